This is an optimization exercise on Yosys and OpenROAD, whose aim is small area, a short achievable clock period and few clock cycles per item, not a production implementation.
Where RTL was checked, it was by simulation tests only, not by an equivalence proof against the original.
Order is by start time. A run may have started before the one above it ended, and the first run may already hold edits.
Not every run is shown, and edits may drop behaviour that the tests do not exercise.
No functional check of the RTL was part of runs 3 to 17, 25, 28 to 30 and 32.

==> flow/design.v <==
`timescale 1ns / 1ps
module absolute_value #(
        parameter DATA_WIDTH = 16
    ) (
        input signed [DATA_WIDTH-1:0] x_in,
        input signed [DATA_WIDTH-1:0] y_in,
        output reg [DATA_WIDTH-1:0] x_out,
        output reg [DATA_WIDTH-1:0] y_out
    );
    always @* begin
        x_out = x_in[DATA_WIDTH-1] ? {1'b0,~x_in[DATA_WIDTH-2:0]+1'b1} : x_in;
        y_out = y_in[DATA_WIDTH-1] ? {1'b0,~y_in[DATA_WIDTH-2:0]+1'b1} : y_in;
    end
endmodule
`timescale 1ns / 1ps
module ip_upscale #(
        parameter DATA_WIDTH = 32,
        parameter CORDIC_WIDTH = 22
    ) (
	      input [DATA_WIDTH-1:0] x_in,
        input [DATA_WIDTH-1:0] y_in,
        input enable,
        output [CORDIC_WIDTH-1:0] x_out,
        output [CORDIC_WIDTH-1:0] y_out
    );
    assign x_out = {x_in,{CORDIC_WIDTH-DATA_WIDTH{1'b0}}};
    assign y_out = {y_in,{CORDIC_WIDTH-DATA_WIDTH{1'b0}}};
endmodule
`timescale 1ns / 1ps
module vec_quad_check(
        input clk,
        input nreset,
        input enable,
        input x_in_MSB,
        input y_in_MSB,
        output [1:0] quad_out
    );
    reg [1:0] quad;    
    always @(posedge clk or negedge nreset) begin
        if (~nreset)
            quad <= 2'b00;
        else if (enable)
            quad <= {y_in_MSB,x_in_MSB};
    end
    assign quad_out = enable ? {y_in_MSB,x_in_MSB} : quad;
endmodule
`timescale 1ns / 1ps
module vec_block_first_stage #(
        parameter CORDIC_WIDTH = 22
    ) (
        input clk,
        input nreset,
        input enable,
        input signed [CORDIC_WIDTH-1:0] x_in,
        input signed [CORDIC_WIDTH-1:0] y_in,
		output signed [CORDIC_WIDTH-1:0] x_out,
		output signed [CORDIC_WIDTH-1:0] y_out,
        output reg micro_rot_o,
        output reg enable_next_stage,
        output reg vec_microRot_out_start         
    );
    reg signed [CORDIC_WIDTH-1:0] x_temp_out;
    reg signed [CORDIC_WIDTH-1:0] y_temp_out;
    assign x_out = x_temp_out;
    assign y_out = y_temp_out;
    always @(posedge clk or negedge nreset) begin
        if (~nreset) begin
            x_temp_out <= {CORDIC_WIDTH{1'b0}};
            y_temp_out <= {CORDIC_WIDTH{1'b0}};
            micro_rot_o <= 1'b0;
            enable_next_stage <= 1'b0;
            vec_microRot_out_start <= 1'b0;
        end
        else begin
            if (enable) begin
                x_temp_out <= x_in + y_in;   
                y_temp_out <= y_in - x_in;   
                micro_rot_o <= 1'b0;
                enable_next_stage <= 1'b1;
                vec_microRot_out_start <= 1'b1;
            end
            else begin
                enable_next_stage <= 1'b0;
                vec_microRot_out_start <= 1'b0;
            end
        end
    end    
endmodule
`timescale 1ns / 1ps
module vec_block #(
        parameter CORDIC_WIDTH = 22,
        parameter MICRO_ROT_STAGE = 1
    ) (
        input clk,
        input nreset,
        input enable,
        input signed [CORDIC_WIDTH-1:0] x_in,
        input signed [CORDIC_WIDTH-1:0] y_in,
        output signed [CORDIC_WIDTH-1:0] x_out,
        output signed [CORDIC_WIDTH-1:0] y_out,
        output reg micro_rot_o,
        output reg enable_next_stage
    );
	reg signed [CORDIC_WIDTH-1:0]	x_temp_out;
	reg signed [CORDIC_WIDTH-1:0]	y_temp_out;
	assign x_out = x_temp_out;
	assign y_out = y_temp_out;
	always @(posedge clk or negedge nreset) begin
	    if (~nreset) begin
		    x_temp_out <= {CORDIC_WIDTH{1'b0}};
			y_temp_out <= {CORDIC_WIDTH{1'b0}};
			micro_rot_o <= 1'b0;
			enable_next_stage <= 1'b0;
		end
		else begin
			if (enable) begin
			    enable_next_stage <= 1'b1;
			    if (!(y_in[CORDIC_WIDTH-1])) begin
				    x_temp_out <= x_in + {{MICRO_ROT_STAGE{y_in[CORDIC_WIDTH-1]}}, y_in[CORDIC_WIDTH-1:MICRO_ROT_STAGE]};  
					y_temp_out <= y_in - {{MICRO_ROT_STAGE{x_in[CORDIC_WIDTH-1]}}, x_in[CORDIC_WIDTH-1:MICRO_ROT_STAGE]};  
					micro_rot_o <= 1'b0;
				end
				else begin
					x_temp_out <= x_in - {{MICRO_ROT_STAGE{y_in[CORDIC_WIDTH-1]}}, y_in[CORDIC_WIDTH-1:MICRO_ROT_STAGE]}; 
					y_temp_out <= y_in + {{MICRO_ROT_STAGE{x_in[CORDIC_WIDTH-1]}}, x_in[CORDIC_WIDTH-1:MICRO_ROT_STAGE]};  
					micro_rot_o <= 1'b1;
				end
			end
			else 
				enable_next_stage <= 1'b0;
		end
	end	
endmodule
`timescale 1ns / 1ps
module vec_block_last_stage #(
        parameter CORDIC_WIDTH = 22,
        parameter MICRO_ROT_STAGE = 15
    ) (
        input clk,
        input nreset,
        input enable,
        input signed [CORDIC_WIDTH-1:0] x_in,
        input signed [CORDIC_WIDTH-1:0] y_in,
        output signed [CORDIC_WIDTH-1:0] x_out,
        output reg micro_rot_o,
        output reg op_valid
    );
	reg signed [CORDIC_WIDTH-1:0]	x_temp_out;
    assign x_out = x_temp_out;
    always @(posedge clk or negedge nreset) begin
        if (~nreset) begin
            x_temp_out <= {CORDIC_WIDTH{1'b0}};
            micro_rot_o <= 1'b0;
            op_valid <= 1'b0;
        end
        else begin
            if (enable) begin
                op_valid <= 1'b1;
                if (!(y_in [CORDIC_WIDTH-1])) begin
                    x_temp_out <= x_in + {{MICRO_ROT_STAGE{y_in[CORDIC_WIDTH-1]}}, y_in [CORDIC_WIDTH-1:MICRO_ROT_STAGE]};   
                    micro_rot_o <= 1'b0;
                end
                else begin
                    x_temp_out <= x_in - {{MICRO_ROT_STAGE{y_in[CORDIC_WIDTH-1]}}, y_in [CORDIC_WIDTH-1:MICRO_ROT_STAGE]};   
                    micro_rot_o <= 1'b1;
                end
            end
            else 
                op_valid <= 1'b0;
        end
    end    
endmodule
`timescale 1ns / 1ps
module vec_scaling #(
        parameter CORDIC_WIDTH = 22
    ) (
		input signed [CORDIC_WIDTH-1:0] x_in,
		input en,
		output reg signed [CORDIC_WIDTH-1:0] scale_out
    );
    always @* begin
	    if (en)
            scale_out = {x_in[CORDIC_WIDTH-1],x_in[CORDIC_WIDTH-1:1]} + {{4{x_in[CORDIC_WIDTH-1]}},x_in[CORDIC_WIDTH-1:4]} +
                        {{5{x_in[CORDIC_WIDTH-1]}},x_in[CORDIC_WIDTH-1:5]} + {{7{x_in[CORDIC_WIDTH-1]}},x_in[CORDIC_WIDTH-1:7]} +
                        {{8{x_in[CORDIC_WIDTH-1]}},x_in[CORDIC_WIDTH-1:8]} + {{10{x_in[CORDIC_WIDTH-1]}},x_in[CORDIC_WIDTH-1:10]} +
                        {{11{x_in[CORDIC_WIDTH-1]}},x_in[CORDIC_WIDTH-1:11]} + {{12{x_in[CORDIC_WIDTH-1]}},x_in[CORDIC_WIDTH-1:12]} +
                        {{14{x_in[CORDIC_WIDTH-1]}},x_in[CORDIC_WIDTH-1:14]};                                 
        else
            scale_out = {CORDIC_WIDTH{1'b0}};
    end
endmodule
`timescale 1ns / 1ps
module vec_op_downscale #(
        parameter CORDIC_WIDTH = 22,
        parameter DATA_WIDTH = 16
   ) (  
        input clk,
        input nreset,
        input enable,
	    input signed [CORDIC_WIDTH-1:0] x_in,
        output signed [DATA_WIDTH-1:0] x_out,
        output op_vld
    );
	reg signed [DATA_WIDTH-1:0] x_downscaled;
	reg enable_r;
	always @(posedge clk or negedge nreset) begin
	    if (~nreset) begin
	        x_downscaled <= {DATA_WIDTH{1'b0}};
	        enable_r <= 1'b0;
	    end
	    else begin
	        if (enable) begin   
			    x_downscaled <= x_in [CORDIC_WIDTH-1:CORDIC_WIDTH-DATA_WIDTH];
                enable_r <= 1'b1;
            end
            else
                enable_r <= 1'b0;
        end
    end
    assign x_out = x_downscaled;
    assign op_vld = enable_r;
endmodule
`timescale 1ns / 1ps
module vec_angle_calc #(
        parameter ANGLE_WIDTH = 16,
        parameter CORDIC_STAGES = 16
    ) (
        input clk,
        input nreset,
        input [CORDIC_STAGES-1:0] enable_in,
        input [CORDIC_STAGES-1:0] micro_rot_dir_in,
        input [1:0] quad_in,
        input quad_vld_in,
        output reg signed [ANGLE_WIDTH-1:0] angle_out
    );
    reg [ANGLE_WIDTH-1:0] atan [CORDIC_STAGES-1:0];
    always @(posedge clk) begin
        atan[0] <= 16'h2000;
        atan[1] <= 16'h12E4;
        atan[2] <= 16'h09FB;
        atan[3] <= 16'h0511;
        atan[4] <= 16'h028B;
        atan[5] <= 16'h0145;
        atan[6] <= 16'h00A2;
        atan[7] <= 16'h0051;
        atan[8] <= 16'h0028;
        atan[9] <= 16'h0014;
        atan[10] <= 16'h000A;
        atan[11] <= 16'h0005;
        atan[12] <= 16'h0002;
        atan[13] <= 16'h0001;
        atan[14] <= 16'h0000;
        atan[15] <= 16'h0000;
    end
    genvar i;
    reg signed [ANGLE_WIDTH-1:0] angle_temp [CORDIC_STAGES-2:0];  
    always @(posedge clk or negedge nreset) begin
        if (~nreset)
            angle_temp[0] <= {ANGLE_WIDTH{1'b0}};
        else if (enable_in[0])
            angle_temp[0] <= micro_rot_dir_in[0] ? -atan[0] : atan[0];
    end
    generate 
        for (i=1;i<CORDIC_STAGES-1;i=i+1) begin: CVM_angle_acc
            always @(posedge clk or negedge nreset) begin
                if (~nreset)
                    angle_temp[i] <= {ANGLE_WIDTH{1'b0}};
                else if (enable_in[i])
                    angle_temp[i] <= micro_rot_dir_in[i] ? angle_temp[i-1]-atan[i] :
                                                                                angle_temp[i-1]+atan[i];
            end
        end
    endgenerate
    wire signed [ANGLE_WIDTH-1:0] angle_final; 
    assign angle_final = enable_in[CORDIC_STAGES-1] && micro_rot_dir_in[CORDIC_STAGES-1] ?
                                                  angle_temp[CORDIC_STAGES-2] - atan[CORDIC_STAGES-1] :
                                                  angle_temp[CORDIC_STAGES-2] + atan[CORDIC_STAGES-1];
    wire signed [ANGLE_WIDTH-1:0] angle_final_neg;  
    assign angle_final_neg = ~angle_final[ANGLE_WIDTH-1:0] + 1'b1;
    reg [1:0] quad_r [CORDIC_STAGES-1:0];
    integer k;
    always @(posedge clk or negedge nreset) begin
        if (~nreset) 
            for (k=0;k<CORDIC_STAGES;k=k+1)
                quad_r[k] <= 2'b00;
        else begin
            if (quad_vld_in) 
                quad_r[0] <= quad_in;
            for (k=1;k<CORDIC_STAGES;k=k+1)
                quad_r[k] <= enable_in[k-1] ? quad_r[k-1] : quad_r[k];
        end
    end
    always @(posedge clk or negedge nreset) begin
        if (~nreset)
            angle_out <= {ANGLE_WIDTH{1'b0}};
        else if (enable_in[CORDIC_STAGES-1]) begin
            case (quad_r[CORDIC_STAGES-1])
                2'b00: angle_out <= angle_final;
                2'b01: angle_out <= {1'b0,angle_final_neg[ANGLE_WIDTH-2:0]}; 
                2'b11: angle_out <= {1'b1,angle_final[ANGLE_WIDTH-2:0]};
                2'b10: angle_out <= {1'b1,angle_final_neg[ANGLE_WIDTH-2:0]};            
            endcase
        end
    end
endmodule
`timescale 1ns / 1ps
module CORDIC_Vectoring_top1 #(
        parameter DATA_WIDTH = 16,
        parameter CORDIC_WIDTH = 22,
        parameter CORDIC_STAGES = 16,
        parameter ANGLE_WIDTH = 16
    ) (        
        input clk,
        input nreset,
        input vec_en,
        input signed [DATA_WIDTH-1:0] x_vec_in,
        input signed [DATA_WIDTH-1:0] y_vec_in,
        input angle_calc_enable_in,    
        output signed [DATA_WIDTH-1:0] x_vec_out,
        output output_valid_o,
        output [CORDIC_STAGES-1:0] micro_angle_o,
        output [1:0] quad_out,
        output vec_microRot_out_start,
        output signed [ANGLE_WIDTH-1:0] angle_out
    );
    wire [DATA_WIDTH-1:0] x_abs;	
    wire [DATA_WIDTH-1:0] y_abs;    
	wire [CORDIC_WIDTH-1:0] x_upscaled;
    wire [CORDIC_WIDTH-1:0] y_upscaled;
	wire upscaled_opvld;
	wire [CORDIC_STAGES*CORDIC_WIDTH-1:0] vect_stage_xin;   
    wire [CORDIC_STAGES*CORDIC_WIDTH-1:0] vect_stage_yin;   
    wire [CORDIC_STAGES-1:0] vect_stage_enable;             
	wire signed [CORDIC_WIDTH-1:0] x_last_stage_out;      
	wire vec_op_vld;    
	wire signed [CORDIC_WIDTH-1:0] x_scaled_o;            
    wire signed [DATA_WIDTH-1:0] x_downscale; 
    wire downscale_vld;   
    wire [CORDIC_STAGES-1:0] angle_calc_enable;
    wire angle_calc_quad_vld;    
    vec_quad_check Vec_Quad_chk(
        .clk (clk),
        .nreset (nreset),
        .enable (vec_en),
        .x_in_MSB (x_vec_in[DATA_WIDTH-1]),            
        .y_in_MSB (y_vec_in[DATA_WIDTH-1]),            
	    .quad_out (quad_out)
	);
	absolute_value #(
	   .DATA_WIDTH (DATA_WIDTH)
    ) abs (
        .x_in (x_vec_in),
        .y_in (y_vec_in),
	    .x_out (x_abs),
	    .y_out (y_abs)
	);
	ip_upscale #(
        .DATA_WIDTH (DATA_WIDTH),
        .CORDIC_WIDTH (CORDIC_WIDTH)
    ) ip_up(
        .enable(vec_en),
        .x_in (x_abs),
        .y_in (y_abs),
        .x_out (x_upscaled),
        .y_out (y_upscaled)
    );
    assign vect_stage_enable[0] = vec_en;
    assign vect_stage_xin[CORDIC_WIDTH-1:0] = x_upscaled;
    assign vect_stage_yin[CORDIC_WIDTH-1:0] = y_upscaled;
	vec_block_first_stage #(
	    .CORDIC_WIDTH (CORDIC_WIDTH)
    ) Vec_Stage_0(
		.clk (clk),
        .nreset (nreset),
        .enable (vect_stage_enable[0]),
        .x_in (vect_stage_xin[CORDIC_WIDTH-1:0]),
        .y_in (vect_stage_yin[CORDIC_WIDTH-1:0]),
        .x_out (vect_stage_xin[2*CORDIC_WIDTH-1:CORDIC_WIDTH]),
        .y_out (vect_stage_yin[2*CORDIC_WIDTH-1:CORDIC_WIDTH]),
        .micro_rot_o (micro_angle_o[0]),
        .enable_next_stage (vect_stage_enable[1]),
        .vec_microRot_out_start (vec_microRot_out_start)
    );    	   
	genvar i;
	generate
        for (i=1;i<CORDIC_STAGES-1;i=i+1) begin: Vec_Stage
	        vec_block #(
	            .CORDIC_WIDTH (CORDIC_WIDTH),
	            .MICRO_ROT_STAGE (i)
	        ) Vect_Block (
		        .clk (clk),
                .nreset (nreset),
                .enable (vect_stage_enable[i]),
                .x_in (vect_stage_xin[CORDIC_WIDTH*(i+1)-1:CORDIC_WIDTH*i]),
                .y_in (vect_stage_yin[CORDIC_WIDTH*(i+1)-1:CORDIC_WIDTH*i]),
                .x_out (vect_stage_xin[CORDIC_WIDTH*(i+2)-1:CORDIC_WIDTH*(i+1)]),
                .y_out (vect_stage_yin[CORDIC_WIDTH*(i+2)-1:CORDIC_WIDTH*(i+1)]),
                .micro_rot_o (micro_angle_o[i]),
                .enable_next_stage (vect_stage_enable[i+1])
            );
	    end
    endgenerate    
	vec_block_last_stage #(
        .CORDIC_WIDTH (CORDIC_WIDTH),
        .MICRO_ROT_STAGE (CORDIC_STAGES-1)
    ) Vec_Stage_Last(
        .clk (clk),
        .nreset (nreset),
        .enable (vect_stage_enable[CORDIC_STAGES-1]),
        .x_in (vect_stage_xin[CORDIC_WIDTH*(CORDIC_STAGES)-1:CORDIC_WIDTH*(CORDIC_STAGES-1)]),
        .y_in (vect_stage_yin[CORDIC_WIDTH*(CORDIC_STAGES)-1:CORDIC_WIDTH*(CORDIC_STAGES-1)]),
        .x_out (x_last_stage_out),
        .micro_rot_o (micro_angle_o[CORDIC_STAGES-1]),
        .op_valid (vec_op_vld)
    );           
	vec_scaling #(
        .CORDIC_WIDTH (CORDIC_WIDTH)
    ) scaling (
		.en (vec_op_vld),
		.x_in (x_last_stage_out),
		.scale_out (x_scaled_o)
	);
	vec_op_downscale #(
        .DATA_WIDTH (DATA_WIDTH),
        .CORDIC_WIDTH (CORDIC_WIDTH)
    ) op_down(
        .clk (clk),
        .nreset (nreset),
        .enable (vec_op_vld),
        .x_in (x_scaled_o),
        .x_out (x_downscale),
        .op_vld (downscale_vld)
    );
	assign angle_calc_enable = angle_calc_enable_in ? 
	           {vec_op_vld,vect_stage_enable[CORDIC_STAGES-1:1]} : {CORDIC_STAGES{1'b0}};
	assign angle_calc_quad_vld = angle_calc_enable_in ? vect_stage_enable[0] : 2'b00;
	vec_angle_calc #(
	   .ANGLE_WIDTH (ANGLE_WIDTH),
	   .CORDIC_STAGES (CORDIC_STAGES)
	) angle_calculation (
	   .clk (clk),
	   .nreset (nreset),
       .enable_in (angle_calc_enable),
       .micro_rot_dir_in (micro_angle_o),
       .quad_in (quad_out),
       .quad_vld_in (angle_calc_quad_vld),
       .angle_out (angle_out)
	);
	assign x_vec_out = x_downscale;
	assign output_valid_o = downscale_vld;		
endmodule
`timescale 1ns / 1ps
module quad_chk #(
        parameter DATA_WIDTH = 16,
        parameter ANGLE_WIDTH = 16,
        parameter CORDIC_STAGES = 16
    ) (
    	input clk,
    	input nreset,
    	input signed [DATA_WIDTH-1:0] x_in,
        input signed [DATA_WIDTH-1:0] y_in,
        input signed [ANGLE_WIDTH-1:0] angle_in,
        input [CORDIC_STAGES-1:0] micro_rot_in,
        input enable,
        input angle_microRot_n,
        input [1:0] quad_in,
        output reg signed [DATA_WIDTH-1:0] x_out,
        output reg signed [DATA_WIDTH-1:0] y_out,  
        output reg signed [ANGLE_WIDTH-1:0] angle_out,
        output [CORDIC_STAGES-1:0] micro_rot_out    
    );
	wire [1:0] quad;
	assign quad = angle_microRot_n ? angle_in[ANGLE_WIDTH-1:ANGLE_WIDTH-2] : {quad_in[1],quad_in[1]^quad_in[0]};	
    reg [CORDIC_STAGES-2:0] quad_r;
    always @(posedge clk or negedge nreset) begin
        if (~nreset)
            quad_r <= {CORDIC_STAGES-1{1'b0}};
        else
            quad_r <= {quad_r[CORDIC_STAGES-3:0],enable && quad[0]};
    end
    assign micro_rot_out = {quad_r,quad[0]} ^ micro_rot_in;
	always @* begin
	    case ({enable,quad})
	        3'b100:									 
			    begin
			        x_out = x_in;
					y_out = y_in;
					angle_out = angle_in;
				end
			3'b101: 
			    begin						 
				    x_out = ~x_in + 1'b1;	 
					y_out = ~y_in + 1'b1;
				    angle_out = {1'b1,angle_in[ANGLE_WIDTH-2:0]};
				end
			3'b110:
			    begin						 
				    x_out = ~x_in + 1'b1;	 
					y_out = ~y_in + 1'b1;
				    angle_out = {1'b0,angle_in[ANGLE_WIDTH-2:0]};
				end
			3'b111: 
			    begin						 
				    x_out = x_in;
					y_out = y_in;
					angle_out = angle_in;
				end
			default: 
			    begin
				    x_out = x_in;
					y_out = y_in;
					angle_out = angle_in;
				end
		endcase
	end	
endmodule
`timescale 1ns / 1ps
module micro_rot_gen #(
        parameter ANGLE_WIDTH = 16,
        parameter CORDIC_STAGES = 16
    ) (
        input clk,
        input nreset,
        input enable_in,
        input angle_microRot_n,
        input signed [ANGLE_WIDTH-1:0] angle_in,     
        input [CORDIC_STAGES-1:0] micro_rot_in,   
        output [CORDIC_STAGES-1:0] micro_rot_out
    );
    reg [ANGLE_WIDTH-1:0] atan [CORDIC_STAGES-1:0];
    always @(posedge clk) begin
        atan[0] <= 16'h2000;
        atan[1] <= 16'h12E4;
        atan[2] <= 16'h09FB;
        atan[3] <= 16'h0511;
        atan[4] <= 16'h028B;
        atan[5] <= 16'h0145;
        atan[6] <= 16'h00A2;
        atan[7] <= 16'h0051;
        atan[8] <= 16'h0028;
        atan[9] <= 16'h0014;
        atan[10] <= 16'h000A;
        atan[11] <= 16'h0005;
        atan[12] <= 16'h0002;
        atan[13] <= 16'h0001;
        atan[14] <= 16'h0000;
        atan[15] <= 16'h0000;
    end
    reg [CORDIC_STAGES-2:0] angle_microRot_n_r;
    always @(posedge clk or negedge nreset) begin
        if (~nreset)
            angle_microRot_n_r <= {CORDIC_STAGES-1{1'b0}};
        else
            angle_microRot_n_r <= {angle_microRot_n_r[CORDIC_STAGES-3:0],enable_in && angle_microRot_n};
    end
    reg signed [ANGLE_WIDTH-1:0] angle_diff [CORDIC_STAGES-2:0];
    always @(posedge clk or negedge nreset) begin
        if (~nreset)
            angle_diff[0] <= {ANGLE_WIDTH{1'b0}};
        else begin
            if (enable_in && angle_microRot_n) begin
                if (angle_in[ANGLE_WIDTH-1])
                    angle_diff[0] <= angle_in + atan[0]; 
                else
                    angle_diff[0] <= angle_in - atan[0];
            end
            else if (~enable_in && angle_microRot_n_r[0])
                angle_diff[0] <= {ANGLE_WIDTH{1'b0}};
        end 
    end
    genvar i;        
    generate
        for (i=1;i<CORDIC_STAGES-1;i=i+1) begin:genblk_CRM_angle_diff
            always @(posedge clk or negedge nreset) begin
                if (~nreset)
                    angle_diff[i] <= {ANGLE_WIDTH{1'b0}};
                else if (angle_microRot_n_r[i-1]) begin
                    if (angle_diff[i-1][ANGLE_WIDTH-1])
                        angle_diff[i] <= angle_diff[i-1] + atan[i];
                    else
                        angle_diff[i] <= angle_diff[i-1] - atan[i];
                end
            end
        end
    endgenerate 
    wire [CORDIC_STAGES-1:0] micro_rot;
    assign micro_rot[0] = angle_in[ANGLE_WIDTH-1];
    generate  
        for (i=1;i<CORDIC_STAGES;i=i+1) begin:genblk_microRot_angle_direct
            assign micro_rot[i] = angle_diff[i-1][ANGLE_WIDTH-1];
        end
    endgenerate
    assign micro_rot_out[0] = angle_microRot_n ? micro_rot[0] : micro_rot_in[0];
    generate  
        for (i=1;i<CORDIC_STAGES;i=i+1) begin:genblk_microRot_out  
            assign micro_rot_out[i] = angle_microRot_n_r[i-1] ? micro_rot[i] : micro_rot_in[i];
        end
    endgenerate
endmodule
`timescale 1ns / 1ps
module rot_block_first_stage #(
        parameter CORDIC_WIDTH = 22
    ) (
        input clk,
        input nreset,
        input enable,    
        input signed [CORDIC_WIDTH-1:0] x_in,
        input signed [CORDIC_WIDTH-1:0] y_in,
        input microRot_dir_in,
        output reg signed [CORDIC_WIDTH-1:0] x_out,
        output reg signed [CORDIC_WIDTH-1:0] y_out,    
        output reg enable_next,
        output reg rot_active
    );
    always @(posedge clk or negedge nreset) begin
        if (~nreset) begin
            x_out <= {CORDIC_WIDTH{1'b0}};
            y_out <= {CORDIC_WIDTH{1'b0}};
            enable_next <= 1'b0;
            rot_active <= 1'b0;
        end
        else begin
            if (!enable) begin
                x_out <= {CORDIC_WIDTH{1'b0}};
                y_out <= {CORDIC_WIDTH{1'b0}};
                enable_next <= 1'b0;
                rot_active <= 1'b0;
            end
            else begin
                enable_next <= 1'b1;
                rot_active <= 1'b1;
                if (~microRot_dir_in) begin
                    x_out <= x_in + y_in;       
                    y_out <= y_in - x_in;
                end
                else begin
                    x_out <= x_in - y_in;
                    y_out <= y_in + x_in;
                end
            end
        end
    end 
endmodule
`timescale 1ns / 1ps
module rot_block #(
        parameter CORDIC_WIDTH = 22,
        parameter MICRO_ROT_STAGE = 1
    ) (
        input clk,
        input nreset,
        input enable,    
        input signed [CORDIC_WIDTH-1:0] x_in,
        input signed [CORDIC_WIDTH-1:0] y_in,
        input microRot_dir_in,
        output reg signed [CORDIC_WIDTH-1:0] x_out,
        output reg signed [CORDIC_WIDTH-1:0] y_out,    
        output reg enable_next
    );
    always @(posedge clk or negedge nreset) begin
        if (~nreset) begin
            x_out <= {CORDIC_WIDTH{1'b0}};
            y_out <= {CORDIC_WIDTH{1'b0}};
            enable_next <= 1'b0;
        end
        else begin
            if (!enable) begin
                x_out <= {CORDIC_WIDTH{1'b0}};
                y_out <= {CORDIC_WIDTH{1'b0}};
                enable_next <= 1'b0;
            end
            else begin
                enable_next <= 1'b1;
                if (~microRot_dir_in) begin     
                    x_out <= x_in + {{MICRO_ROT_STAGE{y_in[CORDIC_WIDTH-1]}},y_in[CORDIC_WIDTH-1:MICRO_ROT_STAGE]};       
                    y_out <= y_in - {{MICRO_ROT_STAGE{x_in[CORDIC_WIDTH-1]}},x_in[CORDIC_WIDTH-1:MICRO_ROT_STAGE]};
                end
                else begin                           
                    x_out <= x_in - {{MICRO_ROT_STAGE{y_in[CORDIC_WIDTH-1]}},y_in[CORDIC_WIDTH-1:MICRO_ROT_STAGE]};
                    y_out <= y_in + {{MICRO_ROT_STAGE{x_in[CORDIC_WIDTH-1]}},x_in[CORDIC_WIDTH-1:MICRO_ROT_STAGE]};
                end
            end
        end
    end 
endmodule
`timescale 1ns / 1ps
module rot_block_last_stage #(
        parameter CORDIC_WIDTH = 22,
        parameter MICRO_ROT_STAGE = 15
    ) (
        input clk,
        input nreset,
        input enable,    
        input signed [CORDIC_WIDTH-1:0] x_in,
        input signed [CORDIC_WIDTH-1:0] y_in,
        input microRot_dir_in,
        output reg signed [CORDIC_WIDTH-1:0] x_out,
        output reg signed [CORDIC_WIDTH-1:0] y_out,
        output reg op_valid
    );
    always @(posedge clk or negedge nreset) begin
        if (~nreset) begin
            x_out <= {CORDIC_WIDTH{1'b0}};
            y_out <= {CORDIC_WIDTH{1'b0}};
            op_valid <= 1'b0;
        end
        else begin
            if (!enable) begin
                x_out <= {CORDIC_WIDTH{1'b0}};
                y_out <= {CORDIC_WIDTH{1'b0}};
                op_valid <= 1'b0;
            end
            else begin
                op_valid <= 1'b1;
                if (~microRot_dir_in) begin
                    x_out <= x_in + {{MICRO_ROT_STAGE{y_in[CORDIC_WIDTH-1]}},y_in[CORDIC_WIDTH-1:MICRO_ROT_STAGE]};       
                    y_out <= y_in - {{MICRO_ROT_STAGE{x_in[CORDIC_WIDTH-1]}},x_in[CORDIC_WIDTH-1:MICRO_ROT_STAGE]};
                end
                else begin
                    x_out <= x_in - {{MICRO_ROT_STAGE{y_in[CORDIC_WIDTH-1]}},y_in[CORDIC_WIDTH-1:MICRO_ROT_STAGE]};
                    y_out <= y_in + {{MICRO_ROT_STAGE{x_in[CORDIC_WIDTH-1]}},x_in[CORDIC_WIDTH-1:MICRO_ROT_STAGE]};
                end
            end
        end
    end 
endmodule
`timescale 1ns / 1ps
module output_scale #(
        parameter CORDIC_WIDTH = 22
    ) (
	    input signed [CORDIC_WIDTH-1:0] x_in,
        input signed [CORDIC_WIDTH-1:0] y_in,
        input en,
        output reg signed [CORDIC_WIDTH-1:0] x_out,
        output reg signed [CORDIC_WIDTH-1:0] y_out    
    );
	always @* begin 
	   if (en) begin
	       x_out = {x_in[CORDIC_WIDTH-1],x_in[CORDIC_WIDTH-1:1]} + {{4{x_in[CORDIC_WIDTH-1]}},x_in[CORDIC_WIDTH-1:4]} +
						{{5{x_in[CORDIC_WIDTH-1]}},x_in[CORDIC_WIDTH-1:5]} + {{7{x_in[CORDIC_WIDTH-1]}},x_in[CORDIC_WIDTH-1:7]} +
						{{8{x_in[CORDIC_WIDTH-1]}},x_in[CORDIC_WIDTH-1:8]} + {{10{x_in[CORDIC_WIDTH-1]}},x_in[CORDIC_WIDTH-1:10]} +
						{{11{x_in[CORDIC_WIDTH-1]}},x_in[CORDIC_WIDTH-1:11]} + {{12{x_in[CORDIC_WIDTH-1]}},x_in[CORDIC_WIDTH-1:12]} +
						{{14{x_in[CORDIC_WIDTH-1]}},x_in[CORDIC_WIDTH-1:14]};
	       y_out = {y_in[CORDIC_WIDTH-1],y_in[CORDIC_WIDTH-1:1]} + {{4{y_in[CORDIC_WIDTH-1]}},y_in[CORDIC_WIDTH-1:4]} +
                        {{5{y_in[CORDIC_WIDTH-1]}},y_in[CORDIC_WIDTH-1:5]} + {{7{y_in[CORDIC_WIDTH-1]}},y_in[CORDIC_WIDTH-1:7]} +
                        {{8{y_in[CORDIC_WIDTH-1]}},y_in[CORDIC_WIDTH-1:8]} + {{10{y_in[CORDIC_WIDTH-1]}},y_in[CORDIC_WIDTH-1:10]} +
                        {{11{y_in[CORDIC_WIDTH-1]}},y_in[CORDIC_WIDTH-1:11]} + {{12{y_in[CORDIC_WIDTH-1]}},y_in[CORDIC_WIDTH-1:12]} +
                        {{14{y_in[CORDIC_WIDTH-1]}},y_in[CORDIC_WIDTH-1:14]};
       end
	   else begin
	       x_out = {CORDIC_WIDTH{1'b0}};
	       y_out = {CORDIC_WIDTH{1'b0}};
       end
   end
endmodule
`timescale 1ns / 1ps
module op_downscale #(
        parameter CORDIC_WIDTH = 22,
        parameter DATA_WIDTH = 16
   ) (
	    input clk,
	    input nreset,
	    input [CORDIC_WIDTH-1:0] x_in,
        input [CORDIC_WIDTH-1:0] y_in,
        input enable,
        output [DATA_WIDTH-1:0] x_out,
        output [DATA_WIDTH-1:0] y_out,
        output op_vld
    );
	reg signed [DATA_WIDTH-1:0] x_downscaled;
    reg signed [DATA_WIDTH-1:0] y_downscaled;
    reg enable_r;
    always @(posedge clk or negedge nreset) begin
        if (~nreset) begin
            x_downscaled <= {DATA_WIDTH{1'b0}};
            y_downscaled <= {DATA_WIDTH{1'b0}};
            enable_r <= 1'b0;
        end
        else begin
            if (enable) begin   
                x_downscaled <= x_in [CORDIC_WIDTH-1:CORDIC_WIDTH-DATA_WIDTH];
                y_downscaled <= y_in [CORDIC_WIDTH-1:CORDIC_WIDTH-DATA_WIDTH];
                enable_r <= 1'b1;
            end
            else
                enable_r <= 1'b0;
        end
    end
    assign x_out = x_downscaled;
    assign y_out = y_downscaled;
    assign op_vld = enable_r;
endmodule
`timescale 1ns / 1ps
module CORDIC_Rotation_top #(
        parameter DATA_WIDTH = 16,
        parameter CORDIC_WIDTH = 22,
        parameter ANGLE_WIDTH = 16,
        parameter CORDIC_STAGES = 16
    ) (
        input clk,
        input nreset,
        input enable_in,
        input angle_microRot_n,                      
        input signed [DATA_WIDTH-1:0] x_in,
        input signed [DATA_WIDTH-1:0] y_in,
        input signed [ANGLE_WIDTH-1:0] angle_in,     
        input [CORDIC_STAGES-1:0] microRot_dir_in,   
        input [1:0] quad_in,                         
        output signed [DATA_WIDTH-1:0] x_out,
        output signed [DATA_WIDTH-1:0] y_out,
        output output_valid_o
    );
	wire signed [DATA_WIDTH-1:0] x_quadChk_out;	
    wire signed [DATA_WIDTH-1:0] y_quadChk_out;
	wire [CORDIC_STAGES-1:0] micro_rot_quadChk_out;
	wire signed [ANGLE_WIDTH-1:0] angle;
	wire signed [CORDIC_WIDTH-1:0] x_upscaled;
	wire signed [CORDIC_WIDTH-1:0] y_upscaled;	
	wire upscaled_opvld;
    wire [CORDIC_STAGES-1:0] microRot_dir;
    wire [CORDIC_STAGES-1:0] enable;
    wire [CORDIC_STAGES*CORDIC_WIDTH-1:0] rot_stage_xin;
    wire [CORDIC_STAGES*CORDIC_WIDTH-1:0] rot_stage_yin;            
    wire signed [CORDIC_WIDTH-1:0] rot_lastStage_xout;
    wire signed [CORDIC_WIDTH-1:0] rot_lastStage_yout;
	wire rot_LastStage_opvld;
	wire signed [CORDIC_WIDTH-1:0] x_scaled_out;
	wire signed [CORDIC_WIDTH-1:0] y_scaled_out;	
	wire signed [DATA_WIDTH-1:0] x_downscale;
    wire signed [DATA_WIDTH-1:0] y_downscale;
    wire downscale_vld;
	wire rot_active_o;
	quad_chk #(
	    .DATA_WIDTH (DATA_WIDTH),
	    .ANGLE_WIDTH (ANGLE_WIDTH),
	    .CORDIC_STAGES (CORDIC_STAGES)
	) Quad(  
        .clk (clk),
        .nreset (nreset),	
		.x_in (x_in),
		.y_in (y_in),
		.angle_in (angle_in),
		.micro_rot_in (microRot_dir_in),
		.enable (enable_in),
		.angle_microRot_n (angle_microRot_n),
		.quad_in (quad_in),
		.x_out (x_quadChk_out),
		.y_out (y_quadChk_out),
		.angle_out (angle),
		.micro_rot_out (micro_rot_quadChk_out)
	);
	ip_upscale #(
        .DATA_WIDTH (DATA_WIDTH),
        .CORDIC_WIDTH (CORDIC_WIDTH)
    ) ip_up(
        .enable (enable_in),
        .x_in (x_quadChk_out),
        .y_in (y_quadChk_out),
        .x_out (x_upscaled),
        .y_out (y_upscaled)
    );
    micro_rot_gen #(
        .ANGLE_WIDTH (ANGLE_WIDTH),
        .CORDIC_STAGES (CORDIC_STAGES)
    ) microRot_Gen(
        .clk (clk),
        .nreset (nreset),
        .enable_in (enable_in),
        .angle_microRot_n (angle_microRot_n),
        .micro_rot_in (micro_rot_quadChk_out),
        .angle_in (angle),
        .micro_rot_out (microRot_dir)
    );
    assign rot_stage_xin[CORDIC_WIDTH-1:0] = x_upscaled;
    assign rot_stage_yin[CORDIC_WIDTH-1:0] = y_upscaled;
    assign enable[0] = enable_in;
	rot_block_first_stage #(
	    .CORDIC_WIDTH (CORDIC_WIDTH)
	) Rot_Stage_0 (
	    .clk (clk),
	    .nreset (nreset),
	    .enable (enable[0]),
	    .x_in (rot_stage_xin[CORDIC_WIDTH-1:0]),
	    .y_in (rot_stage_yin[CORDIC_WIDTH-1:0]),
        .microRot_dir_in (microRot_dir[0]),
        .x_out (rot_stage_xin[CORDIC_WIDTH*2-1:CORDIC_WIDTH]),
        .y_out (rot_stage_yin[CORDIC_WIDTH*2-1:CORDIC_WIDTH]),    
        .enable_next (enable[1]),
        .rot_active (rot_active_o)
	);    	
	genvar i;
	generate
        for (i=1;i<CORDIC_STAGES-1;i=i+1) begin: Rot_Stage
	        rot_block #(
	            .CORDIC_WIDTH (CORDIC_WIDTH),
	            .MICRO_ROT_STAGE (i)
	        ) MicroRot_Stage (
        	    .clk (clk),
                .nreset (nreset),
                .enable (enable[i]),
                .x_in (rot_stage_xin[CORDIC_WIDTH*(i+1)-1:CORDIC_WIDTH*i]),
                .y_in (rot_stage_yin[CORDIC_WIDTH*(i+1)-1:CORDIC_WIDTH*i]),
                .microRot_dir_in (microRot_dir[i]),
                .x_out (rot_stage_xin[CORDIC_WIDTH*(i+2)-1:CORDIC_WIDTH*(i+1)]),
                .y_out (rot_stage_yin[CORDIC_WIDTH*(i+2)-1:CORDIC_WIDTH*(i+1)]),    
                .enable_next (enable[i+1])
            );	            
	    end
	endgenerate
	rot_block_last_stage #(
	    .CORDIC_WIDTH (CORDIC_WIDTH)
	) Rot_Stage_Last (
	    .clk (clk),
	    .nreset (nreset),
	    .enable (enable[CORDIC_STAGES-1]),
	    .x_in (rot_stage_xin[CORDIC_WIDTH*(CORDIC_STAGES)-1:CORDIC_WIDTH*(CORDIC_STAGES-1)]),
	    .y_in (rot_stage_yin[CORDIC_WIDTH*(CORDIC_STAGES)-1:CORDIC_WIDTH*(CORDIC_STAGES-1)]),
        .microRot_dir_in (microRot_dir[CORDIC_STAGES-1]),
        .x_out (rot_lastStage_xout),
        .y_out (rot_lastStage_yout),    
        .op_valid (rot_LastStage_opvld)
	);    		
	output_scale #(
	    .CORDIC_WIDTH (CORDIC_WIDTH)
	) scaling (
		.x_in (rot_lastStage_xout),
		.y_in (rot_lastStage_yout),
		.en (rot_LastStage_opvld),
		.x_out (x_scaled_out),
		.y_out (y_scaled_out)
    );
	op_downscale #(
	    .DATA_WIDTH (DATA_WIDTH),
        .CORDIC_WIDTH (CORDIC_WIDTH)
    ) op_down(
        .clk (clk),
        .nreset (nreset),
        .enable (rot_LastStage_opvld),
		.x_in (x_scaled_out),
		.y_in (y_scaled_out),
		.x_out (x_downscale),
		.y_out (y_downscale),
		.op_vld (downscale_vld)
    );
	assign x_out = x_downscale;
	assign y_out = y_downscale;
    assign output_valid_o = downscale_vld;
endmodule
`timescale 1ns / 1ps
module CORDIC_doubly_pipe_top #(
        parameter DATA_WIDTH = 16,
        parameter CORDIC_WIDTH = 22,
        parameter ANGLE_WIDTH = 16,
        parameter CORDIC_STAGES = 16
    ) (
        input clk,
        input nreset,
        input cordic_vec_en,
        input signed [DATA_WIDTH-1:0] cordic_vec_xin,
        input signed [DATA_WIDTH-1:0] cordic_vec_yin,
        input cordic_vec_angle_calc_en,                                         
        input cordic_rot_en,
        input signed [DATA_WIDTH-1:0] cordic_rot_xin,
        input signed [DATA_WIDTH-1:0] cordic_rot_yin,
        input cordic_rot_angle_microRot_n,                               
        input signed [ANGLE_WIDTH-1:0] cordic_rot_angle_in,     
        input [CORDIC_STAGES-1:0] cordic_rot_microRot_ext_in,
        input cordic_rot_microRot_ext_vld,                                  
        input [1:0] cordic_rot_quad_in,        
        output cordic_vec_opvld,
        output signed [DATA_WIDTH-1:0] cordic_vec_xout,
        output [1:0] vec_quad,
        output signed [ANGLE_WIDTH-1:0] vec_angle_out,
        output [CORDIC_STAGES-1:0] vec_microRot_dir, 
        output vec_microRot_out_start,
        output cordic_rot_opvld,
        output signed [DATA_WIDTH-1:0] cordic_rot_xout,
        output signed [DATA_WIDTH-1:0] cordic_rot_yout
    );
    reg [CORDIC_STAGES-1:0] cordic_rot_microRot_ext_r;
    reg [CORDIC_STAGES-1:0] cordic_rot_microRot_ext_vld_r;
    wire [CORDIC_STAGES-1:0] rot_microRot_dir;
    wire [CORDIC_STAGES-1:0] cordic_rot_microRot;    
    wire [1:0] rot_quad;
    always @(posedge clk or negedge nreset) begin
        if (~nreset)
            cordic_rot_microRot_ext_r <= {CORDIC_STAGES{1'b0}};        
        else
            cordic_rot_microRot_ext_r <= cordic_rot_microRot_ext_in;
    end
    always @(posedge clk or negedge nreset) begin
        if (~nreset)
            cordic_rot_microRot_ext_vld_r <= {CORDIC_STAGES{1'b0}};
        else
            cordic_rot_microRot_ext_vld_r <= {cordic_rot_microRot_ext_vld_r[CORDIC_STAGES-2:0],
                                                                  cordic_rot_en && cordic_rot_microRot_ext_vld};
    end
    genvar i;
    generate
        for (i=0;i<CORDIC_STAGES;i=i+1) begin:genblk_CRM_microRot            
            if (i == 0) begin : g_first
                assign cordic_rot_microRot[i] = cordic_rot_microRot_ext_vld ? 
                                                              cordic_rot_microRot_ext_in[i] : vec_microRot_dir[i];
            end else begin : g_rest
                assign cordic_rot_microRot[i] = {cordic_rot_microRot_ext_vld_r[i-1],cordic_rot_microRot_ext_vld} ? 
                                                              cordic_rot_microRot_ext_in[i] : vec_microRot_dir[i];
            end
        end    
    endgenerate
    assign rot_quad = cordic_rot_microRot_ext_vld ? cordic_rot_quad_in : vec_quad;
    CORDIC_Rotation_top #(
        .DATA_WIDTH (DATA_WIDTH),
        .CORDIC_WIDTH (CORDIC_WIDTH),
        .ANGLE_WIDTH (ANGLE_WIDTH),
        .CORDIC_STAGES (CORDIC_STAGES)
    ) CORDIC_Rotation_Mode(
        .clk (clk),
        .nreset (nreset),
        .enable_in (cordic_rot_en),
        .angle_microRot_n (cordic_rot_angle_microRot_n),                      
        .x_in (cordic_rot_xin),
        .y_in (cordic_rot_yin),
        .angle_in (cordic_rot_angle_in),
        .microRot_dir_in (cordic_rot_microRot),
        .quad_in (rot_quad),
        .x_out (cordic_rot_xout),
        .y_out (cordic_rot_yout),
        .output_valid_o (cordic_rot_opvld)
    );
    CORDIC_Vectoring_top1 #(
        .DATA_WIDTH (DATA_WIDTH),
        .CORDIC_WIDTH (CORDIC_WIDTH),
        .CORDIC_STAGES (CORDIC_STAGES),
        .ANGLE_WIDTH (ANGLE_WIDTH)
    ) CORDIC_Vectoring_Mode(        
        .clk (clk),
        .nreset (nreset),
        .vec_en (cordic_vec_en),
        .x_vec_in (cordic_vec_xin),
        .y_vec_in (cordic_vec_yin),
        .angle_calc_enable_in (cordic_vec_angle_calc_en),
        .x_vec_out (cordic_vec_xout),
        .output_valid_o (cordic_vec_opvld),
        .micro_angle_o (vec_microRot_dir),
        .quad_out (vec_quad),
        .vec_microRot_out_start (vec_microRot_out_start),
        .angle_out (vec_angle_out)        
    );
endmodule
`timescale 1ns / 1ps
module norm_5d #(
    parameter DIMENSIONS = 5,
    parameter DATA_WIDTH = 32,
    parameter CORDIC_WIDTH = 38,
    parameter CORDIC_STAGES = 32,
    parameter ANGLE_WIDTH = 32,
    parameter FRAC_WIDTH = 20
)(
    input clk,
    input nreset,
    input [DIMENSIONS*DATA_WIDTH-1:0] w_in,
    input start,
    output reg [DIMENSIONS*DATA_WIDTH-1:0] W_out,
    output done,
    output reg ica_cordic_vec_en,
    output reg signed [DATA_WIDTH-1:0] ica_cordic_vec_xin,
    output reg signed [DATA_WIDTH-1:0] ica_cordic_vec_yin,
    output reg ica_cordic_vec_angle_calc_en,                       
    output reg ica_cordic_rot1_en,
    output reg signed [DATA_WIDTH-1:0] ica_cordic_rot1_xin,
    output reg signed [DATA_WIDTH-1:0] ica_cordic_rot1_yin,        
    output reg [CORDIC_STAGES-1:0] ica_cordic_rot1_microRot_in,    
    output reg ica_cordic_rot1_microRot_ext_vld,                   
    output reg [1:0] ica_cordic_rot1_quad_in,                  
    output reg ica_cordic_rot1_angle_microRot_n,
    output reg cordic_nrst,
    input cordic_vec_opvld,
    input signed [DATA_WIDTH-1:0] cordic_vec_xout,
    input [CORDIC_STAGES-1:0] cordic_vec_microRot_out,
    input [1:0] cordic_vec_quad_out,
    input cordic_vec_microRot_out_start,
    input signed [ANGLE_WIDTH-1:0] cordic_vec_angle_out,
    input cordic_rot1_opvld,                                         
    input signed [DATA_WIDTH-1:0] cordic_rot1_xout,                 
    input signed [DATA_WIDTH-1:0] cordic_rot1_yout                  
);
    reg signed [DATA_WIDTH-1:0] temp_ica_cordic_vec_xin;
    reg signed [DATA_WIDTH-1:0] temp_ica_cordic_vec_yin;
    reg                     temp_ica_cordic_vec_angle_calc_en;
    reg signed [DATA_WIDTH-1:0] temp_ica_cordic_rot1_xin;
    reg signed [DATA_WIDTH-1:0] temp_ica_cordic_rot1_yin;
    reg signed [ANGLE_WIDTH-1:0] temp_ica_cordic_rot1_angle_in;
    reg                     temp_ica_cordic_rot1_angle_microRot_n;
    reg [CORDIC_STAGES-1:0] temp_ica_cordic_rot1_microRot_in;
    reg [1:0]               temp_ica_cordic_rot1_quad_in;
    reg                     temp_ica_cordic_vec_en; 
    reg                     temp_ica_cordic_rot1_en;
    reg temp_ica_cordic_rot1_microRot_ext_vld;
    wire signed [DATA_WIDTH-1:0] w1, w2, w3, w4, w5;
    assign w1 = w_in[DATA_WIDTH-1:0];
    assign w2 = w_in[2*DATA_WIDTH-1:DATA_WIDTH];
    assign w3 = w_in[3*DATA_WIDTH-1:2*DATA_WIDTH];
    assign w4 = w_in[4*DATA_WIDTH-1:3*DATA_WIDTH];
    assign w5 = w_in[5*DATA_WIDTH-1:4*DATA_WIDTH];
    reg [CORDIC_STAGES-1:0] theta_1, theta_2, theta_3, theta_4;
    reg [1:0] quad_1, quad_2, quad_3, quad_4;
    reg [DATA_WIDTH-1:0] vec_x1_to_y2_ff;
    reg [DATA_WIDTH-1:0] vec_x2_to_y3_ff;
    reg [DATA_WIDTH-1:0] vec_x3_to_y4_ff;
    reg [DATA_WIDTH-1:0] rot_x1_to_y2_fb;
    reg [DATA_WIDTH-1:0] rot_x2_to_y3_fb;
    reg [DATA_WIDTH-1:0] rot_x3_to_y4_fb;
    wire [DATA_WIDTH-1:0] x_zero = {DATA_WIDTH{1'b0}};          
    wire [DATA_WIDTH-1:0] y_one = 32'h00100000;                  
    reg [3:0] current_state, next_state;
    localparam IDLE = 4'd0, 
               VEC_1 = 4'd1,
               VEC_2 = 4'd2,
               VEC_3 = 4'd3,
               VEC_4 = 4'd4,
               ROT_1 = 4'd5,
               ROT_2 = 4'd6,
               ROT_3 = 4'd7,
               ROT_4 = 4'd8,
               DONE = 4'd9;
    always @(posedge clk or negedge nreset) begin
        if (~nreset) begin
            theta_1 <= {CORDIC_STAGES{1'b0}};
            theta_2 <= {CORDIC_STAGES{1'b0}};
            theta_3 <= {CORDIC_STAGES{1'b0}};
            theta_4 <= {CORDIC_STAGES{1'b0}};
            quad_1 <= 2'b00;
            quad_2 <= 2'b00;
            quad_3 <= 2'b00;
            quad_4 <= 2'b00;
            vec_x1_to_y2_ff <= {DATA_WIDTH{1'b0}};
            vec_x2_to_y3_ff <= {DATA_WIDTH{1'b0}};
            vec_x3_to_y4_ff <= {DATA_WIDTH{1'b0}};
            rot_x1_to_y2_fb <= {DATA_WIDTH{1'b0}};
            rot_x2_to_y3_fb <= {DATA_WIDTH{1'b0}};
            rot_x3_to_y4_fb <= {DATA_WIDTH{1'b0}};
        end else if (cordic_vec_opvld) begin
            case(current_state)
                VEC_1: begin
                    theta_1 <= cordic_vec_microRot_out;
                    quad_1 <= cordic_vec_quad_out;
                    vec_x1_to_y2_ff <= cordic_vec_xout;
                end
                VEC_2: begin
                    theta_2 <= cordic_vec_microRot_out;
                    quad_2 <= cordic_vec_quad_out;
                    vec_x2_to_y3_ff <= cordic_vec_xout;
                end
                VEC_3: begin
                    theta_3 <= cordic_vec_microRot_out;
                    quad_3 <= cordic_vec_quad_out;
                    vec_x3_to_y4_ff <= cordic_vec_xout;
                end
                VEC_4: begin
                    theta_4 <= cordic_vec_microRot_out;
                    quad_4 <= cordic_vec_quad_out;
                end
            endcase
        end else if (cordic_rot1_opvld) begin
            case(current_state)
                ROT_1: begin
                    rot_x1_to_y2_fb <= cordic_rot1_xout;
                end
                ROT_2: begin
                    rot_x2_to_y3_fb <= cordic_rot1_xout;
                end
                ROT_3: begin
                    rot_x3_to_y4_fb <= cordic_rot1_xout;                     
                end
            endcase
        end
    end
    always @(posedge clk or negedge nreset) begin
        if (~nreset) begin
            W_out <= {(DIMENSIONS*DATA_WIDTH){1'b0}};
        end else if (current_state == IDLE && start && ~|w_in) begin
            W_out <= { (DIMENSIONS*DATA_WIDTH){1'b0} };
        end else if (cordic_rot1_opvld) begin
            case(current_state)
                ROT_1: begin
                    W_out[5*DATA_WIDTH-1:4*DATA_WIDTH] <= cordic_rot1_yout;
                end
                ROT_2: begin
                    W_out[4*DATA_WIDTH-1:3*DATA_WIDTH] <= cordic_rot1_yout;
                end
                ROT_3: begin
                    W_out[3*DATA_WIDTH-1:2*DATA_WIDTH] <= cordic_rot1_yout;
                end
                ROT_4: begin
                    W_out[DATA_WIDTH-1:0] <= cordic_rot1_yout;                     
                    W_out[2*DATA_WIDTH-1:DATA_WIDTH] <= cordic_rot1_xout;          
                end
            endcase
        end
    end
    always @(*) begin
        case (current_state)
            IDLE: begin
                if (start) begin
                    if (|w_in)  
                        next_state = VEC_1;
                    else
                        next_state = DONE;  
                end else begin
                    next_state = IDLE;
                end
            end
            VEC_1: next_state = (cordic_vec_opvld) ? VEC_2 : VEC_1;
            VEC_2: next_state = (cordic_vec_opvld) ? VEC_3 : VEC_2;
            VEC_3: next_state = (cordic_vec_opvld) ? VEC_4 : VEC_3;
            VEC_4: next_state = (cordic_vec_opvld) ? ROT_1 : VEC_4;  
            ROT_1: next_state = (cordic_rot1_opvld) ? ROT_2 : ROT_1;
            ROT_2: next_state = (cordic_rot1_opvld) ? ROT_3 : ROT_2;
            ROT_3: next_state = (cordic_rot1_opvld) ? ROT_4 : ROT_3;
            ROT_4: next_state = (cordic_rot1_opvld) ? DONE : ROT_4;  
            DONE: next_state = IDLE;
            default: next_state = IDLE;
        endcase
    end
    always @(posedge clk or negedge nreset) begin
        if (~nreset) begin
            current_state <= IDLE;
            temp_ica_cordic_rot1_angle_microRot_n <= 1'b0;
            temp_ica_cordic_rot1_microRot_ext_vld <= 1'b1;              
            temp_ica_cordic_vec_en <= 1'b0;
            temp_ica_cordic_rot1_en <= 1'b0;                                   
            temp_ica_cordic_vec_xin <= {DATA_WIDTH{1'b0}};
            temp_ica_cordic_vec_yin <= {DATA_WIDTH{1'b0}};
            temp_ica_cordic_vec_angle_calc_en <= 1'b0;                  
            temp_ica_cordic_rot1_xin <= {DATA_WIDTH{1'b0}};                     
            temp_ica_cordic_rot1_yin <= {DATA_WIDTH{1'b0}};                     
            temp_ica_cordic_rot1_microRot_in <= {CORDIC_STAGES{1'b0}};          
            temp_ica_cordic_rot1_quad_in <= 2'b00;
            cordic_nrst <= 0;                         
        end else begin
            current_state <= next_state;
            case (next_state)
                IDLE: begin
                    temp_ica_cordic_vec_en <= 1'b0;
                    temp_ica_cordic_rot1_en <= 1'b0;
                    cordic_nrst <= 0;                        
                end
                VEC_1: begin
                    temp_ica_cordic_vec_en <= 1'b1;
                    temp_ica_cordic_rot1_en <= 1'b0;                           
                    temp_ica_cordic_vec_xin <= w1;
                    temp_ica_cordic_vec_yin <= w2;
                    temp_ica_cordic_vec_angle_calc_en <= 1'b0;                  
                    cordic_nrst <= 1;
                end
                VEC_2: begin
                    temp_ica_cordic_vec_en <= 1'b1;
                    temp_ica_cordic_rot1_en <= 1'b0;                           
                    temp_ica_cordic_vec_xin <= w3;
                    temp_ica_cordic_vec_yin <= vec_x1_to_y2_ff;                  
                    temp_ica_cordic_vec_angle_calc_en <= 1'b0;                   
                    cordic_nrst <= 1;
                end
                VEC_3: begin
                    temp_ica_cordic_vec_en <= 1'b1;
                    temp_ica_cordic_rot1_en <= 1'b0;                           
                    temp_ica_cordic_vec_xin <= w4;
                    temp_ica_cordic_vec_yin <= vec_x2_to_y3_ff;                  
                    temp_ica_cordic_vec_angle_calc_en <= 1'b0;                   
                    cordic_nrst <= 1;
                end
                VEC_4: begin
                    temp_ica_cordic_vec_en <= 1'b1;
                    temp_ica_cordic_rot1_en <= 1'b0;
                    temp_ica_cordic_vec_xin <= w5;
                    temp_ica_cordic_vec_yin <= vec_x3_to_y4_ff;
                    temp_ica_cordic_vec_angle_calc_en <= 1'b0;
                    cordic_nrst <= 1;
                end
                ROT_1: begin
                    cordic_nrst <= 1;
                    temp_ica_cordic_rot1_angle_microRot_n <= 1'b0;      
                    temp_ica_cordic_rot1_microRot_ext_vld <= 1'b1;      
                    temp_ica_cordic_vec_en <= 1'b0;
                    temp_ica_cordic_rot1_en <= 1'b1;                           
                    temp_ica_cordic_rot1_xin <= x_zero;                         
                    temp_ica_cordic_rot1_yin <= y_one;                          
                    temp_ica_cordic_rot1_microRot_in <= theta_4;                
                    temp_ica_cordic_rot1_quad_in  <= quad_4;                   
                end
                ROT_2: begin
                    cordic_nrst <= 1;
                    temp_ica_cordic_rot1_angle_microRot_n <= 1'b0;      
                    temp_ica_cordic_rot1_microRot_ext_vld <= 1'b1;      
                    temp_ica_cordic_vec_en <= 1'b0;
                    temp_ica_cordic_rot1_en <= 1'b1;                           
                    temp_ica_cordic_rot1_xin <= x_zero;                         
                    temp_ica_cordic_rot1_yin <= rot_x1_to_y2_fb;   
                    temp_ica_cordic_rot1_microRot_in <= theta_3;                
                    temp_ica_cordic_rot1_quad_in  <= quad_3;                   
                end
                ROT_3: begin
                    cordic_nrst <= 1;
                    temp_ica_cordic_rot1_angle_microRot_n <= 1'b0;      
                    temp_ica_cordic_rot1_microRot_ext_vld <= 1'b1;      
                    temp_ica_cordic_vec_en <= 1'b0;
                    temp_ica_cordic_rot1_en <= 1'b1;                           
                    temp_ica_cordic_rot1_xin <= x_zero;                         
                    temp_ica_cordic_rot1_yin <= rot_x2_to_y3_fb;   
                    temp_ica_cordic_rot1_microRot_in <= theta_2;                
                    temp_ica_cordic_rot1_quad_in  <= quad_2;                   
                end
                ROT_4: begin
                    cordic_nrst <= 1;
                    temp_ica_cordic_rot1_angle_microRot_n <= 1'b0;
                    temp_ica_cordic_rot1_microRot_ext_vld <= 1'b1;      
                    temp_ica_cordic_vec_en <= 1'b0;
                    temp_ica_cordic_rot1_en <= 1'b1;                           
                    temp_ica_cordic_rot1_xin <= x_zero;                         
                    temp_ica_cordic_rot1_yin <= rot_x3_to_y4_fb;   
                    temp_ica_cordic_rot1_microRot_in <= theta_1;                
                    temp_ica_cordic_rot1_quad_in  <= quad_1;                   
                end
                DONE: begin
                    temp_ica_cordic_vec_en <= 1'b0;
                    temp_ica_cordic_rot1_en <= 1'b0;                      
                end
            endcase
            if ((cordic_vec_opvld && (current_state == VEC_1 || current_state == VEC_2 ||
                                      current_state == VEC_3 || current_state == VEC_4)) ||
                (!cordic_vec_opvld && cordic_rot1_opvld &&
                 (current_state == ROT_1 || current_state == ROT_2 || current_state == ROT_3))) begin
                cordic_nrst <= 0;
                temp_ica_cordic_vec_en <= 1'b0;
                temp_ica_cordic_rot1_en <= 1'b0;
            end
        end
    end
    always @(posedge clk) begin
        ica_cordic_vec_xin <= temp_ica_cordic_vec_xin;
        ica_cordic_vec_yin <= temp_ica_cordic_vec_yin;
        ica_cordic_vec_angle_calc_en <= temp_ica_cordic_vec_angle_calc_en;
        ica_cordic_rot1_xin <= temp_ica_cordic_rot1_xin;
        ica_cordic_rot1_yin <= temp_ica_cordic_rot1_yin;
        ica_cordic_rot1_angle_microRot_n <= temp_ica_cordic_rot1_angle_microRot_n;
        ica_cordic_rot1_microRot_in <= temp_ica_cordic_rot1_microRot_in;
        ica_cordic_rot1_quad_in <= temp_ica_cordic_rot1_quad_in;
        ica_cordic_vec_en <= temp_ica_cordic_vec_en;
        ica_cordic_rot1_en <= temp_ica_cordic_rot1_en;
        ica_cordic_rot1_microRot_ext_vld <= temp_ica_cordic_rot1_microRot_ext_vld;
    end
    assign done = (current_state == DONE);
endmodule
`timescale 1ns / 1ps
module norm5_unit #(
    parameter DIMENSIONS    = 5,
    parameter DATA_WIDTH    = 32,
    parameter CORDIC_WIDTH  = 38,
    parameter CORDIC_STAGES = 16,
    parameter ANGLE_WIDTH   = 16
)(
    input                              clk,
    input                              nreset,
    input                              start,
    input  [DIMENSIONS*DATA_WIDTH-1:0] w_in,
    output [DIMENSIONS*DATA_WIDTH-1:0] w_out,
    output                             done
);
    wire ica_cordic_vec_en;
    wire signed [DATA_WIDTH-1:0] ica_cordic_vec_xin;
    wire signed [DATA_WIDTH-1:0] ica_cordic_vec_yin;
    wire ica_cordic_vec_angle_calc_en;
    wire ica_cordic_rot1_en;
    wire signed [DATA_WIDTH-1:0] ica_cordic_rot1_xin;
    wire signed [DATA_WIDTH-1:0] ica_cordic_rot1_yin;
    wire [CORDIC_STAGES-1:0] ica_cordic_rot1_microRot_in;
    wire [1:0] ica_cordic_rot1_quad_in;
    wire ica_cordic_rot1_angle_microRot_n;
    wire ica_cordic_rot1_microRot_ext_vld;
    wire cordic_nrst;
    wire cordic_vec_opvld;
    wire signed [DATA_WIDTH-1:0] cordic_vec_xout;
    wire [CORDIC_STAGES-1:0] cordic_vec_microRot_out;
    wire [1:0] cordic_vec_quad_out;
    wire cordic_vec_microRot_out_start;
    wire signed [ANGLE_WIDTH-1:0] cordic_vec_angle_out;
    wire cordic_rot1_opvld;
    wire signed [DATA_WIDTH-1:0] cordic_rot1_xout;
    wire signed [DATA_WIDTH-1:0] cordic_rot1_yout;
    norm_5d #(
        .DIMENSIONS(DIMENSIONS),
        .DATA_WIDTH(DATA_WIDTH),
        .CORDIC_WIDTH(CORDIC_WIDTH),
        .CORDIC_STAGES(CORDIC_STAGES),
        .ANGLE_WIDTH(ANGLE_WIDTH)
    ) u_norm (
        .clk(clk),
        .nreset(nreset),
        .w_in(w_in),
        .start(start),
        .W_out(w_out),
        .done(done),
        .cordic_nrst(cordic_nrst),
        .ica_cordic_vec_en(ica_cordic_vec_en),
        .ica_cordic_vec_xin(ica_cordic_vec_xin),
        .ica_cordic_vec_yin(ica_cordic_vec_yin),
        .ica_cordic_vec_angle_calc_en(ica_cordic_vec_angle_calc_en),
        .ica_cordic_rot1_en(ica_cordic_rot1_en),
        .ica_cordic_rot1_xin(ica_cordic_rot1_xin),
        .ica_cordic_rot1_yin(ica_cordic_rot1_yin),
        .ica_cordic_rot1_microRot_in(ica_cordic_rot1_microRot_in),
        .ica_cordic_rot1_quad_in(ica_cordic_rot1_quad_in),
        .cordic_vec_opvld(cordic_vec_opvld),
        .cordic_vec_xout(cordic_vec_xout),
        .cordic_vec_microRot_out(cordic_vec_microRot_out),
        .cordic_vec_quad_out(cordic_vec_quad_out),
        .cordic_vec_microRot_out_start(cordic_vec_microRot_out_start),
        .cordic_vec_angle_out(cordic_vec_angle_out),
        .cordic_rot1_opvld(cordic_rot1_opvld),
        .cordic_rot1_xout(cordic_rot1_xout),
        .cordic_rot1_yout(cordic_rot1_yout),
        .ica_cordic_rot1_angle_microRot_n(ica_cordic_rot1_angle_microRot_n),
        .ica_cordic_rot1_microRot_ext_vld(ica_cordic_rot1_microRot_ext_vld)
    );
    CORDIC_doubly_pipe_top #(
        .DATA_WIDTH(DATA_WIDTH),
        .CORDIC_WIDTH(CORDIC_WIDTH),
        .ANGLE_WIDTH(ANGLE_WIDTH),
        .CORDIC_STAGES(CORDIC_STAGES)
    ) u_cordic (
        .clk(clk),
        .nreset(cordic_nrst),
        .cordic_vec_en(ica_cordic_vec_en),
        .cordic_vec_xin(ica_cordic_vec_xin),
        .cordic_vec_yin(ica_cordic_vec_yin),
        .cordic_vec_angle_calc_en(ica_cordic_vec_angle_calc_en),
        .cordic_rot_en(ica_cordic_rot1_en),
        .cordic_rot_xin(ica_cordic_rot1_xin),
        .cordic_rot_yin(ica_cordic_rot1_yin),
        .cordic_rot_angle_microRot_n(ica_cordic_rot1_angle_microRot_n),
        .cordic_rot_angle_in({ANGLE_WIDTH{1'b0}}),
        .cordic_rot_microRot_ext_in(ica_cordic_rot1_microRot_in),
        .cordic_rot_microRot_ext_vld(ica_cordic_rot1_microRot_ext_vld),
        .cordic_rot_quad_in(ica_cordic_rot1_quad_in),
        .cordic_vec_opvld(cordic_vec_opvld),
        .cordic_vec_xout(cordic_vec_xout),
        .vec_quad(cordic_vec_quad_out),
        .vec_angle_out(cordic_vec_angle_out),
        .vec_microRot_dir(cordic_vec_microRot_out),
        .vec_microRot_out_start(cordic_vec_microRot_out_start),
        .cordic_rot_opvld(cordic_rot1_opvld),
        .cordic_rot_xout(cordic_rot1_xout),
        .cordic_rot_yout(cordic_rot1_yout)
    );
endmodule
==> flow/run.sh <==
#!/bin/bash
# synth_recipe.tcl (not shown) runs the flow's synth.tcl, then flattens the netlist and writes it again
# the make line also repeats each setting of config.mk as NAME=value (left out here)
make -C /OpenROAD-flow-scripts/flow DESIGN_CONFIG=/design/flow/config.mk WORK_HOME=/design/flow/orfs CLKGATE_MAP_FILE= SYNTH_SCRIPT=/design/flow/synth_recipe.tcl finish
==> flow/config.mk <==
export PLATFORM = sky130hd
export DESIGN_NAME = norm5_unit
export DESIGN_NICKNAME = norm5_unit
export VERILOG_FILES = /design/flow/design.v
export SDC_FILE = /design/flow/constraint.sdc
export NUM_CORES = 8
export LEC_CHECK = 0
export CAP_MARGIN = 20
export CORE_MARGIN = 2
export CORE_UTILIZATION = 40
export SLEW_MARGIN = 20
==> flow/constraint.sdc <==
create_clock -name core_clock -period 10.0 [get_ports {clk}]
set_input_delay 2.0000 -clock core_clock [delete_from_list [all_inputs] [get_ports {clk}]]
set_output_delay 2.0000 -clock core_clock [all_outputs]
set_load 0.01 [all_outputs]
==> results of run 1 <==
-- stage by stage --
step                        util  area, µm²  cells  hold WS (ns)  worst slack [ns]
after detailed placement  0.4209     280600  38830        0.3348             2.690
after floorplan                -     267400  30265        0.3242            -13.54
final                     0.4407     293800  39543        0.3523             3.488
after CTS                 0.4406     293700  39530        0.3511             3.522
after global placement    0.4209     280600  38830        0.3304             2.769
after global routing      0.4407     293800  39536        0.3644             3.120
-- layer usage --
metal	vias to the layer above	track usage	part of all wire	wire [µm]
li1	107141	-	-	-
met1	107508	0.3276	0.47	376500
met2	5216	0.3712	0.45	362700
met3	993	0.02419	0.048	38400
met4	12	0.06171	0.030	23820
met5	-	0	0.00010	83
-- worst max-delay path, stage by stage --
cell             delay (ns)
clkdlybuf4s50_1        0.49
nor4_1                 0.87
nand4_1                0.42
or4_1                  0.59
nor3_4                 0.44
buf_4                  0.38
a211o_1                0.20
nor2b_4                0.14
buf_4                  0.56
nand2b_2               0.53
nor2b_4                0.28
a221o_1                0.40
-- cells in the final DEF, fill, tap and decap left out, types with 289 or more instances in the layout --
cell	Yosys	routed
xnor2_1	2203	2188
nand3_1	453	449
clkbuf_16	0	378
fa_1	567	567
nor2_1	2941	2939
nand2_1	1866	1863
inv_1	1734	1729
a21oi_1	2670	2670
nor2b_1	381	377
a21o_1	1147	1147
ha_1	2426	2426
clkdlybuf4s50_1	0	322
xor2_1	1390	1375
dfrtp_1	3014	2981
o21ai_0	1515	1515
o21a_1	289	289
nand2b_1	416	415
nor3_1	796	795
and2_1	421	421
o21bai_1	318	318
mux2_2	1136	1136
-- cells by family (layout without fill, tap and decap cells) --
kind of cell             Yosys count  count (layout)  synth area share
AND/OR/NAND/NOR                 8736            8736            0.1569
flip-flops                      3129            3129            0.2907
multiplexers                    1408            1408           0.05803
AO/OA/AOI/OAI                   7819            7819            0.1841
other                              0              11                 0
buffers and inverters           2586            2944           0.03647
XOR/XNOR                        3594            3594            0.1178
adder cells (fa/ha/maj)         2993            2993            0.1560
-- final cells by class --
class / instances / area [µm²]
diodes: 11 / 27.53
clock buffers: 512 / 10640
clock inverters: 188 / 2521
fillers: 65071 / 372800
inverters: 1747 / 6563
multi-input cells: 24550 / 180400
flip-flops and latches: 3129 / 77800
well taps: 8909 / 11150
repair buffers: 497 / 4732
-- how the worst min path moves through the flow --
stage,slack [ns],startpoint,to,cells after the start
final,0.35,u_norm.temp_ica_cordic_rot1_en,u_norm.ica_cordic_rot1_en,0
after global routing,0.36,u_norm.temp_ica_cordic_rot1_en,u_norm.ica_cordic_rot1_en,0
after CTS,0.35,u_norm.temp_ica_cordic_rot1_en,u_norm.ica_cordic_rot1_en,0
after detailed placement,0.33,u_norm.temp_ica_cordic_rot1_en,u_norm.ica_cordic_rot1_en,0
after global placement,0.33,u_norm.temp_ica_cordic_rot1_en,u_norm.ica_cordic_rot1_en,0
after floorplan,0.32,u_norm.temp_ica_cordic_rot1_en,u_norm.ica_cordic_rot1_en,0
==> run summary, run 1 <==
- Status: complete, no violations
- Top-area cell type share of the netlist area: 0.2821
- Nets: 33456
- Max Freq: ~0.15 GHz
- Req. time, crit path: about 11 ns
- Worst Skew: 0.07772 ns
- Crit path launch type: primary input
- Net Count, Synth: 33421
- Final hold vios: 0
- Final period util: 0.6512
- First-pass GRT wire length: ~1300000 µm
- Drt initial violations: roughly 16000
- CTS H-tree lvls: 5
- Reg2Reg Depth: 21
- Crit. End Element: flip-flop
- FF+latch count, synth: ~3100
- Pin slew with the least headroom to its limit: approximately 1.1 ns
- GR Overflow Total: 0
- DRT Wirelength: between 800000 and 900000 µm
- Post-Syn Area: between 200000 and 300000 µm²
- # IOs: about 320
- Post-synth top flop: dfrtp_1
- Commonest cells post-synth: dfrtp_1, nor2_1, a21oi_1
- Critical path startpoint: w_in[156]
- Min-Delay Path Class: reg2reg
- Ranking of synthesized cells by area: dfrtp_1, ha_1, xnor2_1
- GRT Overall Usage: 0.2299
- Critical path type: in2reg
- Critical path arrival: between 7 and 8 ns
- Initial Util: 0.4010
- Relative slew slack: 0.2403
- Share of cells above drive strength 1: 0.07429
- Core footprint: 666600 µm²
- Vias per Instance: 5.586
- Max Slew Vio Count: 0
- DRT Pass-1 Iters: 6
- Post-DP HPWL: roughly 640000 µm
- Largest net degree at the start of global routing: about 170
- Sequential share of the synthesized area: 0.2907
- Die span in x: ~820 µm
- Clock transition at path regs: approximately 0.070 ns
- Post-CTS sizing: 0
- Clk sinks: around 3100
- Most common cell in the netlist: dfrtp_1
- TritonCTS buffer count: about 380
- Setup TNS: 0 ns
- CTS tree: yes
- Layout area overhead: 9.899%
- RSZ-0062 raised after global routing: false
- Vias in the first global route: ~210k
- Routed Antenna Nets: 0
- EDFF count, synth: 0
- WL/cell: 20.27 µm
- Syn avg cell area: 8.834 µm²
- Distinct cells, synth: approximately 120
- Worst skew pair latency: approximately 1.0 ns
- Register-to-Register Setup Slack: ~3.5 ns
- Yosys top cell by area: dfrtp_1
- GPL Wtd Cong: between 0.9 and 1
- Clk buf depth: 4
- DRC: 0
- Input/output buffers: 323
- Cts hold-fix bufs: 0
- Root buffer cell: clkbuf_16
- DIE AREA: about 670000 µm²
- Crit path capture: u_norm.temp_ica_cordic_rot1_yin[26]
- Ys Warns: between 40 and 50
- Synth Instances: 30265
- Async SR Flop Fraction: 0.9632
- Chip Height: approximately 800 µm
- Final min period: approximately 6.5 ns
- Crit Path Max Fanout: 50
- Rows: 300
- Post-CTS setup buffer count: 0
- Max-Cap Viols: 0
- Final setup violation count: 0
- Antenna violations before repair: 32
- Via count: 220870
Testbench counts, summed over its fixed seeds: cycles 30,912, items 192.
Power of run 1 is not shown: default switching activity piles up to over one toggle a cycle in this logic, so the estimate is an artifact.
==> run 2, diff against run 1 <==
==> flow/design.v (replaced) <==
`timescale 1ns / 1ps
module norm5_unit #(
    parameter DIMENSIONS    = 5,
    parameter DATA_WIDTH    = 32,
    parameter CORDIC_WIDTH  = 38,
    parameter CORDIC_STAGES = 16,
    parameter ANGLE_WIDTH   = 16
)(
    input                              clk,
    input                              nreset,
    input                              start,
    input  [DIMENSIONS*DATA_WIDTH-1:0] w_in,
    output [DIMENSIONS*DATA_WIDTH-1:0] w_out,
    output                             done
);
    localparam W  = 36;      
    localparam OW = 22;      
    localparam P_IDLE = 3'd0,    
               P_A1   = 3'd1,    
               P_V    = 3'd2,    
               P_VS   = 3'd3,    
               P_R1L  = 3'd4,    
               P_R    = 3'd5,    
               P_RSY  = 3'd6,    
               P_RSX  = 3'd7;    
    reg  [2:0] ph;
    reg  [1:0] p;
    reg  [3:0] i;
    reg        done_r;
    reg signed [W-1:0] X, Y;
    reg        f;                
    reg        qf;               
    reg        zf;               
    reg [15:0] T1, T2, T3, T4;   
    reg        n1;               
    reg [OW-1:0] O3, O4, O5;
    wire [31:0] w1 = w_in[31:0];
    wire [31:0] w2 = w_in[63:32];
    wire [31:0] w3 = w_in[95:64];
    wire [31:0] w4 = w_in[127:96];
    wire [31:0] w5 = w_in[159:128];
    reg [31:0] wsel;
    always @(*) begin
        case (ph)
            P_IDLE:  wsel = w2;
            P_A1:    wsel = w1;
            default: wsel = (p == 2'd0) ? w3 : (p == 2'd1) ? w4 : w5;
        endcase
    end
    wire [W-1:0] ld = {wsel[29:0], 6'b0} ^ {W{wsel[31]}};
    reg [15:0] Tcur;
    always @(*) begin
        case (p)
            2'd0:    Tcur = T4;
            2'd1:    Tcur = T3;
            2'd2:    Tcur = T2;
            default: Tcur = T1;
        endcase
    end
    wire isV = (ph == P_V);
    wire s0  = (i == 4'd0);
    wire d   = isV ? (~s0 & Y[W-1]) : (s0 ? Tcur[0] : Tcur[1]);
    wire ix  = d;
    wire cx  = s0 ? (d ^ f) : d;
    wire iy  = (s0 & ~isV) ? 1'b0 : ~d;
    wire cy  = s0 ? (isV ? ~f : f) : ~d;
    wire signed [W-1:0] ysh = Y >>> i;
    wire signed [W-1:0] xsh = X >>> i;
    wire [W-1:0] xa = X + (ysh ^ {W{ix}}) + cx;
    wire [W-1:0] ya = Y + (xsh ^ {W{iy}}) + cy;
    wire signed [W-1:0] sci = (ph == P_RSY) ? Y : X;
    wire [W-1:0] sc = (sci >>> 1) + (sci >>> 4) + (sci >>> 5) + (sci >>> 7) + (sci >>> 8) +
                      (sci >>> 10) + (sci >>> 11) + (sci >>> 12) + (sci >>> 14);
    wire [W-1:0] sct = {sc[W-1:6], 6'b0};
    wire nn = (p == 2'd0) ? T3[0] : (p == 2'd1) ? T2[0] : n1;
    localparam [W-1:0] ONE = 36'h004000000;    
    localparam [W-1:0] MONE = -ONE;
    always @(posedge clk) begin
        case (ph)
            P_IDLE: begin X <= ld; Y <= {W{1'b0}}; f <= wsel[31]; zf <= ~|w_in; end
            P_A1:   begin X <= ld; Y <= ya; f <= wsel[31]; qf <= w1[31] ^ w2[31]; n1 <= w1[31]; end
            P_V:    begin X <= xa; Y <= ya; end
            P_VS:   begin X <= ld; Y <= sct; f <= wsel[31]; qf <= wsel[31]; end
            P_R1L:  begin
                        X <= zf ? {W{1'b0}} : ONE;
                        Y <= zf ? {W{1'b0}} : (f ? MONE : ONE);
                    end
            P_R:    begin X <= xa; Y <= ya; end
            P_RSY:  begin Y <= sc; end
            P_RSX:  begin
                        if (p != 2'd3) begin
                            X <= {W{1'b0}};
                            Y <= sct ^ {W{nn}};
                            f <= nn;
                        end else begin
                            X <= sc;
                        end
                    end
        endcase
    end
    wire r = (isV & s0) ? qf : (Y[W-1] ^ qf);
    wire rsh = (ph == P_R) & ~s0;
    always @(posedge clk) begin
        if ((isV && p == 2'd0) || (rsh && p == 2'd3)) T1 <= {r, T1[15:1]};
        if ((isV && p == 2'd1) || (rsh && p == 2'd2)) T2 <= {r, T2[15:1]};
        if ((isV && p == 2'd2) || (rsh && p == 2'd1)) T3 <= {r, T3[15:1]};
        if ((isV && p == 2'd3) || ph == P_R1L || (rsh && p == 2'd0)) T4 <= {r, T4[15:1]};
    end
    always @(posedge clk) begin
        if (ph == P_RSY) begin
            if (p == 2'd0) O5 <= sc[OW+5:6];
            if (p == 2'd1) O4 <= sc[OW+5:6];
            if (p == 2'd2) O3 <= sc[OW+5:6];
        end
    end
    always @(posedge clk or negedge nreset) begin
        if (~nreset) begin
            ph <= P_IDLE;
            p <= 2'd0;
            i <= 4'd0;
            done_r <= 1'b0;
        end else begin
            done_r <= (ph == P_RSX) && (p == 2'd3);
            case (ph)
                P_IDLE: if (start) ph <= P_A1;
                P_A1:   begin ph <= P_V; p <= 2'd0; i <= 4'd0; end
                P_V: begin
                    i <= i + 4'd1;
                    if (p == 2'd3 && i == 4'd14) ph <= P_R1L;
                    else if (i == 4'd15) ph <= P_VS;
                end
                P_VS:   begin ph <= P_V; p <= p + 2'd1; i <= 4'd0; end
                P_R1L:  begin ph <= P_R; p <= 2'd0; i <= 4'd1; end
                P_R: begin
                    i <= i + 4'd1;
                    if (i == 4'd15) ph <= P_RSY;
                end
                P_RSY:  ph <= P_RSX;
                P_RSX: begin
                    i <= 4'd0;
                    if (p == 2'd3) ph <= P_IDLE;
                    else begin ph <= P_R; p <= p + 2'd1; end
                end
            endcase
        end
    end
    assign done = done_r;
    wire [OW-1:0] r1 = Y[OW+5:6];
    wire [OW-1:0] r2 = X[OW+5:6];
    assign w_out = {{(32-OW){O5[OW-1]}}, O5,
                    {(32-OW){O4[OW-1]}}, O4,
                    {(32-OW){O3[OW-1]}}, O3,
                    {(32-OW){r2[OW-1]}}, r2,
                    {(32-OW){r1[OW-1]}}, r1};
endmodule
==> run 2 against run 1 <==
- sequential cell count down 2913
- non-clock buffer count fell by 140
- first-iteration DRC count is 90% lower
- via count fell by 91%
- register-to-register slack got worse by 2.3 ns
- count of clock-buffer cells in the layout shrank 482
- critical path type is now reg2reg
- largest cell class unchanged
==> run summary, run 2 <==
- Status: complete, no violations (unchanged)
- Via count: 20635 (was 220870)
- Most frequent cells in the layout: clkdlybuf4s50_1, nand2_1, inv_1 (was dfrtp_1, nor2_1, a21oi_1)
- Critical path depth: 24 (was 12)
- Initial Util: 0.4067 (was 0.4010)
- Ranking of synthesized cells by area: edfxtp_1, fa_1, ha_1 (was dfrtp_1, ha_1, xnor2_1)
- CTS tree: yes (unchanged)
- CTS H-tree lvls: 1 (was 5)
- Top Registers: X: 36 flops, Y: 36 flops
- Setup TNS: 0 ns (unchanged)
- Bufs and invs on worst path: 5 (was 3)
- Most common cell in the netlist: nand2_1 (was dfrtp_1)
- Chip Height: 252.2 µm (was 821.6 µm)
- Fin area: 28900 µm² (was 293800 µm²)
- Slowest stage delay, CP: 0.80 ns (was 0.87 ns)
- # IOs: 324 (unchanged)
- Fill cells: 5764 (was 65071)
- Top layer in use: met4 (was met5)
- Routed Antenna Nets: 0 (unchanged)
- Rows: 90 (was 300)
- Net Count, Synth: 3044 (was 33421)
- Worst Skew: 0.03694 ns (was 0.07772 ns)
- Routed length on met1: 34180 µm (was 376500 µm)
- Post-DP HPWL: 68690 µm (was 638600 µm)
- Layout area overhead: 17.31% (was 9.899%)
- Crit Path Max Fanout: 45 (was 50)
- Distinct cells, synth: 80 (was 119)
- Routed wl met2: 41600 µm (was 362700 µm)
- Ys Warns: 1 (was 48)
- Vias per Instance: 5.813 (was 5.586)
- Reg2Reg Depth: 24 (was 21)
- WL met3: 5231 µm (was 38400 µm)
- Max Freq: 0.1141 GHz (was 0.1536 GHz)
- Input/output buffers: 323 (unchanged)
- Synth Instances: 2586 (was 30265)
- Nets: 3205 (was 33456)
- Relative slew slack: 0.2544 (was 0.2403)
- Critical path startpoint: ph[2] (was w_in[156])
- Pin slew with the least headroom to its limit: 1.118 ns (was 1.129 ns)
- Commonest cells post-synth: nand2_1, inv_1, edfxtp_1 (was dfrtp_1, nor2_1, a21oi_1)
- Slowest CP cell: dfrtp_1 (was nor4_1)
- Critical R2R Launch: ph[2]
- Final period util: 0.8763 (was 0.6512)
- Min-Delay Path Class: reg2reg (unchanged)
- Final min period: 8.763 ns (was 6.512 ns)
- Post-CTS sizing: 0 (unchanged)
- DRC: 0 (unchanged)
- TritonCTS buffer count: 27 (was 375)
- Largest net degree at the start of global routing: 67 (was 172)
- FF+latch count, synth: 216 (was 3129)
- Max Slew Vio Count: 0 (unchanged)
- Worst r2r dst: Y[26]
- Drt initial violations: 1686 (was 16418)
- Max-Cap Viols: 0 (unchanged)
- Cts hold-fix bufs: 0 (unchanged)
- Post-CTS setup buffer count: 0 (unchanged)
- Async SR Flop Fraction: 0.04630 (was 0.9632)
- Crit. End Element: flip-flop (unchanged)
- Clk sinks: 216 (was 3129)
- Crit path capture: Y[26] (was u_norm.temp_ica_cordic_rot1_yin[26])
- RSZ-0062 raised after global routing: false (unchanged)
- Req. time, crit path: 10.30 ns (was 10.88 ns)
- Placed inst area: 27970 µm² (was 280600 µm²)
- DRT Wirelength: 84740 µm (was 801500 µm)
- Hold path depth: 0 (unchanged)
- Vias in the first global route: 20381 (was 214411)
- Crit path launch type: flip-flop (was primary input)
- Final setup violation count: 0 (unchanged)
- Clock transition at path regs: 0.07 ns (about the same)
- First-pass GRT wire length: 125800 µm (was 1259000 µm)
- DIE AREA: 63600 µm² (was 674900 µm²)
- Post-synth top flop: edfxtp_1 (was dfrtp_1)
- Clk buf depth: 3 (was 4)
- GRT Overall Usage: 0.2613 (was 0.2299)
- Post-Syn Area: 24640 µm² (was 267400 µm²)
- Syn avg cell area: 9.528 µm² (was 8.834 µm²)
- Root buffer cell: clkbuf_16 (unchanged)
- DRT Pass-1 Iters: 7 (was 6)
- Die span in x: 252.2 µm (was 821.6 µm)
- Top-area cell type share of the netlist area: 0.2511 (was 0.2821)
- Critical path type: reg2reg (was in2reg)
- Most common cell on crit path: fa_1
- Core footprint: 60580 µm² (was 666600 µm²)
- WL/cell: 23.87 µm (was 20.27 µm)
- Final hold vios: 0 (unchanged)
- Yosys top cell by area: edfxtp_1 (was dfrtp_1)
- Critical path arrival: 9.07 ns (was 7.40 ns)
- GR Overflow Total: 0 (unchanged)
- Sequential share of the synthesized area: 0.2612 (was 0.2907)
- EDFF count, synth: 206 (was 0)
- GPL Wtd Cong: 0.9349 (was 0.9760)
- Share of cells above drive strength 1: 0.06433 (was 0.07429)
- Antenna violations before repair: 1 (was 32)
- Register-to-Register Setup Slack: 1.24 ns (was 3.54 ns)
- Commonest non-fill, non-tap cell in the layout: clkdlybuf4s50_1 (was dfrtp_1)
- Worst skew pair latency: 0.59 ns (was 1.04 ns)
- Crit-path leading delay family: adder cells (was simple AND/OR/NAND/NOR gates)
- Crit-path cells: inv_1 -> nor3_2 -> buf_4 -> inv_2 -> nand2_1 -> nand2_1 -> fa_1 -> fa_1 -> fa_1 -> inv_1 -> fa_1 -> inv_1 -> ha_1 -> fa_1 -> a21oi_1 -> o211ai_1 -> a21oi_1 -> or3_1 -> nand2_1 -> a21oi_1 -> o21ai_0 -> xor2_1 -> mux2i_1 -> nand2_1 (was clkdlybuf4s50_1 -> nor4_1 -> nand4_1 -> or4_1 -> nor3_4 -> buf_4 -> a211o_1 -> nor2b_4 -> buf_4 -> nand2b_2 -> nor2b_4 -> a221o_1)
run 2: changes by cell type in the layout (fill, tap and decap cells not counted), sizes merged, moves of 1085 or more:
cell	delta
dfrtp	-3004
nor2	-2829
a21oi	-2479
ha	-2289
xnor2	-2091
nand2	-1617
inv	-1522
o21ai	-1407
xor2	-1297
mux2	-1125
a21o	-1085
run 2: layout make-up:
cell class | instances | area, µm² | area share
diodes | 1 | 2.502 | 0.00008658
clock buffers | 30 | 686.9 | 0.02377
clock inverters | 19 | 239.0 | 0.008268
inverters | 236 | 885.9 | 0.03065
multi-input cells | 1909 | 16180 | 0.5597
flip-flops and latches | 216 | 6446 | 0.2230
well taps | 782 | 978.4 | 0.03385
repair buffers | 357 | 3488 | 0.1207
run 2: logic make-up after synthesis:
logic type	Yosys count	synth area share
XOR/XNOR	206	0.07323
AO/OA/AOI/OAI	618	0.1614
multiplexers	209	0.1109
adder cells (fa/ha/maj)	295	0.1979
AND/OR/NAND/NOR	581	0.1099
buffers and inverters	461	0.08547
flip-flops	216	0.2612
run 2: worst register-to-register path: stages, from the launching register on:
cell,delay (ns)
dfrtp_1,0.80
inv_1,0.41
nor3_2,0.27
buf_4,0.55
inv_2,0.55
nand2_1,0.22
nand2_1,0.23
fa_1,0.63
fa_1,0.47
fa_1,0.55
inv_1,0.05
fa_1,0.47
inv_1,0.04
ha_1,0.21
fa_1,0.48
a21oi_1,0.29
o211ai_1,0.16
a21oi_1,0.35
or3_1,0.17
nand2_1,0.15
a21oi_1,0.47
o21ai_0,0.20
xor2_1,0.45
mux2i_1,0.25
nand2_1,0.07
run 2: metal layers:
layer  vias to the layer above  GRT usage
li1                       9503          -
met1                     10110     0.3335
met3                       135    0.02915
met2                       887     0.4520
met5                         -          0
met4                         0     0.1055
run 2: per-stage QoR:
stage / utilization / hold WS (ns) / setup slack (ns) / std cells
after floorplan: - / 0.4003 / 2.402 / 2586
after global placement: 0.4617 / 0.4049 / 1.614 / 3500
after detailed placement: 0.4617 / 0.4045 / 1.380 / 3500
after CTS: 0.4770 / 0.4209 / 1.322 / 3549
after global routing: 0.4770 / 0.4258 / 0.6285 / 3549
final: 0.4771 / 0.4148 / 1.237 / 3550
run 2: how the worst min path moves through the flow:
stage / slack, ns / start / to
2_1_floorplan: 0.40 / T1[11] / T1[10]
3_3_place_gp: 0.40 / T2[2] / T2[1]
3_5_place_dp: 0.40 / T1[6] / T1[5]
4_1_cts: 0.42 / T3[10] / T3[9]
5_1_grt: 0.43 / T2[2] / T2[1]
6_report: 0.41 / T3[12] / T3[11]
Testbench counts for the RTL of run 2, summed over its fixed seeds: cycles 27,072, items 192.
Power of run 2 is left out for the same reason.
==> run 3, diff against run 2 <==
--- a/flow/design.v
+++ b/flow/design.v
@@ -1,4 +1,304 @@
 `timescale 1ns / 1ps
+module gain_comp (input [35:0] v, output [35:0] s);
+    wire n1 = ~v[14] ^ v[1];
+    wire n2 = ~v[14] & v[1];
+    wire n3 = ~v[14] ^ ~v[15] ^ v[2];
+    wire n4 = (~v[14] & ~v[15]) | (~v[14] & v[2]) | (~v[15] & v[2]);
+    wire n5 = v[5] ^ v[6];
+    wire n6 = v[5] & v[6];
+    wire n7 = ~v[15] ^ ~v[16] ^ v[3];
+    wire n8 = (~v[15] & ~v[16]) | (~v[15] & v[3]) | (~v[16] & v[3]);
+    wire n9 = n1 ^ v[4] ^ v[5];
+    wire n10 = (n1 & v[4]) | (n1 & v[5]) | (v[4] & v[5]);
+    wire n11 = v[7] ^ v[8];
+    wire n12 = v[7] & v[8];
+    wire n13 = n2 ^ n3 ^ n5;
+    wire n14 = (n2 & n3) | (n2 & n5) | (n3 & n5);
+    wire n15 = v[8] ^ v[9] ^ v[11];
+    wire n16 = (v[8] & v[9]) | (v[8] & v[11]) | (v[9] & v[11]);
+    wire n17 = v[12] ^ v[13];
+    wire n18 = v[12] & v[13];
+    wire n19 = n4 ^ n6 ^ n7;
+    wire n20 = (n4 & n6) | (n4 & n7) | (n6 & n7);
+    wire n21 = v[6] ^ v[7] ^ v[9];
+    wire n22 = (v[6] & v[7]) | (v[6] & v[9]) | (v[7] & v[9]);
+    wire n23 = v[10] ^ v[12] ^ v[13];
+    wire n24 = (v[10] & v[12]) | (v[10] & v[13]) | (v[12] & v[13]);
+    wire n25 = n8 ^ ~v[16] ^ ~v[17];
+    wire n26 = (n8 & ~v[16]) | (n8 & ~v[17]) | (~v[16] & ~v[17]);
+    wire n27 = v[4] ^ v[7] ^ v[8];
+    wire n28 = (v[4] & v[7]) | (v[4] & v[8]) | (v[7] & v[8]);
+    wire n29 = v[10] ^ v[11] ^ v[13];
+    wire n30 = (v[10] & v[11]) | (v[10] & v[13]) | (v[11] & v[13]);
+    wire n31 = ~v[17] ^ ~v[18] ^ v[5];
+    wire n32 = (~v[17] & ~v[18]) | (~v[17] & v[5]) | (~v[18] & v[5]);
+    wire n33 = v[8] ^ v[9] ^ v[11];
+    wire n34 = (v[8] & v[9]) | (v[8] & v[11]) | (v[9] & v[11]);
+    wire n35 = ~v[14] ^ ~v[18] ^ ~v[19];
+    wire n36 = (~v[14] & ~v[18]) | (~v[14] & ~v[19]) | (~v[18] & ~v[19]);
+    wire n37 = v[6] ^ v[9] ^ v[10];
+    wire n38 = (v[6] & v[9]) | (v[6] & v[10]) | (v[9] & v[10]);
+    wire n39 = v[12] ^ v[13];
+    wire n40 = v[12] & v[13];
+    wire n41 = ~v[15] ^ ~v[19] ^ ~v[20];
+    wire n42 = (~v[15] & ~v[19]) | (~v[15] & ~v[20]) | (~v[19] & ~v[20]);
+    wire n43 = v[7] ^ v[10] ^ v[11];
+    wire n44 = (v[7] & v[10]) | (v[7] & v[11]) | (v[10] & v[11]);
+    wire n45 = ~v[16] ^ ~v[20] ^ ~v[21];
+    wire n46 = (~v[16] & ~v[20]) | (~v[16] & ~v[21]) | (~v[20] & ~v[21]);
+    wire n47 = ~v[14] ^ ~v[17] ^ ~v[21];
+    wire n48 = (~v[14] & ~v[17]) | (~v[14] & ~v[21]) | (~v[17] & ~v[21]);
+    wire n49 = ~v[22] ^ v[9];
+    wire n50 = ~v[22] & v[9];
+    wire n51 = ~v[15] ^ ~v[18] ^ ~v[22];
+    wire n52 = (~v[15] & ~v[18]) | (~v[15] & ~v[22]) | (~v[18] & ~v[22]);
+    wire n53 = v[22] ^ v[24];
+    wire n54 = v[22] & v[24];
+    wire n55 = n9 ^ n11 ^ v[10];
+    wire n56 = (n9 & n11) | (n9 & v[10]) | (n11 & v[10]);
+    wire n57 = n10 ^ n12 ^ n13;
+    wire n58 = (n10 & n12) | (n10 & n13) | (n12 & n13);
+    wire n59 = n15 ^ n17;
+    wire n60 = n15 & n17;
+    wire n61 = n14 ^ n16 ^ n18;
+    wire n62 = (n14 & n16) | (n14 & n18) | (n16 & n18);
+    wire n63 = n19 ^ n21 ^ n23;
+    wire n64 = (n19 & n21) | (n19 & n23) | (n21 & n23);
+    wire n65 = n20 ^ n22 ^ n24;
+    wire n66 = (n20 & n22) | (n20 & n24) | (n22 & n24);
+    wire n67 = n25 ^ n27 ^ n29;
+    wire n68 = (n25 & n27) | (n25 & n29) | (n27 & n29);
+    wire n69 = n26 ^ n28 ^ n30;
+    wire n70 = (n26 & n28) | (n26 & n30) | (n28 & n30);
+    wire n71 = n31 ^ n33 ^ v[12];
+    wire n72 = (n31 & n33) | (n31 & v[12]) | (n33 & v[12]);
+    wire n73 = n32 ^ n34 ^ n35;
+    wire n74 = (n32 & n34) | (n32 & n35) | (n34 & n35);
+    wire n75 = n37 ^ n39 ^ 1'b1;
+    wire n76 = (n37 & n39) | (n37 & 1'b1) | (n39 & 1'b1);
+    wire n77 = n36 ^ n38 ^ n40;
+    wire n78 = (n36 & n38) | (n36 & n40) | (n38 & n40);
+    wire n79 = n41 ^ n43 ^ v[13];
+    wire n80 = (n41 & n43) | (n41 & v[13]) | (n43 & v[13]);
+    wire n81 = n42 ^ n44 ^ n45;
+    wire n82 = (n42 & n44) | (n42 & n45) | (n44 & n45);
+    wire n83 = v[8] ^ v[11] ^ v[12];
+    wire n84 = (v[8] & v[11]) | (v[8] & v[12]) | (v[11] & v[12]);
+    wire n85 = n46 ^ n47 ^ n49;
+    wire n86 = (n46 & n47) | (n46 & n49) | (n47 & n49);
+    wire n87 = v[12] ^ v[13] ^ 1'b1;
+    wire n88 = (v[12] & v[13]) | (v[12] & 1'b1) | (v[13] & 1'b1);
+    wire n89 = n48 ^ n50 ^ n51;
+    wire n90 = (n48 & n50) | (n48 & n51) | (n50 & n51);
+    wire n91 = ~v[23] ^ v[10] ^ v[13];
+    wire n92 = (~v[23] & v[10]) | (~v[23] & v[13]) | (v[10] & v[13]);
+    wire n93 = n52 ^ ~v[16] ^ ~v[19];
+    wire n94 = (n52 & ~v[16]) | (n52 & ~v[19]) | (~v[16] & ~v[19]);
+    wire n95 = ~v[23] ^ ~v[24] ^ v[11];
+    wire n96 = (~v[23] & ~v[24]) | (~v[23] & v[11]) | (~v[24] & v[11]);
+    wire n97 = v[14] ^ ~v[17] ^ ~v[20];
+    wire n98 = (v[14] & ~v[17]) | (v[14] & ~v[20]) | (~v[17] & ~v[20]);
+    wire n99 = ~v[24] ^ ~v[25] ^ v[12];
+    wire n100 = (~v[24] & ~v[25]) | (~v[24] & v[12]) | (~v[25] & v[12]);
+    wire n101 = v[15] ^ ~v[18] ^ ~v[21];
+    wire n102 = (v[15] & ~v[18]) | (v[15] & ~v[21]) | (~v[18] & ~v[21]);
+    wire n103 = ~v[25] ^ ~v[26] ^ v[13];
+    wire n104 = (~v[25] & ~v[26]) | (~v[25] & v[13]) | (~v[26] & v[13]);
+    wire n105 = v[14] ^ v[16] ^ ~v[19];
+    wire n106 = (v[14] & v[16]) | (v[14] & ~v[19]) | (v[16] & ~v[19]);
+    wire n107 = ~v[22] ^ ~v[26] ^ ~v[27];
+    wire n108 = (~v[22] & ~v[26]) | (~v[22] & ~v[27]) | (~v[26] & ~v[27]);
+    wire n109 = v[15] ^ v[17] ^ ~v[20];
+    wire n110 = (v[15] & v[17]) | (v[15] & ~v[20]) | (v[17] & ~v[20]);
+    wire n111 = ~v[23] ^ ~v[27] ^ ~v[28];
+    wire n112 = (~v[23] & ~v[27]) | (~v[23] & ~v[28]) | (~v[27] & ~v[28]);
+    wire n113 = v[16] ^ v[18] ^ ~v[21];
+    wire n114 = (v[16] & v[18]) | (v[16] & ~v[21]) | (v[18] & ~v[21]);
+    wire n115 = ~v[24] ^ ~v[28] ^ ~v[29];
+    wire n116 = (~v[24] & ~v[28]) | (~v[24] & ~v[29]) | (~v[28] & ~v[29]);
+    wire n117 = v[17] ^ v[19] ^ ~v[22];
+    wire n118 = (v[17] & v[19]) | (v[17] & ~v[22]) | (v[19] & ~v[22]);
+    wire n119 = ~v[25] ^ ~v[29] ^ ~v[30];
+    wire n120 = (~v[25] & ~v[29]) | (~v[25] & ~v[30]) | (~v[29] & ~v[30]);
+    wire n121 = v[18] ^ v[20] ^ ~v[23];
+    wire n122 = (v[18] & v[20]) | (v[18] & ~v[23]) | (v[20] & ~v[23]);
+    wire n123 = ~v[26] ^ ~v[30] ^ ~v[31];
+    wire n124 = (~v[26] & ~v[30]) | (~v[26] & ~v[31]) | (~v[30] & ~v[31]);
+    wire n125 = v[19] ^ v[21] ^ ~v[24];
+    wire n126 = (v[19] & v[21]) | (v[19] & ~v[24]) | (v[21] & ~v[24]);
+    wire n127 = ~v[27] ^ ~v[31] ^ ~v[32];
+    wire n128 = (~v[27] & ~v[31]) | (~v[27] & ~v[32]) | (~v[31] & ~v[32]);
+    wire n129 = v[20] ^ v[22] ^ ~v[25];
+    wire n130 = (v[20] & v[22]) | (v[20] & ~v[25]) | (v[22] & ~v[25]);
+    wire n131 = ~v[28] ^ ~v[32] ^ ~v[33];
+    wire n132 = (~v[28] & ~v[32]) | (~v[28] & ~v[33]) | (~v[32] & ~v[33]);
+    wire n133 = v[21] ^ v[23] ^ ~v[26];
+    wire n134 = (v[21] & v[23]) | (v[21] & ~v[26]) | (v[23] & ~v[26]);
+    wire n135 = ~v[29] ^ ~v[33] ^ ~v[34];
+    wire n136 = (~v[29] & ~v[33]) | (~v[29] & ~v[34]) | (~v[33] & ~v[34]);
+    wire n137 = n53 ^ ~v[27] ^ ~v[30];
+    wire n138 = (n53 & ~v[27]) | (n53 & ~v[30]) | (~v[27] & ~v[30]);
+    wire n139 = ~v[34] ^ v[35] ^ 1'b1;
+    wire n140 = (~v[34] & v[35]) | (~v[34] & 1'b1) | (v[35] & 1'b1);
+    wire n141 = n54 ^ v[23] ^ v[25];
+    wire n142 = (n54 & v[23]) | (n54 & v[25]) | (v[23] & v[25]);
+    wire n143 = ~v[28] ^ ~v[31] ^ v[35];
+    wire n144 = (~v[28] & ~v[31]) | (~v[28] & v[35]) | (~v[31] & v[35]);
+    wire n145 = v[24] ^ v[26] ^ ~v[29];
+    wire n146 = (v[24] & v[26]) | (v[24] & ~v[29]) | (v[26] & ~v[29]);
+    wire n147 = ~v[32] ^ 1'b1;
+    wire n148 = ~v[32] & 1'b1;
+    wire n149 = v[25] ^ v[27] ^ ~v[30];
+    wire n150 = (v[25] & v[27]) | (v[25] & ~v[30]) | (v[27] & ~v[30]);
+    wire n151 = ~v[33] ^ 1'b1;
+    wire n152 = ~v[33] & 1'b1;
+    wire n153 = v[26] ^ v[28] ^ ~v[31];
+    wire n154 = (v[26] & v[28]) | (v[26] & ~v[31]) | (v[28] & ~v[31]);
+    wire n155 = ~v[34] ^ 1'b1;
+    wire n156 = ~v[34] & 1'b1;
+    wire n157 = v[27] ^ v[29] ^ ~v[32];
+    wire n158 = (v[27] & v[29]) | (v[27] & ~v[32]) | (v[29] & ~v[32]);
+    wire n159 = v[28] ^ v[30];
+    wire n160 = v[28] & v[30];
+    wire n161 = v[29] ^ v[31];
+    wire n162 = v[29] & v[31];
+    wire n163 = n55 ^ v[11];
+    wire n164 = n55 & v[11];
+    wire n165 = n56 ^ n57 ^ n59;
+    wire n166 = (n56 & n57) | (n56 & n59) | (n57 & n59);
+    wire n167 = n58 ^ n60 ^ n61;
+    wire n168 = (n58 & n60) | (n58 & n61) | (n60 & n61);
+    wire n169 = n62 ^ n64 ^ n65;
+    wire n170 = (n62 & n64) | (n62 & n65) | (n64 & n65);
+    wire n171 = n66 ^ n68 ^ n69;
+    wire n172 = (n66 & n68) | (n66 & n69) | (n68 & n69);
+    wire n173 = n70 ^ n72 ^ n73;
+    wire n174 = (n70 & n72) | (n70 & n73) | (n72 & n73);
+    wire n175 = n74 ^ n76 ^ n77;
+    wire n176 = (n74 & n76) | (n74 & n77) | (n76 & n77);
+    wire n177 = n78 ^ n80 ^ n81;
+    wire n178 = (n78 & n80) | (n78 & n81) | (n80 & n81);
+    wire n179 = n82 ^ n84 ^ n85;
+    wire n180 = (n82 & n84) | (n82 & n85) | (n84 & n85);
+    wire n181 = n86 ^ n88 ^ n89;
+    wire n182 = (n86 & n88) | (n86 & n89) | (n88 & n89);
+    wire n183 = n90 ^ n92 ^ n93;
+    wire n184 = (n90 & n92) | (n90 & n93) | (n92 & n93);
+    wire n185 = n94 ^ n96 ^ n97;
+    wire n186 = (n94 & n96) | (n94 & n97) | (n96 & n97);
+    wire n187 = n98 ^ n100 ^ n101;
+    wire n188 = (n98 & n100) | (n98 & n101) | (n100 & n101);
+    wire n189 = n102 ^ n104 ^ n105;
+    wire n190 = (n102 & n104) | (n102 & n105) | (n104 & n105);
+    wire n191 = n106 ^ n108 ^ n109;
+    wire n192 = (n106 & n108) | (n106 & n109) | (n108 & n109);
+    wire n193 = n110 ^ n112 ^ n113;
+    wire n194 = (n110 & n112) | (n110 & n113) | (n112 & n113);
+    wire n195 = n114 ^ n116 ^ n117;
+    wire n196 = (n114 & n116) | (n114 & n117) | (n116 & n117);
+    wire n197 = n118 ^ n120 ^ n121;
+    wire n198 = (n118 & n120) | (n118 & n121) | (n120 & n121);
+    wire n199 = n122 ^ n124 ^ n125;
+    wire n200 = (n122 & n124) | (n122 & n125) | (n124 & n125);
+    wire n201 = n126 ^ n128 ^ n129;
+    wire n202 = (n126 & n128) | (n126 & n129) | (n128 & n129);
+    wire n203 = n130 ^ n132 ^ n133;
+    wire n204 = (n130 & n132) | (n130 & n133) | (n132 & n133);
+    wire n205 = n134 ^ n136 ^ n137;
+    wire n206 = (n134 & n136) | (n134 & n137) | (n136 & n137);
+    wire n207 = n138 ^ n140 ^ n141;
+    wire n208 = (n138 & n140) | (n138 & n141) | (n140 & n141);
+    wire n209 = n142 ^ n144 ^ n145;
+    wire n210 = (n142 & n144) | (n142 & n145) | (n144 & n145);
+    wire n211 = n146 ^ n148 ^ n149;
+    wire n212 = (n146 & n148) | (n146 & n149) | (n148 & n149);
+    wire n213 = n150 ^ n152 ^ n153;
+    wire n214 = (n150 & n152) | (n150 & n153) | (n152 & n153);
+    wire n215 = n154 ^ n156 ^ n157;
+    wire n216 = (n154 & n156) | (n154 & n157) | (n156 & n157);
+    wire n217 = n158 ^ n159 ^ ~v[33];
+    wire n218 = (n158 & n159) | (n158 & ~v[33]) | (n159 & ~v[33]);
+    wire n219 = n160 ^ n161 ^ ~v[34];
+    wire n220 = (n160 & n161) | (n160 & ~v[34]) | (n161 & ~v[34]);
+    wire n221 = n162 ^ v[30] ^ v[32];
+    wire n222 = (n162 & v[30]) | (n162 & v[32]) | (v[30] & v[32]);
+    wire n223 = v[31] ^ v[33];
+    wire n224 = v[31] & v[33];
+    wire n225 = v[32] ^ v[34];
+    wire n226 = v[32] & v[34];
+    wire n227 = n163 ^ v[12];
+    wire n228 = n163 & v[12];
+    wire n229 = n164 ^ n165 ^ 1'b1;
+    wire n230 = (n164 & n165) | (n164 & 1'b1) | (n165 & 1'b1);
+    wire n231 = n166 ^ n167 ^ n63;
+    wire n232 = (n166 & n167) | (n166 & n63) | (n167 & n63);
+    wire n233 = n168 ^ n169 ^ n67;
+    wire n234 = (n168 & n169) | (n168 & n67) | (n169 & n67);
+    wire n235 = n170 ^ n171 ^ n71;
+    wire n236 = (n170 & n171) | (n170 & n71) | (n171 & n71);
+    wire n237 = n172 ^ n173 ^ n75;
+    wire n238 = (n172 & n173) | (n172 & n75) | (n173 & n75);
+    wire n239 = n174 ^ n175 ^ n79;
+    wire n240 = (n174 & n175) | (n174 & n79) | (n175 & n79);
+    wire n241 = n176 ^ n177 ^ n83;
+    wire n242 = (n176 & n177) | (n176 & n83) | (n177 & n83);
+    wire n243 = n178 ^ n179 ^ n87;
+    wire n244 = (n178 & n179) | (n178 & n87) | (n179 & n87);
+    wire n245 = n180 ^ n181 ^ n91;
+    wire n246 = (n180 & n181) | (n180 & n91) | (n181 & n91);
+    wire n247 = n182 ^ n183 ^ n95;
+    wire n248 = (n182 & n183) | (n182 & n95) | (n183 & n95);
+    wire n249 = n184 ^ n185 ^ n99;
+    wire n250 = (n184 & n185) | (n184 & n99) | (n185 & n99);
+    wire n251 = n186 ^ n187 ^ n103;
+    wire n252 = (n186 & n187) | (n186 & n103) | (n187 & n103);
+    wire n253 = n188 ^ n189 ^ n107;
+    wire n254 = (n188 & n189) | (n188 & n107) | (n189 & n107);
+    wire n255 = n190 ^ n191 ^ n111;
+    wire n256 = (n190 & n191) | (n190 & n111) | (n191 & n111);
+    wire n257 = n192 ^ n193 ^ n115;
+    wire n258 = (n192 & n193) | (n192 & n115) | (n193 & n115);
+    wire n259 = n194 ^ n195 ^ n119;
+    wire n260 = (n194 & n195) | (n194 & n119) | (n195 & n119);
+    wire n261 = n196 ^ n197 ^ n123;
+    wire n262 = (n196 & n197) | (n196 & n123) | (n197 & n123);
+    wire n263 = n198 ^ n199 ^ n127;
+    wire n264 = (n198 & n199) | (n198 & n127) | (n199 & n127);
+    wire n265 = n200 ^ n201 ^ n131;
+    wire n266 = (n200 & n201) | (n200 & n131) | (n201 & n131);
+    wire n267 = n202 ^ n203 ^ n135;
+    wire n268 = (n202 & n203) | (n202 & n135) | (n203 & n135);
+    wire n269 = n204 ^ n205 ^ n139;
+    wire n270 = (n204 & n205) | (n204 & n139) | (n205 & n139);
+    wire n271 = n206 ^ n207 ^ n143;
+    wire n272 = (n206 & n207) | (n206 & n143) | (n207 & n143);
+    wire n273 = n208 ^ n209 ^ n147;
+    wire n274 = (n208 & n209) | (n208 & n147) | (n209 & n147);
+    wire n275 = n210 ^ n211 ^ n151;
+    wire n276 = (n210 & n211) | (n210 & n151) | (n211 & n151);
+    wire n277 = n212 ^ n213 ^ n155;
+    wire n278 = (n212 & n213) | (n212 & n155) | (n213 & n155);
+    wire n279 = n214 ^ n215 ^ v[35];
+    wire n280 = (n214 & n215) | (n214 & v[35]) | (n215 & v[35]);
+    wire n281 = n216 ^ n217 ^ 1'b1;
+    wire n282 = (n216 & n217) | (n216 & 1'b1) | (n217 & 1'b1);
+    wire n283 = n218 ^ n219 ^ 1'b1;
+    wire n284 = (n218 & n219) | (n218 & 1'b1) | (n219 & 1'b1);
+    wire n285 = n220 ^ n221 ^ v[35];
+    wire n286 = (n220 & n221) | (n220 & v[35]) | (n221 & v[35]);
+    wire n287 = n222 ^ n223 ^ 1'b1;
+    wire n288 = (n222 & n223) | (n222 & 1'b1) | (n223 & 1'b1);
+    wire n289 = n224 ^ n225 ^ 1'b1;
+    wire n290 = (n224 & n225) | (n224 & 1'b1) | (n225 & 1'b1);
+    wire n291 = n226 ^ v[33] ^ ~v[35];
+    wire n292 = (n226 & v[33]) | (n226 & ~v[35]) | (v[33] & ~v[35]);
+    wire n293 = v[34] ^ 1'b1;
+    wire n294 = v[34] & 1'b1;
+    wire [35:0] ra = {1'b1, n294, n292, n290, n288, n286, n284, n282, n280, n278, n276, n274, n272, n270, n268, n266, n264, n262, n260, n258, n256, n254, n252, n250, n248, n246, n244, n242, n240, n238, n236, n234, n232, n230, n228, n227};
+    wire [35:0] rb = {1'b0, ~v[35], n293, n291, n289, n287, n285, n283, n281, n279, n277, n275, n273, n271, n269, n267, n265, n263, n261, n259, n257, n255, n253, n251, n249, n247, n245, n243, n241, n239, n237, n235, n233, n231, n229, 1'b1};
+    assign s = ra + rb;
+endmodule
+`timescale 1ns / 1ps
 module norm5_unit #(
     parameter DIMENSIONS    = 5,
     parameter DATA_WIDTH    = 32,
@@ -31,9 +331,12 @@
     reg        f;                
     reg        qf;               
     reg        zf;               
-    reg [15:0] T1, T2, T3, T4;   
+    reg [15:0] T1;               
     reg        n1;               
-    reg [OW-1:0] O3, O4, O5;
+    reg [OW-1:0] O3, O4, O5;     
+    wire [15:0] T2 = O3[15:0];
+    wire [15:0] T3 = O4[15:0];
+    wire [15:0] T4 = O5[15:0];
     wire [31:0] w1 = w_in[31:0];
     wire [31:0] w2 = w_in[63:32];
     wire [31:0] w3 = w_in[95:64];
@@ -69,8 +372,8 @@
     wire [W-1:0] xa = X + (ysh ^ {W{ix}}) + cx;
     wire [W-1:0] ya = Y + (xsh ^ {W{iy}}) + cy;
     wire signed [W-1:0] sci = (ph == P_RSY) ? Y : X;
-    wire [W-1:0] sc = (sci >>> 1) + (sci >>> 4) + (sci >>> 5) + (sci >>> 7) + (sci >>> 8) +
-                      (sci >>> 10) + (sci >>> 11) + (sci >>> 12) + (sci >>> 14);
+    wire [W-1:0] sc;
+    gain_comp u_gc (.v(sci), .s(sc));
     wire [W-1:0] sct = {sc[W-1:6], 6'b0};
     wire nn = (p == 2'd0) ? T3[0] : (p == 2'd1) ? T2[0] : n1;
     localparam [W-1:0] ONE = 36'h004000000;    
@@ -100,18 +403,15 @@
     end
     wire r = (isV & s0) ? qf : (Y[W-1] ^ qf);
     wire rsh = (ph == P_R) & ~s0;
+    wire rsy = (ph == P_RSY);
     always @(posedge clk) begin
         if ((isV && p == 2'd0) || (rsh && p == 2'd3)) T1 <= {r, T1[15:1]};
-        if ((isV && p == 2'd1) || (rsh && p == 2'd2)) T2 <= {r, T2[15:1]};
-        if ((isV && p == 2'd2) || (rsh && p == 2'd1)) T3 <= {r, T3[15:1]};
-        if ((isV && p == 2'd3) || ph == P_R1L || (rsh && p == 2'd0)) T4 <= {r, T4[15:1]};
-    end
-    always @(posedge clk) begin
-        if (ph == P_RSY) begin
-            if (p == 2'd0) O5 <= sc[OW+5:6];
-            if (p == 2'd1) O4 <= sc[OW+5:6];
-            if (p == 2'd2) O3 <= sc[OW+5:6];
-        end
+        if (rsy && p == 2'd2) O3 <= sc[OW+5:6];
+        else if ((isV && p == 2'd1) || (rsh && p == 2'd2)) O3[15:0] <= {r, O3[15:1]};
+        if (rsy && p == 2'd1) O4 <= sc[OW+5:6];
+        else if ((isV && p == 2'd2) || (rsh && p == 2'd1)) O4[15:0] <= {r, O4[15:1]};
+        if (rsy && p == 2'd0) O5 <= sc[OW+5:6];
+        else if ((isV && p == 2'd3) || ph == P_R1L || (rsh && p == 2'd0)) O5[15:0] <= {r, O5[15:1]};
     end
     always @(posedge clk or negedge nreset) begin
         if (~nreset) begin
--- a/flow/config.mk
+++ b/flow/config.mk
@@ -5,7 +5,9 @@
 export SDC_FILE = /design/flow/constraint.sdc
 export NUM_CORES = 8
 export LEC_CHECK = 0
+export ABC_CLOCK_PERIOD_IN_PS = 4000
 export CAP_MARGIN = 20
 export CORE_MARGIN = 2
 export CORE_UTILIZATION = 40
+export SETUP_SLACK_MARGIN = 5
 export SLEW_MARGIN = 20
==> run 3 against run 2 <==
- via count rose by 6.2%
- critical path type unchanged
- cell area is 1.6% higher
- routed wire length increased by 8.3%
- still clean on timing, DRC and antenna
==> run summary, run 3 <==
- WL/cell: 24.78 µm (was 23.87 µm)
- Setup TNS: 0 ns (unchanged)
- Routed Antenna Nets: 0 (unchanged)
- Status: complete, no violations (unchanged)
- Relative slew slack: 0.2236 (was 0.2544)
- Ys Warns: 1 (unchanged)
- Share of cells above drive strength 1: 0.1506 (was 0.06433)
- Final period util: 0.6455 (was 0.8763)
- Post-Syn Area: 22970 µm² (was 24640 µm²)
- Min-Delay Path Class: reg2reg (unchanged)
- EDFF count, synth: 158 (was 206)
- Vias in the first global route: 21860 (was 20381)
- DIE AREA: 59360 µm² (was 63600 µm²)
- Final min period: 6.455 ns (was 8.763 ns)
- Die span in x: 243.6 µm (was 252.2 µm)
- Top-area cell type share of the netlist area: 0.2066 (was 0.2511)
- DRT Pass-1 Iters: 6 (was 7)
- TritonCTS buffer count: 17 (was 27)
- First-pass GRT wire length: 135400 µm (was 125800 µm)
- Crit-path leading delay family: adder cells (unchanged)
- Top Registers: X: 36 flops, Y: 36 flops (unchanged)
- Root buffer cell: clkbuf_16 (unchanged)
- Bufs and invs on worst path: 8 (was 5)
- GR Util met1: 0.3782 (was 0.3335)
- Final hold vios: 0 (unchanged)
- Fill cells: 5238 (was 5764)
- Cts hold-fix bufs: 0 (unchanged)
- Nets: 3348 (was 3205)
- Most common cell in the netlist: nand2_1 (unchanged)
- Crit. End Element: flip-flop (unchanged)
- Crit Path Max Fanout: 5 (was 45)
- Req. time, crit path: 10.19 ns (was 10.30 ns)
- Final Util: 0.5187 (was 0.4771)
- Layout area overhead: 27.81% (was 17.31%)
- Net Count, Synth: 3087 (was 3044)
- Commonest cells post-synth: nand2_1, inv_1, o21ai_0 (was nand2_1, inv_1, edfxtp_1)
- Post-synth top flop: edfxtp_1 (unchanged)
- Max Slew Vio Count: 0 (unchanged)
- Clk buf depth: 2 (was 3)
- Post-DP HPWL: 69280 µm (was 68690 µm)
- DRC: 0 (unchanged)
- Final setup violation count: 0 (unchanged)
- Met3 usage: 0.07898 (was 0.02915)
- Commonest non-fill, non-tap cell in the layout: nand2_1 (was clkdlybuf4s50_1)
- Input/output buffers: 323 (unchanged)
- Most Used Layer, Global Route: met2 (unchanged)
- Worst Skew: 0.02541 ns (was 0.03694 ns)
- # IOs: 324 (unchanged)
- Worst skew pair latency: 0.51 ns (was 0.59 ns)
- Syn avg cell area: 8.590 µm² (was 9.528 µm²)
- Chip Height: 243.6 µm (was 252.2 µm)
- Ranking of synthesized cells by area: edfxtp_1, fa_1, ha_1 (unchanged)
- Clk sinks: 168 (was 216)
- Most frequent cells in the layout: nand2_1, clkdlybuf4s50_1, inv_1 (was clkdlybuf4s50_1, nand2_1, inv_1)
- Drt initial violations: 2183 (was 1686)
- Sequential share of the synthesized area: 0.2175 (was 0.2612)
- CTS H-tree lvls: 4 (was 1)
- Rows: 87 (was 90)
- Initial Util: 0.4058 (was 0.4067)
- GR Overflow Total: 0 (unchanged)
- Met2 usage: 0.4868 (was 0.4520)
- Max-Cap Viols: 0 (unchanged)
- Core footprint: 56600 µm² (was 60580 µm²)
- Distinct cells, synth: 75 (was 80)
- Largest net degree at the start of global routing: 66 (was 67)
- Synth Instances: 2674 (was 2586)
- FF+latch count, synth: 168 (was 216)
- RSZ-0062 raised after global routing: true (was false)
- Yosys top cell by area: edfxtp_1 (unchanged)
- Critical path type: reg2reg (unchanged)
- Diode count: 0 (was 1)
- Slowest stage delay, CP: 0.53 ns (was 0.80 ns)
- Antenna violations before repair: 1 (unchanged)
- Max Freq: 0.1549 GHz (was 0.1141 GHz)
- GRT Overall Usage: 0.3034 (was 0.2613)
- Async SR Flop Fraction: 0.05952 (was 0.04630)
- Vias per Instance: 5.915 (was 5.813)
- CTS tree: yes (unchanged)
- Crit path launch type: flip-flop (unchanged)
- Clock transition at path regs: 0.08 ns (was 0.07 ns)
- GPL Wtd Cong: 1.060 (was 0.9349)
- Critical path arrival: 6.64 ns (was 9.07 ns)
- Pin slew with the least headroom to its limit: 1.152 ns (was 1.118 ns)
- DRT Wirelength: 91790 µm (was 84740 µm)
- Via count: 21911 (was 20635)
- Slowest CP cell: fa_2 (was dfrtp_1)
==> run 3: stage by stage <==
step	cell area (µm²)	hold slack (ns)	cells	setup slack, ns
finish	29360	0.4231	3704	3.545
global route	29360	0.4309	3704	3.406
CTS	28800	0.4236	3671	3.575
detailed placement	26590	0.4045	3557	2.596
global placement	26590	0.4076	3557	2.678
floorplan	23380	0.4003	2674	3.974
==> run 3: path summary, 6_finish.rpt <==
check / from / to / slack [ns] / cells after the start
min in group asynchronous: nreset / p[1] / 1.87 / 1
worst max-delay path: ph[0] / Y[24] / 3.54 / 27
worst min register to register: T1[13] / T1[12] / 0.42 / 0
worst max register to register: ph[0] / Y[24] / 3.54 / 27
max in group asynchronous: nreset / i[0] / 7.69 / 1
worst min-delay path: T1[13] / T1[12] / 0.42 / 0
==> run 3: kinds of logic after synthesis <==
family | after synthesis | synth area share
buffers and inverters | 480 | 0.09435
DFF | 168 | 0.2175
AOI/OAI and AO/OA | 669 | 0.1841
and+or+nand+nor | 685 | 0.1357
muxes | 213 | 0.1148
xor gates and xnor gates | 207 | 0.07893
adders and majority gates | 252 | 0.1746
==> run 3: final cells by class <==
class	instances	area, µm²	area share
sequential	168	5002	0.1704
timing repair inverter	2	17.52	0.0005967
multi-input combinational	2027	17120	0.5831
clock buffer	17	425.4	0.01449
inverter	253	975.9	0.03324
clock inverter	15	178.9	0.006094
tap	756	945.9	0.03222
timing repair buffer	466	4693	0.1599
==> run 3: timing repair <==
| action | 4_1_cts | 5_1_grt |
|---|---|---|
| resized for setup | 155 | 78 |
| setup buffers | 78 | 33 |
| pin swaps | 65 | 46 |
| gates cloned | 4 | 0 |
| setup endpoints to repair | 136 | 136 |
==> run 3: worst register-to-register path, stage by stage, from the launching register on <==
cell       delay [ns]
dfrtp_2          0.43
nor2b_4          0.12
and2_4           0.25
buf_12           0.17
buf_12           0.12
mux2i_4          0.25
and2_4           0.19
nor2_4           0.04
xnor2_2          0.13
fa_2             0.53
inv_2            0.04
fa_2             0.35
fa_1             0.51
inv_2            0.05
fa_2             0.53
inv_2            0.04
ha_4             0.16
a2111oi_4        0.39
o21a_1           0.27
o221ai_4         0.18
and3_4           0.25
buf_4            0.14
buf_6            0.11
o31ai_4          0.21
buf_6            0.16
nand2_4          0.06
xor2_4           0.30
o221ai_1         0.18
==> run 3: per-layer routing <==
metal  wire (µm)  vias to the layer above  share of wire
met3        8780                      246          0.096
met4        5195                        2          0.057
met1       36040                    10623           0.39
met5          11                        -        0.00012
met2       41760                     1123           0.45
li1            -                     9917              -
Power of run 3 is left out for the same reason.
==> run 4, diff against run 3 <==
--- a/flow/config.mk
+++ b/flow/config.mk
@@ -5,9 +5,7 @@
 export SDC_FILE = /design/flow/constraint.sdc
 export NUM_CORES = 8
 export LEC_CHECK = 0
-export ABC_CLOCK_PERIOD_IN_PS = 4000
 export CAP_MARGIN = 20
 export CORE_MARGIN = 2
 export CORE_UTILIZATION = 40
-export SETUP_SLACK_MARGIN = 5
 export SLEW_MARGIN = 20
==> run 4 against run 3 <==
- global-route usage is 1.2 points lower
- cell area is 8.0% lower
- non-clock buffer count is 95 lower
- area after synthesis stayed put
- sequential share of layout area is 1.5 points higher
- maximum frequency is 23% lower
==> run summary, run 4 <==
- Crit path launch type: flip-flop (unchanged)
- Die span in x: 243.6 µm (unchanged)
- Clock transition at path regs: 0.08 ns (about the same)
- Final setup violation count: 0 (unchanged)
- CTS H-tree lvls: 4 (unchanged)
- Most frequent cells in the layout: nand2_1, clkdlybuf4s50_1, inv_1 (unchanged)
- Top-area cell type share of the netlist area: 0.2066 (unchanged)
- Most common cell in the netlist: nand2_1 (unchanged)
- Yosys top cell by area: edfxtp_1 (unchanged)
- Critical path type: reg2reg (unchanged)
- Distinct cells, synth: 75 (unchanged)
- Core footprint: 56600 µm² (unchanged)
- Net Count, Synth: 3087 (unchanged)
- Final period util: 0.8404 (was 0.6455)
- Top Registers: X: 36 flops, Y: 36 flops (unchanged)
- GPL Wtd Cong: 0.9599 (was 1.060)
- DIE AREA: 59360 µm² (unchanged)
- Final min period: 8.404 ns (was 6.455 ns)
- Sequential share of the synthesized area: 0.2175 (unchanged)
- Clk sinks: 168 (unchanged)
- Crit Path Max Fanout: 36 (was 5)
- Syn avg cell area: 8.590 µm² (unchanged)
- DRT Wirelength: 88050 µm (was 91790 µm)
- FF+latch count, synth: 168 (unchanged)
- Crit-path leading delay family: adder cells (unchanged)
- Placed inst area: 26370 µm² (was 26590 µm²)
- Initial Util: 0.4058 (unchanged)
- Vias in the first global route: 20495 (was 21860)
- Post-Syn Area: 22970 µm² (unchanged)
- Max Freq: 0.1190 GHz (was 0.1549 GHz)
- GRT Overall Usage: 0.2911 (was 0.3034)
- Nets: 3250 (was 3348)
- Ranking of synthesized cells by area: edfxtp_1, fa_1, ha_1 (unchanged)
- Post-CTS setup buffer count: 0 (was 78)
- Critical path arrival: 8.61 ns (was 6.64 ns)
- # IOs: 324 (unchanged)
- Post-synth top flop: edfxtp_1 (unchanged)
- DRC: 0 (unchanged)
- First-pass GRT wire length: 130000 µm (was 135400 µm)
- GR Overflow Total: 0 (unchanged)
- Input/output buffers: 323 (unchanged)
- DRT Pass-1 Iters: 6 (unchanged)
- Vias per Instance: 5.805 (was 5.915)
- Root buffer cell: clkbuf_16 (unchanged)
- Post-DP HPWL: 69500 µm (was 69280 µm)
- Commonest non-fill, non-tap cell in the layout: nand2_1 (unchanged)
- Status: complete, no violations (unchanged)
- Min-Delay Path Class: reg2reg (unchanged)
- Largest net degree at the start of global routing: 69 (was 66)
- Worst skew pair latency: 0.47 ns (was 0.51 ns)
- Fin area: 27010 µm² (was 29360 µm²)
- Crit. End Element: flip-flop (unchanged)
- EDFF count, synth: 158 (unchanged)
- Pin slew with the least headroom to its limit: 1.015 ns (was 1.152 ns)
- Share of cells above drive strength 1: 0.06246 (was 0.1506)
- Worst Skew: 0.01755 ns (was 0.02541 ns)
- RSZ-0062 raised after global routing: false (was true)
- Bufs and invs on worst path: 5 (was 8)
- Setup TNS: 0 ns (unchanged)
- Post-CTS sizing: 0 (was 155)
- Ys Warns: 1 (unchanged)
- Async SR Flop Fraction: 0.05952 (unchanged)
- CTS tree: yes (unchanged)
- Slowest CP cell: dfrtp_1 (was fa_2)
- Diode count: 0 (unchanged)
- Routed Antenna Nets: 0 (unchanged)
- Final hold vios: 0 (unchanged)
- Synth Instances: 2674 (unchanged)
- Chip Height: 243.6 µm (unchanged)
- Most common cell on crit path: fa_1
- Via count: 20933 (was 21911)
- TritonCTS buffer count: 17 (unchanged)
- Drt initial violations: 2145 (was 2183)
- Max Slew Vio Count: 0 (unchanged)
- Layout area overhead: 17.59% (was 27.81%)
- Req. time, crit path: 10.21 ns (was 10.19 ns)
- Commonest cells post-synth: nand2_1, inv_1, o21ai_0 (unchanged)
- Max-Cap Viols: 0 (unchanged)
- Cts hold-fix bufs: 0 (unchanged)
- Slowest stage delay, CP: 0.95 ns (was 0.53 ns)
- Relative slew slack: 0.3231 (was 0.2236)
- Antenna violations before repair: 0 (was 1)
- Rows: 87 (unchanged)
- WL/cell: 24.42 µm (was 24.78 µm)
- Clk buf depth: 2 (unchanged)
==> run 4: cell count changes in the layout (fill, tap and decap cells not counted), sizes merged <==
| cell | before | now |
|---|---|---|
| buf | 142 | 48 |
| clkinv | 11 | 9 |
| and2 | 16 | 15 |
| bufbuf | 1 | 0 |
==> run 4: cell families after synthesis <==
family	Yosys count	synth area share
xor+xnor	207	0.07893
simple gates	685	0.1357
buf+inv	480	0.09435
mux	213	0.1148
compound gates	669	0.1841
flops	168	0.2175
fa+ha+maj	252	0.1746
==> run 4: final timing paths <==
kind	start	end	cells after the start	slack [ns]
min in group asynchronous	nreset	p[1]	1	1.90
max in group asynchronous	nreset	i[0]	1	7.67
max	ph[2]	Y[19]	25	1.60
min	T1[2]	T1[1]	0	0.43
min reg2reg	T1[2]	T1[1]	0	0.43
max reg2reg	ph[2]	Y[19]	25	1.60
==> run 4: metrics by stage <==
stage	worst slack (ns)	util	hold slack [ns]	std cells
6_report	1.596	0.4772	0.4278	3606
3_5_place_dp	1.681	0.4659	0.4090	3574
5_1_grt	1.147	0.4772	0.4470	3606
2_1_floorplan	2.472	-	0.4003	2674
4_1_cts	1.641	0.4771	0.4299	3606
3_3_place_gp	1.834	0.4659	0.4077	3574
==> run 4: final cells by class <==
type,count,area [µm²]
timing repair buffer,371,3593
clock buffer,17,425.4
tap,756,945.9
inverter,253,949.7
multi-input combinational,2026,15880
clock inverter,15,211.5
sequential,168,5002
fill,5519,29590
==> run 4: layer usage <==
metal	global-route usage	vias up	wire (µm)	share of wire
li1	-	9710	-	-
met1	0.3933	10204	37380	0.42
met2	0.4800	911	41380	0.47
met3	0.04693	108	6851	0.078
met4	0.08501	0	2437	0.028
met5	0	-	0	0
Power of run 4 is left out for the same reason.
==> run 5, diff against run 4 <==
--- a/flow/design.v
+++ b/flow/design.v
@@ -1,5 +1,5 @@
 `timescale 1ns / 1ps
-module gain_comp (input [35:0] v, output [35:0] s);
+module gain_comp_rows (input [35:0] v, output [35:0] ra, output [35:0] rb);
     wire n1 = ~v[14] ^ v[1];
     wire n2 = ~v[14] & v[1];
     wire n3 = ~v[14] ^ ~v[15] ^ v[2];
@@ -294,9 +294,8 @@
     wire n292 = (n226 & v[33]) | (n226 & ~v[35]) | (v[33] & ~v[35]);
     wire n293 = v[34] ^ 1'b1;
     wire n294 = v[34] & 1'b1;
-    wire [35:0] ra = {1'b1, n294, n292, n290, n288, n286, n284, n282, n280, n278, n276, n274, n272, n270, n268, n266, n264, n262, n260, n258, n256, n254, n252, n250, n248, n246, n244, n242, n240, n238, n236, n234, n232, n230, n228, n227};
-    wire [35:0] rb = {1'b0, ~v[35], n293, n291, n289, n287, n285, n283, n281, n279, n277, n275, n273, n271, n269, n267, n265, n263, n261, n259, n257, n255, n253, n251, n249, n247, n245, n243, n241, n239, n237, n235, n233, n231, n229, 1'b1};
-    assign s = ra + rb;
+    assign ra = {1'b1, n294, n292, n290, n288, n286, n284, n282, n280, n278, n276, n274, n272, n270, n268, n266, n264, n262, n260, n258, n256, n254, n252, n250, n248, n246, n244, n242, n240, n238, n236, n234, n232, n230, n228, n227};
+    assign rb = {1'b0, ~v[35], n293, n291, n289, n287, n285, n283, n281, n279, n277, n275, n273, n271, n269, n267, n265, n263, n261, n259, n257, n255, n253, n251, n249, n247, n245, n243, n241, n239, n237, n235, n233, n231, n229, 1'b1};
 endmodule
 `timescale 1ns / 1ps
 module norm5_unit #(
@@ -315,18 +314,22 @@
 );
     localparam W  = 36;      
     localparam OW = 22;      
-    localparam P_IDLE = 3'd0,    
-               P_A1   = 3'd1,    
-               P_V    = 3'd2,    
-               P_VS   = 3'd3,    
-               P_R1L  = 3'd4,    
-               P_R    = 3'd5,    
-               P_RSY  = 3'd6,    
-               P_RSX  = 3'd7;    
-    reg  [2:0] ph;
-    reg  [1:0] p;
-    reg  [3:0] i;
-    reg        done_r;
+    localparam CW = W - 6;   
+    reg st_idle;    
+    reg st_a1;      
+    reg st_v;       
+    reg st_va;      
+    reg st_vb;      
+    reg st_r1l;     
+    reg st_r;       
+    reg st_ra;      
+    reg st_rb;      
+    reg st_rc;      
+    reg [1:0] p;
+    reg [3:0] i;     
+    reg [3:0] ix;    
+    reg wo3, wo4, wo5;
+    reg done_r;
     reg signed [W-1:0] X, Y;
     reg        f;                
     reg        qf;               
@@ -337,19 +340,16 @@
     wire [15:0] T2 = O3[15:0];
     wire [15:0] T3 = O4[15:0];
     wire [15:0] T4 = O5[15:0];
+    reg [CW-1:0] RA, RB;         
+    reg          RC6;            
     wire [31:0] w1 = w_in[31:0];
     wire [31:0] w2 = w_in[63:32];
     wire [31:0] w3 = w_in[95:64];
     wire [31:0] w4 = w_in[127:96];
     wire [31:0] w5 = w_in[159:128];
-    reg [31:0] wsel;
-    always @(*) begin
-        case (ph)
-            P_IDLE:  wsel = w2;
-            P_A1:    wsel = w1;
-            default: wsel = (p == 2'd0) ? w3 : (p == 2'd1) ? w4 : w5;
-        endcase
-    end
+    wire [31:0] wsel = st_idle ? w2 :
+                       st_a1   ? w1 :
+                       (p == 2'd0) ? w3 : (p == 2'd1) ? w4 : w5;
     wire [W-1:0] ld = {wsel[29:0], 6'b0} ^ {W{wsel[31]}};
     reg [15:0] Tcur;
     always @(*) begin
@@ -360,88 +360,96 @@
             default: Tcur = T1;
         endcase
     end
-    wire isV = (ph == P_V);
     wire s0  = (i == 4'd0);
-    wire d   = isV ? (~s0 & Y[W-1]) : (s0 ? Tcur[0] : Tcur[1]);
-    wire ix  = d;
-    wire cx  = s0 ? (d ^ f) : d;
-    wire iy  = (s0 & ~isV) ? 1'b0 : ~d;
-    wire cy  = s0 ? (isV ? ~f : f) : ~d;
+    wire d   = st_v ? (~s0 & Y[W-1]) : (s0 ? Tcur[0] : Tcur[1]);
+    wire inx = d;
+    wire cnx = s0 ? (d ^ f) : d;
+    wire iny = (s0 & ~st_v) ? 1'b0 : ~d;
+    wire cny = s0 ? (st_v ? ~f : f) : ~d;
     wire signed [W-1:0] ysh = Y >>> i;
-    wire signed [W-1:0] xsh = X >>> i;
-    wire [W-1:0] xa = X + (ysh ^ {W{ix}}) + cx;
-    wire [W-1:0] ya = Y + (xsh ^ {W{iy}}) + cy;
-    wire signed [W-1:0] sci = (ph == P_RSY) ? Y : X;
-    wire [W-1:0] sc;
-    gain_comp u_gc (.v(sci), .s(sc));
-    wire [W-1:0] sct = {sc[W-1:6], 6'b0};
+    wire signed [W-1:0] xsh = X >>> ix;
+    wire [W:0] xs = {X, 1'b1} + {ysh ^ {W{inx}}, cnx};
+    wire [W:0] ys = {Y, 1'b1} + {xsh ^ {W{iny}}, cny};
+    wire [W-1:0] xa = xs[W:1];
+    wire [W-1:0] ya = ys[W:1];
+    wire [W-1:0] tin = st_rb ? Y : X;
+    wire [W-1:0] ra, rb;
+    gain_comp_rows u_gc (.v(tin), .ra(ra), .rb(rb));
+    wire [6:0] lo = ra[5:0] + rb[5:0];
+    always @(posedge clk) begin
+        RA  <= ra[W-1:6];
+        RB  <= rb[W-1:6];
+        RC6 <= lo[6];
+    end
+    wire [CW:0]   cs  = {RA, 1'b1} + {RB, RC6};
+    wire [CW-1:0] cpa = cs[CW:1];                  
     wire nn = (p == 2'd0) ? T3[0] : (p == 2'd1) ? T2[0] : n1;
     localparam [W-1:0] ONE = 36'h004000000;    
     localparam [W-1:0] MONE = -ONE;
     always @(posedge clk) begin
-        case (ph)
-            P_IDLE: begin X <= ld; Y <= {W{1'b0}}; f <= wsel[31]; zf <= ~|w_in; end
-            P_A1:   begin X <= ld; Y <= ya; f <= wsel[31]; qf <= w1[31] ^ w2[31]; n1 <= w1[31]; end
-            P_V:    begin X <= xa; Y <= ya; end
-            P_VS:   begin X <= ld; Y <= sct; f <= wsel[31]; qf <= wsel[31]; end
-            P_R1L:  begin
-                        X <= zf ? {W{1'b0}} : ONE;
-                        Y <= zf ? {W{1'b0}} : (f ? MONE : ONE);
-                    end
-            P_R:    begin X <= xa; Y <= ya; end
-            P_RSY:  begin Y <= sc; end
-            P_RSX:  begin
-                        if (p != 2'd3) begin
-                            X <= {W{1'b0}};
-                            Y <= sct ^ {W{nn}};
-                            f <= nn;
-                        end else begin
-                            X <= sc;
-                        end
-                    end
-        endcase
+        if (st_idle | st_a1 | st_va | st_vb)
+            X <= ld;
+        else if (st_v | st_r | st_ra)
+            X <= xa;
+        else if (st_r1l)
+            X <= zf ? {W{1'b0}} : ONE;
+        else if (st_rb)
+            X <= (p == 2'd3) ? {cpa, 6'b0} : {W{1'b0}};
+        if (st_idle)
+            Y <= {W{1'b0}};
+        else if (st_a1 | st_v | st_r | st_va)
+            Y <= ya;
+        else if (st_r1l)
+            Y <= zf ? {W{1'b0}} : (f ? MONE : ONE);
+        else if (st_vb | st_rb | st_rc)
+            Y <= {cpa ^ {CW{st_rb & nn & (p != 2'd3)}}, {6{st_rb & nn & (p != 2'd3)}}};
+        if (st_idle | st_a1 | st_va) f <= wsel[31];
+        else if (st_rb) f <= nn;
+        if (st_a1) begin qf <= w1[31] ^ w2[31]; n1 <= w1[31]; end
+        else if (st_va) qf <= wsel[31];
+        if (st_idle) zf <= ~|w_in;
     end
-    wire r = (isV & s0) ? qf : (Y[W-1] ^ qf);
-    wire rsh = (ph == P_R) & ~s0;
-    wire rsy = (ph == P_RSY);
+    wire r = (st_v & s0) ? qf : (Y[W-1] ^ qf);
+    wire rsh = st_r & ~s0;
     always @(posedge clk) begin
-        if ((isV && p == 2'd0) || (rsh && p == 2'd3)) T1 <= {r, T1[15:1]};
-        if (rsy && p == 2'd2) O3 <= sc[OW+5:6];
-        else if ((isV && p == 2'd1) || (rsh && p == 2'd2)) O3[15:0] <= {r, O3[15:1]};
-        if (rsy && p == 2'd1) O4 <= sc[OW+5:6];
-        else if ((isV && p == 2'd2) || (rsh && p == 2'd1)) O4[15:0] <= {r, O4[15:1]};
-        if (rsy && p == 2'd0) O5 <= sc[OW+5:6];
-        else if ((isV && p == 2'd3) || ph == P_R1L || (rsh && p == 2'd0)) O5[15:0] <= {r, O5[15:1]};
+        if ((st_v && p == 2'd0) || (rsh && p == 2'd3)) T1 <= {r, T1[15:1]};
+        if (wo3) O3 <= cpa[OW-1:0];
+        else if ((st_v && p == 2'd1) || (rsh && p == 2'd2)) O3[15:0] <= {r, O3[15:1]};
+        if (wo4) O4 <= cpa[OW-1:0];
+        else if ((st_v && p == 2'd2) || (rsh && p == 2'd1)) O4[15:0] <= {r, O4[15:1]};
+        if (wo5) O5 <= cpa[OW-1:0];
+        else if ((st_v && p == 2'd3) || st_r1l || (rsh && p == 2'd0)) O5[15:0] <= {r, O5[15:1]};
     end
     always @(posedge clk or negedge nreset) begin
         if (~nreset) begin
-            ph <= P_IDLE;
+            st_idle <= 1'b1;
+            st_a1 <= 1'b0; st_v <= 1'b0; st_va <= 1'b0; st_vb <= 1'b0; st_r1l <= 1'b0;
+            st_r <= 1'b0; st_ra <= 1'b0; st_rb <= 1'b0; st_rc <= 1'b0;
             p <= 2'd0;
             i <= 4'd0;
+            ix <= 4'd0;
+            wo3 <= 1'b0; wo4 <= 1'b0; wo5 <= 1'b0;
             done_r <= 1'b0;
         end else begin
-            done_r <= (ph == P_RSX) && (p == 2'd3);
-            case (ph)
-                P_IDLE: if (start) ph <= P_A1;
-                P_A1:   begin ph <= P_V; p <= 2'd0; i <= 4'd0; end
-                P_V: begin
-                    i <= i + 4'd1;
-                    if (p == 2'd3 && i == 4'd14) ph <= P_R1L;
-                    else if (i == 4'd15) ph <= P_VS;
-                end
-                P_VS:   begin ph <= P_V; p <= p + 2'd1; i <= 4'd0; end
-                P_R1L:  begin ph <= P_R; p <= 2'd0; i <= 4'd1; end
-                P_R: begin
-                    i <= i + 4'd1;
-                    if (i == 4'd15) ph <= P_RSY;
-                end
-                P_RSY:  ph <= P_RSX;
-                P_RSX: begin
-                    i <= 4'd0;
-                    if (p == 2'd3) ph <= P_IDLE;
-                    else begin ph <= P_R; p <= p + 2'd1; end
-                end
-            endcase
+            st_idle <= (st_idle & ~start) | st_rc;
+            st_a1   <= st_idle & start;
+            st_v    <= st_a1 | st_vb | (st_v & ~(i == 4'd15) & ~(p == 2'd3 && i == 4'd14));
+            st_va   <= st_v & (i == 4'd15) & (p != 2'd3);
+            st_vb   <= st_va;
+            st_r1l  <= st_v & (p == 2'd3) & (i == 4'd14);
+            st_r    <= st_r1l | (st_rb & (p != 2'd3)) | (st_r & (i != 4'd15));
+            st_ra   <= st_r & (i == 4'd15);
+            st_rb   <= st_ra;
+            st_rc   <= st_rb & (p == 2'd3);
+            wo5 <= st_rb & (p == 2'd0);
+            wo4 <= st_rb & (p == 2'd1);
+            wo3 <= st_rb & (p == 2'd2);
+            done_r <= st_rc;
+            if (st_a1 | st_r1l) p <= 2'd0;
+            else if (st_vb | st_rb) p <= p + 2'd1;
+            if (st_a1 | st_vb | st_rb) begin i <= 4'd0; ix <= 4'd0; end
+            else if (st_r1l) begin i <= 4'd1; ix <= 4'd1; end
+            else if (st_v | st_r) begin i <= i + 4'd1; ix <= ix + 4'd1; end
         end
     end
     assign done = done_r;
--- a/flow/config.mk
+++ b/flow/config.mk
@@ -7,5 +7,7 @@
 export LEC_CHECK = 0
 export CAP_MARGIN = 20
 export CORE_MARGIN = 2
-export CORE_UTILIZATION = 40
+export CORE_UTILIZATION = 60
+export PLACE_DENSITY = 0.75
+export SETUP_SLACK_MARGIN = 5
 export SLEW_MARGIN = 20
==> run 5 against run 4 <==
- still clean
- critical path depth is 5 lower
- non-clock buffer count is 24 higher
- worst hold slack worse by 0.050 ns
- final cell count is 3.2% lower
- count of clock-buffer cells in the layout is 18 higher
- routed wire length is 2.0% higher
- register-to-register slack better by 3.5 ns
- area after synthesis is 6.8% higher
- critical path type unchanged
==> run summary, run 5 <==
- Crit Path Max Fanout: 17 (was 36)
- DIE AREA: 42530 µm² (was 59360 µm²)
- Crit. End Element: flip-flop (unchanged)
- Clock transition at path regs: 0.06 ns (was 0.08 ns)
- Chip Height: 206.2 µm (was 243.6 µm)
- CTS tree: yes (unchanged)
- Async SR Flop Fraction: 0.09959 (was 0.05952)
- Largest family of logic cells by synthesized area: adder cells (was compound AO/OA/AOI/OAI gates)
- Post-synthesis compound-gate area fraction: 0.1616 (was 0.1841)
- Max-Cap Viols: 0 (unchanged)
- Commonest cells post-synth: nand2_1, a21oi_1, inv_1 (was nand2_1, inv_1, o21ai_0)
- DRT Wirelength: 89810 µm (was 88050 µm)
- Fill cells: 3079 (was 5519)
- Rows: 74 (was 87)
- Final hold vios: 0 (unchanged)
- Max Freq: 0.2045 GHz (was 0.1190 GHz)
- WL/cell: 25.73 µm (was 24.42 µm)
- Worst skew pair latency: 0.61 ns (was 0.47 ns)
- Relative slew slack: 0.1346 (was 0.3231)
- Post-synth top flop: edfxtp_1 (unchanged)
- Ranking of synthesized cells by area: edfxtp_1, fa_1, dfxtp_1 (was edfxtp_1, fa_1, ha_1)
- Top Registers: X: 36 flops, Y: 36 flops (unchanged)
- Bufs and invs on worst path: 3 (was 5)
- Syn avg cell area: 8.894 µm² (was 8.590 µm²)
- Via count: 22677 (was 20933)
- Final min period: 4.890 ns (was 8.404 ns)
- Core footprint: 40550 µm² (was 56600 µm²)
- Routed wl met2: 39240 µm (was 41380 µm)
- Post-Syn Area: 24540 µm² (was 22970 µm²)
- Distinct cells, synth: 84 (was 75)
- Largest net degree at the start of global routing: 70 (was 69)
- Multiplexer area fraction after synthesis: 0.1191 (was 0.1148)
- Initial Util: 0.6051 (was 0.4058)
- # IOs: 324 (unchanged)
- Final setup violation count: 0 (unchanged)
- Top layer in use: met5 (was met4)
- Vias per Instance: 6.498 (was 5.805)
- Setup TNS: 0 ns (unchanged)
- Clk sinks: 241 (was 168)
- Slowest CP cell: dfrtp_4 (was dfrtp_1)
- Post-synthesis xor/xnor area fraction: 0.08036 (was 0.07893)
- Net Count, Synth: 3180 (was 3087)
- Most common cell in the netlist: nand2_1 (unchanged)
- WL met3: 10190 µm (was 6851 µm)
- Share of cells above drive strength 1: 0.1095 (was 0.06246)
- Input/output buffers: 323 (unchanged)
- Critical path type: reg2reg (unchanged)
- Worst Skew: 0.05185 ns (was 0.01755 ns)
- Req. time, crit path: 10.48 ns (was 10.21 ns)
- Top-area cell type share of the netlist area: 0.1493 (was 0.2066)
- Commonest non-fill, non-tap cell in the layout: clkdlybuf4s50_1 (was nand2_1)
- RSZ-0062 raised after global routing: true (was false)
- Root buffer cell: clkbuf_16 (unchanged)
- Synth Instances: 2759 (was 2674)
- TritonCTS buffer count: 28 (was 17)
- First-pass GRT wire length: 131400 µm (was 130000 µm)
- Critical path arrival: 5.37 ns (was 8.61 ns)
- GRT Overall Usage: 0.4133 (was 0.2911)
- Routed Antenna Nets: 0 (unchanged)
- Die span in x: 206.2 µm (was 243.6 µm)
- FF+latch count, synth: 241 (was 168)
- Crit path launch type: flip-flop (unchanged)
- Crit-path cells: clkinv_8 -> ha_1 -> or3b_4 -> mux2i_2 -> nand4_1 -> buf_4 -> and2_4 -> xnor2_1 -> ha_1 -> a21o_1 -> and4_1 -> o211ai_1 -> buf_4 -> o41ai_4 -> o21ai_0 -> a21boi_0 -> o21ai_0 -> and3_1 -> o41ai_1 -> a21o_1
- GR Overflow Total: 0 (unchanged)
- Diode count: 0 (unchanged)
- Nets: 3358 (was 3250)
- Final period util: 0.4890 (was 0.8404)
- Simple-gate share of the synthesized area: 0.1333 (was 0.1357)
- Routed length on met1: 33630 µm (was 37380 µm)
- Pin slew with the least headroom to its limit: 1.289 ns (was 1.015 ns)
- Vias in the first global route: 21782 (was 20495)
- Status: complete, no violations (unchanged)
- Antenna violations before repair: 3 (was 0)
- Slowest stage delay, CP: 0.52 ns (was 0.95 ns)
- Cts hold-fix bufs: 0 (unchanged)
- DRT Pass-1 Iters: 5 (was 6)
- CTS H-tree lvls: 1 (was 4)
- EDFF count, synth: 122 (was 158)
- Most frequent cells in the layout: clkdlybuf4s50_1, nand2_1, a21oi_1 (was nand2_1, clkdlybuf4s50_1, inv_1)
- Ys Warns: 1 (unchanged)
- Drt initial violations: 2644 (was 2145)
- Sequential share of the synthesized area: 0.2513 (was 0.2175)
- Layout area overhead: 19.13% (was 17.59%)
- Max Slew Vio Count: 0 (unchanged)
- Post-DP HPWL: 67560 µm (was 69500 µm)
- Hold slack: 0.3777 ns (was 0.4278 ns)
- DRC: 0 (unchanged)
- Clk buf depth: 3 (was 2)
- Adder-cell share of the synthesized area: 0.1692 (was 0.1746)
- GPL Wtd Cong: 0.9752 (was 0.9599)
- Min-Delay Path Class: reg2reg (unchanged)
- Crit-path leading delay family: compound AO/OA/AOI/OAI gates (was adder cells)
- Yosys top cell by area: edfxtp_1 (unchanged)
[run 5: cell count changes after synthesis, moves of 38 or more]
cell     change
nand2_1    -105
dfxtp_1     +95
nor2_1      +87
xnor2_1     +56
mux2_2      +51
xor2_1      -43
a21oi_1     +42
inv_1       -40
mux2i_1     -38
[run 5: stage by stage]
| step | util | area, µm² | cells | setup slack (ns) |
|---|---|---|---|---|
| 6_report | 0.7208 | 29230 | 3490 | 5.110 |
| 5_1_grt | 0.7208 | 29230 | 3490 | 4.926 |
| 4_1_cts | 0.7100 | 28790 | 3464 | 5.005 |
| 3_5_place_dp | 0.6783 | 27510 | 3399 | 3.458 |
| 3_3_place_gp | 0.6782 | 27500 | 3399 | 3.602 |
| 2_1_floorplan | - | 24610 | 2759 | 5.019 |
[run 5: logic make-up (layout without fill, tap and decap cells)]
group / after synthesis / after routing
multiplexers: 230 / 230
adder cells (fa/ha/maj): 258 / 258
buffers and inverters: 458 / 657
AO/OA/AOI/OAI: 640 / 640
AND/OR/NAND/NOR: 710 / 710
flip-flops: 241 / 241
XOR/XNOR: 222 / 222
[run 5: timing repair]
action	4_1_cts	5_1_grt
setup endpoints to repair	61	27
buffers inserted	13	24
gates cloned	1	1
pin swaps	4	14
gates resized for setup	42	45
[run 5: layout make-up]
| cell class | count | area [µm²] | share of cell area |
|---|---|---|---|
| clock inverters | 16 | 222.7 | 0.007619 |
| inverters | 211 | 810.8 | 0.02774 |
| clock buffers | 35 | 747.0 | 0.02555 |
| flip-flops and latches | 241 | 6188 | 0.2117 |
| multi-input cells | 2060 | 16670 | 0.5703 |
| repair buffers | 395 | 3925 | 0.1343 |
| well taps | 532 | 665.6 | 0.02277 |
[run 5: final timing paths]
check                      startpoint  cells past startpoint    end  slack (ns)
hold reg to reg                 st_va                      0  st_vb        0.38
setup / recovery                 i[0]                     20  X[27]        5.11
hold / removal                  st_va                      0  st_vb        0.38
min in group asynchronous      nreset                      2    wo5        1.79
max in group asynchronous      nreset                      2   i[1]        7.87
setup reg to reg                 i[0]                     20  X[27]        5.11
[run 5: worst register-to-register path: stages (launching register included)]
cell and delay, ns:
dfrtp_4 0.52, clkinv_8 0.11, ha_1 0.19, or3b_4 0.45, mux2i_2 0.22, nand4_1 0.15, buf_4 0.18, and2_4 0.21
xnor2_1 0.15, ha_1 0.33, a21o_1 0.15, and4_1 0.23, o211ai_1 0.09, buf_4 0.16, o41ai_4 0.50, o21ai_0 0.18
a21boi_0 0.22, o21ai_0 0.13, and3_1 0.20, o41ai_1 0.31, a21o_1 0.13
[run 5: per-layer routing]
layer | global-route usage | vias to the layer above
met5 | 0 | -
met4 | 0.2691 | 2
met3 | 0.1091 | 279
met2 | 0.6188 | 1446
met1 | 0.5286 | 10907
li1 | - | 10043
Power of run 5 is not shown: the default activity estimate is doubtful for this run.
==> run 6, diff against run 5 <==
--- a/flow/config.mk
+++ b/flow/config.mk
@@ -7,7 +7,6 @@
 export LEC_CHECK = 0
 export CAP_MARGIN = 20
 export CORE_MARGIN = 2
-export CORE_UTILIZATION = 60
-export PLACE_DENSITY = 0.75
+export CORE_UTILIZATION = 40
 export SETUP_SLACK_MARGIN = 5
 export SLEW_MARGIN = 20
==> run 6 against run 5 <==
- utilization decreased by 23 points
- register-to-register slack better by 0.06 ns
- synthesized cell count is the same
- non-clock buffer count is 2 lower
- via count decreased by 3.0%
- worst setup slack gained 0.061 ns
- highest routed layer is now met4
==> run summary, run 6 <==
- Crit path launch type: flip-flop (unchanged)
- Startpoint of the worst hold path: st_va (unchanged)
- Drt initial violations: 1686 (was 2644)
- Share of cells above drive strength 1: 0.1131 (was 0.1095)
- Worst skew pair latency: 0.61 ns (about the same)
- Yosys top cell by area: edfxtp_1 (unchanged)
- Hold Crit Endpoint: st_vb (unchanged)
- Setup TNS: 0 ns (unchanged)
- Most common cell in the netlist: nand2_1 (unchanged)
- Pin slew with the least headroom to its limit: 1.159 ns (was 1.289 ns)
- Min-Delay Path Class: reg2reg (unchanged)
- Chip Height: 251.7 µm (was 206.2 µm)
- Routed Antenna Nets: 0 (unchanged)
- WL/cell: 25.37 µm (was 25.73 µm)
- DRT Wirelength: 94980 µm (was 89810 µm)
- Layout area overhead: 20.94% (was 19.13%)
- Critical path type: reg2reg (unchanged)
- Clk sinks: 241 (unchanged)
- Worst Setup Slack, final: 5.171 ns (was 5.110 ns)
- Input/output buffers: 323 (unchanged)
- Nets: 3359 (was 3358)
- Most frequent cells in the layout: clkdlybuf4s50_1, nand2_1, a21oi_1 (unchanged)
- # IOs: 324 (unchanged)
- Post-DP HPWL: 73190 µm (was 67560 µm)
- Final setup violation count: 0 (unchanged)
- Root buffer cell: clkbuf_16 (unchanged)
- Clock transition at path regs: 0.06 ns (about the same)
- EDFF count, synth: 122 (unchanged)
- Final period util: 0.4829 (was 0.4890)
- Critical R2R Launch: i[0] (unchanged)
- Distinct cells, synth: 84 (unchanged)
- Critical path arrival: 5.33 ns (was 5.37 ns)
- Top-area cell type share of the netlist area: 0.1493 (unchanged)
- DRC: 0 (unchanged)
- Sequential share of the synthesized area: 0.2513 (unchanged)
- Area of the multi-input gates: 16750 µm² (was 16670 µm²)
- Worst r2r dst: Y[34] (was X[27])
- Met2 usage: 0.4507 (was 0.6188)
- Final min period: 4.829 ns (was 4.890 ns)
- CTS tree: yes (unchanged)
- Top Registers: X: 36 flops, Y: 36 flops (unchanged)
- Vias per Instance: 5.878 (was 6.498)
- Initial Util: 0.4058 (was 0.6051)
- Post-synth top flop: edfxtp_1 (unchanged)
- Rows: 90 (was 74)
- FF+latch count, synth: 241 (unchanged)
- CTS H-tree lvls: 1 (unchanged)
- Register-to-Register Setup Slack: 5.17 ns (was 5.11 ns)
- TritonCTS buffer count: 30 (was 28)
- Synth Instances: 2759 (unchanged)
- Vias in the first global route: 21353 (was 21782)
- Sequential cell area: 6185 µm² (was 6188 µm²)
- GPL Wtd Cong: 0.9697 (was 0.9752)
- Reg2Reg Depth: 18 (was 20)
- Crit Path Max Fanout: 18 (was 17)
- DIE AREA: 63340 µm² (was 42530 µm²)
- Met3 usage: 0.06046 (was 0.1091)
- Core footprint: 60470 µm² (was 40550 µm²)
- Ranking of synthesized cells by area: edfxtp_1, fa_1, dfxtp_1 (unchanged)
- Max-Cap Viols: 0 (unchanged)
- Syn avg cell area: 8.894 µm² (unchanged)
- Relative slew slack: 0.2239 (was 0.1346)
- Ys Warns: 1 (unchanged)
- Final hold vios: 0 (unchanged)
- GR Overflow Total: 0 (unchanged)
- Max Slew Vio Count: 0 (unchanged)
- Async SR Flop Fraction: 0.09959 (unchanged)
- Cts hold-fix bufs: 0 (unchanged)
- Via count: 22006 (was 22677)
- RSZ-0062 raised after global routing: true (unchanged)
- Commonest cells post-synth: nand2_1, a21oi_1, inv_1 (unchanged)
- Diode count: 0 (unchanged)
- Status: complete, no violations (unchanged)
- Most Used Layer, Global Route: met2 (unchanged)
- Req. time, crit path: 10.50 ns (was 10.48 ns)
- Post-Syn Area: 24540 µm² (unchanged)
- Die span in x: 251.7 µm (was 206.2 µm)
- GR Util met1: 0.3971 (was 0.5286)
- First-pass GRT wire length: 139200 µm (was 131400 µm)
- Commonest non-fill, non-tap cell in the layout: clkdlybuf4s50_1 (unchanged)
- Worst Skew: 0.02626 ns (was 0.05185 ns)
- Max Freq: 0.2071 GHz (was 0.2045 GHz)
- Antenna violations before repair: 0 (was 3)
- GRT Overall Usage: 0.2908 (was 0.4133)
- Worst slack, placed: 3.383 ns (was 3.458 ns)
- DRT Pass-1 Iters: 6 (was 5)
- Clk buf depth: 3 (unchanged)
- Net Count, Synth: 3180 (unchanged)
- Hold path depth: 0 (unchanged)
- Fill cells: 5669 (was 3079)
- Largest net degree at the start of global routing: 70 (unchanged)
- Crit. End Element: flip-flop (unchanged)
==> run 6: cell counts after synthesis <==
No cell type changed its count.
==> run 6: cells by family (layout without fill, tap and decap cells) <==
group,count (synthesis),count (layout),share of synthesized area
AOI/OAI and AO/OA,640,640,0.1616
xor gates and xnor gates,222,222,0.08036
adders and majority gates,258,258,0.1692
buffers and inverters,458,660,0.08515
DFF,241,241,0.2513
muxes,230,230,0.1191
and+or+nand+nor,710,711,0.1333
==> run 6: stage by stage <==
step | area, µm² | util | cells | hold slack (ns)
final | 29680 | 0.4908 | 3744 | 0.3815
after global routing | 29680 | 0.4908 | 3744 | 0.3923
after CTS | 29150 | 0.4821 | 3717 | 0.3759
after detailed placement | 27860 | 0.4607 | 3650 | 0.3625
after global placement | 27860 | 0.4607 | 3650 | 0.3527
after floorplan | 24610 | - | 2759 | 0.3461
==> run 6: metal layers <==
layer	vias to the layer above	part of all wire	wire (µm)
met1	10825	0.43	40430
li1	10048	-	-
met3	160	0.083	7837
met4	0	0.049	4660
met5	-	0	0
met2	973	0.44	42050
==> run 6: worst max-delay path by stage <==
stage               cells after the start  start  slack, ns  endpoint
floorplan                              25   i[1]       5.02     X[21]
global placement                       18   i[0]       3.41     Y[31]
detailed placement                     18   i[0]       3.38     Y[31]
CTS                                    19   i[0]       5.01     X[21]
global route                           19   i[0]       4.91     X[35]
finish                                 18   i[0]       5.17     Y[34]
==> run 6: layout make-up <==
class                      count  share of cell area
multi-input combinational   2061              0.5645
sequential                   241              0.2084
timing repair buffer         393              0.1316
tap                          782             0.03297
inverter                     211             0.02732
clock buffer                  36             0.02639
clock inverter                20            0.008812
==> run 6: timing repair <==
| item | CTS | global route |
|---|---|---|
| endpoints found under the hold margin | 0 | 0 |
| resized for setup | 37 | 61 |
| setup buffers | 11 | 24 |
| gates cloned | 0 | 3 |
| setup endpoints to repair | 59 | 40 |
| pin swaps | 4 | 13 |
==> run 6: worst max-delay path: stages, from the launching register on <==
cell and delay (ns):
dfrtp_4 0.54, clkinv_8 0.11, ha_1 0.18, or3b_4 0.44, nand3_2 0.19, and2_4 0.24
buf_12 0.19, xnor2_1 0.11, ha_1 0.37, nand2_1 0.17, a21oi_1 0.19, a31o_4 0.27
a2111oi_1 0.12, or3_4 0.45, o31a_1 0.31, o21ai_2 0.20, a211oi_1 0.13, or4_1 0.41
o311ai_1 0.09
Power of run 6 is not shown: the default activity estimate is doubtful for this run.
==> run 7, diff against run 6 <==
--- a/flow/design.v
+++ b/flow/design.v
@@ -329,6 +329,10 @@
     reg [3:0] i;     
     reg [3:0] ix;    
     reg wo3, wo4, wo5;
+    reg s0;          
+    reg tsel;        
+    reg ysg;         
+    reg rinx, rcnx, riny, rcny;
     reg done_r;
     reg signed [W-1:0] X, Y;
     reg        f;                
@@ -340,8 +344,7 @@
     wire [15:0] T2 = O3[15:0];
     wire [15:0] T3 = O4[15:0];
     wire [15:0] T4 = O5[15:0];
-    reg [CW-1:0] RA, RB;         
-    reg          RC6;            
+    reg [W-1:0]  RA, RB;         
     wire [31:0] w1 = w_in[31:0];
     wire [31:0] w2 = w_in[63:32];
     wire [31:0] w3 = w_in[95:64];
@@ -360,29 +363,26 @@
             default: Tcur = T1;
         endcase
     end
-    wire s0  = (i == 4'd0);
-    wire d   = st_v ? (~s0 & Y[W-1]) : (s0 ? Tcur[0] : Tcur[1]);
-    wire inx = d;
-    wire cnx = s0 ? (d ^ f) : d;
-    wire iny = (s0 & ~st_v) ? 1'b0 : ~d;
-    wire cny = s0 ? (st_v ? ~f : f) : ~d;
+    wire vd  = ~s0 & ysg;
+    wire inx = st_v ? vd : rinx;
+    wire cnx = st_v ? (s0 ? f : ysg) : rcnx;
+    wire iny = st_v ? ~vd : riny;
+    wire cny = st_v ? (s0 ? ~f : ~ysg) : rcny;
     wire signed [W-1:0] ysh = Y >>> i;
     wire signed [W-1:0] xsh = X >>> ix;
     wire [W:0] xs = {X, 1'b1} + {ysh ^ {W{inx}}, cnx};
     wire [W:0] ys = {Y, 1'b1} + {xsh ^ {W{iny}}, cny};
     wire [W-1:0] xa = xs[W:1];
     wire [W-1:0] ya = ys[W:1];
-    wire [W-1:0] tin = st_rb ? Y : X;
+    wire [W-1:0] tin = tsel ? Y : X;
     wire [W-1:0] ra, rb;
     gain_comp_rows u_gc (.v(tin), .ra(ra), .rb(rb));
-    wire [6:0] lo = ra[5:0] + rb[5:0];
     always @(posedge clk) begin
-        RA  <= ra[W-1:6];
-        RB  <= rb[W-1:6];
-        RC6 <= lo[6];
+        RA <= ra;
+        RB <= rb;
     end
-    wire [CW:0]   cs  = {RA, 1'b1} + {RB, RC6};
-    wire [CW-1:0] cpa = cs[CW:1];                  
+    wire [W-1:0]  cs  = RA + RB;
+    wire [CW-1:0] cpa = cs[W-1:6];                 
     wire nn = (p == 2'd0) ? T3[0] : (p == 2'd1) ? T2[0] : n1;
     localparam [W-1:0] ONE = 36'h004000000;    
     localparam [W-1:0] MONE = -ONE;
@@ -409,7 +409,28 @@
         else if (st_va) qf <= wsel[31];
         if (st_idle) zf <= ~|w_in;
     end
-    wire r = (st_v & s0) ? qf : (Y[W-1] ^ qf);
+    always @(posedge clk) ysg <= ya[W-1];
+    wire [15:0] Tnext = (p == 2'd0) ? T3 : (p == 2'd1) ? T2 : T1;    
+    reg  nd;
+    always @(*) begin
+        if (st_rb)        nd = Tnext[0];           
+        else if (st_r1l)  nd = T4[2];              
+        else if (s0)      nd = Tcur[1];            
+        else              nd = Tcur[2];            
+    end
+    wire n0 = st_rb;                               
+    wire nf = st_rb ? nn : f;
+    always @(posedge clk) begin
+        if (st_idle) begin
+            rinx <= 1'b0; rcnx <= 1'b0; riny <= 1'b0; rcny <= wsel[31];
+        end else begin
+            rinx <= nd;
+            rcnx <= n0 ? (nd ^ nf) : nd;
+            riny <= n0 ? 1'b0 : ~nd;
+            rcny <= n0 ? nf : ~nd;
+        end
+    end
+    wire r = (st_v & s0) ? qf : (ysg ^ qf);
     wire rsh = st_r & ~s0;
     always @(posedge clk) begin
         if ((st_v && p == 2'd0) || (rsh && p == 2'd3)) T1 <= {r, T1[15:1]};
@@ -429,6 +450,8 @@
             i <= 4'd0;
             ix <= 4'd0;
             wo3 <= 1'b0; wo4 <= 1'b0; wo5 <= 1'b0;
+            s0 <= 1'b1;
+            tsel <= 1'b0;
             done_r <= 1'b0;
         end else begin
             st_idle <= (st_idle & ~start) | st_rc;
@@ -445,6 +468,8 @@
             wo4 <= st_rb & (p == 2'd1);
             wo3 <= st_rb & (p == 2'd2);
             done_r <= st_rc;
+            tsel <= st_ra;
+            s0 <= st_a1 | st_vb | st_rb | (s0 & ~(st_v | st_r | st_r1l));
             if (st_a1 | st_r1l) p <= 2'd0;
             else if (st_vb | st_rb) p <= p + 2'd1;
             if (st_a1 | st_vb | st_rb) begin i <= 4'd0; ix <= 4'd0; end
==> run 7 against run 6 <==
- worst hold slack improved by 0.019 ns
- utilization fell by 0.53 points
- count of clock-buffer cells in the layout did not move
- clock skew rose by 0.0065 ns
- non-clock buffer count fell by 16
- cell area fell by 1.3%
- critical path type unchanged
- critical endpoint is now X[32]
- highest routed layer unchanged
==> run summary, run 7 <==
- Hold path depth: 0 (unchanged)
- DRC: 0 (unchanged)
- FF+latch count, synth: 257 (was 241)
- Most frequent cells in the layout: clkdlybuf4s50_1, a21oi_1, inv_1 (was clkdlybuf4s50_1, nand2_1, a21oi_1)
- Post-Syn Area: 24390 µm² (was 24540 µm²)
- Final hold vios: 0 (unchanged)
- Rows: 90 (unchanged)
- Root buffer cell: clkbuf_16 (unchanged)
- Clk sinks: 257 (was 241)
- Chip Height: 251.0 µm (was 251.7 µm)
- GRT Overall Usage: 0.2738 (was 0.2908)
- Ranking of synthesized cells by area: edfxtp_1, fa_1, dfxtp_1 (unchanged)
- # IOs: 324 (unchanged)
- Routed length on met1: 38680 µm (was 40430 µm)
- Crit Path Max Fanout: 6 (was 18)
- Input/output buffers: 323 (unchanged)
- Commonest non-fill, non-tap cell in the layout: clkdlybuf4s50_1 (unchanged)
- CTS tree: yes (unchanged)
- Reg2Reg Depth: 16 (was 18)
- Vias in the first global route: 20591 (was 21353)
- Crit-path cells: buf_6 -> mux4_2 -> mux4_2 -> xnor2_1 -> ha_1 -> nand3_2 -> o22ai_1 -> a221oi_2 -> o22ai_2 -> or2_1 -> a221o_1 -> a221oi_2 -> nor2_1 -> mux2_1 -> o21ai_1 -> a22oi_1 (was clkinv_8 -> ha_1 -> or3b_4 -> nand3_2 -> and2_4 -> buf_12 -> xnor2_1 -> ha_1 -> nand2_1 -> a21oi_1 -> a31o_4 -> a2111oi_1 -> or3_4 -> o31a_1 -> o21ai_2 -> a211oi_1 -> or4_1 -> o311ai_1)
- Critical path arrival: 5.13 ns (was 5.33 ns)
- Status: complete, no violations (unchanged)
- Critical path startpoint: i[0] (unchanged)
- Diode count: 0 (unchanged)
- DIE AREA: 62980 µm² (was 63340 µm²)
- Fill cells: 5740 (was 5669)
- Crit path launch type: flip-flop (unchanged)
- Largest net degree at the start of global routing: 74 (was 70)
- Hold Crit Endpoint: tsel (was st_vb)
- Register-to-Register Setup Slack: 5.20 ns (was 5.17 ns)
- Top layer in use: met4 (unchanged)
- Antenna violations before repair: 3 (was 0)
- Bufs and invs on worst path: 1 (was 2)
- CTS H-tree lvls: 1 (unchanged)
- Share of cells above drive strength 1: 0.1136 (was 0.1131)
- Async SR Flop Fraction: 0.09728 (was 0.09959)
- Min-Delay Path Class: reg2reg (unchanged)
- Crit. End Element: flip-flop (unchanged)
- GR Overflow Total: 0 (unchanged)
- Routed Antenna Nets: 0 (unchanged)
- Commonest cells post-synth: a21oi_1, inv_1, nor2_1 (was nand2_1, a21oi_1, inv_1)
- Max-Cap Viols: 0 (unchanged)
- Critical path type: reg2reg (unchanged)
- Worst r2r dst: X[32] (was Y[34])
- Max Freq: 0.2085 GHz (was 0.2071 GHz)
- WL/cell: 24.20 µm (was 25.37 µm)
- Crit-path leading delay family: compound AO/OA/AOI/OAI gates (was simple AND/OR/NAND/NOR gates)
- TritonCTS buffer count: 31 (was 30)
- Startpoint of the worst hold path: st_ra (was st_va)
- Via count: 20997 (was 22006)
- Worst skew pair latency: 0.63 ns (was 0.61 ns)
- Pin slew with the least headroom to its limit: 1.163 ns (was 1.159 ns)
- Most common cell in the netlist: a21oi_1 (was nand2_1)
- Die span in x: 251.0 µm (was 251.7 µm)
- First-pass GRT wire length: 131400 µm (was 139200 µm)
- Initial Util: 0.4042 (was 0.4058)
- WL met3: 6987 µm (was 7837 µm)
- Worst Skew: 0.03273 ns (was 0.02626 ns)
- Slowest stage delay, CP: 0.54 ns (about the same)
- Relative slew slack: 0.2208 (was 0.2239)
- Ys Warns: 1 (unchanged)
- EDFF count, synth: 121 (was 122)
- Setup TNS: 0 ns (unchanged)
- DRT Pass-1 Iters: 10 (was 6)
- Vias per Instance: 5.762 (was 5.878)
- Syn avg cell area: 9.167 µm² (was 8.894 µm²)
- Nets: 3256 (was 3359)
- RSZ-0062 raised after global routing: true (unchanged)
- Final Util: 0.4855 (was 0.4908)
- Net Count, Synth: 3080 (was 3180)
- Core footprint: 60360 µm² (was 60470 µm²)
- Final setup violation count: 0 (unchanged)
- Post-synth top flop: edfxtp_1 (unchanged)
- Req. time, crit path: 10.33 ns (was 10.50 ns)
- GPL Wtd Cong: 0.9678 (was 0.9697)
- Clk buf depth: 3 (unchanged)
- Drt initial violations: 1888 (was 1686)
- Synth Instances: 2661 (was 2759)
- DRT Wirelength: 88180 µm (was 94980 µm)
- Routed wl met2: 38440 µm (was 42050 µm)
- Hold slack: 0.4009 ns (was 0.3815 ns)
- Critical R2R Launch: i[0] (unchanged)
- Post-DP HPWL: 68500 µm (was 73190 µm)
- Top Registers: X: 36 flops, Y: 36 flops, RA: 35 flops (was X: 36 flops, Y: 36 flops)
- Max Slew Vio Count: 0 (unchanged)
- Sequential share of the synthesized area: 0.2658 (was 0.2513)
- Distinct cells, synth: 76 (was 84)
- Top-area cell type share of the netlist area: 0.1489 (was 0.1493)
- Slowest CP cell: mux4_2 (was dfrtp_4)
- Final min period: 4.797 ns (was 4.829 ns)
- Layout area overhead: 20.13% (was 20.94%)
- Yosys top cell by area: edfxtp_1 (unchanged)
- Cts hold-fix bufs: 0 (unchanged)
- Final period util: 0.4797 (was 0.4829)
- Clock transition at path regs: 0.07 ns (was 0.06 ns)
-- run 7: changes by cell type after synthesis, sizes merged, moves of 13 or more --
cell / previous run / this run
nand2: 245 / 177
xor2: 56 / 114
xnor2: 164 / 109
a221oi: 15 / 38
nand3: 49 / 31
mux2i: 113 / 96
clkbuf: 121 / 105
dfxtp: 95 / 111
mux2: 75 / 88
-- run 7: cells by family (layout without fill, tap and decap cells) --
group / after synthesis / in the layout / share of synthesized area
mux: 231 / 231 / 0.1234
flops: 257 / 257 / 0.2658
buf+inv: 444 / 645 / 0.08304
compound gates: 647 / 647 / 0.1647
fa+ha+maj: 256 / 256 / 0.1688
simple gates: 603 / 603 / 0.1142
xor+xnor: 223 / 223 / 0.08006
-- run 7: how the worst max path moves through the flow --
stage,to,slack (ns),depth (start not counted)
final,X[32],5.20,16
after global routing,X[32],4.95,16
after CTS,X[32],5.00,17
after detailed placement,X[34],4.34,18
after global placement,X[34],4.39,18
after floorplan,X[32],5.03,18
-- run 7: stage by stage --
stage	setup WS (ns)	instance area, µm²	cells
detailed placement	4.335	27750	3558
global route	4.948	29300	3644
finish	5.203	29300	3644
CTS	4.995	28970	3622
floorplan	5.032	24390	2661
global placement	4.389	27740	3558
-- run 7: cell type report --
class                      instances  area, µm²  area share
clock inverter                    22      255.2    0.008710
tap                              782      978.4     0.03339
timing repair inverter             3      17.52   0.0005978
clock buffer                      36      867.1     0.02959
sequential                       257       6501      0.2219
multi-input combinational       1960      16150      0.5512
inverter                         207      797.0     0.02720
timing repair buffer             377       3736      0.1275
-- run 7: what timing repair did --
item,4_1_cts,5_1_grt
setup buffers,4,19
pin swaps,0,6
resized for setup,16,35
cloned,2,2
endpoints found under the setup margin,27,23
-- run 7: layer usage --
| metal | global-route usage | vias to the layer above |
|---|---|---|
| met4 | 0.1102 | 0 |
| met2 | 0.4150 | 862 |
| met5 | 0 | - |
| li1 | - | 9704 |
| met3 | 0.05902 | 141 |
| met1 | 0.3800 | 10290 |
Power of run 7 is not shown: the default activity estimate is doubtful for this run.
==> run 8, diff against run 7 <==
==> flow/flow/run.sh (new file) <==
#!/bin/bash
set -euo pipefail
sed 's/SETUP_SLACK_MARGIN=[0-9.]*/SETUP_SLACK_MARGIN=6.5/' standard.sh > standard_margin.sh
bash standard_margin.sh > standard.log 2>&1
==> flow/standard.sh (new file) <==
#!/bin/bash
# synth_recipe.tcl (not shown) runs the flow's synth.tcl, then flattens the netlist and writes it again
# the make line also repeats each setting of config.mk as NAME=value (left out here)
make -C /OpenROAD-flow-scripts/flow DESIGN_CONFIG=/design/flow/config.mk WORK_HOME=/design/flow/orfs CLKGATE_MAP_FILE= SYNTH_SCRIPT=/design/flow/synth_recipe.tcl "${@:-finish}"
removed: flow/run.sh
==> run 8 against run 7 <==
- still clean on timing, DRC and antenna
- global-route usage rose by 2.7 points
- die area did not move
- utilization rose by 6.7 points
- final cell count rose by 7.5%
- worst hold slack improved by 0.0024 ns
- first-iteration DRC count rose by 9.2%
- clock skew fell by 0.0087 ns
- critical endpoint is now X[33]
- largest cell class unchanged
==> run summary, run 8 <==
- Adder-cell share of the synthesized area: 0.1688 (unchanged)
- Final min period: 4.743 ns (was 4.797 ns)
- Fin area: 33350 µm² (was 29300 µm²)
- Antenna violations before repair: 2 (was 3)
- Rows: 90 (unchanged)
- Top-area cell type share of the netlist area: 0.1489 (unchanged)
- Post-synthesis compound-gate area fraction: 0.1647 (unchanged)
- Final hold vios: 0 (unchanged)
- Ys Warns: 1 (unchanged)
- Synth Instances: 2661 (unchanged)
- Status: complete, no violations (unchanged)
- Max Freq: 0.2108 GHz (was 0.2085 GHz)
- Vias per Instance: 5.882 (was 5.762)
- Largest net degree at the start of global routing: 74 (unchanged)
- Critical path type: reg2reg (unchanged)
- Relative slew slack: 0.1348 (was 0.2208)
- Hold path depth: 0 (unchanged)
- DIE AREA: 62980 µm² (unchanged)
- Via count: 23034 (was 20997)
- Ranking of synthesized cells by area: edfxtp_1, fa_1, dfxtp_1 (unchanged)
- Setup TNS: 0 ns (unchanged)
- Req. time, crit path: 10.34 ns (was 10.33 ns)
- Drt initial violations: 2062 (was 1888)
- Core footprint: 60360 µm² (unchanged)
- Final Util: 0.5526 (was 0.4855)
- Vias in the first global route: 22088 (was 20591)
- RSZ-0062 raised after global routing: true (unchanged)
- Layout area overhead: 36.72% (was 20.13%)
- Crit. End Element: flip-flop (unchanged)
- Final period util: 0.4743 (was 0.4797)
- Most common cell in the netlist: a21oi_1 (unchanged)
- Placed inst area: 27940 µm² (was 27750 µm²)
- Crit path launch type: flip-flop (unchanged)
- Most frequent cells in the layout: buf_4, nor2_1, a21oi_1 (was clkdlybuf4s50_1, a21oi_1, inv_1)
- Worst Skew: 0.02403 ns (was 0.03273 ns)
- EDFF count, synth: 121 (unchanged)
- Max-Cap Viols: 0 (unchanged)
- Post-synth top flop: edfxtp_1 (unchanged)
- Commonest non-fill, non-tap cell in the layout: buf_4 (was clkdlybuf4s50_1)
- Largest family of logic cells by synthesized area: adder cells (unchanged)
- Cts hold-fix bufs: 0 (unchanged)
- Critical path arrival: 5.08 ns (was 5.13 ns)
- Post-DP HPWL: 70360 µm (was 68500 µm)
- Nets: 3522 (was 3256)
- Async SR Flop Fraction: 0.09728 (unchanged)
- DRT Pass-1 Iters: 5 (was 10)
- Net Count, Synth: 3080 (unchanged)
- CTS H-tree lvls: 1 (unchanged)
- Clk buf depth: 3 (unchanged)
- Worst skew pair latency: 0.63 ns (about the same)
- Final setup violation count: 0 (unchanged)
- WL/cell: 25.43 µm (was 24.20 µm)
- Commonest cells post-synth: a21oi_1, inv_1, nor2_1 (unchanged)
- Root buffer cell: clkbuf_16 (unchanged)
- Yosys top cell by area: edfxtp_1 (unchanged)
- Simple-gate share of the synthesized area: 0.1142 (unchanged)
- Input/output buffers: 323 (unchanged)
- First-pass GRT wire length: 142800 µm (was 131400 µm)
- GRT Overall Usage: 0.3007 (was 0.2738)
- Chip Height: 251.0 µm (unchanged)
- Post-synthesis xor/xnor area fraction: 0.08006 (unchanged)
- Min-Delay Path Class: reg2reg (unchanged)
- TritonCTS buffer count: 31 (unchanged)
- GPL Wtd Cong: 1.003 (was 0.9678)
- Share of cells above drive strength 1: 0.2868 (was 0.1136)
- Die span in x: 251.0 µm (unchanged)
- Multiplexer area fraction after synthesis: 0.1234 (unchanged)
- Placed Instances: 3557 (was 3558)
- # IOs: 324 (unchanged)
- CTS tree: yes (unchanged)
- Post-Syn Area: 24390 µm² (unchanged)
- Finished Layout Cells: 3916 (was 3644)
- Sequential share of the synthesized area: 0.2658 (unchanged)
- DRC: 0 (unchanged)
- Clock transition at path regs: 0.07 ns (about the same)
- Distinct cells, synth: 76 (unchanged)
- Reg2Reg Depth: 21 (was 16)
- Crit Path Max Fanout: 5 (was 6)
- DRT Wirelength: 99570 µm (was 88180 µm)
- GR Overflow Total: 0 (unchanged)
- Clk sinks: 257 (unchanged)
- FF+latch count, synth: 257 (unchanged)
- Pin slew with the least headroom to its limit: 1.293 ns (was 1.163 ns)
- Routed Antenna Nets: 0 (unchanged)
- Max Slew Vio Count: 0 (unchanged)
- Top Registers: X: 36 flops, Y: 36 flops, RA: 35 flops (unchanged)
- Syn avg cell area: 9.167 µm² (unchanged)
- Initial Util: 0.4042 (unchanged)
-- run 8: cell types whose count changed in the layout (fill, tap and decap cells not counted), sizes merged --
cell / change
buf: +295
bufbuf: +1
bufinv: -3
clkbuf: +8
clkdlybuf4s15: +3
clkdlybuf4s50: -159
clkinvlp: +9
diode: +6
dlygate4sd2: +114
dlymetal6s2s: +9
inv: -11
-- run 8: what timing repair did --
item	CTS	global route
buffers inserted	204	76
endpoints found under the hold margin	0	0
gates resized for setup	570	213
pin swaps	130	108
gates cloned	13	2
setup endpoints to repair	275	154
-- run 8: final timing paths --
path | from | end | slack [ns]
min in group asynchronous | nreset | ix[3] | 1.77
max in group asynchronous | nreset | s0 | 7.86
worst max-delay path | i[0] | X[33] | 5.26
worst min register to register | st_ra | tsel | 0.40
worst min-delay path | st_ra | tsel | 0.40
worst max register to register | i[0] | X[33] | 5.26
-- run 8: area by class of cell --
class	count	area, µm²
fillers	5363	27000
repair inverters	4	25.02
clock inverters	16	152.6
clock buffers	42	940.9
repair buffers	642	6212
well taps	782	978.4
flip-flops and latches	257	6584
diodes	6	15.01
multi-input cells	1960	17620
inverters	207	825.8
-- run 8: worst max-delay path, stage by stage (launching register included) --
cell      delay (ns)
dfrtp_4         0.50
buf_12          0.14
mux4_2          0.49
and2_1          0.17
a31oi_1         0.14
nor2_1          0.07
a21oi_1         0.20
xor2_1          0.10
buf_4           0.17
fa_2            0.38
a21o_1          0.19
a21o_1          0.20
a211oi_2        0.25
o41a_1          0.28
o31ai_4         0.13
buf_4           0.17
a21oi_2         0.16
o21ai_2         0.09
a21o_1          0.18
a21oi_2         0.15
xor2_1          0.23
o21ai_1         0.08
-- run 8: metrics by stage --
stage          worst slack (ns)  hold slack (ns)
6_report                  5.257           0.4033
2_1_floorplan             5.587           0.3669
3_5_place_dp              4.167           0.3855
5_1_grt                   5.043           0.4073
4_1_cts                   5.305           0.4027
3_3_place_gp              4.180           0.3740
-- run 8: logic make-up after synthesis --
kind of cell / Yosys count
flops: 257
compound gates: 647
xor+xnor: 223
buf+inv: 444
simple gates: 603
mux: 231
fa+ha+maj: 256
-- run 8: per-layer routing --
| metal | vias to the layer above | track usage | part of all wire |
|---|---|---|---|
| met5 | - | 0 | 0 |
| met4 | 0 | 0.1621 | 0.064 |
| met3 | 266 | 0.07227 | 0.10 |
| met2 | 1276 | 0.4440 | 0.42 |
| met1 | 11238 | 0.4068 | 0.41 |
| li1 | 10254 | - | - |
Power of run 8 is not shown: the default activity estimate is doubtful for this run.
==> run 9, diff against run 8 <==
==> flow/run.sh (new file) <==
#!/bin/bash
# synth_recipe.tcl (not shown) runs the flow's synth.tcl, then flattens the netlist and writes it again
# the make line also repeats each setting of config.mk as NAME=value (left out here)
make -C /OpenROAD-flow-scripts/flow DESIGN_CONFIG=/design/flow/config.mk WORK_HOME=/design/flow/orfs CLKGATE_MAP_FILE= SYNTH_SCRIPT=/design/flow/synth_recipe.tcl finish
--- a/flow/config.mk
+++ b/flow/config.mk
@@ -8,5 +8,5 @@
 export CAP_MARGIN = 20
 export CORE_MARGIN = 2
 export CORE_UTILIZATION = 40
-export SETUP_SLACK_MARGIN = 5
+export SETUP_SLACK_MARGIN = 4.5
 export SLEW_MARGIN = 20
removed: flow/flow/run.sh
removed: flow/standard.sh
==> run 9 against run 8 <==
- die area unchanged
- critical path type unchanged
- worst hold slack worse by 0.0023 ns
- worst setup slack worse by 0.42 ns
- maximum frequency decreased by 8.2%
- global-route usage shrank 2.8 points
- still clean
- synthesized cell count is the same
- non-clock buffer count decreased by 282
- largest cell class unchanged
- first-iteration DRC count shrank 8.9%
- critical endpoint is now X[32]
==> run summary, run 9 <==
- Hold slack: 0.4010 ns (was 0.4033 ns)
- Distinct cells, synth: 76 (unchanged)
- Relative slew slack: 0.2177 (was 0.1348)
- Critical path arrival: 5.49 ns (was 5.08 ns)
- Crit. End Element: flip-flop (unchanged)
- Sequential share of the synthesized area: 0.2658 (unchanged)
- Final setup violation count: 0 (unchanged)
- Die span in x: 251.0 µm (unchanged)
- Ys Warns: 1 (unchanged)
- Max-Cap Viols: 0 (unchanged)
- Most frequent cells in the layout: clkdlybuf4s50_1, a21oi_1, inv_1 (was buf_4, nor2_1, a21oi_1)
- TritonCTS buffer count: 31 (unchanged)
- Diode count: 0 (was 6)
- Min-Delay Path Class: reg2reg (unchanged)
- Met2 usage: 0.4148 (was 0.4440)
- Routed Antenna Nets: 0 (unchanged)
- Clk sinks: 257 (unchanged)
- First-pass GRT wire length: 131000 µm (was 142800 µm)
- GRT Overall Usage: 0.2727 (was 0.3007)
- Async SR Flop Fraction: 0.09728 (unchanged)
- Req. time, crit path: 10.33 ns (was 10.34 ns)
- CTS H-tree lvls: 1 (unchanged)
- Post-DP HPWL: 68500 µm (was 70360 µm)
- Max Freq: 0.1936 GHz (was 0.2108 GHz)
- Yosys top cell by area: edfxtp_1 (unchanged)
- WL/cell: 24.20 µm (was 25.43 µm)
- RSZ-0062 raised after global routing: false (was true)
- Crit path launch type: flip-flop (unchanged)
- Drt initial violations: 1878 (was 2062)
- GR Util met1: 0.3772 (was 0.4068)
- DRC: 0 (unchanged)
- Placed inst area: 27750 µm² (was 27940 µm²)
- Commonest non-fill, non-tap cell in the layout: clkdlybuf4s50_1 (was buf_4)
- Final min period: 5.166 ns (was 4.743 ns)
- GR Overflow Total: 0 (unchanged)
- Nets: 3237 (was 3522)
- Cts hold-fix bufs: 0 (unchanged)
- Chip Height: 251.0 µm (unchanged)
- Input/output buffers: 323 (unchanged)
- Met3 usage: 0.05974 (was 0.07227)
- Net Count, Synth: 3080 (unchanged)
- Syn avg cell area: 9.167 µm² (unchanged)
- Fill cells: 5758 (was 5363)
- Top-area cell type share of the netlist area: 0.1489 (unchanged)
- Critical path type: reg2reg (unchanged)
- Worst skew pair latency: 0.63 ns (about the same)
- Post-synth top flop: edfxtp_1 (unchanged)
- Clock transition at path regs: 0.06 ns (was 0.07 ns)
- Final period util: 0.5166 (was 0.4743)
- Share of cells above drive strength 1: 0.1013 (was 0.2868)
- Most common cell in the netlist: a21oi_1 (unchanged)
- Layout area overhead: 18.95% (was 36.72%)
- Clk buf depth: 3 (unchanged)
- FF+latch count, synth: 257 (unchanged)
- Initial Util: 0.4042 (unchanged)
- Core footprint: 60360 µm² (unchanged)
- Final Util: 0.4808 (was 0.5526)
- Pin slew with the least headroom to its limit: 1.169 ns (was 1.293 ns)
- Ranking of synthesized cells by area: edfxtp_1, fa_1, dfxtp_1 (unchanged)
- Max Slew Vio Count: 0 (unchanged)
- DRT Wirelength: 87740 µm (was 99570 µm)
- Status: complete, no violations (unchanged)
- Vias in the first global route: 20539 (was 22088)
- Worst Skew: 0.03281 ns (was 0.02403 ns)
- Final hold vios: 0 (unchanged)
- EDFF count, synth: 121 (unchanged)
- DRT Pass-1 Iters: 6 (was 5)
- Vias per Instance: 5.794 (was 5.882)
- Synth Instances: 2661 (unchanged)
- Crit Path Max Fanout: 33 (was 5)
- Fin area: 29020 µm² (was 33350 µm²)
- Antenna violations before repair: 3 (was 2)
- GPL Wtd Cong: 0.9678 (was 1.003)
- Post-Syn Area: 24390 µm² (unchanged)
- Via count: 21004 (was 23034)
- Largest net degree at the start of global routing: 74 (unchanged)
- Setup TNS: 0 ns (unchanged)
- CTS tree: yes (unchanged)
- Root buffer cell: clkbuf_16 (unchanged)
- Rows: 90 (unchanged)
- Top Registers: X: 36 flops, Y: 36 flops, RA: 35 flops (unchanged)
- Commonest cells post-synth: a21oi_1, inv_1, nor2_1 (unchanged)
- Most Used Layer, Global Route: met2 (unchanged)
- DIE AREA: 62980 µm² (unchanged)
- # IOs: 324 (unchanged)
-- run 9: cell count changes in the layout (fill, tap and decap cells not counted), moves of 23 or more --
cell and change:
dlygate4sd2_1 -114, inv_2 -27, a21oi_1 +37, inv_1 +37, a21oi_2 -33, buf_4 -187, o21ai_0 +60, buf_6 -91
o21ai_1 -39, mux2i_1 +23, clkdlybuf4s50_1 +159
-- run 9: kinds of logic (layout without fill, tap and decap cells) --
kind of cell,Yosys count,after routing,share of synthesized area
simple gates,603,603,0.1142
mux,231,231,0.1234
flops,257,257,0.2658
compound gates,647,647,0.1647
fa+ha+maj,256,256,0.1688
buf+inv,444,626,0.08304
xor+xnor,223,223,0.08006
-- run 9: per-layer routing --
metal	wire length, µm	up-vias
li1	-	9670
met1	38470	10343
met2	38220	843
met3	6958	148
met4	4090	0
met5	0	-
-- run 9: area by class of cell --
type / count / area, µm² / area share
inverter: 207 / 787.0 / 0.02712
clock inverter: 22 / 255.2 / 0.008796
timing repair inverter: 1 / 7.507 / 0.0002587
timing repair buffer: 360 / 3548 / 0.1223
sequential: 257 / 6499 / 0.2240
clock buffer: 36 / 867.1 / 0.02988
tap: 782 / 978.4 / 0.03372
multi-input combinational: 1960 / 16080 / 0.5540
-- run 9: final timing paths --
path,from,endpoint,slack (ns),cells after the start
max in group asynchronous,nreset,st_idle,7.92,2
max reg2reg,i[1],X[32],4.83,19
min in group asynchronous,nreset,st_vb,1.75,2
min reg2reg,st_ra,tsel,0.40,0
min,st_ra,tsel,0.40,0
max,i[1],X[32],4.83,19
-- run 9: timing repair --
item	in CTS	in global routing
gates cloned	0	1
buffers inserted	0	7
gates resized for setup	2	17
endpoints found under the setup margin	5	20
endpoints found under the hold margin	0	0
-- run 9: worst max-delay path, stage by stage (launching register included) --
cell	delay, ns
dfrtp_2	0.52
buf_8	0.29
mux2_2	0.38
o21ai_0	0.29
mux2i_1	0.18
nor2_1	0.14
a31oi_1	0.07
xnor2_1	0.17
ha_1	0.36
nand3_1	0.18
o22ai_1	0.13
a221oi_2	0.35
o22ai_1	0.15
or2_1	0.29
a221o_1	0.42
a221oi_2	0.31
nor2_1	0.08
mux2_1	0.31
o21ai_1	0.12
a22oi_1	0.10
-- run 9: through the flow --
stage / worst slack, ns / instances
after floorplan: 5.032 / 2661
after global placement: 4.389 / 3558
after detailed placement: 4.335 / 3558
after CTS: 4.448 / 3616
after global routing: 4.524 / 3625
final: 4.834 / 3625
Power of run 9 is not shown: the default activity estimate is doubtful for this run.
==> run 10, diff against run 9 <==
--- a/flow/config.mk
+++ b/flow/config.mk
@@ -7,6 +7,6 @@
 export LEC_CHECK = 0
 export CAP_MARGIN = 20
 export CORE_MARGIN = 2
-export CORE_UTILIZATION = 40
-export SETUP_SLACK_MARGIN = 4.5
+export CORE_UTILIZATION = 55
+export SETUP_SLACK_MARGIN = 5
 export SLEW_MARGIN = 20
==> run 10 against run 9 <==
- still clean on timing, DRC and antenna
- global-route usage grew 10 points
- routed wire length shrank 0.26%
- maximum frequency grew 6.8%
- register-to-register slack gained 0.33 ns
- final cell count shrank 4.3%
- critical endpoint is now Y[32]
==> run summary, run 10 <==
- Rows: 77 (was 90)
- Synth Instances: 2661 (unchanged)
- Fill cells: 3614 (was 5758)
- Sequential share of the synthesized area: 0.2658 (unchanged)
- Final setup violation count: 0 (unchanged)
- Pin slew with the least headroom to its limit: 1.173 ns (was 1.169 ns)
- Final Util: 0.6670 (was 0.4808)
- DRT Wirelength: 87510 µm (was 87740 µm)
- Multiplexer area fraction after synthesis: 0.1234 (unchanged)
- EDFF count, synth: 121 (unchanged)
- Ys Warns: 1 (unchanged)
- Critical path arrival: 5.30 ns (was 5.49 ns)
- Vias in the first global route: 21361 (was 20539)
- Commonest cells post-synth: a21oi_1, inv_1, nor2_1 (unchanged)
- Worst r2r dst: Y[32] (was X[32])
- Nets: 3269 (was 3237)
- Root buffer cell: clkbuf_16 (unchanged)
- Worst skew pair latency: 0.62 ns (was 0.63 ns)
- Most frequent cells in the layout: clkdlybuf4s50_1, a21oi_1, inv_1 (unchanged)
- Most common cell on crit path: a21oi_1
- Most common cell in the netlist: a21oi_1 (unchanged)
- Hold path depth: 0 (unchanged)
- GR Overflow Total: 0 (unchanged)
- Critical path type: reg2reg (unchanged)
- Register-to-Register Setup Slack: 5.17 ns (was 4.83 ns)
- CTS tree: yes (unchanged)
- Area of the multi-input gates: 16310 µm² (was 16080 µm²)
- Slowest stage delay, CP: 0.51 ns (was 0.52 ns)
- Commonest non-fill, non-tap cell in the layout: clkdlybuf4s50_1 (unchanged)
- Worst Skew: 0.03281 ns (about the same)
- Hold Crit Endpoint: tsel (unchanged)
- Setup TNS: 0 ns (unchanged)
- Chip Height: 214.6 µm (was 251.0 µm)
- Adder-cell share of the synthesized area: 0.1688 (unchanged)
- Sequential cell area: 6499 µm² (unchanged)
- Share of cells above drive strength 1: 0.1214 (was 0.1013)
- Async SR Flop Fraction: 0.09728 (unchanged)
- GRT Overall Usage: 0.3726 (was 0.2727)
- Max Freq: 0.2068 GHz (was 0.1936 GHz)
- RSZ-0062 raised after global routing: false (unchanged)
- Clk buf depth: 3 (unchanged)
- Crit path launch type: flip-flop (unchanged)
- Syn avg cell area: 9.167 µm² (unchanged)
- DIE AREA: 46060 µm² (was 62980 µm²)
- Crit. End Element: flip-flop (unchanged)
- Reg2Reg Depth: 18 (was 19)
- Input/output buffers: 323 (unchanged)
- Vias per Instance: 6.252 (was 5.794)
- WL/cell: 25.23 µm (was 24.20 µm)
- Status: complete, no violations (unchanged)
- DRC: 0 (unchanged)
- Slowest CP cell: dfrtp_4 (was dfrtp_2)
- Antenna violations before repair: 8 (was 3)
- Post-synthesis xor/xnor area fraction: 0.08006 (unchanged)
- Crit Path Max Fanout: 7 (was 33)
- FF+latch count, synth: 257 (unchanged)
- Layout area overhead: 20.38% (was 18.95%)
- Clock transition at path regs: 0.07 ns (was 0.06 ns)
- Top-area cell type share of the netlist area: 0.1489 (unchanged)
- Crit-path cells: clkbuf_4 -> buf_4 -> mux2_2 -> nor2_1 -> a21oi_1 -> mux4_2 -> xnor2_1 -> ha_1 -> a21oi_1 -> o21ai_0 -> a221o_1 -> a211oi_2 -> o311ai_0 -> a31o_2 -> a21o_1 -> xor2_1 -> a221oi_1 -> nor3_1 (was buf_8 -> mux2_2 -> o21ai_0 -> mux2i_1 -> nor2_1 -> a31oi_1 -> xnor2_1 -> ha_1 -> nand3_1 -> o22ai_1 -> a221oi_2 -> o22ai_1 -> or2_1 -> a221o_1 -> a221oi_2 -> nor2_1 -> mux2_1 -> o21ai_1 -> a22oi_1)
- Min-Delay Path Class: reg2reg (unchanged)
- First-pass GRT wire length: 131300 µm (was 131000 µm)
- Routed Antenna Nets: 0 (unchanged)
- Final hold vios: 0 (unchanged)
- # IOs: 324 (unchanged)
- Simple-gate share of the synthesized area: 0.1142 (unchanged)
- Critical R2R Launch: ix[0] (was i[1])
- Final period util: 0.4835 (was 0.5166)
- Largest net degree at the start of global routing: 73 (was 74)
- Net Count, Synth: 3080 (unchanged)
- Post-synthesis compound-gate area fraction: 0.1647 (unchanged)
- Req. time, crit path: 10.46 ns (was 10.33 ns)
- Die span in x: 214.6 µm (was 251.0 µm)
- Core footprint: 44030 µm² (was 60360 µm²)
- Drt initial violations: 2126 (was 1878)
- DRT Pass-1 Iters: 6 (unchanged)
- Post-synth top flop: edfxtp_1 (unchanged)
- Initial Util: 0.5541 (was 0.4042)
- Clk sinks: 257 (unchanged)
- CTS H-tree lvls: 1 (unchanged)
- Post-DP HPWL: 66010 µm (was 68500 µm)
- Ranking of synthesized cells by area: edfxtp_1, fa_1, dfxtp_1 (unchanged)
- Yosys top cell by area: edfxtp_1 (unchanged)
- Cts hold-fix bufs: 0 (unchanged)
- Max Slew Vio Count: 0 (unchanged)
- Max-Cap Viols: 0 (unchanged)
- TritonCTS buffer count: 31 (unchanged)
- Top Registers: X: 36 flops, Y: 36 flops, RA: 35 flops (unchanged)
- GPL Wtd Cong: 0.9918 (was 0.9678)
- Relative slew slack: 0.2144 (was 0.2177)
- Distinct cells, synth: 76 (unchanged)
- Via count: 21683 (was 21004)
- Final min period: 4.835 ns (was 5.166 ns)
- Largest family of logic cells by synthesized area: adder cells (unchanged)
- Post-Syn Area: 24390 µm² (unchanged)
- Startpoint of the worst hold path: st_ra (unchanged)
[run 10: changes by cell type in the layout (fill, tap and decap cells not counted), sizes merged]
cell	previous run	this run
buf	37	64
clkbuf	36	43
inv	211	205
clkinvlp	7	9
diode	0	2
bufbuf	0	1
bufinv	4	5
clkinv	8	7
[run 10: area by class of cell]
cell class,instances,share of cell area
clock inverter,15,0.007797
inverter,207,0.02718
multi-input combinational,1960,0.5555
clock buffer,42,0.03098
timing repair inverter,4,0.0008522
sequential,257,0.2213
tap,592,0.02522
antenna,2,0.0001704
timing repair buffer,389,0.1310
[run 10: how the worst max path moves through the flow]
stage               start  slack, ns  endpoint
floorplan            i[0]       5.03     X[32]
global placement     i[0]       4.29     X[34]
detailed placement   i[0]       4.23     X[34]
CTS                  i[1]       5.01     X[32]
global route         i[0]       4.99     X[32]
finish              ix[0]       5.17     Y[32]
[run 10: what timing repair did]
action | in CTS | in global routing
gates cloned | 4 | 1
hold endpoints to repair | 0 | 0
setup buffers | 11 | 25
pin swaps | 1 | 10
endpoints found under the setup margin | 29 | 27
resized for setup | 19 | 60
[run 10: layer usage]
metal	routed length (µm)	part of all wire	global-route usage
met5	13	0.00015	0
met4	5515	0.063	0.1991
met3	8985	0.10	0.1011
met2	39310	0.45	0.5850
met1	33680	0.38	0.4702
[run 10: metrics by stage]
| step | instances | setup WS, ns | hold slack (ns) | area, µm² |
|---|---|---|---|---|
| after floorplan | 2661 | 5.032 | 0.3669 | 24390 |
| after global placement | 3368 | 4.291 | 0.3828 | 27520 |
| after detailed placement | 3368 | 4.234 | 0.3886 | 27520 |
| after CTS | 3440 | 5.009 | 0.4188 | 28880 |
| after global routing | 3467 | 4.985 | 0.4084 | 29360 |
| final | 3468 | 5.165 | 0.4206 | 29370 |
[run 10: worst max-delay path, delay by kind of cell, from the launching register on]
family	cells	cell delay (ns)
flops	1	0.51
xor+xnor	2	0.31
compound gates	9	2.22
fa+ha+maj	1	0.27
mux	2	0.84
simple gates	2	0.17
buf+inv	2	0.35
[run 10: logic make-up (layout without fill, tap and decap cells)]
logic type,Yosys count,count (layout)
compound gates,647,647
mux,231,231
flops,257,257
xor+xnor,223,223
simple gates,603,603
fa+ha+maj,256,256
buf+inv,444,657
other cells,0,2
Power of run 10 is not shown: the default activity estimate is doubtful for this run.
==> run 11, diff against run 10 <==
==> flow/flow/run.sh (new file) <==
#!/bin/bash
# The standard layout (standard.sh), with the port buffers made of the smallest
# buffer cell (sky130_fd_sc_hd__buf_1) instead of the one buffer_ports picks by default.
set -euo pipefail
sed 's|"\${@:-finish}"|BUFFER_PORTS_ARGS="-buffer_cell sky130_fd_sc_hd__buf_1" "${@:-finish}"|' standard.sh > standard_buf.sh
grep -q BUFFER_PORTS_ARGS standard_buf.sh
bash standard_buf.sh > standard.log 2>&1
==> flow/standard.sh (new file) <==
#!/bin/bash
# synth_recipe.tcl (not shown) runs the flow's synth.tcl, then flattens the netlist and writes it again
# the make line also repeats each setting of config.mk as NAME=value (left out here)
make -C /OpenROAD-flow-scripts/flow DESIGN_CONFIG=/design/flow/config.mk WORK_HOME=/design/flow/orfs CLKGATE_MAP_FILE= SYNTH_SCRIPT=/design/flow/synth_recipe.tcl "${@:-finish}"
--- a/flow/config.mk
+++ b/flow/config.mk
@@ -7,6 +7,6 @@
 export LEC_CHECK = 0
 export CAP_MARGIN = 20
 export CORE_MARGIN = 2
-export CORE_UTILIZATION = 55
+export CORE_UTILIZATION = 40
 export SETUP_SLACK_MARGIN = 5
 export SLEW_MARGIN = 20
removed: flow/run.sh
==> run 11 against run 10 <==
- via count down 2.4%
- utilization decreased by 22 points
- register-to-register slack got worse by 0.08 ns
- worst hold slack worse by 0.0043 ns
- critical path type unchanged
- critical endpoint is now X[32]
- largest cell class unchanged
==> run summary, run 11 <==
- Routed length on met1: 37840 µm (was 33680 µm)
- Drt initial violations: 1877 (was 2126)
- DRT Pass-1 Iters: 6 (unchanged)
- Worst Skew: 0.04299 ns (was 0.03281 ns)
- GPL Wtd Cong: 0.9694 (was 0.9918)
- Input/output buffers: 323 (unchanged)
- Commonest cells post-synth: a21oi_1, inv_1, nor2_1 (unchanged)
- DRT Wirelength: 86750 µm (was 87510 µm)
- Slowest CP cell: mux4_2 (was dfrtp_4)
- RSZ-0062 raised after global routing: true (was false)
- Share of cells above drive strength 1: 0.1134 (was 0.1214)
- Relative slew slack: 0.1536 (was 0.2144)
- Largest net degree at the start of global routing: 74 (was 73)
- Yosys top cell by area: edfxtp_1 (unchanged)
- Vias in the first global route: 20229 (was 21361)
- Req. time, crit path: 10.35 ns (was 10.46 ns)
- Min-Delay Path Class: reg2reg (unchanged)
- CTS tree: yes (unchanged)
- Setup TNS: 0 ns (unchanged)
- Clock transition at path regs: 0.06 ns (was 0.07 ns)
- First-pass GRT wire length: 127500 µm (was 131300 µm)
- DRC: 0 (unchanged)
- Crit. End Element: flip-flop (unchanged)
- Clk sinks: 257 (unchanged)
- Async SR Flop Fraction: 0.09728 (unchanged)
- DIE AREA: 62980 µm² (was 46060 µm²)
- Max Freq: 0.2036 GHz (was 0.2068 GHz)
- Most common cell in the netlist: a21oi_1 (unchanged)
- WL met3: 7630 µm (was 8985 µm)
- Clk buf depth: 3 (unchanged)
- Nets: 3255 (was 3269)
- Placed Instances: 3555 (was 3368)
- Final min period: 4.911 ns (was 4.835 ns)
- Critical path type: reg2reg (unchanged)
- GRT Overall Usage: 0.2652 (was 0.3726)
- Post-DP HPWL: 67400 µm (was 66010 µm)
- Hold slack: 0.4163 ns (was 0.4206 ns)
- Top layer in use: met5 (unchanged)
- Final setup violation count: 0 (unchanged)
- Area of the multi-input gates: 16220 µm² (was 16310 µm²)
- Sequential cell area: 6507 µm² (was 6499 µm²)
- Routed wl met2: 37700 µm (was 39310 µm)
- Critical path arrival: 5.26 ns (was 5.30 ns)
- Die span in x: 251.0 µm (was 214.6 µm)
- Max-Cap Viols: 0 (unchanged)
- Final hold vios: 0 (unchanged)
- Synth Instances: 2661 (unchanged)
- Crit Path Max Fanout: 6 (was 7)
- Max Slew Vio Count: 0 (unchanged)
- Vias per Instance: 5.809 (was 6.252)
- Final period util: 0.4911 (was 0.4835)
- GR Overflow Total: 0 (unchanged)
- CTS H-tree lvls: 1 (unchanged)
- Ys Warns: 1 (unchanged)
- Finished Layout Cells: 3643 (was 3468)
- Crit path launch type: flip-flop (unchanged)
- Worst skew pair latency: 0.62 ns (about the same)
- Initial Util: 0.4042 (was 0.5541)
- Root buffer cell: clkbuf_16 (unchanged)
- Layout area overhead: 11.67% (was 20.38%)
- Distinct cells, synth: 76 (unchanged)
- Routed Antenna Nets: 0 (unchanged)
- Top Registers: X: 36 flops, Y: 36 flops, RA: 35 flops (unchanged)
- Rows: 90 (was 77)
- FF+latch count, synth: 257 (unchanged)
- Syn avg cell area: 9.167 µm² (unchanged)
- Net Count, Synth: 3080 (unchanged)
- Commonest non-fill, non-tap cell in the layout: buf_1 (was clkdlybuf4s50_1)
- Antenna violations before repair: 5 (was 8)
- TritonCTS buffer count: 30 (was 31)
- Slowest stage delay, CP: 0.55 ns (was 0.51 ns)
- Core footprint: 60360 µm² (was 44030 µm²)
- Fill cells: 5912 (was 3614)
- Crit-path cells: buf_8 -> mux4_2 -> mux4_2 -> xnor2_1 -> ha_1 -> nand3_2 -> o22ai_1 -> a221oi_2 -> o22ai_2 -> or2_4 -> a221o_1 -> a221oi_2 -> nor2_1 -> mux2_1 -> o21ai_1 -> a22oi_1 (was clkbuf_4 -> buf_4 -> mux2_2 -> nor2_1 -> a21oi_1 -> mux4_2 -> xnor2_1 -> ha_1 -> a21oi_1 -> o21ai_0 -> a221o_1 -> a211oi_2 -> o311ai_0 -> a31o_2 -> a21o_1 -> xor2_1 -> a221oi_1 -> nor3_1)
- Via count: 21163 (was 21683)
- Post-Syn Area: 24390 µm² (unchanged)
- EDFF count, synth: 121 (unchanged)
- WL/cell: 23.81 µm (was 25.23 µm)
- Post-synth top flop: edfxtp_1 (unchanged)
- Sequential share of the synthesized area: 0.2658 (unchanged)
- Chip Height: 251.0 µm (was 214.6 µm)
- # IOs: 324 (unchanged)
- Status: complete, no violations (unchanged)
- Ranking of synthesized cells by area: edfxtp_1, fa_1, dfxtp_1 (unchanged)
- Most frequent cells in the layout: buf_1, a21oi_1, inv_1 (was clkdlybuf4s50_1, a21oi_1, inv_1)
- Pin slew with the least headroom to its limit: 1.265 ns (was 1.173 ns)
- Top-area cell type share of the netlist area: 0.1489 (unchanged)
## run 11: cell type report
type | instances | share of cell area
inverter | 207 | 0.02930
timing repair buffer | 376 | 0.06233
sequential | 257 | 0.2389
clock buffer | 40 | 0.03234
timing repair inverter | 4 | 0.0009186
tap | 782 | 0.03592
clock inverter | 14 | 0.004547
antenna | 3 | 0.0002756
multi-input combinational | 1960 | 0.5955
## run 11: cells by family after synthesis
kind of cell             share of synthesized area
AO/OA/AOI/OAI                               0.1647
AND/OR/NAND/NOR                             0.1142
buffers and inverters                      0.08304
flip-flops                                  0.2658
adder cells (fa/ha/maj)                     0.1688
multiplexers                                0.1234
XOR/XNOR                                   0.08006
## run 11: stage by stage
| stage | util | cell area, µm² | worst slack, ns |
|---|---|---|---|
| global route | 0.4512 | 27230 | 4.951 |
| floorplan | - | 24390 | 5.032 |
| CTS | 0.4449 | 26850 | 5.023 |
| global placement | 0.4259 | 25700 | 4.161 |
| detailed placement | 0.4260 | 25710 | 4.089 |
| finish | 0.4513 | 27240 | 5.089 |
## run 11: final timing paths
path	depth (start not counted)	slack, ns	from	to
worst max-delay path	16	5.09	i[0]	X[32]
min in group asynchronous	2	1.40	nreset	wo4
worst max register to register	16	5.09	i[0]	X[32]
worst min-delay path	0	0.42	st_ra	tsel
max in group asynchronous	2	8.26	nreset	i[3]
worst min register to register	0	0.42	st_ra	tsel
## run 11: repair_timing
action / 4_1_cts / 5_1_grt
setup buffers: 8 / 17
gates resized for setup: 17 / 47
cloned: 3 / 2
pin swaps: 0 / 10
hold buffers: 0 / 0
setup endpoints to repair: 30 / 20
## run 11: critical path, delay by kind of cell (launching register included)
| kind | cells | cell delay (ns) |
|---|---|---|
| AO/OA/AOI/OAI | 7 | 1.63 |
| XOR/XNOR | 1 | 0.14 |
| adder cells (fa/ha/maj) | 1 | 0.37 |
| buffers and inverters | 1 | 0.15 |
| flip-flops | 1 | 0.49 |
| multiplexers | 3 | 1.37 |
| AND/OR/NAND/NOR | 3 | 0.50 |
## run 11: per-layer routing
metal | vias up | GRT usage
met2 | 919 | 0.4004
met1 | 10377 | 0.3709
met3 | 156 | 0.06026
met4 | 4 | 0.09881
met5 | - | 0
li1 | 9707 | -
Power of run 11 is not shown: the default activity estimate is doubtful for this run.
==> run 12, diff against run 11 <==
--- a/flow/design.v
+++ b/flow/design.v
@@ -327,7 +327,7 @@
     reg st_rc;      
     reg [1:0] p;
     reg [3:0] i;     
-    reg [3:0] ix;    
+    reg [3:0] yl, yh, xl, xh;    
     reg wo3, wo4, wo5;
     reg s0;          
     reg tsel;        
@@ -368,8 +368,24 @@
     wire cnx = st_v ? (s0 ? f : ysg) : rcnx;
     wire iny = st_v ? ~vd : riny;
     wire cny = st_v ? (s0 ? ~f : ~ysg) : rcny;
-    wire signed [W-1:0] ysh = Y >>> i;
-    wire signed [W-1:0] xsh = X >>> ix;
+    reg [W-1:0] yt, xt, ysh, xsh;
+    integer b, k;
+    always @(*) begin
+        for (b = 0; b < W; b = b + 1) begin
+            yt[b] = 1'b0; xt[b] = 1'b0;
+            for (k = 0; k < 4; k = k + 1) begin
+                yt[b] = yt[b] | (yl[k] & Y[(b + k > W - 1) ? W - 1 : b + k]);
+                xt[b] = xt[b] | (xl[k] & X[(b + k > W - 1) ? W - 1 : b + k]);
+            end
+        end
+        for (b = 0; b < W; b = b + 1) begin
+            ysh[b] = 1'b0; xsh[b] = 1'b0;
+            for (k = 0; k < 4; k = k + 1) begin
+                ysh[b] = ysh[b] | (yh[k] & yt[(b + 4 * k > W - 1) ? W - 1 : b + 4 * k]);
+                xsh[b] = xsh[b] | (xh[k] & xt[(b + 4 * k > W - 1) ? W - 1 : b + 4 * k]);
+            end
+        end
+    end
     wire [W:0] xs = {X, 1'b1} + {ysh ^ {W{inx}}, cnx};
     wire [W:0] ys = {Y, 1'b1} + {xsh ^ {W{iny}}, cny};
     wire [W-1:0] xa = xs[W:1];
@@ -448,7 +464,7 @@
             st_r <= 1'b0; st_ra <= 1'b0; st_rb <= 1'b0; st_rc <= 1'b0;
             p <= 2'd0;
             i <= 4'd0;
-            ix <= 4'd0;
+            yl <= 4'd1; yh <= 4'd1; xl <= 4'd1; xh <= 4'd1;
             wo3 <= 1'b0; wo4 <= 1'b0; wo5 <= 1'b0;
             s0 <= 1'b1;
             tsel <= 1'b0;
@@ -472,9 +488,21 @@
             s0 <= st_a1 | st_vb | st_rb | (s0 & ~(st_v | st_r | st_r1l));
             if (st_a1 | st_r1l) p <= 2'd0;
             else if (st_vb | st_rb) p <= p + 2'd1;
-            if (st_a1 | st_vb | st_rb) begin i <= 4'd0; ix <= 4'd0; end
-            else if (st_r1l) begin i <= 4'd1; ix <= 4'd1; end
-            else if (st_v | st_r) begin i <= i + 4'd1; ix <= ix + 4'd1; end
+            if (st_a1 | st_vb | st_rb) begin
+                i <= 4'd0;
+                yl <= 4'd1; yh <= 4'd1; xl <= 4'd1; xh <= 4'd1;
+            end else if (st_r1l) begin
+                i <= 4'd1;
+                yl <= 4'd2; yh <= 4'd1; xl <= 4'd2; xh <= 4'd1;
+            end else if (st_v | st_r) begin
+                i <= i + 4'd1;
+                yl <= {yl[2:0], yl[3]};
+                xl <= {xl[2:0], xl[3]};
+                if (i[1:0] == 2'd3) begin
+                    yh <= {yh[2:0], yh[3]};
+                    xh <= {xh[2:0], xh[3]};
+                end
+            end
         end
     end
     assign done = done_r;
==> run 12 against run 11 <==
- register-to-register slack improved by 0.12 ns
- synthesized cell count grew 5.8%
- critical endpoint is now X[33]
- critical path type unchanged
- worst hold slack worse by 0.041 ns
==> run summary, run 12 <==
- DIE AREA: 64260 µm² (was 62980 µm²)
- RSZ-0062 raised after global routing: false (was true)
- Vias per Instance: 5.974 (was 5.809)
- Post-synth top flop: edfxtp_1 (unchanged)
- Most common cell on crit path: a21oi_1
- GR Overflow Total: 0 (unchanged)
- Distinct cells, synth: 82 (was 76)
- Async SR Flop Fraction: 0.1375 (was 0.09728)
- Drt initial violations: 2494 (was 1877)
- Layout area overhead: 10.71% (was 11.67%)
- Ranking of synthesized cells by area: edfxtp_1, fa_1, dfxtp_1 (unchanged)
- Largest net degree at the start of global routing: 71 (was 74)
- Clock transition at path regs: 0.06 ns (about the same)
- Crit path launch type: flip-flop (unchanged)
- Share of cells above drive strength 1: 0.07759 (was 0.1134)
- DRC: 0 (unchanged)
- Max Freq: 0.2088 GHz (was 0.2036 GHz)
- Core footprint: 61600 µm² (was 60360 µm²)
- Commonest cells post-synth: nand2_1, inv_1, a21oi_1 (was a21oi_1, inv_1, nor2_1)
- Nets: 3369 (was 3255)
- Top Registers: X: 36 flops, Y: 36 flops, RA: 35 flops (unchanged)
- # IOs: 324 (unchanged)
- Post-CTS setup buffer count: 0 (was 8)
- Critical path type: reg2reg (unchanged)
- CTS H-tree lvls: 2 (was 1)
- Crit. End Element: flip-flop (unchanged)
- Final period util: 0.4789 (was 0.4911)
- First-pass GRT wire length: 138000 µm (was 127500 µm)
- Die span in x: 253.5 µm (was 251.0 µm)
- Status: complete, no violations (unchanged)
- Clk buf depth: 3 (unchanged)
- Slowest stage delay, CP: 0.98 ns (was 0.55 ns)
- Crit-path cells: a22oi_1 -> nand2_1 -> a22o_1 -> a221oi_1 -> xor2_1 -> ha_1 -> o21a_1 -> o21ai_0 -> a211o_1 -> o2111a_1 -> a311oi_2 -> a21oi_1 -> or3_1 -> a21oi_1 -> xnor2_1 -> o221ai_1 (was buf_8 -> mux4_2 -> mux4_2 -> xnor2_1 -> ha_1 -> nand3_2 -> o22ai_1 -> a221oi_2 -> o22ai_2 -> or2_4 -> a221o_1 -> a221oi_2 -> nor2_1 -> mux2_1 -> o21ai_1 -> a22oi_1)
- Pin slew with the least headroom to its limit: 1.238 ns (was 1.265 ns)
- EDFF count, synth: 121 (unchanged)
- GRT Overall Usage: 0.2859 (was 0.2652)
- DRT Wirelength: 93780 µm (was 86750 µm)
- Post-Syn Area: 24900 µm² (was 24390 µm²)
- DRT Pass-1 Iters: 7 (was 6)
- Req. time, crit path: 10.29 ns (was 10.35 ns)
- Via count: 22798 (was 21163)
- Syn avg cell area: 8.845 µm² (was 9.167 µm²)
- TritonCTS buffer count: 34 (was 30)
- Final min period: 4.789 ns (was 4.911 ns)
- WL/cell: 24.58 µm (was 23.81 µm)
- Setup TNS: 0 ns (unchanged)
- Vias in the first global route: 21445 (was 20229)
- Net Count, Synth: 3233 (was 3080)
- Commonest non-fill, non-tap cell in the layout: buf_1 (unchanged)
- Crit Path Max Fanout: 38 (was 6)
- Fill cells: 6033 (was 5912)
- Antenna violations before repair: 7 (was 5)
- Clk sinks: 269 (was 257)
- FF+latch count, synth: 269 (was 257)
- Slowest CP cell: dfstp_2 (was mux4_2)
- Ys Warns: 1 (unchanged)
- Worst skew pair latency: 0.58 ns (was 0.62 ns)
- Relative slew slack: 0.1717 (was 0.1536)
- Yosys top cell by area: edfxtp_1 (unchanged)
- Critical path arrival: 5.08 ns (was 5.26 ns)
- Post-DP HPWL: 71740 µm (was 67400 µm)
- Chip Height: 253.5 µm (was 251.0 µm)
- Most common cell in the netlist: nand2_1 (was a21oi_1)
- Final setup violation count: 0 (unchanged)
- Input/output buffers: 323 (unchanged)
- Top-area cell type share of the netlist area: 0.1459 (was 0.1489)
- GPL Wtd Cong: 0.9409 (was 0.9694)
- Final hold vios: 0 (unchanged)
- CTS tree: yes (unchanged)
- Most frequent cells in the layout: buf_1, nand2_1, inv_1 (was buf_1, a21oi_1, inv_1)
- Root buffer cell: clkbuf_16 (unchanged)
- Initial Util: 0.4042 (about the same)
- Max-Cap Viols: 0 (unchanged)
- Routed Antenna Nets: 0 (unchanged)
- Min-Delay Path Class: reg2reg (unchanged)
- Max Slew Vio Count: 0 (unchanged)
- Synth Instances: 2815 (was 2661)
- Worst Setup Slack, final: 5.211 ns (was 5.089 ns)
- Rows: 91 (was 90)
- Worst Skew: 0.04141 ns (was 0.04299 ns)
- Worst slack, placed: 4.878 ns (was 4.089 ns)
- Sequential share of the synthesized area: 0.2727 (was 0.2658)
[run 12: changes by cell type in the layout (fill, tap and decap cells not counted), sizes merged, moves of 16 or more]
cell and delta:
inv +16, mux2i -51, mux2 -19, mux4 -46, a22o +40, a22oi +165, o21ai -38, nand2 +59
[run 12: final timing paths]
path                       slack (ns)  cells after the start  startpoint  endpoint
max                              5.21                     16       yl[0]     X[33]
min                              0.37                      0       st_va     st_vb
max reg2reg                      5.21                     16       yl[0]     X[33]
min reg2reg                      0.37                      0       st_va     st_vb
max in group asynchronous        7.74                      1      nreset     yl[1]
min in group asynchronous        1.58                      1      nreset     xh[3]
[run 12: metal layers]
metal | global-route usage | part of all wire | vias to the layer above
li1 | - | - | 10312
met1 | 0.3965 | 0.43 | 11128
met2 | 0.4294 | 0.44 | 1179
met3 | 0.06258 | 0.092 | 177
met4 | 0.1185 | 0.042 | 2
met5 | 0 | 0.00013 | -
[run 12: critical path: cells and delay by family (launching register included)]
kind | cells | cell delay (ns)
compound gates | 11 | 2.24
flops | 1 | 0.98
simple gates | 2 | 0.52
fa+ha+maj | 1 | 0.44
xor+xnor | 2 | 0.34
[run 12: layout make-up]
cell class | instances | area (µm²) | share of cell area
Antenna cell | 2 | 5.005 | 0.0001816
Clock buffer | 47 | 1002 | 0.03636
Clock inverter | 15 | 202.7 | 0.007353
Inverter | 216 | 810.8 | 0.02941
Multi-Input combinational cell | 2070 | 16190 | 0.5873
Sequential cell | 269 | 6810 | 0.2471
Tap cell | 837 | 1047 | 0.03799
Timing Repair Buffer | 360 | 1499 | 0.05438
[run 12: timing repair]
action,in CTS,in global routing
resized for setup,5,10
hold buffers,0,0
setup endpoints to repair,5,11
[run 12: through the flow]
stage          hold WS (ns)  utilization  instances  area (µm²)
2_1_floorplan        0.3461            -       2815       24900
3_3_place_gp         0.3537       0.4263       3751       26260
3_5_place_dp         0.3596       0.4269       3752       26300
4_1_cts              0.3749       0.4467       3814       27520
5_1_grt              0.3888       0.4475       3815       27560
6_report             0.3750       0.4475       3816       27570
[run 12: kinds of logic (layout without fill, tap and decap cells)]
kind of cell / count (synthesis) / in the layout / synth area share
compound gates: 832 / 832 / 0.2279
simple gates: 637 / 637 / 0.1151
fa+ha+maj: 255 / 255 / 0.1649
flops: 269 / 269 / 0.2727
buf+inv: 476 / 638 / 0.08623
mux: 115 / 115 / 0.05020
xor+xnor: 231 / 231 / 0.08296
other cells: 0 / 2 / 0
Power of run 12 is not shown: the default activity estimate is doubtful for this run.
==> run 13, diff against run 12 <==
==> flow/run.sh (new file) <==
#!/bin/bash
# synth_recipe.tcl (not shown) runs the flow's synth.tcl, then flattens the netlist and writes it again
# the make line also repeats each setting of config.mk as NAME=value (left out here)
make -C /OpenROAD-flow-scripts/flow DESIGN_CONFIG=/design/flow/config.mk WORK_HOME=/design/flow/orfs CLKGATE_MAP_FILE= SYNTH_SCRIPT=/design/flow/synth_recipe.tcl finish
removed: flow/flow/run.sh
removed: flow/standard.sh
==> run 13 against run 12 <==
- utilization is 3.4 points higher
- still clean
- area after synthesis stayed put
- via count is 0.25% higher
- non-clock buffer count is 5 higher
- final cell count is 0.10% higher
- global-route usage is 0.72 points higher
- sequential cell count stayed put
==> run summary, run 13 <==
- Status: complete, no violations (unchanged)
- Worst Skew: 0.02191 ns (was 0.04141 ns)
- Top Registers: X: 36 flops, Y: 36 flops, RA: 35 flops (unchanged)
- Ranking of synthesized cells by area: edfxtp_1, fa_1, dfxtp_1 (unchanged)
- Max-Cap Viols: 0 (unchanged)
- FF+latch count, synth: 269 (unchanged)
- CTS tree: yes (unchanged)
- Core footprint: 61600 µm² (unchanged)
- Critical path type: reg2reg (unchanged)
- Crit Path Max Fanout: 7 (was 38)
- Syn avg cell area: 8.845 µm² (unchanged)
- Max Freq: 0.2095 GHz (was 0.2088 GHz)
- Commonest non-fill, non-tap cell in the layout: clkdlybuf4s50_1 (was buf_1)
- Final period util: 0.4773 (was 0.4789)
- Rows: 91 (unchanged)
- Async SR Flop Fraction: 0.1375 (unchanged)
- Yosys top cell by area: edfxtp_1 (unchanged)
- Setup TNS: 0 ns (unchanged)
- Post-Syn Area: 24900 µm² (unchanged)
- CTS H-tree lvls: 2 (unchanged)
- DRC: 0 (unchanged)
- Register-to-Register Setup Slack: 5.23 ns (was 5.21 ns)
- Clk sinks: 269 (unchanged)
- Req. time, crit path: 10.44 ns (was 10.29 ns)
- DRT Wirelength: 95900 µm (was 93780 µm)
- Antenna violations before repair: 12 (was 7)
- Net Count, Synth: 3233 (unchanged)
- Crit path launch type: flip-flop (unchanged)
- Via count: 22855 (was 22798)
- Distinct cells, synth: 82 (unchanged)
- GPL Wtd Cong: 0.9646 (was 0.9409)
- Die span in x: 253.5 µm (unchanged)
- Fin area: 29650 µm² (was 27570 µm²)
- Most frequent cells in the layout: clkdlybuf4s50_1, nand2_1, inv_1 (was buf_1, nand2_1, inv_1)
- Final hold vios: 0 (unchanged)
- First-pass GRT wire length: 141200 µm (was 138000 µm)
- DRT Pass-1 Iters: 6 (was 7)
- # IOs: 324 (unchanged)
- Post-synth top flop: edfxtp_1 (unchanged)
- Vias per Instance: 5.983 (was 5.974)
- Most common cell in the netlist: nand2_1 (unchanged)
- Most Used Layer, Global Route: met2 (unchanged)
- Placed inst area: 28270 µm² (was 26300 µm²)
- EDFF count, synth: 121 (unchanged)
- Critical path arrival: 5.22 ns (was 5.08 ns)
- Post-DP HPWL: 73670 µm (was 71740 µm)
- Cts hold-fix bufs: 0 (unchanged)
- Drt initial violations: 2478 (was 2494)
- Clock transition at path regs: 0.06 ns (about the same)
- Input/output buffers: 323 (unchanged)
- WL/cell: 25.11 µm (was 24.58 µm)
- Commonest cells post-synth: nand2_1, inv_1, a21oi_1 (unchanged)
- Max Slew Vio Count: 0 (unchanged)
- Worst skew pair latency: 0.57 ns (was 0.58 ns)
- Vias in the first global route: 21780 (was 21445)
- Chip Height: 253.5 µm (unchanged)
- DIE AREA: 64260 µm² (unchanged)
- RSZ-0062 raised after global routing: false (unchanged)
- Final min period: 4.773 ns (was 4.789 ns)
- Pin slew with the least headroom to its limit: 1.163 ns (was 1.238 ns)
- Met3 usage: 0.06504 (was 0.06258)
- Top-area cell type share of the netlist area: 0.1459 (unchanged)
- Nets: 3374 (was 3369)
- Relative slew slack: 0.2206 (was 0.1717)
- Root buffer cell: clkbuf_16 (unchanged)
- GRT Overall Usage: 0.2931 (was 0.2859)
- GR Util met1: 0.4035 (was 0.3965)
- Met2 usage: 0.4336 (was 0.4294)
- Ys Warns: 1 (unchanged)
- Largest net degree at the start of global routing: 109 (was 71)
- Sequential share of the synthesized area: 0.2727 (unchanged)
- Clk buf depth: 3 (unchanged)
- Share of cells above drive strength 1: 0.07881 (was 0.07759)
- Min-Delay Path Class: reg2reg (unchanged)
- Final setup violation count: 0 (unchanged)
- Crit. End Element: flip-flop (unchanged)
- TritonCTS buffer count: 34 (unchanged)
- Initial Util: 0.4042 (unchanged)
- Routed Antenna Nets: 0 (unchanged)
- Synth Instances: 2815 (unchanged)
- Layout area overhead: 19.10% (was 10.71%)
- GR Overflow Total: 0 (unchanged)
[run 13: per-stage QoR]
stage	instances	util	hold slack (ns)	setup WS, ns
after detailed placement	3748	0.4590	0.3524	4.924
after global placement	3747	0.4587	0.3581	5.052
after CTS	3810	0.4796	0.3798	5.032
final	3820	0.4814	0.3849	5.227
after global routing	3819	0.4814	0.4041	5.003
after floorplan	2815	-	0.3461	5.492
[run 13: layer usage]
layer  wire (µm)  up-vias
met2       41000     1256
met4        5195        0
met1       40690    11064
met5           0        -
met3        9014      198
li1            -    10337
[run 13: final timing paths]
check | endpoint | startpoint | depth (start not counted)
worst max-delay path | Y[35] | X[19] | 16
worst min-delay path | st_vb | st_va | 0
worst max register to register | Y[35] | X[19] | 16
worst min register to register | st_vb | st_va | 0
max in group asynchronous | xl[3] | nreset | 1
min in group asynchronous | xh[3] | nreset | 1
[run 13: layout make-up]
type                       count  area (µm²)
antenna                        1       2.502
inverter                     216       810.8
fill                        5823       31940
clock buffer                  39       900.9
timing repair buffer         365        3558
multi-input combinational   2070       16150
tap                          837        1047
sequential                   269        6819
clock inverter                23       365.4
[run 13: cell families after synthesis]
kind of cell,synth area share
AOI/OAI and AO/OA,0.2279
xor gates and xnor gates,0.08296
adders and majority gates,0.1649
buffers and inverters,0.08623
DFF,0.2727
muxes,0.05020
and+or+nand+nor,0.1151
[run 13: worst max-delay path: stages (launching register included)]
cell and delay, ns:
edfxtp_1 0.71, a22oi_1 0.32, nand2_1 0.17, a22o_1 0.25
a221oi_1 0.35, xor2_1 0.22, ha_1 0.33, and4_1 0.28
and3_1 0.19, a22oi_1 0.21, o31ai_2 0.17, a31oi_1 0.50
o21ai_0 0.19, and3_1 0.20, o21a_1 0.19, xnor2_1 0.14
a22o_1 0.21
[run 13: timing repair]
item	in CTS	in global routing
resized for setup	2	9
gates cloned	0	0
setup buffers	0	8
endpoints found under the setup margin	4	13
pin swaps	0	0
Power of run 13 is not shown: the default activity estimate is doubtful for this run.
==> run 14, diff against run 13 <==
==> flow/flow/run.sh (new file) <==
#!/bin/bash
# The standard layout (standard.sh), with the port buffers made of the smallest
# buffer cell (sky130_fd_sc_hd__buf_1) and the timing repair aimed 6.0 ns below the period.
set -euo pipefail
sed -e 's|"\${@:-finish}"|BUFFER_PORTS_ARGS="-buffer_cell sky130_fd_sc_hd__buf_1" "${@:-finish}"|' \
    -e 's|SETUP_SLACK_MARGIN=[0-9.]*|SETUP_SLACK_MARGIN=6.0|' standard.sh > standard_mod.sh
grep -q BUFFER_PORTS_ARGS standard_mod.sh
bash standard_mod.sh > standard.log 2>&1
==> flow/standard.sh (new file) <==
#!/bin/bash
# synth_recipe.tcl (not shown) runs the flow's synth.tcl, then flattens the netlist and writes it again
# the make line also repeats each setting of config.mk as NAME=value (left out here)
make -C /OpenROAD-flow-scripts/flow DESIGN_CONFIG=/design/flow/config.mk WORK_HOME=/design/flow/orfs CLKGATE_MAP_FILE= SYNTH_SCRIPT=/design/flow/synth_recipe.tcl "${@:-finish}"
removed: flow/run.sh
==> run 14 against run 13 <==
- routed wire length grew 3.3%
- sequential share of layout area shrank 0.27 points
- sequential cell count is the same
==> run summary, run 14 <==
- Status: complete, no violations (unchanged)
- GR Overflow Total: 0 (unchanged)
- RSZ-0062 raised after global routing: true (was false)
- Input/output buffers: 323 (unchanged)
- Cts hold-fix bufs: 0 (unchanged)
- Placed Instances: 3754 (was 3748)
- First-pass GRT wire length: 143000 µm (was 141200 µm)
- Crit Path Max Fanout: 8 (was 7)
- GPL Wtd Cong: 0.9865 (was 0.9646)
- Routed Antenna Nets: 0 (unchanged)
- Final setup violation count: 0 (unchanged)
- Synth Instances: 2815 (unchanged)
- Clock transition at path regs: 0.06 ns (about the same)
- Sequential share of the synthesized area: 0.2727 (unchanged)
- Crit path capture: X[33] (was Y[35])
- Largest net degree at the start of global routing: 109 (unchanged)
- Post-Syn Area: 24900 µm² (unchanged)
- Die span in x: 253.5 µm (unchanged)
- Clk buf depth: 3 (unchanged)
- Top Registers: X: 36 flops, Y: 36 flops, RA: 35 flops (unchanged)
- Final period util: 0.4277 (was 0.4773)
- DRT Pass-1 Iters: 7 (was 6)
- Worst Skew: 0.02415 ns (was 0.02191 ns)
- Placed inst area: 26340 µm² (was 28270 µm²)
- DRC: 0 (unchanged)
- Fin area: 30000 µm² (was 29650 µm²)
- Relative slew slack: 0.2337 (was 0.2206)
- Vias in the first global route: 22621 (was 21780)
- Antenna violations before repair: 20 (was 12)
- DRT Wirelength: 99060 µm (was 95900 µm)
- TritonCTS buffer count: 35 (was 34)
- Min-Delay Path Class: reg2reg (unchanged)
- Yosys top cell by area: edfxtp_1 (unchanged)
- DIE AREA: 64260 µm² (unchanged)
- Max Slew Vio Count: 0 (unchanged)
- Max-Cap Viols: 0 (unchanged)
- CTS tree: yes (unchanged)
- Critical path arrival: 4.56 ns (was 5.22 ns)
- Critical path type: reg2reg (unchanged)
- Final hold vios: 0 (unchanged)
- Reg2Reg Depth: 17 (was 16)
- Vias per Instance: 6.009 (was 5.983)
- Commonest cells post-synth: nand2_1, inv_1, a21oi_1 (unchanged)
- Nets: 3531 (was 3374)
- Initial Util: 0.4042 (unchanged)
- # IOs: 324 (unchanged)
- EDFF count, synth: 121 (unchanged)
- Syn avg cell area: 8.845 µm² (unchanged)
- Req. time, crit path: 10.28 ns (was 10.44 ns)
- Max Freq: 0.2338 GHz (was 0.2095 GHz)
- FF+latch count, synth: 269 (unchanged)
- Clk sinks: 269 (unchanged)
- Drt initial violations: 2893 (was 2478)
- Final min period: 4.277 ns (was 4.773 ns)
- Worst slack, placed: 4.962 ns (was 4.924 ns)
- Ys Warns: 1 (unchanged)
- Worst skew pair latency: 0.56 ns (was 0.57 ns)
- Pin slew with the least headroom to its limit: 1.148 ns (was 1.163 ns)
- Top-area cell type share of the netlist area: 0.1459 (unchanged)
- Rows: 91 (unchanged)
- Most frequent cells in the layout: buf_1, inv_1, nand2_1 (was clkdlybuf4s50_1, nand2_1, inv_1)
- Distinct cells, synth: 82 (unchanged)
- Most common cell in the netlist: nand2_1 (unchanged)
- Core footprint: 61600 µm² (unchanged)
- Fill cells: 5890 (was 5823)
- Critical R2R Launch: yl[2] (was X[19])
- WL/cell: 24.89 µm (was 25.11 µm)
- GRT Overall Usage: 0.2958 (was 0.2931)
- Post-DP HPWL: 72470 µm (was 73670 µm)
- Crit. End Element: flip-flop (unchanged)
- Register-to-Register Setup Slack: 5.72 ns (was 5.23 ns)
- Ranking of synthesized cells by area: edfxtp_1, fa_1, dfxtp_1 (unchanged)
- Layout area overhead: 20.47% (was 19.10%)
- Net Count, Synth: 3233 (unchanged)
- Worst Setup Slack, final: 5.723 ns (was 5.227 ns)
- Chip Height: 253.5 µm (unchanged)
- Async SR Flop Fraction: 0.1375 (unchanged)
- Root buffer cell: clkbuf_16 (unchanged)
- Finished Layout Cells: 3980 (was 3820)
- Commonest non-fill, non-tap cell in the layout: buf_1 (was clkdlybuf4s50_1)
- CTS H-tree lvls: 2 (unchanged)
- Critical path startpoint: yl[2] (was X[19])
- Worst r2r dst: X[33] (was Y[35])
- Setup TNS: 0 ns (unchanged)
- Via count: 23915 (was 22855)
- Post-synth top flop: edfxtp_1 (unchanged)
- Hold path depth: 0 (unchanged)
- Crit path launch type: flip-flop (unchanged)
- Share of cells above drive strength 1: 0.1811 (was 0.07881)
## run 14: worst min-delay path by stage
stage	startpoint	end	slack, ns
2_1_floorplan	st_va	st_vb	0.35
3_3_place_gp	st_ra	tsel	0.39
3_5_place_dp	st_va	st_vb	0.40
4_1_cts	st_va	st_vb	0.41
5_1_grt	T1[8]	T1[7]	0.42
6_report	T1[11]	T1[10]	0.42
## run 14: cells by family (layout without fill, tap and decap cells)
kind of cell	count (synthesis)	count (layout)	synth area share
AOI/OAI and AO/OA	832	832	0.2279
xor gates and xnor gates	231	231	0.08296
adders and majority gates	255	255	0.1649
buffers and inverters	476	798	0.08623
DFF	269	269	0.2727
muxes	115	115	0.05020
other	0	6	0
and+or+nand+nor	637	637	0.1151
## run 14: metrics by stage
stage / hold slack, ns / utilization
after global placement: 0.3873 / 0.4272
after global routing: 0.4247 / 0.4869
final: 0.4153 / 0.4869
after floorplan: 0.3461 / -
after detailed placement: 0.3960 / 0.4276
after CTS: 0.4140 / 0.4693
## run 14: repair_timing
item,4_1_cts,5_1_grt
pin swaps,88,97
cloned,2,1
gates resized for setup,132,143
endpoints found under the setup margin,68,52
buffers inserted,103,53
## run 14: area by class of cell
type | count | area [µm²] | share of cell area
clock inverters | 20 | 221.5 | 0.007383
flip-flops and latches | 269 | 6818 | 0.2273
multi-input cells | 2070 | 17220 | 0.5740
repair buffers | 521 | 2948 | 0.09828
inverters | 216 | 810.8 | 0.02703
clock buffers | 41 | 918.4 | 0.03062
diodes | 6 | 15.01 | 0.0005006
well taps | 837 | 1047 | 0.03491
## run 14: per-layer routing
layer  wire, µm  track usage  vias to the layer above  share of wire
met5        100            0                        -         0.0010
met3      10640      0.08491                      273           0.11
met2      42780       0.4368                     1379           0.43
met1      40240       0.3950                    11606           0.41
li1           -            -                    10643              -
met4       5294       0.1454                       14          0.053
## run 14: worst max-delay path, stage by stage (launching register included)
cell and delay, ns:
dfrtp_4 0.56, buf_8 0.17, a22oi_1 0.18, nand2_1 0.11, a22o_1 0.26, a221oi_2 0.21, xor2_1 0.13, ha_1 0.36
nand4_1 0.20, nor3_4 0.26, nor4b_4 0.08, o2111a_1 0.29, a311oi_4 0.30, a21oi_2 0.15, or3_4 0.35, a21oi_2 0.16
xnor2_1 0.13, o221ai_1 0.11
Power of run 14 is not shown: the default activity estimate is doubtful for this run.
==> run 15, diff against run 14 <==
==> flow/flow/run.sh (replaced) <==
#!/bin/bash
# The standard layout (standard.sh), with the port buffers made of the smallest
# buffer cell (sky130_fd_sc_hd__buf_1) and the timing repair aimed 5.5 ns below the period.
set -euo pipefail
sed -e 's|"\${@:-finish}"|BUFFER_PORTS_ARGS="-buffer_cell sky130_fd_sc_hd__buf_1" "${@:-finish}"|' \
    -e 's|SETUP_SLACK_MARGIN=[0-9.]*|SETUP_SLACK_MARGIN=5.5|' standard.sh > standard_mod.sh
grep -q BUFFER_PORTS_ARGS standard_mod.sh
bash standard_mod.sh > standard.log 2>&1
==> run 15 against run 14 <==
- final cell count fell by 2.7%
- utilization is 2.7 points lower
- clock skew decreased by 0.0044 ns
- largest cell class unchanged
==> run summary, run 15 <==
- Status: complete, no violations (unchanged)
- Max Freq: 0.2236 GHz (was 0.2338 GHz)
- # IOs: 324 (unchanged)
- Core footprint: 61600 µm² (unchanged)
- CTS H-tree lvls: 2 (unchanged)
- Via count: 23176 (was 23915)
- Critical path type: reg2reg (unchanged)
- Relative slew slack: 0.2135 (was 0.2337)
- Worst slack, placed: 4.863 ns (was 4.962 ns)
- Async SR Flop Fraction: 0.1375 (unchanged)
- Placed Instances: 3751 (was 3754)
- CTS tree: yes (unchanged)
- Setup TNS: 0 ns (unchanged)
- Distinct cells, synth: 82 (unchanged)
- Slowest CP cell: edfxtp_1 (was dfrtp_4)
- Rows: 91 (unchanged)
- Finished Layout Cells: 3873 (was 3980)
- Synth Instances: 2815 (unchanged)
- WL/cell: 24.88 µm (was 24.89 µm)
- WL met3: 8108 µm (was 10640 µm)
- Sequential share of the synthesized area: 0.2727 (unchanged)
- RSZ-0062 raised after global routing: true (unchanged)
- Final Util: 0.4595 (was 0.4869)
- Share of cells above drive strength 1: 0.1088 (was 0.1811)
- Root buffer cell: clkbuf_16 (unchanged)
- Routed wl met2: 42610 µm (was 42780 µm)
- Antenna violations before repair: 12 (was 20)
- Top Registers: X: 36 flops, Y: 36 flops, RA: 35 flops (unchanged)
- Max-Cap Viols: 0 (unchanged)
- Nets: 3424 (was 3531)
- Initial Util: 0.4042 (unchanged)
- Crit. End Element: flip-flop (unchanged)
- Drt initial violations: 2463 (was 2893)
- First-pass GRT wire length: 139800 µm (was 143000 µm)
- DIE AREA: 64260 µm² (unchanged)
- GR Overflow Total: 0 (unchanged)
- Clk sinks: 269 (unchanged)
- DRT Pass-1 Iters: 9 (was 7)
- Chip Height: 253.5 µm (unchanged)
- Worst skew pair latency: 0.56 ns (about the same)
- Crit Path Max Fanout: 7 (was 8)
- Die span in x: 253.5 µm (unchanged)
- Post-DP HPWL: 72630 µm (was 72470 µm)
- TritonCTS buffer count: 35 (unchanged)
- Input/output buffers: 323 (unchanged)
- Yosys top cell by area: edfxtp_1 (unchanged)
- Routed Antenna Nets: 0 (unchanged)
- Slowest stage delay, CP: 0.61 ns (was 0.56 ns)
- Most frequent cells in the layout: buf_1, nand2_1, inv_1 (was buf_1, inv_1, nand2_1)
- Worst Setup Slack, final: 5.528 ns (was 5.723 ns)
- Largest net degree at the start of global routing: 109 (unchanged)
- Crit path launch type: flip-flop (unchanged)
- Cts hold-fix bufs: 0 (unchanged)
- Worst Skew: 0.01978 ns (was 0.02415 ns)
- GPL Wtd Cong: 0.9525 (was 0.9865)
- GRT Overall Usage: 0.2895 (was 0.2958)
- Top layer in use: met5 (unchanged)
- Routed length on met1: 41180 µm (was 40240 µm)
- Crit-path cells: a22oi_1 -> nand2_1 -> a22o_1 -> a221oi_1 -> xor2_1 -> ha_1 -> and4_1 -> and3_1 -> a22oi_2 -> o31ai_4 -> buf_4 -> a31oi_4 -> o21ai_0 -> and3_1 -> o21a_1 -> xnor2_1 -> a22o_1 (was buf_8 -> a22oi_1 -> nand2_1 -> a22o_1 -> a221oi_2 -> xor2_1 -> ha_1 -> nand4_1 -> nor3_4 -> nor4b_4 -> o2111a_1 -> a311oi_4 -> a21oi_2 -> or3_4 -> a21oi_2 -> xnor2_1 -> o221ai_1)
- Clk buf depth: 3 (unchanged)
- Vias in the first global route: 21879 (was 22621)
- Syn avg cell area: 8.845 µm² (unchanged)
- Final min period: 4.472 ns (was 4.277 ns)
- Post-synth top flop: edfxtp_1 (unchanged)
- Ranking of synthesized cells by area: edfxtp_1, fa_1, dfxtp_1 (unchanged)
- DRC: 0 (unchanged)
- Max Slew Vio Count: 0 (unchanged)
- FF+latch count, synth: 269 (unchanged)
- Commonest non-fill, non-tap cell in the layout: buf_1 (unchanged)
- Net Count, Synth: 3233 (unchanged)
- DRT Wirelength: 96370 µm (was 99060 µm)
- Req. time, crit path: 10.50 ns (was 10.28 ns)
- Pin slew with the least headroom to its limit: 1.176 ns (was 1.148 ns)
- Critical path arrival: 4.97 ns (was 4.56 ns)
- Post-Syn Area: 24900 µm² (unchanged)
- Vias per Instance: 5.984 (was 6.009)
- Commonest cells post-synth: nand2_1, inv_1, a21oi_1 (unchanged)
- Final setup violation count: 0 (unchanged)
- Final hold vios: 0 (unchanged)
- Ys Warns: 1 (unchanged)
- Clock transition at path regs: 0.06 ns (about the same)
- Most common cell in the netlist: nand2_1 (unchanged)
- EDFF count, synth: 121 (unchanged)
- Top-area cell type share of the netlist area: 0.1459 (unchanged)
- Min-Delay Path Class: reg2reg (unchanged)
- Final period util: 0.4472 (was 0.4277)
- Layout area overhead: 13.67% (was 20.47%)
==> run 15: cell types whose count changed in the layout (fill, tap and decap cells not counted), sizes merged <==
cell      change
clkinv        -1
clkbuf        +2
inv           +1
bufbuf        -1
bufinv        +2
clkinvlp      -2
diode         -3
buf         -105
==> run 15: critical path: cells and delay by family, from the launching register on <==
family                     cells  cell delay [ns]
adders and majority gates      1             0.33
and+or+nand+nor                4             0.83
buffers and inverters          1             0.17
DFF                            1             0.61
AOI/OAI and AO/OA              9             1.98
xor gates and xnor gates       2             0.49
==> run 15: repair_timing <==
item / CTS / global route
setup buffers: 10 / 45
resized for setup: 26 / 59
setup endpoints to repair: 32 / 28
pin swaps: 0 / 26
==> run 15: logic make-up (layout without fill, tap and decap cells) <==
| logic type | after synthesis | in the layout | synth area share |
|---|---|---|---|
| buffers and inverters | 476 | 694 | 0.08623 |
| adders and majority gates | 255 | 255 | 0.1649 |
| DFF | 269 | 269 | 0.2727 |
| and+or+nand+nor | 637 | 637 | 0.1151 |
| AOI/OAI and AO/OA | 832 | 832 | 0.2279 |
| other | 0 | 3 | 0 |
| muxes | 115 | 115 | 0.05020 |
| xor gates and xnor gates | 231 | 231 | 0.08296 |
==> run 15: final cells by class <==
type,count,area (µm²)
Multi-Input combinational cell,2070,16480
Inverter,216,810.8
Antenna cell,3,7.507
Clock inverter,20,264.0
Clock buffer,44,909.6
Tap cell,837,1047
Fill cell,6081,33300
Sequential cell,269,6823
Timing Repair Buffer,414,1959
==> run 15: per-layer routing <==
metal / GRT usage / up-vias
met4: 0.1202 / 2
met5: 0 / -
li1: - / 10428
met3: 0.05869 / 187
met1: 0.3987 / 11406
met2: 0.4419 / 1153
==> run 15: per-stage QoR <==
step	instance area [µm²]	hold WS, ns
5_1_grt	28300	0.3937
3_3_place_gp	26250	0.3568
3_5_place_dp	26260	0.3525
4_1_cts	27620	0.3690
2_1_floorplan	24900	0.3461
6_report	28300	0.3698
==> run 15: path summary, 6_finish.rpt <==
| kind | start | endpoint | slack [ns] | cells after the start |
|---|---|---|---|---|
| max reg2reg | X[17] | Y[35] | 5.53 | 17 |
| max in group asynchronous | nreset | xl[1] | 7.67 | 1 |
| min in group asynchronous | nreset | yl[2] | 1.59 | 1 |
| min | st_va | st_vb | 0.37 | 0 |
| min reg2reg | st_va | st_vb | 0.37 | 0 |
| max | X[17] | Y[35] | 5.53 | 17 |
Power of run 15 is not shown: the default activity estimate is doubtful for this run.
==> run 16, diff against run 15 <==
--- a/flow/design.v
+++ b/flow/design.v
@@ -330,7 +330,6 @@
     reg [3:0] yl, yh, xl, xh;    
     reg wo3, wo4, wo5;
     reg s0;          
-    reg tsel;        
     reg ysg;         
     reg rinx, rcnx, riny, rcny;
     reg done_r;
@@ -390,7 +389,7 @@
     wire [W:0] ys = {Y, 1'b1} + {xsh ^ {W{iny}}, cny};
     wire [W-1:0] xa = xs[W:1];
     wire [W-1:0] ya = ys[W:1];
-    wire [W-1:0] tin = tsel ? Y : X;
+    wire [W-1:0] tin = X;
     wire [W-1:0] ra, rb;
     gain_comp_rows u_gc (.v(tin), .ra(ra), .rb(rb));
     always @(posedge clk) begin
@@ -405,19 +404,21 @@
     always @(posedge clk) begin
         if (st_idle | st_a1 | st_va | st_vb)
             X <= ld;
-        else if (st_v | st_r | st_ra)
+        else if (st_v | st_r)
             X <= xa;
+        else if (st_ra)
+            X <= Y;                          
         else if (st_r1l)
             X <= zf ? {W{1'b0}} : ONE;
         else if (st_rb)
             X <= (p == 2'd3) ? {cpa, 6'b0} : {W{1'b0}};
         if (st_idle)
             Y <= {W{1'b0}};
-        else if (st_a1 | st_v | st_r | st_va)
+        else if (st_a1 | st_v | st_r | st_va | st_ra)
             Y <= ya;
         else if (st_r1l)
             Y <= zf ? {W{1'b0}} : (f ? MONE : ONE);
-        else if (st_vb | st_rb | st_rc)
+        else     
             Y <= {cpa ^ {CW{st_rb & nn & (p != 2'd3)}}, {6{st_rb & nn & (p != 2'd3)}}};
         if (st_idle | st_a1 | st_va) f <= wsel[31];
         else if (st_rb) f <= nn;
@@ -462,12 +463,6 @@
             st_idle <= 1'b1;
             st_a1 <= 1'b0; st_v <= 1'b0; st_va <= 1'b0; st_vb <= 1'b0; st_r1l <= 1'b0;
             st_r <= 1'b0; st_ra <= 1'b0; st_rb <= 1'b0; st_rc <= 1'b0;
-            p <= 2'd0;
-            i <= 4'd0;
-            yl <= 4'd1; yh <= 4'd1; xl <= 4'd1; xh <= 4'd1;
-            wo3 <= 1'b0; wo4 <= 1'b0; wo5 <= 1'b0;
-            s0 <= 1'b1;
-            tsel <= 1'b0;
             done_r <= 1'b0;
         end else begin
             st_idle <= (st_idle & ~start) | st_rc;
@@ -480,28 +475,29 @@
             st_ra   <= st_r & (i == 4'd15);
             st_rb   <= st_ra;
             st_rc   <= st_rb & (p == 2'd3);
-            wo5 <= st_rb & (p == 2'd0);
-            wo4 <= st_rb & (p == 2'd1);
-            wo3 <= st_rb & (p == 2'd2);
-            done_r <= st_rc;
-            tsel <= st_ra;
-            s0 <= st_a1 | st_vb | st_rb | (s0 & ~(st_v | st_r | st_r1l));
-            if (st_a1 | st_r1l) p <= 2'd0;
-            else if (st_vb | st_rb) p <= p + 2'd1;
-            if (st_a1 | st_vb | st_rb) begin
-                i <= 4'd0;
-                yl <= 4'd1; yh <= 4'd1; xl <= 4'd1; xh <= 4'd1;
-            end else if (st_r1l) begin
-                i <= 4'd1;
-                yl <= 4'd2; yh <= 4'd1; xl <= 4'd2; xh <= 4'd1;
-            end else if (st_v | st_r) begin
-                i <= i + 4'd1;
-                yl <= {yl[2:0], yl[3]};
-                xl <= {xl[2:0], xl[3]};
-                if (i[1:0] == 2'd3) begin
-                    yh <= {yh[2:0], yh[3]};
-                    xh <= {xh[2:0], xh[3]};
-                end
+            done_r  <= st_rc;
+        end
+    end
+    always @(posedge clk) begin
+        wo5 <= st_rb & (p == 2'd0);
+        wo4 <= st_rb & (p == 2'd1);
+        wo3 <= st_rb & (p == 2'd2);
+        s0 <= st_a1 | st_vb | st_rb | (s0 & ~(st_v | st_r | st_r1l));
+        if (st_a1 | st_r1l) p <= 2'd0;
+        else if (st_vb | st_rb) p <= p + 2'd1;
+        if (st_idle | st_a1 | st_vb | st_rb) begin      
+            i <= 4'd0;
+            yl <= 4'd1; yh <= 4'd1; xl <= 4'd1; xh <= 4'd1;
+        end else if (st_r1l) begin
+            i <= 4'd1;
+            yl <= 4'd2; yh <= 4'd1; xl <= 4'd2; xh <= 4'd1;
+        end else if (st_v | st_r) begin
+            i <= i + 4'd1;
+            yl <= {yl[2:0], yl[3]};
+            xl <= {xl[2:0], xl[3]};
+            if (i[1:0] == 2'd3) begin
+                yh <= {yh[2:0], yh[3]};
+                xh <= {xh[2:0], xh[3]};
             end
         end
     end
==> run 16 against run 15 <==
- utilization grew 0.72 points
- highest routed layer is now met4
- final cell count shrank 1.1%
- die area shrank 1.9%
- still clean
- register-to-register slack gained 0.08 ns
- first-iteration DRC count shrank 4.8%
- critical endpoint is now X[34]
==> run summary, run 16 <==
- Status: complete, no violations (unchanged)
- Crit Path Max Fanout: 11 (was 7)
- Top Registers: X: 36 flops, Y: 36 flops, RA: 35 flops (unchanged)
- DRT Pass-1 Iters: 8 (was 9)
- Routed Antenna Nets: 0 (unchanged)
- Slowest CP cell: ha_1 (was edfxtp_1)
- GR Overflow Total: 0 (unchanged)
- Rows: 90 (was 91)
- Syn avg cell area: 8.769 µm² (was 8.845 µm²)
- Root buffer cell: clkbuf_16 (unchanged)
- Pin slew with the least headroom to its limit: 1.138 ns (was 1.176 ns)
- Most common cell in the netlist: nand2_1 (unchanged)
- Commonest non-fill, non-tap cell in the layout: buf_1 (unchanged)
- Fill cells: 5934 (was 6081)
- Critical path arrival: 4.68 ns (was 4.97 ns)
- Final setup violation count: 0 (unchanged)
- Final hold vios: 0 (unchanged)
- Most common cell on crit path: a21o_1
- First-pass GRT wire length: 143400 µm (was 139800 µm)
- Largest net degree at the start of global routing: 73 (was 109)
- Worst Skew: 0.01352 ns (was 0.01978 ns)
- Max Freq: 0.2275 GHz (was 0.2236 GHz)
- Drt initial violations: 2346 (was 2463)
- Setup TNS: 0 ns (unchanged)
- Initial Util: 0.4045 (was 0.4042)
- Vias per Instance: 6.091 (was 5.984)
- Fin area: 28170 µm² (was 28300 µm²)
- Crit-path leading delay family: compound AO/OA/AOI/OAI gates (unchanged)
- Async SR Flop Fraction: 0.04089 (was 0.1375)
- Relative slew slack: 0.2391 (was 0.2135)
- WL/cell: 25.78 µm (was 24.88 µm)
- Bufs and invs on worst path: 2 (was 1)
- Die span in x: 251.0 µm (was 253.5 µm)
- Critical path type: reg2reg (unchanged)
- Chip Height: 251.0 µm (was 253.5 µm)
- Most frequent cells in the layout: buf_1, nand2_1, a21oi_1 (was buf_1, nand2_1, inv_1)
- Max Slew Vio Count: 0 (unchanged)
- Min-Delay Path Class: reg2reg (unchanged)
- Crit. End Element: flip-flop (unchanged)
- Layout area overhead: 15.39% (was 13.67%)
- Ys Warns: 1 (unchanged)
- GRT Overall Usage: 0.3026 (was 0.2895)
- Max-Cap Viols: 0 (unchanged)
- Synth Instances: 2784 (was 2815)
- Ranking of synthesized cells by area: edfxtp_1, dfxtp_1, fa_1 (was edfxtp_1, fa_1, dfxtp_1)
- Antenna violations before repair: 8 (was 12)
- Crit path launch type: flip-flop (unchanged)
- Final min period: 4.396 ns (was 4.472 ns)
- Slowest stage delay, CP: 0.41 ns (was 0.61 ns)
- Final Util: 0.4667 (was 0.4595)
- Top-area cell type share of the netlist area: 0.1488 (was 0.1459)
- Post-synth top flop: dfxtp_1 (was edfxtp_1)
- EDFF count, synth: 121 (unchanged)
- Cts hold-fix bufs: 0 (unchanged)
- Yosys top cell by area: edfxtp_1 (unchanged)
- Placed inst area: 25780 µm² (was 26260 µm²)
- DRC: 0 (unchanged)
- Via count: 23324 (was 23176)
- Final period util: 0.4396 (was 0.4472)
- Clk sinks: 269 (unchanged)
- Post-Syn Area: 24410 µm² (was 24900 µm²)
- Net Count, Synth: 3200 (was 3233)
- Worst skew pair latency: 0.57 ns (was 0.56 ns)
- Share of cells above drive strength 1: 0.1152 (was 0.1088)
- CTS tree: yes (unchanged)
- Core footprint: 60360 µm² (was 61600 µm²)
- DIE AREA: 63020 µm² (was 64260 µm²)
- Crit-path cells: buf_4 -> clkbuf_16 -> or3_1 -> o21ai_1 -> nor2_1 -> a221oi_1 -> xor2_1 -> ha_1 -> a21o_1 -> a21o_1 -> a21oi_1 -> nor2b_1 -> nor2_1 -> o21ai_0 -> a21o_1 -> or3_1 -> nand3_1 -> a22oi_1 (was a22oi_1 -> nand2_1 -> a22o_1 -> a221oi_1 -> xor2_1 -> ha_1 -> and4_1 -> and3_1 -> a22oi_2 -> o31ai_4 -> buf_4 -> a31oi_4 -> o21ai_0 -> and3_1 -> o21a_1 -> xnor2_1 -> a22o_1)
- Vias in the first global route: 22242 (was 21879)
- Commonest cells post-synth: nand2_1, a21oi_1, inv_1 (was nand2_1, inv_1, a21oi_1)
- FF+latch count, synth: 269 (unchanged)
- Hold slack: 0.3884 ns (was 0.3698 ns)
- Clock transition at path regs: 0.06 ns (about the same)
- Sequential share of the synthesized area: 0.2725 (was 0.2727)
- TritonCTS buffer count: 35 (unchanged)
- Clk buf depth: 3 (unchanged)
- GPL Wtd Cong: 0.9959 (was 0.9525)
- Req. time, crit path: 10.28 ns (was 10.50 ns)
- RSZ-0062 raised after global routing: true (unchanged)
- Input/output buffers: 323 (unchanged)
- Post-DP HPWL: 75030 µm (was 72630 µm)
- Nets: 3435 (was 3424)
- DRT Wirelength: 98710 µm (was 96370 µm)
- CTS H-tree lvls: 2 (unchanged)
- # IOs: 324 (unchanged)
- Distinct cells, synth: 89 (was 82)
## run 16: kinds of logic (layout without fill, tap and decap cells)
family	after synthesis	after routing	share of synthesized area
xor gates and xnor gates	230	230	0.08252
other	0	1	0
buffers and inverters	465	727	0.08646
adders and majority gates	253	253	0.1672
and+or+nand+nor	648	648	0.1200
AOI/OAI and AO/OA	837	837	0.2348
muxes	82	82	0.03654
DFF	269	269	0.2725
## run 16: what timing repair did
item                                    in CTS  in global routing
gates cloned                                 0                  3
setup buffers                               55                 32
endpoints found under the setup margin      41                 23
gates resized for setup                     31                 82
pin swaps                                    4                 28
endpoints found under the hold margin        0                  0
## run 16: worst paths after layout
kind / from / endpoint / slack, ns / cells after the start
max: yl[3] / X[34] / 5.60 / 18
min: st_va / st_vb / 0.39 / 0
max reg2reg: yl[3] / X[34] / 5.60 / 18
min reg2reg: st_va / st_vb / 0.39 / 0
max in group asynchronous: nreset / st_v / 8.10 / 1
min in group asynchronous: nreset / done_r / 1.43 / 1
## run 16: metal layers
| layer | GRT usage | routed length, µm |
|---|---|---|
| met1 | 0.3848 | 39450 |
| met3 | 0.05974 | 8077 |
| met4 | 0.1617 | 6154 |
| met5 | 0 | 0 |
| met2 | 0.4856 | 45030 |
## run 16: area by class of cell
type,count,area (µm²),share of cell area
antenna,1,2.502,0.00008883
clock buffer,45,954.7,0.03389
clock inverter,19,229.0,0.008128
inverter,205,773.2,0.02745
multi-input combinational,2050,16160,0.5736
sequential,269,6675,0.2370
tap,782,978.4,0.03473
timing repair buffer,458,2399,0.08515
## run 16: through the flow
step	worst slack, ns	cells
after floorplan	5.586	2784
after global placement	4.838	3672
after detailed placement	4.671	3674
after CTS	5.484	3793
after global routing	5.451	3829
final	5.604	3829
Power of run 16 is not shown: the default activity estimate is doubtful for this run.
==> run 17, diff against run 16 <==
==> flow/flow/run.sh (replaced) <==
#!/bin/bash
# The standard layout (standard.sh), with the port buffers made of the smallest
# buffer cell (sky130_fd_sc_hd__buf_1) and the timing repair aimed 6.0 ns below the period.
set -euo pipefail
sed -e 's|"\${@:-finish}"|BUFFER_PORTS_ARGS="-buffer_cell sky130_fd_sc_hd__buf_1" "${@:-finish}"|' \
    -e 's|SETUP_SLACK_MARGIN=[0-9.]*|SETUP_SLACK_MARGIN=6.0|' standard.sh > standard_mod.sh
grep -q BUFFER_PORTS_ARGS standard_mod.sh
bash standard_mod.sh > standard.log 2>&1
==> run 17 against run 16 <==
- worst setup slack improved by 0.085 ns
- synthesized cell count is the same
- sequential share of layout area down 1.1 points
- global-route usage is 0.32 points higher
- utilization rose by 2.4 points
- critical path type unchanged
- area after synthesis is the same
- maximum frequency up 2.0%
- first-iteration DRC count grew 6.7%
- register-to-register slack gained 0.09 ns
==> run summary, run 17 <==
- CTS tree: yes (unchanged)
- Chip Height: 251.0 µm (unchanged)
- Req. time, crit path: 10.29 ns (was 10.28 ns)
- Distinct cells, synth: 89 (unchanged)
- Async SR Flop Fraction: 0.04089 (unchanged)
- Diode count: 0 (was 1)
- Slowest stage delay, CP: 0.39 ns (was 0.41 ns)
- Most common cell in the netlist: nand2_1 (unchanged)
- Worst Skew: 0.01449 ns (was 0.01352 ns)
- Commonest cells post-synth: nand2_1, a21oi_1, inv_1 (unchanged)
- CTS H-tree lvls: 2 (unchanged)
- Relative slew slack: 0.2743 (was 0.2391)
- WL/cell: 25.82 µm (was 25.78 µm)
- Hold slack: 0.3714 ns (was 0.3884 ns)
- Worst skew pair latency: 0.57 ns (about the same)
- Critical path type: reg2reg (unchanged)
- Slowest CP cell: dfxtp_4 (was ha_1)
- TritonCTS buffer count: 36 (was 35)
- Final min period: 4.311 ns (was 4.396 ns)
- DIE AREA: 63020 µm² (unchanged)
- Critical path arrival: 4.61 ns (was 4.68 ns)
- Clock transition at path regs: 0.06 ns (about the same)
- Vias per Instance: 6.074 (was 6.091)
- Sequential share of the synthesized area: 0.2725 (unchanged)
- Nets: 3494 (was 3435)
- Clk buf depth: 3 (unchanged)
- Via count: 23611 (was 23324)
- Max-Cap Viols: 0 (unchanged)
- Top-area cell type share of the netlist area: 0.1488 (unchanged)
- GPL Wtd Cong: 1.026 (was 0.9959)
- Max Slew Vio Count: 0 (unchanged)
- Antenna violations before repair: 3 (was 8)
- Critical path startpoint: yl[1] (was yl[3])
- Crit. End Element: flip-flop (unchanged)
- DRT Wirelength: 100400 µm (was 98710 µm)
- Fin area: 29640 µm² (was 28170 µm²)
- Cts hold-fix bufs: 0 (unchanged)
- Layout area overhead: 21.42% (was 15.39%)
- FF+latch count, synth: 269 (unchanged)
- Commonest non-fill, non-tap cell in the layout: buf_1 (unchanged)
- Post-DP HPWL: 73860 µm (was 75030 µm)
- Initial Util: 0.4045 (unchanged)
- Root buffer cell: clkbuf_16 (unchanged)
- Ys Warns: 1 (unchanged)
- GRT Overall Usage: 0.3058 (was 0.3026)
- Setup TNS: 0 ns (unchanged)
- Max Freq: 0.2320 GHz (was 0.2275 GHz)
- Final setup violation count: 0 (unchanged)
- DRC: 0 (unchanged)
- Post-Syn Area: 24410 µm² (unchanged)
- Die span in x: 251.0 µm (unchanged)
- Top Registers: X: 36 flops, Y: 36 flops, RA: 35 flops (unchanged)
- First-pass GRT wire length: 144800 µm (was 143400 µm)
- Crit Path Max Fanout: 5 (was 11)
- Drt initial violations: 2504 (was 2346)
- Largest net degree at the start of global routing: 73 (unchanged)
- Vias in the first global route: 22828 (was 22242)
- Crit-path cells: buf_12 -> a22oi_2 -> nand2_2 -> a22o_1 -> a221oi_4 -> xor2_2 -> ha_4 -> and3_4 -> a31o_4 -> a211oi_4 -> buf_4 -> o211ai_1 -> a221oi_2 -> buf_4 -> nor2_4 -> a31oi_4 -> xnor2_1 -> a222oi_1 -> a21oi_1 (was buf_4 -> clkbuf_16 -> or3_1 -> o21ai_1 -> nor2_1 -> a221oi_1 -> xor2_1 -> ha_1 -> a21o_1 -> a21o_1 -> a21oi_1 -> nor2b_1 -> nor2_1 -> o21ai_0 -> a21o_1 -> or3_1 -> nand3_1 -> a22oi_1)
- Routed Antenna Nets: 0 (unchanged)
- Crit path launch type: flip-flop (unchanged)
- Core footprint: 60360 µm² (unchanged)
- Min-Delay Path Class: reg2reg (unchanged)
- Critical R2R Launch: yl[1] (was yl[3])
- Ranking of synthesized cells by area: edfxtp_1, dfxtp_1, fa_1 (unchanged)
- Placed inst area: 25760 µm² (was 25780 µm²)
- Post-synth top flop: dfxtp_1 (unchanged)
- Share of cells above drive strength 1: 0.1791 (was 0.1152)
- EDFF count, synth: 121 (unchanged)
- Input/output buffers: 323 (unchanged)
- # IOs: 324 (unchanged)
- Final period util: 0.4311 (was 0.4396)
- GR Overflow Total: 0 (unchanged)
- Most common cell on crit path: buf_4 (was a21o_1)
- Synth Instances: 2784 (unchanged)
- Syn avg cell area: 8.769 µm² (unchanged)
- Startpoint of the worst hold path: st_va (unchanged)
- Yosys top cell by area: edfxtp_1 (unchanged)
- Pin slew with the least headroom to its limit: 1.079 ns (was 1.138 ns)
- Status: complete, no violations (unchanged)
- Most frequent cells in the layout: buf_1, nand2_1, a21oi_1 (unchanged)
- Final hold vios: 0 (unchanged)
- RSZ-0062 raised after global routing: true (unchanged)
- Net Count, Synth: 3200 (unchanged)
- DRT Pass-1 Iters: 7 (was 8)
- Clk sinks: 269 (unchanged)
- Rows: 90 (unchanged)
[run 17: cell types whose count changed in the layout (fill, tap and decap cells not counted), moves of 14 or more]
cell	change
o21ai_0	-16
a22oi_2	+14
a21oi_2	+17
nand2_1	-18
dfxtp_1	-15
a221oi_1	-18
a21oi_1	-18
buf_4	+38
buf_6	+19
dfxtp_2	+15
a22oi_1	-14
nand2_2	+18
[run 17: critical path, delay by kind of cell, from the launching register on]
kind,cells,cell delay [ns]
DFF,1,0.39
buffers and inverters,3,0.52
adders and majority gates,1,0.25
AOI/OAI and AO/OA,10,2.17
and+or+nand+nor,3,0.35
xor gates and xnor gates,2,0.35
[run 17: final cells by class]
type	count	area, µm²
Fill cell	5758	30720
Multi-Input combinational cell	2050	17020
Sequential cell	269	6694
Timing Repair Buffer	516	2968
Clock buffer	51	1072
Tap cell	782	978.4
Inverter	205	772.0
Clock inverter	14	135.1
[run 17: timing repair]
item                       in CTS  in global routing
setup endpoints to repair      54                 42
resized for setup             155                174
pin swaps                      83                103
gates cloned                    4                  2
buffers inserted              110                 30
[run 17: path summary, 6_finish.rpt]
| path | to | cells after the start | slack [ns] |
|---|---|---|---|
| max | X[29] | 19 | 5.69 |
| max in group asynchronous | st_v | 1 | 8.11 |
| max reg2reg | X[29] | 19 | 5.69 |
| min reg2reg | st_vb | 0 | 0.37 |
| min | st_vb | 0 | 0.37 |
| min in group asynchronous | done_r | 1 | 1.43 |
[run 17: kinds of logic after synthesis]
family	after synthesis	share of synthesized area
XOR/XNOR	230	0.08252
adder cells (fa/ha/maj)	253	0.1672
buffers and inverters	465	0.08646
flip-flops	269	0.2725
AND/OR/NAND/NOR	648	0.1200
AO/OA/AOI/OAI	837	0.2348
multiplexers	82	0.03654
[run 17: per-stage QoR]
step                      setup WS, ns  utilization  instances
after floorplan                  5.951            -       2784
after CTS                        5.742       0.4733       3855
after global routing             5.532       0.4911       3887
after detailed placement         4.795       0.4268       3676
after global placement           4.802       0.4268       3676
final                            5.689       0.4911       3887
[run 17: per-layer routing]
layer	track usage	routed length (µm)	vias to the layer above	part of all wire
met1	0.3801	38970	11519	0.39
li1	-	-	10572	-
met2	0.4904	45790	1245	0.46
met4	0.1760	6749	0	0.067
met3	0.06709	8842	275	0.088
met5	0	0	-	0
Power of run 17 is not shown: the default activity estimate is doubtful for this run.
==> run 18, diff against run 17 <==
--- a/flow/design.v
+++ b/flow/design.v
@@ -337,7 +337,7 @@
     reg        f;                
     reg        qf;               
     reg        zf;               
-    reg [15:0] T1;               
+    reg [OW-1:0] T1;             
     reg        n1;               
     reg [OW-1:0] O3, O4, O5;     
     wire [15:0] T2 = O3[15:0];
@@ -359,7 +359,7 @@
             2'd0:    Tcur = T4;
             2'd1:    Tcur = T3;
             2'd2:    Tcur = T2;
-            default: Tcur = T1;
+            default: Tcur = T1[15:0];
         endcase
     end
     wire vd  = ~s0 & ysg;
@@ -410,8 +410,8 @@
             X <= Y;                          
         else if (st_r1l)
             X <= zf ? {W{1'b0}} : ONE;
-        else if (st_rb)
-            X <= (p == 2'd3) ? {cpa, 6'b0} : {W{1'b0}};
+        else     
+            X <= {W{1'b0}};
         if (st_idle)
             Y <= {W{1'b0}};
         else if (st_a1 | st_v | st_r | st_va | st_ra)
@@ -427,7 +427,7 @@
         if (st_idle) zf <= ~|w_in;
     end
     always @(posedge clk) ysg <= ya[W-1];
-    wire [15:0] Tnext = (p == 2'd0) ? T3 : (p == 2'd1) ? T2 : T1;    
+    wire [15:0] Tnext = (p == 2'd0) ? T3 : (p == 2'd1) ? T2 : T1[15:0];    
     reg  nd;
     always @(*) begin
         if (st_rb)        nd = Tnext[0];           
@@ -450,7 +450,8 @@
     wire r = (st_v & s0) ? qf : (ysg ^ qf);
     wire rsh = st_r & ~s0;
     always @(posedge clk) begin
-        if ((st_v && p == 2'd0) || (rsh && p == 2'd3)) T1 <= {r, T1[15:1]};
+        if (st_rb && p == 2'd3) T1 <= cpa[OW-1:0];
+        else if ((st_v && p == 2'd0) || (rsh && p == 2'd3)) T1[15:0] <= {r, T1[15:1]};
         if (wo3) O3 <= cpa[OW-1:0];
         else if ((st_v && p == 2'd1) || (rsh && p == 2'd2)) O3[15:0] <= {r, O3[15:1]};
         if (wo4) O4 <= cpa[OW-1:0];
@@ -503,7 +504,7 @@
     end
     assign done = done_r;
     wire [OW-1:0] r1 = Y[OW+5:6];
-    wire [OW-1:0] r2 = X[OW+5:6];
+    wire [OW-1:0] r2 = T1;
     assign w_out = {{(32-OW){O5[OW-1]}}, O5,
                     {(32-OW){O4[OW-1]}}, O4,
                     {(32-OW){O3[OW-1]}}, O3,
==> flow/flow/run.sh (replaced) <==
#!/bin/bash
# The standard layout (standard.sh), with the port buffers made of the smallest
# buffer cell (sky130_fd_sc_hd__buf_1) and the timing repair aimed 5.5 ns below the period.
set -euo pipefail
sed -e 's|"\${@:-finish}"|BUFFER_PORTS_ARGS="-buffer_cell sky130_fd_sc_hd__buf_1" "${@:-finish}"|' \
    -e 's|SETUP_SLACK_MARGIN=[0-9.]*|SETUP_SLACK_MARGIN=5.5|' standard.sh > standard_mod.sh
grep -q BUFFER_PORTS_ARGS standard_mod.sh
bash standard_mod.sh > standard.log 2>&1
==> run 18 against run 17 <==
- largest cell class unchanged
- global-route usage is 2.9 points lower
- final cell count is 4.9% lower
- worst setup slack worse by 0.037 ns
- critical endpoint is now Y[35]
- area after synthesis is 2.1% lower
- worst hold slack worse by 0.00050 ns
- critical path type unchanged
- first-iteration DRC count is 14% lower
- cell area is 11% lower
- still clean on timing, DRC and antenna
- utilization is 4.2 points lower
- sequential cell count is 6 higher
- sequential share of layout area is 2.0 points higher
- register-to-register slack worse by 0.04 ns
- maximum frequency is 0.86% lower
==> run summary, run 18 <==
- Core footprint: 59020 µm² (was 60360 µm²)
- Post-synthesis compound-gate area fraction: 0.2316 (was 0.2348)
- Relative slew slack: 0.1991 (was 0.2743)
- Worst r2r dst: Y[35] (was X[29])
- Hold path depth: 0 (unchanged)
- Rows: 89 (was 90)
- Distinct cells, synth: 86 (was 89)
- Chip Height: 248.4 µm (was 251.0 µm)
- Largest family of logic cells by synthesized area: compound AO/OA/AOI/OAI gates (unchanged)
- Status: complete, no violations (unchanged)
- Top layer in use: met4 (unchanged)
- Max Slew Vio Count: 0 (unchanged)
- Crit. End Element: flip-flop (unchanged)
- Sequential cell area: 6524 µm² (was 6694 µm²)
- Commonest non-fill, non-tap cell in the layout: buf_1 (unchanged)
- Crit-path cells: a22oi_1 -> nand2_1 -> a22o_1 -> a221oi_1 -> xor2_1 -> ha_1 -> a21oi_1 -> o21ai_0 -> a221oi_1 -> o41a_1 -> o21ai_1 -> a211o_1 -> a21oi_1 -> xor2_1 -> a21oi_1 -> o2bb2ai_1 (was buf_12 -> a22oi_2 -> nand2_2 -> a22o_1 -> a221oi_4 -> xor2_2 -> ha_4 -> and3_4 -> a31o_4 -> a211oi_4 -> buf_4 -> o211ai_1 -> a221oi_2 -> buf_4 -> nor2_4 -> a31oi_4 -> xnor2_1 -> a222oi_1 -> a21oi_1)
- Via count: 22171 (was 23611)
- Clk buf depth: 3 (unchanged)
- Most frequent cells in the layout: buf_1, nand2_1, a21oi_1 (unchanged)
- Post-synth top flop: dfxtp_1 (unchanged)
- Setup TNS: 0 ns (unchanged)
- Largest net degree at the start of global routing: 102 (was 73)
- Drt initial violations: 2153 (was 2504)
- CTS H-tree lvls: 1 (was 2)
- Yosys top cell by area: dfxtp_1 (was edfxtp_1)
- Vias in the first global route: 22026 (was 22828)
- GPL Wtd Cong: 1.006 (was 1.026)
- Die span in x: 248.4 µm (was 251.0 µm)
- Critical R2R Launch: X[24] (was yl[1])
- Top Registers: X: 36 flops, Y: 36 flops, RA: 35 flops (unchanged)
- Cts hold-fix bufs: 0 (unchanged)
- Max-Cap Viols: 0 (unchanged)
- Adder-cell share of the synthesized area: 0.1708 (was 0.1672)
- Reg2Reg Depth: 16 (was 19)
- Register-to-Register Setup Slack: 5.65 ns (was 5.69 ns)
- Final setup violation count: 0 (unchanged)
- Initial Util: 0.4049 (was 0.4045)
- Antenna violations before repair: 3 (unchanged)
- Sequential share of the synthesized area: 0.2709 (was 0.2725)
- Vias per Instance: 5.997 (was 6.074)
- Slowest CP cell: dfxtp_1 (was dfxtp_4)
- Worst skew pair latency: 0.61 ns (was 0.57 ns)
- Final min period: 4.348 ns (was 4.311 ns)
- Critical path arrival: 4.87 ns (was 4.61 ns)
- GR Overflow Total: 0 (unchanged)
- Layout area overhead: 10.98% (was 21.42%)
- Share of cells above drive strength 1: 0.07666 (was 0.1791)
- Synth Instances: 2739 (was 2784)
- Post-synthesis xor/xnor area fraction: 0.08320 (was 0.08252)
- Max Freq: 0.2300 GHz (was 0.2320 GHz)
- # IOs: 324 (unchanged)
- Clk sinks: 275 (was 269)
- Root buffer cell: clkbuf_16 (unchanged)
- Post-DP HPWL: 68180 µm (was 73860 µm)
- Nets: 3313 (was 3494)
- Async SR Flop Fraction: 0.04000 (was 0.04089)
- EDFF count, synth: 91 (was 121)
- Net Count, Synth: 3155 (was 3200)
- Critical path type: reg2reg (unchanged)
- DRT Pass-1 Iters: 8 (was 7)
- Input/output buffers: 323 (unchanged)
- WL met3: 7084 µm (was 8842 µm)
- GRT Overall Usage: 0.2772 (was 0.3058)
- Routed length on met1: 35360 µm (was 38970 µm)
- Most common cell on crit path: a21oi_1 (was buf_4)
- DRT Wirelength: 89340 µm (was 100400 µm)
- Clock transition at path regs: 0.07 ns (was 0.06 ns)
- CTS tree: yes (unchanged)
- Final period util: 0.4348 (was 0.4311)
- Hold slack: 0.3709 ns (was 0.3714 ns)
- Crit Path Max Fanout: 8 (was 5)
- Simple-gate share of the synthesized area: 0.1209 (was 0.1200)
- Hold Crit Endpoint: st_vb (unchanged)
- Req. time, crit path: 10.53 ns (was 10.29 ns)
- Ranking of synthesized cells by area: dfxtp_1, edfxtp_1, fa_1 (was edfxtp_1, dfxtp_1, fa_1)
- Commonest cells post-synth: nand2_1, a21oi_1, inv_1 (unchanged)
- RSZ-0062 raised after global routing: true (unchanged)
- Syn avg cell area: 8.725 µm² (was 8.769 µm²)
- FF+latch count, synth: 275 (was 269)
- Routed wl met2: 41940 µm (was 45790 µm)
- Routed Antenna Nets: 0 (unchanged)
- DRC: 0 (unchanged)
- Area of the multi-input gates: 15620 µm² (was 17020 µm²)
- Startpoint of the worst hold path: st_va (unchanged)
- Fill cells: 5746 (was 5758)
- Multiplexer area fraction after synthesis: 0.04131 (was 0.03654)
- Ys Warns: 1 (unchanged)
- Min-Delay Path Class: reg2reg (unchanged)
- Most common cell in the netlist: nand2_1 (unchanged)
- First-pass GRT wire length: 133400 µm (was 144800 µm)
- Final hold vios: 0 (unchanged)
- Pin slew with the least headroom to its limit: 1.190 ns (was 1.079 ns)
- Top-area cell type share of the netlist area: 0.1449 (was 0.1488)
- DIE AREA: 61710 µm² (was 63020 µm²)
- Crit path launch type: flip-flop (unchanged)
- Post-Syn Area: 23900 µm² (was 24410 µm²)
- Slowest stage delay, CP: 0.51 ns (was 0.39 ns)
- TritonCTS buffer count: 31 (was 36)
- Worst Skew: 0.02600 ns (was 0.01449 ns)
- WL/cell: 24.17 µm (was 25.82 µm)
## run 18: cells by family (layout without fill, tap and decap cells)
kind of cell	after synthesis	count (layout)
XOR/XNOR	227	227
AND/OR/NAND/NOR	635	635
buffers and inverters	441	624
flip-flops	275	275
multiplexers	91	91
other	0	2
AO/OA/AOI/OAI	817	817
adder cells (fa/ha/maj)	253	253
## run 18: area by class of cell
cell class	instances	share of cell area
antenna	2	0.0001887
multi-input combinational	2023	0.5889
sequential	275	0.2460
timing repair buffer	365	0.05817
inverter	201	0.02845
clock buffer	36	0.03071
clock inverter	22	0.01113
tap	773	0.03647
## run 18: per-stage QoR
stage          area (µm²)  std cells  setup WS [ns]    util
6_report            26520       3697          5.652  0.4494
5_1_grt             26520       3696          5.442  0.4493
4_1_cts             26360       3693          5.564  0.4466
2_1_floorplan       23900       2739          5.957       -
3_3_place_gp        25240       3635          5.379  0.4277
3_5_place_dp        25240       3635          5.321  0.4277
## run 18: timing repair
action | 4_1_cts | 5_1_grt
buffers inserted | 0 | 2
resized for setup | 4 | 46
setup endpoints to repair | 12 | 20
pin swaps | 0 | 3
## run 18: layer usage
layer / global-route usage / up-vias
met5: 0 / -
met2: 0.4601 / 1059
li1: - / 10111
met3: 0.05422 / 230
met1: 0.3397 / 10771
met4: 0.1473 / 0
## run 18: critical path, delay by kind of cell (launching register included)
family	cells	cell delay, ns
AOI/OAI and AO/OA	12	2.88
xor gates and xnor gates	2	0.45
adders and majority gates	1	0.31
DFF	1	0.51
and+or+nand+nor	1	0.15
## run 18: how the worst max path moves through the flow
stage | from | endpoint | slack [ns] | depth (start not counted)
floorplan | s0 | X[31] | 5.96 | 17
global placement | xl[1] | Y[33] | 5.38 | 16
detailed placement | yl[3] | X[31] | 5.32 | 16
CTS | ysg | Y[35] | 5.56 | 16
global route | xl[0] | Y[35] | 5.44 | 17
finish | X[24] | Y[35] | 5.65 | 16
Testbench counts for the RTL of run 18, summed over its fixed seeds: cycles 27,840, items 192.
Power of run 18 is not shown: the default activity estimate is doubtful for this run.
==> run 19, diff against run 18 <==
==> flow/flow/run.sh (replaced) <==
#!/bin/bash
# The standard layout (standard.sh), with the port buffers made of the smallest
# buffer cell (sky130_fd_sc_hd__buf_1) and the timing repair aimed 5.75 ns below the period.
set -euo pipefail
sed -e 's|"\${@:-finish}"|BUFFER_PORTS_ARGS="-buffer_cell sky130_fd_sc_hd__buf_1" "${@:-finish}"|' \
    -e 's|SETUP_SLACK_MARGIN=[0-9.]*|SETUP_SLACK_MARGIN=5.75|' standard.sh > standard_mod.sh
grep -q BUFFER_PORTS_ARGS standard_mod.sh
bash standard_mod.sh > standard.log 2>&1
==> run 19 against run 18 <==
- worst setup slack gained 0.15 ns
- die area is the same
- maximum frequency grew 3.7%
- clock skew grew 0.0020 ns
- non-clock buffer count grew 22
- worst hold slack lost 0.00075 ns
- highest routed layer unchanged
==> run summary, run 19 <==
- Most common cell in the netlist: nand2_1 (unchanged)
- Clock transition at path regs: 0.06 ns (was 0.07 ns)
- Post-synth top flop: dfxtp_1 (unchanged)
- Most Used Layer, Global Route: met2 (unchanged)
- RSZ-0062 raised after global routing: true (unchanged)
- Final period util: 0.4193 (was 0.4348)
- Final min period: 4.193 ns (was 4.348 ns)
- WL/cell: 24.37 µm (was 24.17 µm)
- Fill cells: 5710 (was 5746)
- Net Count, Synth: 3155 (unchanged)
- Pin slew with the least headroom to its limit: 1.163 ns (was 1.190 ns)
- Crit Path Max Fanout: 20 (was 8)
- Slowest stage delay, CP: 0.43 ns (was 0.51 ns)
- TritonCTS buffer count: 31 (unchanged)
- Min-Delay Path Class: reg2reg (unchanged)
- Bufs and invs on worst path: 1 (was 0)
- Syn avg cell area: 8.725 µm² (unchanged)
- Max Slew Vio Count: 0 (unchanged)
- # IOs: 324 (unchanged)
- Req. time, crit path: 10.44 ns (was 10.53 ns)
- Critical path arrival: 4.64 ns (was 4.87 ns)
- Final hold vios: 0 (unchanged)
- FF+latch count, synth: 275 (unchanged)
- Vias per Instance: 5.992 (was 5.997)
- Crit. End Element: flip-flop (unchanged)
- Crit path launch type: flip-flop (unchanged)
- GRT Overall Usage: 0.2776 (was 0.2772)
- Max-Cap Viols: 0 (unchanged)
- Most frequent cells in the layout: buf_1, nand2_1, a21oi_1 (unchanged)
- Layout area overhead: 14.18% (was 10.98%)
- Via count: 22277 (was 22171)
- Worst Skew: 0.02795 ns (was 0.02600 ns)
- Chip Height: 248.4 µm (unchanged)
- CTS H-tree lvls: 1 (unchanged)
- Distinct cells, synth: 86 (unchanged)
- Commonest cells post-synth: nand2_1, a21oi_1, inv_1 (unchanged)
- Sequential share of the synthesized area: 0.2709 (unchanged)
- Slowest CP cell: dfxtp_4 (was dfxtp_1)
- Setup TNS: 0 ns (unchanged)
- Final setup violation count: 0 (unchanged)
- Drt initial violations: 2141 (was 2153)
- Antenna violations before repair: 3 (unchanged)
- Status: complete, no violations (unchanged)
- Area of the multi-input gates: 16110 µm² (was 15620 µm²)
- GR Overflow Total: 0 (unchanged)
- DRC: 0 (unchanged)
- Initial Util: 0.4049 (unchanged)
- GPL Wtd Cong: 1.006 (unchanged)
- Crit-path leading delay family: compound AO/OA/AOI/OAI gates (unchanged)
- DRT Wirelength: 90610 µm (was 89340 µm)
- Nets: 3335 (was 3313)
- Post-DP HPWL: 68180 µm (unchanged)
- Crit-path cells: buf_6 -> a22oi_1 -> nand2_2 -> a22o_1 -> a221oi_2 -> xor2_1 -> ha_2 -> nand2_1 -> nor2_2 -> a21oi_2 -> a211oi_2 -> o31a_1 -> o31a_1 -> or2_4 -> xor2_1 -> a221oi_2 -> a21oi_1 (was a22oi_1 -> nand2_1 -> a22o_1 -> a221oi_1 -> xor2_1 -> ha_1 -> a21oi_1 -> o21ai_0 -> a221oi_1 -> o41a_1 -> o21ai_1 -> a211o_1 -> a21oi_1 -> xor2_1 -> a21oi_1 -> o2bb2ai_1)
- Ys Warns: 1 (unchanged)
- Async SR Flop Fraction: 0.04000 (unchanged)
- Routed Antenna Nets: 0 (unchanged)
- GR Util met1: 0.3389 (was 0.3397)
- Clk sinks: 275 (unchanged)
- Vias in the first global route: 22064 (was 22026)
- Sequential cell area: 6563 µm² (was 6524 µm²)
- Ranking of synthesized cells by area: dfxtp_1, edfxtp_1, fa_1 (unchanged)
- DRT Pass-1 Iters: 9 (was 8)
- Die span in x: 248.4 µm (unchanged)
- CTS tree: yes (unchanged)
- Critical path type: reg2reg (unchanged)
- Top Registers: X: 36 flops, Y: 36 flops, RA: 35 flops (unchanged)
- Max Freq: 0.2385 GHz (was 0.2300 GHz)
- Root buffer cell: clkbuf_16 (unchanged)
- Top-area cell type share of the netlist area: 0.1449 (unchanged)
- Worst skew pair latency: 0.61 ns (about the same)
- EDFF count, synth: 91 (unchanged)
- Largest net degree at the start of global routing: 102 (unchanged)
- First-pass GRT wire length: 133600 µm (was 133400 µm)
- Synth Instances: 2739 (unchanged)
- Met2 usage: 0.4615 (was 0.4601)
- Clk buf depth: 3 (unchanged)
- Share of cells above drive strength 1: 0.1199 (was 0.07666)
- Post-Syn Area: 23900 µm² (unchanged)
- Rows: 89 (unchanged)
- Input/output buffers: 323 (unchanged)
- Met3 usage: 0.05600 (was 0.05422)
- Yosys top cell by area: dfxtp_1 (unchanged)
- Core footprint: 59020 µm² (unchanged)
- Commonest non-fill, non-tap cell in the layout: buf_1 (unchanged)
- DIE AREA: 61710 µm² (unchanged)
- Relative slew slack: 0.2189 (was 0.1991)
-- run 19: cell counts after synthesis --
Identical to the previous run, type by type.
-- run 19: per-stage QoR --
stage / hold slack [ns] / util / cell area [µm²] / setup WS, ns / std cells
after floorplan: 0.3461 / - / 23900 / 5.957 / 2739
after global placement: 0.3547 / 0.4277 / 25240 / 5.379 / 3635
after detailed placement: 0.3590 / 0.4277 / 25240 / 5.321 / 3635
after CTS: 0.3727 / 0.4482 / 26450 / 5.741 / 3693
after global routing: 0.3958 / 0.4623 / 27290 / 5.692 / 3718
final: 0.3702 / 0.4623 / 27290 / 5.807 / 3718
-- run 19: path summary, 6_finish.rpt --
kind	startpoint	end	slack [ns]	depth (start not counted)
worst max-delay path	yl[2]	X[27]	5.81	17
worst min-delay path	st_va	st_vb	0.37	0
worst max register to register	yl[2]	X[27]	5.81	17
worst min register to register	st_va	st_vb	0.37	0
max in group asynchronous	nreset	st_v	8.16	1
min in group asynchronous	nreset	st_rc	1.39	1
-- run 19: routing by layer --
layer,vias to the layer above,share of wire
li1,10157,-
met1,10814,0.39
met2,1070,0.47
met3,236,0.078
met4,0,0.056
met5,-,0
-- run 19: area by class of cell --
| class | instances | share of cell area |
|---|---|---|
| diodes | 1 | 0.00009171 |
| well taps | 773 | 0.03545 |
| clock inverters | 22 | 0.01082 |
| flip-flops and latches | 275 | 0.2405 |
| clock buffers | 36 | 0.02985 |
| repair buffers | 387 | 0.06534 |
| inverters | 201 | 0.02765 |
| multi-input cells | 2023 | 0.5903 |
-- run 19: worst reg2reg max path, delay by kind of cell, from the launching register on --
family / cells / cell delay [ns]
AO/OA/AOI/OAI: 9 / 2.09
XOR/XNOR: 2 / 0.37
flip-flops: 1 / 0.43
AND/OR/NAND/NOR: 4 / 0.61
buffers and inverters: 1 / 0.20
adder cells (fa/ha/maj): 1 / 0.33
-- run 19: logic make-up (layout without fill, tap and decap cells) --
family                     after synthesis  in the layout  share of synthesized area
muxes                                   91             91                    0.04131
buffers and inverters                  441            646                    0.08131
other                                    0              1                          0
xor gates and xnor gates               227            227                    0.08320
and+or+nand+nor                        635            635                     0.1209
adders and majority gates              253            253                     0.1708
AOI/OAI and AO/OA                      817            817                     0.2316
DFF                                    275            275                     0.2709
-- run 19: what timing repair did --
| item | in CTS | in global routing |
|---|---|---|
| endpoints found under the setup margin | 35 | 29 |
| pin swaps | 0 | 39 |
| gates resized for setup | 37 | 152 |
| gates cloned | 0 | 1 |
| setup buffers | 0 | 23 |
| hold buffers | 0 | 0 |
Power of run 19 is not shown: the default activity estimate is doubtful for this run.
==> run 20, diff against run 19 <==
==> flow/flow/run.sh (replaced) <==
#!/bin/bash
# The standard layout (standard.sh), with the port buffers made of the smallest
# buffer cell (sky130_fd_sc_hd__buf_1) and the timing repair aimed 6.0 ns below the period.
set -euo pipefail
sed -e 's|"\${@:-finish}"|BUFFER_PORTS_ARGS="-buffer_cell sky130_fd_sc_hd__buf_1" "${@:-finish}"|' \
    -e 's|SETUP_SLACK_MARGIN=[0-9.]*|SETUP_SLACK_MARGIN=6.0|' standard.sh > standard_mod.sh
grep -q BUFFER_PORTS_ARGS standard_mod.sh
bash standard_mod.sh > standard.log 2>&1
==> run 20 against run 19 <==
- critical path depth rose by 1
- cell area increased by 4.4%
- register-to-register slack improved by 0.18 ns
- highest routed layer is now met5
- via count grew 2.4%
- utilization rose by 2.0 points
- count of clock-buffer cells in the layout is 15 higher
==> run summary, run 20 <==
- Post-synthesis compound-gate area fraction: 0.2316 (unchanged)
- Max Slew Vio Count: 0 (unchanged)
- TritonCTS buffer count: 34 (was 31)
- Die span in x: 248.4 µm (unchanged)
- Status: complete, no violations (unchanged)
- DRT Wirelength: 93680 µm (was 90610 µm)
- Final setup violation count: 0 (unchanged)
- Max-Cap Viols: 0 (unchanged)
- Final min period: 4.017 ns (was 4.193 ns)
- Req. time, crit path: 10.46 ns (was 10.44 ns)
- CTS tree: yes (unchanged)
- Most common cell in the netlist: nand2_1 (unchanged)
- Hold path depth: 0 (unchanged)
- Input/output buffers: 323 (unchanged)
- Worst r2r dst: X[31] (was X[27])
- Yosys top cell by area: dfxtp_1 (unchanged)
- Hold slack: 0.3714 ns (was 0.3702 ns)
- Critical R2R Launch: yl[1] (was yl[2])
- Via count: 22801 (was 22277)
- GRT Overall Usage: 0.2847 (was 0.2776)
- Ys Warns: 1 (unchanged)
- Simple-gate share of the synthesized area: 0.1209 (unchanged)
- Commonest non-fill, non-tap cell in the layout: buf_1 (unchanged)
- Post-synthesis xor/xnor area fraction: 0.08320 (unchanged)
- Root buffer cell: clkbuf_16 (unchanged)
- Share of cells above drive strength 1: 0.1666 (was 0.1199)
- Sequential share of the synthesized area: 0.2709 (unchanged)
- Startpoint of the worst hold path: st_va (unchanged)
- # IOs: 324 (unchanged)
- Async SR Flop Fraction: 0.04000 (unchanged)
- Rows: 89 (unchanged)
- Post-DP HPWL: 69200 µm (was 68180 µm)
- FF+latch count, synth: 275 (unchanged)
- Distinct cells, synth: 86 (unchanged)
- Vias per Instance: 6.008 (was 5.992)
- Critical path arrival: 4.48 ns (was 4.64 ns)
- DIE AREA: 61710 µm² (unchanged)
- Antenna violations before repair: 4 (was 3)
- Clk sinks: 275 (unchanged)
- Placed inst area: 25290 µm² (was 25240 µm²)
- Vias in the first global route: 22051 (was 22064)
- Core footprint: 59020 µm² (unchanged)
- CTS H-tree lvls: 2 (was 1)
- Adder-cell share of the synthesized area: 0.1708 (unchanged)
- Worst skew pair latency: 0.56 ns (was 0.61 ns)
- RSZ-0062 raised after global routing: true (unchanged)
- Initial Util: 0.4049 (unchanged)
- Ranking of synthesized cells by area: dfxtp_1, edfxtp_1, fa_1 (unchanged)
- Clock transition at path regs: 0.06 ns (about the same)
- Critical path type: reg2reg (unchanged)
- Clk buf depth: 3 (unchanged)
- Register-to-Register Setup Slack: 5.98 ns (was 5.81 ns)
- Finished Layout Cells: 3795 (was 3718)
- Max Freq: 0.2489 GHz (was 0.2385 GHz)
- Most frequent cells in the layout: buf_1, nand2_1, a21oi_1 (unchanged)
- DRC: 0 (unchanged)
- First-pass GRT wire length: 135800 µm (was 133600 µm)
- Largest family of logic cells by synthesized area: compound AO/OA/AOI/OAI gates (unchanged)
- Placed Instances: 3638 (was 3635)
- Reg2Reg Depth: 18 (was 17)
- GPL Wtd Cong: 0.9576 (was 1.006)
- Nets: 3412 (was 3335)
- Commonest cells post-synth: nand2_1, a21oi_1, inv_1 (unchanged)
- Syn avg cell area: 8.725 µm² (unchanged)
- Hold Crit Endpoint: st_vb (unchanged)
- Multiplexer area fraction after synthesis: 0.04131 (unchanged)
- Net Count, Synth: 3155 (unchanged)
- Relative slew slack: 0.2409 (was 0.2189)
- Post-synth top flop: dfxtp_1 (unchanged)
- Largest net degree at the start of global routing: 72 (was 102)
- Final hold vios: 0 (unchanged)
- DRT Pass-1 Iters: 7 (was 9)
- Chip Height: 248.4 µm (unchanged)
- Layout area overhead: 19.24% (was 14.18%)
- Min-Delay Path Class: reg2reg (unchanged)
- Crit path launch type: flip-flop (unchanged)
- GR Overflow Total: 0 (unchanged)
- Routed Antenna Nets: 0 (unchanged)
- Top-area cell type share of the netlist area: 0.1449 (unchanged)
- Post-Syn Area: 23900 µm² (unchanged)
- Crit Path Max Fanout: 10 (was 20)
- EDFF count, synth: 91 (unchanged)
- Drt initial violations: 2431 (was 2141)
- Crit. End Element: flip-flop (unchanged)
- Final period util: 0.4017 (was 0.4193)
- Pin slew with the least headroom to its limit: 1.130 ns (was 1.163 ns)
- Fin area: 28490 µm² (was 27290 µm²)
- Worst Skew: 0.02653 ns (was 0.02795 ns)
- Top Registers: X: 36 flops, Y: 36 flops, RA: 35 flops (unchanged)
- Setup TNS: 0 ns (unchanged)
- Synth Instances: 2739 (unchanged)
- WL/cell: 24.68 µm (was 24.37 µm)
[run 20: cells by family after synthesis]
group,Yosys count
compound gates,817
mux,91
xor+xnor,227
flops,275
fa+ha+maj,253
simple gates,635
buf+inv,441
[run 20: what timing repair did]
| item | CTS | global route |
|---|---|---|
| hold buffers | 0 | 0 |
| cloned | 1 | 4 |
| endpoints found under the setup margin | 47 | 33 |
| pin swaps | 32 | 88 |
| buffers inserted | 32 | 58 |
| resized for setup | 108 | 211 |
| hold endpoints to repair | 0 | 0 |
[run 20: layout make-up]
type                    count  area [µm²]
clock inverters             9       80.08
fillers                  5602       30520
well taps                 773       967.2
repair buffers            461        2532
diodes                      2       5.005
clock buffers              51       991.0
multi-input cells        2023       16580
inverters                 201       754.5
flip-flops and latches    275        6581
[run 20: critical path: stages, from the launching register on]
cell	delay (ns)
dfxtp_4	0.39
buf_6	0.17
a22oi_1	0.18
nand2_1	0.11
buf_4	0.17
a22oi_2	0.17
nand2_1	0.15
xnor2_1	0.16
ha_1	0.35
a21oi_2	0.19
o211ai_1	0.14
nand4_1	0.19
a211oi_2	0.11
o31a_1	0.33
o31a_1	0.33
or2_4	0.29
a21oi_2	0.15
xor2_1	0.10
a221oi_1	0.25
[run 20: through the flow]
step,util,setup slack [ns]
final,0.4828,5.983
after global routing,0.4828,5.849
after CTS,0.4581,5.939
after detailed placement,0.4285,5.328
after global placement,0.4279,5.382
after floorplan,-,6.000
[run 20: worst max-delay path by stage]
stage | startpoint | end | slack [ns] | cells after the start
after floorplan | yl[1] | X[31] | 6.00 | 19
after global placement | yl[1] | X[31] | 5.38 | 16
after detailed placement | yl[1] | X[31] | 5.33 | 16
after CTS | xl[1] | Y[35] | 5.94 | 17
after global routing | yl[0] | X[35] | 5.85 | 17
final | yl[1] | X[31] | 5.98 | 18
[run 20: metal layers]
layer	wire [µm]	vias to the layer above	part of all wire	track usage
met1	36730	11014	0.39	0.3523
met5	13	-	0.00014	0
met2	43530	1196	0.46	0.4677
li1	-	10309	-	-
met4	6260	2	0.067	0.1625
met3	7153	280	0.076	0.04972
Power of run 20 is not shown: the default activity estimate is doubtful for this run.
==> run 21, diff against run 20 <==
==> flow/flow/run.sh (replaced) <==
#!/bin/bash
# The standard layout (standard.sh), with the port buffers made of the smallest
# buffer cell (sky130_fd_sc_hd__buf_1) and the timing repair aimed 5.75 ns below the period.
set -euo pipefail
sed -e 's|"\${@:-finish}"|BUFFER_PORTS_ARGS="-buffer_cell sky130_fd_sc_hd__buf_1" "${@:-finish}"|' \
    -e 's|SETUP_SLACK_MARGIN=[0-9.]*|SETUP_SLACK_MARGIN=5.75|' standard.sh > standard_mod.sh
grep -q BUFFER_PORTS_ARGS standard_mod.sh
bash standard_mod.sh > standard.log 2>&1
--- a/flow/config.mk
+++ b/flow/config.mk
@@ -8,5 +8,6 @@
 export CAP_MARGIN = 20
 export CORE_MARGIN = 2
 export CORE_UTILIZATION = 40
+export CTS_BUF_LIST = sky130_fd_sc_hd__clkbuf_4
 export SETUP_SLACK_MARGIN = 5
 export SLEW_MARGIN = 20
==> run 21 against run 20 <==
- register-to-register slack worse by 0.17 ns
- sequential share of layout area up 0.80 points
- sequential cell count unchanged
- still clean on timing, DRC and antenna
- clock skew is 0.056 ns higher
- utilization shrank 1.7 points
- worst setup slack got worse by 0.17 ns
- critical endpoint is now X[35]
- non-clock buffer count shrank 58
- maximum frequency down 4.1%
- die area is the same
- final cell count grew 0.69%
- global-route usage shrank 0.31 points
==> run summary, run 21 <==
- Status: complete, no violations (unchanged)
- DIE AREA: 61710 µm² (unchanged)
- Distinct cells, synth: 86 (unchanged)
- DRC: 0 (unchanged)
- CTS H-tree lvls: 3 (was 2)
- Relative slew slack: 0.1764 (was 0.2409)
- Clock transition at path regs: 0.08 ns (was 0.06 ns)
- Post-Syn Area: 23900 µm² (unchanged)
- Critical path arrival: 4.93 ns (was 4.48 ns)
- Top-area cell type share of the netlist area: 0.1449 (unchanged)
- GPL Wtd Cong: 1.006 (was 0.9576)
- Hold Crit Endpoint: st_vb (unchanged)
- Crit Path Max Fanout: 18 (was 10)
- Max-Cap Viols: 0 (unchanged)
- DRT Pass-1 Iters: 9 (was 7)
- Nets: 3397 (was 3412)
- Yosys top cell by area: dfxtp_1 (unchanged)
- Sequential share of the synthesized area: 0.2709 (unchanged)
- Share of cells above drive strength 1: 0.1518 (was 0.1666)
- Syn avg cell area: 8.725 µm² (unchanged)
- Via count: 22811 (was 22801)
- Synth Instances: 2739 (unchanged)
- Initial Util: 0.4049 (unchanged)
- Most frequent cells in the layout: buf_1, nand2_1, a21oi_1 (unchanged)
- Commonest non-fill, non-tap cell in the layout: buf_1 (unchanged)
- Largest net degree at the start of global routing: 102 (was 72)
- GRT Overall Usage: 0.2816 (was 0.2847)
- Final setup violation count: 0 (unchanged)
- Antenna violations before repair: 5 (was 4)
- Max Slew Vio Count: 0 (unchanged)
- Net Count, Synth: 3155 (unchanged)
- TritonCTS buffer count: 77 (was 34)
- GR Overflow Total: 0 (unchanged)
- Min-Delay Path Class: reg2reg (unchanged)
- Reg2Reg Depth: 17 (was 18)
- Max Freq: 0.2388 GHz (was 0.2489 GHz)
- Vias per Instance: 5.970 (was 6.008)
- Clk buf depth: 3 (unchanged)
- FF+latch count, synth: 275 (unchanged)
- Layout area overhead: 14.96% (was 19.24%)
- Ranking of synthesized cells by area: dfxtp_1, edfxtp_1, fa_1 (unchanged)
- # IOs: 324 (unchanged)
- Post-DP HPWL: 68180 µm (was 69200 µm)
- Critical R2R Launch: yl[2] (was yl[1])
- Final period util: 0.4187 (was 0.4017)
- Final min period: 4.187 ns (was 4.017 ns)
- Drt initial violations: 1931 (was 2431)
- Setup TNS: 0 ns (unchanged)
- Worst skew pair latency: 0.87 ns (was 0.56 ns)
- CTS tree: yes (unchanged)
- Cts hold-fix bufs: 0 (unchanged)
- Worst Skew: 0.08248 ns (was 0.02653 ns)
- Commonest cells post-synth: nand2_1, a21oi_1, inv_1 (unchanged)
- Hold path depth: 0 (unchanged)
- Post-synth top flop: dfxtp_1 (unchanged)
- Top Registers: X: 36 flops, Y: 36 flops, RA: 35 flops (unchanged)
- Ys Warns: 1 (unchanged)
- Startpoint of the worst hold path: st_va (unchanged)
- Final hold vios: 0 (unchanged)
- Rows: 89 (unchanged)
- Req. time, crit path: 10.74 ns (was 10.46 ns)
- Fin area: 27470 µm² (was 28490 µm²)
- WL/cell: 23.94 µm (was 24.68 µm)
- RSZ-0062 raised after global routing: false (was true)
- EDFF count, synth: 91 (unchanged)
- DRT Wirelength: 91490 µm (was 93680 µm)
- Input/output buffers: 323 (unchanged)
- Chip Height: 248.4 µm (unchanged)
- Pin slew with the least headroom to its limit: 1.226 ns (was 1.130 ns)
- Worst r2r dst: X[35] (was X[31])
- First-pass GRT wire length: 134600 µm (was 135800 µm)
- Core footprint: 59020 µm² (unchanged)
- Most common cell in the netlist: nand2_1 (unchanged)
- Clk sinks: 275 (unchanged)
- Crit. End Element: flip-flop (unchanged)
- Die span in x: 248.4 µm (unchanged)
- Root buffer cell: clkbuf_4 (was clkbuf_16)
- Register-to-Register Setup Slack: 5.81 ns (was 5.98 ns)
- Routed Antenna Nets: 0 (unchanged)
- Critical path type: reg2reg (unchanged)
- Vias in the first global route: 22418 (was 22051)
- Async SR Flop Fraction: 0.04000 (unchanged)
- Placed inst area: 25240 µm² (was 25290 µm²)
- Crit path launch type: flip-flop (unchanged)
-- run 21: worst max path at each step --
stage,from,end,slack (ns)
5_1_grt,yl[2],X[35],5.70
2_1_floorplan,s0,X[31],5.96
6_report,yl[2],X[35],5.81
4_1_cts,yl[1],X[31],5.74
3_3_place_gp,xl[1],Y[33],5.38
3_5_place_dp,yl[3],X[31],5.32
-- run 21: cells by family (layout without fill, tap and decap cells) --
group | count (synthesis) | count (layout) | share of synthesized area
and+or+nand+nor | 635 | 635 | 0.1209
adders and majority gates | 253 | 253 | 0.1708
other | 0 | 5 | 0
AOI/OAI and AO/OA | 817 | 817 | 0.2316
xor gates and xnor gates | 227 | 227 | 0.08320
buffers and inverters | 441 | 745 | 0.08131
DFF | 275 | 275 | 0.2709
muxes | 91 | 91 | 0.04131
-- run 21: critical path, stage by stage (launching register included) --
cell and delay, ns:
dfxtp_4 0.41, buf_6 0.19, a22oi_1 0.16, nand2_1 0.16, a22o_1 0.28, a221oi_2 0.32
xor2_1 0.12, ha_1 0.41, nand2_1 0.11, nor2_2 0.17, nand4_1 0.22, a211oi_2 0.31
o31a_1 0.20, o31a_1 0.26, a21oi_1 0.11, a21oi_1 0.20, xnor2_1 0.10, o221ai_1 0.33
-- run 21: timing repair --
item	in CTS	in global routing
gates resized for setup	40	179
pin swaps	0	46
endpoints found under the setup margin	36	30
gates cloned	0	2
buffers inserted	0	38
-- run 21: area by class of cell --
| type | instances | area (µm²) |
|---|---|---|
| Clock inverter | 31 | 186.4 |
| Tap cell | 773 | 967.2 |
| Fill cell | 5752 | 31550 |
| Antenna cell | 5 | 12.51 |
| Timing Repair Buffer | 403 | 1944 |
| Clock buffer | 110 | 825.8 |
| Inverter | 201 | 754.5 |
| Sequential cell | 275 | 6565 |
| Multi-Input combinational cell | 2023 | 16220 |
-- run 21: metrics by stage --
stage,hold slack (ns),instances,setup slack [ns],util
2_1_floorplan,0.3461,2739,5.957,-
5_1_grt,0.3968,3819,5.701,0.4654
3_5_place_dp,0.3590,3635,5.321,0.4277
6_report,0.3693,3821,5.813,0.4655
4_1_cts,0.3726,3776,5.742,0.4467
3_3_place_gp,0.3547,3635,5.379,0.4277
-- run 21: metal layers --
metal / global-route usage / vias up / wire length (µm)
met3: 0.06595 / 288 / 7520
li1: - / 10338 / -
met4: 0.1660 / 0 / 5345
met2: 0.4578 / 1160 / 42690
met1: 0.3398 / 11025 / 35930
met5: 0 / - / 0
Power of run 21 is not shown: the default activity estimate is doubtful for this run.
==> run 22, diff against run 21 <==
--- a/flow/config.mk
+++ b/flow/config.mk
@@ -8,6 +8,6 @@
 export CAP_MARGIN = 20
 export CORE_MARGIN = 2
 export CORE_UTILIZATION = 40
-export CTS_BUF_LIST = sky130_fd_sc_hd__clkbuf_4
+export CTS_BUF_LIST = sky130_fd_sc_hd__clkbuf_8
 export SETUP_SLACK_MARGIN = 5
 export SLEW_MARGIN = 20
==> run 22 against run 21 <==
- utilization down 0.093 points
- critical path depth stayed put
- first-iteration DRC count increased by 4.7%
- register-to-register slack barely moved
- critical endpoint is now X[27]
- worst hold slack worse by 0.00050 ns
- maximum frequency is 0.25% higher
- sequential share of layout area is 0.085 points higher
- still clean on timing, DRC and antenna
- critical path type unchanged
- die area unchanged
- via count fell by 0.83%
==> run summary, run 22 <==
- Most common cell in the netlist: nand2_1 (unchanged)
- Crit-path leading delay family: compound AO/OA/AOI/OAI gates (unchanged)
- Max-Cap Viols: 0 (unchanged)
- EDFF count, synth: 91 (unchanged)
- Worst Skew: 0.04860 ns (was 0.08248 ns)
- Root buffer cell: clkbuf_8 (was clkbuf_4)
- Die span in x: 248.4 µm (unchanged)
- Post-Syn Area: 23900 µm² (unchanged)
- Clk buf depth: 3 (unchanged)
- Post-synth top flop: dfxtp_1 (unchanged)
- Yosys top cell by area: dfxtp_1 (unchanged)
- Bufs and invs on worst path: 1 (unchanged)
- Antenna violations before repair: 3 (was 5)
- Worst r2r dst: X[27] (was X[35])
- Most frequent cells in the layout: buf_1, nand2_1, inv_1, a21oi_1, nor2_1 (was buf_1, nand2_1, a21oi_1)
- # IOs: 324 (unchanged)
- Hold Crit Endpoint: st_vb (unchanged)
- WL/cell: 24.30 µm (was 23.94 µm)
- DIE AREA: 61710 µm² (unchanged)
- Syn avg cell area: 8.725 µm² (unchanged)
- Register-to-Register Setup Slack: 5.82 ns (was 5.81 ns)
- Reg2Reg Depth: 17 (unchanged)
- Ranking of synthesized cells by area: dfxtp_1, edfxtp_1, fa_1 (unchanged)
- DRT Wirelength: 91410 µm (was 91490 µm)
- Distinct cells, synth: 86 (unchanged)
- Routed Antenna Nets: 0 (unchanged)
- Critical path arrival: 4.66 ns (was 4.93 ns)
- Crit path launch type: flip-flop (unchanged)
- Post-DP HPWL: 68180 µm (unchanged)
- Req. time, crit path: 10.48 ns (was 10.74 ns)
- Worst skew pair latency: 0.67 ns (was 0.87 ns)
- GRT Overall Usage: 0.2796 (was 0.2816)
- Top-area cell type share of the netlist area: 0.1449 (unchanged)
- Slowest stage delay, CP: 0.37 ns (was 0.41 ns)
- Crit-path cells: buf_6 -> a22oi_1 -> nand2_1 -> a22o_1 -> a221oi_2 -> xor2_1 -> ha_4 -> a21o_1 -> a31oi_4 -> o21ai_2 -> a32o_2 -> o31a_1 -> o31a_1 -> or2_4 -> xor2_2 -> a221oi_2 -> a21oi_1 (was buf_6 -> a22oi_1 -> nand2_1 -> a22o_1 -> a221oi_2 -> xor2_1 -> ha_1 -> nand2_1 -> nor2_2 -> nand4_1 -> a211oi_2 -> o31a_1 -> o31a_1 -> a21oi_1 -> a21oi_1 -> xnor2_1 -> o221ai_1)
- Startpoint of the worst hold path: st_va (unchanged)
- Input/output buffers: 323 (unchanged)
- CTS H-tree lvls: 2 (was 3)
- Final setup violation count: 0 (unchanged)
- DRC: 0 (unchanged)
- Min-Delay Path Class: reg2reg (unchanged)
- Ys Warns: 1 (unchanged)
- Via count: 22621 (was 22811)
- Net Count, Synth: 3155 (unchanged)
- Chip Height: 248.4 µm (unchanged)
- TritonCTS buffer count: 49 (was 77)
- Status: complete, no violations (unchanged)
- Core footprint: 59020 µm² (unchanged)
- GR Overflow Total: 0 (unchanged)
- DRT Pass-1 Iters: 6 (was 9)
- Final period util: 0.4177 (was 0.4187)
- Clk sinks: 275 (unchanged)
- Largest net degree at the start of global routing: 102 (unchanged)
- Critical R2R Launch: yl[3] (was yl[2])
- Final min period: 4.177 ns (was 4.187 ns)
- Initial Util: 0.4049 (unchanged)
- Layout area overhead: 14.73% (was 14.96%)
- Final hold vios: 0 (unchanged)
- Top Registers: X: 36 flops, Y: 36 flops, RA: 35 flops (unchanged)
- Relative slew slack: 0.1280 (was 0.1764)
- Crit Path Max Fanout: 5 (was 18)
- Critical path type: reg2reg (unchanged)
- Setup TNS: 0 ns (unchanged)
- Sequential share of the synthesized area: 0.2709 (unchanged)
- FF+latch count, synth: 275 (unchanged)
- CTS tree: yes (unchanged)
- Rows: 89 (unchanged)
- Max Freq: 0.2394 GHz (was 0.2388 GHz)
- Slowest CP cell: dfxtp_4 (unchanged)
- Placed inst area: 25240 µm² (unchanged)
- Clock transition at path regs: 0.06 ns (was 0.08 ns)
- Max Slew Vio Count: 0 (unchanged)
- Vias in the first global route: 22184 (was 22418)
- Nets: 3363 (was 3397)
- Async SR Flop Fraction: 0.04000 (unchanged)
- Fin area: 27420 µm² (was 27470 µm²)
- Pin slew with the least headroom to its limit: 1.298 ns (was 1.226 ns)
- Commonest cells post-synth: nand2_1, a21oi_1, inv_1 (unchanged)
- RSZ-0062 raised after global routing: true (was false)
- Drt initial violations: 2022 (was 1931)
- First-pass GRT wire length: 134100 µm (was 134600 µm)
- Synth Instances: 2739 (unchanged)
- Crit. End Element: flip-flop (unchanged)
- Commonest non-fill, non-tap cell in the layout: buf_1 (unchanged)
- Vias per Instance: 6.013 (was 5.970)
- GPL Wtd Cong: 1.006 (unchanged)
- Share of cells above drive strength 1: 0.1286 (was 0.1518)
- Fill cells: 5720 (was 5752)
- Hold path depth: 0 (unchanged)
## run 22: per-layer routing
metal	vias to the layer above	wire [µm]	GRT usage
met1	10952	36290	0.3391
li1	10231	-	-
met4	0	5629	0.1622
met2	1138	42460	0.4556
met5	-	0	0
met3	300	7031	0.06291
## run 22: final cells by class
class | instances | area [µm²] | share of cell area
Antenna cell | 3 | 7.507 | 0.0002738
Timing Repair Buffer | 397 | 1929 | 0.07037
Tap cell | 773 | 967.2 | 0.03528
Multi-Input combinational cell | 2023 | 16120 | 0.5878
Clock buffer | 60 | 825.8 | 0.03012
Inverter | 201 | 754.5 | 0.02752
Clock inverter | 30 | 242.7 | 0.008853
Sequential cell | 275 | 6575 | 0.2398
## run 22: worst max path at each step
stage / start / endpoint / slack, ns / cells after the start
finish: yl[3] / X[27] / 5.82 / 17
global route: yl[2] / X[27] / 5.67 / 15
CTS: xl[2] / Y[33] / 5.75 / 16
detailed placement: yl[3] / X[31] / 5.32 / 16
global placement: xl[1] / Y[33] / 5.38 / 16
floorplan: s0 / X[31] / 5.96 / 17
## run 22: cell families after synthesis
kind of cell,synth area share
AO/OA/AOI/OAI,0.2316
flip-flops,0.2709
XOR/XNOR,0.08320
adder cells (fa/ha/maj),0.1708
AND/OR/NAND/NOR,0.1209
buffers and inverters,0.08131
multiplexers,0.04131
## run 22: worst reg2reg max path, delay by kind of cell, from the launching register on
kind,cells,cell delay [ns]
compound gates,11,2.37
simple gates,2,0.44
flops,1,0.37
buf+inv,1,0.14
xor+xnor,2,0.43
fa+ha+maj,1,0.26
## run 22: through the flow
step	cells	setup slack, ns	hold slack (ns)	util
after floorplan	2739	5.957	0.3461	-
after CTS	3725	5.755	0.3718	0.4477
after global routing	3761	5.671	0.3950	0.4645
final	3762	5.823	0.3688	0.4646
after global placement	3635	5.379	0.3547	0.4277
after detailed placement	3635	5.321	0.3590	0.4277
## run 22: what timing repair did
action	in CTS	in global routing
resized for setup	38	158
buffers inserted	0	29
cloned	0	5
endpoints found under the setup margin	35	20
hold buffers	0	0
pin swaps	0	42
Power of run 22 is not shown: the default activity estimate is doubtful for this run.
==> run 23, diff against run 22 <==
--- a/flow/config.mk
+++ b/flow/config.mk
@@ -8,6 +8,6 @@
 export CAP_MARGIN = 20
 export CORE_MARGIN = 2
 export CORE_UTILIZATION = 40
-export CTS_BUF_LIST = sky130_fd_sc_hd__clkbuf_8
+export PLACE_DENSITY = 0.75
 export SETUP_SLACK_MARGIN = 5
 export SLEW_MARGIN = 20
==> run 23 against run 22 <==
- critical endpoint unchanged
- area after synthesis did not move
- first-iteration DRC count rose by 40%
- die area did not move
- synthesized cell count did not move
- register-to-register slack got worse by 0.06 ns
- global-route usage fell by 2.9 points
- cell area fell by 1.3%
- via count fell by 1.2%
- worst hold slack improved by 0.0055 ns
- critical path depth did not move
- clock skew fell by 0.018 ns
- final cell count fell by 1.2%
==> run summary, run 23 <==
- Vias per Instance: 6.013 (about the same)
- # IOs: 324 (unchanged)
- Routed Antenna Nets: 0 (unchanged)
- Largest net degree at the start of global routing: 72 (was 102)
- Req. time, crit path: 10.46 ns (was 10.48 ns)
- FF+latch count, synth: 275 (unchanged)
- Final min period: 4.238 ns (was 4.177 ns)
- Top Registers: X: 36 flops, Y: 36 flops, RA: 35 flops (unchanged)
- CTS tree: yes (unchanged)
- Via count: 22345 (was 22621)
- Worst skew pair latency: 0.61 ns (was 0.67 ns)
- Net Count, Synth: 3155 (unchanged)
- Synth Instances: 2739 (unchanged)
- Chip Height: 248.4 µm (unchanged)
- Post-DP HPWL: 60750 µm (was 68180 µm)
- Crit path capture: X[27] (unchanged)
- DRC: 0 (unchanged)
- Max-Cap Viols: 0 (unchanged)
- Min-Delay Path Class: reg2reg (unchanged)
- Most frequent cells in the layout: buf_1, nand2_1, a21oi_1 (was buf_1, nand2_1, inv_1, a21oi_1, nor2_1)
- Register-to-Register Setup Slack: 5.76 ns (was 5.82 ns)
- Post-synth top flop: dfxtp_1 (unchanged)
- Crit Path Max Fanout: 19 (was 5)
- Critical path startpoint: yl[0] (was yl[3])
- Area of the multi-input gates: 16060 µm² (was 16120 µm²)
- Share of cells above drive strength 1: 0.1150 (was 0.1286)
- Drt initial violations: 2826 (was 2022)
- Layout area overhead: 13.29% (was 14.73%)
- Input/output buffers: 323 (unchanged)
- Yosys top cell by area: dfxtp_1 (unchanged)
- Ys Warns: 1 (unchanged)
- Critical path type: reg2reg (unchanged)
- Rows: 89 (unchanged)
- WL/cell: 22.19 µm (was 24.30 µm)
- Worst r2r dst: X[27] (unchanged)
- Antenna violations before repair: 3 (unchanged)
- Max Slew Vio Count: 0 (unchanged)
- Sequential cell area: 6559 µm² (was 6575 µm²)
- Critical R2R Launch: yl[0] (was yl[3])
- Clk buf depth: 3 (unchanged)
- Crit path launch type: flip-flop (unchanged)
- Pin slew with the least headroom to its limit: 1.272 ns (was 1.298 ns)
- DIE AREA: 61710 µm² (unchanged)
- Max Freq: 0.2360 GHz (was 0.2394 GHz)
- Commonest cells post-synth: nand2_1, a21oi_1, inv_1 (unchanged)
- Final hold vios: 0 (unchanged)
- Fill cells: 5692 (was 5720)
- GRT Overall Usage: 0.2509 (was 0.2796)
- First-pass GRT wire length: 123800 µm (was 134100 µm)
- Async SR Flop Fraction: 0.04000 (unchanged)
- Nets: 3330 (was 3363)
- Ranking of synthesized cells by area: dfxtp_1, edfxtp_1, fa_1 (unchanged)
- Top-area cell type share of the netlist area: 0.1449 (unchanged)
- Crit. End Element: flip-flop (unchanged)
- Status: complete, no violations (unchanged)
- Clk sinks: 275 (unchanged)
- CTS H-tree lvls: 1 (was 2)
- Vias in the first global route: 21019 (was 22184)
- Root buffer cell: clkbuf_16 (was clkbuf_8)
- Core footprint: 59020 µm² (unchanged)
- Commonest non-fill, non-tap cell in the layout: buf_1 (unchanged)
- Clock transition at path regs: 0.07 ns (was 0.06 ns)
- GR Overflow Total: 0 (unchanged)
- Post-Syn Area: 23900 µm² (unchanged)
- RSZ-0062 raised after global routing: true (unchanged)
- TritonCTS buffer count: 31 (was 49)
- Critical path arrival: 4.69 ns (was 4.66 ns)
- Worst Skew: 0.03109 ns (was 0.04860 ns)
- Distinct cells, synth: 86 (unchanged)
- Sequential share of the synthesized area: 0.2709 (unchanged)
- Most common cell in the netlist: nand2_1 (unchanged)
- DRT Wirelength: 82440 µm (was 91410 µm)
- Reg2Reg Depth: 17 (unchanged)
- Relative slew slack: 0.1490 (was 0.1280)
- Initial Util: 0.4049 (unchanged)
- Setup TNS: 0 ns (unchanged)
- Syn avg cell area: 8.725 µm² (unchanged)
- Final period util: 0.4238 (was 0.4177)
- EDFF count, synth: 91 (unchanged)
- GPL Wtd Cong: 0.9539 (was 1.006)
- DRT Pass-1 Iters: 7 (was 6)
- Die span in x: 248.4 µm (unchanged)
- Final setup violation count: 0 (unchanged)
## run 23: changes by cell type in the layout (fill, tap and decap cells not counted), sizes merged
cell,change
clkinvlp,+1
clkbuf,-19
diode,+1
buf,-12
inv,-15
bufinv,-3
clkinv,+1
## run 23: worst min path at each step
| stage | from | endpoint | depth (start not counted) |
|---|---|---|---|
| CTS | st_va | st_vb | 0 |
| global route | st_va | st_vb | 0 |
| global placement | st_va | st_vb | 0 |
| detailed placement | st_va | st_vb | 0 |
| finish | st_va | st_vb | 0 |
| floorplan | st_va | st_vb | 0 |
## run 23: layer usage
metal	up-vias	part of all wire	GRT usage	routed length (µm)
met2	1287	0.46	0.4017	37690
met4	0	0.042	0.09769	3498
li1	10151	-	-	-
met3	203	0.10	0.04543	8440
met5	-	0	0	0
met1	10704	0.40	0.3361	32820
## run 23: area by class of cell
class	count	share of cell area
Antenna cell	4	0.0003697
Clock buffer	44	0.03272
Clock inverter	14	0.003466
Inverter	201	0.02801
Multi-Input combinational cell	2023	0.5932
Sequential cell	275	0.2423
Tap cell	773	0.03573
Timing Repair Buffer	382	0.06420
## run 23: metrics by stage
| stage | instances | setup slack (ns) | instance area (µm²) | utilization | hold WS [ns] |
|---|---|---|---|---|---|
| after floorplan | 2739 | 5.957 | 23900 | - | 0.3461 |
| after global placement | 3622 | 5.358 | 25140 | 0.4260 | 0.3514 |
| after detailed placement | 3622 | 5.422 | 25150 | 0.4261 | 0.3597 |
| after CTS | 3683 | 5.754 | 26210 | 0.4441 | 0.3727 |
| after global routing | 3715 | 5.571 | 27070 | 0.4587 | 0.3847 |
| final | 3716 | 5.762 | 27070 | 0.4587 | 0.3742 |
## run 23: kinds of logic (layout without fill, tap and decap cells)
| group | count (synthesis) | after routing | synth area share |
|---|---|---|---|
| multiplexers | 91 | 91 | 0.04131 |
| AO/OA/AOI/OAI | 817 | 817 | 0.2316 |
| other | 0 | 4 | 0 |
| buffers and inverters | 441 | 641 | 0.08131 |
| AND/OR/NAND/NOR | 635 | 635 | 0.1209 |
| XOR/XNOR | 227 | 227 | 0.08320 |
| adder cells (fa/ha/maj) | 253 | 253 | 0.1708 |
| flip-flops | 275 | 275 | 0.2709 |
## run 23: worst max-delay path: stages (launching register included)
cell and delay [ns]:
dfxtp_4 0.37, buf_12 0.16, a22oi_2 0.15, nand2_1 0.13
a22o_1 0.25, a221oi_2 0.26, xor2_1 0.32, ha_4 0.28
and4_4 0.20, a31oi_1 0.15, o21ai_1 0.12, a32o_2 0.29
o31a_1 0.29, o31a_1 0.37, or2_4 0.29, xor2_1 0.15
a221oi_2 0.22, a21oi_1 0.07
## run 23: timing repair
action / 4_1_cts / 5_1_grt
gates resized for setup: 26 / 147
pin swaps: 2 / 35
setup endpoints to repair: 21 / 20
buffers inserted: 3 / 28
cloned: 0 / 1
hold buffers: 0 / 0
Power of run 23 is not shown: the default activity estimate is doubtful for this run.
==> run 24, diff against run 23 <==
--- a/flow/config.mk
+++ b/flow/config.mk
@@ -8,6 +8,6 @@
 export CAP_MARGIN = 20
 export CORE_MARGIN = 2
 export CORE_UTILIZATION = 40
-export PLACE_DENSITY = 0.75
+export PLACE_DENSITY = 0.9
 export SETUP_SLACK_MARGIN = 5
 export SLEW_MARGIN = 20
==> run 24 against run 23 <==
- still clean
- final cell count fell by 0.59%
- utilization decreased by 0.44 points
- sequential share of layout area is 0.25 points higher
- sequential cell count unchanged
- count of clock-buffer cells in the layout is 10 lower
- area after synthesis stayed put
- maximum frequency shrank 1.3%
- worst setup slack lost 0.056 ns
- die area is the same
- via count up 4.8%
- cell area shrank 0.96%
- worst hold slack lost 0.0062 ns
- critical path type unchanged
==> run summary, run 24 <==
- Status: complete, no violations (unchanged)
- Syn avg cell area: 8.725 µm² (unchanged)
- Relative slew slack: 0.1858 (was 0.1490)
- Sequential share of the synthesized area: 0.2709 (unchanged)
- Input/output buffers: 323 (unchanged)
- Vias in the first global route: 22063 (was 21019)
- Initial Util: 0.4049 (unchanged)
- DRT Pass-1 Iters: 10 (was 7)
- Crit. End Element: flip-flop (unchanged)
- Req. time, crit path: 10.48 ns (was 10.46 ns)
- Top Registers: X: 36 flops, Y: 36 flops, RA: 35 flops (unchanged)
- First-pass GRT wire length: 128500 µm (was 123800 µm)
- GPL Wtd Cong: 0.9898 (was 0.9539)
- CTS tree: yes (unchanged)
- Post-synth top flop: dfxtp_1 (unchanged)
- Most frequent cells in the layout: buf_1, nand2_1, a21oi_1 (unchanged)
- Async SR Flop Fraction: 0.04000 (unchanged)
- # IOs: 324 (unchanged)
- Largest net degree at the start of global routing: 72 (unchanged)
- Critical path type: reg2reg (unchanged)
- CTS H-tree lvls: 1 (unchanged)
- Top-area cell type share of the netlist area: 0.1449 (unchanged)
- Clk sinks: 275 (unchanged)
- Die span in x: 248.4 µm (unchanged)
- Ys Warns: 1 (unchanged)
- DIE AREA: 61710 µm² (unchanged)
- DRT Wirelength: 86410 µm (was 82440 µm)
- TritonCTS buffer count: 29 (was 31)
- Final hold vios: 0 (unchanged)
- Antenna violations before repair: 2 (was 3)
- Critical path arrival: 4.77 ns (was 4.69 ns)
- Core footprint: 59020 µm² (unchanged)
- Routed Antenna Nets: 0 (unchanged)
- Via count: 23419 (was 22345)
- Most common cell in the netlist: nand2_1 (unchanged)
- Pin slew with the least headroom to its limit: 1.213 ns (was 1.272 ns)
- Distinct cells, synth: 86 (unchanged)
- Final min period: 4.293 ns (was 4.238 ns)
- DRC: 0 (unchanged)
- Commonest non-fill, non-tap cell in the layout: buf_1 (unchanged)
- Critical path startpoint: st_v (was yl[0])
- Critical R2R Launch: st_v (was yl[0])
- Clock transition at path regs: 0.06 ns (was 0.07 ns)
- Rows: 89 (unchanged)
- Max Slew Vio Count: 0 (unchanged)
- Ranking of synthesized cells by area: dfxtp_1, edfxtp_1, fa_1 (unchanged)
- Drt initial violations: 3573 (was 2826)
- Layout area overhead: 12.20% (was 13.29%)
- FF+latch count, synth: 275 (unchanged)
- Worst Skew: 0.03204 ns (was 0.03109 ns)
- Synth Instances: 2739 (unchanged)
- Vias per Instance: 6.340 (was 6.013)
- Max Freq: 0.2329 GHz (was 0.2360 GHz)
- WL/cell: 23.39 µm (was 22.19 µm)
- Min-Delay Path Class: reg2reg (unchanged)
- Clk buf depth: 3 (unchanged)
- Nets: 3313 (was 3330)
- Chip Height: 248.4 µm (unchanged)
- Final period util: 0.4293 (was 0.4238)
- Area of the multi-input gates: 15870 µm² (was 16060 µm²)
- RSZ-0062 raised after global routing: true (unchanged)
- Setup TNS: 0 ns (unchanged)
- Crit Path Max Fanout: 36 (was 19)
- Startpoint of the worst hold path: st_va (unchanged)
- Post-DP HPWL: 61560 µm (was 60750 µm)
- Share of cells above drive strength 1: 0.1000 (was 0.1150)
- Max-Cap Viols: 0 (unchanged)
- Sequential cell area: 6563 µm² (was 6559 µm²)
- GR Overflow Total: 0 (unchanged)
- Final setup violation count: 0 (unchanged)
- Post-Syn Area: 23900 µm² (unchanged)
- Net Count, Synth: 3155 (unchanged)
- Yosys top cell by area: dfxtp_1 (unchanged)
- GRT Overall Usage: 0.2597 (was 0.2509)
- Worst skew pair latency: 0.61 ns (about the same)
- Commonest cells post-synth: nand2_1, a21oi_1, inv_1 (unchanged)
- Fill cells: 5405 (was 5692)
- EDFF count, synth: 91 (unchanged)
- Root buffer cell: clkbuf_16 (unchanged)
- Crit path launch type: flip-flop (unchanged)
## run 24: cell counts after synthesis
No cell type changed its count.
## run 24: cell type report
class,instances,area share
antenna,1,0.00009333
clock buffer,34,0.02851
clock inverter,20,0.008586
inverter,201,0.02814
multi-input combinational,2023,0.5920
sequential,275,0.2448
tap,773,0.03607
timing repair buffer,367,0.06188
## run 24: stage by stage
step	area [µm²]	util	setup slack [ns]	std cells	hold WS [ns]
after detailed placement	25140	0.4259	5.516	3620	0.3510
after global routing	26810	0.4543	5.671	3693	0.3674
after global placement	25130	0.4259	5.404	3620	0.3484
after CTS	26190	0.4438	5.752	3674	0.3646
final	26810	0.4543	5.707	3694	0.3680
after floorplan	23900	-	5.957	2739	0.3461
## run 24: cells by family after synthesis
kind of cell    synth area share
fa+ha+maj                 0.1708
simple gates              0.1209
buf+inv                  0.08131
mux                      0.04131
flops                     0.2709
compound gates            0.2316
xor+xnor                 0.08320
## run 24: final timing paths
kind	to	slack (ns)	cells after the start
worst max register to register	X[28]	5.71	14
min in group asynchronous	st_rb	1.42	1
worst max-delay path	X[28]	5.71	14
worst min register to register	st_vb	0.37	0
worst min-delay path	st_vb	0.37	0
max in group asynchronous	st_v	8.08	1
## run 24: worst max-delay path, stage by stage, from the launching register on
cell	delay, ns
dfrtp_4	0.56
mux2i_4	0.30
buf_12	0.26
xnor2_1	0.16
ha_1	0.38
o21ai_0	0.36
nand2b_1	0.22
a31oi_2	0.16
o211a_1	0.28
o21ai_2	0.30
a21oi_4	0.14
o21ai_2	0.32
a31oi_1	0.19
xor2_1	0.18
a221oi_1	0.31
## run 24: metal layers
metal | share of wire | GRT usage
met3 | 0.12 | 0.05548
met1 | 0.37 | 0.3290
met2 | 0.45 | 0.4150
met4 | 0.062 | 0.1372
met5 | 0.00015 | 0
## run 24: repair_timing
| action | CTS | global route |
|---|---|---|
| pin swaps | 1 | 27 |
| endpoints found under the setup margin | 15 | 19 |
| gates cloned | 0 | 2 |
| resized for setup | 28 | 118 |
| setup buffers | 0 | 17 |
| hold buffers | 0 | 0 |
Power of run 24 is not shown: the default activity estimate is doubtful for this run.
==> run 25, diff against run 24 <==
--- a/flow/design.v
+++ b/flow/design.v
@@ -327,7 +327,8 @@
     reg st_rc;      
     reg [1:0] p;
     reg [3:0] i;     
-    reg [3:0] yl, yh, xl, xh;    
+    reg [1:0] yl, xl;            
+    reg [7:0] yh, xh;            
     reg wo3, wo4, wo5;
     reg s0;          
     reg ysg;         
@@ -372,16 +373,16 @@
     always @(*) begin
         for (b = 0; b < W; b = b + 1) begin
             yt[b] = 1'b0; xt[b] = 1'b0;
-            for (k = 0; k < 4; k = k + 1) begin
+            for (k = 0; k < 2; k = k + 1) begin
                 yt[b] = yt[b] | (yl[k] & Y[(b + k > W - 1) ? W - 1 : b + k]);
                 xt[b] = xt[b] | (xl[k] & X[(b + k > W - 1) ? W - 1 : b + k]);
             end
         end
         for (b = 0; b < W; b = b + 1) begin
             ysh[b] = 1'b0; xsh[b] = 1'b0;
-            for (k = 0; k < 4; k = k + 1) begin
-                ysh[b] = ysh[b] | (yh[k] & yt[(b + 4 * k > W - 1) ? W - 1 : b + 4 * k]);
-                xsh[b] = xsh[b] | (xh[k] & xt[(b + 4 * k > W - 1) ? W - 1 : b + 4 * k]);
+            for (k = 0; k < 8; k = k + 1) begin
+                ysh[b] = ysh[b] | (yh[k] & yt[(b + 2 * k > W - 1) ? W - 1 : b + 2 * k]);
+                xsh[b] = xsh[b] | (xh[k] & xt[(b + 2 * k > W - 1) ? W - 1 : b + 2 * k]);
             end
         end
     end
@@ -488,17 +489,17 @@
         else if (st_vb | st_rb) p <= p + 2'd1;
         if (st_idle | st_a1 | st_vb | st_rb) begin      
             i <= 4'd0;
-            yl <= 4'd1; yh <= 4'd1; xl <= 4'd1; xh <= 4'd1;
+            yl <= 2'd1; yh <= 8'd1; xl <= 2'd1; xh <= 8'd1;
         end else if (st_r1l) begin
             i <= 4'd1;
-            yl <= 4'd2; yh <= 4'd1; xl <= 4'd2; xh <= 4'd1;
+            yl <= 2'd2; yh <= 8'd1; xl <= 2'd2; xh <= 8'd1;
         end else if (st_v | st_r) begin
             i <= i + 4'd1;
-            yl <= {yl[2:0], yl[3]};
-            xl <= {xl[2:0], xl[3]};
-            if (i[1:0] == 2'd3) begin
-                yh <= {yh[2:0], yh[3]};
-                xh <= {xh[2:0], xh[3]};
+            yl <= {yl[0], yl[1]};
+            xl <= {xl[0], xl[1]};
+            if (i[0]) begin
+                yh <= {yh[6:0], yh[7]};
+                xh <= {xh[6:0], xh[7]};
             end
         end
     end
--- a/flow/config.mk
+++ b/flow/config.mk
@@ -8,6 +8,5 @@
 export CAP_MARGIN = 20
 export CORE_MARGIN = 2
 export CORE_UTILIZATION = 40
-export PLACE_DENSITY = 0.9
 export SETUP_SLACK_MARGIN = 5
 export SLEW_MARGIN = 20
==> run 25 against run 24 <==
- sequential cell count up 4
- worst hold slack improved by 0.020 ns
- routed wire length is 10% higher
- critical endpoint is now X[35]
- largest cell class unchanged
- non-clock buffer count grew 11
- maximum frequency increased by 3.8%
- via count shrank 1.1%
- still clean
==> run summary, run 25 <==
- Cts hold-fix bufs: 0 (unchanged)
- Status: complete, no violations (unchanged)
- GPL Wtd Cong: 0.9868 (was 0.9898)
- Final period util: 0.4136 (was 0.4293)
- Max Slew Vio Count: 0 (unchanged)
- Largest net degree at the start of global routing: 104 (was 72)
- DRT Pass-1 Iters: 7 (was 10)
- Crit Path Max Fanout: 21 (was 36)
- Vias per Instance: 6.149 (was 6.340)
- Share of cells above drive strength 1: 0.09691 (was 0.1000)
- EDFF count, synth: 91 (unchanged)
- DRC: 0 (unchanged)
- Distinct cells, synth: 81 (was 86)
- # IOs: 324 (unchanged)
- Post-Syn Area: 24390 µm² (was 23900 µm²)
- Nets: 3375 (was 3313)
- Crit path launch type: flip-flop (unchanged)
- Max Freq: 0.2418 GHz (was 0.2329 GHz)
- Syn avg cell area: 8.756 µm² (was 8.725 µm²)
- WL/cell: 25.27 µm (was 23.39 µm)
- Chip Height: 251.0 µm (was 248.4 µm)
- Top-area cell type share of the netlist area: 0.1453 (was 0.1449)
- Setup TNS: 0 ns (unchanged)
- GR Overflow Total: 0 (unchanged)
- Ranking of synthesized cells by area: dfxtp_1, edfxtp_1, fa_1 (unchanged)
- Worst Skew: 0.03391 ns (was 0.03204 ns)
- Critical path type: reg2reg (unchanged)
- Core footprint: 60360 µm² (was 59020 µm²)
- DRT Wirelength: 95240 µm (was 86410 µm)
- Vias in the first global route: 22275 (was 22063)
- Top Registers: X: 36 flops, Y: 36 flops, RA: 35 flops (unchanged)
- Clock transition at path regs: 0.06 ns (about the same)
- Crit. End Element: flip-flop (unchanged)
- Initial Util: 0.4042 (was 0.4049)
- Sequential share of the synthesized area: 0.2686 (was 0.2709)
- Most common cell in the netlist: a21oi_1 (was nand2_1)
- Relative slew slack: 0.2413 (was 0.1858)
- DIE AREA: 62980 µm² (was 61710 µm²)
- Commonest non-fill, non-tap cell in the layout: buf_1 (unchanged)
- Largest family of logic cells by synthesized area: compound AO/OA/AOI/OAI gates (unchanged)
- Clk sinks: 279 (was 275)
- Layout area overhead: 12.41% (was 12.20%)
- Post-synth top flop: dfxtp_1 (unchanged)
- Worst skew pair latency: 0.57 ns (was 0.61 ns)
- FF+latch count, synth: 279 (was 275)
- Commonest cells post-synth: a21oi_1, inv_1, nand2_1 (was nand2_1, a21oi_1, inv_1)
- Final hold vios: 0 (unchanged)
- RSZ-0062 raised after global routing: true (unchanged)
- Post-synthesis xor/xnor area fraction: 0.08114 (was 0.08320)
- Yosys top cell by area: dfxtp_1 (unchanged)
- Synth Instances: 2786 (was 2739)
- Routed Antenna Nets: 0 (unchanged)
- Pin slew with the least headroom to its limit: 1.137 ns (was 1.213 ns)
- Die span in x: 251.0 µm (was 248.4 µm)
- Multiplexer area fraction after synthesis: 0.04503 (was 0.04131)
- Critical path arrival: 4.57 ns (was 4.77 ns)
- CTS H-tree lvls: 2 (was 1)
- Ys Warns: 1 (unchanged)
- GRT Overall Usage: 0.2909 (was 0.2597)
- Min-Delay Path Class: reg2reg (unchanged)
- Placed Instances: 3693 (was 3620)
- Net Count, Synth: 3202 (was 3155)
- Drt initial violations: 2244 (was 3573)
- Via count: 23170 (was 23419)
- CTS tree: yes (unchanged)
- Rows: 90 (was 89)
- Simple-gate share of the synthesized area: 0.1260 (was 0.1209)
- Async SR Flop Fraction: 0.03943 (was 0.04000)
- Adder-cell share of the synthesized area: 0.1673 (was 0.1708)
- Root buffer cell: clkbuf_16 (unchanged)
- Input/output buffers: 323 (unchanged)
- Final setup violation count: 0 (unchanged)
- Post-DP HPWL: 71350 µm (was 61560 µm)
- Most frequent cells in the layout: buf_1, inv_1, a21oi_1 (was buf_1, nand2_1, a21oi_1)
- Clk buf depth: 3 (unchanged)
- Finished Layout Cells: 3768 (was 3694)
- Final min period: 4.136 ns (was 4.293 ns)
- Req. time, crit path: 10.44 ns (was 10.48 ns)
- Post-synthesis compound-gate area fraction: 0.2300 (was 0.2316)
- Antenna violations before repair: 5 (was 2)
- First-pass GRT wire length: 139100 µm (was 128500 µm)
- Max-Cap Viols: 0 (unchanged)
- TritonCTS buffer count: 34 (was 29)
-- run 25: path summary, 6_finish.rpt --
kind                              from      to  cells after the start  slack (ns)
worst max-delay path             yl[1]   X[35]                     16        5.86
worst min-delay path             st_rc  done_r                      0        0.39
worst max register to register   yl[1]   X[35]                     16        5.86
worst min register to register   st_rc  done_r                      0        0.39
max in group asynchronous       nreset    st_v                      1        8.12
min in group asynchronous       nreset  done_r                      1        1.43
-- run 25: routing by layer --
layer / global-route usage / vias up / part of all wire
li1: - / 10373 / -
met1: 0.3596 / 11270 / 0.39
met2: 0.4725 / 1241 / 0.46
met3: 0.06968 / 284 / 0.090
met4: 0.1507 / 2 / 0.059
met5: 0 / - / 0.00014
-- run 25: cell type report --
cell class | count | area (µm²)
Antenna cell | 4 | 10.01
Clock buffer | 45 | 942.2
Clock inverter | 14 | 225.2
Fill cell | 5910 | 32940
Inverter | 215 | 810.8
Multi-Input combinational cell | 2051 | 16120
Sequential cell | 279 | 6635
Tap cell | 782 | 978.4
Timing Repair Buffer | 378 | 1697
-- run 25: worst max-delay path, cell delays in order, from the launching register on --
cell and delay [ns]:
dfxtp_4 0.43, buf_8 0.19, a22o_1 0.29, a221oi_1 0.33
nand3_1 0.20, xnor2_1 0.18, ha_1 0.35, nand2_1 0.12
o211ai_1 0.37, nand3_1 0.19, nand3_2 0.14, a41oi_2 0.17
o21ai_4 0.25, a31oi_2 0.15, o31ai_1 0.29, xnor2_1 0.09
o221a_2 0.24
-- run 25: timing repair --
action / 4_1_cts / 5_1_grt
gates resized for setup: 30 / 83
setup buffers: 0 / 11
endpoints found under the setup margin: 36 / 28
pin swaps: 0 / 13
-- run 25: cells by family after synthesis --
logic type,after synthesis
fa+ha+maj,253
flops,279
simple gates,645
compound gates,826
buf+inv,456
xor+xnor,226
mux,101
-- run 25: per-stage QoR --
| stage | area, µm² | util | hold slack, ns | worst slack, ns |
|---|---|---|---|---|
| 3_3_place_gp | 25780 | 0.4271 | 0.3526 | 5.275 |
| 5_1_grt | 27420 | 0.4543 | 0.4029 | 5.703 |
| 3_5_place_dp | 25780 | 0.4271 | 0.3714 | 5.208 |
| 4_1_cts | 27010 | 0.4474 | 0.3843 | 5.733 |
| 2_1_floorplan | 24390 | - | 0.3461 | 6.007 |
| 6_report | 27420 | 0.4543 | 0.3883 | 5.864 |
Power of run 25 is not shown: the default activity estimate is doubtful for this run.
==> run 26, diff against run 25 <==
--- a/flow/design.v
+++ b/flow/design.v
@@ -327,8 +327,7 @@
     reg st_rc;      
     reg [1:0] p;
     reg [3:0] i;     
-    reg [1:0] yl, xl;            
-    reg [7:0] yh, xh;            
+    reg [3:0] yl, yh, xl, xh;    
     reg wo3, wo4, wo5;
     reg s0;          
     reg ysg;         
@@ -373,16 +372,16 @@
     always @(*) begin
         for (b = 0; b < W; b = b + 1) begin
             yt[b] = 1'b0; xt[b] = 1'b0;
-            for (k = 0; k < 2; k = k + 1) begin
+            for (k = 0; k < 4; k = k + 1) begin
                 yt[b] = yt[b] | (yl[k] & Y[(b + k > W - 1) ? W - 1 : b + k]);
                 xt[b] = xt[b] | (xl[k] & X[(b + k > W - 1) ? W - 1 : b + k]);
             end
         end
         for (b = 0; b < W; b = b + 1) begin
             ysh[b] = 1'b0; xsh[b] = 1'b0;
-            for (k = 0; k < 8; k = k + 1) begin
-                ysh[b] = ysh[b] | (yh[k] & yt[(b + 2 * k > W - 1) ? W - 1 : b + 2 * k]);
-                xsh[b] = xsh[b] | (xh[k] & xt[(b + 2 * k > W - 1) ? W - 1 : b + 2 * k]);
+            for (k = 0; k < 4; k = k + 1) begin
+                ysh[b] = ysh[b] | (yh[k] & yt[(b + 4 * k > W - 1) ? W - 1 : b + 4 * k]);
+                xsh[b] = xsh[b] | (xh[k] & xt[(b + 4 * k > W - 1) ? W - 1 : b + 4 * k]);
             end
         end
     end
@@ -489,17 +488,17 @@
         else if (st_vb | st_rb) p <= p + 2'd1;
         if (st_idle | st_a1 | st_vb | st_rb) begin      
             i <= 4'd0;
-            yl <= 2'd1; yh <= 8'd1; xl <= 2'd1; xh <= 8'd1;
+            yl <= 4'd1; yh <= 4'd1; xl <= 4'd1; xh <= 4'd1;
         end else if (st_r1l) begin
             i <= 4'd1;
-            yl <= 2'd2; yh <= 8'd1; xl <= 2'd2; xh <= 8'd1;
+            yl <= 4'd2; yh <= 4'd1; xl <= 4'd2; xh <= 4'd1;
         end else if (st_v | st_r) begin
             i <= i + 4'd1;
-            yl <= {yl[0], yl[1]};
-            xl <= {xl[0], xl[1]};
-            if (i[0]) begin
-                yh <= {yh[6:0], yh[7]};
-                xh <= {xh[6:0], xh[7]};
+            yl <= {yl[2:0], yl[3]};
+            xl <= {xl[2:0], xl[3]};
+            if (i[1:0] == 2'd3) begin
+                yh <= {yh[2:0], yh[3]};
+                xh <= {xh[2:0], xh[3]};
             end
         end
     end
==> flow/run.sh (new file) <==
#!/bin/bash
# synth_recipe.tcl (not shown) runs the flow's synth.tcl, then flattens the netlist and writes it again
# the make line also repeats each setting of config.mk as NAME=value (left out here)
make -C /OpenROAD-flow-scripts/flow DESIGN_CONFIG=/design/flow/config.mk WORK_HOME=/design/flow/orfs CLKGATE_MAP_FILE= SYNTH_SCRIPT=/design/flow/synth_recipe.tcl finish
removed: flow/flow/run.sh
removed: flow/standard.sh
==> run 26 against run 25 <==
- sequential cell count shrank 4
- final cell count shrank 1.4%
- routed wire length shrank 4.3%
- die area shrank 2.0%
- worst hold slack gained 0.0068 ns
- via count shrank 4.9%
==> run summary, run 26 <==
- DRC: 0 (unchanged)
- Final min period: 4.596 ns (was 4.136 ns)
- Pin slew with the least headroom to its limit: 1.147 ns (was 1.137 ns)
- Layout area overhead: 19.31% (was 12.41%)
- Share of cells above drive strength 1: 0.06714 (was 0.09691)
- Post-synth top flop: dfxtp_1 (unchanged)
- Top Registers: X: 36 flops, Y: 36 flops, RA: 35 flops (unchanged)
- Post-CTS setup buffer count: 0 (unchanged)
- # IOs: 324 (unchanged)
- Reg2Reg Depth: 17 (was 16)
- Largest net degree at the start of global routing: 72 (was 104)
- Clock transition at path regs: 0.06 ns (about the same)
- Max Slew Vio Count: 0 (unchanged)
- Syn avg cell area: 8.725 µm² (was 8.756 µm²)
- Final hold vios: 0 (unchanged)
- CTS H-tree lvls: 2 (unchanged)
- Antenna violations before repair: 17 (was 5)
- Adder-cell share of the synthesized area: 0.1708 (was 0.1673)
- Post-Syn Area: 23900 µm² (was 24390 µm²)
- CTS tree: yes (unchanged)
- Max-Cap Viols: 0 (unchanged)
- Core footprint: 59020 µm² (was 60360 µm²)
- Most common cell in the netlist: nand2_1 (was a21oi_1)
- Critical path startpoint: xl[0] (was yl[1])
- GRT Overall Usage: 0.2855 (was 0.2909)
- Commonest non-fill, non-tap cell in the layout: clkdlybuf4s50_1 (was buf_1)
- Worst Skew: 0.02926 ns (was 0.03391 ns)
- Final setup violation count: 0 (unchanged)
- Post-synthesis xor/xnor area fraction: 0.08320 (was 0.08114)
- Cts hold-fix bufs: 0 (unchanged)
- Simple-gate share of the synthesized area: 0.1209 (was 0.1260)
- DRT Wirelength: 91130 µm (was 95240 µm)
- Relative slew slack: 0.2293 (was 0.2413)
- Sequential share of the synthesized area: 0.2709 (was 0.2686)
- Crit path capture: Y[35] (was X[35])
- WL/cell: 24.54 µm (was 25.27 µm)
- Net Count, Synth: 3155 (was 3202)
- Clk sinks: 275 (was 279)
- Clk buf depth: 3 (unchanged)
- Post-synthesis compound-gate area fraction: 0.2316 (was 0.2300)
- Critical R2R Launch: xl[0] (was yl[1])
- RSZ-0062 raised after global routing: false (was true)
- Critical path type: reg2reg (unchanged)
- Yosys top cell by area: dfxtp_1 (unchanged)
- Post-DP HPWL: 70440 µm (was 71350 µm)
- DIE AREA: 61710 µm² (was 62980 µm²)
- Ys Warns: 1 (unchanged)
- Status: complete, no violations (unchanged)
- Worst r2r dst: Y[35] (was X[35])
- Nets: 3324 (was 3375)
- Final period util: 0.4596 (was 0.4136)
- Ranking of synthesized cells by area: dfxtp_1, edfxtp_1, fa_1 (unchanged)
- Distinct cells, synth: 86 (was 81)
- Largest family of logic cells by synthesized area: compound AO/OA/AOI/OAI gates (unchanged)
- TritonCTS buffer count: 34 (unchanged)
- Multiplexer area fraction after synthesis: 0.04131 (was 0.04503)
- EDFF count, synth: 91 (unchanged)
- Die span in x: 248.4 µm (was 251.0 µm)
- Commonest cells post-synth: nand2_1, a21oi_1, inv_1 (was a21oi_1, inv_1, nand2_1)
- Rows: 89 (was 90)
- Worst slack, placed: 5.400 ns (was 5.208 ns)
- Most frequent cells in the layout: clkdlybuf4s50_1, nand2_1, a21oi_1 (was buf_1, inv_1, a21oi_1)
- DRT Pass-1 Iters: 6 (was 7)
- Routed Antenna Nets: 0 (unchanged)
- Worst skew pair latency: 0.58 ns (was 0.57 ns)
- Chip Height: 248.4 µm (was 251.0 µm)
- Max Freq: 0.2176 GHz (was 0.2418 GHz)
- Crit Path Max Fanout: 23 (was 21)
- Synth Instances: 2739 (was 2786)
- Setup TNS: 0 ns (unchanged)
- Root buffer cell: clkbuf_16 (unchanged)
- Vias in the first global route: 22026 (was 22275)
- Vias per Instance: 5.933 (was 6.149)
- Register-to-Register Setup Slack: 5.40 ns (was 5.86 ns)
- Drt initial violations: 1892 (was 2244)
- GPL Wtd Cong: 0.9257 (was 0.9868)
- Async SR Flop Fraction: 0.04000 (was 0.03943)
- Input/output buffers: 323 (unchanged)
- GR Overflow Total: 0 (unchanged)
- Worst Setup Slack, final: 5.404 ns (was 5.864 ns)
- Critical path arrival: 5.09 ns (was 4.57 ns)
- Top-area cell type share of the netlist area: 0.1449 (was 0.1453)
- Initial Util: 0.4049 (was 0.4042)
- Min-Delay Path Class: reg2reg (unchanged)
- First-pass GRT wire length: 136000 µm (was 139100 µm)
- FF+latch count, synth: 275 (was 279)
- Post-CTS sizing: 0 (was 30)
- Req. time, crit path: 10.49 ns (was 10.44 ns)
- Crit. End Element: flip-flop (unchanged)
- Via count: 22034 (was 23170)
- Crit path launch type: flip-flop (unchanged)
[run 26: cell types whose count changed after synthesis, sizes merged, moves of 29 or more]
cell   delta
xor2     +37
nand3    -29
a22o     -39
nand2    +50
xnor2    -36
[run 26: cells by family (layout without fill, tap and decap cells)]
family / after synthesis / after routing
AO/OA/AOI/OAI: 817 / 817
AND/OR/NAND/NOR: 635 / 635
buffers and inverters: 441 / 636
flip-flops: 275 / 275
adder cells (fa/ha/maj): 253 / 253
XOR/XNOR: 227 / 227
multiplexers: 91 / 91
other: 0 / 7
[run 26: critical path, stage by stage (launching register included)]
cell and delay [ns]:
dfxtp_1 0.49, buf_4 0.32, a22oi_1 0.19, nand2_1 0.14
a22o_1 0.25, a221oi_1 0.40, xor2_1 0.23, ha_1 0.32
a21oi_1 0.23, o21ai_0 0.15, a221oi_1 0.31, o41a_1 0.34
o21ai_1 0.18, a211o_1 0.30, a21oi_1 0.21, xor2_1 0.21
a21oi_1 0.09, o2bb2ai_1 0.17
[run 26: metrics by stage]
| step | instance area, µm² | hold slack (ns) | cells | util |
|---|---|---|---|---|
| 2_1_floorplan | 23900 | 0.3461 | 2739 | - |
| 6_report | 28510 | 0.3951 | 3714 | 0.4831 |
| 3_3_place_gp | 27340 | 0.3494 | 3645 | 0.4632 |
| 3_5_place_dp | 27340 | 0.3716 | 3645 | 0.4632 |
| 5_1_grt | 28510 | 0.4084 | 3713 | 0.4831 |
| 4_1_cts | 28490 | 0.3986 | 3707 | 0.4827 |
[run 26: how the worst min path moves through the flow]
stage	start	endpoint	slack, ns	depth (start not counted)
after CTS	st_rc	done_r	0.40	0
after global placement	st_va	st_vb	0.35	0
after floorplan	st_va	st_vb	0.35	0
after detailed placement	st_va	st_vb	0.37	0
final	st_va	st_vb	0.40	0
after global routing	st_rc	done_r	0.41	0
[run 26: layout make-up]
class / count / area [µm²]
Tap cell: 773 / 967.2
Multi-Input combinational cell: 2023 / 15530
Inverter: 201 / 754.5
Clock buffer: 48 / 1006
Timing Repair Buffer: 373 / 3608
Clock inverter: 14 / 146.4
Fill cell: 5644 / 30510
Antenna cell: 7 / 17.52
Sequential cell: 275 / 6484
[run 26: routing by layer]
layer  GRT usage  vias up  share of wire
met1      0.3473    10689           0.40
met5           0        -        0.00078
met2      0.4730     1002           0.47
met4      0.1454       12          0.054
met3     0.06501      217          0.075
li1            -    10114              -
Testbench counts for the RTL of run 26, summed over its fixed seeds: cycles 27,840, items 192.
Power of run 26 is not shown: the default activity estimate is doubtful for this run.
==> run 27, diff against run 26 <==
--- a/flow/design.v
+++ b/flow/design.v
@@ -320,7 +320,6 @@
     reg st_v;       
     reg st_va;      
     reg st_vb;      
-    reg st_r1l;     
     reg st_r;       
     reg st_ra;      
     reg st_rb;      
@@ -362,6 +361,7 @@
             default: Tcur = T1[15:0];
         endcase
     end
+    wire v4e = st_v & (p == 2'd3) & (i == 4'd14);
     wire vd  = ~s0 & ysg;
     wire inx = st_v ? vd : rinx;
     wire cnx = st_v ? (s0 ? f : ysg) : rcnx;
@@ -404,20 +404,20 @@
     always @(posedge clk) begin
         if (st_idle | st_a1 | st_va | st_vb)
             X <= ld;
+        else if (v4e)
+            X <= zf ? {W{1'b0}} : ONE;
         else if (st_v | st_r)
             X <= xa;
         else if (st_ra)
             X <= Y;                          
-        else if (st_r1l)
-            X <= zf ? {W{1'b0}} : ONE;
         else     
             X <= {W{1'b0}};
         if (st_idle)
             Y <= {W{1'b0}};
+        else if (v4e)
+            Y <= zf ? {W{1'b0}} : (f ? MONE : ONE);
         else if (st_a1 | st_v | st_r | st_va | st_ra)
             Y <= ya;
-        else if (st_r1l)
-            Y <= zf ? {W{1'b0}} : (f ? MONE : ONE);
         else     
             Y <= {cpa ^ {CW{st_rb & nn & (p != 2'd3)}}, {6{st_rb & nn & (p != 2'd3)}}};
         if (st_idle | st_a1 | st_va) f <= wsel[31];
@@ -431,7 +431,8 @@
     reg  nd;
     always @(*) begin
         if (st_rb)        nd = Tnext[0];           
-        else if (st_r1l)  nd = T4[2];              
+        else if (v4e | (st_r & (p == 2'd0)))
+                          nd = T4[3];              
         else if (s0)      nd = Tcur[1];            
         else              nd = Tcur[2];            
     end
@@ -457,12 +458,12 @@
         if (wo4) O4 <= cpa[OW-1:0];
         else if ((st_v && p == 2'd2) || (rsh && p == 2'd1)) O4[15:0] <= {r, O4[15:1]};
         if (wo5) O5 <= cpa[OW-1:0];
-        else if ((st_v && p == 2'd3) || st_r1l || (rsh && p == 2'd0)) O5[15:0] <= {r, O5[15:1]};
+        else if ((st_v && p == 2'd3) || (rsh && p == 2'd0)) O5[15:0] <= {r, O5[15:1]};
     end
     always @(posedge clk or negedge nreset) begin
         if (~nreset) begin
             st_idle <= 1'b1;
-            st_a1 <= 1'b0; st_v <= 1'b0; st_va <= 1'b0; st_vb <= 1'b0; st_r1l <= 1'b0;
+            st_a1 <= 1'b0; st_v <= 1'b0; st_va <= 1'b0; st_vb <= 1'b0;
             st_r <= 1'b0; st_ra <= 1'b0; st_rb <= 1'b0; st_rc <= 1'b0;
             done_r <= 1'b0;
         end else begin
@@ -471,8 +472,7 @@
             st_v    <= st_a1 | st_vb | (st_v & ~(i == 4'd15) & ~(p == 2'd3 && i == 4'd14));
             st_va   <= st_v & (i == 4'd15) & (p != 2'd3);
             st_vb   <= st_va;
-            st_r1l  <= st_v & (p == 2'd3) & (i == 4'd14);
-            st_r    <= st_r1l | (st_rb & (p != 2'd3)) | (st_r & (i != 4'd15));
+            st_r    <= v4e | (st_rb & (p != 2'd3)) | (st_r & (i != 4'd15));
             st_ra   <= st_r & (i == 4'd15);
             st_rb   <= st_ra;
             st_rc   <= st_rb & (p == 2'd3);
@@ -483,13 +483,13 @@
         wo5 <= st_rb & (p == 2'd0);
         wo4 <= st_rb & (p == 2'd1);
         wo3 <= st_rb & (p == 2'd2);
-        s0 <= st_a1 | st_vb | st_rb | (s0 & ~(st_v | st_r | st_r1l));
-        if (st_a1 | st_r1l) p <= 2'd0;
+        s0 <= st_a1 | st_vb | st_rb | (s0 & ~(st_v | st_r));
+        if (st_a1 | v4e) p <= 2'd0;
         else if (st_vb | st_rb) p <= p + 2'd1;
         if (st_idle | st_a1 | st_vb | st_rb) begin      
             i <= 4'd0;
             yl <= 4'd1; yh <= 4'd1; xl <= 4'd1; xh <= 4'd1;
-        end else if (st_r1l) begin
+        end else if (v4e) begin
             i <= 4'd1;
             yl <= 4'd2; yh <= 4'd1; xl <= 4'd2; xh <= 4'd1;
         end else if (st_v | st_r) begin
==> flow/flow/run.sh (new file) <==
#!/bin/bash
# The standard layout (standard.sh), with the port buffers made of the smallest
# buffer cell (sky130_fd_sc_hd__buf_1) and the timing repair aimed 5.75 ns below the period.
set -euo pipefail
sed -e 's|"\${@:-finish}"|BUFFER_PORTS_ARGS="-buffer_cell sky130_fd_sc_hd__buf_1" "${@:-finish}"|' \
    -e 's|SETUP_SLACK_MARGIN=[0-9.]*|SETUP_SLACK_MARGIN=5.75|' standard.sh > standard_mod.sh
grep -q BUFFER_PORTS_ARGS standard_mod.sh
bash standard_mod.sh > standard.log 2>&1
==> flow/standard.sh (new file) <==
#!/bin/bash
# synth_recipe.tcl (not shown) runs the flow's synth.tcl, then flattens the netlist and writes it again
# the make line also repeats each setting of config.mk as NAME=value (left out here)
make -C /OpenROAD-flow-scripts/flow DESIGN_CONFIG=/design/flow/config.mk WORK_HOME=/design/flow/orfs CLKGATE_MAP_FILE= SYNTH_SCRIPT=/design/flow/synth_recipe.tcl "${@:-finish}"
removed: flow/run.sh
==> run 27 against run 26 <==
- critical path depth is 1 lower
- sequential share of layout area is 1.8 points higher
- maximum frequency is 9.4% higher
- area after synthesis is 1.2% lower
- sequential cell count is 1 lower
- highest routed layer unchanged
- cell area is 6.8% lower
- first-iteration DRC count is 22% higher
- non-clock buffer count is 5 lower
==> run summary, run 27 <==
- Slowest stage delay, CP: 0.49 ns (about the same)
- TritonCTS buffer count: 34 (unchanged)
- Rows: 89 (unchanged)
- Final period util: 0.4203 (was 0.4596)
- Crit Path Max Fanout: 7 (was 23)
- Pin slew with the least headroom to its limit: 1.068 ns (was 1.147 ns)
- Min-Delay Path Class: reg2reg (unchanged)
- Most common cell in the netlist: nand2_1 (unchanged)
- CTS H-tree lvls: 2 (unchanged)
- Die span in x: 247.0 µm (was 248.4 µm)
- Cts hold-fix bufs: 0 (unchanged)
- Reg2Reg Depth: 16 (was 17)
- Max Slew Vio Count: 0 (unchanged)
- Final hold vios: 0 (unchanged)
- Via count: 21840 (was 22034)
- Crit. End Element: flip-flop (unchanged)
- Critical path arrival: 4.63 ns (was 5.09 ns)
- GR Overflow Total: 0 (unchanged)
- Worst Skew: 0.02697 ns (was 0.02926 ns)
- Initial Util: 0.4025 (was 0.4049)
- Post-Syn Area: 23620 µm² (was 23900 µm²)
- Final min period: 4.203 ns (was 4.596 ns)
- Routed Antenna Nets: 0 (unchanged)
- EDFF count, synth: 91 (unchanged)
- Largest net degree at the start of global routing: 74 (was 72)
- Sequential share of the synthesized area: 0.2730 (was 0.2709)
- Vias per Instance: 5.940 (was 5.933)
- RSZ-0062 raised after global routing: true (was false)
- Fin area: 26560 µm² (was 28510 µm²)
- Drt initial violations: 2300 (was 1892)
- DRT Pass-1 Iters: 7 (was 6)
- DRC: 0 (unchanged)
- Diode count: 0 (was 7)
- Status: complete, no violations (unchanged)
- DIE AREA: 61010 µm² (was 61710 µm²)
- Post-DP HPWL: 66470 µm (was 70440 µm)
- Setup TNS: 0 ns (unchanged)
- Chip Height: 247.0 µm (was 248.4 µm)
- GPL Wtd Cong: 0.9496 (was 0.9257)
- Relative slew slack: 0.2878 (was 0.2293)
- Crit path capture: X[28] (was Y[35])
- Max Freq: 0.2379 GHz (was 0.2176 GHz)
- First-pass GRT wire length: 130000 µm (was 136000 µm)
- Register-to-Register Setup Slack: 5.80 ns (was 5.40 ns)
- Root buffer cell: clkbuf_16 (unchanged)
- WL/cell: 24.04 µm (was 24.54 µm)
- FF+latch count, synth: 274 (was 275)
- Critical path type: reg2reg (unchanged)
- Slowest CP cell: dfxtp_1 (unchanged)
- Worst r2r dst: X[28] (was Y[35])
- Share of cells above drive strength 1: 0.09573 (was 0.06714)
- Crit-path cells: a22oi_1 -> nand2_1 -> a22o_1 -> a221oi_1 -> xor2_1 -> ha_1 -> a21oi_1 -> nand2_1 -> nor4_4 -> nor2_4 -> a21oi_2 -> o21ai_1 -> a311o_1 -> a311oi_2 -> xor2_1 -> o21ai_1 (was buf_4 -> a22oi_1 -> nand2_1 -> a22o_1 -> a221oi_1 -> xor2_1 -> ha_1 -> a21oi_1 -> o21ai_0 -> a221oi_1 -> o41a_1 -> o21ai_1 -> a211o_1 -> a21oi_1 -> xor2_1 -> a21oi_1 -> o2bb2ai_1)
- CTS tree: yes (unchanged)
- Distinct cells, synth: 83 (was 86)
- Top Registers: X: 36 flops, Y: 36 flops, RA: 35 flops (unchanged)
- Input/output buffers: 323 (unchanged)
- Net Count, Synth: 3119 (was 3155)
- Ranking of synthesized cells by area: dfxtp_1, edfxtp_1, fa_1 (unchanged)
- Async SR Flop Fraction: 0.03650 (was 0.04000)
- Clk sinks: 274 (was 275)
- Clock transition at path regs: 0.06 ns (about the same)
- Critical path startpoint: Y[10] (was xl[0])
- Ys Warns: 1 (unchanged)
- Final setup violation count: 0 (unchanged)
- DRT Wirelength: 88400 µm (was 91130 µm)
- Clk buf depth: 3 (unchanged)
- Syn avg cell area: 8.745 µm² (was 8.725 µm²)
- Vias in the first global route: 21181 (was 22026)
- Most frequent cells in the layout: buf_1, nand2_1, a21oi_1 (was clkdlybuf4s50_1, nand2_1, a21oi_1)
- Top-area cell type share of the netlist area: 0.1466 (was 0.1449)
- Critical R2R Launch: Y[10] (was xl[0])
- Worst skew pair latency: 0.57 ns (was 0.58 ns)
- GRT Overall Usage: 0.2822 (was 0.2855)
- Core footprint: 58690 µm² (was 59020 µm²)
- Crit path launch type: flip-flop (unchanged)
- Commonest non-fill, non-tap cell in the layout: buf_1 (was clkdlybuf4s50_1)
- Max-Cap Viols: 0 (unchanged)
- Post-synth top flop: dfxtp_1 (unchanged)
- Yosys top cell by area: dfxtp_1 (unchanged)
- Commonest cells post-synth: nand2_1, a21oi_1, inv_1 (unchanged)
- # IOs: 324 (unchanged)
- Layout area overhead: 12.47% (was 19.31%)
- Synth Instances: 2701 (was 2739)
- Antenna violations before repair: 3 (was 17)
- Placed inst area: 24980 µm² (was 27340 µm²)
- Nets: 3299 (was 3324)
- Req. time, crit path: 10.42 ns (was 10.49 ns)
[run 27: critical path: cells and delay by family (launching register included)]
kind | cells | cell delay [ns]
and+or+nand+nor | 4 | 0.63
AOI/OAI and AO/OA | 9 | 2.21
xor gates and xnor gates | 2 | 0.41
DFF | 1 | 0.49
adders and majority gates | 1 | 0.29
[run 27: kinds of logic after synthesis]
| family | synth area share |
|---|---|
| AO/OA/AOI/OAI | 0.2240 |
| AND/OR/NAND/NOR | 0.1181 |
| buffers and inverters | 0.08248 |
| flip-flops | 0.2730 |
| adder cells (fa/ha/maj) | 0.1739 |
| XOR/XNOR | 0.08487 |
| multiplexers | 0.04376 |
[run 27: how the worst min path moves through the flow]
stage / startpoint / end / slack (ns) / depth (start not counted)
6_report: st_rc / done_r / 0.39 / 0
5_1_grt: st_rc / done_r / 0.40 / 0
2_1_floorplan: st_rc / done_r / 0.36 / 0
3_3_place_gp: st_rc / done_r / 0.37 / 0
3_5_place_dp: st_rc / done_r / 0.37 / 0
4_1_cts: st_rc / done_r / 0.39 / 0
[run 27: layer usage]
layer / global-route usage / part of all wire / vias to the layer above
met2: 0.4682 / 0.47 / 1104
met5: 0 / 0.00012 / -
met3: 0.04895 / 0.076 / 227
met4: 0.1449 / 0.052 / 2
li1: - / - / 9959
met1: 0.3511 / 0.40 / 10548
[run 27: repair_timing]
item,CTS,global route
gates resized for setup,45,64
setup buffers,0,12
pin swaps,1,15
setup endpoints to repair,38,32
[run 27: final cells by class]
type                    count  area (µm²)
fillers                  5716       32120
multi-input cells        1982       15570
flip-flops and latches    274        6514
repair buffers            368        1587
well taps                 773       967.2
clock buffers              46       955.9
inverters                 221       829.5
clock inverters            13       137.6
[run 27: per-stage QoR]
step	utilization	setup slack, ns	hold slack [ns]	instances
5_1_grt	0.4527	5.705	0.4045	3677
4_1_cts	0.4462	5.661	0.3896	3665
3_5_place_dp	0.4257	5.141	0.3676	3606
2_1_floorplan	-	5.833	0.3554	2701
6_report	0.4527	5.797	0.3886	3677
3_3_place_gp	0.4256	5.262	0.3660	3606
Testbench counts for the RTL of run 27, summed over its fixed seeds: cycles 27,648, items 192.
Power of run 27 is not shown: the default activity estimate is doubtful for this run.
==> run 28, diff against run 27 <==
--- a/flow/design.v
+++ b/flow/design.v
@@ -315,12 +315,19 @@
     localparam W  = 36;      
     localparam OW = 22;      
     localparam CW = W - 6;   
+    localparam [W-1:0] ONE = 36'h004000000;    
+    localparam [W-1:0] MONE = -ONE;
+    localparam [W-1:0] TWO  = 36'h002000000;   
+    localparam [W-1:0] SIX  = 36'h006000000;   
+    localparam [W-1:0] MTWO = -TWO;
+    localparam [W-1:0] MSIX = -SIX;
     reg st_idle;    
     reg st_a1;      
     reg st_v;       
     reg st_va;      
     reg st_vb;      
     reg st_r;       
+    reg st_r1m;     
     reg st_ra;      
     reg st_rb;      
     reg st_rc;      
@@ -329,6 +336,7 @@
     reg [3:0] yl, yh, xl, xh;    
     reg wo3, wo4, wo5;
     reg s0;          
+    reg zy, zx;      
     reg ysg;         
     reg rinx, rcnx, riny, rcny;
     reg done_r;
@@ -362,6 +370,9 @@
         endcase
     end
     wire v4e = st_v & (p == 2'd3) & (i == 4'd14);
+    wire d1  = T4[2];                    
+    wire [W-1:0] X2 = zf ? {W{1'b0}} : ((d1 ^ f) ? TWO : SIX);            
+    wire [W-1:0] Y2 = zf ? {W{1'b0}} : f ? (d1 ? MTWO : MSIX) : (d1 ? SIX : TWO);
     wire vd  = ~s0 & ysg;
     wire inx = st_v ? vd : rinx;
     wire cnx = st_v ? (s0 ? f : ysg) : rcnx;
@@ -380,13 +391,26 @@
         for (b = 0; b < W; b = b + 1) begin
             ysh[b] = 1'b0; xsh[b] = 1'b0;
             for (k = 0; k < 4; k = k + 1) begin
-                ysh[b] = ysh[b] | (yh[k] & yt[(b + 4 * k > W - 1) ? W - 1 : b + 4 * k]);
-                xsh[b] = xsh[b] | (xh[k] & xt[(b + 4 * k > W - 1) ? W - 1 : b + 4 * k]);
+                ysh[b] = ysh[b] | (yh[k] & ~zy & yt[(b + 4 * k > W - 1) ? W - 1 : b + 4 * k]);
+                xsh[b] = xsh[b] | (xh[k] & ~zx & xt[(b + 4 * k > W - 1) ? W - 1 : b + 4 * k]);
             end
         end
     end
-    wire [W:0] xs = {X, 1'b1} + {ysh ^ {W{inx}}, cnx};
-    wire [W:0] ys = {Y, 1'b1} + {xsh ^ {W{iny}}, cny};
+    wire xstep = st_v | st_r;
+    wire nx_step = st_a1 | st_vb | (st_v & ~(i == 4'd15) & ~v4e) |
+                   st_r1m | (st_rb & (p != 2'd3)) | (st_r & (i != 4'd15));
+    wire [W-1:0] xA = xstep ? X :
+                      (st_idle | st_a1 | st_va | st_vb) ? ld :
+                      st_r1m ? X2 :
+                      st_ra ? Y :                    
+                      {W{1'b0}};                     
+    wire [W-1:0] yA = xstep ? Y :
+                      st_r1m ? Y2 :
+                      (st_vb | st_rb | st_rc) ?
+                          {cpa ^ {CW{st_rb & nn & (p != 2'd3)}}, {6{st_rb & nn & (p != 2'd3)}}} :
+                      {W{1'b0}};                     
+    wire [W:0] xs = {xA, 1'b1} + {ysh ^ {W{inx}}, cnx};
+    wire [W:0] ys = {yA, 1'b1} + {xsh ^ {W{iny}}, cny};
     wire [W-1:0] xa = xs[W:1];
     wire [W-1:0] ya = ys[W:1];
     wire [W-1:0] tin = X;
@@ -399,27 +423,9 @@
     wire [W-1:0]  cs  = RA + RB;
     wire [CW-1:0] cpa = cs[W-1:6];                 
     wire nn = (p == 2'd0) ? T3[0] : (p == 2'd1) ? T2[0] : n1;
-    localparam [W-1:0] ONE = 36'h004000000;    
-    localparam [W-1:0] MONE = -ONE;
     always @(posedge clk) begin
-        if (st_idle | st_a1 | st_va | st_vb)
-            X <= ld;
-        else if (v4e)
-            X <= zf ? {W{1'b0}} : ONE;
-        else if (st_v | st_r)
-            X <= xa;
-        else if (st_ra)
-            X <= Y;                          
-        else     
-            X <= {W{1'b0}};
-        if (st_idle)
-            Y <= {W{1'b0}};
-        else if (v4e)
-            Y <= zf ? {W{1'b0}} : (f ? MONE : ONE);
-        else if (st_a1 | st_v | st_r | st_va | st_ra)
-            Y <= ya;
-        else     
-            Y <= {cpa ^ {CW{st_rb & nn & (p != 2'd3)}}, {6{st_rb & nn & (p != 2'd3)}}};
+        X <= xa;
+        Y <= ya;
         if (st_idle | st_a1 | st_va) f <= wsel[31];
         else if (st_rb) f <= nn;
         if (st_a1) begin qf <= w1[31] ^ w2[31]; n1 <= w1[31]; end
@@ -431,16 +437,18 @@
     reg  nd;
     always @(*) begin
         if (st_rb)        nd = Tnext[0];           
-        else if (v4e | (st_r & (p == 2'd0)))
+        else if (st_r1m | (st_r & (p == 2'd0)))
                           nd = T4[3];              
         else if (s0)      nd = Tcur[1];            
         else              nd = Tcur[2];            
     end
-    wire n0 = st_rb;                               
+    wire n0 = st_rb & (p != 2'd3);                 
     wire nf = st_rb ? nn : f;
     always @(posedge clk) begin
         if (st_idle) begin
             rinx <= 1'b0; rcnx <= 1'b0; riny <= 1'b0; rcny <= wsel[31];
+        end else if (~nx_step) begin
+            rinx <= 1'b0; rcnx <= 1'b0; riny <= 1'b0; rcny <= 1'b0;
         end else begin
             rinx <= nd;
             rcnx <= n0 ? (nd ^ nf) : nd;
@@ -458,12 +466,12 @@
         if (wo4) O4 <= cpa[OW-1:0];
         else if ((st_v && p == 2'd2) || (rsh && p == 2'd1)) O4[15:0] <= {r, O4[15:1]};
         if (wo5) O5 <= cpa[OW-1:0];
-        else if ((st_v && p == 2'd3) || (rsh && p == 2'd0)) O5[15:0] <= {r, O5[15:1]};
+        else if ((st_v && p == 2'd3) || st_r1m || (rsh && p == 2'd0)) O5[15:0] <= {r, O5[15:1]};
     end
     always @(posedge clk or negedge nreset) begin
         if (~nreset) begin
             st_idle <= 1'b1;
-            st_a1 <= 1'b0; st_v <= 1'b0; st_va <= 1'b0; st_vb <= 1'b0;
+            st_a1 <= 1'b0; st_v <= 1'b0; st_va <= 1'b0; st_vb <= 1'b0; st_r1m <= 1'b0;
             st_r <= 1'b0; st_ra <= 1'b0; st_rb <= 1'b0; st_rc <= 1'b0;
             done_r <= 1'b0;
         end else begin
@@ -472,7 +480,8 @@
             st_v    <= st_a1 | st_vb | (st_v & ~(i == 4'd15) & ~(p == 2'd3 && i == 4'd14));
             st_va   <= st_v & (i == 4'd15) & (p != 2'd3);
             st_vb   <= st_va;
-            st_r    <= v4e | (st_rb & (p != 2'd3)) | (st_r & (i != 4'd15));
+            st_r1m  <= v4e;
+            st_r    <= st_r1m | (st_rb & (p != 2'd3)) | (st_r & (i != 4'd15));
             st_ra   <= st_r & (i == 4'd15);
             st_rb   <= st_ra;
             st_rc   <= st_rb & (p == 2'd3);
@@ -480,18 +489,20 @@
         end
     end
     always @(posedge clk) begin
+        zy <= ~nx_step;
+        zx <= ~(nx_step | (st_idle & start));
         wo5 <= st_rb & (p == 2'd0);
         wo4 <= st_rb & (p == 2'd1);
         wo3 <= st_rb & (p == 2'd2);
-        s0 <= st_a1 | st_vb | st_rb | (s0 & ~(st_v | st_r));
-        if (st_a1 | v4e) p <= 2'd0;
+        s0 <= st_a1 | st_vb | st_rb | (s0 & ~(st_v | st_r | st_r1m));
+        if (st_a1 | st_r1m) p <= 2'd0;
         else if (st_vb | st_rb) p <= p + 2'd1;
         if (st_idle | st_a1 | st_vb | st_rb) begin      
             i <= 4'd0;
             yl <= 4'd1; yh <= 4'd1; xl <= 4'd1; xh <= 4'd1;
-        end else if (v4e) begin
-            i <= 4'd1;
-            yl <= 4'd2; yh <= 4'd1; xl <= 4'd2; xh <= 4'd1;
+        end else if (st_r1m) begin
+            i <= 4'd2;
+            yl <= 4'd4; yh <= 4'd1; xl <= 4'd4; xh <= 4'd1;
         end else if (st_v | st_r) begin
             i <= i + 4'd1;
             yl <= {yl[2:0], yl[3]};
==> run 28 against run 27 <==
- still clean on timing, DRC and antenna
- utilization up 4.9 points
- maximum frequency down 24%
- critical path depth up 6
- non-clock buffer count up 128
- area after synthesis down 0.31%
- worst setup slack worse by 1.3 ns
- synthesized cell count down 1.3%
- clock skew up 0.0027 ns
- sequential share of layout area down 2.1 points
- global-route usage up 1.5 points
- critical path type is now in2reg
==> run summary, run 28 <==
- Status: complete, no violations (unchanged)
- DRT Pass-1 Iters: 6 (was 7)
- Crit. End Element: flip-flop (unchanged)
- Initial Util: 0.4066 (was 0.4025)
- Layout area overhead: 23.35% (was 12.47%)
- FF+latch count, synth: 276 (was 274)
- Hold path depth: 0 (unchanged)
- GPL Wtd Cong: 0.9843 (was 0.9496)
- WL/cell: 24.90 µm (was 24.04 µm)
- Worst Skew: 0.02971 ns (was 0.02697 ns)
- Largest net degree at the start of global routing: 88 (was 74)
- Synth Instances: 2667 (was 2701)
- Chip Height: 246.6 µm (was 247.0 µm)
- Commonest non-fill, non-tap cell in the layout: buf_1 (unchanged)
- RSZ-0062 raised after global routing: true (unchanged)
- CTS H-tree lvls: 2 (unchanged)
- Worst skew pair latency: 0.57 ns (about the same)
- Most frequent cells in the layout: buf_1, a21oi_1, inv_1 (was buf_1, nand2_1, a21oi_1)
- GR Overflow Total: 0 (unchanged)
- Root buffer cell: clkbuf_16 (unchanged)
- Yosys top cell by area: dfxtp_1 (unchanged)
- Drt initial violations: 2099 (was 2300)
- TritonCTS buffer count: 34 (unchanged)
- Worst r2r dst: X[33] (was X[28])
- Most flops, register: X
- Worst Setup Slack, final: 4.469 ns (was 5.797 ns)
- DRT Wirelength: 93730 µm (was 88400 µm)
- Core footprint: 57920 µm² (was 58690 µm²)
- Startpoint of the worst hold path: st_ra (was st_rc)
- Register-to-Register Setup Slack: 4.73 ns (was 5.80 ns)
- Clock transition at path regs: 0.06 ns (about the same)
- Antenna violations before repair: 2 (was 3)
- Routed Antenna Nets: 0 (unchanged)
- Post-DP HPWL: 70460 µm (was 66470 µm)
- Post-Syn Area: 23550 µm² (was 23620 µm²)
- DIE AREA: 60820 µm² (was 61010 µm²)
- Max Freq: 0.1808 GHz (was 0.2379 GHz)
- Final setup violation count: 0 (unchanged)
- Die span in x: 246.6 µm (was 247.0 µm)
- Vias in the first global route: 21606 (was 21181)
- Setup TNS: 0 ns (unchanged)
- Min-Delay Path Class: reg2reg (unchanged)
- Top-area cell type share of the netlist area: 0.1479 (was 0.1466)
- Pin slew with the least headroom to its limit: 1.135 ns (was 1.068 ns)
- Ranking of synthesized cells by area: dfxtp_1, edfxtp_1, fa_1 (unchanged)
- DRC: 0 (unchanged)
- Crit Path Max Fanout: 5 (was 7)
- Net Count, Synth: 3083 (was 3119)
- Post-synth top flop: dfxtp_1 (unchanged)
- Critical path arrival: 5.97 ns (was 4.63 ns)
- EDFF count, synth: 91 (unchanged)
- Critical path startpoint: w_in[127] (was Y[10])
- Async SR Flop Fraction: 0.03986 (was 0.03650)
- Syn avg cell area: 8.829 µm² (was 8.745 µm²)
- Vias per Instance: 5.975 (was 5.940)
- Hold Crit Endpoint: st_rb (was done_r)
- Rows: 88 (was 89)
- First-pass GRT wire length: 135800 µm (was 130000 µm)
- Final min period: 5.532 ns (was 4.203 ns)
- Critical path type: in2reg (was reg2reg)
- Clk sinks: 276 (was 274)
- Max Slew Vio Count: 0 (unchanged)
- Share of cells above drive strength 1: 0.1711 (was 0.09573)
- Worst slack, placed: 2.935 ns (was 5.141 ns)
- Reg2Reg Depth: 19 (was 16)
- Crit path launch type: primary input (was flip-flop)
- Max-Cap Viols: 0 (unchanged)
- Req. time, crit path: 10.44 ns (was 10.42 ns)
- Via count: 22491 (was 21840)
- Nets: 3391 (was 3299)
- Most common cell in the netlist: a21oi_1 (was nand2_1)
- Fill cells: 5447 (was 5716)
- CTS tree: yes (unchanged)
- Relative slew slack: 0.2433 (was 0.2878)
- Ys Warns: 1 (unchanged)
- Final hold vios: 0 (unchanged)
- Sequential share of the synthesized area: 0.2757 (was 0.2730)
- Input/output buffers: 323 (unchanged)
- Final period util: 0.5532 (was 0.4203)
- # IOs: 324 (unchanged)
- Commonest cells post-synth: a21oi_1, inv_1, nor2_1 (was nand2_1, a21oi_1, inv_1)
- Max FFs per register: 36
- Critical R2R Launch: st_a1 (was Y[10])
- Clk buf depth: 3 (unchanged)
- Top Registers: X: 36 flops, RA: 35 flops, Y: 35 flops (was X: 36 flops, Y: 36 flops, RA: 35 flops)
- Distinct cells, synth: 73 (was 83)
- GRT Overall Usage: 0.2975 (was 0.2822)
[run 28: worst max path at each step]
stage                       end  slack (ns)  cells past startpoint
after detailed placement  X[33]        2.94                     21
final                     X[33]        4.47                     22
after global placement    X[33]        2.90                     21
after CTS                 X[33]        4.43                     22
after floorplan           X[33]        4.20                     20
after global routing      X[33]        4.23                     23
[run 28: logic make-up after synthesis]
logic type | Yosys count | share of synthesized area
AOI/OAI and AO/OA | 802 | 0.2257
xor gates and xnor gates | 229 | 0.08518
adders and majority gates | 253 | 0.1733
buffers and inverters | 435 | 0.08151
DFF | 276 | 0.2757
muxes | 100 | 0.04612
and+or+nand+nor | 572 | 0.1124
[run 28: metrics by stage]
| step | cells | area [µm²] | utilization | hold WS, ns |
|---|---|---|---|---|
| 2_1_floorplan | 2667 | 23790 | - | 0.3461 |
| 3_3_place_gp | 3565 | 25110 | 0.4335 | 0.3563 |
| 4_1_cts | 3726 | 28260 | 0.4879 | 0.3700 |
| 6_report | 3764 | 29040 | 0.5015 | 0.3670 |
| 5_1_grt | 3763 | 29040 | 0.5014 | 0.3868 |
| 3_5_place_dp | 3565 | 25120 | 0.4337 | 0.3558 |
[run 28: critical path, stage by stage]
cell and delay, ns:
buf_1 0.08, mux2i_1 0.13, o21ai_1 0.10, mux2_4 0.29, mux2i_4 0.20, buf_12 0.14
buf_12 0.11, xor2_1 0.14, nor2_1 0.05, a31oi_1 0.16, o21ai_1 0.09, ha_1 0.33
buf_4 0.17, nand4_1 0.13, a21oi_1 0.06, o31a_1 0.37, o311ai_4 0.30, a211oi_2 0.13
or2_1 0.27, a211o_1 0.27, nor4bb_1 0.13, or3_1 0.32
[run 28: what timing repair did]
item,in CTS,in global routing
endpoints found under the hold margin,0,0
hold buffers,0,0
endpoints found under the setup margin,56,55
resized for setup,213,101
buffers inserted,101,37
gates cloned,1,0
pin swaps,108,83
[run 28: area by class of cell]
cell class / count / area [µm²] / area share
diodes: 1 / 2.502 / 0.00008616
clock buffers: 43 / 925.9 / 0.03188
clock inverters: 16 / 262.8 / 0.009047
inverters: 211 / 792.0 / 0.02727
multi-input cells: 1956 / 16850 / 0.5802
flip-flops and latches: 276 / 6502 / 0.2239
well taps: 765 / 957.2 / 0.03296
repair buffers: 496 / 2750 / 0.09469
[run 28: metal layers]
| metal | up-vias | wire length (µm) | GRT usage |
|---|---|---|---|
| met3 | 240 | 7263 | 0.05991 |
| met2 | 1093 | 43530 | 0.4796 |
| met1 | 11021 | 38500 | 0.3854 |
| met5 | - | 24 | 0 |
| met4 | 4 | 4408 | 0.1308 |
| li1 | 10133 | - | - |
Power of run 28 is not shown: the default activity estimate is doubtful for this run.
==> run 29, diff against run 28 <==
--- a/flow/design.v
+++ b/flow/design.v
@@ -400,7 +400,6 @@
     wire nx_step = st_a1 | st_vb | (st_v & ~(i == 4'd15) & ~v4e) |
                    st_r1m | (st_rb & (p != 2'd3)) | (st_r & (i != 4'd15));
     wire [W-1:0] xA = xstep ? X :
-                      (st_idle | st_a1 | st_va | st_vb) ? ld :
                       st_r1m ? X2 :
                       st_ra ? Y :                    
                       {W{1'b0}};                     
@@ -424,7 +423,7 @@
     wire [CW-1:0] cpa = cs[W-1:6];                 
     wire nn = (p == 2'd0) ? T3[0] : (p == 2'd1) ? T2[0] : n1;
     always @(posedge clk) begin
-        X <= xa;
+        X <= (st_idle | st_a1 | st_va | st_vb) ? ld : xa;      
         Y <= ya;
         if (st_idle | st_a1 | st_va) f <= wsel[31];
         else if (st_rb) f <= nn;
==> run 29 against run 28 <==
- still clean on timing, DRC and antenna
- first-iteration DRC count shrank 7.0%
- maximum frequency is 26% higher
- register-to-register slack better by 0.87 ns
- cell area down 0.99%
- synthesized cell count grew 2.5%
- worst setup slack improved by 1.1 ns
- via count decreased by 0.34%
- sequential cell count is the same
- utilization shrank 1.1 points
- critical endpoint is now Y[27]
- largest cell class unchanged
- highest routed layer unchanged
==> run summary, run 29 <==
- Input/output buffers: 323 (unchanged)
- First-pass GRT wire length: 135000 µm (was 135800 µm)
- Via count: 22414 (was 22491)
- Layout area overhead: 21.92% (was 23.35%)
- Clk buf depth: 3 (unchanged)
- Worst r2r dst: Y[27] (was X[33])
- Top-area cell type share of the netlist area: 0.1477 (was 0.1479)
- Core footprint: 58690 µm² (was 57920 µm²)
- Commonest non-fill, non-tap cell in the layout: buf_1 (unchanged)
- Drt initial violations: 1952 (was 2099)
- Min-Delay Path Class: reg2reg (unchanged)
- Crit path launch type: flip-flop (was primary input)
- Placed Instances: 3647 (was 3565)
- Post-Syn Area: 23590 µm² (was 23550 µm²)
- Commonest cells post-synth: nor2_1, a21oi_1, inv_1, nand2_1, dfxtp_1 (was a21oi_1, inv_1, nor2_1)
- Distinct cells, synth: 74 (was 73)
- Final hold vios: 0 (unchanged)
- Critical path arrival: 4.85 ns (was 5.97 ns)
- Pin slew with the least headroom to its limit: 1.043 ns (was 1.135 ns)
- # IOs: 324 (unchanged)
- Hold slack: 0.3708 ns (was 0.3670 ns)
- Sequential share of the synthesized area: 0.2752 (was 0.2757)
- Post-DP HPWL: 70210 µm (was 70460 µm)
- Hold Crit Endpoint: st_vb (was st_rb)
- Diode count: 0 (was 1)
- Root buffer cell: clkbuf_16 (unchanged)
- EDFF count, synth: 91 (unchanged)
- DRT Wirelength: 93370 µm (was 93730 µm)
- CTS tree: yes (unchanged)
- Register-to-Register Setup Slack: 5.60 ns (was 4.73 ns)
- Hold path depth: 0 (unchanged)
- Req. time, crit path: 10.45 ns (was 10.44 ns)
- Bufs and invs on worst path: 2 (was 4)
- Final setup violation count: 0 (unchanged)
- Chip Height: 246.8 µm (was 246.6 µm)
- Async SR Flop Fraction: 0.03986 (unchanged)
- DRT Pass-1 Iters: 6 (unchanged)
- Finished Layout Cells: 3811 (was 3764)
- Setup TNS: 0 ns (unchanged)
- CTS H-tree lvls: 2 (unchanged)
- Worst Skew: 0.02916 ns (was 0.02971 ns)
- Largest net degree at the start of global routing: 75 (was 88)
- Status: complete, no violations (unchanged)
- Fill cells: 5593 (was 5447)
- DIE AREA: 60930 µm² (was 60820 µm²)
- GRT Overall Usage: 0.2941 (was 0.2975)
- RSZ-0062 raised after global routing: true (unchanged)
- TritonCTS buffer count: 34 (unchanged)
- Clk sinks: 276 (unchanged)
- Top Registers: X: 36 flops, RA: 35 flops, Y: 35 flops (unchanged)
- Crit-path cells: ha_4 -> a211oi_2 -> o21ai_2 -> buf_4 -> o2111ai_4 -> a21boi_2 -> o21a_4 -> buf_6 -> nor2_4 -> xnor2_4 -> xnor2_1 -> o21ai_1 -> ha_1 -> a21oi_2 -> o21ai_4 -> nor3b_4 -> a21oi_2 -> a21o_1 -> a21o_1 -> a221oi_4 -> o21bai_1 -> xnor2_1 (was buf_1 -> mux2i_1 -> o21ai_1 -> mux2_4 -> mux2i_4 -> buf_12 -> buf_12 -> xor2_1 -> nor2_1 -> a31oi_1 -> o21ai_1 -> ha_1 -> buf_4 -> nand4_1 -> a21oi_1 -> o31a_1 -> o311ai_4 -> a211oi_2 -> or2_1 -> a211o_1 -> nor4bb_1 -> or3_1)
- DRC: 0 (unchanged)
- Yosys top cell by area: dfxtp_1 (unchanged)
- Critical path type: reg2reg (was in2reg)
- Most common cell in the netlist: nor2_1 (was a21oi_1)
- Ys Warns: 1 (unchanged)
- Max-Cap Viols: 0 (unchanged)
- Ranking of synthesized cells by area: dfxtp_1, edfxtp_1, fa_1 (unchanged)
- Reg2Reg Depth: 22 (was 19)
- Crit Path Max Fanout: 4 (was 5)
- Slowest stage delay, CP: 0.36 ns (was 0.37 ns)
- Most frequent cells in the layout: buf_1, nor2_1, a21oi_1 (was buf_1, a21oi_1, inv_1)
- Critical R2R Launch: RA[1] (was st_a1)
- Crit. End Element: flip-flop (unchanged)
- Vias per Instance: 5.881 (was 5.975)
- WL/cell: 24.50 µm (was 24.90 µm)
- Syn avg cell area: 8.628 µm² (was 8.829 µm²)
- Die span in x: 246.8 µm (was 246.6 µm)
- Share of cells above drive strength 1: 0.1679 (was 0.1711)
- Rows: 89 (was 88)
- Area of the multi-input gates: 16840 µm² (was 16850 µm²)
- GR Overflow Total: 0 (unchanged)
- Antenna violations before repair: 3 (was 2)
- Worst skew pair latency: 0.59 ns (was 0.57 ns)
- Max FFs per register: 36 (unchanged)
- Nets: 3430 (was 3391)
- FF+latch count, synth: 276 (unchanged)
- Sequential cell area: 6529 µm² (was 6502 µm²)
- Initial Util: 0.4019 (was 0.4066)
- Max Slew Vio Count: 0 (unchanged)
- Net Count, Synth: 3150 (was 3083)
- Post-synth top flop: dfxtp_1 (unchanged)
- Synth Instances: 2734 (was 2667)
- GPL Wtd Cong: 0.9802 (was 0.9843)
- Routed Antenna Nets: 0 (unchanged)
- Clock transition at path regs: 0.06 ns (about the same)
- Most flops, register: X (unchanged)
- Slowest CP cell: a221oi_4 (was o31a_1)
- Relative slew slack: 0.3046 (was 0.2433)
- Vias in the first global route: 21669 (was 21606)
- Max Freq: 0.2273 GHz (was 0.1808 GHz)
- Crit-path leading delay family: compound AO/OA/AOI/OAI gates (unchanged)
- Final period util: 0.4400 (was 0.5532)
- Final min period: 4.400 ns (was 5.532 ns)
- Startpoint of the worst hold path: st_va (was st_ra)
[run 29: cell types whose count changed in the layout (fill, tap and decap cells not counted), sizes merged, moves of 15 or more]
| cell | previous run | this run |
|---|---|---|
| a311oi | 23 | 4 |
| buf | 494 | 459 |
| nand2 | 150 | 209 |
| nor2 | 209 | 236 |
| nor2b | 27 | 12 |
| o21ai | 120 | 145 |
| o221ai | 26 | 8 |
| o22ai | 43 | 81 |
[run 29: kinds of logic after synthesis]
family / Yosys count / share of synthesized area
compound gates: 810 / 0.2240
xor+xnor: 222 / 0.08243
fa+ha+maj: 253 / 0.1730
buf+inv: 431 / 0.08047
flops: 276 / 0.2752
mux: 87 / 0.04005
simple gates: 655 / 0.1248
[run 29: repair_timing]
action,4_1_cts,5_1_grt
setup buffers,60,38
gates resized for setup,223,142
hold buffers,0,0
setup endpoints to repair,49,36
gates cloned,2,4
pin swaps,77,84
[run 29: how the worst max path moves through the flow]
| stage | startpoint | endpoint | slack [ns] | cells after the start |
|---|---|---|---|---|
| after floorplan | RA[15] | ysg | 5.79 | 19 |
| after global placement | RA[1] | ysg | 4.73 | 20 |
| after detailed placement | RA[1] | ysg | 4.59 | 20 |
| after CTS | RA[2] | Y[32] | 5.68 | 21 |
| after global routing | RA[1] | ysg | 5.43 | 23 |
| final | RA[1] | Y[27] | 5.60 | 22 |
[run 29: final cells by class]
class | count | share of cell area
multi-input combinational | 2027 | 0.5855
sequential | 276 | 0.2270
timing repair buffer | 465 | 0.08763
tap | 773 | 0.03363
clock buffer | 41 | 0.03194
inverter | 210 | 0.02741
clock inverter | 19 | 0.006874
[run 29: metrics by stage]
stage,setup WS [ns],utilization,cell area (µm²)
2_1_floorplan,5.786,-,23590
3_3_place_gp,4.731,0.4257,24980
3_5_place_dp,4.589,0.4257,24980
4_1_cts,5.683,0.4724,27720
5_1_grt,5.425,0.4900,28760
6_report,5.600,0.4900,28760
[run 29: routing by layer]
| layer | vias to the layer above | wire length (µm) | track usage |
|---|---|---|---|
| li1 | 10231 | - | - |
| met5 | - | 17 | 0 |
| met2 | 1131 | 43180 | 0.4836 |
| met3 | 229 | 7301 | 0.05752 |
| met4 | 2 | 5042 | 0.1302 |
| met1 | 10821 | 37820 | 0.3742 |
Power of run 29 is not shown: the default activity estimate is doubtful for this run.
==> run 30, diff against run 29 <==
--- a/flow/design.v
+++ b/flow/design.v
@@ -405,8 +405,6 @@
                       {W{1'b0}};                     
     wire [W-1:0] yA = xstep ? Y :
                       st_r1m ? Y2 :
-                      (st_vb | st_rb | st_rc) ?
-                          {cpa ^ {CW{st_rb & nn & (p != 2'd3)}}, {6{st_rb & nn & (p != 2'd3)}}} :
                       {W{1'b0}};                     
     wire [W:0] xs = {xA, 1'b1} + {ysh ^ {W{inx}}, cnx};
     wire [W:0] ys = {yA, 1'b1} + {xsh ^ {W{iny}}, cny};
@@ -424,7 +422,8 @@
     wire nn = (p == 2'd0) ? T3[0] : (p == 2'd1) ? T2[0] : n1;
     always @(posedge clk) begin
         X <= (st_idle | st_a1 | st_va | st_vb) ? ld : xa;      
-        Y <= ya;
+        Y <= (st_vb | st_rb | st_rc) ?       
+             {cpa ^ {CW{st_rb & nn & (p != 2'd3)}}, {6{st_rb & nn & (p != 2'd3)}}} : ya;
         if (st_idle | st_a1 | st_va) f <= wsel[31];
         else if (st_rb) f <= nn;
         if (st_a1) begin qf <= w1[31] ^ w2[31]; n1 <= w1[31]; end
==> run 30 against run 29 <==
- still clean
- maximum frequency rose by 6.0%
- count of clock-buffer cells in the layout rose by 6
- worst setup slack better by 0.25 ns
- utilization shrank 3.1 points
- sequential cell count rose by 1
- cell area is 5.9% lower
==> run summary, run 30 <==
- Status: complete, no violations (unchanged)
- # IOs: 324 (unchanged)
- Crit Path Max Fanout: 38 (was 4)
- Sequential cell area: 6554 µm² (was 6529 µm²)
- GR Overflow Total: 0 (unchanged)
- Final hold vios: 0 (unchanged)
- Max Freq: 0.2408 GHz (was 0.2273 GHz)
- Layout area overhead: 13.77% (was 21.92%)
- Worst r2r dst: Y[34] (was Y[27])
- Area of the multi-input gates: 15980 µm² (was 16840 µm²)
- Post-DP HPWL: 65880 µm (was 70210 µm)
- Crit-path cells: buf_8 -> a22o_1 -> a221oi_4 -> o22ai_1 -> nor2_1 -> xor2_1 -> ha_1 -> and2_1 -> a311o_1 -> a21oi_2 -> o31ai_1 -> a22o_2 -> a31o_1 -> a221oi_2 -> xnor2_1 -> nor2_1 -> a21oi_1 (was ha_4 -> a211oi_2 -> o21ai_2 -> buf_4 -> o2111ai_4 -> a21boi_2 -> o21a_4 -> buf_6 -> nor2_4 -> xnor2_4 -> xnor2_1 -> o21ai_1 -> ha_1 -> a21oi_2 -> o21ai_4 -> nor3b_4 -> a21oi_2 -> a21o_1 -> a21o_1 -> a221oi_4 -> o21bai_1 -> xnor2_1)
- Drt initial violations: 2090 (was 1952)
- Final period util: 0.4152 (was 0.4400)
- Post-Syn Area: 23780 µm² (was 23590 µm²)
- Final min period: 4.152 ns (was 4.400 ns)
- DRT Wirelength: 86010 µm (was 93370 µm)
- Routed wl met2: 38530 µm (was 43180 µm)
- Fill cells: 5786 (was 5593)
- Max Slew Vio Count: 0 (unchanged)
- Share of cells above drive strength 1: 0.09976 (was 0.1679)
- Critical path arrival: 4.65 ns (was 4.85 ns)
- Synth Instances: 2743 (was 2734)
- GPL Wtd Cong: 0.9859 (was 0.9802)
- DIE AREA: 61410 µm² (was 60930 µm²)
- CTS H-tree lvls: 2 (unchanged)
- Syn avg cell area: 8.668 µm² (was 8.628 µm²)
- Core footprint: 58910 µm² (was 58690 µm²)
- Post-synth top flop: dfxtp_1 (unchanged)
- Async SR Flop Fraction: 0.03971 (was 0.03986)
- DRC: 0 (unchanged)
- First-pass GRT wire length: 126000 µm (was 135000 µm)
- Top-area cell type share of the netlist area: 0.1473 (was 0.1477)
- WL met3: 6722 µm (was 7301 µm)
- DRT Pass-1 Iters: 7 (was 6)
- Critical R2R Launch: xl[0] (was RA[1])
- Initial Util: 0.4036 (was 0.4019)
- Cts hold-fix bufs: 0 (unchanged)
- Top Registers: X: 36 flops, Y: 36 flops, RA: 35 flops (was X: 36 flops, RA: 35 flops, Y: 35 flops)
- Clk sinks: 277 (was 276)
- Input/output buffers: 323 (unchanged)
- Worst Skew: 0.03032 ns (was 0.02916 ns)
- WL/cell: 23.06 µm (was 24.50 µm)
- Yosys top cell by area: dfxtp_1 (unchanged)
- Ys Warns: 1 (unchanged)
- Root buffer cell: clkbuf_16 (unchanged)
- Most common cell in the netlist: a21oi_1 (was nor2_1)
- Most common cell on crit path: nor2_1
- Pin slew with the least headroom to its limit: 1.160 ns (was 1.043 ns)
- Routed length on met1: 37090 µm (was 37820 µm)
- FF+latch count, synth: 277 (was 276)
- Commonest cells post-synth: a21oi_1, nor2_1, inv_1 (was nor2_1, a21oi_1, inv_1, nand2_1, dfxtp_1)
- EDFF count, synth: 91 (unchanged)
- TritonCTS buffer count: 34 (unchanged)
- Vias in the first global route: 20769 (was 21669)
- Distinct cells, synth: 79 (was 74)
- Diode count: 0 (unchanged)
- Startpoint of the worst hold path: st_va (unchanged)
- Relative slew slack: 0.2210 (was 0.3046)
- Final setup violation count: 0 (unchanged)
- Rows: 89 (unchanged)
- CTS tree: yes (unchanged)
- Critical path type: reg2reg (unchanged)
- Via count: 21952 (was 22414)
- Most frequent cells in the layout: buf_1, a21oi_1, nor2_1 (was buf_1, nor2_1, a21oi_1)
- Setup TNS: 0 ns (unchanged)
- Max-Cap Viols: 0 (unchanged)
- Vias per Instance: 5.885 (was 5.881)
- Chip Height: 247.8 µm (was 246.8 µm)
- Slowest CP cell: a311o_1 (was a221oi_4)
- Clock transition at path regs: 0.07 ns (was 0.06 ns)
- Top layer in use: met5 (unchanged)
- Net Count, Synth: 3160 (was 3150)
- Clk buf depth: 3 (unchanged)
- Crit. End Element: flip-flop (unchanged)
- Register-to-Register Setup Slack: 5.85 ns (was 5.60 ns)
- RSZ-0062 raised after global routing: true (unchanged)
- Slowest stage delay, CP: 0.37 ns (was 0.36 ns)
- Crit path launch type: flip-flop (unchanged)
- Req. time, crit path: 10.50 ns (was 10.45 ns)
- Min-Delay Path Class: reg2reg (unchanged)
- Commonest non-fill, non-tap cell in the layout: buf_1 (unchanged)
- Routed Antenna Nets: 0 (unchanged)
- Worst skew pair latency: 0.57 ns (was 0.59 ns)
- Die span in x: 247.8 µm (was 246.8 µm)
- Hold path depth: 0 (unchanged)
- GRT Overall Usage: 0.2692 (was 0.2941)
- Sequential share of the synthesized area: 0.2739 (was 0.2752)
- Ranking of synthesized cells by area: dfxtp_1, edfxtp_1, fa_1 (unchanged)
- Hold Crit Endpoint: st_vb (unchanged)
- Reg2Reg Depth: 17 (was 22)
- Largest net degree at the start of global routing: 73 (was 75)
- Nets: 3349 (was 3430)
- Antenna violations before repair: 3 (unchanged)
## run 30: cell types whose count changed after synthesis, sizes merged, moves of 11 or more
cell / change
o22ai: -31
a21oi: +30
and2: +28
clkbuf: +17
a22oi: +16
xor2: -16
nor2: -14
buf: -13
nand2: -13
inv: -11
## run 30: worst max-delay path by stage
stage | slack, ns | to | cells after the start | from
3_3_place_gp | 5.18 | Y[35] | 17 | xl[1]
3_5_place_dp | 5.30 | X[34] | 13 | st_v
5_1_grt | 5.70 | Y[34] | 16 | X[32]
4_1_cts | 5.75 | Y[35] | 15 | X[19]
2_1_floorplan | 6.09 | Y[35] | 19 | xl[1]
6_report | 5.85 | Y[34] | 17 | xl[0]
## run 30: layer usage
metal / track usage / up-vias
met5: 0 / -
met4: 0.1131 / 2
li1: - / 10113
met1: 0.3667 / 10604
met3: 0.04596 / 160
met2: 0.4212 / 1073
## run 30: per-stage QoR
stage	cell area (µm²)	hold slack [ns]	instances	util	setup slack, ns
2_1_floorplan	23780	0.3461	2743	-	6.090
3_3_place_gp	25160	0.3516	3654	0.4271	5.180
3_5_place_dp	25160	0.3635	3654	0.4271	5.297
4_1_cts	26480	0.3772	3715	0.4495	5.751
5_1_grt	27050	0.3968	3730	0.4592	5.696
6_report	27050	0.3915	3730	0.4592	5.848
## run 30: worst max-delay path, delay by kind of cell (launching register included)
| family | cells | cell delay (ns) |
|---|---|---|
| flip-flops | 1 | 0.32 |
| XOR/XNOR | 2 | 0.44 |
| buffers and inverters | 1 | 0.18 |
| AO/OA/AOI/OAI | 10 | 2.49 |
| adder cells (fa/ha/maj) | 1 | 0.29 |
| AND/OR/NAND/NOR | 3 | 0.36 |
## run 30: final cells by class
type,count,share of cell area
inverters,199,0.02761
clock inverters,14,0.004302
multi-input cells,2042,0.5909
repair buffers,378,0.06327
well taps,773,0.03575
clock buffers,47,0.03589
flip-flops and latches,277,0.2423
## run 30: timing repair
action / 4_1_cts / 5_1_grt
buffers inserted: 0 / 14
setup endpoints to repair: 38 / 34
gates cloned: 0 / 0
gates resized for setup: 51 / 103
pin swaps: 0 / 19
## run 30: kinds of logic after synthesis
family                     share of synthesized area
adders and majority gates                     0.1722
and+or+nand+nor                               0.1246
DFF                                           0.2739
xor gates and xnor gates                     0.07809
AOI/OAI and AO/OA                             0.2305
buffers and inverters                        0.07888
muxes                                        0.04184
Power of run 30 is not shown: the default activity estimate is doubtful for this run.
==> run 31, diff against run 30 <==
==> flow/design.v: back to that of run 27 <==
==> flow/flow/run.sh (replaced) <==
#!/bin/bash
# The standard layout (standard.sh), with the port buffers made of the smallest
# buffer cell (sky130_fd_sc_hd__buf_1) and the timing repair aimed 6.25 ns below the period.
set -euo pipefail
sed -e 's|"\${@:-finish}"|BUFFER_PORTS_ARGS="-buffer_cell sky130_fd_sc_hd__buf_1" "${@:-finish}"|' \
    -e 's|SETUP_SLACK_MARGIN=[0-9.]*|SETUP_SLACK_MARGIN=6.25|' standard.sh > standard_mod.sh
grep -q BUFFER_PORTS_ARGS standard_mod.sh
bash standard_mod.sh > standard.log 2>&1
==> run 31 against run 30 <==
- still clean
- maximum frequency rose by 3.4%
- count of clock-buffer cells in the layout rose by 2
- sequential cell count fell by 3
- first-iteration DRC count fell by 2.4%
- register-to-register slack improved by 0.14 ns
- cell area rose by 6.5%
==> run summary, run 31 <==
- Min-Delay Path Class: reg2reg (unchanged)
- Net Count, Synth: 3119 (was 3160)
- Max Freq: 0.2490 GHz (was 0.2408 GHz)
- Layout area overhead: 21.95% (was 13.77%)
- Yosys top cell by area: dfxtp_1 (unchanged)
- Root buffer cell: clkbuf_16 (unchanged)
- DRT Pass-1 Iters: 8 (was 7)
- CTS H-tree lvls: 2 (unchanged)
- Status: complete, no violations (unchanged)
- GR Overflow Total: 0 (unchanged)
- Via count: 22412 (was 21952)
- Syn avg cell area: 8.745 µm² (was 8.668 µm²)
- First-pass GRT wire length: 131500 µm (was 126000 µm)
- Relative slew slack: 0.3239 (was 0.2210)
- Register-to-Register Setup Slack: 5.98 ns (was 5.85 ns)
- # IOs: 324 (unchanged)
- Setup TNS: 0 ns (unchanged)
- Post-DP HPWL: 66550 µm (was 65880 µm)
- Antenna violations before repair: 1 (was 3)
- GRT Overall Usage: 0.2854 (was 0.2692)
- Ys Warns: 1 (unchanged)
- Core footprint: 58690 µm² (was 58910 µm²)
- Drt initial violations: 2039 (was 2090)
- Synth Instances: 2701 (was 2743)
- DIE AREA: 61010 µm² (was 61410 µm²)
- Sequential share of the synthesized area: 0.2730 (was 0.2739)
- Final setup violation count: 0 (unchanged)
- Crit Path Max Fanout: 19 (was 38)
- Final period util: 0.4017 (was 0.4152)
- Max Slew Vio Count: 0 (unchanged)
- Fill cells: 5478 (was 5786)
- Critical path arrival: 4.43 ns (was 4.65 ns)
- TritonCTS buffer count: 34 (unchanged)
- Pin slew with the least headroom to its limit: 1.005 ns (was 1.160 ns)
- Commonest non-fill, non-tap cell in the layout: buf_1 (unchanged)
- Async SR Flop Fraction: 0.03650 (was 0.03971)
- Crit path launch type: flip-flop (unchanged)
- Final min period: 4.017 ns (was 4.152 ns)
- Clk sinks: 274 (was 277)
- EDFF count, synth: 91 (unchanged)
- Finished Layout Cells: 3782 (was 3730)
- Share of cells above drive strength 1: 0.1901 (was 0.09976)
- Most frequent cells in the layout: buf_1, inv_1, nand2_1 (was buf_1, a21oi_1, nor2_1)
- RSZ-0062 raised after global routing: true (unchanged)
- Clk buf depth: 3 (unchanged)
- Input/output buffers: 323 (unchanged)
- FF+latch count, synth: 274 (was 277)
- Placed Instances: 3609 (was 3654)
- Post-synth top flop: dfxtp_1 (unchanged)
- Vias in the first global route: 21587 (was 20769)
- Die span in x: 247.0 µm (was 247.8 µm)
- Diode count: 0 (unchanged)
- Top Registers: X: 36 flops, Y: 36 flops, RA: 35 flops (unchanged)
- Req. time, crit path: 10.41 ns (was 10.50 ns)
- Clock transition at path regs: 0.06 ns (was 0.07 ns)
- Rows: 89 (unchanged)
- DRC: 0 (unchanged)
- Chip Height: 247.0 µm (was 247.8 µm)
- Initial Util: 0.4025 (was 0.4036)
- Top-area cell type share of the netlist area: 0.1466 (was 0.1473)
- GPL Wtd Cong: 0.9788 (was 0.9859)
- Crit. End Element: flip-flop (unchanged)
- Final hold vios: 0 (unchanged)
- Commonest cells post-synth: nand2_1, a21oi_1, inv_1 (was a21oi_1, nor2_1, inv_1)
- CTS tree: yes (unchanged)
- Distinct cells, synth: 83 (was 79)
- Post-Syn Area: 23620 µm² (was 23780 µm²)
- WL/cell: 24.02 µm (was 23.06 µm)
- Worst skew pair latency: 0.56 ns (was 0.57 ns)
- Routed Antenna Nets: 0 (unchanged)
- Largest net degree at the start of global routing: 74 (was 73)
- Worst Skew: 0.02622 ns (was 0.03032 ns)
- Vias per Instance: 5.926 (was 5.885)
- Ranking of synthesized cells by area: dfxtp_1, edfxtp_1, fa_1 (unchanged)
- Most common cell in the netlist: nand2_1 (was a21oi_1)
- DRT Wirelength: 90860 µm (was 86010 µm)
- Max-Cap Viols: 0 (unchanged)
- Cts hold-fix bufs: 0 (unchanged)
- Critical path type: reg2reg (unchanged)
- Nets: 3401 (was 3349)
[run 31: per-layer routing]
layer | vias up | part of all wire | global-route usage
met4 | 0 | 0.062 | 0.1637
met2 | 1068 | 0.48 | 0.4762
li1 | 10156 | - | -
met5 | - | 0 | 0
met1 | 10917 | 0.39 | 0.3506
met3 | 271 | 0.068 | 0.04265
[run 31: timing repair]
| action | 4_1_cts | 5_1_grt |
|---|---|---|
| pin swaps | 66 | 129 |
| cloned | 4 | 5 |
| resized for setup | 188 | 200 |
| buffers inserted | 45 | 57 |
| endpoints found under the setup margin | 60 | 47 |
[run 31: cell families after synthesis]
logic type               after synthesis  share of synthesized area
buffers and inverters                445                    0.08248
adder cells (fa/ha/maj)              255                     0.1739
AO/OA/AOI/OAI                        790                     0.2240
multiplexers                          95                    0.04376
XOR/XNOR                             228                    0.08487
AND/OR/NAND/NOR                      614                     0.1181
flip-flops                           274                     0.2730
[run 31: final cells by class]
class,instances,area [µm²],share of cell area
timing repair buffer,469,2653,0.09209
clock buffer,49,980.9,0.03406
tap,773,967.2,0.03358
inverter,221,832.0,0.02889
clock inverter,13,196.4,0.006820
multi-input combinational,1983,16620,0.5769
sequential,274,6556,0.2276
[run 31: path summary, 6_finish.rpt]
| check | startpoint | end | cells after the start |
|---|---|---|---|
| setup / recovery | yl[1] | X[28] | 17 |
| max in group asynchronous | nreset | st_v | 1 |
| hold / removal | st_rc | done_r | 0 |
| min in group asynchronous | nreset | st_ra | 1 |
| hold reg to reg | st_rc | done_r | 0 |
| setup reg to reg | yl[1] | X[28] | 17 |
[run 31: metrics by stage]
step | setup slack, ns | cell area (µm²) | hold slack, ns | util
2_1_floorplan | 6.220 | 23650 | 0.3554 | -
3_3_place_gp | 5.208 | 25020 | 0.3684 | 0.4263
3_5_place_dp | 5.101 | 25020 | 0.3749 | 0.4264
4_1_cts | 6.165 | 27360 | 0.4033 | 0.4663
5_1_grt | 5.837 | 28800 | 0.4237 | 0.4908
6_report | 5.983 | 28800 | 0.3956 | 0.4908
[run 31: critical path, stage by stage (launching register included)]
cell	delay, ns
dfxtp_4	0.36
buf_12	0.16
a22oi_1	0.21
nand2_1	0.10
a22o_1	0.22
a221oi_4	0.24
xor2_1	0.23
ha_1	0.30
a21oi_2	0.17
nand2_1	0.10
nor4_4	0.36
nor2_2	0.11
a21oi_2	0.22
o21ai_2	0.09
a311o_1	0.39
a311oi_2	0.30
xor2_1	0.19
o21ai_1	0.07
Testbench counts for the RTL of run 31, summed over its fixed seeds: cycles 27,648, items 192.
Power of run 31 is not shown: the default activity estimate is doubtful for this run.
==> run 32, diff against run 31 <==
==> flow/design.v: back to that of run 30 <==
==> run 32 against run 31 <==
- utilization rose by 0.24 points
- count of clock-buffer cells in the layout fell by 5
- cell area rose by 0.86%
- non-clock buffer count fell by 7
- die area rose by 0.66%
- worst setup slack improved by 0.073 ns
- register-to-register slack improved by 0.07 ns
- worst hold slack got worse by 0.018 ns
- sequential share of layout area barely moved
- synthesized cell count rose by 1.6%
- first-iteration DRC count rose by 24%
- via count rose by 1.7%
==> run summary, run 32 <==
- DIE AREA: 61410 µm² (was 61010 µm²)
- Adder-cell share of the synthesized area: 0.1722 (was 0.1739)
- Most frequent cells in the layout: buf_1, a21oi_1, nor2_1 (was buf_1, inv_1, nand2_1)
- Pin slew with the least headroom to its limit: 1.202 ns (was 1.005 ns)
- Via count: 22794 (was 22412)
- Largest net degree at the start of global routing: 75 (was 74)
- Critical path arrival: 4.40 ns (was 4.43 ns)
- Ranking of synthesized cells by area: dfxtp_1, edfxtp_1, fa_1 (unchanged)
- Top Registers: X: 36 flops, Y: 36 flops, RA: 35 flops (unchanged)
- Critical path type: reg2reg (unchanged)
- Slowest stage delay, CP: 0.52 ns (was 0.39 ns)
- Critical path startpoint: xl[2] (was yl[1])
- Simple-gate share of the synthesized area: 0.1246 (was 0.1181)
- Crit path launch type: flip-flop (unchanged)
- Crit Path Max Fanout: 6 (was 19)
- Status: complete, no violations (unchanged)
- Core footprint: 58910 µm² (was 58690 µm²)
- Clock transition at path regs: 0.06 ns (about the same)
- Syn avg cell area: 8.668 µm² (was 8.745 µm²)
- Drt initial violations: 2523 (was 2039)
- Worst skew pair latency: 0.57 ns (was 0.56 ns)
- Initial Util: 0.4036 (was 0.4025)
- Post-synth top flop: dfxtp_1 (unchanged)
- Yosys top cell by area: dfxtp_1 (unchanged)
- GRT Overall Usage: 0.2750 (was 0.2854)
- Worst Skew: 0.01545 ns (was 0.02622 ns)
- Max-Cap Viols: 0 (unchanged)
- Final setup violation count: 0 (unchanged)
- Vias per Instance: 5.970 (was 5.926)
- DRT Wirelength: 87950 µm (was 90860 µm)
- Req. time, crit path: 10.45 ns (was 10.41 ns)
- GPL Wtd Cong: 0.9556 (was 0.9788)
- Post-DP HPWL: 64310 µm (was 66550 µm)
- Critical R2R Launch: xl[2] (was yl[1])
- Layout area overhead: 22.19% (was 21.95%)
- Post-synthesis compound-gate area fraction: 0.2305 (was 0.2240)
- Post-Syn Area: 23780 µm² (was 23620 µm²)
- EDFF count, synth: 91 (unchanged)
- Commonest cells post-synth: a21oi_1, nor2_1, inv_1 (was nand2_1, a21oi_1, inv_1)
- Relative slew slack: 0.1958 (was 0.3239)
- Min-Delay Path Class: reg2reg (unchanged)
- Multiplexer area fraction after synthesis: 0.04184 (was 0.04376)
- Hold slack: 0.3780 ns (was 0.3956 ns)
- DRC: 0 (unchanged)
- WL/cell: 23.03 µm (was 24.02 µm)
- Share of cells above drive strength 1: 0.1692 (was 0.1901)
- Input/output buffers: 323 (unchanged)
- Cts hold-fix bufs: 0 (unchanged)
- Startpoint of the worst hold path: st_va (was st_rc)
- Setup TNS: 0 ns (unchanged)
- Net Count, Synth: 3160 (was 3119)
- Sequential share of the synthesized area: 0.2739 (was 0.2730)
- GR Overflow Total: 0 (unchanged)
- Clk sinks: 277 (was 274)
- Ys Warns: 1 (unchanged)
- Vias in the first global route: 21733 (was 21587)
- Final period util: 0.3944 (was 0.4017)
- Rows: 89 (unchanged)
- DRT Pass-1 Iters: 8 (unchanged)
- Antenna violations before repair: 5 (was 1)
- Crit-path cells: buf_12 -> buf_8 -> a221oi_4 -> nor2_1 -> a21oi_1 -> o221ai_2 -> xnor2_1 -> ha_1 -> a21o_1 -> a221oi_2 -> a21bo_2 -> nand3_2 -> a2111oi_2 -> or4b_4 -> a31oi_4 -> xnor2_2 -> a22oi_2 -> nor2_1 (was buf_12 -> a22oi_1 -> nand2_1 -> a22o_1 -> a221oi_4 -> xor2_1 -> ha_1 -> a21oi_2 -> nand2_1 -> nor4_4 -> nor2_2 -> a21oi_2 -> o21ai_2 -> a311o_1 -> a311oi_2 -> xor2_1 -> o21ai_1)
- Post-synthesis xor/xnor area fraction: 0.07809 (was 0.08487)
- Async SR Flop Fraction: 0.03971 (was 0.03650)
- Max Freq: 0.2535 GHz (was 0.2490 GHz)
- FF+latch count, synth: 277 (was 274)
- Routed Antenna Nets: 0 (unchanged)
- Commonest non-fill, non-tap cell in the layout: buf_1 (unchanged)
- Synth Instances: 2743 (was 2701)
- Die span in x: 247.8 µm (was 247.0 µm)
- Most common cell in the netlist: a21oi_1 (was nand2_1)
- Most common cell on crit path: nor2_1
- Bufs and invs on worst path: 2 (was 1)
- TritonCTS buffer count: 35 (was 34)
- CTS tree: yes (unchanged)
- Clk buf depth: 3 (unchanged)
- Nets: 3436 (was 3401)
- Crit-path leading delay family: compound AO/OA/AOI/OAI gates (unchanged)
- Chip Height: 247.8 µm (was 247.0 µm)
- Crit. End Element: flip-flop (unchanged)
- Max Slew Vio Count: 0 (unchanged)
- First-pass GRT wire length: 129500 µm (was 131500 µm)
- Final min period: 3.944 ns (was 4.017 ns)
- Top-area cell type share of the netlist area: 0.1473 (was 0.1466)
- Largest family of logic cells by synthesized area: compound AO/OA/AOI/OAI gates (unchanged)
- Distinct cells, synth: 79 (was 83)
- Slowest CP cell: or4b_4 (was a311o_1)
- RSZ-0062 raised after global routing: true (unchanged)
- Root buffer cell: clkbuf_16 (unchanged)
- CTS H-tree lvls: 2 (unchanged)
- Final hold vios: 0 (unchanged)
- # IOs: 324 (unchanged)
==> run 32: area by class of cell <==
cell class,instances,area (µm²)
well taps,773,967.2
fillers,5508,29850
clock buffers,44,939.7
diodes,1,2.502
repair buffers,462,2608
multi-input cells,2044,16920
flip-flops and latches,277,6608
inverters,199,747.0
clock inverters,18,266.5
==> run 32: cells by family (layout without fill, tap and decap cells) <==
logic type | count (synthesis) | after routing
and+or+nand+nor | 645 | 646
muxes | 92 | 93
other | 0 | 1
adders and majority gates | 254 | 254
AOI/OAI and AO/OA | 839 | 839
buffers and inverters | 424 | 723
xor gates and xnor gates | 212 | 212
DFF | 277 | 277
==> run 32: path summary, 6_finish.rpt <==
kind,to,slack (ns),cells past startpoint
min reg2reg,st_vb,0.38,0
max reg2reg,Y[35],6.06,18
min in group asynchronous,st_rc,1.44,1
max,Y[35],6.06,18
max in group asynchronous,st_v,8.08,1
min,st_vb,0.38,0
==> run 32: stage by stage <==
stage | cells | instance area [µm²] | util | setup slack, ns
floorplan | 2743 | 23840 | - | 6.235
global placement | 3651 | 25190 | 0.4276 | 5.176
detailed placement | 3651 | 25190 | 0.4276 | 5.230
CTS | 3772 | 28150 | 0.4779 | 6.126
global route | 3817 | 29050 | 0.4932 | 5.902
finish | 3818 | 29050 | 0.4932 | 6.056
==> run 32: worst reg2reg max path, stage by stage (launching register included) <==
cell and delay, ns:
dfxtp_4 0.39, buf_12 0.16, buf_8 0.13, a221oi_4 0.36
nor2_1 0.08, a21oi_1 0.15, o221ai_2 0.12, xnor2_1 0.19
ha_1 0.28, a21o_1 0.19, a221oi_2 0.26, a21bo_2 0.29
nand3_2 0.10, a2111oi_2 0.07, or4b_4 0.52, a31oi_4 0.23
xnor2_2 0.11, a22oi_2 0.16, nor2_1 0.06
==> run 32: timing repair <==
item / CTS / global route
pin swaps: 61 / 65
endpoints found under the setup margin: 65 / 41
setup buffers: 54 / 42
resized for setup: 247 / 125
cloned: 5 / 2
==> run 32: layer usage <==
metal	vias up	wire [µm]	part of all wire	global-route usage
li1	10305	-	-	-
met5	-	0	0	0
met2	1201	39050	0.44	0.4215
met1	11050	37220	0.42	0.3796
met4	0	4132	0.047	0.1199
met3	238	7539	0.086	0.04779
Power of run 32 is not shown: the default activity estimate is doubtful for this run.

separate check: timing with driven ports:
Ports are ideal in the flow. The routed layouts listed here were re-timed in OpenROAD. Step 1 sets driving cells, clkbuf_16 on the clock port and buf_2 on the other inputs (assumed; they add their load-dependent delay and slew). Step 2 moves the port delays by t, midway between the first and last clock arrival at a register: inputs arrive t later, outputs are due t later. That takes back most of the time a late clock gives input paths. Three values: ideal, step 1, step 2; two values: the first two.
run | t, ns | setup slack, ns | worst data-port slew with drivers (ns)
run 1 | 1.148 | 3.488 / 3.536 / 2.456 | 0.16
run 2 | 0.632 | 1.237 / 1.237 / 1.237 | 0.06
run 3 | 0.561 | 3.545 / 3.545 / 3.545 | 0.05
run 4 | 0.520 | 1.596 / 1.596 / 1.596 | 0.08
run 5 | 0.648 | 5.110 / 5.110 / 5.110 | 0.09
run 6 | 0.649 | 5.171 / 5.171 / 5.171 | 0.08
run 7 | 0.673 | 5.203 / 5.203 / 5.203 | 0.08
run 8 | 0.682 | 5.257 / 5.257 / 5.257 | 0.10
run 9 | 0.674 | 4.834 / 4.834 / 4.834 | 0.08
run 10 | 0.667 | 5.165 / 5.165 / 5.147 | 0.09
run 11 | 0.662 | 5.089 / 5.089 / 5.089 | 0.09
run 12 | 0.618 | 5.211 / 5.211 / 5.211 | 0.10
run 13 | 0.619 | 5.227 / 5.227 / 5.227 | 0.10
run 14 | 0.609 | 5.723 / 5.723 / 5.723 | 0.10
run 15 | 0.620 | 5.528 / 5.528 / 5.528 | 0.10
run 16 | 0.628 | 5.604 / 5.604 / 5.531 | 0.08
run 17 | 0.625 | 5.689 / 5.689 / 5.527 | 0.07
run 18 | 0.663 | 5.652 / 5.652 / 5.652 | 0.09
run 19 | 0.663 | 5.807 / 5.807 / 5.807 | 0.09
run 20 | 0.605 | 5.983 / 5.983 / 5.939 | 0.09
run 21 | 0.885 | 5.813 / 5.813 / 5.813 | 0.09
run 22 | 0.703 | 5.823 / 5.823 / 5.823 | 0.09
run 23 | 0.659 | 5.762 / 5.762 / 5.762 | 0.11
run 24 | 0.651 | 5.707 / 5.707 / 5.707 | 0.09
run 25 | 0.615 | 5.864 / 5.864 / 5.864 | 0.09
run 26 | 0.623 | 5.404 / 5.404 / 5.404 | 0.11
run 27 | 0.621 | 5.797 / 5.797 / 5.797 | 0.08
run 28 | 0.610 | 4.468 / 4.505 / 3.895 | 0.10
run 29 | 0.633 | 5.600 / 5.600 / 5.567 | 0.11
run 30 | 0.611 | 5.848 / 5.848 / 5.848 | 0.07
run 31 | 0.615 | 5.983 / 5.983 / 5.892 | 0.08
run 32 | 0.623 | 6.056 / 6.056 / 5.916 | 0.06
After both steps every run listed still meets setup and hold. The setup slack of run 1, which loses most, moves by +0.048 ns with the drivers and by -1.032 ns with both steps.
